Background: an optimization exercise with open tools, aiming at small area and a short achievable clock period. Do not read the settings as production practice.
Where RTL was checked, it was by simulation tests only, not by an equivalence proof against the original.
Order is by start time. A run may have started before the one above it ended, and the first run may already hold edits.
Some runs may be left out. An edit can pass the tests and still lose a function that they never use.
The RTL of runs 2 to 14, 16, 17, 21, 22, 24, 27, 34 to 36 and 45 was laid out without a check of its function.

==> design/flow/design.v <==
module cordic(clk, angle, sine, cosine);
  input clk;
  input signed [31:0] angle;  
  output signed [15:0] sine;  
  output signed [15:0] cosine;
  reg signed [15:0] x [0:12];
  reg signed [15:0] y [0:12];
  reg signed [31:0] z [0:12];
  parameter scaling_factor = 19896;  
  wire [1:0] sector;
  assign sector = angle[31:30];
  assign sine = y[12];
  assign cosine = x[12];
  wire signed [31:0] theta [0:12];
  assign theta [ 0] = 'h20000000;   
  assign theta [ 1] = 'h12E4051D;   
  assign theta [ 2] = 'h9FB385B;    
  assign theta [ 3] = 'h51111D4;    
  assign theta [ 4] = 'h28B0D43;    
  assign theta [ 5] = 'h145D7E1;    
  assign theta [ 6] = 'hA2F61E;     
  assign theta [ 7] = 'h517C55;     
  assign theta [ 8] = 'h28BE53;     
  assign theta [ 9] = 'h145F2E;     
  assign theta [10] = 'hA2F98;      
  assign theta [11] = 'h517CC;      
  assign theta [12] = 'h28BE6;      
  always @(posedge clk)
  begin 
    if (sector == 2'b00) begin
	  x[0] <= scaling_factor;
      y[0] <= 0;
      z[0] <= angle;      
    end
    else if  (sector == 2'b11) begin
	  x[0] <= scaling_factor;
      y[0] <= 0;
      z[0] <= angle;      
    end      
    else if (sector == 2'b01) begin
      x[0] <= -0;
      y[0] <= scaling_factor;
      z[0] <= {2'b00,angle[29:0]};      
    end
    else if (sector == 2'b10) begin
      x[0] <= 0;
      y[0] <= -scaling_factor;
      z[0] <= {2'b11,angle[29:0]};
    end
  end
  genvar i;
  generate
    for (i=0; i<13; i=i+1)
      begin
        wire sgn; 
	assign sgn = z[i][31];  
	wire signed [15:0] xnew, ynew;
        assign xnew = x[i] >>> i;  
        assign ynew = y[i] >>> i;
        always @(posedge clk)
          begin
            if (sgn==1)
              begin
                x[i+1] <= x[i]+ynew;
                y[i+1] <= y[i]-xnew;
                z[i+1] <= z[i]+theta[i];
              end
            else
              begin
                x[i+1] <= x[i]-ynew;
                y[i+1] <= y[i]+xnew;
                z[i+1] <= z[i]-theta[i];
              end
          end
      end
  endgenerate
endmodule
==> design/flow/run.sh <==
#!/bin/bash
# synth_recipe.tcl (not shown) runs the flow's synth.tcl, then flattens the netlist and writes it again
# the make line also repeats each setting of config.mk as NAME=value (left out here)
make -C /OpenROAD-flow-scripts/flow DESIGN_CONFIG=/design/flow/config.mk WORK_HOME=/design/flow/orfs CLKGATE_MAP_FILE= SYNTH_SCRIPT=/design/flow/synth_recipe.tcl finish
==> design/flow/config.mk <==
export PLATFORM = sky130hd
export DESIGN_NAME = cordic
export DESIGN_NICKNAME = cordic
export VERILOG_FILES = /design/flow/design.v
export SDC_FILE = /design/flow/constraint.sdc
export NUM_CORES = 4
export LEC_CHECK = 0
export CAP_MARGIN = 20
export CORE_MARGIN = 2
export CORE_UTILIZATION = 40
export SLEW_MARGIN = 20
==> design/flow/constraint.sdc <==
create_clock -name core_clock -period 3.5 [get_ports {clk}]
set_input_delay 0.7000 -clock core_clock [delete_from_list [all_inputs] [get_ports {clk}]]
set_output_delay 0.7000 -clock core_clock [all_outputs]
set_load 0.01 [all_outputs]
==> results by group, run 1 <==
Run status
  – Status: no timing/DRC/antenna violations

Worst setup path
  – Worst path cell trace: inv_1, ha_1, mux2_2, ha_1, a21o_1, a21oi_1, o21bai_1, a21oi_1, o21ai_1, a21oi_1, nand3_1, a31o_2, a21oi_1, xnor2_1
  – Cell mode on critical path: a21oi_1
  – CP max stage delay: 0.44 ns
  – Crit. End Element: register
  – WS Path Type: register to register
  – Crit-path max FO: 5
  – Crit start category: register
  – Slowest cell on crit path: dfxtp_1
  – Capturing point of the worst reg2reg path: x[9][15]
  – CP required: 4.07 ns
  – R2R setup slack: 0.16 ns
  – CP arrival: 3.90 ns
  – R2R cell count: 14
  – Crit Reg-Reg Startpoint: y[8][8]

Global route
  – Largest net degree at the start of global routing: 39
  – GRT Total Usage: 0.153
  – Global-route wire length before repair: 158 mm
  – Vias in the first global route: 34389
  – Grt total ovfl: 0
  – Initial antenna violation count: 0

Drt
  – DR pass1 iterations: 7
  – Post-route ant nets: 0
  – Routed wire length per instance: 13.5 um
  – Vias per inst: 5.06
  – DRC: 0
  – Drt initial violations: 1276
  – Final WL: 93.8 mm
  – Vias post-DR: 35124
  – Top routing layer in use: met4
  – Met2 wire length: 47.7 mm
  – Routed length on met1: 40.2 mm
  – Met3 wire len: 2.09 mm

Timing
  – Fmax: 300 MHz
  – Final setup fails: 0
  – Min Clock Period, post-route: 3.34 ns
  – Setup TNS: 0 ns
  – Slew HR: 0.483
  – Crit share post-route: 0.953
  – Max-slew violations: 0
  – Worst clock skew: 0.0305 ns
  – Final hold vios: 0
  – Worst-Margin Slew: 0.774 ns
  – RSZ-0062 raised after global routing: true

Clock tree
  – Htree depth: 3
  – Clock Path Buffers: 3
  – Clock transition at path regs: 0.06 ns
  – Clock latency (worst-skew pair): 0.64 ns
  – TritonCTS Buffers: 81
  – CTS tree: done
  – TritonCTS Sinks: 724
  – Clock Root Buffer: clkbuf_16

Yosys
  – Avg Synthesized Cell Area: 9.04 um2
  – Async SR Flop Fraction: 0
  – Number of distinct library cells after synthesis: 83
  – Synth Instances: 5156
  – Seq/Total Area, Yosys: 0.311
  – Syn Nets: 5921
  – Dominant synthesized flop cell: dfxtp_1
  – #FFs+latches synth: 724
  – EDFF count, synth: 0
  – Mapped Area: 46600 um2
  – Yosys warns: 4

Finish
  – Syn-to-layout area delta: 14.0%
  – Nets: 6116
  – Share of cells above drive strength 1: 0.0723
  – N_diodes: 0
  – Fillers: 11123

Die
  – DIE AREA: 119000 um2
  – IO Count: 65
  – Die Width: 345 um
  – Core area: 116000 um2
  – Die Y: 345 um
  – Row count: 125
  – Initial Utilization: 0.402

Worst hold path
  – Worst hold endpoint: z[1][22]
  – Hold Startpoint: z[0][22]
  – Worst min-delay path category: register to register
  – Cell count of the worst hold path: 0

Placement
  – Port bufs: 64
  – RePlAce Congestion: 0.889
  – Detailed Place HPWL: 75.4 mm

Flow run
  – Maxcap violations: 0
## through the flow
step           area (um2)  setup WS, ns  std cells   util  hold slack (ns)
2_1_floorplan       46700       -0.0625       5156      -            0.310
3_3_place_gp        49900        0.0998       6788  0.431            0.310
3_5_place_dp        49900        0.0656       6788  0.431            0.312
4_1_cts             52800        0.0271       6931  0.456            0.325
5_1_grt             53100       -0.0160       6935  0.458            0.328
6_report            53100         0.163       6935  0.458            0.323
## Yosys cell counts, types with 94 or more instances
cell type,n,area (um2)
inv_1,282,1060
a21o_1,238,1790
ha_1,697,8720
nand2_1,246,923
o21bai_1,94,706
nor3_1,128,641
o21ai_0,200,1000
nor2_1,338,1270
dfxtp_1,724,14500
xor2_1,245,2150
xnor2_1,469,4110
a21oi_1,561,2810
## worst max-delay path: cells and delay by family (launching register included)
kind | cells | cell delay, ns
AOI/OAI and AO/OA | 8 | 1.62
adders and majority gates | 2 | 0.58
DFF | 1 | 0.44
muxes | 1 | 0.29
xor gates and xnor gates | 1 | 0.14
and+or+nand+nor | 1 | 0.12
buffers and inverters | 1 | 0.09
## cells in the final DEF (no fill, tap or decap), drive strengths merged, types with 25 or more instances in the layout
| cell | synthesis | final |
|---|---|---|
| nor3 | 128 | 128 |
| nand3 | 92 | 92 |
| a31oi | 54 | 54 |
| inv | 283 | 280 |
| nand2b | 56 | 56 |
| o21ai | 227 | 227 |
| nand4 | 41 | 41 |
| a21o | 238 | 238 |
| and3 | 49 | 49 |
| o21a | 64 | 64 |
| mux2i | 31 | 31 |
| o21bai | 94 | 94 |
| a21oi | 564 | 564 |
| and2 | 25 | 25 |
| nor2 | 338 | 338 |
| nand2 | 246 | 246 |
| a211oi | 29 | 29 |
| xnor2 | 469 | 469 |
| clkbuf | 58 | 112 |
| nor2b | 57 | 57 |
| buf | 5 | 111 |
| ha | 697 | 697 |
| dfxtp | 724 | 724 |
| clkdlybuf4s50 | 0 | 64 |
| fa | 35 | 35 |
| xor2 | 245 | 245 |
## metal layers
layer / GRT usage / up-vias
met5: 0 / -
met4: 0.0679 / 0
met3: 0.0193 / 207
met2: 0.294 / 419
met1: 0.168 / 15722
li1: - / 18776
## state kept, by name (all words and copies together), names as in the netlist
name and cells:
x 185, y 189, z 349, genblk1.xnew 1
## worst max path at each step
stage	from	to	slack (ns)	depth (start not counted)
floorplan	z[4][31]	z[5][30]	-0.06	14
global placement	z[4][31]	y[5][15]	0.1	12
detailed placement	z[8][31]	z[9][29]	0.07	13
CTS	z[4][31]	y[5][15]	0.03	12
global route	y[11][11]	x[12][14]	-0.02	14
finish	y[8][8]	x[9][15]	0.16	14
## final cells by class
cell class	count	area (um2)	share of cell area
Timing Repair Buffer	175	1580	0.0297
Clock inverter	31	551	0.0104
Tap cell	1524	1910	0.0359
Sequential cell	724	14500	0.273
Clock buffer	112	2380	0.0447
Multi-Input combinational cell	4086	31100	0.586
Inverter	283	1080	0.0204
## logic make-up after synthesis
| kind of cell | Yosys count | synth area share |
|---|---|---|
| AO/OA/AOI/OAI | 1461 | 0.197 |
| AND/OR/NAND/NOR | 1132 | 0.117 |
| adder cells (fa/ha/maj) | 732 | 0.202 |
| flip-flops | 724 | 0.311 |
| XOR/XNOR | 714 | 0.134 |
| buffers and inverters | 346 | 0.0279 |
| multiplexers | 47 | 0.0105 |
## timing repair
item | CTS | global route
setup buffers | 0 | 4
endpoints found under the setup margin | 0 | 40
gates resized for setup | 0 | 60
hold buffers | 0 | 0
Power of run 1 is not shown: default switching activity piles up to over one toggle a cycle in this logic, so the estimate is an artifact.
==> run 2: changes to the inputs <==
==> design/flow/design.v (replaced) <==
module cordic(clk, angle, sine, cosine);
  input clk;
  input signed [31:0] angle;
  output signed [15:0] sine;
  output signed [15:0] cosine;
  reg [31:0] a0;
  always @(posedge clk) a0 <= angle;
  wire [29:0] z1 = {~a0[29], a0[28:0]};
  wire d1_0 = z1[29];
  reg [29:0] z2;   
  always @(posedge clk) z2 <= z1[29] ? z1[29:0] + 30'h12E4051D : z1[29:0] + 30'h2D1BFAE3;
  reg [28:0] z3;   
  always @(posedge clk) z3 <= z2[29] ? z2[28:0] + 29'h9FB385B : z2[28:0] + 29'h1604C7A5;
  reg [27:0] z4;   
  always @(posedge clk) z4 <= z3[28] ? z3[27:0] + 28'h51111D4 : z3[27:0] + 28'hAEEEE2C;
  reg [26:0] z5;   
  always @(posedge clk) z5 <= z4[27] ? z4[26:0] + 27'h28B0D43 : z4[26:0] + 27'h574F2BD;
  reg [25:0] z6;   
  always @(posedge clk) z6 <= z5[26] ? z5[25:0] + 26'h145D7E1 : z5[25:0] + 26'h2BA281F;
  reg [24:0] z7;   
  always @(posedge clk) z7 <= z6[25] ? z6[24:0] + 25'hA2F61E : z6[24:0] + 25'h15D09E2;
  reg [23:0] z8;   
  always @(posedge clk) z8 <= z7[24] ? z7[23:0] + 24'h517C55 : z7[23:0] + 24'hAE83AB;
  reg [22:0] z9;   
  always @(posedge clk) z9 <= z8[23] ? z8[22:0] + 23'h28BE53 : z8[22:0] + 23'h5741AD;
  reg [21:0] z10;   
  always @(posedge clk) z10 <= z9[22] ? z9[21:0] + 22'h145F2E : z9[21:0] + 22'h2BA0D2;
  wire [20:0] z11 = z10[21] ? z10[20:0] + 21'hA2F98 : z10[20:0] + 21'h15D068;
  reg d1_1; always @(posedge clk) d1_1 <= z1[29];
  reg d1_2; always @(posedge clk) d1_2 <= d1_1;
  reg d1_3; always @(posedge clk) d1_3 <= d1_2;
  wire dd1 = d1_3;
  reg d2_2; always @(posedge clk) d2_2 <= z2[29];
  reg d2_3; always @(posedge clk) d2_3 <= d2_2;
  wire dd2 = d2_3;
  reg d3_3; always @(posedge clk) d3_3 <= z3[28];
  wire dd3 = d3_3;
  reg d4_4; always @(posedge clk) d4_4 <= z4[27];
  wire dd4 = d4_4;
  reg d5_5; always @(posedge clk) d5_5 <= z5[26];
  wire dd5 = d5_5;
  reg d6_6; always @(posedge clk) d6_6 <= z6[25];
  wire dd6 = d6_6;
  reg d7_7; always @(posedge clk) d7_7 <= z7[24];
  wire dd7 = d7_7;
  reg d8_8; always @(posedge clk) d8_8 <= z8[23];
  wire dd8 = d8_8;
  reg d9_9; always @(posedge clk) d9_9 <= z9[22];
  wire dd9 = d9_9;
  reg d10_10; always @(posedge clk) d10_10 <= z10[21];
  wire dd10 = d10_10;
  reg d11_10; always @(posedge clk) d11_10 <= z11[20];
  reg d11_11; always @(posedge clk) d11_11 <= d11_10;
  wire dd11 = d11_11;
  reg s31_1, s30_1; always @(posedge clk) begin s31_1 <= a0[31]; s30_1 <= a0[30]; end
  reg s31_2, s30_2; always @(posedge clk) begin s31_2 <= s31_1; s30_2 <= s30_1; end
  reg s31_3, s30_3; always @(posedge clk) begin s31_3 <= s31_2; s30_3 <= s30_2; end
  wire s31 = s31_3, s30 = s30_3;
  wire [4:0] tsel = {s31, s30, dd1, dd2, dd3};
  reg [15:0] tx, ty;
  always @(*) begin
    case (tsel)
      5'd0: begin tx = 16'hF9EE; ty = 16'h7F81; end
      5'd1: begin tx = 16'h1980; ty = 16'h7D15; end
      5'd2: begin tx = 16'h36A6; ty = 16'h735D; end
      5'd3: begin tx = 16'h515C; ty = 16'h625D; end
      5'd4: begin tx = 16'h625D; ty = 16'h515C; end
      5'd5: begin tx = 16'h735D; ty = 16'h36A6; end
      5'd6: begin tx = 16'h7D15; ty = 16'h1980; end
      5'd7: begin tx = 16'h7F81; ty = 16'hF9EE; end
      5'd8: begin tx = 16'h807F; ty = 16'hF9ED; end
      5'd9: begin tx = 16'h82EB; ty = 16'h1981; end
      5'd10: begin tx = 16'h8CA3; ty = 16'h36A5; end
      5'd11: begin tx = 16'h9DA3; ty = 16'h515D; end
      5'd12: begin tx = 16'hAEA4; ty = 16'h625C; end
      5'd13: begin tx = 16'hC95A; ty = 16'h735E; end
      5'd14: begin tx = 16'hE680; ty = 16'h7D14; end
      5'd15: begin tx = 16'h0612; ty = 16'h7F82; end
      5'd16: begin tx = 16'h0613; ty = 16'h807E; end
      5'd17: begin tx = 16'hE67F; ty = 16'h82EC; end
      5'd18: begin tx = 16'hC95B; ty = 16'h8CA2; end
      5'd19: begin tx = 16'hAEA3; ty = 16'h9DA4; end
      5'd20: begin tx = 16'h9DA4; ty = 16'hAEA3; end
      5'd21: begin tx = 16'h8CA2; ty = 16'hC95B; end
      5'd22: begin tx = 16'h82EC; ty = 16'hE67F; end
      5'd23: begin tx = 16'h807E; ty = 16'h0613; end
      5'd24: begin tx = 16'h7F82; ty = 16'h0612; end
      5'd25: begin tx = 16'h7D14; ty = 16'hE680; end
      5'd26: begin tx = 16'h735E; ty = 16'hC95A; end
      5'd27: begin tx = 16'h625C; ty = 16'hAEA4; end
      5'd28: begin tx = 16'h515D; ty = 16'h9DA3; end
      5'd29: begin tx = 16'h36A5; ty = 16'h8CA3; end
      5'd30: begin tx = 16'h1981; ty = 16'h82EB; end
      5'd31: begin tx = 16'hF9ED; ty = 16'h807F; end
      default: begin tx = 16'h0000; ty = 16'h0000; end
    endcase
  end
  reg signed [15:0] x4, y4;
  always @(posedge clk) begin x4 <= tx; y4 <= ty; end
  wire signed [15:0] xs4 = x4 >>> 4, ys4 = y4 >>> 4;
  wire [16:0] xa4 = {x4, 1'b1} + {ys4 ^ {16{~dd4}}, ~dd4};
  wire [16:0] ya4 = {y4, 1'b1} + {xs4 ^ {16{dd4}}, dd4};
  reg signed [15:0] x5, y5;
  always @(posedge clk) begin x5 <= xa4[16:1]; y5 <= ya4[16:1]; end
  wire signed [15:0] xs5 = x5 >>> 5, ys5 = y5 >>> 5;
  wire [16:0] xa5 = {x5, 1'b1} + {ys5 ^ {16{~dd5}}, ~dd5};
  wire [16:0] ya5 = {y5, 1'b1} + {xs5 ^ {16{dd5}}, dd5};
  reg signed [15:0] x6, y6;
  always @(posedge clk) begin x6 <= xa5[16:1]; y6 <= ya5[16:1]; end
  wire signed [15:0] xs6 = x6 >>> 6, ys6 = y6 >>> 6;
  wire [16:0] xa6 = {x6, 1'b1} + {ys6 ^ {16{~dd6}}, ~dd6};
  wire [16:0] ya6 = {y6, 1'b1} + {xs6 ^ {16{dd6}}, dd6};
  reg signed [15:0] x7, y7;
  always @(posedge clk) begin x7 <= xa6[16:1]; y7 <= ya6[16:1]; end
  wire signed [15:0] xs7 = x7 >>> 7, ys7 = y7 >>> 7;
  wire [16:0] xa7 = {x7, 1'b1} + {ys7 ^ {16{~dd7}}, ~dd7};
  wire [16:0] ya7 = {y7, 1'b1} + {xs7 ^ {16{dd7}}, dd7};
  reg signed [15:0] x8, y8;
  always @(posedge clk) begin x8 <= xa7[16:1]; y8 <= ya7[16:1]; end
  wire signed [15:0] xs8 = x8 >>> 8, ys8 = y8 >>> 8;
  wire [16:0] xa8 = {x8, 1'b1} + {ys8 ^ {16{~dd8}}, ~dd8};
  wire [16:0] ya8 = {y8, 1'b1} + {xs8 ^ {16{dd8}}, dd8};
  reg signed [15:0] x9, y9;
  always @(posedge clk) begin x9 <= xa8[16:1]; y9 <= ya8[16:1]; end
  wire signed [15:0] xs9 = x9 >>> 9, ys9 = y9 >>> 9;
  wire [16:0] xa9 = {x9, 1'b1} + {ys9 ^ {16{~dd9}}, ~dd9};
  wire [16:0] ya9 = {y9, 1'b1} + {xs9 ^ {16{dd9}}, dd9};
  reg signed [15:0] x10, y10;
  always @(posedge clk) begin x10 <= xa9[16:1]; y10 <= ya9[16:1]; end
  wire signed [15:0] xs10 = x10 >>> 10, ys10 = y10 >>> 10;
  wire [16:0] xa10 = {x10, 1'b1} + {ys10 ^ {16{~dd10}}, ~dd10};
  wire [16:0] ya10 = {y10, 1'b1} + {xs10 ^ {16{dd10}}, dd10};
  reg signed [15:0] x11, y11;
  always @(posedge clk) begin x11 <= xa10[16:1]; y11 <= ya10[16:1]; end
  wire signed [15:0] xs11 = x11 >>> 11, ys11 = y11 >>> 11;
  wire [16:0] xa11 = {x11, 1'b1} + {ys11 ^ {16{~dd11}}, ~dd11};
  wire [16:0] ya11 = {y11, 1'b1} + {xs11 ^ {16{dd11}}, dd11};
  reg signed [15:0] x12, y12;
  always @(posedge clk) begin x12 <= xa11[16:1]; y12 <= ya11[16:1]; end
  assign sine = y12;
  assign cosine = x12;
endmodule
==> run 2 against run 1 <==
Compared with the run above:
- via count is 26% lower
- routed wire length shrank 29%
- sequential share of layout area increased by 1.6 points
- area after synthesis is 25% lower
- hold slack got worse by 0.0026 ns
- first-iteration DRC count down 25%
- final cell count is 25% lower
- critical path type unchanged
==> results by group, run 2 <==
Yosys
  – EDFF count, synth: 0 (unchanged)
  – Seq/Total Area, Yosys: 0.327 (+0.0162)
  – #FFs+latches synth: 569 (-21%)
  – Synth area leaders: dfxtp_1, ha_1, xnor2_1, a21oi_1, xor2_1
  – Synth Instances: 3836 (-26%)
  – Number of distinct library cells after synthesis: 91 (+9.6%)
  – Most numerous cell in the Yosys netlist: dfxtp_1
  – Syn Nets: 4353 (-26%)
  – Dominant synthesized flop cell: dfxtp_1
  – Leading area contributor after synthesis: dfxtp_1
  – List of most frequent post-synthesis cells: dfxtp_1, ha_1, xnor2_1
  – Async SR Flop Fraction: 0 (unchanged)
  – Avg Synthesized Cell Area: 9.07 um2 (+0.39%)
  – Synth top area share: 0.327 (+0.0162)
  – Mapped Area: 34800 um2 (-25%)
  – Yosys warns: 1 (-3)

Worst setup path
  – WS Path Type: register to register
  – CP max stage delay: 0.48 ns (+0.04 ns)
  – Worst path cell trace: buf_4, xnor2_1, ha_1, a21boi_0, o21ai_0, o21ai_1, a311oi_1, nor3_1, or4_1, nand3_1
  – Crit start category: register
  – WP buf/inv: 1 (unchanged)
  – Crit. End Element: register
  – CP required: 4.04 ns (-0.03 ns)
  – Crit-path max FO: 12 (+7)
  – Top Family by Delay on Critical Path: compound AO/OA/AOI/OAI gates
  – Slowest cell on crit path: dfxtp_1
  – CP arrival: 3.73 ns (-0.17 ns)

Finish
  – Nets: 4479 (-27%)
  – N_diodes: 0 (unchanged)
  – Commonest non-fill, non-tap cells in the layout: dfxtp_1, ha_1, xnor2_1
  – Syn-to-layout area delta: 13.0%
  – Final instance area: 39300 um2 (-26%)
  – Fillers: 8430 (-24%)
  – Share of cells above drive strength 1: 0.0518 (-0.0205)
  – Commonest non-fill, non-tap cell in the layout: dfxtp_1
  – Largest Register: a0
  – Largest regs: a0 (32), z2 (30), z3 (29)
  – Post-route insts no fill: 5172 (-25%)
  – Max reg flops: 32 (-91%)
  – Core Util, Final: 0.455 (-0.00364)

Global route
  – Grt total ovfl: 0 (unchanged)
  – Global-route wire length before repair: 115 mm (-27%)
  – GRT Total Usage: 0.149 (-0.00412)
  – Largest net degree at the start of global routing: 46 (+18%)
  – Vias in the first global route: 25291 (-26%)
  – Initial antenna violation count: 0 (unchanged)

Clock tree
  – Clock transition at path regs: 0.06 ns (about the same)
  – Htree depth: 3 (unchanged)
  – CTS tree: done
  – TritonCTS Sinks: 569 (-21%)
  – Clock latency (worst-skew pair): 0.61 ns (-0.03 ns)
  – Clock Path Buffers: 3 (unchanged)
  – Clock Root Buffer: clkbuf_16
  – TritonCTS Buffers: 69 (-15%)
  – Post-CTS setup buffers: 0 (unchanged)

Timing
  – Setup TNS: 0 ns (unchanged)
  – Final hold vios: 0 (unchanged)
  – Max-slew violations: 0 (unchanged)
  – Min Clock Period, post-route: 3.18 ns (-0.156 ns)
  – RSZ-0062 raised after global routing: false
  – Fmax: 314 MHz (+4.9%)
  – Worst clock skew: 0.0175 ns (-0.0130 ns)
  – Worst-Margin Slew: 0.838 ns (+0.0641 ns)
  – Crit share post-route: 0.909 (-0.0445)
  – Final setup fails: 0 (unchanged)
  – Slew HR: 0.437 (-0.0461)

Die
  – DIE AREA: 89400 um2 (-25%)
  – Core area: 86500 um2 (-25%)
  – Die Width: 299 um (-13%)
  – Initial Utilization: 0.403 (about the same)
  – Row count: 108 (-14%)
  – Die Y: 299 um (-13%)
  – IO Count: 65 (unchanged)

Placement
  – Detailed Place HPWL: 52.7 mm (-30%)
  – Port bufs: 64 (unchanged)
  – Placed cell areas: 37000 um2 (-26%)
  – Placed Cells: 5046 (-26%)
  – RePlAce Congestion: 0.840 (-5.4%)

Drt
  – DR pass1 iterations: 6 (-1)
  – DRC: 0 (unchanged)
  – Final WL: 67.0 mm (-29%)
  – Vias per inst: 5.05 (-0.38%)
  – Routed wire length per instance: 13.0 um (-4.2%)
  – Drt initial violations: 951 (-25%)
  – Post-route ant nets: 0 (unchanged)
  – Vias post-DR: 26095 (-26%)

Worst hold path
  – Worst min-delay path category: register to register

Flow run
  – Maxcap violations: 0 (unchanged)

Run status
  – Status: no timing/DRC/antenna violations
## run 2: cell count changes in the layout (fill, tap and decap cells not counted), moves of 80 or more
cell and delta:
inv_1 -109, ha_1 -218, a21o_1 -131, a21oi_1 -254
dfxtp_1 -142, xor2_1 -84, xnor2_1 -80
## run 2: logic make-up (layout without fill, tap and decap cells)
kind of cell | count (synthesis) | in the layout | synth area share
DFF | 569 | 569 | 0.327
AOI/OAI and AO/OA | 1077 | 1077 | 0.202
and+or+nand+nor | 920 | 920 | 0.128
adders and majority gates | 484 | 484 | 0.176
xor gates and xnor gates | 550 | 550 | 0.138
buffers and inverters | 224 | 405 | 0.0251
muxes | 12 | 12 | 0.00352
## run 2: worst reg2reg max path, delay by kind of cell (launching register included)
family,cells,cell delay [ns]
buffers and inverters,1,0.27
adder cells (fa/ha/maj),1,0.31
flip-flops,1,0.48
AO/OA/AOI/OAI,4,1.17
AND/OR/NAND/NOR,3,0.69
XOR/XNOR,1,0.21
## run 2: routing by layer
metal | global-route usage | part of all wire
met1 | 0.174 | 0.45
met2 | 0.275 | 0.49
met3 | 0.0213 | 0.027
met4 | 0.0568 | 0.033
met5 | 0 | 0
## run 2: stage by stage
step                hold WS [ns]  setup WS, ns
floorplan                  0.310         0.160
global placement           0.310         0.353
detailed placement         0.313         0.282
CTS                        0.325         0.257
global route               0.331        0.0536
finish                     0.321         0.319
## run 2: final cells by class
class | count | area (um2) | area share
inverters | 170 | 638 | 0.0162
multi-input cells | 3043 | 22500 | 0.573
well taps | 1155 | 1450 | 0.0368
clock buffers | 93 | 1950 | 0.0495
flip-flops and latches | 569 | 11400 | 0.290
clock inverters | 33 | 358 | 0.00910
repair buffers | 109 | 991 | 0.0252
## run 2: timing repair
item | 4_1_cts | 5_1_grt
gates resized for setup | 0 | 1
hold buffers | 0 | 0
setup endpoints to repair | 0 | 1
## run 2: path summary, 6_finish.rpt
check        slack (ns)  depth (start not counted)  startpoint      end
min                0.32                          0      a0[30]    s30_1
max                0.32                         10      d10_10  x11[14]
min reg2reg        0.32                          0      a0[30]    s30_1
max reg2reg        0.32                         10      d10_10  x11[14]
Power of run 2 is left out for the same reason.
==> run 3: changes to the inputs <==
--- a/design/flow/config.mk
+++ b/design/flow/config.mk
@@ -8,4 +8,5 @@
 export CAP_MARGIN = 20
 export CORE_MARGIN = 2
 export CORE_UTILIZATION = 40
+export SETUP_SLACK_MARGIN = 1.6
 export SLEW_MARGIN = 20
==> run 3 against run 2 <==
Compared with the run above:
- still clean on timing, DRC and antenna
- clock skew increased by 0.0079 ns
- area after synthesis is the same
- via count is 14% higher
- utilization grew 15 points
- routed wire length up 35%
- setup slack improved by 0.36 ns
- design area rose by 32%
- synthesized cell count unchanged
- hold slack got worse by 0.013 ns
- sequential share of layout area decreased by 6.9 points
- die area unchanged
==> results by group, run 3 <==
Yosys
  – #FFs+latches synth: 569 (unchanged)
  – Avg Synthesized Cell Area: 9.07 um2 (unchanged)
  – Post-Synth Simple-Gate Area: 0.128 (unchanged)
  – Async SR Flop Fraction: 0 (unchanged)
  – Synth top area share: 0.327 (unchanged)
  – List of most frequent post-synthesis cells: dfxtp_1, ha_1, xnor2_1
  – Mapped Area: 34800 um2 (unchanged)
  – Seq/Total Area, Yosys: 0.327 (unchanged)
  – Mux contribution to synthesized area: 0.00352 (unchanged)
  – EDFF count, synth: 0 (unchanged)
  – Xor-xnor portion of the synthesized cell area: 0.138 (unchanged)
  – Dominant synthesized flop cell: dfxtp_1
  – Yosys warns: 1 (unchanged)
  – Most numerous cell in the Yosys netlist: dfxtp_1
  – Leading area contributor after synthesis: dfxtp_1
  – Synth Instances: 3836 (unchanged)
  – Synth area leaders: dfxtp_1, ha_1, xnor2_1, a21oi_1, xor2_1
  – Number of distinct library cells after synthesis: 91 (unchanged)
  – Syn Nets: 4353 (unchanged)
  – Largest family of logic cells by synthesized area: compound AO/OA/AOI/OAI gates
  – Synth Area in Compound Gates: 0.202 (unchanged)
  – Synth Area in Adders: 0.176 (unchanged)

Clock tree
  – CTS tree: done
  – Clock latency (worst-skew pair): 0.62 ns (about the same)
  – Clock transition at path regs: 0.06 ns (about the same)
  – Clock Path Buffers: 3 (unchanged)
  – Htree depth: 3 (unchanged)
  – Cts-stage hold buffer count: 0 (unchanged)
  – TritonCTS Buffers: 69 (unchanged)
  – TritonCTS Sinks: 569 (unchanged)
  – Clock Root Buffer: clkbuf_16

Die
  – Row count: 108 (unchanged)
  – DIE AREA: 89400 um2 (unchanged)
  – Initial Utilization: 0.403 (unchanged)
  – IO Count: 65 (unchanged)
  – Core area: 86500 um2 (unchanged)
  – Die Y: 299 um (unchanged)
  – Die Width: 299 um (unchanged)

Drt
  – Vias per inst: 5.16 (+2.3%)
  – DRC: 0 (unchanged)
  – Vias post-DR: 29787 (+14%)
  – DR pass1 iterations: 5 (-1)
  – Drt initial violations: 922 (-3.0%)
  – Routed wire length per instance: 15.7 um (+21%)
  – Routed length on met1: 36.6 mm (+21%)
  – Met2 wire length: 48.6 mm (+49%)
  – Top routing layer in use: met4
  – Final WL: 90.5 mm (+35%)
  – Met3 wire len: 2.77 mm (+53%)
  – Post-route ant nets: 0 (unchanged)

Finish
  – Syn-to-layout area delta: 49.5%
  – Multi-input logic area: 29300 um2 (+30%)
  – Area occupied by registers: 11500 um2 (+0.96%)
  – Largest Register: a0
  – Max reg flops: 32 (unchanged)
  – Largest regs: a0 (32), z2 (30), z3 (29)
  – Nets: 5085 (+14%)
  – Fillers: 6854 (-19%)
  – N_diodes: 0 (unchanged)
  – Share of cells above drive strength 1: 0.384 (+0.332)
  – Commonest non-fill, non-tap cell in the layout: dfxtp_1
  – Commonest non-fill, non-tap cells in the layout: dfxtp_1, buf_4, ha_1

Global route
  – Initial antenna violation count: 0 (unchanged)
  – Grt total ovfl: 0 (unchanged)
  – Vias in the first global route: 29405 (+16%)
  – Largest net degree at the start of global routing: 42 (-8.7%)
  – GRT Total Usage: 0.184 (+0.0345)
  – Global-route wire length before repair: 139 mm (+21%)

Worst setup path
  – CP arrival: 3.36 ns (-0.37 ns)
  – WS Path Type: register to register
  – Worst path cell trace: buf_8, ha_2, nand4_1, a311oi_2, o311a_1, a21oi_2, a211o_1, nor2b_2, o2111ai_1, a21oi_1, xor2_1
  – Crit-path max FO: 6 (-6)
  – Crit. End Element: register
  – CP max stage delay: 0.42 ns (-0.06 ns)
  – Crit start category: register
  – CP required: 4.04 ns (about the same)
  – Slowest cell on crit path: ha_2

Timing
  – Crit share post-route: 0.805 (-0.104)
  – Worst-Margin Slew: 0.899 ns (+0.0605 ns)
  – Min Clock Period, post-route: 2.82 ns (-0.363 ns)
  – Fmax: 355 MHz (+13%)
  – Slew HR: 0.395 (-0.0426)
  – Worst clock skew: 0.0254 ns (+0.00793 ns)
  – Setup TNS: 0 ns (unchanged)
  – RSZ-0062 raised after global routing: true
  – Final setup fails: 0 (unchanged)
  – PnR worst setup slack: 0.682 ns (+0.363 ns)
  – Final hold vios: 0 (unchanged)
  – Max-slew violations: 0 (unchanged)

Placement
  – RePlAce Congestion: 0.853 (+1.5%)
  – Detailed Place HPWL: 54.7 mm (+3.7%)
  – Dpl ws: 0.377 ns (+0.0945 ns)
  – Port bufs: 64 (unchanged)

Flow run
  – Maxcap violations: 0 (unchanged)

Worst hold path
  – Worst min-delay path category: register to register

Run status
  – Status: no timing/DRC/antenna violations
## run 3: cell counts after synthesis
No cell type changed its count.
## run 3: kinds of logic (layout without fill, tap and decap cells)
kind of cell,count (synthesis),in the layout
fa+ha+maj,484,484
xor+xnor,550,550
mux,12,12
simple gates,920,920
compound gates,1077,1077
flops,569,569
buf+inv,224,1005
## run 3: metrics by stage
step                hold WS, ns  std cells  utilization  instance area, um2
finish                    0.307       5772        0.602               52000
global route              0.311       5772        0.602               52000
CTS                       0.312       5592        0.554               47900
detailed placement        0.312       5028        0.448               38700
global placement          0.311       5028        0.448               38700
floorplan                 0.310       3836            -               36900
## run 3: worst max-delay path, delay by kind of cell (launching register included)
family | cells | cell delay, ns
AND/OR/NAND/NOR | 2 | 0.34
buffers and inverters | 1 | 0.14
flip-flops | 1 | 0.36
AO/OA/AOI/OAI | 6 | 1.33
adder cells (fa/ha/maj) | 1 | 0.42
XOR/XNOR | 1 | 0.15
## run 3: per-layer routing
| metal | vias to the layer above | global-route usage |
|---|---|---|
| li1 | 15280 | - |
| met1 | 13853 | 0.205 |
| met2 | 477 | 0.354 |
| met3 | 177 | 0.0251 |
| met4 | 0 | 0.0619 |
| met5 | - | 0 |
## run 3: final timing paths
| path | from | end | slack (ns) | cells after the start |
|---|---|---|---|---|
| max reg2reg | a0[29] | z2[26] | 0.68 | 11 |
| min | d1_2 | d1_3 | 0.31 | 0 |
| min reg2reg | d1_2 | d1_3 | 0.31 | 0 |
| max | a0[29] | z2[26] | 0.68 | 11 |
## run 3: cell type report
class / count / area share
clock buffers: 106 / 0.0408
clock inverters: 14 / 0.00337
inverters: 170 / 0.0138
multi-input cells: 3043 / 0.563
flip-flops and latches: 569 / 0.221
well taps: 1155 / 0.0278
repair buffers: 715 / 0.130
## run 3: timing repair
item | CTS | global route
endpoints found under the setup margin | 425 | 383
pin swaps | 520 | 497
resized for setup | 754 | 553
endpoints found under the hold margin | 0 | 0
buffers inserted | 439 | 180
gates cloned | 5 | 0
Power of run 3 is left out for the same reason.
==> run 4: changes to the inputs <==
--- a/design/flow/config.mk
+++ b/design/flow/config.mk
@@ -8,5 +8,5 @@
 export CAP_MARGIN = 20
 export CORE_MARGIN = 2
 export CORE_UTILIZATION = 40
-export SETUP_SLACK_MARGIN = 1.6
+export SETUP_SLACK_MARGIN = 1.2
 export SLEW_MARGIN = 20
==> run 4 against run 3 <==
Compared with the run above:
- still clean on timing, DRC and antenna
- die area did not move
- sequential share of layout area rose by 1.1 points
- via count decreased by 1.4%
- synthesized cell count did not move
- maximum frequency increased by 0.14%
- clock skew up 0.0034 ns
- utilization decreased by 3.0 points
- critical path depth rose by 2
- flip-flop and latch count unchanged
- clock-buffer cell count down 7
- register-to-register slack about the same
- critical path type unchanged
- critical endpoint is now z5[22]
- highest routed layer unchanged
==> results by group, run 4 <==
Run status
  – Status: no timing/DRC/antenna violations

Worst hold path
  – Worst hold endpoint: z7[0]
  – Worst min-delay path category: register to register
  – Cell count of the worst hold path: 0 (unchanged)
  – Hold Startpoint: z6[0]

Yosys
  – Synth Instances: 3836 (unchanged)
  – Synth Area in Compound Gates: 0.202 (unchanged)
  – Dominant synthesized flop cell: dfxtp_1
  – Yosys warns: 1 (unchanged)
  – EDFF count, synth: 0 (unchanged)
  – Syn Nets: 4353 (unchanged)
  – Avg Synthesized Cell Area: 9.07 um2 (unchanged)
  – Async SR Flop Fraction: 0 (unchanged)
  – Largest family of logic cells by synthesized area: compound AO/OA/AOI/OAI gates
  – Synth top area share: 0.327 (unchanged)
  – Synth Area in Adders: 0.176 (unchanged)
  – Number of distinct library cells after synthesis: 91 (unchanged)
  – Mapped Area: 34800 um2 (unchanged)
  – #FFs+latches synth: 569 (unchanged)
  – List of most frequent post-synthesis cells: dfxtp_1, ha_1, xnor2_1
  – Most numerous cell in the Yosys netlist: dfxtp_1
  – Leading area contributor after synthesis: dfxtp_1
  – Seq/Total Area, Yosys: 0.327 (unchanged)
  – Mux contribution to synthesized area: 0.00352 (unchanged)
  – Post-Synth Simple-Gate Area: 0.128 (unchanged)
  – Xor-xnor portion of the synthesized cell area: 0.138 (unchanged)
  – Synth area leaders: dfxtp_1, ha_1, xnor2_1, a21oi_1, xor2_1

Timing
  – Min Clock Period, post-route: 2.81 ns (-0.00382 ns)
  – Final hold vios: 0 (unchanged)
  – Crit share post-route: 0.804 (-0.00109)
  – Slew HR: 0.314 (-0.0807)
  – Max-slew violations: 0 (unchanged)
  – Worst-Margin Slew: 1.02 ns (+0.120 ns)
  – Fmax: 355 MHz (+0.14%)
  – Setup TNS: 0 ns (unchanged)
  – RSZ-0062 raised after global routing: true
  – Final setup fails: 0 (unchanged)
  – Worst clock skew: 0.0289 ns (+0.00345 ns)

Global route
  – Largest net degree at the start of global routing: 46 (+9.5%)
  – Global-route wire length before repair: 135 mm (-3.4%)
  – Grt total ovfl: 0 (unchanged)
  – Initial antenna violation count: 0 (unchanged)
  – GRT Total Usage: 0.177 (-0.00670)
  – Vias in the first global route: 28941 (-1.6%)

Finish
  – Nets: 4978 (-2.1%)
  – Commonest non-fill, non-tap cell in the layout: dfxtp_1
  – Syn-to-layout area delta: 41.9%
  – Largest Register: a0
  – Largest regs: a0 (32), z2 (30), z3 (29)
  – Fillers: 7094 (+3.5%)
  – N_diodes: 0 (unchanged)
  – Commonest non-fill, non-tap cells in the layout: dfxtp_1, buf_4, ha_1
  – Max reg flops: 32 (unchanged)
  – Share of cells above drive strength 1: 0.329 (-0.0550)

Clock tree
  – Cts-stage hold buffer count: 0 (unchanged)
  – TritonCTS Sinks: 569 (unchanged)
  – Clock latency (worst-skew pair): 0.62 ns (about the same)
  – Clock Path Buffers: 3 (unchanged)
  – CTS tree: done
  – Clock Root Buffer: clkbuf_16
  – Htree depth: 3 (unchanged)
  – TritonCTS Buffers: 69 (unchanged)
  – Clock transition at path regs: 0.06 ns (about the same)

Die
  – DIE AREA: 89400 um2 (unchanged)
  – Die Y: 299 um (unchanged)
  – IO Count: 65 (unchanged)
  – Core area: 86500 um2 (unchanged)
  – Row count: 108 (unchanged)
  – Die Width: 299 um (unchanged)
  – Initial Utilization: 0.403 (unchanged)

Placement
  – RePlAce Congestion: 0.813 (-4.7%)
  – Detailed Place HPWL: 54.4 mm (-0.52%)
  – Port bufs: 64 (unchanged)

Worst setup path
  – Worst path cell trace: clkinvlp_4, buf_12, fa_2, nor2b_2, o21ai_2, a21boi_2, o211ai_1, a21oi_2, and4b_4, or4_4, buf_4, a21oi_2, a31oi_1
  – WS Path Type: register to register
  – Crit-path max FO: 3 (-3)
  – Slowest cell on crit path: or4_4
  – CP required: 3.98 ns (-0.06 ns)
  – Cell mode on critical path: a21oi_2
  – CP arrival: 3.30 ns (-0.06 ns)
  – R2R setup slack: 0.69 ns (about the same)
  – Crit. End Element: register
  – Crit Reg-Reg Startpoint: z4[27]
  – R2R cell count: 13 (+2)
  – Crit start category: register
  – Capturing point of the worst reg2reg path: z5[22]
  – CP max stage delay: 0.44 ns (+0.02 ns)

Drt
  – DRC: 0 (unchanged)
  – Routed wire length per instance: 15.4 um (-2.1%)
  – Drt initial violations: 1093 (+19%)
  – DR pass1 iterations: 5 (unchanged)
  – Post-route ant nets: 0 (unchanged)
  – Met3 wire len: 2.41 mm (-13%)
  – Routed length on met1: 35.9 mm (-2.0%)
  – Final WL: 87.0 mm (-3.9%)
  – Vias post-DR: 29384 (-1.4%)
  – Top routing layer in use: met4
  – Vias per inst: 5.19 (+0.51%)
  – Met2 wire length: 45.6 mm (-6.2%)

Flow run
  – Maxcap violations: 0 (unchanged)
run 4: changes by cell type in the layout (fill, tap and decap cells not counted), sizes merged:
cell and change:
clkdlybuf4s15 -19, bufinv +5, clkinvlp -5, clkbuf -12, inv +5, clkinv +3, bufbuf -2, buf -114
clkdlybuf4s50 +32
run 4: how the worst max path moves through the flow:
stage / endpoint / start / cells past startpoint / slack (ns)
3_5_place_dp: y8[15] / d7_7 / 11 / 0.37
5_1_grt: z2[26] / a0[29] / 11 / 0.57
4_1_cts: z8[20] / z7[24] / 11 / 0.71
2_1_floorplan: z5[26] / z4[27] / 11 / 0.69
6_report: z5[22] / z4[27] / 13 / 0.69
3_3_place_gp: y8[15] / d7_7 / 11 / 0.41
run 4: layout make-up:
cell class / instances / area (um2) / area share
clock inverter: 21 / 335 / 0.00679
timing repair buffer: 607 / 5540 / 0.112
tap: 1155 / 1450 / 0.0293
sequential: 569 / 11500 / 0.232
multi-input combinational: 3043 / 28000 / 0.566
inverter: 170 / 688 / 0.0139
timing repair inverter: 1 / 6.26 / 0.000127
clock buffer: 99 / 1930 / 0.0391
run 4: repair_timing:
action                     CTS  global route
cloned                       3             1
pin swaps                  402           427
setup endpoints to repair  272           260
gates resized for setup    458           575
buffers inserted           347           159
run 4: per-layer routing:
layer	vias up	global-route usage
li1	15083	-
met1	13586	0.200
met2	510	0.332
met3	205	0.0264
met4	0	0.0690
met5	-	0
run 4: kinds of logic after synthesis:
family	count (synthesis)
multiplexers	12
AO/OA/AOI/OAI	1077
flip-flops	569
AND/OR/NAND/NOR	920
buffers and inverters	224
XOR/XNOR	550
adder cells (fa/ha/maj)	484
run 4: per-stage QoR:
stage                     setup WS (ns)  area, um2   util  hold slack (ns)  instances
after detailed placement          0.368      38100  0.440            0.312       5035
after global placement            0.407      38100  0.440            0.312       5035
after global routing              0.573      49400  0.571            0.340       5665
final                             0.686      49400  0.571            0.324       5665
after CTS                         0.710      45300  0.523            0.326       5505
after floorplan                   0.685      36200      -            0.310       3836
run 4: critical path: cells and delay by family, from the launching register on:
| family | cells | cell delay, ns |
|---|---|---|
| AOI/OAI and AO/OA | 6 | 0.75 |
| adders and majority gates | 1 | 0.37 |
| buffers and inverters | 3 | 0.42 |
| DFF | 1 | 0.36 |
| and+or+nand+nor | 3 | 0.82 |
Power of run 4 is left out for the same reason.
==> run 5: too many edits to list; what changed since run 4 <==
design/flow/design.v: 142 -> 3917 lines; modules unchanged: 0
  cordic: edited, 142 -> 3917 lines, not shown
--- a/design/flow/config.mk
+++ b/design/flow/config.mk
@@ -8,5 +8,4 @@
 export CAP_MARGIN = 20
 export CORE_MARGIN = 2
 export CORE_UTILIZATION = 40
-export SETUP_SLACK_MARGIN = 1.2
 export SLEW_MARGIN = 20
==> run 5 against run 4 <==
Compared with the run above:
- still clean on timing, DRC and antenna
- maximum frequency shrank 13%
- sequential share of layout area grew 8.0 points
- flip-flop and latch count is the same
- final cell count shrank 22%
- via count shrank 31%
- clock skew shrank 0.0069 ns
- utilization shrank 11 points
- register-to-register slack lost 0.41 ns
- design area shrank 26%
- area after synthesis shrank 8.2%
- largest cell class unchanged
==> results by group, run 5 <==
Run status
  – Status: no timing/DRC/antenna violations

Global route
  – GRT Total Usage: 0.130 (-0.0470)
  – Vias in the first global route: 20067 (-31%)
  – Initial antenna violation count: 0 (unchanged)
  – Largest net degree at the start of global routing: 48 (+4.3%)
  – Grt total ovfl: 0 (unchanged)
  – Global-route wire length before repair: 91.0 mm (-32%)

Yosys
  – Mapped Area: 31900 um2 (-8.2%)
  – Async SR Flop Fraction: 0 (unchanged)
  – List of most frequent post-synthesis cells: dfxtp_1, ha_1, xnor2_1
  – #FFs+latches synth: 569 (unchanged)
  – Seq/Total Area, Yosys: 0.357 (+0.0293)
  – EDFF count, synth: 0 (unchanged)
  – Avg Synthesized Cell Area: 10.1 um2 (+12%)
  – Most numerous cell in the Yosys netlist: dfxtp_1
  – Dominant synthesized flop cell: dfxtp_1
  – Leading area contributor after synthesis: dfxtp_1
  – Yosys warns: 1 (unchanged)
  – Number of distinct library cells after synthesis: 68 (-25%)
  – Syn Nets: 3764 (-14%)
  – Synth Instances: 3153 (-18%)
  – Synth top area share: 0.357 (+0.0293)
  – Synth area leaders: dfxtp_1, ha_1, xnor2_1, fa_1, xor2_1

Worst setup path
  – Worst path cell trace: inv_2, ha_1, o21ai_0, nand2b_1, o311a_1, a311o_1, a311o_1, a41oi_2, nor2_1, a21o_1, a211oi_1, nor2_1
  – CP arrival: 3.70 ns (+0.40 ns)
  – Crit-path max FO: 8 (+5)
  – CP required: 3.97 ns (about the same)
  – Crit start category: register
  – R2R cell count: 12 (-1)
  – Capturing point of the worst reg2reg path: z5[23]
  – Critical Path Start: z4[27]
  – WS Path Type: register to register
  – Crit Reg-Reg Startpoint: z4[27]
  – Crit path to: z5[23]
  – CP max stage delay: 0.45 ns (about the same)
  – Crit. End Element: register
  – R2R setup slack: 0.27 ns (-0.41 ns)
  – Slowest cell on crit path: dfxtp_1

Finish
  – Largest regs: a0 (32), z2 (30), z3 (29)
  – Syn-to-layout area delta: 14.1%
  – Share of cells above drive strength 1: 0.0594 (-0.270)
  – Max reg flops: 32 (unchanged)
  – N_diodes: 0 (unchanged)
  – Fillers: 7440 (+4.9%)
  – Commonest non-fill, non-tap cell in the layout: dfxtp_1
  – Nets: 3910 (-21%)
  – Core Util, Final: 0.461 (-0.110)
  – Commonest non-fill, non-tap cells in the layout: dfxtp_1, ha_1, xnor2_1
  – Largest Register: a0

Drt
  – Vias post-DR: 20230 (-31%)
  – Routed wire length per instance: 11.8 um (-23%)
  – Post-route ant nets: 0 (unchanged)
  – DRC: 0 (unchanged)
  – DR pass1 iterations: 5 (unchanged)
  – Drt initial violations: 688 (-37%)
  – Final WL: 51.9 mm (-40%)
  – Vias per inst: 4.60 (-11%)

Die
  – Die Y: 287 um (-4.1%)
  – Row count: 103 (-4.6%)
  – IO Count: 65 (unchanged)
  – Core area: 79000 um2 (-8.7%)
  – DIE AREA: 82100 um2 (-8.1%)
  – Initial Utilization: 0.404 (+0.00187)
  – Die Width: 287 um (-4.1%)

Timing
  – Worst-Margin Slew: 1.11 ns (+0.0952 ns)
  – Worst clock skew: 0.0219 ns (-0.00693 ns)
  – Worst Hold Margin: 0.305 ns (-0.0189 ns)
  – RSZ-0062 raised after global routing: false
  – Max-slew violations: 0 (unchanged)
  – Slew HR: 0.257 (-0.0569)
  – Final setup fails: 0 (unchanged)
  – Min Clock Period, post-route: 3.23 ns (+0.411 ns)
  – Crit share post-route: 0.922 (+0.117)
  – Fmax: 310 MHz (-13%)
  – Setup TNS: 0 ns (unchanged)
  – Final hold vios: 0 (unchanged)

Clock tree
  – Cts-stage hold buffer count: 0 (unchanged)
  – CTS tree: done
  – Clock Root Buffer: clkbuf_16
  – Clock Path Buffers: 3 (unchanged)
  – Post-cts resize count: 0 (-100%)
  – Post-CTS setup buffers: 0 (-100%)
  – Clock transition at path regs: 0.06 ns (about the same)
  – Htree depth: 3 (unchanged)
  – TritonCTS Buffers: 67 (-2.9%)
  – TritonCTS Sinks: 569 (unchanged)
  – Clock latency (worst-skew pair): 0.60 ns (-0.02 ns)

Worst hold path
  – Worst min-delay path category: register to register

Placement
  – RePlAce Congestion: 0.796 (-2.0%)
  – Port bufs: 64 (unchanged)
  – Detailed Place HPWL: 41.0 mm (-25%)

Flow run
  – Maxcap violations: 0 (unchanged)
[run 5: critical path, delay by kind of cell (launching register included)]
kind	cells	cell delay, ns
compound gates	7	1.93
flops	1	0.45
fa+ha+maj	1	0.34
simple gates	3	0.22
buf+inv	1	0.14
[run 5: kinds of logic after synthesis]
group	share of synthesized area
compound gates	0.127
fa+ha+maj	0.248
simple gates	0.0859
xor+xnor	0.145
flops	0.357
mux	0.00188
buf+inv	0.0352
[run 5: per-stage QoR]
step	instances	worst slack, ns	cell area (um2)
after global placement	4280	0.178	34200
after detailed placement	4280	0.172	34200
after CTS	4399	0.159	36400
after floorplan	3153	0.0168	32000
after global routing	4399	0.0133	36400
final	4399	0.275	36400
[run 5: how the worst min path moves through the flow]
stage	from	to	cells after the start
finish	d2_1	d2_2	0
global route	d2_1	d2_2	0
CTS	d2_1	d2_2	0
detailed placement	a0[31]	s31_1	0
global placement	s31_1	s31_2	0
floorplan	d1_1	d1_2	0
[run 5: final cells by class]
class	count	area (um2)	area share
Multi-Input combinational cell	2284	19500	0.535
Sequential cell	569	11400	0.313
Clock buffer	90	1910	0.0525
Tap cell	1050	1310	0.0361
Inverter	274	1030	0.0283
Timing Repair Buffer	103	933	0.0256
Clock inverter	29	343	0.00941
[run 5: per-layer routing]
metal / track usage / wire [um] / vias up
met4: 0.0453 / 1390 / 0
met3: 0.0219 / 1550 / 97
met1: 0.158 / 24300 / 8822
met2: 0.231 / 24700 / 215
li1: - / - / 11096
met5: 0 / 0 / -
Power of run 5 is left out for the same reason.
--- run 6: outline of the changes from run 5 ---
design/flow/design.v: 3917 -> 5415 lines; modules unchanged: 0
  cordic: edited, 3917 -> 5415 lines, not shown
==> run 6 against run 5 <==
Compared with the run above:
- routed wire length up 41%
- non-clock buffer count down 8
- first-iteration DRC count up 75%
- largest cell class unchanged
- flip-flop and latch count unchanged
- critical endpoint is now z3[26]
- setup slack better by 0.058 ns
- final cell count up 26%
- die area up 16%
- utilization down 0.88 points
- clock-buffer cell count up 12
- global-route usage up 2.3 points
- clock skew down 0.00093 ns
==> results by group, run 6 <==
Finish
  – Commonest non-fill, non-tap cells in the layout: dfxtp_1, ha_1, xnor2_1
  – Largest regs: a0 (32), z2 (30), z3 (29)
  – Syn-to-layout area delta: 11.8%
  – Max reg flops: 32 (unchanged)
  – Nets: 4825 (+23%)
  – Largest Register: a0
  – Commonest non-fill, non-tap cell in the layout: dfxtp_1
  – Fillers: 9081 (+22%)
  – Share of cells above drive strength 1: 0.0467 (-0.0127)
  – Core Util, Final: 0.453 (-0.00879)
  – N_diodes: 0 (unchanged)

Timing
  – PnR worst setup slack: 0.332 ns (+0.0577 ns)
  – Crit share post-route: 0.905 (-0.0165)
  – Max-slew violations: 0 (unchanged)
  – Slew HR: 0.444 (+0.187)
  – Worst-Margin Slew: 0.831 ns (-0.283 ns)
  – Worst clock skew: 0.0210 ns (-0.000931 ns)
  – Fmax: 316 MHz (+1.8%)
  – RSZ-0062 raised after global routing: false
  – Final hold vios: 0 (unchanged)
  – Final setup fails: 0 (unchanged)
  – Min Clock Period, post-route: 3.17 ns (-0.0577 ns)
  – Setup TNS: 0 ns (unchanged)

Yosys
  – Syn Nets: 4725 (+26%)
  – Avg Synthesized Cell Area: 8.92 um2 (-12%)
  – Dominant synthesized flop cell: dfxtp_1
  – Mapped Area: 37200 um2 (+16%)
  – Number of distinct library cells after synthesis: 90 (+32%)
  – Synth Instances: 4171 (+32%)
  – List of most frequent post-synthesis cells: dfxtp_1, ha_1, xnor2_1
  – Most numerous cell in the Yosys netlist: dfxtp_1
  – Yosys warns: 1 (unchanged)
  – #FFs+latches synth: 569 (unchanged)
  – EDFF count, synth: 0 (unchanged)
  – Seq/Total Area, Yosys: 0.306 (-0.0504)
  – Synth area leaders: dfxtp_1, ha_1, xnor2_1, a21oi_1, xor2_1
  – Synth top area share: 0.306 (-0.0504)
  – Async SR Flop Fraction: 0 (unchanged)
  – Leading area contributor after synthesis: dfxtp_1

Die
  – Die Y: 309 um (+7.8%)
  – Core area: 91900 um2 (+16%)
  – Row count: 111 (+7.8%)
  – Die Width: 309 um (+7.8%)
  – Initial Utilization: 0.405 (about the same)
  – IO Count: 65 (unchanged)
  – DIE AREA: 95500 um2 (+16%)

Placement
  – Port bufs: 64 (unchanged)
  – RePlAce Congestion: 0.844 (+6.0%)
  – Dpl ws: 0.357 ns (+0.186 ns)
  – Detailed Place HPWL: 58.0 mm (+41%)

Drt
  – Post-route ant nets: 0 (unchanged)
  – Drt initial violations: 1203 (+75%)
  – DR pass1 iterations: 5 (unchanged)
  – Final WL: 73.4 mm (+41%)
  – DRC: 0 (unchanged)
  – Vias per inst: 5.08 (+11%)
  – Routed wire length per instance: 13.2 um (+12%)
  – Vias post-DR: 28290 (+40%)

Worst setup path
  – CP arrival: 3.67 ns (-0.03 ns)
  – Crit. End Element: register
  – Capturing point of the worst reg2reg path: z3[26]
  – Crit-path max FO: 12 (+4)
  – Critical Path Start: z2[29]
  – R2R setup slack: 0.33 ns (+0.06 ns)
  – WS Path Type: register to register
  – Crit Reg-Reg Startpoint: z2[29]
  – R2R cell count: 11 (-1)
  – Crit start category: register
  – CP required: 4.00 ns (+0.03 ns)

Clock tree
  – Clock latency (worst-skew pair): 0.61 ns (about the same)
  – TritonCTS Buffers: 69 (+3.0%)
  – Clock transition at path regs: 0.06 ns (about the same)
  – Cts-stage hold buffer count: 0 (unchanged)
  – Post-CTS setup buffers: 0 (unchanged)
  – Clock Path Buffers: 3 (unchanged)
  – Clock Root Buffer: clkbuf_16
  – TritonCTS Sinks: 569 (unchanged)
  – Htree depth: 3 (unchanged)
  – Post-cts resize count: 0 (unchanged)
  – CTS tree: done

Global route
  – Grt total ovfl: 0 (unchanged)
  – Global-route wire length before repair: 126 mm (+38%)
  – Vias in the first global route: 27301 (+36%)
  – Initial antenna violation count: 0 (unchanged)
  – Largest net degree at the start of global routing: 35 (-27%)
  – GRT Total Usage: 0.153 (+0.0232)

Run status
  – Status: no timing/DRC/antenna violations

Flow run
  – Maxcap violations: 0 (unchanged)

Worst hold path
  – Worst hold endpoint: d1_3
  – Hold Startpoint: d1_2
  – Cell count of the worst hold path: 0 (unchanged)
  – Worst min-delay path category: register to register
run 6: cell types whose count changed after synthesis, moves of 33 or more:
cell	before	now
o21ai_1	3	89
clkbuf_1	20	54
nand3_1	50	102
o21ai_0	83	139
a21oi_1	170	342
nand4_1	10	43
fa_1	91	14
nand2_1	79	221
xnor2_1	360	401
a21o_1	113	193
run 6: layer usage:
metal / track usage / share of wire
met5: 0 / 0
met4: 0.0434 / 0.023
met3: 0.0227 / 0.031
met2: 0.275 / 0.47
met1: 0.190 / 0.47
run 6: worst max path at each step:
stage                   to  slack [ns]  cells past startpoint
finish              z3[26]        0.33                     11
detailed placement  z3[26]        0.36                     11
CTS                 z3[26]        0.35                     11
floorplan           z2[15]        0.28                     11
global route        z3[26]        0.03                     11
global placement    z3[26]        0.42                     11
run 6: cell type report:
class / count / area (um2) / share of cell area
multi-input combinational: 3288 / 24600 / 0.592
sequential: 569 / 11400 / 0.274
clock buffer: 102 / 2050 / 0.0492
tap: 1243 / 1560 / 0.0374
inverter: 248 / 931 / 0.0224
timing repair buffer: 95 / 873 / 0.0210
clock inverter: 19 / 179 / 0.00430
run 6: logic make-up (layout without fill, tap and decap cells):
group	after synthesis	after routing	synth area share
multiplexers	18	18	0.00521
flip-flops	569	569	0.306
AO/OA/AOI/OAI	1186	1186	0.209
XOR/XNOR	577	577	0.137
buffers and inverters	314	464	0.0321
AND/OR/NAND/NOR	986	986	0.133
adder cells (fa/ha/maj)	521	521	0.178
run 6: stage by stage:
stage | std cells | area, um2 | hold slack (ns)
6_report | 5564 | 41600 | 0.311
3_5_place_dp | 5443 | 39400 | 0.312
2_1_floorplan | 4171 | 37200 | 0.310
3_3_place_gp | 5443 | 39400 | 0.310
5_1_grt | 5564 | 41600 | 0.336
4_1_cts | 5564 | 41600 | 0.313
run 6: worst max-delay path: stages (launching register included):
cell      delay [ns]
dfxtp_1         0.48
inv_1           0.30
ha_1            0.44
a21oi_1         0.28
nand2_1         0.11
a211oi_1        0.31
nor4_1          0.13
o31ai_1         0.29
o21ai_1         0.14
a31oi_1         0.31
o21ai_1         0.14
xnor2_1         0.14
Power of run 6 is left out for the same reason.
--- run 7: outline of the changes from run 6 ---
design/flow/design.v: 5415 -> 2271 lines; modules unchanged: 0
  cordic: edited, 5415 -> 2271 lines, not shown
==> run 7 against run 6 <==
Compared with the run above:
- design area fell by 10%
- routed wire length fell by 3.5%
- clock skew rose by 0.0019 ns
- die area fell by 9.3%
- final cell count fell by 11%
- setup slack improved by 0.54 ns
- highest routed layer unchanged
- clock-buffer cell count fell by 6
- first-iteration DRC count rose by 1.0%
- area after synthesis fell by 9.5%
- non-clock buffer count fell by 1
- maximum frequency rose by 21%
- critical path depth fell by 2
==> results by group, run 7 <==
Timing
  – Min Clock Period, post-route: 2.63 ns (-0.542 ns)
  – Slew HR: 0.411 (-0.0327)
  – Final hold vios: 0 (unchanged)
  – RSZ-0062 raised after global routing: false
  – Final setup fails: 0 (unchanged)
  – Fmax: 381 MHz (+21%)
  – Setup TNS: 0 ns (unchanged)
  – Worst-Margin Slew: 0.872 ns (+0.0405 ns)
  – Crit share post-route: 0.750 (-0.155)
  – Worst clock skew: 0.0229 ns (+0.00188 ns)
  – Max-slew violations: 0 (unchanged)

Finish
  – Share of cells above drive strength 1: 0.0488 (+0.00210)
  – Largest Register: a0
  – Syn-to-layout area delta: 11.2%
  – N_diodes: 0 (unchanged)
  – Nets: 4177 (-13%)
  – Max reg flops: 32 (unchanged)
  – Largest regs: a0 (32), z2 (30), z3 (29)
  – Core Util, Final: 0.448 (-0.00427)
  – Area occupied by registers: 11400 um2 (about the same)
  – Commonest non-fill, non-tap cells in the layout: dfxtp_1, xnor2_1, nor2_1, ha_1, inv_1
  – Commonest non-fill, non-tap cell in the layout: dfxtp_1
  – Multi-input logic area: 20800 um2 (-16%)
  – Fillers: 8074 (-11%)

Global route
  – Initial antenna violation count: 0 (unchanged)
  – Grt total ovfl: 0 (unchanged)
  – GRT Total Usage: 0.164 (+0.0101)
  – Largest net degree at the start of global routing: 45 (+29%)
  – Vias in the first global route: 25129 (-8.0%)
  – Global-route wire length before repair: 120 mm (-4.7%)

Die
  – Die Y: 294 um (-4.8%)
  – Die Width: 294 um (-4.8%)
  – Core area: 83600 um2 (-9.1%)
  – Initial Utilization: 0.403 (-0.00154)
  – Row count: 106 (-4.5%)
  – DIE AREA: 86600 um2 (-9.3%)
  – IO Count: 65 (unchanged)

Yosys
  – Seq/Total Area, Yosys: 0.338 (+0.0320)
  – Synth area leaders: dfxtp_1, ha_1, xnor2_1, xor2_1, a21oi_1
  – Xor-xnor portion of the synthesized cell area: 0.147 (+0.00961)
  – List of most frequent post-synthesis cells: dfxtp_1, xnor2_1, ha_1, nor2_1, inv_1
  – Mapped Area: 33700 um2 (-9.5%)
  – Async SR Flop Fraction: 0 (unchanged)
  – Largest family of logic cells by synthesized area: compound AO/OA/AOI/OAI gates
  – #FFs+latches synth: 569 (unchanged)
  – Number of distinct library cells after synthesis: 93 (+3.3%)
  – EDFF count, synth: 0 (unchanged)
  – Most numerous cell in the Yosys netlist: dfxtp_1
  – Syn Nets: 4171 (-12%)
  – Yosys warns: 1 (unchanged)
  – Synth top area share: 0.338 (+0.0320)
  – Synth Area in Compound Gates: 0.169 (-0.0394)
  – Dominant synthesized flop cell: dfxtp_1
  – Post-Synth Simple-Gate Area: 0.153 (+0.0205)
  – Mux contribution to synthesized area: 0.0123 (+0.00712)
  – Leading area contributor after synthesis: dfxtp_1
  – Synth Area in Adders: 0.134 (-0.0437)
  – Avg Synthesized Cell Area: 8.84 um2 (-0.89%)
  – Synth Instances: 3810 (-8.7%)

Worst setup path
  – WP buf/inv: 0 (-1)
  – Crit-path max FO: 4 (-8)
  – Crit. End Element: register
  – Crit Reg-Reg Startpoint: d8_1
  – CP required: 3.96 ns (-0.04 ns)
  – Slowest cell on crit path: fa_1
  – WS Path Type: register to register
  – Crit start category: register
  – R2R cell count: 9 (-2)
  – Worst path cell trace: fa_1, nand2b_1, a21oi_1, o21ai_0, nand2b_1, a21o_1, a21oi_1, fa_1, xnor2_1
  – Critical Path Start: d8_1
  – Worst path depth: 9 (-2)
  – CP arrival: 3.09 ns (-0.58 ns)
  – Top Family by Delay on Critical Path: adder cells
  – CP max stage delay: 0.46 ns (-0.02 ns)

Placement
  – Detailed Place HPWL: 55.2 mm (-4.9%)
  – Port bufs: 64 (unchanged)
  – RePlAce Congestion: 0.850 (+0.75%)

Drt
  – DRC: 0 (unchanged)
  – Vias per inst: 5.21 (+2.5%)
  – Post-route ant nets: 0 (unchanged)
  – Vias post-DR: 25782 (-8.9%)
  – Final WL: 70.8 mm (-3.5%)
  – DR pass1 iterations: 5 (unchanged)
  – Drt initial violations: 1215 (+1.0%)
  – Routed wire length per instance: 14.3 um (+8.5%)

Clock tree
  – Clock latency (worst-skew pair): 0.60 ns (about the same)
  – CTS tree: done
  – Htree depth: 3 (unchanged)
  – Clock Path Buffers: 3 (unchanged)
  – Clock transition at path regs: 0.06 ns (about the same)
  – Cts-stage hold buffer count: 0 (unchanged)
  – Post-cts resize count: 0 (unchanged)
  – TritonCTS Sinks: 569 (unchanged)
  – Post-CTS setup buffers: 0 (unchanged)
  – TritonCTS Buffers: 66 (-4.3%)
  – Clock Root Buffer: clkbuf_16

Run status
  – Status: no timing/DRC/antenna violations

Worst hold path
  – Cell count of the worst hold path: 0 (unchanged)
  – Hold Startpoint: s31_2
  – Worst min-delay path category: register to register

Flow run
  – Maxcap violations: 0 (unchanged)
==> run 7: cell families (layout without fill, tap and decap cells) <==
kind of cell	Yosys count	after routing
buf+inv	403	462
compound gates	885	885
mux	40	40
simple gates	1021	1021
xor+xnor	564	564
flops	569	569
fa+ha+maj	328	328
==> run 7: layer usage <==
layer  global-route usage  routed length, um  vias up
met5                    0                  0        -
met4               0.0595               2190        0
met3               0.0231               2110      142
met2                0.303              35800      404
met1                0.190              30700    11853
li1                     -                  -    13383
==> run 7: layout make-up <==
cell class	count	share of cell area
Timing Repair Buffer	94	0.0231
Sequential cell	569	0.304
Multi-Input combinational cell	2838	0.555
Clock inverter	25	0.00591
Tap cell	1080	0.0361
Inverter	247	0.0248
Clock buffer	96	0.0506
==> run 7: through the flow <==
step	cell area, um2	hold WS, ns	std cells	setup slack [ns]
detailed placement	35300	0.314	4828	0.908
global placement	35300	0.311	4828	0.926
CTS	37500	0.322	4949	0.891
finish	37500	0.324	4949	0.874
floorplan	33700	0.310	3810	1.18
global route	37500	0.327	4949	0.627
==> run 7: path summary, 6_finish.rpt <==
path,endpoint,slack (ns)
worst min-delay path,s31_3,0.32
worst max register to register,x9[8],0.87
worst max-delay path,x9[8],0.87
worst min register to register,s31_3,0.32
Power of run 7 is not shown: the default activity estimate is doubtful for this run.
## Run 8: large edit since run 7, in outline
design/flow/design.v: 2271 -> 7737 lines; modules unchanged: 0
  cordic: edited, 2271 -> 7737 lines, not shown
==> run 8 against run 7 <==
Compared with the run above:
- synthesized cell count decreased by 14%
- utilization increased by 0.85 points
- critical path depth is the same
- first-iteration DRC count down 33%
- still clean
- die area fell by 8.9%
- largest cell class unchanged
- via count down 18%
- setup slack worse by 0.23 ns
==> results by group, run 8 <==
Run status
  – Status: no timing/DRC/antenna violations

Clock tree
  – Post-cts resize count: 0 (unchanged)
  – Clock Root Buffer: clkbuf_16
  – Clock Path Buffers: 3 (unchanged)
  – Htree depth: 3 (unchanged)
  – Post-CTS setup buffers: 0 (unchanged)
  – TritonCTS Buffers: 67 (+1.5%)
  – Clock transition at path regs: 0.06 ns (about the same)
  – Cts-stage hold buffer count: 0 (unchanged)
  – Clock latency (worst-skew pair): 0.62 ns (+0.02 ns)
  – CTS tree: done
  – TritonCTS Sinks: 569 (unchanged)

Worst setup path
  – Slowest cell on crit path: a21boi_0
  – WS Path Type: register to register
  – Top Family by Delay on Critical Path: compound AO/OA/AOI/OAI gates
  – WP buf/inv: 0 (unchanged)
  – CP max stage delay: 0.56 ns (+0.10 ns)
  – Worst path cell trace: fa_1, nor2b_1, o211ai_1, a21boi_0, o41ai_1, a211oi_1, o32a_1, a21o_1, xnor2_1
  – CP arrival: 3.35 ns (+0.26 ns)
  – Crit-path max FO: 3 (-1)
  – Crit. End Element: register
  – CP required: 3.99 ns (+0.03 ns)
  – Crit start category: register

Flow run
  – Maxcap violations: 0 (unchanged)

Timing
  – Slew HR: 0.305 (-0.106)
  – Final hold vios: 0 (unchanged)
  – Setup TNS: 0 ns (unchanged)
  – Final setup fails: 0 (unchanged)
  – Worst-Margin Slew: 1.04 ns (+0.170 ns)
  – Crit share post-route: 0.815 (+0.0650)
  – Max-slew violations: 0 (unchanged)
  – Worst Hold Margin: 0.323 ns (-0.00142 ns)
  – Fmax: 350 MHz (-8.0%)
  – Worst clock skew: 0.0254 ns (+0.00247 ns)
  – PnR worst setup slack: 0.647 ns (-0.228 ns)
  – Min Clock Period, post-route: 2.85 ns (+0.228 ns)
  – RSZ-0062 raised after global routing: false

Yosys
  – Synth Instances: 3286 (-14%)
  – Leading area contributor after synthesis: dfxtp_1
  – Number of distinct library cells after synthesis: 88 (-5.4%)
  – Synth area leaders: dfxtp_1, xnor2_1, ha_1, xor2_1, fa_1
  – Most numerous cell in the Yosys netlist: dfxtp_1
  – List of most frequent post-synthesis cells: dfxtp_1, xnor2_1, inv_1
  – EDFF count, synth: 0 (unchanged)
  – Mapped Area: 30700 um2 (-9.0%)
  – Synth top area share: 0.372 (+0.0334)
  – Async SR Flop Fraction: 0 (unchanged)
  – Avg Synthesized Cell Area: 9.33 um2 (+5.5%)
  – Dominant synthesized flop cell: dfxtp_1
  – Yosys warns: 1 (unchanged)
  – Seq/Total Area, Yosys: 0.372 (+0.0334)
  – #FFs+latches synth: 569 (unchanged)
  – Syn Nets: 3618 (-13%)

Die
  – IO Count: 65 (unchanged)
  – Die Y: 281 um (-4.5%)
  – Core area: 75900 um2 (-9.1%)
  – DIE AREA: 78900 um2 (-8.9%)
  – Initial Utilization: 0.404 (+0.000540)
  – Die Width: 281 um (-4.5%)
  – Row count: 101 (-4.7%)

Global route
  – Largest net degree at the start of global routing: 43 (-4.4%)
  – Grt total ovfl: 0 (unchanged)
  – GRT Total Usage: 0.138 (-0.0255)
  – Vias in the first global route: 20062 (-20%)
  – Initial antenna violation count: 0 (unchanged)
  – Global-route wire length before repair: 92.1 mm (-23%)

Finish
  – Max reg flops: 32 (unchanged)
  – Share of cells above drive strength 1: 0.0532 (+0.00435)
  – Commonest non-fill, non-tap cells in the layout: dfxtp_1, xnor2_1, inv_1
  – Final instance area: 34700 um2 (-7.4%)
  – Largest regs: a0 (32), z2 (30), z3 (29)
  – N_diodes: 0 (unchanged)
  – Syn-to-layout area delta: 13.1%
  – Commonest non-fill, non-tap cell in the layout: dfxtp_1
  – Nets: 3683 (-12%)
  – Largest Register: a0

Placement
  – Detailed Place HPWL: 41.9 mm (-24%)
  – Port bufs: 64 (unchanged)
  – RePlAce Congestion: 0.794 (-6.6%)
  – Placed cell areas: 32500 um2 (-8.2%)
  – Dpl ws: 0.619 ns (-0.289 ns)

Worst hold path
  – Worst min-delay path category: register to register

Drt
  – Final WL: 53.9 mm (-24%)
  – Vias per inst: 4.77 (-8.5%)
  – DRC: 0 (unchanged)
  – DR pass1 iterations: 5 (unchanged)
  – Drt initial violations: 816 (-33%)
  – Post-route ant nets: 0 (unchanged)
  – Routed wire length per instance: 12.2 um (-15%)
  – Vias post-DR: 21125 (-18%)
==> run 8: area by class of cell <==
class | count | area [um2]
clock buffer | 101 | 1960
clock inverter | 19 | 241
fill | 7358 | 41300
inverter | 263 | 987
multi-input combinational | 2362 | 18000
sequential | 569 | 11400
tap | 1030 | 1290
timing repair buffer | 88 | 825
==> run 8: layer usage <==
| layer | vias to the layer above | track usage | part of all wire |
|---|---|---|---|
| met5 | - | 0 | 0 |
| met1 | 9340 | 0.160 | 0.45 |
| li1 | 11426 | - | - |
| met4 | 0 | 0.0554 | 0.035 |
| met2 | 251 | 0.250 | 0.48 |
| met3 | 108 | 0.0251 | 0.029 |
==> run 8: through the flow <==
stage          utilization  instances
4_1_cts              0.456       4431
3_3_place_gp         0.427       4311
2_1_floorplan            -       3286
3_5_place_dp         0.427       4311
5_1_grt              0.457       4432
6_report             0.457       4432
==> run 8: cell families (layout without fill, tap and decap cells) <==
kind of cell | after synthesis | after routing | share of synthesized area
mux | 45 | 45 | 0.0155
fa+ha+maj | 299 | 299 | 0.136
simple gates | 782 | 782 | 0.125
flops | 569 | 569 | 0.372
compound gates | 655 | 655 | 0.142
xor+xnor | 581 | 581 | 0.166
buf+inv | 355 | 471 | 0.0441
==> run 8: path summary, 6_finish.rpt <==
| check | start | end | slack [ns] | cells after the start |
|---|---|---|---|---|
| worst min-delay path | d1_1 | d1_2 | 0.32 | 0 |
| worst min register to register | d1_1 | d1_2 | 0.32 | 0 |
| worst max register to register | d10_1 | x11[15] | 0.65 | 9 |
| worst max-delay path | d10_1 | x11[15] | 0.65 | 9 |
Power of run 8 is not shown: the default activity estimate is doubtful for this run.
--- run 9: outline of the changes from run 8 ---
design/flow/design.v: 7737 -> 7865 lines; modules unchanged: 0
  cordic: edited, 7737 -> 7865 lines, not shown
==> run 9 against run 8 <==
Compared with the run above:
- still clean on timing, DRC and antenna
- die area decreased by 2.0%
- non-clock buffer count increased by 1
- flip-flop and latch count unchanged
- via count decreased by 2.5%
- hold slack improved by 0.0013 ns
- synthesized cell count decreased by 1.1%
- utilization decreased by 0.27 points
- clock-buffer cell count decreased by 10
- maximum frequency increased by 3.6%
- critical path depth unchanged
- clock skew decreased by 0.0063 ns
==> results by group, run 9 <==
Run status
  – Status: no timing/DRC/antenna violations

Clock tree
  – Htree depth: 2 (-1)
  – TritonCTS Buffers: 61 (-9.0%)
  – Clock latency (worst-skew pair): 0.63 ns (about the same)
  – Clock transition at path regs: 0.06 ns (about the same)
  – Post-CTS setup buffers: 0 (unchanged)
  – Post-cts resize count: 0 (unchanged)
  – CTS tree: done
  – Clock Root Buffer: clkbuf_16
  – Cts-stage hold buffer count: 0 (unchanged)
  – TritonCTS Sinks: 569 (unchanged)
  – Clock Path Buffers: 3 (unchanged)

Finish
  – Largest regs: a0 (32), z2 (30), z3 (29)
  – Multi-input logic area: 17500 um2 (-2.8%)
  – Max reg flops: 32 (unchanged)
  – Post-route insts no fill: 4318 (-2.6%)
  – Syn-to-layout area delta: 12.5%
  – Share of cells above drive strength 1: 0.0460 (-0.00722)
  – N_diodes: 0 (unchanged)
  – Nets: 3612 (-1.9%)
  – Fillers: 7195 (-2.2%)
  – Largest Register: a0
  – Commonest non-fill, non-tap cell in the layout: dfxtp_1
  – Core Util, Final: 0.454 (-0.00266)
  – Area occupied by registers: 11400 um2 (about the same)
  – Commonest non-fill, non-tap cells in the layout: dfxtp_1, xnor2_1, ha_1
  – Final instance area: 33800 um2 (-2.5%)

Yosys
  – Synth Instances: 3250 (-1.1%)
  – Async SR Flop Fraction: 0 (unchanged)
  – List of most frequent post-synthesis cells: dfxtp_1, xnor2_1, ha_1
  – Seq/Total Area, Yosys: 0.379 (+0.00756)
  – #FFs+latches synth: 569 (unchanged)
  – EDFF count, synth: 0 (unchanged)
  – Dominant synthesized flop cell: dfxtp_1
  – Number of distinct library cells after synthesis: 88 (unchanged)
  – Most numerous cell in the Yosys netlist: dfxtp_1
  – Leading area contributor after synthesis: dfxtp_1
  – Synth area leaders: dfxtp_1, xnor2_1, ha_1, xor2_1, a21oi_1
  – Mapped Area: 30000 um2 (-2.0%)
  – Synth top area share: 0.379 (+0.00756)
  – Yosys warns: 1 (unchanged)
  – Syn Nets: 3558 (-1.7%)
  – Avg Synthesized Cell Area: 9.25 um2 (-0.91%)

Worst setup path
  – Crit-path max FO: 12 (+9)
  – R2R cell count: 9 (unchanged)
  – CP required: 4.06 ns (+0.07 ns)
  – Slowest cell on crit path: dfxtp_1
  – Cell mode on critical path: a21oi_1
  – Crit start category: register
  – Crit. End Element: register
  – CP arrival: 3.31 ns (-0.04 ns)
  – Worst path cell trace: ha_1, o21ai_0, or3_1, a21oi_1, nor4_1, a21oi_1, a41oi_1, o21bai_1, xor2_1
  – CP max stage delay: 0.64 ns (+0.08 ns)
  – WS Path Type: register to register

Placement
  – Port bufs: 64 (unchanged)
  – Placed cell areas: 31800 um2 (-2.1%)
  – RePlAce Congestion: 0.814 (+2.5%)
  – Detailed Place HPWL: 39.4 mm (-6.0%)
  – Placed Cells: 4210 (-2.3%)

Die
  – Core area: 74400 um2 (-2.0%)
  – Die Y: 278 um (-0.99%)
  – Initial Utilization: 0.404 (about the same)
  – Row count: 100 (-0.99%)
  – Die Width: 278 um (-0.99%)
  – IO Count: 65 (unchanged)
  – DIE AREA: 77300 um2 (-2.0%)

Drt
  – DR pass1 iterations: 5 (unchanged)
  – Post-route ant nets: 0 (unchanged)
  – Drt initial violations: 645 (-21%)
  – Vias per inst: 4.77 (about the same)
  – Vias post-DR: 20588 (-2.5%)
  – Routed wire length per instance: 11.8 um (-3.1%)
  – Final WL: 51.0 mm (-5.5%)
  – DRC: 0 (unchanged)

Timing
  – Slew HR: 0.394 (+0.0885)
  – Final setup fails: 0 (unchanged)
  – Max-slew violations: 0 (unchanged)
  – Worst-Margin Slew: 0.909 ns (-0.133 ns)
  – Final hold vios: 0 (unchanged)
  – Min Clock Period, post-route: 2.75 ns (-0.100 ns)
  – Setup TNS: 0 ns (unchanged)
  – Fmax: 363 MHz (+3.6%)
  – RSZ-0062 raised after global routing: false
  – Crit share post-route: 0.787 (-0.0286)
  – Worst clock skew: 0.0190 ns (-0.00632 ns)

Global route
  – Global-route wire length before repair: 87.5 mm (-5.0%)
  – Initial antenna violation count: 0 (unchanged)
  – Vias in the first global route: 19390 (-3.3%)
  – Largest net degree at the start of global routing: 36 (-16%)
  – GRT Total Usage: 0.131 (-0.00746)
  – Grt total ovfl: 0 (unchanged)

Flow run
  – Maxcap violations: 0 (unchanged)

Worst hold path
  – Worst min-delay path category: register to register
  – Cell count of the worst hold path: 0 (unchanged)
[run 9: changes by cell type in the layout (fill, tap and decap cells not counted), moves of 12 or more]
cell	previous run	this run
nand2_1	183	148
or3_1	39	25
o21ai_1	2	84
a21oi_1	176	214
nand2b_1	22	69
fa_1	56	32
o21ai_0	117	80
inv_1	262	219
a21boi_0	12	0
or2_2	25	7
nand3_1	79	52
nor2_1	179	200
nor2b_1	45	19
[run 9: worst paths after layout]
kind | slack (ns) | from | end
hold reg to reg | 0.32 | d2_1 | d2_2
setup reg to reg | 0.75 | y10[15] | x11[14]
setup / recovery | 0.75 | y10[15] | x11[14]
hold / removal | 0.32 | d2_1 | d2_2
[run 9: worst max-delay path, delay by kind of cell, from the launching register on]
family	cells	cell delay, ns
AOI/OAI and AO/OA	5	1.16
DFF	1	0.64
and+or+nand+nor	2	0.42
adders and majority gates	1	0.33
xor gates and xnor gates	1	0.15
[run 9: kinds of logic (layout without fill, tap and decap cells)]
family	after synthesis	after routing	synth area share
xor gates and xnor gates	598	598	0.174
adders and majority gates	275	275	0.123
and+or+nand+nor	759	759	0.127
AOI/OAI and AO/OA	695	695	0.145
muxes	32	32	0.0111
DFF	569	569	0.379
buffers and inverters	322	421	0.0407
[run 9: layer usage]
layer | routed length (um) | global-route usage
met5 | 0 | 0
met4 | 1910 | 0.0539
met3 | 1430 | 0.0194
met2 | 24500 | 0.236
met1 | 23100 | 0.154
[run 9: cell type report]
type                       instances  share of cell area
clock inverter                    17             0.00729
clock buffer                      91              0.0533
tap                              969              0.0359
sequential                       569               0.337
multi-input combinational       2359               0.517
timing repair buffer              89              0.0245
inverter                         224              0.0249
[run 9: through the flow]
step	hold slack (ns)	worst slack, ns
5_1_grt	0.330	0.381
3_5_place_dp	0.312	0.717
6_report	0.324	0.747
2_1_floorplan	0.310	0.976
3_3_place_gp	0.310	0.751
4_1_cts	0.325	0.706
Power of run 9 is not shown: the default activity estimate is doubtful for this run.
## Run 10: large edit since run 9, in outline
design/flow/design.v: 7865 -> 7673 lines; modules unchanged: 0
  cordic: edited, 7865 -> 7673 lines, not shown
==> run 10 against run 9 <==
Compared with the run above:
- sequential share of layout area is 0.44 points lower
- critical path depth is 1 lower
- area after synthesis is 1.6% higher
- die area is 1.6% higher
- maximum frequency is 2.9% higher
- critical path type unchanged
- largest cell class unchanged
==> results by group, run 10 <==
Run status
  – Status: no timing/DRC/antenna violations

Finish
  – Share of cells above drive strength 1: 0.0555 (+0.00947)
  – Nets: 3590 (-0.61%)
  – Largest regs: a0 (32), z2 (30), z3 (29)
  – Largest Register: a0
  – Max reg flops: 32 (unchanged)
  – Commonest non-fill, non-tap cells in the layout: dfxtp_1, xnor2_1, ha_1
  – Final instance area: 34300 um2 (+1.3%)
  – Commonest non-fill, non-tap cell in the layout: dfxtp_1
  – Fillers: 7232 (+0.51%)
  – N_diodes: 0 (unchanged)
  – Syn-to-layout area delta: 12.2%

Timing
  – Worst-Margin Slew: 1.08 ns (+0.168 ns)
  – PnR worst setup slack: 0.825 ns (+0.0780 ns)
  – Worst clock skew: 0.0343 ns (+0.0153 ns)
  – Crit share post-route: 0.764 (-0.0223)
  – Slew HR: 0.281 (-0.112)
  – Min Clock Period, post-route: 2.68 ns (-0.0780 ns)
  – RSZ-0062 raised after global routing: false
  – Final setup fails: 0 (unchanged)
  – Fmax: 374 MHz (+2.9%)
  – Max-slew violations: 0 (unchanged)
  – Setup TNS: 0 ns (unchanged)
  – Final hold vios: 0 (unchanged)

Clock tree
  – Clock latency (worst-skew pair): 0.63 ns (about the same)
  – Post-CTS setup buffers: 0 (unchanged)
  – Htree depth: 2 (unchanged)
  – Clock Path Buffers: 3 (unchanged)
  – Clock transition at path regs: 0.06 ns (about the same)
  – Post-cts resize count: 0 (unchanged)
  – Cts-stage hold buffer count: 0 (unchanged)
  – Clock Root Buffer: clkbuf_16
  – TritonCTS Sinks: 569 (unchanged)
  – TritonCTS Buffers: 60 (-1.6%)
  – CTS tree: done

Yosys
  – Synth area leaders: dfxtp_1, xnor2_1, ha_1, xor2_1, fa_1
  – Seq/Total Area, Yosys: 0.373 (-0.00595)
  – Number of distinct library cells after synthesis: 86 (-2.3%)
  – Synth Instances: 3202 (-1.5%)
  – Synth top area share: 0.373 (-0.00595)
  – Mapped Area: 30500 um2 (+1.6%)
  – Syn Nets: 3541 (-0.48%)
  – Async SR Flop Fraction: 0 (unchanged)
  – Yosys warns: 1 (unchanged)
  – List of most frequent post-synthesis cells: dfxtp_1, xnor2_1, ha_1
  – Leading area contributor after synthesis: dfxtp_1
  – Dominant synthesized flop cell: dfxtp_1
  – Avg Synthesized Cell Area: 9.53 um2 (+3.1%)
  – EDFF count, synth: 0 (unchanged)
  – Most numerous cell in the Yosys netlist: dfxtp_1
  – #FFs+latches synth: 569 (unchanged)

Worst setup path
  – Crit start category: register
  – CP required: 4.01 ns (-0.05 ns)
  – Crit. End Element: register
  – Crit-path max FO: 14 (+2)
  – R2R cell count: 8 (-1)
  – WS Path Type: register to register
  – CP arrival: 3.19 ns (-0.12 ns)

Global route
  – Largest net degree at the start of global routing: 39 (+8.3%)
  – GRT Total Usage: 0.138 (+0.00711)
  – Vias in the first global route: 19923 (+2.7%)
  – Grt total ovfl: 0 (unchanged)
  – Initial antenna violation count: 0 (unchanged)
  – Global-route wire length before repair: 91.9 mm (+5.1%)

Drt
  – Post-route ant nets: 0 (unchanged)
  – Drt initial violations: 768 (+19%)
  – Vias per inst: 4.87 (+2.0%)
  – DRC: 0 (unchanged)
  – DR pass1 iterations: 5 (unchanged)
  – Final WL: 54.2 mm (+6.3%)
  – Routed wire length per instance: 12.7 um (+7.3%)
  – Vias post-DR: 20813 (+1.1%)

Die
  – IO Count: 65 (unchanged)
  – Initial Utilization: 0.403 (about the same)
  – DIE AREA: 78500 um2 (+1.6%)
  – Row count: 101 (+1.0%)
  – Core area: 75700 um2 (+1.7%)
  – Die Y: 280 um (+0.78%)
  – Die Width: 280 um (+0.78%)

Placement
  – Placed cell areas: 32200 um2 (+1.4%)
  – RePlAce Congestion: 0.825 (+1.2%)
  – Detailed Place HPWL: 42.4 mm (+7.7%)
  – Port bufs: 64 (unchanged)
  – Dpl ws: 0.830 ns (+0.113 ns)

Worst hold path
  – Cell count of the worst hold path: 0 (unchanged)
  – Worst min-delay path category: register to register

Flow run
  – Maxcap violations: 0 (unchanged)
-- run 10: changes by cell type after synthesis, sizes merged, moves of 25 or more --
| cell | before | now |
|---|---|---|
| a21oi | 214 | 171 |
| and3 | 21 | 49 |
| fa | 32 | 64 |
| nand2b | 70 | 39 |
| nor2 | 202 | 163 |
| o21ai | 164 | 126 |
| xnor2 | 421 | 396 |
-- run 10: layer usage --
metal | routed length, um | global-route usage
met4 | 1700 | 0.0499
met5 | 0 | 0
met2 | 27000 | 0.256
met1 | 24000 | 0.159
met3 | 1490 | 0.0194
-- run 10: stage by stage --
stage / cells / util / hold WS [ns]
2_1_floorplan: 3202 / - / 0.310
3_3_place_gp: 4167 / 0.426 / 0.310
3_5_place_dp: 4167 / 0.426 / 0.312
4_1_cts: 4278 / 0.453 / 0.324
5_1_grt: 4278 / 0.453 / 0.335
6_report: 4278 / 0.453 / 0.324
-- run 10: final timing paths --
path / startpoint / to / slack [ns]
worst max register to register: y9[15] / x10[14] / 0.82
worst max-delay path: y9[15] / x10[14] / 0.82
worst min-delay path: d1_2 / d1_3 / 0.32
worst min register to register: d1_2 / d1_3 / 0.32
-- run 10: final cells by class --
type	count	area [um2]	area share
clock inverters	32	395	0.0115
well taps	978	1220	0.0357
flip-flops and latches	569	11400	0.333
clock buffers	79	1650	0.0482
inverters	241	905	0.0264
repair buffers	84	791	0.0231
multi-input cells	2295	17900	0.522
-- run 10: cell families after synthesis --
family	count (synthesis)	synth area share
flops	569	0.373
fa+ha+maj	307	0.141
mux	38	0.0129
simple gates	718	0.121
buf+inv	338	0.0423
xor+xnor	578	0.166
compound gates	654	0.144
-- run 10: worst max-delay path: stages (launching register included) --
cell and delay [ns]:
dfxtp_1 0.75, ha_1 0.40, and3_1 0.16, a21oi_1 0.17, a31oi_1 0.16, a31oi_1 0.29, inv_1 0.09, fa_1 0.38
xor2_1 0.17
Power of run 10 is not shown: the default activity estimate is doubtful for this run.
==> run 11: changes to the inputs <==
--- a/design/flow/config.mk
+++ b/design/flow/config.mk
@@ -8,4 +8,5 @@
 export CAP_MARGIN = 20
 export CORE_MARGIN = 2
 export CORE_UTILIZATION = 40
+export SETUP_SLACK_MARGIN = 0.5
 export SLEW_MARGIN = 20
==> run 11 against run 10 <==
Compared with the run above:
- still clean on timing, DRC and antenna
- first-iteration DRC count is the same
- area after synthesis is the same
- clock skew is the same
- via count is the same
- non-clock buffer count is the same
- utilization is the same
- clock-buffer cell count is the same
- final cell count is the same
- sequential share of layout area is the same
- routed wire length is the same
- die area is the same
- global-route usage is the same
==> results by group, run 11 <==
Run status
  – Status: no timing/DRC/antenna violations

Drt
  – Routed wire length per instance: 12.7 um (unchanged)
  – Vias post-DR: 20813 (unchanged)
  – Post-route ant nets: 0 (unchanged)
  – DR pass1 iterations: 5 (unchanged)
  – Drt initial violations: 768 (unchanged)
  – Final WL: 54.2 mm (unchanged)
  – DRC: 0 (unchanged)
  – Vias per inst: 4.87 (unchanged)

Yosys
  – Yosys warns: 1 (unchanged)
  – #FFs+latches synth: 569 (unchanged)
  – List of most frequent post-synthesis cells: dfxtp_1, xnor2_1, ha_1
  – Synth top area share: 0.373 (unchanged)
  – Avg Synthesized Cell Area: 9.53 um2 (unchanged)
  – EDFF count, synth: 0 (unchanged)
  – Synth Instances: 3202 (unchanged)
  – Number of distinct library cells after synthesis: 86 (unchanged)
  – Leading area contributor after synthesis: dfxtp_1
  – Syn Nets: 3541 (unchanged)
  – Dominant synthesized flop cell: dfxtp_1
  – Synth area leaders: dfxtp_1, xnor2_1, ha_1, xor2_1, fa_1
  – Async SR Flop Fraction: 0 (unchanged)
  – Mapped Area: 30500 um2 (unchanged)
  – Seq/Total Area, Yosys: 0.373 (unchanged)
  – Most numerous cell in the Yosys netlist: dfxtp_1

Worst setup path
  – Slowest cell on crit path: dfxtp_1
  – CP max stage delay: 0.75 ns (about the same)
  – Worst path cell trace: ha_1, and3_1, a21oi_1, a31oi_1, a31oi_1, inv_1, fa_1, xor2_1
  – R2R cell count: 8 (unchanged)
  – R2R setup slack: 0.82 ns (about the same)
  – CP arrival: 3.19 ns (about the same)
  – Crit. End Element: register
  – CP required: 4.01 ns (about the same)
  – Crit-path max FO: 14 (unchanged)
  – WS Path Type: register to register
  – Crit start category: register
  – Cell mode on critical path: a31oi_1

Finish
  – N_diodes: 0 (unchanged)
  – Final instance area: 34300 um2 (unchanged)
  – Largest regs: a0 (32), z2 (30), z3 (29)
  – Nets: 3590 (unchanged)
  – Largest Register: a0
  – Max reg flops: 32 (unchanged)
  – Fillers: 7232 (unchanged)
  – Share of cells above drive strength 1: 0.0555 (unchanged)
  – Commonest non-fill, non-tap cell in the layout: dfxtp_1
  – Commonest non-fill, non-tap cells in the layout: dfxtp_1, xnor2_1, ha_1
  – Syn-to-layout area delta: 12.2% (unchanged)

Timing
  – Worst-Margin Slew: 1.08 ns (unchanged)
  – Setup TNS: 0 ns (unchanged)
  – Slew HR: 0.281 (unchanged)
  – RSZ-0062 raised after global routing: false
  – Fmax: 374 MHz (unchanged)
  – Final setup fails: 0 (unchanged)
  – Min Clock Period, post-route: 2.68 ns (unchanged)
  – Final hold vios: 0 (unchanged)
  – Crit share post-route: 0.764 (unchanged)
  – Max-slew violations: 0 (unchanged)
  – Worst clock skew: 0.0343 ns (unchanged)

Placement
  – Detailed Place HPWL: 42.4 mm (unchanged)
  – Placed cell areas: 32200 um2 (unchanged)
  – Port bufs: 64 (unchanged)
  – RePlAce Congestion: 0.825 (unchanged)

Die
  – DIE AREA: 78500 um2 (unchanged)
  – Initial Utilization: 0.403 (unchanged)
  – IO Count: 65 (unchanged)
  – Row count: 101 (unchanged)
  – Core area: 75700 um2 (unchanged)
  – Die Width: 280 um (unchanged)
  – Die Y: 280 um (unchanged)

Clock tree
  – Post-CTS setup buffers: 0 (unchanged)
  – Clock latency (worst-skew pair): 0.63 ns (about the same)
  – CTS tree: done
  – TritonCTS Buffers: 60 (unchanged)
  – Cts-stage hold buffer count: 0 (unchanged)
  – Clock transition at path regs: 0.06 ns (about the same)
  – Clock Root Buffer: clkbuf_16
  – TritonCTS Sinks: 569 (unchanged)
  – Post-cts resize count: 0 (unchanged)
  – Htree depth: 2 (unchanged)
  – Clock Path Buffers: 3 (unchanged)

Global route
  – Global-route wire length before repair: 91.9 mm (unchanged)
  – Initial antenna violation count: 0 (unchanged)
  – Largest net degree at the start of global routing: 39 (unchanged)
  – Grt total ovfl: 0 (unchanged)
  – GRT Total Usage: 0.138 (unchanged)
  – Vias in the first global route: 19923 (unchanged)

Worst hold path
  – Worst min-delay path category: register to register
  – Cell count of the worst hold path: 0 (unchanged)

Flow run
  – Maxcap violations: 0 (unchanged)
-- run 11: cell counts after synthesis --
No cell type changed its count.
-- run 11: cells by family after synthesis --
family / share of synthesized area
simple gates: 0.121
compound gates: 0.144
xor+xnor: 0.166
flops: 0.373
buf+inv: 0.0423
fa+ha+maj: 0.141
mux: 0.0129
-- run 11: path summary, 6_finish.rpt --
kind | from | end
worst min-delay path | d1_2 | d1_3
worst max register to register | y9[15] | x10[14]
worst min register to register | d1_2 | d1_3
worst max-delay path | y9[15] | x10[14]
-- run 11: through the flow --
stage | cells | utilization | worst slack (ns) | hold WS [ns]
6_report | 4278 | 0.453 | 0.825 | 0.324
3_3_place_gp | 4167 | 0.426 | 0.874 | 0.310
3_5_place_dp | 4167 | 0.426 | 0.830 | 0.312
5_1_grt | 4278 | 0.453 | 0.612 | 0.335
4_1_cts | 4278 | 0.453 | 0.821 | 0.324
2_1_floorplan | 3202 | - | 1.07 | 0.310
-- run 11: area by class of cell --
type	instances	area [um2]	share of cell area
clock buffers	79	1650	0.0482
clock inverters	32	395	0.0115
inverters	241	905	0.0264
multi-input cells	2295	17900	0.522
flip-flops and latches	569	11400	0.333
well taps	978	1220	0.0357
repair buffers	84	791	0.0231
-- run 11: routing by layer --
metal  vias to the layer above  routed length, um  part of all wire  GRT usage
met2                       231              27000              0.50      0.256
met3                        98               1490             0.027     0.0194
met1                      9272              24000              0.44      0.159
met4                         0               1700             0.031     0.0499
li1                      11212                  -                 -          -
met5                         -                  0                 0          0
-- run 11: critical path, delay by kind of cell, from the launching register on --
| kind | cells | cell delay [ns] |
|---|---|---|
| buf+inv | 1 | 0.09 |
| fa+ha+maj | 2 | 0.78 |
| flops | 1 | 0.75 |
| simple gates | 1 | 0.16 |
| compound gates | 3 | 0.62 |
| xor+xnor | 1 | 0.17 |
Power of run 11 is not shown: the default activity estimate is doubtful for this run.
==> run 12: changes to the inputs <==
--- a/design/flow/config.mk
+++ b/design/flow/config.mk
@@ -8,5 +8,5 @@
 export CAP_MARGIN = 20
 export CORE_MARGIN = 2
 export CORE_UTILIZATION = 40
-export SETUP_SLACK_MARGIN = 0.5
+export SETUP_SLACK_MARGIN = 1.0
 export SLEW_MARGIN = 20
==> run 12 against run 11 <==
Compared with the run above:
- sequential share of layout area fell by 0.47 points
- critical path depth did not move
- hold slack barely moved
- first-iteration DRC count rose by 6.1%
- clock-buffer cell count did not move
- area after synthesis did not move
- utilization rose by 0.71 points
- largest cell class unchanged
==> results by group, run 12 <==
Run status
  – Status: no timing/DRC/antenna violations

Die
  – Initial Utilization: 0.403 (unchanged)
  – Die Y: 280 um (unchanged)
  – Die Width: 280 um (unchanged)
  – DIE AREA: 78500 um2 (unchanged)
  – Row count: 101 (unchanged)
  – IO Count: 65 (unchanged)
  – Core area: 75700 um2 (unchanged)

Timing
  – Slew HR: 0.280 (-0.00109)
  – Worst clock skew: 0.0339 ns (-0.000438 ns)
  – Crit share post-route: 0.709 (-0.0549)
  – PnR worst setup slack: 1.02 ns (+0.192 ns)
  – Fmax: 403 MHz (+7.7%)
  – RSZ-0062 raised after global routing: true
  – Max-slew violations: 0 (unchanged)
  – Setup TNS: 0 ns (unchanged)
  – Worst-Margin Slew: 1.08 ns (+0.00164 ns)
  – Min Clock Period, post-route: 2.48 ns (-0.192 ns)
  – Final setup fails: 0 (unchanged)
  – Final hold vios: 0 (unchanged)

Yosys
  – Avg Synthesized Cell Area: 9.53 um2 (unchanged)
  – #FFs+latches synth: 569 (unchanged)
  – Most numerous cell in the Yosys netlist: dfxtp_1
  – Syn Nets: 3541 (unchanged)
  – List of most frequent post-synthesis cells: dfxtp_1, xnor2_1, ha_1
  – EDFF count, synth: 0 (unchanged)
  – Synth area leaders: dfxtp_1, xnor2_1, ha_1, xor2_1, fa_1
  – Leading area contributor after synthesis: dfxtp_1
  – Yosys warns: 1 (unchanged)
  – Async SR Flop Fraction: 0 (unchanged)
  – Synth Instances: 3202 (unchanged)
  – Number of distinct library cells after synthesis: 86 (unchanged)
  – Synth top area share: 0.373 (unchanged)
  – Mapped Area: 30500 um2 (unchanged)
  – Dominant synthesized flop cell: dfxtp_1
  – Seq/Total Area, Yosys: 0.373 (unchanged)

Drt
  – Vias post-DR: 20932 (+0.57%)
  – DR pass1 iterations: 5 (unchanged)
  – Routed wire length per instance: 12.8 um (+1.3%)
  – DRC: 0 (unchanged)
  – Drt initial violations: 815 (+6.1%)
  – Vias per inst: 4.89 (+0.43%)
  – Post-route ant nets: 0 (unchanged)
  – Final WL: 54.9 mm (+1.4%)

Placement
  – Port bufs: 64 (unchanged)
  – RePlAce Congestion: 0.825 (unchanged)
  – Dpl ws: 0.830 ns (unchanged)
  – Detailed Place HPWL: 42.4 mm (unchanged)

Worst hold path
  – Worst min-delay path category: register to register
  – Worst hold endpoint: d1_3
  – Cell count of the worst hold path: 0 (unchanged)
  – Hold Startpoint: d1_2

Global route
  – Vias in the first global route: 19976 (+0.27%)
  – Largest net degree at the start of global routing: 39 (unchanged)
  – Initial antenna violation count: 0 (unchanged)
  – Global-route wire length before repair: 92.2 mm (+0.33%)
  – Grt total ovfl: 0 (unchanged)
  – GRT Total Usage: 0.138 (+0.000448)

Finish
  – Largest Register: a0
  – Largest regs: a0 (32), z2 (30), z3 (29)
  – Commonest non-fill, non-tap cells in the layout: dfxtp_1, xnor2_1, ha_1
  – N_diodes: 0 (unchanged)
  – Nets: 3596 (+0.17%)
  – Syn-to-layout area delta: 14.0%
  – Max reg flops: 32 (unchanged)
  – Share of cells above drive strength 1: 0.0796 (+0.0241)
  – Commonest non-fill, non-tap cell in the layout: dfxtp_1

Worst setup path
  – Capturing point of the worst reg2reg path: x11[13]
  – R2R setup slack: 1.02 ns (+0.19 ns)
  – Crit-path max FO: 3 (-11)
  – Worst path cell trace: fa_1, nand2b_1, a21oi_2, o2111ai_1, a31oi_1, a31oi_2, inv_1, fa_1
  – Top Family by Delay on Critical Path: compound AO/OA/AOI/OAI gates
  – CP max stage delay: 0.45 ns (-0.30 ns)
  – Slowest cell on crit path: fa_1
  – Cell mode on critical path: fa_1
  – Crit. End Element: register
  – Critical Path Start: d10_1
  – CP arrival: 2.99 ns (-0.20 ns)
  – WS Path Type: register to register
  – Crit Reg-Reg Startpoint: d10_1
  – R2R cell count: 8 (unchanged)
  – WP buf/inv: 1 (unchanged)
  – Crit start category: register
  – CP required: 4.01 ns (about the same)

Clock tree
  – TritonCTS Buffers: 60 (unchanged)
  – Htree depth: 2 (unchanged)
  – Cts-stage hold buffer count: 0 (unchanged)
  – Clock Root Buffer: clkbuf_16
  – Clock Path Buffers: 3 (unchanged)
  – CTS tree: done
  – Clock latency (worst-skew pair): 0.63 ns (about the same)
  – TritonCTS Sinks: 569 (unchanged)
  – Clock transition at path regs: 0.06 ns (about the same)

Flow run
  – Maxcap violations: 0 (unchanged)
run 12: per-stage QoR:
stage	hold WS [ns]	cell area, um2	std cells	utilization
6_report	0.324	34800	4284	0.460
4_1_cts	0.324	34400	4280	0.454
3_3_place_gp	0.310	32200	4167	0.426
2_1_floorplan	0.310	30500	3202	-
5_1_grt	0.335	34800	4284	0.460
3_5_place_dp	0.312	32200	4167	0.426
run 12: what timing repair did:
| action | 4_1_cts | 5_1_grt |
|---|---|---|
| buffers inserted | 2 | 4 |
| pin swaps | 0 | 14 |
| resized for setup | 27 | 68 |
| setup endpoints to repair | 24 | 46 |
run 12: area by class of cell:
cell class | instances | area [um2]
Clock inverter | 32 | 395
Clock buffer | 79 | 1650
Inverter | 241 | 916
Fill cell | 7166 | 40900
Timing Repair Buffer | 90 | 836
Tap cell | 978 | 1220
Sequential cell | 569 | 11400
Multi-Input combinational cell | 2295 | 18400
run 12: layer usage:
layer  vias to the layer above  track usage  routed length (um)
met5                         -            0                   0
met4                         0       0.0498                1660
li1                      11219            -                   -
met3                        98       0.0194                1540
met1                      9372        0.160               24100
met2                       243        0.257               27700
run 12: worst register-to-register path: cells and delay by family (launching register included):
family | cells | cell delay [ns]
compound gates | 4 | 0.91
fa+ha+maj | 2 | 0.86
flops | 1 | 0.35
simple gates | 1 | 0.18
buf+inv | 1 | 0.09
run 12: worst max-delay path by stage:
| stage | to | depth (start not counted) |
|---|---|---|
| final | x11[13] | 8 |
| after global routing | x11[13] | 8 |
| after detailed placement | x10[13] | 8 |
| after CTS | x8[13] | 9 |
| after global placement | x12[13] | 7 |
| after floorplan | x12[14] | 8 |
run 12: cells by family (layout without fill, tap and decap cells):
group | Yosys count | in the layout | synth area share
compound gates | 654 | 654 | 0.144
xor+xnor | 578 | 578 | 0.166
fa+ha+maj | 307 | 307 | 0.141
buf+inv | 338 | 442 | 0.0423
flops | 569 | 569 | 0.373
mux | 38 | 38 | 0.0129
simple gates | 718 | 718 | 0.121
Power of run 12 is not shown: default switching activity piles up to over one toggle a cycle in this logic, so the estimate is an artifact.
==> run 13: changes to the inputs <==
--- a/design/flow/config.mk
+++ b/design/flow/config.mk
@@ -8,5 +8,5 @@
 export CAP_MARGIN = 20
 export CORE_MARGIN = 2
 export CORE_UTILIZATION = 40
-export SETUP_SLACK_MARGIN = 1.0
+export SETUP_SLACK_MARGIN = 1.6
 export SLEW_MARGIN = 20
==> run 13 against run 12 <==
Compared with the run above:
- utilization rose by 8.6 points
- flip-flop and latch count did not move
- highest routed layer unchanged
- synthesized cell count did not move
- via count rose by 7.8%
- non-clock buffer count rose by 262
- design area rose by 19%
- hold slack got worse by 0.012 ns
- clock-buffer cell count rose by 11
==> results by group, run 13 <==
Clock tree
  – Cts-stage hold buffer count: 0 (unchanged)
  – Clock latency (worst-skew pair): 0.62 ns (about the same)
  – TritonCTS Buffers: 66 (+10%)
  – Clock transition at path regs: 0.06 ns (about the same)
  – Clock Path Buffers: 3 (unchanged)
  – Htree depth: 3 (+1)
  – TritonCTS Sinks: 569 (unchanged)
  – Clock Root Buffer: clkbuf_16
  – CTS tree: done

Timing
  – Worst-Margin Slew: 0.984 ns (-0.0950 ns)
  – Setup TNS: 0 ns (unchanged)
  – Final setup fails: 0 (unchanged)
  – Fmax: 442 MHz (+9.8%)
  – Worst Hold Margin: 0.312 ns (-0.0121 ns)
  – RSZ-0062 raised after global routing: true
  – Slew HR: 0.344 (+0.0634)
  – Crit share post-route: 0.646 (-0.0635)
  – Min Clock Period, post-route: 2.26 ns (-0.222 ns)
  – Max-slew violations: 0 (unchanged)
  – Worst clock skew: 0.0288 ns (-0.00513 ns)
  – Final hold vios: 0 (unchanged)

Yosys
  – Avg Synthesized Cell Area: 9.53 um2 (unchanged)
  – Syn Nets: 3541 (unchanged)
  – Number of distinct library cells after synthesis: 86 (unchanged)
  – Synth top area share: 0.373 (unchanged)
  – Leading area contributor after synthesis: dfxtp_1
  – Async SR Flop Fraction: 0 (unchanged)
  – Post-Synth Simple-Gate Area: 0.121 (unchanged)
  – Synth Instances: 3202 (unchanged)
  – Synth area leaders: dfxtp_1, xnor2_1, ha_1, xor2_1, fa_1
  – Mapped Area: 30500 um2 (unchanged)
  – Xor-xnor portion of the synthesized cell area: 0.166 (unchanged)
  – Seq/Total Area, Yosys: 0.373 (unchanged)
  – Most numerous cell in the Yosys netlist: dfxtp_1
  – #FFs+latches synth: 569 (unchanged)
  – Dominant synthesized flop cell: dfxtp_1
  – Synth Area in Compound Gates: 0.144 (unchanged)
  – EDFF count, synth: 0 (unchanged)
  – List of most frequent post-synthesis cells: dfxtp_1, xnor2_1, ha_1
  – Largest family of logic cells by synthesized area: XOR/XNOR gates
  – Yosys warns: 1 (unchanged)
  – Synth Area in Adders: 0.141 (unchanged)
  – Mux contribution to synthesized area: 0.0129 (unchanged)

Global route
  – GRT Total Usage: 0.159 (+0.0211)
  – Initial antenna violation count: 0 (unchanged)
  – Grt total ovfl: 0 (unchanged)
  – Largest net degree at the start of global routing: 44 (+13%)
  – Vias in the first global route: 22496 (+13%)
  – Global-route wire length before repair: 106 mm (+15%)

Finish
  – Largest Register: a0
  – Syn-to-layout area delta: 35.2%
  – Share of cells above drive strength 1: 0.342 (+0.263)
  – Core Util, Final: 0.545 (+0.0858)
  – Commonest non-fill, non-tap cells in the layout: dfxtp_1, xnor2_1, buf_4
  – N_diodes: 0 (unchanged)
  – Largest regs: a0 (32), z2 (30), z3 (29)
  – Nets: 3864 (+7.5%)
  – Max reg flops: 32 (unchanged)
  – Fillers: 6412 (-11%)
  – Post-route insts no fill: 4553 (+6.3%)
  – Commonest non-fill, non-tap cell in the layout: dfxtp_1

Worst hold path
  – Cell count of the worst hold path: 0 (unchanged)
  – Worst min-delay path category: register to register
  – Hold Startpoint: s30_1

Worst setup path
  – WS Path Type: register to register
  – Crit-path max FO: 3 (unchanged)
  – Crit start category: register
  – WP buf/inv: 0 (-1)
  – CP max stage delay: 0.44 ns (about the same)
  – Worst path depth: 7 (-1)
  – Crit Reg-Reg Startpoint: d11_1
  – Worst path cell trace: fa_2, nand2b_4, a21oi_4, o2111ai_4, a31oi_2, a31o_2, fa_2
  – Slowest cell on crit path: fa_2
  – CP arrival: 2.74 ns (-0.25 ns)
  – Top Family by Delay on Critical Path: adder cells
  – CP required: 3.98 ns (-0.03 ns)
  – Crit. End Element: register
  – R2R cell count: 7 (-1)
  – R2R setup slack: 1.24 ns (+0.22 ns)
  – Critical Path Start: d11_1
  – Cell mode on critical path: fa_2

Placement
  – Placed Cells: 4165 (-0.048%)
  – Detailed Place HPWL: 44.1 mm (+4.0%)
  – Port bufs: 64 (unchanged)
  – RePlAce Congestion: 0.805 (-2.4%)

Die
  – Row count: 101 (unchanged)
  – Initial Utilization: 0.403 (unchanged)
  – Die Y: 280 um (unchanged)
  – IO Count: 65 (unchanged)
  – Die Width: 280 um (unchanged)
  – Core area: 75700 um2 (unchanged)
  – DIE AREA: 78500 um2 (unchanged)

Drt
  – Final WL: 63.9 mm (+16%)
  – DR pass1 iterations: 5 (unchanged)
  – Routed wire length per instance: 14.0 um (+9.4%)
  – Post-route ant nets: 0 (unchanged)
  – Vias post-DR: 22560 (+7.8%)
  – Vias per inst: 4.95 (+1.4%)
  – Drt initial violations: 879 (+7.9%)
  – DRC: 0 (unchanged)

Flow run
  – Maxcap violations: 0 (unchanged)

Run status
  – Status: no timing/DRC/antenna violations
==> run 13: cell count changes in the layout (fill, tap and decap cells not counted), moves of 38 or more <==
cell | previous run | this run
fa_2 | 1 | 41
buf_4 | 26 | 222
a21oi_1 | 163 | 91
dfxtp_2 | 5 | 111
inv_1 | 236 | 193
dfxtp_1 | 562 | 397
dfxtp_4 | 2 | 61
ha_1 | 239 | 153
a21oi_2 | 5 | 48
ha_4 | 3 | 71
o21ai_0 | 119 | 81
buf_6 | 0 | 64
fa_1 | 63 | 23
==> run 13: worst register-to-register path: stages (launching register included) <==
cell	delay, ns
dfxtp_4	0.35
fa_2	0.38
nand2b_4	0.16
a21oi_4	0.24
o2111ai_4	0.14
a31oi_2	0.23
a31o_2	0.22
fa_2	0.44
==> run 13: area by class of cell <==
type	count	area, um2	area share
Multi-Input combinational cell	2295	22100	0.536
Clock inverter	28	295	0.00715
Clock buffer	90	1860	0.0451
Timing Repair Buffer	352	3050	0.0738
Tap cell	978	1220	0.0296
Inverter	241	952	0.0231
Sequential cell	569	11800	0.285
==> run 13: timing repair <==
action	in CTS	in global routing
pin swaps	308	254
resized for setup	568	342
setup endpoints to repair	301	294
gates cloned	0	0
setup buffers	190	80
==> run 13: cells by family after synthesis <==
group           after synthesis
compound gates              654
xor+xnor                    578
fa+ha+maj                   307
buf+inv                     338
flops                       569
mux                          38
simple gates                718
==> run 13: routing by layer <==
layer  track usage  routed length [um]  up-vias
met5             0                   0        -
met4        0.0553                2000        0
met3        0.0229                1490      132
met2         0.307               33900      261
met1         0.176               26500    10409
li1              -                   -    11758
==> run 13: final timing paths <==
kind / endpoint
min reg2reg: s30_2
min: s30_2
max: x12[13]
max reg2reg: x12[13]
==> run 13: through the flow <==
stage,setup WS (ns),area (um2)
finish,1.24,41300
global route,1.16,41300
CTS,1.25,39300
detailed placement,0.940,33500
global placement,1.00,33500
floorplan,1.33,31900
Power of run 13 is left out for the same reason.
==> run 14: changes to the inputs <==
--- a/design/flow/config.mk
+++ b/design/flow/config.mk
@@ -8,5 +8,5 @@
 export CAP_MARGIN = 20
 export CORE_MARGIN = 2
 export CORE_UTILIZATION = 40
-export SETUP_SLACK_MARGIN = 1.6
+export SETUP_SLACK_MARGIN = 1.3
 export SLEW_MARGIN = 20
==> run 14 against run 13 <==
Compared with the run above:
- critical path type unchanged
- global-route usage shrank 1.3 points
- critical path depth grew 1
- flip-flop and latch count is the same
- hold slack lost 0.0039 ns
- setup slack lost 0.0090 ns
==> results by group, run 14 <==
Run status
  – Status: no timing/DRC/antenna violations

Global route
  – Grt total ovfl: 0 (unchanged)
  – Met1 usage: 0.165 (-0.0111)
  – GRT met2 Usage: 0.274 (-0.0334)
  – GR Util met3: 0.0259 (+0.00300)
  – GRT Total Usage: 0.146 (-0.0130)
  – GRT Max-Usage Layer: met2
  – Global-route wire length before repair: 97.1 mm (-8.1%)
  – Initial antenna violation count: 0 (unchanged)
  – Vias in the first global route: 20848 (-7.3%)
  – Largest net degree at the start of global routing: 43 (-2.3%)

Die
  – Die Width: 280 um (unchanged)
  – Row count: 101 (unchanged)
  – Core area: 75700 um2 (unchanged)
  – DIE AREA: 78500 um2 (unchanged)
  – IO Count: 65 (unchanged)
  – Die Y: 280 um (unchanged)
  – Initial Utilization: 0.403 (unchanged)

Yosys
  – Syn Nets: 3541 (unchanged)
  – Synth top area share: 0.373 (unchanged)
  – Dominant synthesized flop cell: dfxtp_1
  – Synth Instances: 3202 (unchanged)
  – Avg Synthesized Cell Area: 9.53 um2 (unchanged)
  – #FFs+latches synth: 569 (unchanged)
  – Leading area contributor after synthesis: dfxtp_1
  – Number of distinct library cells after synthesis: 86 (unchanged)
  – EDFF count, synth: 0 (unchanged)
  – Yosys warns: 1 (unchanged)
  – Most numerous cell in the Yosys netlist: dfxtp_1
  – List of most frequent post-synthesis cells: dfxtp_1, xnor2_1, ha_1
  – Mapped Area: 30500 um2 (unchanged)
  – Seq/Total Area, Yosys: 0.373 (unchanged)
  – Async SR Flop Fraction: 0 (unchanged)
  – Synth area leaders: dfxtp_1, xnor2_1, ha_1, xor2_1, fa_1

Finish
  – Commonest non-fill, non-tap cell in the layout: dfxtp_1
  – Largest Register: a0
  – Commonest non-fill, non-tap cells in the layout: dfxtp_1, xnor2_1, inv_1
  – Max reg flops: 32 (unchanged)
  – Nets: 3707 (-4.1%)
  – Post-route insts no fill: 4393 (-3.5%)
  – Syn-to-layout area delta: 24.0%
  – Largest regs: a0 (32), z2 (30), z3 (29)
  – Multi-input logic area: 20200 um2 (-8.6%)
  – Area occupied by registers: 11600 um2 (-1.7%)
  – N_diodes: 0 (unchanged)
  – Fillers: 6826 (+6.5%)
  – Share of cells above drive strength 1: 0.204 (-0.138)

Flow run
  – Maxcap violations: 0 (unchanged)

Timing
  – Crit share post-route: 0.649 (+0.00258)
  – Max-slew violations: 0 (unchanged)
  – Setup TNS: 0 ns (unchanged)
  – Worst-Margin Slew: 0.982 ns (-0.00150 ns)
  – Final hold vios: 0 (unchanged)
  – Worst clock skew: 0.0323 ns (+0.00355 ns)
  – Min Clock Period, post-route: 2.27 ns (+0.00904 ns)
  – Slew HR: 0.345 (+0.00100)
  – Fmax: 441 MHz (-0.40%)
  – RSZ-0062 raised after global routing: true
  – Final setup fails: 0 (unchanged)

Worst hold path
  – Worst min-delay path category: register to register

Clock tree
  – Clock Root Buffer: clkbuf_16
  – Clock transition at path regs: 0.06 ns (about the same)
  – TritonCTS Sinks: 569 (unchanged)
  – TritonCTS Buffers: 66 (unchanged)
  – Clock Path Buffers: 3 (unchanged)
  – Clock latency (worst-skew pair): 0.62 ns (about the same)
  – Cts-stage hold buffer count: 0 (unchanged)
  – CTS tree: done
  – Htree depth: 3 (unchanged)

Placement
  – Placed Cells: 4167 (+0.048%)
  – Detailed Place HPWL: 42.8 mm (-3.0%)
  – RePlAce Congestion: 0.815 (+1.2%)
  – Port bufs: 64 (unchanged)

Worst setup path
  – Cell mode on critical path: fa_2
  – Slowest cell on crit path: fa_2
  – CP required: 3.99 ns (about the same)
  – CP max stage delay: 0.42 ns (-0.02 ns)
  – Crit start category: register
  – Crit-path max FO: 2 (-1)
  – CP arrival: 2.75 ns (about the same)
  – Worst path cell trace: fa_2, nand2b_4, a21oi_4, o2111ai_4, a31oi_4, a31oi_2, inv_1, fa_2
  – WS Path Type: register to register
  – Crit. End Element: register

Drt
  – Vias post-DR: 21763 (-3.5%)
  – Drt initial violations: 722 (-18%)
  – DR pass1 iterations: 4 (-1)
  – Vias per inst: 4.95 (about the same)
  – Final WL: 59.5 mm (-6.9%)
  – DRC: 0 (unchanged)
  – Post-route ant nets: 0 (unchanged)
  – Routed wire length per instance: 13.5 um (-3.5%)
==> run 14: cell counts after synthesis <==
Identical to the previous run, type by type.
==> run 14: timing repair <==
| item | CTS | global route |
|---|---|---|
| setup endpoints to repair | 131 | 152 |
| resized for setup | 270 | 252 |
| pin swaps | 90 | 164 |
| buffers inserted | 46 | 64 |
==> run 14: routing by layer <==
layer  vias up  share of wire
li1      11425              -
met1      9961           0.43
met2       247           0.51
met3       130          0.027
met4         0          0.032
met5         -              0
==> run 14: area by class of cell <==
type,instances,area share
clock buffers,94,0.0499
clock inverters,21,0.00856
inverters,241,0.0247
multi-input cells,2295,0.535
flip-flops and latches,569,0.306
well taps,978,0.0323
repair buffers,195,0.0441
==> run 14: cell families after synthesis <==
| kind of cell | count (synthesis) | synth area share |
|---|---|---|
| simple gates | 718 | 0.121 |
| compound gates | 654 | 0.144 |
| xor+xnor | 578 | 0.166 |
| flops | 569 | 0.373 |
| buf+inv | 338 | 0.0423 |
| fa+ha+maj | 307 | 0.141 |
| mux | 38 | 0.0129 |
==> run 14: path summary, 6_finish.rpt <==
check	start	depth (start not counted)	endpoint	slack, ns
worst max-delay path	d10_1	8	x11[13]	1.23
worst min-delay path	s30_1	0	s30_2	0.31
worst max register to register	d10_1	8	x11[13]	1.23
worst min register to register	s30_1	0	s30_2	0.31
==> run 14: per-stage QoR <==
stage	hold slack (ns)	setup slack, ns	instance area, um2	utilization
finish	0.308	1.23	37800	0.500
global route	0.316	1.16	37800	0.500
CTS	0.316	1.22	36100	0.478
detailed placement	0.312	0.825	32300	0.427
global placement	0.311	0.877	32300	0.427
floorplan	0.310	1.24	30600	-
==> run 14: worst max-delay path, delay by kind of cell, from the launching register on <==
family / cells / cell delay, ns
fa+ha+maj: 2 / 0.81
compound gates: 4 / 0.74
flops: 1 / 0.35
simple gates: 1 / 0.16
buf+inv: 1 / 0.09
Power of run 14 is left out for the same reason.
==> run 15: too many edits to list; what changed since run 14 <==
design/flow/design.v: 7673 -> 7232 lines; modules unchanged: 0
  cordic: edited, 7673 -> 7232 lines, shown in part
==> module cordic, changes in run 15, first 35 of 587 lines <==
@@ -5775,10 +5775,17 @@
   reg d1_1; always @(posedge clk) d1_1 <= ~a0[29];
   reg d1_2; always @(posedge clk) d1_2 <= d1_1;
   reg d1_3; always @(posedge clk) d1_3 <= d1_2;
+  reg d1_4; always @(posedge clk) d1_4 <= d1_3;
+  reg d1_5; always @(posedge clk) d1_5 <= d1_4;
   reg d2_1; always @(posedge clk) d2_1 <= z2[29];
   reg d2_2; always @(posedge clk) d2_2 <= d2_1;
+  reg d2_3; always @(posedge clk) d2_3 <= d2_2;
+  reg d2_4; always @(posedge clk) d2_4 <= d2_3;
   reg d3_1; always @(posedge clk) d3_1 <= z3[28];
+  reg d3_2; always @(posedge clk) d3_2 <= d3_1;
+  reg d3_3; always @(posedge clk) d3_3 <= d3_2;
   reg d4_1; always @(posedge clk) d4_1 <= z4[27];
+  reg d4_2; always @(posedge clk) d4_2 <= d4_1;
   reg d5_1; always @(posedge clk) d5_1 <= z5[26];
   reg d6_1; always @(posedge clk) d6_1 <= z6[25];
   reg d7_1; always @(posedge clk) d7_1 <= z7[24];
@@ -5789,529 +5796,81 @@
   reg s31_1; always @(posedge clk) s31_1 <= a0[31];
   reg s31_2; always @(posedge clk) s31_2 <= s31_1;
   reg s31_3; always @(posedge clk) s31_3 <= s31_2;
+  reg s31_4; always @(posedge clk) s31_4 <= s31_3;
+  reg s31_5; always @(posedge clk) s31_5 <= s31_4;
   reg s30_1; always @(posedge clk) s30_1 <= a0[30];
   reg s30_2; always @(posedge clk) s30_2 <= s30_1;
   reg s30_3; always @(posedge clk) s30_3 <= s30_2;
-  wire [4:0] tsel = {s31_3, s30_3, d1_3, d2_2, d3_1};
+  reg s30_4; always @(posedge clk) s30_4 <= s30_3;
+  reg s30_5; always @(posedge clk) s30_5 <= s30_4;
+  wire [6:0] tsel = {s31_5, s30_5, d1_5, d2_4, d3_3, d4_2, d5_1};
   wire [15:0] tx, ty;
-  wire [31:0] tx0_tt = 32'hF00F0FF0;
-  wire [31:0] ty0_tt = 32'hF0F00F0F;
+  wire [127:0] tx0_tt = 128'hCF3CC3CFFCC33CF0F0C33CC0033CC30C;
--- a/design/flow/config.mk
+++ b/design/flow/config.mk
@@ -8,5 +8,5 @@
 export CAP_MARGIN = 20
 export CORE_MARGIN = 2
 export CORE_UTILIZATION = 40
-export SETUP_SLACK_MARGIN = 1.3
+export SETUP_SLACK_MARGIN = 1.0
 export SLEW_MARGIN = 20
==> run 15 against run 14 <==
Compared with the run above:
- still clean on timing, DRC and antenna
- hold slack better by 0.0055 ns
- largest cell class unchanged
- non-clock buffer count is 44 lower
- sequential share of layout area rose by 0.60 points
==> results by group, run 15 <==
Worst hold path
  – Cell count of the worst hold path: 0 (unchanged)
  – Worst min-delay path category: register to register

Timing
  – Min Clock Period, post-route: 2.48 ns (+0.206 ns)
  – Fmax: 404 MHz (-8.3%)
  – Worst clock skew: 0.0308 ns (-0.00151 ns)
  – Final setup fails: 0 (unchanged)
  – Final hold vios: 0 (unchanged)
  – Slew HR: 0.352 (+0.00730)
  – Worst-Margin Slew: 0.971 ns (-0.0109 ns)
  – RSZ-0062 raised after global routing: true
  – PnR worst setup slack: 1.02 ns (-0.206 ns)
  – Max-slew violations: 0 (unchanged)
  – Setup TNS: 0 ns (unchanged)
  – Crit share post-route: 0.708 (+0.0590)

Worst setup path
  – CP arrival: 2.95 ns (+0.20 ns)
  – Crit-path max FO: 4 (+2)
  – R2R cell count: 8 (unchanged)
  – Crit start category: register
  – WS Path Type: register to register
  – CP required: 3.97 ns (-0.02 ns)
  – Crit. End Element: register

Placement
  – Detailed Place HPWL: 42.4 mm (-1.0%)
  – Port bufs: 64 (unchanged)
  – Dpl ws: 0.732 ns (-0.0936 ns)
  – RePlAce Congestion: 0.906 (+11%)

Finish
  – Commonest non-fill, non-tap cell in the layout: dfxtp_1
  – Fillers: 6816 (-0.15%)
  – N_diodes: 0 (unchanged)
  – Largest regs: a0 (32), z2 (30), z3 (29)
  – Syn-to-layout area delta: 17.0%
  – Share of cells above drive strength 1: 0.126 (-0.0781)
  – Largest Register: a0
  – Nets: 3487 (-5.9%)
  – Max reg flops: 32 (unchanged)
  – Commonest non-fill, non-tap cells in the layout: dfxtp_1, xnor2_1, a21oi_1

Drt
  – Vias post-DR: 21173 (-2.7%)
  – Vias per inst: 5.04 (+1.7%)
  – Post-route ant nets: 0 (unchanged)
  – Routed wire length per instance: 13.8 um (+1.9%)
  – DR pass1 iterations: 6 (+2)
  – Drt initial violations: 860 (+19%)
  – Final WL: 58.0 mm (-2.5%)
  – DRC: 0 (unchanged)

Die
  – DIE AREA: 73700 um2 (-6.1%)
  – Row count: 98 (-3.0%)
  – Die Width: 272 um (-3.1%)
  – Initial Utilization: 0.403 (-0.000745)
  – Die Y: 272 um (-3.1%)
  – IO Count: 65 (unchanged)
  – Core area: 71100 um2 (-6.0%)

Yosys
  – Mapped Area: 28600 um2 (-6.2%)
  – Number of distinct library cells after synthesis: 89 (+3.5%)
  – EDFF count, synth: 0 (unchanged)
  – List of most frequent post-synthesis cells: dfxtp_1, xnor2_1, ha_1
  – Mux contribution to synthesized area: 0.0182 (+0.00536)
  – Post-Synth Simple-Gate Area: 0.133 (+0.0117)
  – Synth Area in Compound Gates: 0.173 (+0.0290)
  – Largest family of logic cells by synthesized area: compound AO/OA/AOI/OAI gates
  – Synth area leaders: dfxtp_1, xnor2_1, ha_1, xor2_1, a21oi_1
  – Synth Instances: 3129 (-2.3%)
  – Async SR Flop Fraction: 0 (unchanged)
  – Xor-xnor portion of the synthesized cell area: 0.150 (-0.0159)
  – Seq/Total Area, Yosys: 0.362 (-0.0109)
  – Avg Synthesized Cell Area: 9.15 um2 (-4.0%)
  – Yosys warns: 1 (unchanged)
  – Synth Area in Adders: 0.122 (-0.0192)
  – Synth top area share: 0.362 (-0.0109)
  – Syn Nets: 3413 (-3.6%)
  – #FFs+latches synth: 518 (-9.0%)
  – Leading area contributor after synthesis: dfxtp_1
  – Dominant synthesized flop cell: dfxtp_1
  – Most numerous cell in the Yosys netlist: dfxtp_1

Global route
  – Global-route wire length before repair: 95.9 mm (-1.2%)
  – GRT Total Usage: 0.153 (+0.00666)
  – Initial antenna violation count: 0 (unchanged)
  – Grt total ovfl: 0 (unchanged)
  – Largest net degree at the start of global routing: 68 (+58%)
  – Vias in the first global route: 19973 (-4.2%)

Clock tree
  – Clock transition at path regs: 0.06 ns (about the same)
  – Cts-stage hold buffer count: 0 (unchanged)
  – Clock Path Buffers: 3 (unchanged)
  – Clock latency (worst-skew pair): 0.62 ns (about the same)
  – TritonCTS Sinks: 518 (-9.0%)
  – TritonCTS Buffers: 58 (-12%)
  – Clock Root Buffer: clkbuf_16
  – CTS tree: done
  – Htree depth: 2 (-1)

Flow run
  – Maxcap violations: 0 (unchanged)

Run status
  – Status: no timing/DRC/antenna violations
## run 15: worst paths after layout
check	slack, ns	end	start
min	0.31	d1_3	d1_2
min reg2reg	0.31	d1_3	d1_2
max	1.02	z4[24]	z3[3]
max reg2reg	1.02	z4[24]	z3[3]
## run 15: stage by stage
step | instances | hold WS, ns | utilization | area, um2
4_1_cts | 4162 | 0.312 | 0.459 | 32600
3_3_place_gp | 4034 | 0.311 | 0.425 | 30200
3_5_place_dp | 4034 | 0.312 | 0.425 | 30200
5_1_grt | 4203 | 0.320 | 0.471 | 33500
6_report | 4203 | 0.313 | 0.471 | 33500
2_1_floorplan | 3129 | 0.310 | - | 28600
## run 15: critical path: stages (launching register included)
cell and delay [ns]:
dfxtp_4 0.34, o21a_1 0.18, o2111a_1 0.25, o41a_1 0.34
o41a_1 0.35, o41a_1 0.41, nor3b_2 0.21, a31oi_1 0.07
xor2_1 0.18
## run 15: what timing repair did
item | 4_1_cts | 5_1_grt
gates resized for setup | 77 | 128
pin swaps | 29 | 70
endpoints found under the setup margin | 66 | 86
gates cloned | 0 | 0
setup buffers | 18 | 41
## run 15: cells by family after synthesis
group	count (synthesis)
simple gates	756
compound gates	752
flops	518
xor+xnor	490
buf+inv	320
fa+ha+maj	251
mux	42
## run 15: final cells by class
class                      instances  area [um2]  area share
multi-input combinational       2291       17900       0.534
inverter                         183         706      0.0211
sequential                       518       10400       0.312
clock buffer                      80        1660      0.0494
clock inverter                    30         305     0.00911
tap                              950        1190      0.0355
timing repair buffer             151        1310      0.0392
## run 15: metal layers
metal	global-route usage	part of all wire	vias up	wire length, um
li1	-	-	11094	-
met1	0.186	0.44	9554	25200
met2	0.273	0.49	402	28500
met3	0.0235	0.043	123	2510
met4	0.0528	0.030	0	1740
met5	0.00193	0	-	0
Power of run 15 is not shown: the default activity estimate is doubtful for this run.
==> run 16: changes to the inputs <==
==> design/flow/design.v: back to that of run 10 <==
--- a/design/flow/config.mk
+++ b/design/flow/config.mk
@@ -8,5 +8,7 @@
 export CAP_MARGIN = 20
 export CORE_MARGIN = 2
 export CORE_UTILIZATION = 40
+export CTS_CLUSTER_DIAMETER = 100
+export CTS_CLUSTER_SIZE = 30
 export SETUP_SLACK_MARGIN = 1.0
 export SLEW_MARGIN = 20
==> run 16 against run 15 <==
Compared with the run above:
- hold slack gained 0.020 ns
- utilization is 2.5 points lower
- final cell count is 0.40% higher
- maximum frequency up 3.0%
- register-to-register slack improved by 0.07 ns
- critical path type unchanged
- critical endpoint is now x10[13]
- highest routed layer unchanged
==> results by group, run 16 <==
Drt
  – DR pass1 iterations: 5 (-1)
  – Drt initial violations: 755 (-12%)
  – Routed wire length per instance: 12.7 um (-8.0%)
  – DRC: 0 (unchanged)
  – Vias per inst: 4.90 (-2.8%)
  – Post-route ant nets: 0 (unchanged)
  – Vias post-DR: 20674 (-2.4%)
  – Final WL: 53.6 mm (-7.6%)

Timing
  – Setup TNS: 0 ns (unchanged)
  – Worst clock skew: 0.0201 ns (-0.0107 ns)
  – Slew HR: 0.288 (-0.0641)
  – Fmax: 416 MHz (+3.0%)
  – Final hold vios: 0 (unchanged)
  – RSZ-0062 raised after global routing: true
  – Final setup fails: 0 (unchanged)
  – Crit share post-route: 0.687 (-0.0205)
  – Min Clock Period, post-route: 2.40 ns (-0.0717 ns)
  – Max-slew violations: 0 (unchanged)
  – Worst-Margin Slew: 1.07 ns (+0.0960 ns)

Global route
  – GRT Total Usage: 0.134 (-0.0190)
  – Initial antenna violation count: 0 (unchanged)
  – Largest net degree at the start of global routing: 39 (-43%)
  – Global-route wire length before repair: 90.3 mm (-5.9%)
  – Grt total ovfl: 0 (unchanged)
  – Vias in the first global route: 19583 (-2.0%)

Yosys
  – Xor-xnor portion of the synthesized cell area: 0.166 (+0.0159)
  – Largest family of logic cells by synthesized area: XOR/XNOR gates
  – EDFF count, synth: 0 (unchanged)
  – Dominant synthesized flop cell: dfxtp_1
  – Async SR Flop Fraction: 0 (unchanged)
  – #FFs+latches synth: 569 (+9.8%)
  – List of most frequent post-synthesis cells: dfxtp_1, xnor2_1, ha_1
  – Leading area contributor after synthesis: dfxtp_1
  – Mux contribution to synthesized area: 0.0129 (-0.00536)
  – Post-Synth Simple-Gate Area: 0.121 (-0.0117)
  – Yosys warns: 1 (unchanged)
  – Most numerous cell in the Yosys netlist: dfxtp_1
  – Mapped Area: 30500 um2 (+6.6%)
  – Seq/Total Area, Yosys: 0.373 (+0.0109)
  – Number of distinct library cells after synthesis: 86 (-3.4%)
  – Synth Area in Compound Gates: 0.144 (-0.0290)
  – Avg Synthesized Cell Area: 9.53 um2 (+4.2%)
  – Synth area leaders: dfxtp_1, xnor2_1, ha_1, xor2_1, fa_1
  – Syn Nets: 3541 (+3.8%)
  – Synth Instances: 3202 (+2.3%)
  – Synth Area in Adders: 0.141 (+0.0192)
  – Synth top area share: 0.373 (+0.0109)

Finish
  – Largest Register: a0
  – Share of cells above drive strength 1: 0.0669 (-0.0591)
  – Commonest non-fill, non-tap cell in the layout: dfxtp_1
  – Largest regs: a0 (32), z2 (30), z3 (29)
  – Max reg flops: 32 (unchanged)
  – Commonest non-fill, non-tap cells in the layout: dfxtp_1, xnor2_1, ha_1
  – N_diodes: 0 (unchanged)
  – Nets: 3563 (+2.2%)
  – Core Util, Final: 0.446 (-0.0253)
  – Syn-to-layout area delta: 10.5%

Clock tree
  – Cts-stage hold buffer count: 0 (unchanged)
  – Clock Root Buffer: clkbuf_16
  – TritonCTS Sinks: 569 (+9.8%)
  – Htree depth: 1 (-1)
  – CTS tree: done
  – Clock transition at path regs: 0.10 ns (+0.04 ns)
  – Clock latency (worst-skew pair): 0.60 ns (-0.02 ns)
  – TritonCTS Buffers: 26 (-55%)
  – Clock Path Buffers: 3 (unchanged)

Worst setup path
  – CP arrival: 2.88 ns (-0.07 ns)
  – Capturing point of the worst reg2reg path: x10[13]
  – R2R cell count: 8 (unchanged)
  – R2R setup slack: 1.10 ns (+0.07 ns)
  – Crit-path max FO: 3 (-1)
  – Slowest cell on crit path: fa_1
  – Worst path cell trace: fa_1, nand2b_4, a21oi_4, o2111ai_2, a31oi_2, a31oi_1, inv_1, fa_1
  – Crit. End Element: register
  – CP required: 3.98 ns (about the same)
  – Cell mode on critical path: fa_1
  – WP buf/inv: 1 (+1)
  – WS Path Type: register to register
  – Top Family by Delay on Critical Path: adder cells
  – Crit Reg-Reg Startpoint: d9_1
  – Crit start category: register
  – CP max stage delay: 0.47 ns (+0.06 ns)

Placement
  – Port bufs: 64 (unchanged)
  – Detailed Place HPWL: 42.4 mm (+0.14%)
  – RePlAce Congestion: 0.825 (-9.0%)

Die
  – Die Width: 280 um (+3.2%)
  – Row count: 101 (+3.1%)
  – Die Y: 280 um (+3.2%)
  – Core area: 75700 um2 (+6.4%)
  – IO Count: 65 (unchanged)
  – DIE AREA: 78500 um2 (+6.5%)
  – Initial Utilization: 0.403 (+0.000745)

Worst hold path
  – Cell count of the worst hold path: 0 (unchanged)
  – Worst min-delay path category: register to register
  – Worst hold endpoint: d2_2
  – Hold Startpoint: d2_1

Run status
  – Status: no timing/DRC/antenna violations

Flow run
  – Maxcap violations: 0 (unchanged)
-- run 16: timing repair --
item | in CTS | in global routing
hold endpoints to repair | 0 | 0
pin swaps | 2 | 13
buffers inserted | 3 | 4
gates cloned | 0 | 0
resized for setup | 31 | 75
endpoints found under the setup margin | 29 | 49
-- run 16: cell families (layout without fill, tap and decap cells) --
logic type / count (synthesis) / count (layout)
AOI/OAI and AO/OA: 654 / 654
xor gates and xnor gates: 578 / 578
adders and majority gates: 307 / 307
buffers and inverters: 338 / 378
DFF: 569 / 569
muxes: 38 / 38
and+or+nand+nor: 718 / 718
-- run 16: final cells by class --
class / count / area [um2]
Sequential cell: 569 / 11400
Clock inverter: 16 / 248
Timing Repair Buffer: 91 / 843
Inverter: 241 / 916
Clock buffer: 30 / 697
Fill cell: 7264 / 42000
Tap cell: 978 / 1220
Multi-Input combinational cell: 2295 / 18400
-- run 16: worst max path at each step --
stage | from | to | slack, ns | cells after the start
after floorplan | y11[15] | x12[14] | 1.07 | 8
after detailed placement | d9_1 | x10[13] | 0.83 | 8
after CTS | d9_1 | x10[13] | 0.94 | 8
after global routing | y6[6] | x7[13] | 0.97 | 9
final | d9_1 | x10[13] | 1.10 | 8
after global placement | d11_1 | x12[13] | 0.87 | 7
-- run 16: layer usage --
metal	wire [um]	track usage	vias to the layer above
li1	-	-	11124
met1	23800	0.158	9279
met2	27300	0.255	195
met3	970	0.0127	76
met4	1540	0.0380	0
met5	0	0	-
-- run 16: through the flow --
step	cell area (um2)	hold slack, ns	instances	worst slack [ns]
floorplan	30500	0.310	3202	1.07
global placement	32200	0.310	4167	0.874
detailed placement	32200	0.312	4167	0.830
CTS	33300	0.337	4216	0.941
global route	33700	0.341	4220	0.967
finish	33700	0.333	4220	1.10
Power of run 16 is left out: the tool's default activity adds up to more than one toggle a clock period on the data nets, which glitch-free logic cannot reach.
==> run 17: changes to the inputs <==
==> design/flow/flow/run.sh (new file) <==
#!/bin/bash
# The standard layout (standard.sh, standard synthesis unchanged), with two
# changes to how the layout is made:
#  - port buffers are buf_2 cells instead of the delay cell buffer_ports picks by default;
#  - the resizer may swap a cell for any cell of the same function, not only one
#    of the same footprint.
set -uo pipefail
export BUFFER_PORTS_ARGS="-buffer_cell sky130_fd_sc_hd__buf_2"
bash standard.sh MATCH_CELL_FOOTPRINT=0 finish > standard.log 2>&1
status=$?
exit $status
==> design/flow/standard.sh (new file) <==
#!/bin/bash
# synth_recipe.tcl (not shown) runs the flow's synth.tcl, then flattens the netlist and writes it again
# the make line also repeats each setting of config.mk as NAME=value (left out here)
make -C /OpenROAD-flow-scripts/flow DESIGN_CONFIG=/design/flow/config.mk WORK_HOME=/design/flow/orfs CLKGATE_MAP_FILE= SYNTH_SCRIPT=/design/flow/synth_recipe.tcl "${@:-finish}"
--- a/design/flow/config.mk
+++ b/design/flow/config.mk
@@ -8,7 +8,5 @@
 export CAP_MARGIN = 20
 export CORE_MARGIN = 2
 export CORE_UTILIZATION = 40
-export CTS_CLUSTER_DIAMETER = 100
-export CTS_CLUSTER_SIZE = 30
-export SETUP_SLACK_MARGIN = 1.0
+export SETUP_SLACK_MARGIN = 1.3
 export SLEW_MARGIN = 20
removed: design/flow/run.sh
==> run 17 against run 16 <==
Compared with the run above:
- still clean on timing, DRC and antenna
- synthesized cell count is the same
- critical path depth is 1 higher
- first-iteration DRC count shrank 2.3%
- clock skew increased by 0.0040 ns
==> results by group, run 17 <==
Timing
  – Fmax: 448 MHz (+7.7%)
  – Crit share post-route: 0.638 (-0.0490)
  – Final setup fails: 0 (unchanged)
  – Min Clock Period, post-route: 2.23 ns (-0.171 ns)
  – RSZ-0062 raised after global routing: true
  – Max-slew violations: 0 (unchanged)
  – Slew HR: 0.272 (-0.0158)
  – Worst-Margin Slew: 1.09 ns (+0.0236 ns)
  – Setup TNS: 0 ns (unchanged)
  – Worst clock skew: 0.0242 ns (+0.00404 ns)
  – Final hold vios: 0 (unchanged)

Finish
  – Largest regs: a0 (32), z2 (30), z3 (29)
  – Fillers: 6830 (-6.0%)
  – Nets: 3703 (+3.9%)
  – Commonest non-fill, non-tap cells in the layout: dfxtp_1, xnor2_1, inv_1
  – Share of cells above drive strength 1: 0.221 (+0.154)
  – Commonest non-fill, non-tap cell in the layout: dfxtp_1
  – N_diodes: 0 (unchanged)
  – Syn-to-layout area delta: 22.6%
  – Largest Register: a0
  – Max reg flops: 32 (unchanged)

Worst setup path
  – CP max stage delay: 0.42 ns (-0.05 ns)
  – Slowest cell on crit path: fa_2
  – Crit-path max FO: 3 (unchanged)
  – R2R setup slack: 1.27 ns (+0.17 ns)
  – WS Path Type: register to register
  – CP arrival: 2.69 ns (-0.19 ns)
  – Worst path cell trace: inv_2, fa_2, nand2b_4, a21oi_4, o2111ai_4, a31oi_4, a31oi_2, inv_1, fa_2
  – Cell mode on critical path: fa_2
  – Crit start category: register
  – R2R cell count: 9 (+1)
  – Crit Reg-Reg Startpoint: y8[8]
  – CP required: 3.96 ns (-0.02 ns)
  – Capturing point of the worst reg2reg path: x9[13]
  – Top Family by Delay on Critical Path: adder cells
  – Crit. End Element: register
  – WP buf/inv: 2 (+1)

Yosys
  – Avg Synthesized Cell Area: 9.53 um2 (unchanged)
  – Synth Area in Compound Gates: 0.144 (unchanged)
  – Dominant synthesized flop cell: dfxtp_1
  – Seq/Total Area, Yosys: 0.373 (unchanged)
  – Number of distinct library cells after synthesis: 86 (unchanged)
  – Post-Synth Simple-Gate Area: 0.121 (unchanged)
  – List of most frequent post-synthesis cells: dfxtp_1, xnor2_1, ha_1
  – Async SR Flop Fraction: 0 (unchanged)
  – Most numerous cell in the Yosys netlist: dfxtp_1
  – Syn Nets: 3541 (unchanged)
  – Synth area leaders: dfxtp_1, xnor2_1, ha_1, xor2_1, fa_1
  – Yosys warns: 1 (unchanged)
  – EDFF count, synth: 0 (unchanged)
  – Xor-xnor portion of the synthesized cell area: 0.166 (unchanged)
  – #FFs+latches synth: 569 (unchanged)
  – Synth top area share: 0.373 (unchanged)
  – Synth Area in Adders: 0.141 (unchanged)
  – Mux contribution to synthesized area: 0.0129 (unchanged)
  – Mapped Area: 30500 um2 (unchanged)
  – Leading area contributor after synthesis: dfxtp_1
  – Largest family of logic cells by synthesized area: XOR/XNOR gates
  – Synth Instances: 3202 (unchanged)

Die
  – Die Width: 280 um (unchanged)
  – Core area: 75700 um2 (unchanged)
  – IO Count: 65 (unchanged)
  – Row count: 101 (unchanged)
  – Initial Utilization: 0.403 (unchanged)
  – Die Y: 280 um (unchanged)
  – DIE AREA: 78500 um2 (unchanged)

Clock tree
  – TritonCTS Sinks: 569 (unchanged)
  – Clock Root Buffer: clkbuf_16
  – Clock latency (worst-skew pair): 0.59 ns (about the same)
  – Clock Path Buffers: 3 (unchanged)
  – Htree depth: 3 (+2)
  – TritonCTS Buffers: 67 (+160%)
  – Clock transition at path regs: 0.06 ns (-0.04 ns)
  – Cts-stage hold buffer count: 0 (unchanged)
  – CTS tree: done

Global route
  – Initial antenna violation count: 0 (unchanged)
  – GRT Total Usage: 0.147 (+0.0135)
  – Vias in the first global route: 21120 (+7.8%)
  – Largest net degree at the start of global routing: 44 (+13%)
  – Grt total ovfl: 0 (unchanged)
  – Global-route wire length before repair: 98.4 mm (+9.0%)

Drt
  – Post-route ant nets: 0 (unchanged)
  – Drt initial violations: 738 (-2.3%)
  – Routed wire length per instance: 13.6 um (+6.8%)
  – DRC: 0 (unchanged)
  – Vias post-DR: 21756 (+5.2%)
  – DR pass1 iterations: 7 (+2)
  – Vias per inst: 4.95 (+1.1%)
  – Final WL: 59.5 mm (+11%)

Flow run
  – Maxcap violations: 0 (unchanged)

Placement
  – Port bufs: 64 (unchanged)
  – RePlAce Congestion: 0.818 (-0.78%)
  – Detailed Place HPWL: 42.8 mm (+0.75%)

Worst hold path
  – Worst hold endpoint: a0[31]
  – Cell count of the worst hold path: 1 (+1)
  – Worst min-delay path category: primary input to register
  – Hold Startpoint: angle[31]

Run status
  – Status: no timing/DRC/antenna violations
## run 17: worst reg2reg max path, cell delays in order (launching register included)
cell	delay, ns
dfxtp_2	0.34
inv_2	0.04
fa_2	0.35
nand2b_4	0.16
a21oi_4	0.21
o2111ai_4	0.19
a31oi_4	0.21
a31oi_2	0.11
inv_1	0.08
fa_2	0.42
## run 17: cell families (layout without fill, tap and decap cells)
family	Yosys count	after routing
AO/OA/AOI/OAI	654	654
XOR/XNOR	578	578
multiplexers	38	38
flip-flops	569	569
adder cells (fa/ha/maj)	307	307
buffers and inverters	338	549
AND/OR/NAND/NOR	718	718
## run 17: worst max-delay path by stage
stage | startpoint | endpoint | slack, ns | cells past startpoint
floorplan | y10[15] | x11[14] | 1.24 | 8
global placement | y7[7] | x8[13] | 0.87 | 9
detailed placement | d11_1 | x12[13] | 0.86 | 7
CTS | y7[10] | x8[14] | 1.20 | 8
global route | x4[5] | x5[14] | 1.17 | 8
finish | y8[8] | x9[13] | 1.27 | 9
## run 17: timing repair
action	CTS	global route
pin swaps	87	139
hold endpoints to repair	0	0
endpoints found under the setup margin	133	140
resized for setup	263	241
setup buffers	47	60
## run 17: through the flow
step	instances	utilization	setup WS [ns]	hold WS, ns	cell area [um2]
final	4391	0.494	1.27	0.206	37400
after global placement	4165	0.422	0.874	0.310	32000
after global routing	4391	0.494	1.17	0.173	37400
after detailed placement	4165	0.422	0.862	0.313	32000
after CTS	4330	0.474	1.20	0.162	35900
after floorplan	3202	-	1.24	0.310	30600
## run 17: final cells by class
cell class                      instances  area [um2]  share of cell area
Clock inverter                         22         294             0.00786
Multi-Input combinational cell       2295       20200               0.540
Clock buffer                           96        1940              0.0517
Timing Repair Buffer                  190        1270              0.0340
Inverter                              241         930              0.0248
Tap cell                              978        1220              0.0327
Sequential cell                       569       11600               0.309
## run 17: layer usage
layer	share of wire	up-vias	track usage	routed length [um]
li1	-	11448	-	-
met1	0.43	9947	0.169	25500
met2	0.52	255	0.277	31000
met3	0.026	106	0.0230	1530
met4	0.025	0	0.0458	1460
met5	0	-	0	0
Power of run 17 is left out for the same reason.
==> run 18: changes to the inputs <==
==> design/flow/design.v: back to that of run 15 <==
--- a/design/flow/config.mk
+++ b/design/flow/config.mk
@@ -8,5 +8,7 @@
 export CAP_MARGIN = 20
 export CORE_MARGIN = 2
 export CORE_UTILIZATION = 40
-export SETUP_SLACK_MARGIN = 1.3
+export CTS_CLUSTER_DIAMETER = 100
+export CTS_CLUSTER_SIZE = 30
+export SETUP_SLACK_MARGIN = 1.4
 export SLEW_MARGIN = 20
==> run 18 against run 17 <==
Compared with the run above:
- still clean on timing, DRC and antenna
- sequential share of layout area decreased by 1.4 points
- flip-flop and latch count decreased by 51
- area after synthesis decreased by 6.2%
- hold slack got worse by 0.017 ns
- utilization increased by 1.1 points
- critical endpoint is now z4[22]
==> results by group, run 18 <==
Timing
  – Worst clock skew: 0.0251 ns (+0.000947 ns)
  – Worst-Margin Slew: 1.03 ns (-0.0641 ns)
  – Min Clock Period, post-route: 2.50 ns (+0.265 ns)
  – Max-slew violations: 0 (unchanged)
  – Setup TNS: 0 ns (unchanged)
  – Worst Hold Margin: 0.189 ns (-0.0169 ns)
  – Crit share post-route: 0.714 (+0.0758)
  – RSZ-0062 raised after global routing: true
  – Final hold vios: 0 (unchanged)
  – Fmax: 400 MHz (-11%)
  – Slew HR: 0.315 (+0.0428)
  – Final setup fails: 0 (unchanged)

Clock tree
  – Htree depth: 1 (-2)
  – Clock Path Buffers: 3 (unchanged)
  – CTS tree: done
  – Clock latency (worst-skew pair): 0.61 ns (+0.02 ns)
  – Cts-stage hold buffer count: 0 (unchanged)
  – TritonCTS Sinks: 518 (-9.0%)
  – TritonCTS Buffers: 27 (-60%)
  – Clock transition at path regs: 0.11 ns (+0.05 ns)
  – Clock Root Buffer: clkbuf_16

Yosys
  – Synth Instances: 3129 (-2.3%)
  – Async SR Flop Fraction: 0 (unchanged)
  – EDFF count, synth: 0 (unchanged)
  – Avg Synthesized Cell Area: 9.15 um2 (-4.0%)
  – Most numerous cell in the Yosys netlist: dfxtp_1
  – Syn Nets: 3413 (-3.6%)
  – Synth area leaders: dfxtp_1, xnor2_1, ha_1, xor2_1, a21oi_1
  – Yosys warns: 1 (unchanged)
  – Seq/Total Area, Yosys: 0.362 (-0.0109)
  – Dominant synthesized flop cell: dfxtp_1
  – Leading area contributor after synthesis: dfxtp_1
  – List of most frequent post-synthesis cells: dfxtp_1, xnor2_1, ha_1
  – Mapped Area: 28600 um2 (-6.2%)
  – Number of distinct library cells after synthesis: 89 (+3.5%)
  – #FFs+latches synth: 518 (-9.0%)
  – Synth top area share: 0.362 (-0.0109)

Worst setup path
  – R2R setup slack: 1.00 ns (-0.27 ns)
  – Crit-path max FO: 4 (+1)
  – Top Family by Delay on Critical Path: compound AO/OA/AOI/OAI gates
  – Capturing point of the worst reg2reg path: z4[22]
  – Slowest cell on crit path: o41a_1
  – R2R cell count: 9 (unchanged)
  – WS Path Type: register to register
  – Worst path cell trace: o21a_1, o2111a_1, o41a_1, o41a_1, o41a_1, buf_4, nor3_2, a31oi_1, xnor2_1
  – Crit Reg-Reg Startpoint: z3[2]
  – Crit start category: register
  – WP buf/inv: 1 (-1)
  – CP arrival: 2.99 ns (+0.30 ns)
  – CP required: 3.99 ns (+0.03 ns)
  – Cell mode on critical path: o41a_1
  – CP max stage delay: 0.41 ns (about the same)
  – Worst path depth: 9 (unchanged)
  – Crit. End Element: register

Finish
  – Largest regs: a0 (32), z2 (30), z3 (29)
  – Syn-to-layout area delta: 25.5%
  – Nets: 3654 (-1.3%)
  – Commonest non-fill, non-tap cell in the layout: dfxtp_1
  – Share of cells above drive strength 1: 0.286 (+0.0651)
  – Commonest non-fill, non-tap cells in the layout: dfxtp_1, xnor2_1, buf_4
  – Largest Register: a0
  – N_diodes: 0 (unchanged)
  – Max reg flops: 32 (unchanged)

Drt
  – Post-route ant nets: 0 (unchanged)
  – Final WL: 62.0 mm (+4.1%)
  – Drt initial violations: 1132 (+53%)
  – Vias post-DR: 22233 (+2.2%)
  – DR pass1 iterations: 5 (-2)
  – DRC: 0 (unchanged)
  – Routed wire length per instance: 14.3 um (+5.4%)
  – Vias per inst: 5.13 (+3.4%)

Global route
  – Initial antenna violation count: 0 (unchanged)
  – Largest net degree at the start of global routing: 63 (+43%)
  – GRT Total Usage: 0.158 (+0.0104)
  – Global-route wire length before repair: 99.7 mm (+1.3%)
  – Vias in the first global route: 20722 (-1.9%)
  – Grt total ovfl: 0 (unchanged)

Worst hold path
  – Worst min-delay path category: primary input to register
  – Cell count of the worst hold path: 1 (unchanged)
  – Hold Startpoint: angle[10]
  – Worst hold endpoint: a0[10]

Die
  – Initial Utilization: 0.403 (-0.000745)
  – Core area: 71100 um2 (-6.0%)
  – IO Count: 65 (unchanged)
  – Row count: 98 (-3.0%)
  – Die Y: 272 um (-3.1%)
  – DIE AREA: 73700 um2 (-6.1%)
  – Die Width: 272 um (-3.1%)

Placement
  – RePlAce Congestion: 0.911 (+11%)
  – Port bufs: 64 (unchanged)
  – Detailed Place HPWL: 42.5 mm (-0.54%)

Flow run
  – Maxcap violations: 0 (unchanged)

Run status
  – Status: no timing/DRC/antenna violations
==> run 18: changes by cell type in the layout (fill, tap and decap cells not counted), moves of 28 or more <==
cell	delta
ha_1	-30
buf_6	+32
a21oi_2	+28
fa_1	-31
clkbuf_16	-40
xor2_1	-46
nand2_1	+46
xnor2_1	-49
dfxtp_1	-66
inv_1	-69
buf_4	+117
==> run 18: area by class of cell <==
class | count | area (um2)
clock buffer | 28 | 689
clock inverter | 19 | 260
fill | 6520 | 35200
inverter | 183 | 746
multi-input combinational | 2291 | 19700
sequential | 518 | 10600
tap | 950 | 1190
timing repair buffer | 348 | 2690
timing repair inverter | 1 | 8.76
==> run 18: through the flow <==
stage / setup slack, ns / std cells / util / instance area (um2)
after floorplan: 1.14 / 3129 / - / 29100
after global placement: 0.913 / 4036 / 0.427 / 30400
after detailed placement: 0.908 / 4036 / 0.427 / 30400
after CTS: 1.01 / 4239 / 0.477 / 33900
after global routing: 0.883 / 4338 / 0.505 / 35900
final: 1.00 / 4338 / 0.505 / 35900
==> run 18: worst max-delay path by stage <==
stage	from	to	slack (ns)
after global routing	z3[2]	z4[22]	0.88
after floorplan	z3[2]	z4[24]	1.14
after CTS	z3[2]	z4[24]	1.01
after global placement	x7[9]	y8[15]	0.91
after detailed placement	x11[1]	x12[14]	0.91
final	z3[2]	z4[22]	1.00
==> run 18: per-layer routing <==
metal | part of all wire | vias up | GRT usage
met5 | 0 | - | 0
met4 | 0.037 | 0 | 0.0529
met3 | 0.042 | 155 | 0.0192
met2 | 0.50 | 490 | 0.291
met1 | 0.42 | 10195 | 0.188
li1 | - | 11393 | -
==> run 18: repair_timing <==
item	CTS	global route
pin swaps	188	193
gates resized for setup	357	282
gates cloned	2	0
buffers inserted	154	99
endpoints found under the setup margin	177	195
==> run 18: logic make-up (layout without fill, tap and decap cells) <==
| group | Yosys count | in the layout | synth area share |
|---|---|---|---|
| compound gates | 752 | 752 | 0.173 |
| xor+xnor | 490 | 490 | 0.150 |
| fa+ha+maj | 251 | 251 | 0.122 |
| buf+inv | 320 | 579 | 0.0422 |
| flops | 518 | 518 | 0.362 |
| mux | 42 | 42 | 0.0182 |
| simple gates | 756 | 756 | 0.133 |
Power of run 18 is not shown: the default activity estimate is doubtful for this run.
==> run 19: changes to the inputs <==
==> design/flow/run.sh (new file) <==
#!/bin/bash
# synth_recipe.tcl (not shown) runs the flow's synth.tcl, then flattens the netlist and writes it again
# the make line also repeats each setting of config.mk as NAME=value (left out here)
make -C /OpenROAD-flow-scripts/flow DESIGN_CONFIG=/design/flow/config.mk WORK_HOME=/design/flow/orfs CLKGATE_MAP_FILE= SYNTH_SCRIPT=/design/flow/synth_recipe.tcl finish
--- a/design/flow/config.mk
+++ b/design/flow/config.mk
@@ -10,5 +10,5 @@
 export CORE_UTILIZATION = 40
 export CTS_CLUSTER_DIAMETER = 100
 export CTS_CLUSTER_SIZE = 30
-export SETUP_SLACK_MARGIN = 1.4
+export SETUP_SLACK_MARGIN = 1.0
 export SLEW_MARGIN = 20
removed: design/flow/flow/run.sh
removed: design/flow/standard.sh
==> run 19 against run 18 <==
Compared with the run above:
- maximum frequency rose by 0.41%
- final cell count fell by 4.7%
- non-clock buffer count fell by 205
- synthesized cell count did not move
- hold slack improved by 0.14 ns
- still clean on timing, DRC and antenna
- routed wire length fell by 9.0%
==> results by group, run 19 <==
Placement
  – Detailed Place HPWL: 42.4 mm (-0.34%)
  – RePlAce Congestion: 0.906 (-0.52%)
  – Port bufs: 64 (unchanged)

Drt
  – Vias post-DR: 20792 (-6.5%)
  – DRC: 0 (unchanged)
  – Post-route ant nets: 0 (unchanged)
  – Drt initial violations: 946 (-16%)
  – Routed wire length per instance: 13.6 um (-4.5%)
  – Final WL: 56.4 mm (-9.0%)
  – Vias per inst: 5.03 (-1.8%)
  – DR pass1 iterations: 5 (unchanged)

Yosys
  – Dominant synthesized flop cell: dfxtp_1
  – Synth Area in Compound Gates: 0.173 (unchanged)
  – Leading area contributor after synthesis: dfxtp_1
  – Synth top area share: 0.362 (unchanged)
  – EDFF count, synth: 0 (unchanged)
  – Mapped Area: 28600 um2 (unchanged)
  – Synth area leaders: dfxtp_1, xnor2_1, ha_1, xor2_1, a21oi_1
  – Largest family of logic cells by synthesized area: compound AO/OA/AOI/OAI gates
  – Syn Nets: 3413 (unchanged)
  – Async SR Flop Fraction: 0 (unchanged)
  – Post-Synth Simple-Gate Area: 0.133 (unchanged)
  – List of most frequent post-synthesis cells: dfxtp_1, xnor2_1, ha_1
  – Xor-xnor portion of the synthesized cell area: 0.150 (unchanged)
  – Avg Synthesized Cell Area: 9.15 um2 (unchanged)
  – Number of distinct library cells after synthesis: 89 (unchanged)
  – Synth Area in Adders: 0.122 (unchanged)
  – Yosys warns: 1 (unchanged)
  – Mux contribution to synthesized area: 0.0182 (unchanged)
  – Most numerous cell in the Yosys netlist: dfxtp_1
  – #FFs+latches synth: 518 (unchanged)
  – Seq/Total Area, Yosys: 0.362 (unchanged)
  – Synth Instances: 3129 (unchanged)

Timing
  – Fmax: 402 MHz (+0.41%)
  – Setup TNS: 0 ns (unchanged)
  – Min Clock Period, post-route: 2.49 ns (-0.0103 ns)
  – Final setup fails: 0 (unchanged)
  – Worst clock skew: 0.0210 ns (-0.00417 ns)
  – Slew HR: 0.351 (+0.0356)
  – RSZ-0062 raised after global routing: true
  – Worst-Margin Slew: 0.973 ns (-0.0533 ns)
  – Final hold vios: 0 (unchanged)
  – Max-slew violations: 0 (unchanged)
  – Crit share post-route: 0.711 (-0.00295)

Die
  – DIE AREA: 73700 um2 (unchanged)
  – Initial Utilization: 0.403 (unchanged)
  – Die Y: 272 um (unchanged)
  – Row count: 98 (unchanged)
  – Die Width: 272 um (unchanged)
  – IO Count: 65 (unchanged)
  – Core area: 71100 um2 (unchanged)

Clock tree
  – Clock transition at path regs: 0.11 ns (about the same)
  – Clock latency (worst-skew pair): 0.60 ns (about the same)
  – TritonCTS Buffers: 27 (unchanged)
  – Clock Root Buffer: clkbuf_16
  – CTS tree: done
  – Htree depth: 1 (unchanged)
  – Clock Path Buffers: 3 (unchanged)
  – Cts-stage hold buffer count: 0 (unchanged)
  – TritonCTS Sinks: 518 (unchanged)

Global route
  – Global-route wire length before repair: 94.0 mm (-5.7%)
  – Met1 usage: 0.182 (-0.00589)
  – Initial antenna violation count: 0 (unchanged)
  – Largest net degree at the start of global routing: 68 (+7.9%)
  – GR Util met3: 0.0192 (unchanged)
  – Grt total ovfl: 0 (unchanged)
  – Vias in the first global route: 19546 (-5.7%)
  – GRT Max-Usage Layer: met2
  – GRT Total Usage: 0.149 (-0.00920)
  – GRT met2 Usage: 0.270 (-0.0211)

Finish
  – N_diodes: 0 (unchanged)
  – Largest regs: a0 (32), z2 (30), z3 (29)
  – Nets: 3448 (-5.6%)
  – Max reg flops: 32 (unchanged)
  – Share of cells above drive strength 1: 0.109 (-0.177)
  – Commonest non-fill, non-tap cell in the layout: dfxtp_1
  – Largest Register: a0
  – Area occupied by registers: 10400 um2 (-1.5%)
  – Multi-input logic area: 17800 um2 (-9.7%)
  – Fillers: 6912 (+6.0%)
  – Commonest non-fill, non-tap cells in the layout: dfxtp_1, xnor2_1, a21oi_1
  – Syn-to-layout area delta: 13.0%

Worst setup path
  – Critical Path Start: z3[2]
  – Worst path cell trace: o21a_1, o2111a_1, o41a_1, o41a_1, o41a_1, nor3b_2, a31oi_1, xor2_1
  – CP max stage delay: 0.41 ns (about the same)
  – WS Path Type: register to register
  – Crit-path max FO: 4 (unchanged)
  – CP arrival: 2.97 ns (-0.02 ns)
  – Cell mode on critical path: o41a_1
  – R2R cell count: 8 (-1)
  – CP required: 3.98 ns (about the same)
  – Crit start category: register
  – Slowest cell on crit path: o41a_1
  – Crit. End Element: register
  – Crit Reg-Reg Startpoint: z3[2]

Flow run
  – Maxcap violations: 0 (unchanged)

Worst hold path
  – Hold Startpoint: d2_3
  – Worst min-delay path category: register to register
  – Cell count of the worst hold path: 0 (-1)

Run status
  – Status: no timing/DRC/antenna violations
run 19: cell count changes in the layout (fill, tap and decap cells not counted), moves of 29 or more:
cell             change
a21oi_1             +47
a21oi_2             -36
buf_2               -64
buf_4              -167
buf_6               -29
clkdlybuf4s50_1     +64
dfxtp_1             +69
dfxtp_2             -40
dfxtp_4             -29
ha_1                +32
ha_4                -31
o21ai_0             +41
run 19: worst paths after layout:
check,endpoint,slack [ns]
hold / removal,d2_4,0.33
setup / recovery,z4[24],1.01
hold reg to reg,d2_4,0.33
setup reg to reg,z4[24],1.01
run 19: final cells by class:
| cell class | count | area share |
|---|---|---|
| multi-input cells | 2291 | 0.551 |
| flip-flops and latches | 518 | 0.322 |
| repair buffers | 143 | 0.0387 |
| well taps | 950 | 0.0367 |
| inverters | 183 | 0.0220 |
| clock buffers | 29 | 0.0214 |
| clock inverters | 18 | 0.00766 |
run 19: cell families (layout without fill, tap and decap cells):
| family | after synthesis | count (layout) |
|---|---|---|
| xor+xnor | 490 | 490 |
| flops | 518 | 518 |
| fa+ha+maj | 251 | 251 |
| buf+inv | 320 | 373 |
| mux | 42 | 42 |
| simple gates | 756 | 756 |
| compound gates | 752 | 752 |
run 19: what timing repair did:
action,4_1_cts,5_1_grt
setup buffers,18,33
pin swaps,29,58
endpoints found under the setup margin,70,94
resized for setup,74,119
run 19: critical path, delay by kind of cell, from the launching register on:
family	cells	cell delay (ns)
xor gates and xnor gates	1	0.18
AOI/OAI and AO/OA	6	1.61
and+or+nand+nor	1	0.21
DFF	1	0.36
run 19: through the flow:
step	worst slack [ns]	instances	area, um2	utilization	hold WS, ns
final	1.01	4132	32400	0.455	0.330
after global routing	0.910	4132	32400	0.455	0.335
after CTS	0.932	4099	31600	0.444	0.331
after detailed placement	0.732	4034	30200	0.425	0.312
after global placement	0.736	4034	30200	0.425	0.311
after floorplan	1.04	3129	28600	-	0.310
run 19: per-layer routing:
metal,up-vias,share of wire
met2,339,0.50
met5,-,0
li1,10972,-
met4,0,0.027
met3,88,0.039
met1,9393,0.44
Power of run 19 is not shown: the default activity estimate is doubtful for this run.
==> run 20: changes to the inputs <==
--- a/design/flow/config.mk
+++ b/design/flow/config.mk
@@ -10,5 +10,5 @@
 export CORE_UTILIZATION = 40
 export CTS_CLUSTER_DIAMETER = 100
 export CTS_CLUSTER_SIZE = 30
-export SETUP_SLACK_MARGIN = 1.0
+export SETUP_SLACK_MARGIN = 1.2
 export SLEW_MARGIN = 20
==> run 20 against run 19 <==
Compared with the run above:
- area after synthesis unchanged
- routed wire length increased by 6.2%
- critical path type unchanged
- utilization increased by 2.8 points
- global-route usage rose by 0.64 points
- synthesized cell count unchanged
- clock-buffer cell count did not move
==> results by group, run 20 <==
Finish
  – Nets: 3559 (+3.2%)
  – Max reg flops: 32 (unchanged)
  – Largest Register: a0
  – N_diodes: 0 (unchanged)
  – Syn-to-layout area delta: 20.1%
  – Commonest non-fill, non-tap cell in the layout: dfxtp_1
  – Share of cells above drive strength 1: 0.192 (+0.0837)
  – Commonest non-fill, non-tap cells in the layout: dfxtp_1, xnor2_1, nand2_1
  – Largest regs: a0 (32), z2 (30), z3 (29)

Worst setup path
  – Cell mode on critical path: o41a_1
  – R2R cell count: 8 (unchanged)
  – Crit Reg-Reg Startpoint: z3[3]
  – Slowest cell on crit path: o41a_1
  – CP required: 3.97 ns (about the same)
  – CP max stage delay: 0.42 ns (about the same)
  – Crit. End Element: register
  – WS Path Type: register to register
  – Crit-path max FO: 4 (unchanged)
  – Capturing point of the worst reg2reg path: z4[24]
  – R2R setup slack: 1.02 ns (about the same)
  – Worst path cell trace: o21a_1, o2111a_1, o41a_1, o41a_1, o41a_1, nor3b_2, a31oi_1, xor2_1
  – CP arrival: 2.95 ns (-0.02 ns)
  – Crit start category: register

Yosys
  – EDFF count, synth: 0 (unchanged)
  – Number of distinct library cells after synthesis: 89 (unchanged)
  – List of most frequent post-synthesis cells: dfxtp_1, xnor2_1, ha_1
  – Avg Synthesized Cell Area: 9.15 um2 (unchanged)
  – Synth area leaders: dfxtp_1, xnor2_1, ha_1, xor2_1, a21oi_1
  – Leading area contributor after synthesis: dfxtp_1
  – Seq/Total Area, Yosys: 0.362 (unchanged)
  – Dominant synthesized flop cell: dfxtp_1
  – Synth Instances: 3129 (unchanged)
  – Mapped Area: 28600 um2 (unchanged)
  – Most numerous cell in the Yosys netlist: dfxtp_1
  – Async SR Flop Fraction: 0 (unchanged)
  – Yosys warns: 1 (unchanged)
  – Syn Nets: 3413 (unchanged)
  – Synth top area share: 0.362 (unchanged)
  – #FFs+latches synth: 518 (unchanged)

Timing
  – Worst Hold Margin: 0.314 ns (-0.0160 ns)
  – Slew HR: 0.325 (-0.0254)
  – Min Clock Period, post-route: 2.48 ns (-0.00805 ns)
  – Crit share post-route: 0.709 (-0.00230)
  – Max-slew violations: 0 (unchanged)
  – Setup TNS: 0 ns (unchanged)
  – Final setup fails: 0 (unchanged)
  – Final hold vios: 0 (unchanged)
  – Fmax: 403 MHz (+0.32%)
  – Worst-Margin Slew: 1.01 ns (+0.0381 ns)
  – Worst clock skew: 0.0200 ns (-0.000936 ns)
  – RSZ-0062 raised after global routing: true

Drt
  – Final WL: 59.9 mm (+6.2%)
  – Vias per inst: 5.10 (+1.3%)
  – Vias post-DR: 21617 (+4.0%)
  – DR pass1 iterations: 5 (unchanged)
  – DRC: 0 (unchanged)
  – Post-route ant nets: 0 (unchanged)
  – Routed wire length per instance: 14.1 um (+3.6%)
  – Drt initial violations: 1072 (+13%)

Clock tree
  – Clock latency (worst-skew pair): 0.59 ns (about the same)
  – TritonCTS Buffers: 25 (-7.4%)
  – Clock transition at path regs: 0.11 ns (about the same)
  – TritonCTS Sinks: 518 (unchanged)
  – Clock Root Buffer: clkbuf_16
  – Htree depth: 1 (unchanged)
  – Clock Path Buffers: 3 (unchanged)
  – Cts-stage hold buffer count: 0 (unchanged)
  – CTS tree: done

Placement
  – Detailed Place HPWL: 42.7 mm (+0.74%)
  – Port bufs: 64 (unchanged)
  – RePlAce Congestion: 0.916 (+1.1%)

Die
  – IO Count: 65 (unchanged)
  – Core area: 71100 um2 (unchanged)
  – Initial Utilization: 0.403 (unchanged)
  – Die Width: 272 um (unchanged)
  – Row count: 98 (unchanged)
  – DIE AREA: 73700 um2 (unchanged)
  – Die Y: 272 um (unchanged)

Global route
  – Vias in the first global route: 20335 (+4.0%)
  – Initial antenna violation count: 0 (unchanged)
  – Grt total ovfl: 0 (unchanged)
  – GRT Total Usage: 0.155 (+0.00640)
  – Largest net degree at the start of global routing: 69 (+1.5%)
  – Global-route wire length before repair: 97.7 mm (+4.0%)

Worst hold path
  – Hold Startpoint: s30_2
  – Cell count of the worst hold path: 0 (unchanged)
  – Worst hold endpoint: s30_3
  – Worst min-delay path category: register to register

Flow run
  – Maxcap violations: 0 (unchanged)

Run status
  – Status: no timing/DRC/antenna violations
==> run 20: cell counts after synthesis <==
Identical to the previous run, type by type.
==> run 20: cells by family (layout without fill, tap and decap cells) <==
| logic type | after synthesis | in the layout | synth area share |
|---|---|---|---|
| XOR/XNOR | 490 | 490 | 0.150 |
| buffers and inverters | 320 | 480 | 0.0422 |
| flip-flops | 518 | 518 | 0.362 |
| AND/OR/NAND/NOR | 756 | 756 | 0.133 |
| adder cells (fa/ha/maj) | 251 | 251 | 0.122 |
| AO/OA/AOI/OAI | 752 | 752 | 0.173 |
| multiplexers | 42 | 42 | 0.0182 |
==> run 20: how the worst max path moves through the flow <==
stage	from	endpoint	depth (start not counted)
5_1_grt	z3[3]	z4[24]	8
4_1_cts	z3[3]	z4[24]	8
3_3_place_gp	d3_3	y6[1]	10
6_report	z3[3]	z4[24]	8
3_5_place_dp	d3_3	y6[1]	10
2_1_floorplan	z3[2]	z4[24]	8
==> run 20: area by class of cell <==
type | count | area [um2]
fill | 6711 | 36700
sequential | 518 | 10500
tap | 950 | 1190
inverter | 183 | 711
clock buffer | 29 | 661
clock inverter | 12 | 189
multi-input combinational | 2291 | 18800
timing repair buffer | 256 | 2260
==> run 20: worst max-delay path: cells and delay by family, from the launching register on <==
family | cells | cell delay (ns)
flip-flops | 1 | 0.36
XOR/XNOR | 1 | 0.17
AO/OA/AOI/OAI | 6 | 1.62
AND/OR/NAND/NOR | 1 | 0.23
==> run 20: metrics by stage <==
stage               setup slack (ns)  area [um2]  std cells   util
finish                          1.02       34400       4239  0.483
detailed placement             0.718       30400       4041  0.427
global placement               0.643       30400       4041  0.427
global route                   0.935       34400       4239  0.483
floorplan                       1.14       28800       3129      -
CTS                             1.02       32900       4179  0.463
==> run 20: timing repair <==
action | CTS | global route
cloned | 0 | 1
setup endpoints to repair | 135 | 141
buffers inserted | 97 | 59
gates resized for setup | 230 | 234
pin swaps | 135 | 124
==> run 20: per-layer routing <==
| layer | GRT usage | share of wire |
|---|---|---|
| met4 | 0.0395 | 0.027 |
| met5 | 0 | 0 |
| met2 | 0.289 | 0.50 |
| met3 | 0.0189 | 0.040 |
| met1 | 0.187 | 0.43 |
Power of run 20 is not shown: the default activity estimate is doubtful for this run.
==> run 21: too many edits to list; what changed since run 20 <==
design/flow/design.v: 7232 -> 5580 lines; modules unchanged: 0
  cordic: edited, 7232 -> 5580 lines, not shown
--- a/design/flow/config.mk
+++ b/design/flow/config.mk
@@ -10,5 +10,5 @@
 export CORE_UTILIZATION = 40
 export CTS_CLUSTER_DIAMETER = 100
 export CTS_CLUSTER_SIZE = 30
-export SETUP_SLACK_MARGIN = 1.2
+export SETUP_SLACK_MARGIN = 1.0
 export SLEW_MARGIN = 20
==> run 21 against run 20 <==
Compared with the run above:
- still clean on timing, DRC and antenna
- non-clock buffer count fell by 100
- synthesized cell count rose by 2.0%
- clock-buffer cell count did not move
- area after synthesis rose by 1.5%
- maximum frequency fell by 5.3%
- clock skew rose by 0.0052 ns
- sequential share of layout area rose by 0.98 points
- first-iteration DRC count rose by 26%
- utilization fell by 2.3 points
- critical path type unchanged
==> results by group, run 21 <==
Die
  – Row count: 98 (unchanged)
  – Die Width: 274 um (+0.74%)
  – Die Y: 274 um (+0.74%)
  – Core area: 71700 um2 (+0.86%)
  – IO Count: 65 (unchanged)
  – DIE AREA: 74800 um2 (+1.5%)
  – Initial Utilization: 0.405 (+0.00261)

Placement
  – Placed cell areas: 30800 um2 (+1.3%)
  – Port bufs: 64 (unchanged)
  – Placed Cells: 4117 (+1.9%)
  – RePlAce Congestion: 0.947 (+3.4%)
  – Detailed Place HPWL: 42.4 mm (-0.73%)

Drt
  – Vias post-DR: 21281 (-1.6%)
  – Post-route ant nets: 0 (unchanged)
  – Drt initial violations: 1350 (+26%)
  – DRC: 0 (unchanged)
  – Final WL: 57.3 mm (-4.4%)
  – DR pass1 iterations: 5 (unchanged)
  – Routed wire length per instance: 13.6 um (-4.0%)
  – Vias per inst: 5.04 (-1.2%)

Timing
  – Worst-Margin Slew: 1.09 ns (+0.0759 ns)
  – Min Clock Period, post-route: 2.62 ns (+0.138 ns)
  – Slew HR: 0.274 (-0.0507)
  – Max-slew violations: 0 (unchanged)
  – RSZ-0062 raised after global routing: true
  – Setup TNS: 0 ns (unchanged)
  – Final setup fails: 0 (unchanged)
  – Fmax: 382 MHz (-5.3%)
  – Crit share post-route: 0.748 (+0.0395)
  – Final hold vios: 0 (unchanged)
  – Worst clock skew: 0.0252 ns (+0.00521 ns)

Finish
  – Area occupied by registers: 10500 um2 (-0.77%)
  – Commonest non-fill, non-tap cells in the layout: dfxtp_1, xnor2_1, ha_1
  – Largest regs: a0 (32), z2 (30), z3 (29)
  – Nets: 3593 (+0.96%)
  – Final instance area: 33100 um2 (-3.8%)
  – N_diodes: 0 (unchanged)
  – Post-route insts no fill: 4224 (-0.35%)
  – Syn-to-layout area delta: 13.7%
  – Max reg flops: 32 (unchanged)
  – Multi-input logic area: 18300 um2 (-3.0%)
  – Share of cells above drive strength 1: 0.108 (-0.0843)
  – Commonest non-fill, non-tap cell in the layout: dfxtp_1
  – Largest Register: a0
  – Fillers: 6944 (+3.5%)
  – Core Util, Final: 0.461 (-0.0226)

Yosys
  – Synth top area share: 0.357 (-0.00541)
  – Most numerous cell in the Yosys netlist: dfxtp_1
  – Async SR Flop Fraction: 0 (unchanged)
  – Seq/Total Area, Yosys: 0.357 (-0.00541)
  – #FFs+latches synth: 518 (unchanged)
  – Syn Nets: 3528 (+3.4%)
  – Mapped Area: 29100 um2 (+1.5%)
  – Synth Instances: 3192 (+2.0%)
  – Yosys warns: 1 (unchanged)
  – Leading area contributor after synthesis: dfxtp_1
  – EDFF count, synth: 0 (unchanged)
  – List of most frequent post-synthesis cells: dfxtp_1, xnor2_1, ha_1
  – Dominant synthesized flop cell: dfxtp_1
  – Avg Synthesized Cell Area: 9.10 um2 (-0.49%)
  – Synth area leaders: dfxtp_1, ha_1, xnor2_1, xor2_1, a21oi_1
  – Number of distinct library cells after synthesis: 75 (-16%)

Global route
  – Met1 usage: 0.191 (+0.00438)
  – Global-route wire length before repair: 95.3 mm (-2.4%)
  – GRT Max-Usage Layer: met2
  – Grt total ovfl: 0 (unchanged)
  – Vias in the first global route: 19908 (-2.1%)
  – Initial antenna violation count: 0 (unchanged)
  – GR Util met3: 0.0199 (+0.000983)
  – GRT Total Usage: 0.149 (-0.00605)
  – Largest net degree at the start of global routing: 118 (+71%)
  – GRT met2 Usage: 0.258 (-0.0314)

Clock tree
  – CTS tree: done
  – Clock Root Buffer: clkbuf_16
  – TritonCTS Sinks: 518 (unchanged)
  – Clock Path Buffers: 3 (unchanged)
  – TritonCTS Buffers: 26 (+4.0%)
  – Cts-stage hold buffer count: 0 (unchanged)
  – Htree depth: 1 (unchanged)
  – Clock latency (worst-skew pair): 0.60 ns (about the same)
  – Clock transition at path regs: 0.11 ns (about the same)

Flow run
  – Maxcap violations: 0 (unchanged)

Worst setup path
  – Crit-path max FO: 2 (-2)
  – WS Path Type: register to register
  – CP max stage delay: 0.53 ns (+0.11 ns)
  – Slowest cell on crit path: or4_4
  – Crit start category: register
  – Crit. End Element: register
  – Worst path cell trace: or4_4, and4_4, o31a_1, o41a_1, o21a_1, or4b_4, nand3_2, xnor2_1
  – CP required: 4.02 ns (+0.05 ns)
  – CP arrival: 3.14 ns (+0.19 ns)

Run status
  – Status: no timing/DRC/antenna violations

Worst hold path
  – Worst min-delay path category: register to register
## run 21: changes by cell type after synthesis, moves of 14 or more
| cell | previous run | this run |
|---|---|---|
| ha_1 | 203 | 255 |
| xnor2_1 | 355 | 313 |
| inv_1 | 179 | 218 |
| a21o_1 | 30 | 62 |
| nor2_1 | 177 | 206 |
| xor2_1 | 135 | 163 |
| mux2i_1 | 33 | 58 |
| o21a_1 | 34 | 10 |
| nand2b_1 | 47 | 30 |
| o31a_1 | 18 | 4 |
## run 21: final cells by class
cell class / instances / share of cell area
inverters: 222 / 0.0257
repair inverters: 1 / 0.000151
clock inverters: 16 / 0.00625
well taps: 950 / 0.0360
clock buffers: 29 / 0.0210
repair buffers: 156 / 0.0421
multi-input cells: 2332 / 0.552
flip-flops and latches: 518 / 0.316
## run 21: worst paths after layout
kind	startpoint	end	slack (ns)	cells after the start
setup / recovery	z6[2]	z7[24]	0.88	8
hold / removal	s30_3	s30_4	0.32	0
setup reg to reg	z6[2]	z7[24]	0.88	8
hold reg to reg	s30_3	s30_4	0.32	0
## run 21: through the flow
step / hold WS, ns / worst slack (ns)
2_1_floorplan: 0.310 / 0.866
3_3_place_gp: 0.309 / 0.523
3_5_place_dp: 0.312 / 0.478
4_1_cts: 0.327 / 0.753
5_1_grt: 0.319 / 0.819
6_report: 0.318 / 0.882
## run 21: routing by layer
metal,share of wire,vias to the layer above
met1,0.45,9517
li1,-,11215
met3,0.044,110
met4,0.033,0
met2,0.47,439
met5,0,-
## run 21: what timing repair did
item	4_1_cts	5_1_grt
endpoints found under the setup margin	87	84
setup buffers	24	37
pin swaps	35	56
cloned	0	1
resized for setup	110	117
## run 21: worst max-delay path, delay by kind of cell (launching register included)
kind	cells	cell delay, ns
AND/OR/NAND/NOR	4	1.30
AO/OA/AOI/OAI	3	0.80
flip-flops	1	0.34
XOR/XNOR	1	0.11
## run 21: cell families after synthesis
group           synth area share
xor+xnor                   0.143
mux                       0.0227
buf+inv                   0.0442
compound gates             0.166
fa+ha+maj                  0.143
simple gates               0.123
flops                      0.357
Power of run 21 is not shown: the default activity estimate is doubtful for this run.
==> run 22: too many edits to list; what changed since run 21 <==
design/flow/design.v: 5580 -> 5004 lines; modules unchanged: 0
  cordic: edited, 5580 -> 5004 lines, not shown
==> run 22 against run 21 <==
Compared with the run above:
- non-clock buffer count shrank 5
- via count grew 0.44%
- global-route usage shrank 0.61 points
- register-to-register slack lost 0.25 ns
- setup slack lost 0.25 ns
- area after synthesis grew 4.5%
- utilization shrank 0.27 points
- critical path type unchanged
- clock-buffer cell count shrank 2
- highest routed layer unchanged
- clock skew shrank 0.010 ns
- critical path depth grew 2
- critical endpoint is now z5[25]
==> results by group, run 22 <==
Run status
  – Status: no timing/DRC/antenna violations

Worst setup path
  – WS Path Type: register to register
  – CP arrival: 3.40 ns (+0.26 ns)
  – Crit start category: register
  – CP required: 4.03 ns (about the same)
  – R2R cell count: 10 (+2)
  – R2R setup slack: 0.63 ns (-0.25 ns)
  – Crit. End Element: register
  – Crit-path max FO: 3 (+1)

Clock tree
  – Htree depth: 1 (unchanged)
  – Clock Root Buffer: clkbuf_16
  – CTS tree: done
  – TritonCTS Sinks: 518 (unchanged)
  – Clock Path Buffers: 3 (unchanged)
  – Clock transition at path regs: 0.11 ns (about the same)
  – TritonCTS Buffers: 27 (+3.8%)
  – Clock latency (worst-skew pair): 0.60 ns (about the same)

Yosys
  – Synth Instances: 3245 (+1.7%)
  – Avg Synthesized Cell Area: 9.36 um2 (+2.8%)
  – Async SR Flop Fraction: 0 (unchanged)
  – Mapped Area: 30400 um2 (+4.5%)
  – Dominant synthesized flop cell: dfxtp_1
  – Syn Nets: 3729 (+5.7%)
  – EDFF count, synth: 0 (unchanged)
  – Seq/Total Area, Yosys: 0.341 (-0.0155)
  – #FFs+latches synth: 518 (unchanged)
  – Synth top area share: 0.341 (-0.0155)
  – Yosys warns: 1 (unchanged)
  – List of most frequent post-synthesis cells: dfxtp_1, ha_1, inv_1
  – Synth area leaders: dfxtp_1, ha_1, xnor2_1, mux2i_1, inv_1
  – Number of distinct library cells after synthesis: 77 (+2.7%)
  – Leading area contributor after synthesis: dfxtp_1
  – Most numerous cell in the Yosys netlist: dfxtp_1

Drt
  – Vias per inst: 4.95 (-1.7%)
  – Routed wire length per instance: 13.1 um (-3.1%)
  – DR pass1 iterations: 6 (+1)
  – DRC: 0 (unchanged)
  – Post-route ant nets: 0 (unchanged)
  – Drt initial violations: 991 (-27%)
  – Vias post-DR: 21375 (+0.44%)
  – Final WL: 56.7 mm (-1.0%)

Die
  – Row count: 101 (+3.1%)
  – Die Y: 280 um (+2.2%)
  – Core area: 75600 um2 (+5.4%)
  – DIE AREA: 78200 um2 (+4.5%)
  – Initial Utilization: 0.402 (-0.00313)
  – Die Width: 280 um (+2.2%)
  – IO Count: 65 (unchanged)

Worst hold path
  – Worst min-delay path category: register to register
  – Cell count of the worst hold path: 0 (unchanged)

Timing
  – Slew HR: 0.313 (+0.0387)
  – Final setup fails: 0 (unchanged)
  – RSZ-0062 raised after global routing: true
  – Worst clock skew: 0.0148 ns (-0.0104 ns)
  – PnR worst setup slack: 0.634 ns (-0.248 ns)
  – Final hold vios: 0 (unchanged)
  – Fmax: 349 MHz (-8.7%)
  – Crit share post-route: 0.819 (+0.0709)
  – Min Clock Period, post-route: 2.87 ns (+0.248 ns)
  – Max-slew violations: 0 (unchanged)
  – Setup TNS: 0 ns (unchanged)
  – Worst-Margin Slew: 1.03 ns (-0.0580 ns)

Global route
  – Initial antenna violation count: 0 (unchanged)
  – Largest net degree at the start of global routing: 53 (-55%)
  – Vias in the first global route: 20617 (+3.6%)
  – Grt total ovfl: 0 (unchanged)
  – Global-route wire length before repair: 95.8 mm (+0.45%)
  – GRT Total Usage: 0.143 (-0.00610)

Finish
  – Max reg flops: 32 (unchanged)
  – Nets: 3805 (+5.9%)
  – N_diodes: 0 (unchanged)
  – Fillers: 7229 (+4.1%)
  – Core Util, Final: 0.458 (-0.00273)
  – Multi-input logic area: 19400 um2 (+6.1%)
  – Largest Register: a0
  – Commonest non-fill, non-tap cell in the layout: dfxtp_1
  – Area occupied by registers: 10500 um2 (about the same)
  – Share of cells above drive strength 1: 0.101 (-0.00750)
  – Post-route insts no fill: 4317 (+2.2%)
  – Syn-to-layout area delta: 13.9%
  – Commonest non-fill, non-tap cells in the layout: dfxtp_1, ha_1, inv_1
  – Largest regs: a0 (32), z2 (30), z3 (29)

Placement
  – Placed Cells: 4217 (+2.4%)
  – Dpl ws: 0.496 ns (+0.0183 ns)
  – Port bufs: 64 (unchanged)
  – Detailed Place HPWL: 42.6 mm (+0.50%)
  – RePlAce Congestion: 0.909 (-4.0%)

Flow run
  – Maxcap violations: 0 (unchanged)
-- run 22: critical path, cell delays in order (launching register included) --
cell	delay, ns
dfxtp_4	0.36
a2111oi_4	0.39
a21bo_4	0.20
o22ai_4	0.07
a2111o_1	0.41
a311o_1	0.36
a2111o_1	0.39
a21o_1	0.17
ha_2	0.30
inv_1	0.03
mux2i_1	0.11
-- run 22: repair_timing --
action,in CTS,in global routing
hold buffers,0,0
pin swaps,31,58
setup endpoints to repair,79,80
gates resized for setup,89,130
setup buffers,23,30
-- run 22: worst paths after layout --
check | from | end
worst max-delay path | z4[1] | z5[25]
worst min-delay path | z3[0] | z4[0]
worst max register to register | z4[1] | z5[25]
worst min register to register | z3[0] | z4[0]
-- run 22: cell families (layout without fill, tap and decap cells) --
| group | Yosys count | in the layout | synth area share |
|---|---|---|---|
| and+or+nand+nor | 619 | 619 | 0.0967 |
| muxes | 159 | 159 | 0.0545 |
| DFF | 518 | 518 | 0.341 |
| adders and majority gates | 451 | 451 | 0.198 |
| buffers and inverters | 431 | 525 | 0.0534 |
| AOI/OAI and AO/OA | 667 | 667 | 0.141 |
| xor gates and xnor gates | 400 | 400 | 0.115 |
-- run 22: metal layers --
metal	up-vias	GRT usage	wire length (um)
met5	-	0	0
met4	0	0.0431	1860
met3	101	0.0163	2220
met2	380	0.258	27200
met1	9614	0.177	25400
li1	11280	-	-
-- run 22: layout make-up --
class,count,share of cell area
timing repair buffer,151,0.0392
inverter,327,0.0357
clock buffer,27,0.0195
clock inverter,20,0.00828
tap,978,0.0354
multi-input combinational,2296,0.560
sequential,518,0.302
-- run 22: through the flow --
stage	area, um2	hold slack, ns
after floorplan	30400	0.310
after global placement	32200	0.310
after detailed placement	32200	0.312
after CTS	33700	0.324
after global routing	34600	0.330
final	34600	0.327
Power of run 22 is not shown: the default activity estimate is doubtful for this run.
==> run 23: changes to the inputs <==
==> design/flow/design.v: back to that of run 15 <==
--- a/design/flow/config.mk
+++ b/design/flow/config.mk
@@ -7,8 +7,9 @@
 export LEC_CHECK = 0
 export CAP_MARGIN = 20
 export CORE_MARGIN = 2
-export CORE_UTILIZATION = 40
+export CORE_UTILIZATION = 60
 export CTS_CLUSTER_DIAMETER = 100
 export CTS_CLUSTER_SIZE = 30
+export PLACE_DENSITY = 0.75
 export SETUP_SLACK_MARGIN = 1.0
 export SLEW_MARGIN = 20
==> run 23 against run 22 <==
Compared with the run above:
- still clean
- setup slack improved by 0.37 ns
- maximum frequency increased by 15%
- die area decreased by 37%
- critical path depth decreased by 2
- first-iteration DRC count increased by 11%
- synthesized cell count decreased by 3.6%
- non-clock buffer count increased by 32
- final cell count decreased by 12%
- clock skew increased by 0.0044 ns
- routed wire length increased by 13%
- hold slack improved by 0.0074 ns
==> results by group, run 23 <==
Run status
  – Status: no timing/DRC/antenna violations

Placement
  – Detailed Place HPWL: 47.6 mm (+12%)
  – Placed cell areas: 29900 um2 (-7.2%)
  – Dpl ws: 0.696 ns (+0.199 ns)
  – Placed Cells: 3713 (-12%)
  – Port bufs: 64 (unchanged)
  – RePlAce Congestion: 0.971 (+6.8%)

Worst setup path
  – Crit start category: register
  – CP arrival: 2.95 ns (-0.45 ns)
  – CP required: 3.96 ns (-0.07 ns)
  – Crit. End Element: register
  – WS Path Type: register to register
  – Crit-path max FO: 4 (+1)

Timing
  – Worst clock skew: 0.0192 ns (+0.00440 ns)
  – Max-slew violations: 0 (unchanged)
  – Crit share post-route: 0.712 (-0.107)
  – Worst-Margin Slew: 1.01 ns (-0.0160 ns)
  – Fmax: 401 MHz (+15%)
  – Final hold vios: 0 (unchanged)
  – Setup TNS: 0 ns (unchanged)
  – PnR worst setup slack: 1.01 ns (+0.374 ns)
  – RSZ-0062 raised after global routing: true
  – Slew HR: 0.324 (+0.0107)
  – Min Clock Period, post-route: 2.49 ns (-0.374 ns)
  – Final setup fails: 0 (unchanged)

Finish
  – Post-route insts no fill: 3817 (-12%)
  – Commonest non-fill, non-tap cell in the layout: dfxtp_1
  – Share of cells above drive strength 1: 0.121 (+0.0202)
  – Largest Register: a0
  – Commonest non-fill, non-tap cells in the layout: dfxtp_1, xnor2_1, a21oi_1
  – Largest regs: a0 (32), z2 (30), z3 (29)
  – Max reg flops: 32 (unchanged)
  – Final instance area: 32000 um2 (-7.7%)
  – Syn-to-layout area delta: 11.6%
  – Nets: 3483 (-8.5%)
  – N_diodes: 0 (unchanged)

Yosys
  – Yosys warns: 1 (unchanged)
  – EDFF count, synth: 0 (unchanged)
  – Seq/Total Area, Yosys: 0.362 (+0.0209)
  – Syn Nets: 3413 (-8.5%)
  – List of most frequent post-synthesis cells: dfxtp_1, xnor2_1, ha_1
  – #FFs+latches synth: 518 (unchanged)
  – Most numerous cell in the Yosys netlist: dfxtp_1
  – Avg Synthesized Cell Area: 9.15 um2 (-2.3%)
  – Dominant synthesized flop cell: dfxtp_1
  – Async SR Flop Fraction: 0 (unchanged)
  – Number of distinct library cells after synthesis: 89 (+16%)
  – Synth area leaders: dfxtp_1, xnor2_1, ha_1, xor2_1, a21oi_1
  – Synth top area share: 0.362 (+0.0209)
  – Mapped Area: 28600 um2 (-5.8%)
  – Leading area contributor after synthesis: dfxtp_1
  – Synth Instances: 3129 (-3.6%)

Drt
  – DRC: 0 (unchanged)
  – DR pass1 iterations: 5 (-1)
  – Drt initial violations: 1100 (+11%)
  – Post-route ant nets: 0 (unchanged)
  – Routed wire length per instance: 16.8 um (+28%)
  – Vias per inst: 5.76 (+16%)
  – Vias post-DR: 21994 (+2.9%)
  – Final WL: 64.0 mm (+13%)

Die
  – DIE AREA: 49500 um2 (-37%)
  – Die Y: 222 um (-20%)
  – Row count: 80 (-21%)
  – Initial Utilization: 0.603 (+0.201)
  – IO Count: 65 (unchanged)
  – Die Width: 222 um (-20%)
  – Core area: 47400 um2 (-37%)

Global route
  – Grt total ovfl: 0 (unchanged)
  – GRT Total Usage: 0.246 (+0.103)
  – Vias in the first global route: 21192 (+2.8%)
  – Global-route wire length before repair: 101 mm (+5.7%)
  – Initial antenna violation count: 1 (+1)
  – Largest net degree at the start of global routing: 80 (+51%)

Clock tree
  – Clock Root Buffer: clkbuf_16
  – CTS tree: done
  – Htree depth: 1 (unchanged)
  – Clock latency (worst-skew pair): 0.57 ns (-0.03 ns)
  – Clock transition at path regs: 0.10 ns (about the same)
  – TritonCTS Sinks: 518 (unchanged)
  – Clock Path Buffers: 3 (unchanged)
  – TritonCTS Buffers: 22 (-19%)

Flow run
  – Maxcap violations: 0 (unchanged)

Worst hold path
  – Worst min-delay path category: register to register
==> run 23: path summary, 6_finish.rpt <==
kind	startpoint	to	slack, ns	depth (start not counted)
worst max-delay path	z3[2]	z4[24]	1.01	8
worst min-delay path	d1_4	d1_5	0.33	0
worst max register to register	z3[2]	z4[24]	1.01	8
worst min register to register	d1_4	d1_5	0.33	0
==> run 23: layout make-up <==
type	instances	area [um2]
well taps	615	769
clock inverters	5	80.1
fillers	3640	15500
flip-flops and latches	518	10500
inverters	183	698
multi-input cells	2291	17800
repair buffers	183	1590
clock buffers	22	551
==> run 23: what timing repair did <==
action                                  CTS  global route
endpoints found under the setup margin   61            91
buffers inserted                         38            39
gates resized for setup                  79           127
hold buffers                              0             0
pin swaps                                34            69
==> run 23: kinds of logic (layout without fill, tap and decap cells) <==
logic type	Yosys count	count (layout)	share of synthesized area
muxes	42	42	0.0182
xor gates and xnor gates	490	490	0.150
and+or+nand+nor	756	756	0.133
DFF	518	518	0.362
buffers and inverters	320	393	0.0422
adders and majority gates	251	251	0.122
AOI/OAI and AO/OA	752	752	0.173
==> run 23: critical path: stages, from the launching register on <==
cell and delay (ns):
dfxtp_4 0.35, o21a_1 0.19, o2111a_1 0.28, o41a_1 0.34, o41a_1 0.36, o41a_1 0.41
nor3b_2 0.22, a31oi_1 0.07, xor2_1 0.16
==> run 23: metal layers <==
metal,part of all wire,global-route usage,up-vias
met3,0.034,0.0214,164
met2,0.52,0.473,502
met5,0.00028,0,-
met4,0.041,0.101,2
li1,-,-,11025
met1,0.40,0.278,10301
==> run 23: per-stage QoR <==
| step | hold slack, ns | util |
|---|---|---|
| 6_report | 0.335 | 0.674 |
| 5_1_grt | 0.343 | 0.674 |
| 4_1_cts | 0.335 | 0.656 |
| 3_5_place_dp | 0.312 | 0.630 |
| 3_3_place_gp | 0.309 | 0.630 |
| 2_1_floorplan | 0.310 | - |
Power of run 23 is not shown: the default activity estimate is doubtful for this run.
==> run 24: changes to the inputs <==
--- a/design/flow/design.v
+++ b/design/flow/design.v
@@ -5776,16 +5776,12 @@
   reg d1_2; always @(posedge clk) d1_2 <= d1_1;
   reg d1_3; always @(posedge clk) d1_3 <= d1_2;
   reg d1_4; always @(posedge clk) d1_4 <= d1_3;
-  reg d1_5; always @(posedge clk) d1_5 <= d1_4;
   reg d2_1; always @(posedge clk) d2_1 <= z2[29];
   reg d2_2; always @(posedge clk) d2_2 <= d2_1;
   reg d2_3; always @(posedge clk) d2_3 <= d2_2;
-  reg d2_4; always @(posedge clk) d2_4 <= d2_3;
   reg d3_1; always @(posedge clk) d3_1 <= z3[28];
   reg d3_2; always @(posedge clk) d3_2 <= d3_1;
-  reg d3_3; always @(posedge clk) d3_3 <= d3_2;
   reg d4_1; always @(posedge clk) d4_1 <= z4[27];
-  reg d4_2; always @(posedge clk) d4_2 <= d4_1;
   reg d5_1; always @(posedge clk) d5_1 <= z5[26];
   reg d6_1; always @(posedge clk) d6_1 <= z6[25];
   reg d7_1; always @(posedge clk) d7_1 <= z7[24];
@@ -5797,80 +5793,304 @@
   reg s31_2; always @(posedge clk) s31_2 <= s31_1;
   reg s31_3; always @(posedge clk) s31_3 <= s31_2;
   reg s31_4; always @(posedge clk) s31_4 <= s31_3;
-  reg s31_5; always @(posedge clk) s31_5 <= s31_4;
   reg s30_1; always @(posedge clk) s30_1 <= a0[30];
   reg s30_2; always @(posedge clk) s30_2 <= s30_1;
   reg s30_3; always @(posedge clk) s30_3 <= s30_2;
   reg s30_4; always @(posedge clk) s30_4 <= s30_3;
-  reg s30_5; always @(posedge clk) s30_5 <= s30_4;
-  wire [6:0] tsel = {s31_5, s30_5, d1_5, d2_4, d3_3, d4_2, d5_1};
+  wire [5:0] tsel = {s31_4, s30_4, d1_4, d2_3, d3_2, d4_1};
   wire [15:0] tx, ty;
-  wire [127:0] tx0_tt = 128'hCF3CC3CFFCC33CF0F0C33CC0033CC30C;
-  wire [127:0] ty0_tt = 128'h33CC30F0F3CC33FF3C33CF330C33CC0;
+  wire [63:0] tx0_tt = 64'h3F33FCFC3F3FFCFC;
+  wire [63:0] ty0_tt = 64'hFCFC3F3FCCFC3F3F;
   assign tx[0] = tx0_tt[tsel];
   assign ty[0] = ty0_tt[tsel];
-  wire [127:0] tx1_tt = 128'hB37D447CC2E1823F9A142D15AB88EB57;
-  wire [127:0] ty1_tt = 128'hA8B42859FC4187433E22BECDEAD711D5;
+  wire [63:0] tx1_tt = 64'h7FE2AB02D94CCE67;
+  wire [63:0] ty1_tt = 64'h329B40D547FEE673;
   assign tx[1] = tx1_tt[tsel];
   assign ty[1] = ty1_tt[tsel];
-  wire [127:0] tx2_tt = 128'h77411B60F83B3C110DBDF79C925356EF;
-  wire [127:0] ty2_tt = 128'h39EFBDB0883CDC1F06D882EEF76ACA49;
+  wire [63:0] tx2_tt = 64'hEA8CDEA91D62B847;
+  wire [63:0] ty2_tt = 64'h46B8957B3157E21D;
   assign tx[2] = tx2_tt[tsel];
   assign ty[2] = ty2_tt[tsel];
-  wire [127:0] tx3_tt = 128'hC9BBB230F2B6636C36464DCC884D9D93;
-  wire [127:0] ty3_tt = 128'h33B2626C36C66D4F0C4DDD93C9B9B211;
+  wire [63:0] tx3_tt = 64'h2C1CC7CBDBF2B124;
+  wire [63:0] ty3_tt = 64'h4FDBD3E33834248D;
   assign tx[3] = tx3_tt[tsel];
   assign ty[3] = ty3_tt[tsel];
-  wire [127:0] tx4_tt = 128'h8ABE20BF03FB82AE7541DF4379047D51;
-  wire [127:0] ty4_tt = 128'hC2FB82AE7541DFC0FD047D518ABE209E;
+  wire [63:0] tx4_tt = 64'h9668E99661969679;
+  wire [63:0] ty4_tt = 64'h6986699716699E69;
   assign tx[4] = tx4_tt[tsel];
   assign ty[4] = ty4_tt[tsel];
-  wire [127:0] tx5_tt = 128'hFFCD049556DF4C000032FB6AAD20B3FF;
-  wire [127:0] ty5_tt = 128'h56DF4C000032FB6AA920B3FFFFCD04B5;
+  wire [63:0] tx5_tt = 64'hEA6F09A815917657;
+  wire [63:0] ty5_tt = 64'h89A81590F657EA6E;
   assign tx[5] = tx5_tt[tsel];
   assign ty[5] = ty5_tt[tsel];
-  wire [127:0] tx6_tt = 128'hF23D178CCE1743B00DC2E87331E8BC4F;
-  wire [127:0] ty6_tt = 128'hCE1743B00DC2E87331E8BC4FF23D178C;
+  wire [63:0] tx6_tt = 64'hDCFAA0C423055F3B;
+  wire [63:0] ty6_tt = 64'hA0C423055F3BDCFA;
   assign tx[6] = tx6_tt[tsel];
   assign ty[6] = ty6_tt[tsel];
-  wire [127:0] tx7_tt = 128'hFC8A944F0DD6AEC003756BB0F229513F;
-  wire [127:0] ty7_tt = 128'hDD6AEC003756BB0F229513FFC8A944F;
+  wire [63:0] tx7_tt = 64'hE53693581AC96CA7;
+  wire [63:0] ty7_tt = 64'h93581AC96CA7E536;
   assign tx[7] = tx7_tt[tsel];
   assign ty[7] = ty7_tt[tsel];
-  wire [127:0] tx8_tt = 128'hFFD8361E8793E4000027C9E1786C1BFF;
-  wire [127:0] ty8_tt = 128'h8793E4000027C9E1786C1BFFFFD8361E;
+  wire [63:0] tx8_tt = 64'hFFEB28000014D7FF;
+  wire [63:0] ty8_tt = 64'h28000014D7FFFFEB;
   assign tx[8] = tx8_tt[tsel];
   assign ty[8] = ty8_tt[tsel];
-  wire [127:0] tx9_tt = 128'hED88BF02EE48FFFF127740FD11B700;
-  wire [127:0] ty9_tt = 128'h2EE48FFFF127740FD11B70000ED88BF;
+  wire [63:0] tx9_tt = 64'hB7F012FF480FED0;
+  wire [63:0] ty9_tt = 64'h12FF480FED00B7F;
   assign tx[9] = tx9_tt[tsel];
   assign ty[9] = ty9_tt[tsel];
-  wire [127:0] tx10_tt = 128'hFF0E2A7F01AB8F0000F1D580FE5470FF;
-  wire [127:0] ty10_tt = 128'h1AB8F0000F1D580FE5470FFFF0E2A7F;
+  wire [63:0] tx10_tt = 64'hDF7104FF208EFB0;
+  wire [63:0] ty10_tt = 64'h104FF208EFB00DF7;
   assign tx[10] = tx10_tt[tsel];
   assign ty[10] = ty10_tt[tsel];
-  wire [127:0] tx11_tt = 128'hAAA599FF00665AAA555A6600FF99A555;
-  wire [127:0] ty11_tt = 128'h665AAA555A6600FF99A555AAA599FF;
+  wire [63:0] tx11_tt = 64'hEAF0A8FF150F570;
+  wire [63:0] ty11_tt = 64'hA8FF150F5700EAF;
   assign tx[11] = tx11_tt[tsel];
   assign ty[11] = ty11_tt[tsel];
-  wire [127:0] tx12_tt = 128'h666387FF001E3999999C7800FFE1C666;
-  wire [127:0] ty12_tt = 128'h1E3999999C7800FFE1C666666387FF;
+  wire [63:0] tx12_tt = 64'hA59F065A5A60F9A5;
+  wire [63:0] ty12_tt = 64'h65A5A60F9A5A59F;
   assign tx[12] = tx12_tt[tsel];
   assign ty[12] = ty12_tt[tsel];
-  wire [127:0] tx13_tt = 128'hE1E07FFF0001F8781E1F8000FFFE0787;
-  wire [127:0] ty13_tt = 128'h1F8781E1F8000FFFE0787E1E07FFF;
+  wire [63:0] tx13_tt = 64'h9C7F01C66380FE39;
+  wire [63:0] ty13_tt = 64'h1C66380FE399C7F;
   assign tx[13] = tx13_tt[tsel];
   assign ty[13] = ty13_tt[tsel];
-  wire [127:0] tx14_tt = 128'hE01FFFFF000007F81FE00000FFFFF807;
-  wire [127:0] ty14_tt = 128'h7F81FE00000FFFFF807E01FFFFF;
+  wire [63:0] tx14_tt = 64'h83FF003E7C00FFC1;
+  wire [63:0] ty14_tt = 64'h3E7C00FFC183FF;
   assign tx[14] = tx14_tt[tsel];
   assign ty[14] = ty14_tt[tsel];
-  wire [127:0] tx15_tt = 128'hE0000000FFFFFFF81FFFFFFF00000007;
-  wire [127:0] ty15_tt = 128'hFFFFFFF81FFFFFFF00000007E0000000;
+  wire [63:0] tx15_tt = 64'h8000FFFE7FFF0001;
+  wire [63:0] ty15_tt = 64'hFFFE7FFF00018000;
   assign tx[15] = tx15_tt[tsel];
   assign ty[15] = ty15_tt[tsel];
-  reg [15:0] x6, y6;   
-  always @(posedge clk) begin x6 <= tx; y6 <= ty ^ {16{~z6[25]}}; end
+  reg [15:0] x5, y5;   
+  always @(posedge clk) begin x5 <= tx; y5 <= ty ^ {16{~z5[26]}}; end
+  wire xa5_p0 = x5[0] ^ y5[5];
+  wire xa5_g0 = x5[0] & y5[5];
+  wire xa5_p1 = x5[1] ^ y5[6];
+  wire xa5_g1 = x5[1] & y5[6];
+  wire xa5_p2 = x5[2] ^ y5[7];
+  wire xa5_g2 = x5[2] & y5[7];
+  wire xa5_p3 = x5[3] ^ y5[8];
+  wire xa5_g3 = x5[3] & y5[8];
+  wire xa5_p4 = x5[4] ^ y5[9];
+  wire xa5_g4 = x5[4] & y5[9];
+  wire xa5_p5 = x5[5] ^ y5[10];
+  wire xa5_g5 = x5[5] & y5[10];
+  wire xa5_p6 = x5[6] ^ y5[11];
+  wire xa5_g6 = x5[6] & y5[11];
+  wire xa5_p7 = x5[7] ^ y5[12];
+  wire xa5_g7 = x5[7] & y5[12];
+  wire xa5_p8 = x5[8] ^ y5[13];
+  wire xa5_g8 = x5[8] & y5[13];
+  wire xa5_p9 = x5[9] ^ y5[14];
+  wire xa5_g9 = x5[9] & y5[14];
+  wire xa5_p10 = x5[10] ^ y5[15];
+  wire xa5_g10 = x5[10] & y5[15];
+  wire xa5_p11 = x5[11] ^ y5[15];
+  wire xa5_g11 = x5[11] & y5[15];
+  wire xa5_p12 = x5[12] ^ y5[15];
+  wire xa5_g12 = x5[12] & y5[15];
+  wire xa5_p13 = x5[13] ^ y5[15];
+  wire xa5_g13 = x5[13] & y5[15];
+  wire xa5_p14 = x5[14] ^ y5[15];
+  wire xa5_g14 = x5[14] & y5[15];
+  wire xa5_p15 = x5[15] ^ y5[15];
+  wire xa5_g15 = x5[15] & y5[15];
+  wire xa5_G0_1 = xa5_g0 | (xa5_p0 & ~d5_1);
+  wire xa5_P0_1 = xa5_p0 & 1'b0;
+  wire xa5_G0_3 = xa5_g2 | (xa5_p2 & xa5_g1);
+  wire xa5_P0_3 = xa5_p2 & xa5_p1;
+  wire xa5_G0_5 = xa5_g4 | (xa5_p4 & xa5_g3);
+  wire xa5_P0_5 = xa5_p4 & xa5_p3;
+  wire xa5_G0_7 = xa5_g6 | (xa5_p6 & xa5_g5);
+  wire xa5_P0_7 = xa5_p6 & xa5_p5;
+  wire xa5_G0_9 = xa5_g8 | (xa5_p8 & xa5_g7);
+  wire xa5_P0_9 = xa5_p8 & xa5_p7;
+  wire xa5_G0_11 = xa5_g10 | (xa5_p10 & xa5_g9);
+  wire xa5_P0_11 = xa5_p10 & xa5_p9;
+  wire xa5_G0_13 = xa5_g12 | (xa5_p12 & xa5_g11);
+  wire xa5_P0_13 = xa5_p12 & xa5_p11;
+  wire xa5_G0_15 = xa5_g14 | (xa5_p14 & xa5_g13);
+  wire xa5_P0_15 = xa5_p14 & xa5_p13;
+  wire xa5_G1_3 = xa5_G0_3 | (xa5_P0_3 & xa5_G0_1);
+  wire xa5_P1_3 = xa5_P0_3 & xa5_P0_1;
+  wire xa5_G1_7 = xa5_G0_7 | (xa5_P0_7 & xa5_G0_5);
+  wire xa5_P1_7 = xa5_P0_7 & xa5_P0_5;
+  wire xa5_G1_11 = xa5_G0_11 | (xa5_P0_11 & xa5_G0_9);
+  wire xa5_P1_11 = xa5_P0_11 & xa5_P0_9;
+  wire xa5_G1_15 = xa5_G0_15 | (xa5_P0_15 & xa5_G0_13);
+  wire xa5_P1_15 = xa5_P0_15 & xa5_P0_13;
+  wire xa5_G2_7 = xa5_G1_7 | (xa5_P1_7 & xa5_G1_3);
+  wire xa5_P2_7 = xa5_P1_7 & xa5_P1_3;
+  wire xa5_G2_15 = xa5_G1_15 | (xa5_P1_15 & xa5_G1_11);
+  wire xa5_P2_15 = xa5_P1_15 & xa5_P1_11;
+  wire xa5_G3_15 = xa5_G2_15 | (xa5_P2_15 & xa5_G2_7);
+  wire xa5_P3_15 = xa5_P2_15 & xa5_P2_7;
+  wire xa5_G7_11 = xa5_G1_11 | (xa5_P1_11 & xa5_G2_7);
+  wire xa5_P7_11 = xa5_P1_11 & xa5_P2_7;
+  wire xa5_G8_5 = xa5_G0_5 | (xa5_P0_5 & xa5_G1_3);
+  wire xa5_P8_5 = xa5_P0_5 & xa5_P1_3;
+  wire xa5_G8_9 = xa5_G0_9 | (xa5_P0_9 & xa5_G2_7);
+  wire xa5_P8_9 = xa5_P0_9 & xa5_P2_7;
+  wire xa5_G8_13 = xa5_G0_13 | (xa5_P0_13 & xa5_G7_11);
+  wire xa5_P8_13 = xa5_P0_13 & xa5_P7_11;
+  wire xa5_G9_2 = xa5_g1 | (xa5_p1 & xa5_G0_1);
+  wire xa5_P9_2 = xa5_p1 & xa5_P0_1;
+  wire xa5_G9_4 = xa5_g3 | (xa5_p3 & xa5_G1_3);
+  wire xa5_P9_4 = xa5_p3 & xa5_P1_3;
+  wire xa5_G9_6 = xa5_g5 | (xa5_p5 & xa5_G8_5);
+  wire xa5_P9_6 = xa5_p5 & xa5_P8_5;
+  wire xa5_G9_8 = xa5_g7 | (xa5_p7 & xa5_G2_7);
+  wire xa5_P9_8 = xa5_p7 & xa5_P2_7;
+  wire xa5_G9_10 = xa5_g9 | (xa5_p9 & xa5_G8_9);
+  wire xa5_P9_10 = xa5_p9 & xa5_P8_9;
+  wire xa5_G9_12 = xa5_g11 | (xa5_p11 & xa5_G7_11);
+  wire xa5_P9_12 = xa5_p11 & xa5_P7_11;
+  wire xa5_G9_14 = xa5_g13 | (xa5_p13 & xa5_G8_13);
+  wire xa5_P9_14 = xa5_p13 & xa5_P8_13;
+  wire xa5_G9_16 = xa5_g15 | (xa5_p15 & xa5_G3_15);
+  wire xa5_P9_16 = xa5_p15 & xa5_P3_15;
+  wire xa5_s0 = xa5_p0 ^ ~d5_1;
+  wire xa5_s1 = xa5_p1 ^ xa5_G0_1;
+  wire xa5_s2 = xa5_p2 ^ xa5_G9_2;
+  wire xa5_s3 = xa5_p3 ^ xa5_G1_3;
+  wire xa5_s4 = xa5_p4 ^ xa5_G9_4;
+  wire xa5_s5 = xa5_p5 ^ xa5_G8_5;
+  wire xa5_s6 = xa5_p6 ^ xa5_G9_6;
+  wire xa5_s7 = xa5_p7 ^ xa5_G2_7;
+  wire xa5_s8 = xa5_p8 ^ xa5_G9_8;
+  wire xa5_s9 = xa5_p9 ^ xa5_G8_9;
+  wire xa5_s10 = xa5_p10 ^ xa5_G9_10;
+  wire xa5_s11 = xa5_p11 ^ xa5_G7_11;
+  wire xa5_s12 = xa5_p12 ^ xa5_G9_12;
+  wire xa5_s13 = xa5_p13 ^ xa5_G8_13;
+  wire xa5_s14 = xa5_p14 ^ xa5_G9_14;
+  wire xa5_s15 = xa5_p15 ^ xa5_G3_15;
+  wire m5 = d5_1 ^ z6[25];
+  wire ya5_p0 = y5[0] ^ ~x5[5];
+  wire ya5_g0 = y5[0] & ~x5[5];
+  wire ya5_p1 = y5[1] ^ ~x5[6];
+  wire ya5_g1 = y5[1] & ~x5[6];
+  wire ya5_p2 = y5[2] ^ ~x5[7];
+  wire ya5_g2 = y5[2] & ~x5[7];
+  wire ya5_p3 = y5[3] ^ ~x5[8];
+  wire ya5_g3 = y5[3] & ~x5[8];
+  wire ya5_p4 = y5[4] ^ ~x5[9];
+  wire ya5_g4 = y5[4] & ~x5[9];
+  wire ya5_p5 = y5[5] ^ ~x5[10];
+  wire ya5_g5 = y5[5] & ~x5[10];
+  wire ya5_p6 = y5[6] ^ ~x5[11];
+  wire ya5_g6 = y5[6] & ~x5[11];
+  wire ya5_p7 = y5[7] ^ ~x5[12];
+  wire ya5_g7 = y5[7] & ~x5[12];
+  wire ya5_p8 = y5[8] ^ ~x5[13];
+  wire ya5_g8 = y5[8] & ~x5[13];
+  wire ya5_p9 = y5[9] ^ ~x5[14];
+  wire ya5_g9 = y5[9] & ~x5[14];
+  wire ya5_p10 = y5[10] ^ ~x5[15];
+  wire ya5_g10 = y5[10] & ~x5[15];
+  wire ya5_p11 = y5[11] ^ ~x5[15];
+  wire ya5_g11 = y5[11] & ~x5[15];
+  wire ya5_p12 = y5[12] ^ ~x5[15];
+  wire ya5_g12 = y5[12] & ~x5[15];
+  wire ya5_p13 = y5[13] ^ ~x5[15];
+  wire ya5_g13 = y5[13] & ~x5[15];
+  wire ya5_p14 = y5[14] ^ ~x5[15];
+  wire ya5_g14 = y5[14] & ~x5[15];
+  wire ya5_p15 = y5[15] ^ ~x5[15];
+  wire ya5_g15 = y5[15] & ~x5[15];
+  wire ya5_G0_1 = ya5_g0 | (ya5_p0 & 1'b1);
+  wire ya5_P0_1 = ya5_p0 & 1'b0;
+  wire ya5_G0_3 = ya5_g2 | (ya5_p2 & ya5_g1);
+  wire ya5_P0_3 = ya5_p2 & ya5_p1;
+  wire ya5_G0_5 = ya5_g4 | (ya5_p4 & ya5_g3);
+  wire ya5_P0_5 = ya5_p4 & ya5_p3;
+  wire ya5_G0_7 = ya5_g6 | (ya5_p6 & ya5_g5);
+  wire ya5_P0_7 = ya5_p6 & ya5_p5;
+  wire ya5_G0_9 = ya5_g8 | (ya5_p8 & ya5_g7);
+  wire ya5_P0_9 = ya5_p8 & ya5_p7;
+  wire ya5_G0_11 = ya5_g10 | (ya5_p10 & ya5_g9);
+  wire ya5_P0_11 = ya5_p10 & ya5_p9;
+  wire ya5_G0_13 = ya5_g12 | (ya5_p12 & ya5_g11);
+  wire ya5_P0_13 = ya5_p12 & ya5_p11;
+  wire ya5_G0_15 = ya5_g14 | (ya5_p14 & ya5_g13);
+  wire ya5_P0_15 = ya5_p14 & ya5_p13;
+  wire ya5_G1_3 = ya5_G0_3 | (ya5_P0_3 & ya5_G0_1);
+  wire ya5_P1_3 = ya5_P0_3 & ya5_P0_1;
+  wire ya5_G1_7 = ya5_G0_7 | (ya5_P0_7 & ya5_G0_5);
+  wire ya5_P1_7 = ya5_P0_7 & ya5_P0_5;
+  wire ya5_G1_11 = ya5_G0_11 | (ya5_P0_11 & ya5_G0_9);
+  wire ya5_P1_11 = ya5_P0_11 & ya5_P0_9;
+  wire ya5_G1_15 = ya5_G0_15 | (ya5_P0_15 & ya5_G0_13);
+  wire ya5_P1_15 = ya5_P0_15 & ya5_P0_13;
+  wire ya5_G2_7 = ya5_G1_7 | (ya5_P1_7 & ya5_G1_3);
+  wire ya5_P2_7 = ya5_P1_7 & ya5_P1_3;
+  wire ya5_G2_15 = ya5_G1_15 | (ya5_P1_15 & ya5_G1_11);
+  wire ya5_P2_15 = ya5_P1_15 & ya5_P1_11;
+  wire ya5_G3_15 = ya5_G2_15 | (ya5_P2_15 & ya5_G2_7);
+  wire ya5_P3_15 = ya5_P2_15 & ya5_P2_7;
+  wire ya5_G7_11 = ya5_G1_11 | (ya5_P1_11 & ya5_G2_7);
+  wire ya5_P7_11 = ya5_P1_11 & ya5_P2_7;
+  wire ya5_G8_5 = ya5_G0_5 | (ya5_P0_5 & ya5_G1_3);
+  wire ya5_P8_5 = ya5_P0_5 & ya5_P1_3;
+  wire ya5_G8_9 = ya5_G0_9 | (ya5_P0_9 & ya5_G2_7);
+  wire ya5_P8_9 = ya5_P0_9 & ya5_P2_7;
+  wire ya5_G8_13 = ya5_G0_13 | (ya5_P0_13 & ya5_G7_11);
+  wire ya5_P8_13 = ya5_P0_13 & ya5_P7_11;
+  wire ya5_G9_2 = ya5_g1 | (ya5_p1 & ya5_G0_1);
+  wire ya5_P9_2 = ya5_p1 & ya5_P0_1;
+  wire ya5_G9_4 = ya5_g3 | (ya5_p3 & ya5_G1_3);
+  wire ya5_P9_4 = ya5_p3 & ya5_P1_3;
+  wire ya5_G9_6 = ya5_g5 | (ya5_p5 & ya5_G8_5);
+  wire ya5_P9_6 = ya5_p5 & ya5_P8_5;
+  wire ya5_G9_8 = ya5_g7 | (ya5_p7 & ya5_G2_7);
+  wire ya5_P9_8 = ya5_p7 & ya5_P2_7;
+  wire ya5_G9_10 = ya5_g9 | (ya5_p9 & ya5_G8_9);
+  wire ya5_P9_10 = ya5_p9 & ya5_P8_9;
+  wire ya5_G9_12 = ya5_g11 | (ya5_p11 & ya5_G7_11);
+  wire ya5_P9_12 = ya5_p11 & ya5_P7_11;
+  wire ya5_G9_14 = ya5_g13 | (ya5_p13 & ya5_G8_13);
+  wire ya5_P9_14 = ya5_p13 & ya5_P8_13;
+  wire ya5_G9_16 = ya5_g15 | (ya5_p15 & ya5_G3_15);
+  wire ya5_P9_16 = ya5_p15 & ya5_P3_15;
+  wire ya5_q0 = ya5_p0 ^ m5;
+  wire ya5_s0 = ya5_q0 ^ 1'b1;
+  wire ya5_q1 = ya5_p1 ^ m5;
+  wire ya5_s1 = ya5_q1 ^ ya5_G0_1;
+  wire ya5_q2 = ya5_p2 ^ m5;
+  wire ya5_s2 = ya5_q2 ^ ya5_G9_2;
+  wire ya5_q3 = ya5_p3 ^ m5;
+  wire ya5_s3 = ya5_q3 ^ ya5_G1_3;
+  wire ya5_q4 = ya5_p4 ^ m5;
+  wire ya5_s4 = ya5_q4 ^ ya5_G9_4;
+  wire ya5_q5 = ya5_p5 ^ m5;
+  wire ya5_s5 = ya5_q5 ^ ya5_G8_5;
+  wire ya5_q6 = ya5_p6 ^ m5;
+  wire ya5_s6 = ya5_q6 ^ ya5_G9_6;
+  wire ya5_q7 = ya5_p7 ^ m5;
+  wire ya5_s7 = ya5_q7 ^ ya5_G2_7;
+  wire ya5_q8 = ya5_p8 ^ m5;
+  wire ya5_s8 = ya5_q8 ^ ya5_G9_8;
+  wire ya5_q9 = ya5_p9 ^ m5;
+  wire ya5_s9 = ya5_q9 ^ ya5_G8_9;
+  wire ya5_q10 = ya5_p10 ^ m5;
+  wire ya5_s10 = ya5_q10 ^ ya5_G9_10;
+  wire ya5_q11 = ya5_p11 ^ m5;
+  wire ya5_s11 = ya5_q11 ^ ya5_G7_11;
+  wire ya5_q12 = ya5_p12 ^ m5;
+  wire ya5_s12 = ya5_q12 ^ ya5_G9_12;
+  wire ya5_q13 = ya5_p13 ^ m5;
+  wire ya5_s13 = ya5_q13 ^ ya5_G8_13;
+  wire ya5_q14 = ya5_p14 ^ m5;
+  wire ya5_s14 = ya5_q14 ^ ya5_G9_14;
+  wire ya5_q15 = ya5_p15 ^ m5;
+  wire ya5_s15 = ya5_q15 ^ ya5_G3_15;
+  reg [15:0] x6, y6;
+  always @(posedge clk) begin
+    x6 <= {xa5_s15,xa5_s14,xa5_s13,xa5_s12,xa5_s11,xa5_s10,xa5_s9,xa5_s8,xa5_s7,xa5_s6,xa5_s5,xa5_s4,xa5_s3,xa5_s2,xa5_s1,xa5_s0};
+    y6 <= {ya5_s15,ya5_s14,ya5_s13,ya5_s12,ya5_s11,ya5_s10,ya5_s9,ya5_s8,ya5_s7,ya5_s6,ya5_s5,ya5_s4,ya5_s3,ya5_s2,ya5_s1,ya5_s0};
+  end
   wire xa6_p0 = x6[0] ^ y6[6];
   wire xa6_g0 = x6[0] & y6[6];
   wire xa6_p1 = x6[1] ^ y6[7];
--- a/design/flow/config.mk
+++ b/design/flow/config.mk
@@ -7,9 +7,8 @@
 export LEC_CHECK = 0
 export CAP_MARGIN = 20
 export CORE_MARGIN = 2
-export CORE_UTILIZATION = 60
+export CORE_UTILIZATION = 40
 export CTS_CLUSTER_DIAMETER = 100
 export CTS_CLUSTER_SIZE = 30
-export PLACE_DENSITY = 0.75
 export SETUP_SLACK_MARGIN = 1.0
 export SLEW_MARGIN = 20
==> run 24 against run 23 <==
Compared with the run above:
- synthesized cell count up 0.54%
- clock skew rose by 0.018 ns
- die area up 51%
- critical endpoint is now x6[14]
==> results by group, run 24 <==
Run status
  – Status: no timing/DRC/antenna violations

Die
  – Row count: 98 (+23%)
  – DIE AREA: 74700 um2 (+51%)
  – Die Y: 273 um (+23%)
  – Initial Utilization: 0.405 (-0.199)
  – Die Width: 273 um (+23%)
  – IO Count: 65 (unchanged)
  – Core area: 71700 um2 (+51%)

Yosys
  – Async SR Flop Fraction: 0 (unchanged)
  – Yosys warns: 1 (unchanged)
  – Post-Synth Simple-Gate Area: 0.125 (-0.00761)
  – Mapped Area: 29000 um2 (+1.4%)
  – Avg Synthesized Cell Area: 9.23 um2 (+0.85%)
  – Xor-xnor portion of the synthesized cell area: 0.162 (+0.0118)
  – Synth Area in Compound Gates: 0.150 (-0.0230)
  – Most numerous cell in the Yosys netlist: dfxtp_1
  – Number of distinct library cells after synthesis: 84 (-5.6%)
  – #FFs+latches synth: 544 (+5.0%)
  – Syn Nets: 3442 (+0.85%)
  – Mux contribution to synthesized area: 0.0177 (-0.000554)
  – Synth top area share: 0.375 (+0.0129)
  – EDFF count, synth: 0 (unchanged)
  – Seq/Total Area, Yosys: 0.375 (+0.0129)
  – Leading area contributor after synthesis: dfxtp_1
  – Synth Area in Adders: 0.128 (+0.00555)
  – Dominant synthesized flop cell: dfxtp_1
  – Largest family of logic cells by synthesized area: XOR/XNOR gates
  – Synth Instances: 3146 (+0.54%)
  – List of most frequent post-synthesis cells: dfxtp_1, xnor2_1, inv_1
  – Synth area leaders: dfxtp_1, xnor2_1, ha_1, xor2_1, fa_1

Drt
  – Vias per inst: 4.90 (-15%)
  – Vias post-DR: 20381 (-7.3%)
  – Routed wire length per instance: 12.2 um (-27%)
  – DRC: 0 (unchanged)
  – Final WL: 50.7 mm (-21%)
  – Post-route ant nets: 0 (unchanged)
  – DR pass1 iterations: 5 (unchanged)
  – Drt initial violations: 850 (-23%)

Global route
  – Initial antenna violation count: 0 (-1)
  – Largest net degree at the start of global routing: 57 (-29%)
  – GRT Total Usage: 0.132 (-0.114)
  – Vias in the first global route: 18969 (-10%)
  – Global-route wire length before repair: 86.1 mm (-15%)
  – Grt total ovfl: 0 (unchanged)

Placement
  – RePlAce Congestion: 0.848 (-13%)
  – Detailed Place HPWL: 38.4 mm (-19%)
  – Port bufs: 64 (unchanged)
  – Placed Cells: 4077 (+9.8%)

Finish
  – Largest Register: a0
  – Largest regs: a0 (32), z2 (30), z3 (29)
  – Syn-to-layout area delta: 12.5%
  – Max reg flops: 32 (unchanged)
  – Share of cells above drive strength 1: 0.0876 (-0.0333)
  – N_diodes: 0 (unchanged)
  – Nets: 3489 (+0.17%)
  – Commonest non-fill, non-tap cell in the layout: dfxtp_1
  – Post-route insts no fill: 4158 (+8.9%)
  – Commonest non-fill, non-tap cells in the layout: dfxtp_1, xnor2_1, inv_1

Timing
  – Crit share post-route: 0.708 (-0.00373)
  – Slew HR: 0.260 (-0.0636)
  – Max-slew violations: 0 (unchanged)
  – Worst clock skew: 0.0373 ns (+0.0181 ns)
  – Setup TNS: 0 ns (unchanged)
  – Final hold vios: 0 (unchanged)
  – Worst-Margin Slew: 1.11 ns (+0.0953 ns)
  – Final setup fails: 0 (unchanged)
  – Min Clock Period, post-route: 2.48 ns (-0.0130 ns)
  – RSZ-0062 raised after global routing: true
  – Fmax: 403 MHz (+0.53%)

Worst setup path
  – Crit. End Element: register
  – Crit-path max FO: 3 (-1)
  – CP required: 4.00 ns (+0.04 ns)
  – WS Path Type: register to register
  – CP arrival: 2.98 ns (+0.03 ns)
  – Crit start category: register

Clock tree
  – Htree depth: 1 (unchanged)
  – CTS tree: done
  – Clock latency (worst-skew pair): 0.60 ns (+0.03 ns)
  – Clock Path Buffers: 3 (unchanged)
  – TritonCTS Sinks: 544 (+5.0%)
  – Cts-stage hold buffer count: 0 (unchanged)
  – Clock Root Buffer: clkbuf_16
  – TritonCTS Buffers: 26 (+18%)
  – Clock transition at path regs: 0.11 ns (about the same)

Worst hold path
  – Worst min-delay path category: register to register

Flow run
  – Maxcap violations: 0 (unchanged)
## run 24: path summary, 6_finish.rpt
check | depth (start not counted) | from | slack, ns | endpoint
hold / removal | 0 | d2_2 | 0.32 | d2_3
setup / recovery | 10 | y5[5] | 1.02 | x6[14]
hold reg to reg | 0 | d2_2 | 0.32 | d2_3
setup reg to reg | 10 | y5[5] | 1.02 | x6[14]
## run 24: layout make-up
class	instances	area (um2)
fill	6993	39100
multi-input combinational	2274	17600
sequential	544	10900
tap	950	1190
timing repair buffer	134	1170
inverter	213	811
clock buffer	28	689
clock inverter	15	208
## run 24: cell families after synthesis
| kind of cell | count (synthesis) |
|---|---|
| xor+xnor | 536 |
| simple gates | 738 |
| buf+inv | 328 |
| fa+ha+maj | 263 |
| mux | 50 |
| compound gates | 687 |
| flops | 544 |
## run 24: what timing repair did
| action | 4_1_cts | 5_1_grt |
|---|---|---|
| endpoints found under the setup margin | 65 | 76 |
| endpoints found under the hold margin | 0 | 0 |
| gates cloned | 0 | 0 |
| resized for setup | 82 | 102 |
| buffers inserted | 16 | 22 |
| pin swaps | 20 | 36 |
## run 24: through the flow
step / worst slack (ns) / hold WS (ns) / util / instance area (um2)
finish: 1.02 / 0.322 / 0.455 / 32600
global placement: 0.600 / 0.310 / 0.428 / 30700
floorplan: 1.01 / 0.310 / - / 29000
detailed placement: 0.535 / 0.312 / 0.428 / 30700
CTS: 0.964 / 0.333 / 0.447 / 32100
global route: 0.922 / 0.333 / 0.455 / 32600
## run 24: per-layer routing
layer | routed length (um) | track usage
met5 | 0 | 0
met4 | 1410 | 0.0384
met2 | 24800 | 0.238
met3 | 1470 | 0.0157
met1 | 23000 | 0.165
## run 24: worst max-delay path, cell delays in order, from the launching register on
cell,delay (ns)
dfxtp_2,0.34
inv_2,0.05
fa_2,0.20
inv_2,0.03
a21o_1,0.15
a311o_1,0.35
a21o_1,0.24
a31o_4,0.24
a211o_1,0.28
fa_2,0.34
xor2_1,0.16
Power of run 24 is not shown: the default activity estimate is doubtful for this run.
==> run 25: changes to the inputs <==
==> design/flow/design.v: back to that of run 15 <==
==> design/flow/flow/run.sh (new file) <==
#!/bin/bash
# Own layout flow: the standard flow (standard.sh) with these changes to how
# the layout is made:
#  1. synthesis is the standard synthesis script (synth_recipe.tcl), but ABC
#     maps the logic without the slow 4-high stacked cells (patch_abc.py);
#     registers are mapped before ABC, so they are the standard synthesis's;
#  2. port buffers are buf_2 cells instead of the delay cell buffer_ports picks;
#  3. the resizer may swap a cell for any cell of the same function.
# Each step's full output goes to a log file in this folder.
set -uo pipefail
here=$(pwd)
rm -rf "$here/myscripts"
cp -r "$FLOW_HOME/scripts" "$here/myscripts"
python3 flow/patch_abc.py "$here/myscripts/synth_preamble.tcl" > patch.log 2>&1 || exit 1
bash standard.sh SCRIPTS_DIR="$here/myscripts" synth > synth.log 2>&1 || exit 1
export BUFFER_PORTS_ARGS="-buffer_cell sky130_fd_sc_hd__buf_2"
bash standard.sh MATCH_CELL_FOOTPRINT=0 finish > layout.log 2>&1
==> design/flow/flow/patch_abc.py (new file) <==
# Adds -dont_use for the slow 4-high stacked cells to ABC's arguments only.
import sys
p = sys.argv[1]
s = open(p).read()
anchor = 'set abc_args [list -script $abc_script \\\n  {*}$lib_args {*}$lib_dont_use_args -constr $::env(OBJECTS_DIR)/abc.constr]\n'
assert anchor in s, "anchor not found"
cells = ("a2111o a2111oi o2111a o2111ai a311o a311oi o311a o311ai a41o a41oi o41a o41ai "
         "or4 or4b or4bb nor4 nor4b nor4bb and4 and4b and4bb a221o a221oi o221a o221ai "
         "a222oi a32o a32oi o32a o32ai").split()
extra = "foreach c {%s} {\n  lappend abc_args -dont_use sky130_fd_sc_hd__${c}_*\n}\n" % " ".join(cells)
open(p, "w").write(s.replace(anchor, anchor + extra))
print("patched", p)
==> design/flow/standard.sh (new file) <==
#!/bin/bash
# synth_recipe.tcl (not shown) runs the flow's synth.tcl, then flattens the netlist and writes it again
# the make line also repeats each setting of config.mk as NAME=value (left out here)
make -C /OpenROAD-flow-scripts/flow DESIGN_CONFIG=/design/flow/config.mk WORK_HOME=/design/flow/orfs CLKGATE_MAP_FILE= SYNTH_SCRIPT=/design/flow/synth_recipe.tcl "${@:-finish}"
--- a/design/flow/config.mk
+++ b/design/flow/config.mk
@@ -10,5 +10,5 @@
 export CORE_UTILIZATION = 40
 export CTS_CLUSTER_DIAMETER = 100
 export CTS_CLUSTER_SIZE = 30
-export SETUP_SLACK_MARGIN = 1.0
+export SETUP_SLACK_MARGIN = 1.3
 export SLEW_MARGIN = 20
removed: design/flow/run.sh
==> run 25 against run 24 <==
Compared with the run above:
- register-to-register slack improved by 0.15 ns
- via count rose by 9.6%
- utilization rose by 1.4 points
==> results by group, run 25 <==
Run status
  – Status: no timing/DRC/antenna violations

Worst setup path
  – R2R setup slack: 1.17 ns (+0.15 ns)
  – Crit Reg-Reg Startpoint: y11[12]
  – Critical Path Start: y11[12]
  – Top Family by Delay on Critical Path: compound AO/OA/AOI/OAI gates
  – Worst path cell trace: ha_4, nor2b_4, o31a_1, o22a_2, a211oi_4, o31ai_4, fa_2, xor2_1
  – Crit-path max FO: 3 (unchanged)
  – Crit. End Element: register
  – Crit start category: register
  – CP required: 4.00 ns (about the same)
  – Crit path to: x12[14]
  – R2R cell count: 8 (-2)
  – Slowest cell on crit path: fa_2
  – WP buf/inv: 0 (-2)
  – CP arrival: 2.83 ns (-0.15 ns)
  – WS Path Type: register to register
  – CP max stage delay: 0.38 ns (+0.03 ns)
  – Capturing point of the worst reg2reg path: x12[14]
  – Worst path depth: 8 (-2)

Global route
  – Global-route wire length before repair: 101 mm (+17%)
  – Vias in the first global route: 20752 (+9.4%)
  – GRT Total Usage: 0.157 (+0.0249)
  – Grt total ovfl: 0 (unchanged)
  – Largest net degree at the start of global routing: 62 (+8.8%)
  – Initial antenna violation count: 0 (unchanged)

Yosys
  – Avg Synthesized Cell Area: 8.94 um2 (-3.1%)
  – Dominant synthesized flop cell: dfxtp_1
  – Most numerous cell in the Yosys netlist: dfxtp_1
  – Mapped Area: 29400 um2 (+1.3%)
  – Synth Instances: 3289 (+4.5%)
  – Async SR Flop Fraction: 0 (unchanged)
  – Synth top area share: 0.353 (-0.0226)
  – #FFs+latches synth: 518 (-4.8%)
  – EDFF count, synth: 0 (unchanged)
  – Seq/Total Area, Yosys: 0.353 (-0.0226)
  – Number of distinct library cells after synthesis: 67 (-20%)
  – Synth area leaders: dfxtp_1, xnor2_1, ha_1, xor2_1, a21oi_1
  – Leading area contributor after synthesis: dfxtp_1
  – Yosys warns: 1 (unchanged)
  – List of most frequent post-synthesis cells: dfxtp_1, xnor2_1, ha_1
  – Syn Nets: 3573 (+3.8%)

Timing
  – Worst-Margin Slew: 0.862 ns (-0.246 ns)
  – Setup TNS: 0 ns (unchanged)
  – Worst clock skew: 0.0216 ns (-0.0157 ns)
  – Crit share post-route: 0.665 (-0.0439)
  – Fmax: 430 MHz (+6.6%)
  – Slew HR: 0.425 (+0.164)
  – Final setup fails: 0 (unchanged)
  – Final hold vios: 0 (unchanged)
  – RSZ-0062 raised after global routing: true
  – Worst Hold Margin: 0.193 ns (-0.129 ns)
  – Min Clock Period, post-route: 2.33 ns (-0.153 ns)
  – Max-slew violations: 0 (unchanged)

Drt
  – Vias post-DR: 22336 (+9.6%)
  – Final WL: 61.7 mm (+22%)
  – Drt initial violations: 1288 (+52%)
  – Routed wire length per instance: 14.1 um (+15%)
  – DR pass1 iterations: 5 (unchanged)
  – Vias per inst: 5.10 (+4.0%)
  – DRC: 0 (unchanged)
  – Post-route ant nets: 0 (unchanged)

Clock tree
  – Cts-stage hold buffer count: 0 (unchanged)
  – TritonCTS Sinks: 518 (-4.8%)
  – Clock Root Buffer: clkbuf_16
  – TritonCTS Buffers: 27 (+3.8%)
  – Clock transition at path regs: 0.10 ns (about the same)
  – CTS tree: done
  – Clock latency (worst-skew pair): 0.60 ns (about the same)
  – Clock Path Buffers: 3 (unchanged)
  – Htree depth: 1 (unchanged)

Worst hold path
  – Cell count of the worst hold path: 1 (+1)
  – Hold Startpoint: angle[29]
  – Worst min-delay path category: primary input to register

Finish
  – Largest Register: a0
  – Final instance area: 34200 um2 (+4.6%)
  – Max reg flops: 32 (unchanged)
  – Fillers: 6944 (-0.70%)
  – Syn-to-layout area delta: 16.1%
  – Largest regs: a0 (32), z2 (30), z3 (29)
  – N_diodes: 0 (unchanged)
  – Share of cells above drive strength 1: 0.184 (+0.0960)
  – Commonest non-fill, non-tap cell in the layout: dfxtp_1
  – Nets: 3687 (+5.7%)
  – Commonest non-fill, non-tap cells in the layout: dfxtp_1, xnor2_1, nand2_1

Placement
  – Port bufs: 64 (unchanged)
  – Detailed Place HPWL: 44.9 mm (+17%)
  – RePlAce Congestion: 0.978 (+15%)
  – Placed cell areas: 30900 um2 (+0.69%)

Die
  – Die Y: 275 um (+0.65%)
  – IO Count: 65 (unchanged)
  – Die Width: 275 um (+0.65%)
  – Row count: 99 (+1.0%)
  – Core area: 72800 um2 (+1.5%)
  – Initial Utilization: 0.404 (-0.000841)
  – DIE AREA: 75700 um2 (+1.3%)

Flow run
  – Maxcap violations: 0 (unchanged)
[run 25: cell types whose count changed in the layout (fill, tap and decap cells not counted), moves of 22 or more]
cell and delta:
inv_1 -47, xnor2_1 -30, o21a_1 +28, dfxtp_1 -70, ha_4 +32, ha_1 -40
or3_1 +30, dfxtp_2 +27, a21o_1 -26, buf_4 +64, clkdlybuf4s50_1 -64, or2_2 +22
buf_2 +65
[run 25: how the worst min path moves through the flow]
stage               endpoint  slack [ns]
floorplan               d3_3        0.31
global placement        d3_2        0.31
detailed placement     s31_5        0.31
CTS                   a0[17]        0.15
global route          a0[19]        0.16
finish                a0[29]        0.19
[run 25: cell families (layout without fill, tap and decap cells)]
kind of cell / Yosys count / count (layout) / synth area share
and+or+nand+nor: 919 / 919 / 0.158
DFF: 518 / 518 / 0.353
buffers and inverters: 309 / 441 / 0.0404
adders and majority gates: 251 / 251 / 0.119
AOI/OAI and AO/OA: 753 / 753 / 0.163
xor gates and xnor gates: 486 / 486 / 0.145
muxes: 53 / 53 / 0.0229
[run 25: worst reg2reg max path, cell delays in order, from the launching register on]
cell	delay, ns
dfxtp_4	0.37
ha_4	0.21
nor2b_4	0.12
o31a_1	0.30
o22a_2	0.29
a211oi_4	0.27
o31ai_4	0.12
fa_2	0.38
xor2_1	0.14
[run 25: per-layer routing]
metal	vias to the layer above	GRT usage	part of all wire
met2	494	0.283	0.49
met5	-	0	0
met3	152	0.0187	0.042
met4	0	0.0560	0.036
li1	11673	-	-
met1	10017	0.192	0.44
[run 25: area by class of cell]
class                      count  area, um2  share of cell area
tap                          959       1200              0.0351
multi-input combinational   2462      19300               0.565
timing repair buffer         211       1510              0.0441
sequential                   518      10500               0.308
inverter                     183        721              0.0211
clock inverter                20        249             0.00729
clock buffer                  27        676              0.0198
[run 25: stage by stage]
stage	setup slack [ns]	utilization	instances
2_1_floorplan	1.15	-	3289
3_3_place_gp	0.812	0.424	4222
3_5_place_dp	0.817	0.424	4222
4_1_cts	1.11	0.451	4315
5_1_grt	1.12	0.469	4380
6_report	1.17	0.469	4380
[run 25: timing repair]
item | CTS | global route
setup buffers | 46 | 65
pin swaps | 43 | 88
gates resized for setup | 166 | 204
endpoints found under the setup margin | 123 | 125
Power of run 25 is not shown: the default activity estimate is doubtful for this run.
==> run 26: changes to the inputs <==
--- a/design/flow/config.mk
+++ b/design/flow/config.mk
@@ -10,5 +10,5 @@
 export CORE_UTILIZATION = 40
 export CTS_CLUSTER_DIAMETER = 100
 export CTS_CLUSTER_SIZE = 30
-export SETUP_SLACK_MARGIN = 1.3
+export SETUP_SLACK_MARGIN = 1.0
 export SLEW_MARGIN = 20
==> run 26 against run 25 <==
Compared with the run above:
- global-route usage shrank 0.23 points
- hold slack got worse by 0.0053 ns
- final cell count is 2.1% lower
- critical path depth decreased by 4
- still clean on timing, DRC and antenna
- utilization decreased by 2.7 points
- via count shrank 2.9%
==> results by group, run 26 <==
Run status
  – Status: no timing/DRC/antenna violations

Clock tree
  – Cts-stage hold buffer count: 0 (unchanged)
  – CTS tree: done
  – Clock Root Buffer: clkbuf_16
  – TritonCTS Sinks: 518 (unchanged)
  – Htree depth: 1 (unchanged)
  – Clock Path Buffers: 3 (unchanged)
  – Clock latency (worst-skew pair): 0.60 ns (about the same)
  – TritonCTS Buffers: 26 (-3.7%)
  – Clock transition at path regs: 0.10 ns (about the same)

Yosys
  – Synth top area share: 0.353 (unchanged)
  – Leading area contributor after synthesis: dfxtp_1
  – EDFF count, synth: 0 (unchanged)
  – List of most frequent post-synthesis cells: dfxtp_1, xnor2_1, ha_1
  – #FFs+latches synth: 518 (unchanged)
  – Syn Nets: 3573 (unchanged)
  – Most numerous cell in the Yosys netlist: dfxtp_1
  – Avg Synthesized Cell Area: 8.94 um2 (unchanged)
  – Number of distinct library cells after synthesis: 67 (unchanged)
  – Synth Instances: 3289 (unchanged)
  – Async SR Flop Fraction: 0 (unchanged)
  – Synth area leaders: dfxtp_1, xnor2_1, ha_1, xor2_1, a21oi_1
  – Yosys warns: 1 (unchanged)
  – Seq/Total Area, Yosys: 0.353 (unchanged)
  – Mapped Area: 29400 um2 (unchanged)
  – Dominant synthesized flop cell: dfxtp_1

Finish
  – Post-route insts no fill: 4289 (-2.1%)
  – N_diodes: 0 (unchanged)
  – Commonest non-fill, non-tap cells in the layout: dfxtp_1, xnor2_1, a21oi_1, nand2_1, nor2_1
  – Final instance area: 32200 um2 (-5.8%)
  – Max reg flops: 32 (unchanged)
  – Largest Register: a0
  – Nets: 3598 (-2.4%)
  – Largest regs: a0 (32), z2 (30), z3 (29)
  – Commonest non-fill, non-tap cell in the layout: dfxtp_1
  – Area occupied by registers: 10400 um2 (-1.2%)
  – Fillers: 7207 (+3.8%)
  – Multi-input logic area: 18200 um2 (-5.9%)
  – Syn-to-layout area delta: 9.33%
  – Share of cells above drive strength 1: 0.0973 (-0.0863)

Die
  – Row count: 99 (unchanged)
  – DIE AREA: 75700 um2 (unchanged)
  – Initial Utilization: 0.404 (unchanged)
  – IO Count: 65 (unchanged)
  – Die Y: 275 um (unchanged)
  – Core area: 72800 um2 (unchanged)
  – Die Width: 275 um (unchanged)

Worst setup path
  – Slowest cell on crit path: dfxtp_2
  – CP max stage delay: 0.71 ns (+0.33 ns)
  – WP buf/inv: 1 (+1)
  – Worst path cell trace: clkinvlp_4, o21a_1, mux4_2, xnor2_1
  – Top Family by Delay on Critical Path: flip-flops
  – WS Path Type: register to register
  – Crit-path max FO: 25 (+22)
  – CP required: 3.96 ns (-0.04 ns)
  – Crit start category: register
  – Crit. End Element: register
  – CP arrival: 2.90 ns (+0.07 ns)

Drt
  – Post-route ant nets: 0 (unchanged)
  – Vias per inst: 5.06 (-0.81%)
  – Drt initial violations: 1004 (-22%)
  – Vias post-DR: 21695 (-2.9%)
  – DRC: 0 (unchanged)
  – Final WL: 59.3 mm (-3.8%)
  – DR pass1 iterations: 6 (+1)
  – Routed wire length per instance: 13.8 um (-1.8%)

Timing
  – Min Clock Period, post-route: 2.44 ns (+0.119 ns)
  – Final hold vios: 0 (unchanged)
  – Fmax: 409 MHz (-4.9%)
  – Crit share post-route: 0.699 (+0.0341)
  – Final setup fails: 0 (unchanged)
  – RSZ-0062 raised after global routing: true
  – Max-slew violations: 0 (unchanged)
  – Worst clock skew: 0.0230 ns (+0.00137 ns)
  – Worst-Margin Slew: 1.01 ns (+0.148 ns)
  – Worst Hold Margin: 0.188 ns (-0.00534 ns)
  – Setup TNS: 0 ns (unchanged)
  – Slew HR: 0.326 (-0.0988)

Placement
  – Port bufs: 64 (unchanged)
  – Detailed Place HPWL: 45.4 mm (+1.0%)
  – Placed cell areas: 30800 um2 (-0.42%)
  – RePlAce Congestion: 0.911 (-6.9%)
  – Placed Cells: 4222 (unchanged)

Global route
  – Grt total ovfl: 0 (unchanged)
  – Initial antenna violation count: 0 (unchanged)
  – Global-route wire length before repair: 98.5 mm (-2.0%)
  – Largest net degree at the start of global routing: 86 (+39%)
  – Vias in the first global route: 20397 (-1.7%)
  – GRT Total Usage: 0.155 (-0.00230)

Worst hold path
  – Worst min-delay path category: primary input to register

Flow run
  – Maxcap violations: 0 (unchanged)
[run 26: cell counts after synthesis]
No cell type changed its count.
[run 26: logic make-up after synthesis]
logic type,Yosys count,share of synthesized area
compound gates,753,0.163
flops,518,0.353
mux,53,0.0229
buf+inv,309,0.0404
fa+ha+maj,251,0.119
simple gates,919,0.158
xor+xnor,486,0.145
[run 26: layer usage]
layer  vias up  track usage  wire, um  share of wire
met5         -            0         0              0
met4         0       0.0469      1770          0.030
met3       100       0.0159      1810          0.030
met2       342        0.284     29300           0.49
met1      9788        0.189     26400           0.45
li1      11465            -         -              -
[run 26: final cells by class]
class / count / area share
inverter: 183 / 0.0219
sequential: 518 / 0.323
clock inverter: 16 / 0.00731
multi-input combinational: 2462 / 0.564
tap: 959 / 0.0373
clock buffer: 28 / 0.0211
timing repair buffer: 123 / 0.0249
[run 26: through the flow]
step	setup WS (ns)	util
after floorplan	1.02	-
after global placement	0.766	0.423
after detailed placement	0.759	0.423
after CTS	0.952	0.437
after global routing	0.935	0.442
final	1.06	0.442
[run 26: timing repair]
action / 4_1_cts / 5_1_grt
buffers inserted: 8 / 15
pin swaps: 7 / 15
endpoints found under the setup margin: 35 / 51
resized for setup: 24 / 55
[run 26: path summary, 6_finish.rpt]
check            to  cells after the start  slack [ns]      start
max           y6[3]                      4        1.06      s30_5
min          a0[23]                      1        0.19  angle[23]
max reg2reg   y6[3]                      4        1.06      s30_5
min reg2reg    d1_5                      0        0.33       d1_4
Power of run 26 is not shown: the default activity estimate is doubtful for this run.
## Run 27: large edit since run 26, in outline
design/flow/design.v: 7232 -> 7453 lines; modules unchanged: 0
  cordic: edited, 7232 -> 7453 lines, shown in part
==> module cordic, changes in run 27, first 20 of 392 lines <==
@@ -5776,16 +5776,12 @@
   reg d1_2; always @(posedge clk) d1_2 <= d1_1;
   reg d1_3; always @(posedge clk) d1_3 <= d1_2;
   reg d1_4; always @(posedge clk) d1_4 <= d1_3;
-  reg d1_5; always @(posedge clk) d1_5 <= d1_4;
   reg d2_1; always @(posedge clk) d2_1 <= z2[29];
   reg d2_2; always @(posedge clk) d2_2 <= d2_1;
   reg d2_3; always @(posedge clk) d2_3 <= d2_2;
-  reg d2_4; always @(posedge clk) d2_4 <= d2_3;
   reg d3_1; always @(posedge clk) d3_1 <= z3[28];
   reg d3_2; always @(posedge clk) d3_2 <= d3_1;
-  reg d3_3; always @(posedge clk) d3_3 <= d3_2;
   reg d4_1; always @(posedge clk) d4_1 <= z4[27];
-  reg d4_2; always @(posedge clk) d4_2 <= d4_1;
   reg d5_1; always @(posedge clk) d5_1 <= z5[26];
   reg d6_1; always @(posedge clk) d6_1 <= z6[25];
   reg d7_1; always @(posedge clk) d7_1 <= z7[24];
@@ -5797,80 +5793,305 @@
   reg s31_2; always @(posedge clk) s31_2 <= s31_1;
   reg s31_3; always @(posedge clk) s31_3 <= s31_2;
==> design/flow/flow/run.sh (replaced) <==
#!/bin/bash
# Own layout flow: the standard flow (standard.sh) with these changes to how
# the layout is made:
#  1. synthesis is the standard synthesis script (synth_recipe.tcl), but ABC
#     maps the logic without the slow 4-high stacked cells (patch_abc.py) and
#     without first mapping adders to fa/ha cells (ADDER_MAP_FILE empty);
#     registers are mapped before ABC, so they are the standard synthesis's;
#  2. port buffers are buf_2 cells instead of the delay cell buffer_ports picks;
#  3. the resizer may swap a cell for any cell of the same function.
# Each step's full output goes to a log file in this folder.
set -uo pipefail
here=$(pwd)
rm -rf "$here/myscripts"
cp -r "$FLOW_HOME/scripts" "$here/myscripts"
python3 flow/patch_abc.py "$here/myscripts/synth_preamble.tcl" > patch.log 2>&1 || exit 1
bash standard.sh SCRIPTS_DIR="$here/myscripts" ADDER_MAP_FILE= synth > synth.log 2>&1 || exit 1
export BUFFER_PORTS_ARGS="-buffer_cell sky130_fd_sc_hd__buf_2"
bash standard.sh MATCH_CELL_FOOTPRINT=0 finish > layout.log 2>&1
--- a/design/flow/config.mk
+++ b/design/flow/config.mk
@@ -10,5 +10,5 @@
 export CORE_UTILIZATION = 40
 export CTS_CLUSTER_DIAMETER = 100
 export CTS_CLUSTER_SIZE = 30
-export SETUP_SLACK_MARGIN = 1.0
+export SETUP_SLACK_MARGIN = 1.3
 export SLEW_MARGIN = 20
==> run 27 against run 26 <==
Compared with the run above:
- still clean on timing, DRC and antenna
- clock-buffer cell count fell by 1
- clock skew shrank 0.0075 ns
- critical path depth increased by 6
- non-clock buffer count increased by 223
- maximum frequency shrank 12%
- flip-flop and latch count rose by 26
- hold slack better by 0.017 ns
==> results by group, run 27 <==
Run status
  – Status: no timing/DRC/antenna violations

Drt
  – DR pass1 iterations: 5 (-1)
  – Vias post-DR: 21196 (-2.3%)
  – DRC: 0 (unchanged)
  – Final WL: 53.2 mm (-10%)
  – Routed wire length per instance: 12.4 um (-11%)
  – Vias per inst: 4.93 (-2.6%)
  – Drt initial violations: 1097 (+9.3%)
  – Post-route ant nets: 0 (unchanged)

Clock tree
  – Clock Root Buffer: clkbuf_16
  – TritonCTS Buffers: 25 (-3.8%)
  – Clock latency (worst-skew pair): 0.59 ns (about the same)
  – Clock transition at path regs: 0.10 ns (about the same)
  – Htree depth: 1 (unchanged)
  – Clock Path Buffers: 3 (unchanged)
  – TritonCTS Sinks: 544 (+5.0%)
  – CTS tree: done
  – Cts-stage hold buffer count: 0 (unchanged)

Flow run
  – Maxcap violations: 0 (unchanged)

Worst setup path
  – WS Path Type: register to register
  – CP arrival: 3.31 ns (+0.41 ns)
  – CP required: 4.03 ns (+0.07 ns)
  – Top Family by Delay on Critical Path: adder cells
  – Cell mode on critical path: maj3_2
  – Worst path cell trace: a21boi_4, o31ai_4, maj3_2, maj3_2, maj3_2, nand4bb_4, or3_4, or3_1, o21ai_2, xor2_1
  – Crit start category: register
  – Crit-path max FO: 4 (-84%)
  – Crit. End Element: register
  – Slowest cell on crit path: dfxtp_4
  – WP buf/inv: 0 (-1)
  – CP max stage delay: 0.38 ns (-0.33 ns)

Finish
  – Largest Register: a0
  – Max reg flops: 32 (unchanged)
  – Share of cells above drive strength 1: 0.262 (+0.165)
  – Commonest non-fill, non-tap cells in the layout: xnor2_1, dfxtp_1, buf_4
  – N_diodes: 0 (unchanged)
  – Nets: 3439 (-4.4%)
  – Syn-to-layout area delta: 23.4%
  – Commonest non-fill, non-tap cell in the layout: xnor2_1
  – Largest regs: a0 (32), z2 (30), z3 (29)
  – Fillers: 6281 (-13%)

Timing
  – Final hold vios: 0 (unchanged)
  – Slew HR: 0.527 (+0.202)
  – Worst-Margin Slew: 0.708 ns (-0.303 ns)
  – Final setup fails: 0 (unchanged)
  – RSZ-0062 raised after global routing: true
  – Setup TNS: 0 ns (unchanged)
  – Fmax: 359 MHz (-12%)
  – Min Clock Period, post-route: 2.78 ns (+0.338 ns)
  – Worst clock skew: 0.0155 ns (-0.00750 ns)
  – Max-slew violations: 0 (unchanged)
  – Crit share post-route: 0.795 (+0.0967)

Yosys
  – Syn Nets: 3207 (-10%)
  – Most numerous cell in the Yosys netlist: dfxtp_1
  – Synth Instances: 3174 (-3.5%)
  – Async SR Flop Fraction: 0 (unchanged)
  – List of most frequent post-synthesis cells: dfxtp_1, xnor2_1, nor2_1
  – Yosys warns: 1 (unchanged)
  – EDFF count, synth: 0 (unchanged)
  – Leading area contributor after synthesis: dfxtp_1
  – Avg Synthesized Cell Area: 8.65 um2 (-3.2%)
  – Number of distinct library cells after synthesis: 62 (-7.5%)
  – Mapped Area: 27500 um2 (-6.6%)
  – Seq/Total Area, Yosys: 0.396 (+0.0439)
  – Synth area leaders: dfxtp_1, xnor2_1, xor2_1, nor2_1, a21oi_1
  – Dominant synthesized flop cell: dfxtp_1
  – Synth top area share: 0.396 (+0.0439)
  – #FFs+latches synth: 544 (+5.0%)

Global route
  – Global-route wire length before repair: 87.4 mm (-11%)
  – Largest net degree at the start of global routing: 62 (-28%)
  – Initial antenna violation count: 0 (unchanged)
  – Grt total ovfl: 0 (unchanged)
  – GRT Total Usage: 0.141 (-0.0132)
  – Vias in the first global route: 19315 (-5.3%)

Die
  – DIE AREA: 70800 um2 (-6.5%)
  – Row count: 96 (-3.0%)
  – Core area: 68300 um2 (-6.2%)
  – Initial Utilization: 0.402 (-0.00194)
  – IO Count: 65 (unchanged)
  – Die Width: 266 um (-3.3%)
  – Die Y: 266 um (-3.3%)

Placement
  – Port bufs: 64 (unchanged)
  – RePlAce Congestion: 0.836 (-8.2%)
  – Detailed Place HPWL: 35.9 mm (-21%)

Worst hold path
  – Worst min-delay path category: primary input to register
==> run 27: cell count changes after synthesis, moves of 28 or more <==
| cell | before | now |
|---|---|---|
| inv_1 | 178 | 90 |
| nor2_1 | 195 | 243 |
| nor2b_1 | 29 | 57 |
| o21a_1 | 41 | 13 |
| fa_1 | 48 | 0 |
| nand2_1 | 194 | 223 |
| ha_1 | 203 | 0 |
| maj3_1 | 0 | 32 |
| or3_1 | 73 | 36 |
| xnor2_1 | 328 | 509 |
==> run 27: routing by layer <==
metal  GRT usage  vias to the layer above  routed length, um
li1            -                    11269                  -
met1       0.165                     9578              22800
met2       0.273                      277              28000
met5           0                        -                  0
met3      0.0136                       72               1260
met4      0.0381                        0               1110
==> run 27: area by class of cell <==
type | instances | area, um2 | share of cell area
tap | 882 | 1100 | 0.0325
clock buffer | 27 | 654 | 0.0193
timing repair buffer | 346 | 2640 | 0.0777
sequential | 544 | 11200 | 0.329
clock inverter | 14 | 154 | 0.00454
multi-input combinational | 2391 | 17800 | 0.526
inverter | 98 | 382 | 0.0113
==> run 27: per-stage QoR <==
| stage | instances | util | hold slack [ns] | worst slack, ns | area, um2 |
|---|---|---|---|---|---|
| floorplan | 3174 | - | 0.310 | 0.694 | 28200 |
| global placement | 3999 | 0.427 | 0.312 | 0.531 | 29200 |
| detailed placement | 4000 | 0.427 | 0.312 | 0.521 | 29200 |
| CTS | 4228 | 0.473 | 0.168 | 0.673 | 32300 |
| global route | 4302 | 0.496 | 0.170 | 0.632 | 33900 |
| finish | 4302 | 0.496 | 0.205 | 0.717 | 33900 |
==> run 27: repair_timing <==
| item | in CTS | in global routing |
|---|---|---|
| resized for setup | 278 | 246 |
| pin swaps | 190 | 191 |
| buffers inserted | 187 | 74 |
| setup endpoints to repair | 175 | 187 |
| cloned | 0 | 0 |
==> run 27: logic make-up after synthesis <==
logic type / Yosys count / share of synthesized area
simple gates: 976 / 0.175
xor+xnor: 682 / 0.217
compound gates: 642 / 0.144
flops: 544 / 0.396
buf+inv: 239 / 0.0331
mux: 52 / 0.0190
fa+ha+maj: 39 / 0.0145
==> run 27: worst register-to-register path, delay by kind of cell (launching register included) <==
family / cells / cell delay, ns
compound gates: 3 / 0.34
fa+ha+maj: 3 / 0.96
simple gates: 3 / 0.90
xor+xnor: 1 / 0.14
flops: 1 / 0.38
==> run 27: worst paths after layout <==
kind | startpoint | endpoint | slack (ns) | depth (start not counted)
worst min register to register | d2_1 | d2_2 | 0.32 | 0
worst max register to register | y10[10] | x11[14] | 0.72 | 10
worst max-delay path | y10[10] | x11[14] | 0.72 | 10
worst min-delay path | angle[12] | a0[12] | 0.20 | 1
Power of run 27 is not shown: the default activity estimate is doubtful for this run.
==> run 28: changes to the inputs <==
--- a/design/flow/design.v
+++ b/design/flow/design.v
@@ -5776,12 +5776,16 @@
   reg d1_2; always @(posedge clk) d1_2 <= d1_1;
   reg d1_3; always @(posedge clk) d1_3 <= d1_2;
   reg d1_4; always @(posedge clk) d1_4 <= d1_3;
+  reg d1_5; always @(posedge clk) d1_5 <= d1_4;
   reg d2_1; always @(posedge clk) d2_1 <= z2[29];
   reg d2_2; always @(posedge clk) d2_2 <= d2_1;
   reg d2_3; always @(posedge clk) d2_3 <= d2_2;
+  reg d2_4; always @(posedge clk) d2_4 <= d2_3;
   reg d3_1; always @(posedge clk) d3_1 <= z3[28];
   reg d3_2; always @(posedge clk) d3_2 <= d3_1;
+  reg d3_3; always @(posedge clk) d3_3 <= d3_2;
   reg d4_1; always @(posedge clk) d4_1 <= z4[27];
+  reg d4_2; always @(posedge clk) d4_2 <= d4_1;
   reg d5_1; always @(posedge clk) d5_1 <= z5[26];
   reg d6_1; always @(posedge clk) d6_1 <= z6[25];
   reg d7_1; always @(posedge clk) d7_1 <= z7[24];
@@ -5793,305 +5797,81 @@
   reg s31_2; always @(posedge clk) s31_2 <= s31_1;
   reg s31_3; always @(posedge clk) s31_3 <= s31_2;
   reg s31_4; always @(posedge clk) s31_4 <= s31_3;
+  reg s31_5; always @(posedge clk) s31_5 <= s31_4;
   reg s30_1; always @(posedge clk) s30_1 <= a0[30];
   reg s30_2; always @(posedge clk) s30_2 <= s30_1;
   reg s30_3; always @(posedge clk) s30_3 <= s30_2;
   reg s30_4; always @(posedge clk) s30_4 <= s30_3;
-  wire [5:0] tselx = {s31_4, s30_4, d1_4, d2_3, d3_2, d4_1};
-  wire [5:0] tsely = tselx;
+  reg s30_5; always @(posedge clk) s30_5 <= s30_4;
+  wire [6:0] tselx = {s31_5, s30_5, d1_5, d2_4, d3_3, d4_2, d5_1};
+  wire [6:0] tsely = tselx;
   wire [15:0] tx, ty;
-  wire [63:0] tx0_tt = 64'h3F33FCFC3F3FFCFC;
-  wire [63:0] ty0_tt = 64'hFCFC3F3FCCFC3F3F;
+  wire [127:0] tx0_tt = 128'hCF3CC3CFFCC33CF0F0C33CC0033CC30C;
+  wire [127:0] ty0_tt = 128'h33CC30F0F3CC33FF3C33CF330C33CC0;
   assign tx[0] = tx0_tt[tselx];
   assign ty[0] = ty0_tt[tsely];
-  wire [63:0] tx1_tt = 64'h7FE2AB02D94CCE67;
-  wire [63:0] ty1_tt = 64'h329B40D547FEE673;
+  wire [127:0] tx1_tt = 128'hB37D447CC2E1823F9A142D15AB88EB57;
+  wire [127:0] ty1_tt = 128'hA8B42859FC4187433E22BECDEAD711D5;
   assign tx[1] = tx1_tt[tselx];
   assign ty[1] = ty1_tt[tsely];
-  wire [63:0] tx2_tt = 64'hEA8CDEA91D62B847;
-  wire [63:0] ty2_tt = 64'h46B8957B3157E21D;
+  wire [127:0] tx2_tt = 128'h77411B60F83B3C110DBDF79C925356EF;
+  wire [127:0] ty2_tt = 128'h39EFBDB0883CDC1F06D882EEF76ACA49;
   assign tx[2] = tx2_tt[tselx];
   assign ty[2] = ty2_tt[tsely];
-  wire [63:0] tx3_tt = 64'h2C1CC7CBDBF2B124;
-  wire [63:0] ty3_tt = 64'h4FDBD3E33834248D;
+  wire [127:0] tx3_tt = 128'hC9BBB230F2B6636C36464DCC884D9D93;
+  wire [127:0] ty3_tt = 128'h33B2626C36C66D4F0C4DDD93C9B9B211;
   assign tx[3] = tx3_tt[tselx];
   assign ty[3] = ty3_tt[tsely];
-  wire [63:0] tx4_tt = 64'h9668E99661969679;
-  wire [63:0] ty4_tt = 64'h6986699716699E69;
+  wire [127:0] tx4_tt = 128'h8ABE20BF03FB82AE7541DF4379047D51;
+  wire [127:0] ty4_tt = 128'hC2FB82AE7541DFC0FD047D518ABE209E;
   assign tx[4] = tx4_tt[tselx];
   assign ty[4] = ty4_tt[tsely];
-  wire [63:0] tx5_tt = 64'hEA6F09A815917657;
-  wire [63:0] ty5_tt = 64'h89A81590F657EA6E;
+  wire [127:0] tx5_tt = 128'hFFCD049556DF4C000032FB6AAD20B3FF;
+  wire [127:0] ty5_tt = 128'h56DF4C000032FB6AA920B3FFFFCD04B5;
   assign tx[5] = tx5_tt[tselx];
   assign ty[5] = ty5_tt[tsely];
-  wire [63:0] tx6_tt = 64'hDCFAA0C423055F3B;
-  wire [63:0] ty6_tt = 64'hA0C423055F3BDCFA;
+  wire [127:0] tx6_tt = 128'hF23D178CCE1743B00DC2E87331E8BC4F;
+  wire [127:0] ty6_tt = 128'hCE1743B00DC2E87331E8BC4FF23D178C;
   assign tx[6] = tx6_tt[tselx];
   assign ty[6] = ty6_tt[tsely];
-  wire [63:0] tx7_tt = 64'hE53693581AC96CA7;
-  wire [63:0] ty7_tt = 64'h93581AC96CA7E536;
+  wire [127:0] tx7_tt = 128'hFC8A944F0DD6AEC003756BB0F229513F;
+  wire [127:0] ty7_tt = 128'hDD6AEC003756BB0F229513FFC8A944F;
   assign tx[7] = tx7_tt[tselx];
   assign ty[7] = ty7_tt[tsely];
-  wire [63:0] tx8_tt = 64'hFFEB28000014D7FF;
-  wire [63:0] ty8_tt = 64'h28000014D7FFFFEB;
+  wire [127:0] tx8_tt = 128'hFFD8361E8793E4000027C9E1786C1BFF;
+  wire [127:0] ty8_tt = 128'h8793E4000027C9E1786C1BFFFFD8361E;
   assign tx[8] = tx8_tt[tselx];
   assign ty[8] = ty8_tt[tsely];
-  wire [63:0] tx9_tt = 64'hB7F012FF480FED0;
-  wire [63:0] ty9_tt = 64'h12FF480FED00B7F;
+  wire [127:0] tx9_tt = 128'hED88BF02EE48FFFF127740FD11B700;
+  wire [127:0] ty9_tt = 128'h2EE48FFFF127740FD11B70000ED88BF;
   assign tx[9] = tx9_tt[tselx];
   assign ty[9] = ty9_tt[tsely];
-  wire [63:0] tx10_tt = 64'hDF7104FF208EFB0;
-  wire [63:0] ty10_tt = 64'h104FF208EFB00DF7;
+  wire [127:0] tx10_tt = 128'hFF0E2A7F01AB8F0000F1D580FE5470FF;
+  wire [127:0] ty10_tt = 128'h1AB8F0000F1D580FE5470FFFF0E2A7F;
   assign tx[10] = tx10_tt[tselx];
   assign ty[10] = ty10_tt[tsely];
-  wire [63:0] tx11_tt = 64'hEAF0A8FF150F570;
-  wire [63:0] ty11_tt = 64'hA8FF150F5700EAF;
+  wire [127:0] tx11_tt = 128'hAAA599FF00665AAA555A6600FF99A555;
+  wire [127:0] ty11_tt = 128'h665AAA555A6600FF99A555AAA599FF;
   assign tx[11] = tx11_tt[tselx];
   assign ty[11] = ty11_tt[tsely];
-  wire [63:0] tx12_tt = 64'hA59F065A5A60F9A5;
-  wire [63:0] ty12_tt = 64'h65A5A60F9A5A59F;
+  wire [127:0] tx12_tt = 128'h666387FF001E3999999C7800FFE1C666;
+  wire [127:0] ty12_tt = 128'h1E3999999C7800FFE1C666666387FF;
   assign tx[12] = tx12_tt[tselx];
   assign ty[12] = ty12_tt[tsely];
-  wire [63:0] tx13_tt = 64'h9C7F01C66380FE39;
-  wire [63:0] ty13_tt = 64'h1C66380FE399C7F;
+  wire [127:0] tx13_tt = 128'hE1E07FFF0001F8781E1F8000FFFE0787;
+  wire [127:0] ty13_tt = 128'h1F8781E1F8000FFFE0787E1E07FFF;
   assign tx[13] = tx13_tt[tselx];
   assign ty[13] = ty13_tt[tsely];
-  wire [63:0] tx14_tt = 64'h83FF003E7C00FFC1;
-  wire [63:0] ty14_tt = 64'h3E7C00FFC183FF;
+  wire [127:0] tx14_tt = 128'hE01FFFFF000007F81FE00000FFFFF807;
+  wire [127:0] ty14_tt = 128'h7F81FE00000FFFFF807E01FFFFF;
   assign tx[14] = tx14_tt[tselx];
   assign ty[14] = ty14_tt[tsely];
-  wire [63:0] tx15_tt = 64'h8000FFFE7FFF0001;
-  wire [63:0] ty15_tt = 64'hFFFE7FFF00018000;
+  wire [127:0] tx15_tt = 128'hE0000000FFFFFFF81FFFFFFF00000007;
+  wire [127:0] ty15_tt = 128'hFFFFFFF81FFFFFFF00000007E0000000;
   assign tx[15] = tx15_tt[tselx];
   assign ty[15] = ty15_tt[tsely];
-  reg [15:0] x5, y5;   
-  always @(posedge clk) begin x5 <= tx; y5 <= ty ^ {16{~z5[26]}}; end
-  wire xa5_p0 = x5[0] ^ y5[5];
-  wire xa5_g0 = x5[0] & y5[5];
-  wire xa5_p1 = x5[1] ^ y5[6];
-  wire xa5_g1 = x5[1] & y5[6];
-  wire xa5_p2 = x5[2] ^ y5[7];
-  wire xa5_g2 = x5[2] & y5[7];
-  wire xa5_p3 = x5[3] ^ y5[8];
-  wire xa5_g3 = x5[3] & y5[8];
-  wire xa5_p4 = x5[4] ^ y5[9];
-  wire xa5_g4 = x5[4] & y5[9];
-  wire xa5_p5 = x5[5] ^ y5[10];
-  wire xa5_g5 = x5[5] & y5[10];
-  wire xa5_p6 = x5[6] ^ y5[11];
-  wire xa5_g6 = x5[6] & y5[11];
-  wire xa5_p7 = x5[7] ^ y5[12];
-  wire xa5_g7 = x5[7] & y5[12];
-  wire xa5_p8 = x5[8] ^ y5[13];
-  wire xa5_g8 = x5[8] & y5[13];
-  wire xa5_p9 = x5[9] ^ y5[14];
-  wire xa5_g9 = x5[9] & y5[14];
-  wire xa5_p10 = x5[10] ^ y5[15];
-  wire xa5_g10 = x5[10] & y5[15];
-  wire xa5_p11 = x5[11] ^ y5[15];
-  wire xa5_g11 = x5[11] & y5[15];
-  wire xa5_p12 = x5[12] ^ y5[15];
-  wire xa5_g12 = x5[12] & y5[15];
-  wire xa5_p13 = x5[13] ^ y5[15];
-  wire xa5_g13 = x5[13] & y5[15];
-  wire xa5_p14 = x5[14] ^ y5[15];
-  wire xa5_g14 = x5[14] & y5[15];
-  wire xa5_p15 = x5[15] ^ y5[15];
-  wire xa5_g15 = x5[15] & y5[15];
-  wire xa5_G0_1 = xa5_g0 | (xa5_p0 & ~d5_1);
-  wire xa5_P0_1 = xa5_p0 & 1'b0;
-  wire xa5_G0_3 = xa5_g2 | (xa5_p2 & xa5_g1);
-  wire xa5_P0_3 = xa5_p2 & xa5_p1;
-  wire xa5_G0_5 = xa5_g4 | (xa5_p4 & xa5_g3);
-  wire xa5_P0_5 = xa5_p4 & xa5_p3;
-  wire xa5_G0_7 = xa5_g6 | (xa5_p6 & xa5_g5);
-  wire xa5_P0_7 = xa5_p6 & xa5_p5;
-  wire xa5_G0_9 = xa5_g8 | (xa5_p8 & xa5_g7);
-  wire xa5_P0_9 = xa5_p8 & xa5_p7;
-  wire xa5_G0_11 = xa5_g10 | (xa5_p10 & xa5_g9);
-  wire xa5_P0_11 = xa5_p10 & xa5_p9;
-  wire xa5_G0_13 = xa5_g12 | (xa5_p12 & xa5_g11);
-  wire xa5_P0_13 = xa5_p12 & xa5_p11;
-  wire xa5_G0_15 = xa5_g14 | (xa5_p14 & xa5_g13);
-  wire xa5_P0_15 = xa5_p14 & xa5_p13;
-  wire xa5_G1_3 = xa5_G0_3 | (xa5_P0_3 & xa5_G0_1);
-  wire xa5_P1_3 = xa5_P0_3 & xa5_P0_1;
-  wire xa5_G1_7 = xa5_G0_7 | (xa5_P0_7 & xa5_G0_5);
-  wire xa5_P1_7 = xa5_P0_7 & xa5_P0_5;
-  wire xa5_G1_11 = xa5_G0_11 | (xa5_P0_11 & xa5_G0_9);
-  wire xa5_P1_11 = xa5_P0_11 & xa5_P0_9;
-  wire xa5_G1_15 = xa5_G0_15 | (xa5_P0_15 & xa5_G0_13);
-  wire xa5_P1_15 = xa5_P0_15 & xa5_P0_13;
-  wire xa5_G2_7 = xa5_G1_7 | (xa5_P1_7 & xa5_G1_3);
-  wire xa5_P2_7 = xa5_P1_7 & xa5_P1_3;
-  wire xa5_G2_15 = xa5_G1_15 | (xa5_P1_15 & xa5_G1_11);
-  wire xa5_P2_15 = xa5_P1_15 & xa5_P1_11;
-  wire xa5_G3_15 = xa5_G2_15 | (xa5_P2_15 & xa5_G2_7);
-  wire xa5_P3_15 = xa5_P2_15 & xa5_P2_7;
-  wire xa5_G7_11 = xa5_G1_11 | (xa5_P1_11 & xa5_G2_7);
-  wire xa5_P7_11 = xa5_P1_11 & xa5_P2_7;
-  wire xa5_G8_5 = xa5_G0_5 | (xa5_P0_5 & xa5_G1_3);
-  wire xa5_P8_5 = xa5_P0_5 & xa5_P1_3;
-  wire xa5_G8_9 = xa5_G0_9 | (xa5_P0_9 & xa5_G2_7);
-  wire xa5_P8_9 = xa5_P0_9 & xa5_P2_7;
-  wire xa5_G8_13 = xa5_G0_13 | (xa5_P0_13 & xa5_G7_11);
-  wire xa5_P8_13 = xa5_P0_13 & xa5_P7_11;
-  wire xa5_G9_2 = xa5_g1 | (xa5_p1 & xa5_G0_1);
-  wire xa5_P9_2 = xa5_p1 & xa5_P0_1;
-  wire xa5_G9_4 = xa5_g3 | (xa5_p3 & xa5_G1_3);
-  wire xa5_P9_4 = xa5_p3 & xa5_P1_3;
-  wire xa5_G9_6 = xa5_g5 | (xa5_p5 & xa5_G8_5);
-  wire xa5_P9_6 = xa5_p5 & xa5_P8_5;
-  wire xa5_G9_8 = xa5_g7 | (xa5_p7 & xa5_G2_7);
-  wire xa5_P9_8 = xa5_p7 & xa5_P2_7;
-  wire xa5_G9_10 = xa5_g9 | (xa5_p9 & xa5_G8_9);
-  wire xa5_P9_10 = xa5_p9 & xa5_P8_9;
-  wire xa5_G9_12 = xa5_g11 | (xa5_p11 & xa5_G7_11);
-  wire xa5_P9_12 = xa5_p11 & xa5_P7_11;
-  wire xa5_G9_14 = xa5_g13 | (xa5_p13 & xa5_G8_13);
-  wire xa5_P9_14 = xa5_p13 & xa5_P8_13;
-  wire xa5_G9_16 = xa5_g15 | (xa5_p15 & xa5_G3_15);
-  wire xa5_P9_16 = xa5_p15 & xa5_P3_15;
-  wire xa5_s0 = xa5_p0 ^ ~d5_1;
-  wire xa5_s1 = xa5_p1 ^ xa5_G0_1;
-  wire xa5_s2 = xa5_p2 ^ xa5_G9_2;
-  wire xa5_s3 = xa5_p3 ^ xa5_G1_3;
-  wire xa5_s4 = xa5_p4 ^ xa5_G9_4;
-  wire xa5_s5 = xa5_p5 ^ xa5_G8_5;
-  wire xa5_s6 = xa5_p6 ^ xa5_G9_6;
-  wire xa5_s7 = xa5_p7 ^ xa5_G2_7;
-  wire xa5_s8 = xa5_p8 ^ xa5_G9_8;
-  wire xa5_s9 = xa5_p9 ^ xa5_G8_9;
-  wire xa5_s10 = xa5_p10 ^ xa5_G9_10;
-  wire xa5_s11 = xa5_p11 ^ xa5_G7_11;
-  wire xa5_s12 = xa5_p12 ^ xa5_G9_12;
-  wire xa5_s13 = xa5_p13 ^ xa5_G8_13;
-  wire xa5_s14 = xa5_p14 ^ xa5_G9_14;
-  wire xa5_s15 = xa5_p15 ^ xa5_G3_15;
-  wire m5 = d5_1 ^ z6[25];
-  wire ya5_p0 = y5[0] ^ ~x5[5];
-  wire ya5_g0 = y5[0] & ~x5[5];
-  wire ya5_p1 = y5[1] ^ ~x5[6];
-  wire ya5_g1 = y5[1] & ~x5[6];
-  wire ya5_p2 = y5[2] ^ ~x5[7];
-  wire ya5_g2 = y5[2] & ~x5[7];
-  wire ya5_p3 = y5[3] ^ ~x5[8];
-  wire ya5_g3 = y5[3] & ~x5[8];
-  wire ya5_p4 = y5[4] ^ ~x5[9];
-  wire ya5_g4 = y5[4] & ~x5[9];
-  wire ya5_p5 = y5[5] ^ ~x5[10];
-  wire ya5_g5 = y5[5] & ~x5[10];
-  wire ya5_p6 = y5[6] ^ ~x5[11];
-  wire ya5_g6 = y5[6] & ~x5[11];
-  wire ya5_p7 = y5[7] ^ ~x5[12];
-  wire ya5_g7 = y5[7] & ~x5[12];
-  wire ya5_p8 = y5[8] ^ ~x5[13];
-  wire ya5_g8 = y5[8] & ~x5[13];
-  wire ya5_p9 = y5[9] ^ ~x5[14];
-  wire ya5_g9 = y5[9] & ~x5[14];
-  wire ya5_p10 = y5[10] ^ ~x5[15];
-  wire ya5_g10 = y5[10] & ~x5[15];
-  wire ya5_p11 = y5[11] ^ ~x5[15];
-  wire ya5_g11 = y5[11] & ~x5[15];
-  wire ya5_p12 = y5[12] ^ ~x5[15];
-  wire ya5_g12 = y5[12] & ~x5[15];
-  wire ya5_p13 = y5[13] ^ ~x5[15];
-  wire ya5_g13 = y5[13] & ~x5[15];
-  wire ya5_p14 = y5[14] ^ ~x5[15];
-  wire ya5_g14 = y5[14] & ~x5[15];
-  wire ya5_p15 = y5[15] ^ ~x5[15];
-  wire ya5_g15 = y5[15] & ~x5[15];
-  wire ya5_G0_1 = ya5_g0 | (ya5_p0 & 1'b1);
-  wire ya5_P0_1 = ya5_p0 & 1'b0;
-  wire ya5_G0_3 = ya5_g2 | (ya5_p2 & ya5_g1);
-  wire ya5_P0_3 = ya5_p2 & ya5_p1;
-  wire ya5_G0_5 = ya5_g4 | (ya5_p4 & ya5_g3);
-  wire ya5_P0_5 = ya5_p4 & ya5_p3;
-  wire ya5_G0_7 = ya5_g6 | (ya5_p6 & ya5_g5);
-  wire ya5_P0_7 = ya5_p6 & ya5_p5;
-  wire ya5_G0_9 = ya5_g8 | (ya5_p8 & ya5_g7);
-  wire ya5_P0_9 = ya5_p8 & ya5_p7;
-  wire ya5_G0_11 = ya5_g10 | (ya5_p10 & ya5_g9);
-  wire ya5_P0_11 = ya5_p10 & ya5_p9;
-  wire ya5_G0_13 = ya5_g12 | (ya5_p12 & ya5_g11);
-  wire ya5_P0_13 = ya5_p12 & ya5_p11;
-  wire ya5_G0_15 = ya5_g14 | (ya5_p14 & ya5_g13);
-  wire ya5_P0_15 = ya5_p14 & ya5_p13;
-  wire ya5_G1_3 = ya5_G0_3 | (ya5_P0_3 & ya5_G0_1);
-  wire ya5_P1_3 = ya5_P0_3 & ya5_P0_1;
-  wire ya5_G1_7 = ya5_G0_7 | (ya5_P0_7 & ya5_G0_5);
-  wire ya5_P1_7 = ya5_P0_7 & ya5_P0_5;
-  wire ya5_G1_11 = ya5_G0_11 | (ya5_P0_11 & ya5_G0_9);
-  wire ya5_P1_11 = ya5_P0_11 & ya5_P0_9;
-  wire ya5_G1_15 = ya5_G0_15 | (ya5_P0_15 & ya5_G0_13);
-  wire ya5_P1_15 = ya5_P0_15 & ya5_P0_13;
-  wire ya5_G2_7 = ya5_G1_7 | (ya5_P1_7 & ya5_G1_3);
-  wire ya5_P2_7 = ya5_P1_7 & ya5_P1_3;
-  wire ya5_G2_15 = ya5_G1_15 | (ya5_P1_15 & ya5_G1_11);
-  wire ya5_P2_15 = ya5_P1_15 & ya5_P1_11;
-  wire ya5_G3_15 = ya5_G2_15 | (ya5_P2_15 & ya5_G2_7);
-  wire ya5_P3_15 = ya5_P2_15 & ya5_P2_7;
-  wire ya5_G7_11 = ya5_G1_11 | (ya5_P1_11 & ya5_G2_7);
-  wire ya5_P7_11 = ya5_P1_11 & ya5_P2_7;
-  wire ya5_G8_5 = ya5_G0_5 | (ya5_P0_5 & ya5_G1_3);
-  wire ya5_P8_5 = ya5_P0_5 & ya5_P1_3;
-  wire ya5_G8_9 = ya5_G0_9 | (ya5_P0_9 & ya5_G2_7);
-  wire ya5_P8_9 = ya5_P0_9 & ya5_P2_7;
-  wire ya5_G8_13 = ya5_G0_13 | (ya5_P0_13 & ya5_G7_11);
-  wire ya5_P8_13 = ya5_P0_13 & ya5_P7_11;
-  wire ya5_G9_2 = ya5_g1 | (ya5_p1 & ya5_G0_1);
-  wire ya5_P9_2 = ya5_p1 & ya5_P0_1;
-  wire ya5_G9_4 = ya5_g3 | (ya5_p3 & ya5_G1_3);
-  wire ya5_P9_4 = ya5_p3 & ya5_P1_3;
-  wire ya5_G9_6 = ya5_g5 | (ya5_p5 & ya5_G8_5);
-  wire ya5_P9_6 = ya5_p5 & ya5_P8_5;
-  wire ya5_G9_8 = ya5_g7 | (ya5_p7 & ya5_G2_7);
-  wire ya5_P9_8 = ya5_p7 & ya5_P2_7;
-  wire ya5_G9_10 = ya5_g9 | (ya5_p9 & ya5_G8_9);
-  wire ya5_P9_10 = ya5_p9 & ya5_P8_9;
-  wire ya5_G9_12 = ya5_g11 | (ya5_p11 & ya5_G7_11);
-  wire ya5_P9_12 = ya5_p11 & ya5_P7_11;
-  wire ya5_G9_14 = ya5_g13 | (ya5_p13 & ya5_G8_13);
-  wire ya5_P9_14 = ya5_p13 & ya5_P8_13;
-  wire ya5_G9_16 = ya5_g15 | (ya5_p15 & ya5_G3_15);
-  wire ya5_P9_16 = ya5_p15 & ya5_P3_15;
-  wire ya5_q0 = ya5_p0 ^ m5;
-  wire ya5_s0 = ya5_q0 ^ 1'b1;
-  wire ya5_q1 = ya5_p1 ^ m5;
-  wire ya5_s1 = ya5_q1 ^ ya5_G0_1;
-  wire ya5_q2 = ya5_p2 ^ m5;
-  wire ya5_s2 = ya5_q2 ^ ya5_G9_2;
-  wire ya5_q3 = ya5_p3 ^ m5;
-  wire ya5_s3 = ya5_q3 ^ ya5_G1_3;
-  wire ya5_q4 = ya5_p4 ^ m5;
-  wire ya5_s4 = ya5_q4 ^ ya5_G9_4;
-  wire ya5_q5 = ya5_p5 ^ m5;
-  wire ya5_s5 = ya5_q5 ^ ya5_G8_5;
-  wire ya5_q6 = ya5_p6 ^ m5;
-  wire ya5_s6 = ya5_q6 ^ ya5_G9_6;
-  wire ya5_q7 = ya5_p7 ^ m5;
-  wire ya5_s7 = ya5_q7 ^ ya5_G2_7;
-  wire ya5_q8 = ya5_p8 ^ m5;
-  wire ya5_s8 = ya5_q8 ^ ya5_G9_8;
-  wire ya5_q9 = ya5_p9 ^ m5;
-  wire ya5_s9 = ya5_q9 ^ ya5_G8_9;
-  wire ya5_q10 = ya5_p10 ^ m5;
-  wire ya5_s10 = ya5_q10 ^ ya5_G9_10;
-  wire ya5_q11 = ya5_p11 ^ m5;
-  wire ya5_s11 = ya5_q11 ^ ya5_G7_11;
-  wire ya5_q12 = ya5_p12 ^ m5;
-  wire ya5_s12 = ya5_q12 ^ ya5_G9_12;
-  wire ya5_q13 = ya5_p13 ^ m5;
-  wire ya5_s13 = ya5_q13 ^ ya5_G8_13;
-  wire ya5_q14 = ya5_p14 ^ m5;
-  wire ya5_s14 = ya5_q14 ^ ya5_G9_14;
-  wire ya5_q15 = ya5_p15 ^ m5;
-  wire ya5_s15 = ya5_q15 ^ ya5_G3_15;
-  reg [15:0] x6, y6;
-  always @(posedge clk) begin
-    x6 <= {xa5_s15,xa5_s14,xa5_s13,xa5_s12,xa5_s11,xa5_s10,xa5_s9,xa5_s8,xa5_s7,xa5_s6,xa5_s5,xa5_s4,xa5_s3,xa5_s2,xa5_s1,xa5_s0};
-    y6 <= {ya5_s15,ya5_s14,ya5_s13,ya5_s12,ya5_s11,ya5_s10,ya5_s9,ya5_s8,ya5_s7,ya5_s6,ya5_s5,ya5_s4,ya5_s3,ya5_s2,ya5_s1,ya5_s0};
-  end
+  reg [15:0] x6, y6;   
+  always @(posedge clk) begin x6 <= tx; y6 <= ty ^ {16{~z6[25]}}; end
   wire xa6_p0 = x6[0] ^ y6[6];
   wire xa6_g0 = x6[0] & y6[6];
   wire xa6_p1 = x6[1] ^ y6[7];
--- a/design/flow/config.mk
+++ b/design/flow/config.mk
@@ -10,5 +10,5 @@
 export CORE_UTILIZATION = 40
 export CTS_CLUSTER_DIAMETER = 100
 export CTS_CLUSTER_SIZE = 30
-export SETUP_SLACK_MARGIN = 1.3
+export SETUP_SLACK_MARGIN = 1.6
 export SLEW_MARGIN = 20
==> run 28 against run 27 <==
Compared with the run above:
- critical path depth is 1 lower
- design area is 7.8% higher
- clock-buffer cell count is 2 higher
- area after synthesis is 0.61% higher
==> results by group, run 28 <==
Global route
  – Met1 usage: 0.199 (+0.0337)
  – Global-route wire length before repair: 103 mm (+17%)
  – GRT Max-Usage Layer: met2
  – Largest net degree at the start of global routing: 52 (-16%)
  – Vias in the first global route: 21447 (+11%)
  – GRT Total Usage: 0.169 (+0.0276)
  – GR Util met3: 0.0296 (+0.0160)
  – Grt total ovfl: 0 (unchanged)
  – Initial antenna violation count: 0 (unchanged)
  – GRT met2 Usage: 0.310 (+0.0372)

Timing
  – RSZ-0062 raised after global routing: true
  – Worst-Margin Slew: 0.788 ns (+0.0806 ns)
  – Setup TNS: 0 ns (unchanged)
  – Worst clock skew: 0.0329 ns (+0.0174 ns)
  – Fmax: 426 MHz (+18%)
  – Max-slew violations: 0 (unchanged)
  – Min Clock Period, post-route: 2.35 ns (-0.434 ns)
  – Crit share post-route: 0.671 (-0.124)
  – Final setup fails: 0 (unchanged)
  – Slew HR: 0.474 (-0.0537)
  – Final hold vios: 0 (unchanged)

Yosys
  – Number of distinct library cells after synthesis: 74 (+19%)
  – Mapped Area: 27600 um2 (+0.61%)
  – Yosys warns: 1 (unchanged)
  – Largest family of logic cells by synthesized area: XOR/XNOR gates
  – Synth Instances: 3339 (+5.2%)
  – #FFs+latches synth: 518 (-4.8%)
  – Synth area leaders: dfxtp_1, xnor2_1, xor2_1, a21oi_1, nor2_1
  – Leading area contributor after synthesis: dfxtp_1
  – List of most frequent post-synthesis cells: dfxtp_1, xnor2_1, nor2_1
  – Syn Nets: 3372 (+5.1%)
  – Synth top area share: 0.375 (-0.0212)
  – Synth Area in Adders: 0.0113 (-0.00321)
  – Most numerous cell in the Yosys netlist: dfxtp_1
  – Post-Synth Simple-Gate Area: 0.190 (+0.0151)
  – Synth Area in Compound Gates: 0.168 (+0.0237)
  – Async SR Flop Fraction: 0 (unchanged)
  – Mux contribution to synthesized area: 0.0175 (-0.00152)
  – Xor-xnor portion of the synthesized cell area: 0.198 (-0.0197)
  – Dominant synthesized flop cell: dfxtp_1
  – EDFF count, synth: 0 (unchanged)
  – Seq/Total Area, Yosys: 0.375 (-0.0212)
  – Avg Synthesized Cell Area: 8.28 um2 (-4.4%)

Worst setup path
  – R2R setup slack: 1.15 ns (+0.43 ns)
  – Crit. End Element: register
  – CP max stage delay: 0.40 ns (+0.02 ns)
  – Cell mode on critical path: or3_4
  – Worst path cell trace: or3_4, o211ai_4, nor3_4, o31a_1, or3_4, or3b_4, a21oi_4, a211oi_2, xnor2_1
  – WS Path Type: register to register
  – CP arrival: 2.88 ns (-0.43 ns)
  – Crit-path max FO: 4 (unchanged)
  – Slowest cell on crit path: or3_4
  – CP required: 4.03 ns (about the same)
  – Crit start category: register

Clock tree
  – Clock transition at path regs: 0.11 ns (about the same)
  – Htree depth: 1 (unchanged)
  – TritonCTS Sinks: 518 (-4.8%)
  – Cts-stage hold buffer count: 0 (unchanged)
  – CTS tree: done
  – Clock Path Buffers: 3 (unchanged)
  – Clock Root Buffer: clkbuf_16
  – TritonCTS Buffers: 26 (+4.0%)
  – Clock latency (worst-skew pair): 0.61 ns (+0.02 ns)

Finish
  – Final instance area: 36500 um2 (+7.8%)
  – Fillers: 6111 (-2.7%)
  – Post-route insts no fill: 4549 (+5.7%)
  – Nets: 3683 (+7.1%)
  – Commonest non-fill, non-tap cell in the layout: xnor2_1
  – Syn-to-layout area delta: 32.2%
  – Commonest non-fill, non-tap cells in the layout: xnor2_1, dfxtp_1, buf_4
  – Max reg flops: 32 (unchanged)
  – N_diodes: 0 (unchanged)
  – Largest Register: a0
  – Largest regs: a0 (32), z2 (30), z3 (29)
  – Share of cells above drive strength 1: 0.335 (+0.0732)

Placement
  – Port bufs: 64 (unchanged)
  – RePlAce Congestion: 0.949 (+14%)
  – Detailed Place HPWL: 41.2 mm (+15%)
  – Placed Cells: 4138 (+3.5%)
  – Placed cell areas: 29400 um2 (+0.57%)

Run status
  – Status: no timing/DRC/antenna violations

Die
  – Die Width: 267 um (+0.30%)
  – DIE AREA: 71200 um2 (+0.60%)
  – Core area: 68500 um2 (+0.18%)
  – Initial Utilization: 0.404 (+0.00174)
  – IO Count: 65 (unchanged)
  – Row count: 96 (unchanged)
  – Die Y: 267 um (+0.30%)

Drt
  – Drt initial violations: 1649 (+50%)
  – Vias post-DR: 23801 (+12%)
  – DR pass1 iterations: 10 (+5)
  – Final WL: 66.3 mm (+25%)
  – Post-route ant nets: 0 (unchanged)
  – Routed wire length per instance: 14.6 um (+18%)
  – Vias per inst: 5.23 (+6.2%)
  – DRC: 0 (unchanged)

Worst hold path
  – Worst min-delay path category: primary input to register

Flow run
  – Maxcap violations: 0 (unchanged)
-- run 28: changes by cell type in the layout (fill, tap and decap cells not counted), sizes merged, moves of 13 or more --
cell / previous run / this run
nor2: 243 / 293
xnor2: 509 / 472
buf: 346 / 467
nand2: 223 / 243
xor2: 173 / 152
a21oi: 174 / 221
or2: 14 / 31
nand4: 28 / 41
a211oi: 32 / 45
o21ai: 149 / 185
nand3: 90 / 106
and3: 51 / 32
dfxtp: 544 / 518
-- run 28: layout make-up --
type,instances,area (um2),area share
clock buffer,29,683,0.0187
clock inverter,16,199,0.00544
inverter,96,374,0.0102
multi-input combinational,2533,19400,0.532
sequential,518,10700,0.293
tap,882,1100,0.0302
timing repair buffer,475,4060,0.111
-- run 28: worst max-delay path, delay by kind of cell (launching register included) --
family | cells | cell delay (ns)
AND/OR/NAND/NOR | 4 | 1.10
AO/OA/AOI/OAI | 4 | 0.72
flip-flops | 1 | 0.34
XOR/XNOR | 1 | 0.13
-- run 28: stage by stage --
| stage | utilization | worst slack (ns) | hold WS (ns) |
|---|---|---|---|
| global route | 0.534 | 1.05 | 0.158 |
| finish | 0.534 | 1.15 | 0.186 |
| global placement | 0.429 | 0.946 | 0.310 |
| detailed placement | 0.429 | 0.900 | 0.312 |
| floorplan | - | 1.13 | 0.310 |
| CTS | 0.493 | 1.15 | 0.159 |
-- run 28: layer usage --
layer | routed length, um | part of all wire | up-vias
met2 | 33000 | 0.50 | 709
met1 | 26500 | 0.40 | 10789
li1 | - | - | 12069
met5 | 0 | 0 | -
met3 | 4150 | 0.063 | 234
met4 | 2730 | 0.041 | 0
-- run 28: worst paths after layout --
check / from / endpoint / depth (start not counted)
setup / recovery: z6[3] / z7[24] / 9
hold / removal: angle[29] / a0[29] / 1
setup reg to reg: z6[3] / z7[24] / 9
hold reg to reg: d1_4 / d1_5 / 0
-- run 28: cells by family after synthesis --
group / Yosys count
flip-flops: 518
AND/OR/NAND/NOR: 1078
adder cells (fa/ha/maj): 30
multiplexers: 48
buffers and inverters: 288
AO/OA/AOI/OAI: 753
XOR/XNOR: 624
-- run 28: timing repair --
| item | CTS | global route |
|---|---|---|
| cloned | 2 | 6 |
| pin swaps | 263 | 307 |
| gates resized for setup | 463 | 422 |
| endpoints found under the setup margin | 259 | 257 |
| buffers inserted | 237 | 121 |
Power of run 28 is not shown: the default activity estimate is doubtful for this run.
==> run 29: changes to the inputs <==
--- a/design/flow/config.mk
+++ b/design/flow/config.mk
@@ -10,5 +10,5 @@
 export CORE_UTILIZATION = 40
 export CTS_CLUSTER_DIAMETER = 100
 export CTS_CLUSTER_SIZE = 30
-export SETUP_SLACK_MARGIN = 1.6
+export SETUP_SLACK_MARGIN = 1.45
 export SLEW_MARGIN = 20
==> run 29 against run 28 <==
Compared with the run above:
- still clean
- utilization fell by 3.1 points
- clock skew shrank 0.017 ns
- design area down 5.9%
- clock-buffer cell count shrank 1
- sequential share of layout area up 1.8 points
- via count fell by 3.6%
- register-to-register slack about the same
- maximum frequency down 0.12%
- die area stayed put
- area after synthesis unchanged
- critical endpoint unchanged
==> results by group, run 29 <==
Global route
  – Global-route wire length before repair: 99.1 mm (-3.3%)
  – Grt total ovfl: 0 (unchanged)
  – GRT Total Usage: 0.163 (-0.00626)
  – Largest net degree at the start of global routing: 52 (unchanged)
  – Vias in the first global route: 20867 (-2.7%)
  – Initial antenna violation count: 0 (unchanged)

Finish
  – Fillers: 6405 (+4.8%)
  – Largest Register: a0
  – Multi-input logic area: 18400 um2 (-5.2%)
  – Syn-to-layout area delta: 24.5%
  – Commonest non-fill, non-tap cell in the layout: xnor2_1
  – Commonest non-fill, non-tap cells in the layout: xnor2_1, dfxtp_1, buf_4
  – N_diodes: 0 (unchanged)
  – Max reg flops: 32 (unchanged)
  – Nets: 3571 (-3.0%)
  – Largest regs: a0 (32), z2 (30), z3 (29)
  – Share of cells above drive strength 1: 0.270 (-0.0654)
  – Area occupied by registers: 10700 um2 (-0.20%)

Worst setup path
  – Critical Path Start: z6[3]
  – CP required: 4.01 ns (-0.02 ns)
  – R2R cell count: 9 (unchanged)
  – Crit path to: z7[24]
  – Capturing point of the worst reg2reg path: z7[24]
  – Crit. End Element: register
  – Crit start category: register
  – R2R setup slack: 1.15 ns (about the same)
  – WS Path Type: register to register
  – CP arrival: 2.87 ns (about the same)
  – Crit Reg-Reg Startpoint: z6[3]
  – Crit-path max FO: 4 (unchanged)

Die
  – Initial Utilization: 0.404 (unchanged)
  – Die Width: 267 um (unchanged)
  – Core area: 68500 um2 (unchanged)
  – IO Count: 65 (unchanged)
  – Die Y: 267 um (unchanged)
  – DIE AREA: 71200 um2 (unchanged)
  – Row count: 96 (unchanged)

Flow run
  – Maxcap violations: 0 (unchanged)

Worst hold path
  – Worst min-delay path category: primary input to register

Yosys
  – Seq/Total Area, Yosys: 0.375 (unchanged)
  – Dominant synthesized flop cell: dfxtp_1
  – Synth Area in Adders: 0.0113 (unchanged)
  – Syn Nets: 3372 (unchanged)
  – Mapped Area: 27600 um2 (unchanged)
  – Number of distinct library cells after synthesis: 74 (unchanged)
  – Leading area contributor after synthesis: dfxtp_1
  – Avg Synthesized Cell Area: 8.28 um2 (unchanged)
  – Yosys warns: 1 (unchanged)
  – Async SR Flop Fraction: 0 (unchanged)
  – Post-Synth Simple-Gate Area: 0.190 (unchanged)
  – Most numerous cell in the Yosys netlist: dfxtp_1
  – Largest family of logic cells by synthesized area: XOR/XNOR gates
  – EDFF count, synth: 0 (unchanged)
  – Synth area leaders: dfxtp_1, xnor2_1, xor2_1, a21oi_1, nor2_1
  – #FFs+latches synth: 518 (unchanged)
  – Synth Area in Compound Gates: 0.168 (unchanged)
  – Synth top area share: 0.375 (unchanged)
  – Synth Instances: 3339 (unchanged)
  – List of most frequent post-synthesis cells: dfxtp_1, xnor2_1, nor2_1
  – Mux contribution to synthesized area: 0.0175 (unchanged)
  – Xor-xnor portion of the synthesized cell area: 0.198 (unchanged)

Drt
  – DR pass1 iterations: 5 (-5)
  – Routed wire length per instance: 14.0 um (-3.9%)
  – DRC: 0 (unchanged)
  – Drt initial violations: 1511 (-8.4%)
  – Final WL: 62.1 mm (-6.3%)
  – Vias per inst: 5.17 (-1.1%)
  – Post-route ant nets: 0 (unchanged)
  – Vias post-DR: 22938 (-3.6%)

Timing
  – Worst-Margin Slew: 0.799 ns (+0.0108 ns)
  – Crit share post-route: 0.672 (+0.000797)
  – Min Clock Period, post-route: 2.35 ns (+0.00279 ns)
  – Final setup fails: 0 (unchanged)
  – Worst clock skew: 0.0161 ns (-0.0168 ns)
  – Fmax: 425 MHz (-0.12%)
  – Max-slew violations: 0 (unchanged)
  – Setup TNS: 0 ns (unchanged)
  – Slew HR: 0.467 (-0.00719)
  – Final hold vios: 0 (unchanged)
  – RSZ-0062 raised after global routing: true

Placement
  – Detailed Place HPWL: 40.1 mm (-2.7%)
  – Port bufs: 64 (unchanged)
  – RePlAce Congestion: 0.933 (-1.7%)

Run status
  – Status: no timing/DRC/antenna violations

Clock tree
  – CTS tree: done
  – Htree depth: 1 (unchanged)
  – Clock transition at path regs: 0.10 ns (about the same)
  – TritonCTS Sinks: 518 (unchanged)
  – Clock Root Buffer: clkbuf_16
  – Clock latency (worst-skew pair): 0.57 ns (-0.04 ns)
  – TritonCTS Buffers: 25 (-3.8%)
  – Cts-stage hold buffer count: 0 (unchanged)
  – Clock Path Buffers: 3 (unchanged)
==> run 29: cell types whose count changed in the layout (fill, tap and decap cells not counted), moves of 13 or more <==
cell     change
o21ai_0     +35
o21ai_1     -22
nand2_1     +18
nor2_1      +16
xnor2_2     -13
buf_6       -44
a21oi_1     +24
a21oi_2     -22
buf_4       -57
xnor2_1     +14
==> run 29: worst min path at each step <==
stage	from	endpoint	slack [ns]	depth (start not counted)
2_1_floorplan	d1_1	d1_2	0.31	0
3_3_place_gp	d2_3	d2_4	0.31	0
3_5_place_dp	s31_4	s31_5	0.31	0
4_1_cts	angle[28]	a0[28]	0.18	1
5_1_grt	angle[31]	a0[31]	0.18	1
6_report	angle[0]	a0[0]	0.22	1
==> run 29: what timing repair did <==
item | 4_1_cts | 5_1_grt
endpoints found under the hold margin | 0 | 0
gates cloned | 4 | 3
endpoints found under the setup margin | 216 | 211
buffers inserted | 161 | 95
pin swaps | 184 | 224
resized for setup | 332 | 312
==> run 29: final cells by class <==
cell class / count / share of cell area
Clock buffer: 28 / 0.0188
Clock inverter: 13 / 0.00582
Inverter: 96 / 0.0109
Multi-Input combinational cell: 2533 / 0.535
Sequential cell: 518 / 0.311
Tap cell: 882 / 0.0321
Timing Repair Buffer: 364 / 0.0864
==> run 29: cells by family (layout without fill, tap and decap cells) <==
family,Yosys count,in the layout
and+or+nand+nor,1078,1078
muxes,48,48
xor gates and xnor gates,624,624
DFF,518,518
adders and majority gates,30,30
buffers and inverters,288,501
AOI/OAI and AO/OA,753,753
==> run 29: through the flow <==
stage,instance area [um2],std cells,worst slack [ns],utilization,hold slack (ns)
5_1_grt,34400,4434,1.07,0.502,0.184
3_5_place_dp,29100,4130,0.850,0.425,0.312
6_report,34400,4434,1.15,0.502,0.217
4_1_cts,32400,4336,1.18,0.473,0.177
3_3_place_gp,29100,4130,0.858,0.425,0.309
2_1_floorplan,28100,3339,1.13,-,0.310
==> run 29: critical path, cell delays in order (launching register included) <==
cell	delay, ns
dfxtp_2	0.33
or3_4	0.40
o211ai_4	0.20
nor3_4	0.07
o31a_1	0.27
or3_4	0.39
or3b_4	0.27
a21oi_2	0.06
a211oi_2	0.17
xnor2_1	0.13
==> run 29: per-layer routing <==
metal	part of all wire	up-vias	routed length, um	GRT usage
met1	0.41	10250	25200	0.193
met5	0	-	0	0
met3	0.060	170	3750	0.0279
li1	-	11851	-	-
met2	0.50	667	30800	0.295
met4	0.037	0	2310	0.0551
Power of run 29 is not shown: the default activity estimate is doubtful for this run.
==> run 30: changes to the inputs <==
--- a/design/flow/config.mk
+++ b/design/flow/config.mk
@@ -10,5 +10,5 @@
 export CORE_UTILIZATION = 40
 export CTS_CLUSTER_DIAMETER = 100
 export CTS_CLUSTER_SIZE = 30
-export SETUP_SLACK_MARGIN = 1.45
+export SETUP_SLACK_MARGIN = 1.3
 export SLEW_MARGIN = 20
==> run 30 against run 29 <==
Compared with the run above:
- hold slack lost 0.012 ns
- clock skew grew 0.014 ns
- maximum frequency shrank 0.31%
- first-iteration DRC count shrank 3.1%
- setup slack got worse by 0.0074 ns
- design area decreased by 4.8%
- routed wire length shrank 2.5%
- flip-flop and latch count stayed put
- sequential share of layout area rose by 1.3 points
- clock-buffer cell count unchanged
- synthesized cell count did not move
- global-route usage is 0.41 points lower
==> results by group, run 30 <==
Run status
  – Status: no timing/DRC/antenna violations

Flow run
  – Maxcap violations: 0 (unchanged)

Yosys
  – Synth Instances: 3339 (unchanged)
  – #FFs+latches synth: 518 (unchanged)
  – Syn Nets: 3372 (unchanged)
  – List of most frequent post-synthesis cells: dfxtp_1, xnor2_1, nor2_1
  – Number of distinct library cells after synthesis: 74 (unchanged)
  – Synth top area share: 0.375 (unchanged)
  – Leading area contributor after synthesis: dfxtp_1
  – Yosys warns: 1 (unchanged)
  – Dominant synthesized flop cell: dfxtp_1
  – Most numerous cell in the Yosys netlist: dfxtp_1
  – Avg Synthesized Cell Area: 8.28 um2 (unchanged)
  – Async SR Flop Fraction: 0 (unchanged)
  – Synth area leaders: dfxtp_1, xnor2_1, xor2_1, a21oi_1, nor2_1
  – EDFF count, synth: 0 (unchanged)
  – Seq/Total Area, Yosys: 0.375 (unchanged)
  – Mapped Area: 27600 um2 (unchanged)

Die
  – Die Y: 267 um (unchanged)
  – IO Count: 65 (unchanged)
  – Core area: 68500 um2 (unchanged)
  – Initial Utilization: 0.404 (unchanged)
  – Row count: 96 (unchanged)
  – Die Width: 267 um (unchanged)
  – DIE AREA: 71200 um2 (unchanged)

Global route
  – Global-route wire length before repair: 96.5 mm (-2.7%)
  – Initial antenna violation count: 1 (+1)
  – GRT Total Usage: 0.159 (-0.00410)
  – Grt total ovfl: 0 (unchanged)
  – Vias in the first global route: 20115 (-3.6%)
  – Largest net degree at the start of global routing: 102 (+96%)

Finish
  – Share of cells above drive strength 1: 0.212 (-0.0575)
  – Area occupied by registers: 10600 um2 (-0.66%)
  – Syn-to-layout area delta: 18.5%
  – Nets: 3483 (-2.5%)
  – N_diodes: 0 (unchanged)
  – Largest regs: a0 (32), z2 (30), z3 (29)
  – Multi-input logic area: 17800 um2 (-3.6%)
  – Largest Register: a0
  – Max reg flops: 32 (unchanged)
  – Commonest non-fill, non-tap cells in the layout: xnor2_1, dfxtp_1, nor2_1
  – Fillers: 6531 (+2.0%)
  – Commonest non-fill, non-tap cell in the layout: xnor2_1

Drt
  – Post-route ant nets: 0 (unchanged)
  – Final WL: 60.6 mm (-2.5%)
  – Vias post-DR: 22392 (-2.4%)
  – Routed wire length per instance: 13.9 um (-0.51%)
  – DRC: 0 (unchanged)
  – Vias per inst: 5.15 (-0.40%)
  – Drt initial violations: 1464 (-3.1%)
  – DR pass1 iterations: 11 (+6)

Timing
  – RSZ-0062 raised after global routing: true
  – Final setup fails: 0 (unchanged)
  – Final hold vios: 0 (unchanged)
  – PnR worst setup slack: 1.14 ns (-0.00741 ns)
  – Setup TNS: 0 ns (unchanged)
  – Fmax: 424 MHz (-0.31%)
  – Worst-Margin Slew: 0.802 ns (+0.00322 ns)
  – Slew HR: 0.465 (-0.00187)
  – Crit share post-route: 0.674 (+0.00212)
  – Min Clock Period, post-route: 2.36 ns (+0.00741 ns)
  – Worst clock skew: 0.0305 ns (+0.0144 ns)
  – Max-slew violations: 0 (unchanged)

Worst setup path
  – CP max stage delay: 0.40 ns (about the same)
  – Worst path cell trace: or3_4, o211ai_4, nor3_4, o31a_1, or3_4, or3b_4, a21oi_2, a211oi_2, xnor2_1
  – Slowest cell on crit path: or3_4
  – Cell mode on critical path: or3_4
  – WS Path Type: register to register
  – CP required: 4.02 ns (about the same)
  – CP arrival: 2.88 ns (about the same)
  – Crit. End Element: register
  – Crit start category: register
  – Crit-path max FO: 4 (unchanged)

Worst hold path
  – Worst min-delay path category: primary input to register

Clock tree
  – Clock latency (worst-skew pair): 0.60 ns (+0.03 ns)
  – Clock Path Buffers: 3 (unchanged)
  – CTS tree: done
  – Htree depth: 1 (unchanged)
  – TritonCTS Sinks: 518 (unchanged)
  – Cts-stage hold buffer count: 0 (unchanged)
  – Clock transition at path regs: 0.10 ns (about the same)
  – TritonCTS Buffers: 24 (-4.0%)
  – Clock Root Buffer: clkbuf_16

Placement
  – Dpl ws: 0.781 ns (-0.0687 ns)
  – Port bufs: 64 (unchanged)
  – RePlAce Congestion: 0.945 (+1.3%)
  – Detailed Place HPWL: 41.1 mm (+2.6%)
-- run 30: per-layer routing --
layer / global-route usage / part of all wire
met3: 0.0194 / 0.050
met4: 0.0518 / 0.033
met5: 0 / 0
met1: 0.194 / 0.42
met2: 0.288 / 0.50
-- run 30: final cells by class --
class | count | area share
multi-input cells | 2533 | 0.542
repair buffers | 277 | 0.0642
clock inverters | 12 | 0.00470
flip-flops and latches | 518 | 0.324
clock buffers | 28 | 0.0201
well taps | 882 | 0.0337
inverters | 96 | 0.0110
-- run 30: path summary, 6_finish.rpt --
check	end	from	slack, ns	cells past startpoint
setup / recovery	z7[24]	z6[3]	1.14	9
hold / removal	a0[12]	angle[12]	0.21	1
setup reg to reg	z7[24]	z6[3]	1.14	9
hold reg to reg	z4[1]	z3[1]	0.32	0
-- run 30: critical path: cells and delay by family, from the launching register on --
kind / cells / cell delay, ns
AOI/OAI and AO/OA: 4 / 0.73
and+or+nand+nor: 4 / 1.10
xor gates and xnor gates: 1 / 0.13
DFF: 1 / 0.34
-- run 30: through the flow --
step / hold slack (ns) / instances / util / area (um2)
2_1_floorplan: 0.310 / 3339 / - / 27800
3_5_place_dp: 0.312 / 4140 / 0.423 / 28900
5_1_grt: 0.159 / 4346 / 0.478 / 32800
4_1_cts: 0.161 / 4261 / 0.454 / 31100
3_3_place_gp: 0.310 / 4140 / 0.423 / 28900
6_report: 0.205 / 4346 / 0.478 / 32800
-- run 30: kinds of logic after synthesis --
kind of cell / synth area share
compound gates: 0.168
fa+ha+maj: 0.0113
flops: 0.375
mux: 0.0175
simple gates: 0.190
buf+inv: 0.0401
xor+xnor: 0.198
-- run 30: repair_timing --
action / CTS / global route
setup endpoints to repair: 175 / 156
pin swaps: 90 / 171
cloned: 0 / 3
resized for setup: 206 / 257
buffers inserted: 81 / 82
hold endpoints to repair: 0 / 0
Power of run 30 is not shown: the default activity estimate is doubtful for this run.
==> run 31: changes to the inputs <==
--- a/design/flow/flow/run.sh
+++ b/design/flow/flow/run.sh
@@ -2,7 +2,7 @@
 # Own layout flow: the standard flow (standard.sh) with these changes to how
 # the layout is made:
 #  1. synthesis is the standard synthesis script (synth_recipe.tcl), but ABC
-#     maps the logic without the slow 4-high stacked cells (patch_abc.py) and
+#     maps the logic without the slow 4-high stacked cells and a few slow two-stage cells (patch_abc.py) and
 #     without first mapping adders to fa/ha cells (ADDER_MAP_FILE empty);
 #     registers are mapped before ABC, so they are the standard synthesis's;
 #  2. port buffers are buf_2 cells instead of the delay cell buffer_ports picks;
--- a/design/flow/flow/patch_abc.py
+++ b/design/flow/flow/patch_abc.py
@@ -6,7 +6,7 @@
 assert anchor in s, "anchor not found"
 cells = ("a2111o a2111oi o2111a o2111ai a311o a311oi o311a o311ai a41o a41oi o41a o41ai "
          "or4 or4b or4bb nor4 nor4b nor4bb and4 and4b and4bb a221o a221oi o221a o221ai "
-         "a222oi a32o a32oi o32a o32ai").split()
+         "a222oi a32o a32oi o32a o32ai maj3 or3 or3b and3b o31a a31o o2bb2a a2bb2o").split()
 extra = "foreach c {%s} {\n  lappend abc_args -dont_use sky130_fd_sc_hd__${c}_*\n}\n" % " ".join(cells)
 open(p, "w").write(s.replace(anchor, anchor + extra))
 print("patched", p)
--- a/design/flow/config.mk
+++ b/design/flow/config.mk
@@ -10,5 +10,5 @@
 export CORE_UTILIZATION = 40
 export CTS_CLUSTER_DIAMETER = 100
 export CTS_CLUSTER_SIZE = 30
-export SETUP_SLACK_MARGIN = 1.3
+export SETUP_SLACK_MARGIN = 1.5
 export SLEW_MARGIN = 20
==> run 31 against run 30 <==
Compared with the run above:
- routed wire length up 5.6%
- sequential share of layout area down 1.9 points
- design area up 7.0%
- clock skew up 0.0080 ns
- first-iteration DRC count about the same
- utilization up 3.1 points
- critical path type unchanged
- largest cell class unchanged
- highest routed layer unchanged
==> results by group, run 31 <==
Worst setup path
  – CP required: 3.97 ns (-0.05 ns)
  – WP buf/inv: 0 (unchanged)
  – CP max stage delay: 0.38 ns (-0.02 ns)
  – Crit start category: register
  – CP arrival: 2.70 ns (-0.18 ns)
  – Crit-path max FO: 6 (+2)
  – Top Family by Delay on Critical Path: compound AO/OA/AOI/OAI gates
  – Cell mode on critical path: a22o_1
  – Crit. End Element: register
  – Worst path cell trace: a22o_1, a211o_4, a31oi_4, o21ai_2, a21oi_4, a211oi_2, o21a_1, a22o_1, xor2_1
  – Slowest cell on crit path: dfxtp_4
  – WS Path Type: register to register

Clock tree
  – CTS tree: done
  – Clock transition at path regs: 0.10 ns (about the same)
  – Clock Root Buffer: clkbuf_16
  – TritonCTS Sinks: 518 (unchanged)
  – Clock Path Buffers: 3 (unchanged)
  – Clock latency (worst-skew pair): 0.61 ns (about the same)
  – Htree depth: 1 (unchanged)
  – TritonCTS Buffers: 26 (+8.3%)

Finish
  – Syn-to-layout area delta: 25.4%
  – Commonest non-fill, non-tap cells in the layout: xnor2_1, dfxtp_1, buf_4
  – N_diodes: 0 (unchanged)
  – Commonest non-fill, non-tap cell in the layout: xnor2_1
  – Largest regs: a0 (32), z2 (30), z3 (29)
  – Core Util, Final: 0.509 (+0.0310)
  – Largest Register: a0
  – Share of cells above drive strength 1: 0.282 (+0.0695)
  – Nets: 3625 (+4.1%)
  – Max reg flops: 32 (unchanged)

Drt
  – Final WL: 64.0 mm (+5.6%)
  – Vias post-DR: 23042 (+2.9%)
  – DR pass1 iterations: 7 (-4)
  – Vias per inst: 5.07 (-1.5%)
  – Routed wire length per instance: 14.1 um (+1.1%)
  – Post-route ant nets: 0 (unchanged)
  – DRC: 0 (unchanged)
  – Drt initial violations: 1463 (-0.068%)

Yosys
  – Yosys warns: 1 (unchanged)
  – Seq/Total Area, Yosys: 0.371 (-0.00418)
  – Avg Synthesized Cell Area: 8.28 um2 (about the same)
  – Synth Area in Adders: 0 (-0.0113)
  – Post-Synth Simple-Gate Area: 0.194 (+0.00357)
  – Most numerous cell in the Yosys netlist: dfxtp_1
  – EDFF count, synth: 0 (unchanged)
  – Mux contribution to synthesized area: 0.0191 (+0.00160)
  – Number of distinct library cells after synthesis: 79 (+6.8%)
  – List of most frequent post-synthesis cells: dfxtp_1, xnor2_1, nor2_1
  – Mapped Area: 27900 um2 (+1.1%)
  – Async SR Flop Fraction: 0 (unchanged)
  – Synth Area in Compound Gates: 0.180 (+0.0116)
  – Xor-xnor portion of the synthesized cell area: 0.195 (-0.00288)
  – Syn Nets: 3409 (+1.1%)
  – Leading area contributor after synthesis: dfxtp_1
  – Synth Instances: 3376 (+1.1%)
  – Largest family of logic cells by synthesized area: XOR/XNOR gates
  – #FFs+latches synth: 518 (unchanged)
  – Dominant synthesized flop cell: dfxtp_1
  – Synth area leaders: dfxtp_1, xnor2_1, xor2_1, nor2_1, a21oi_1
  – Synth top area share: 0.371 (-0.00418)

Global route
  – Initial antenna violation count: 0 (-1)
  – Largest net degree at the start of global routing: 50 (-51%)
  – Vias in the first global route: 21121 (+5.0%)
  – Grt total ovfl: 0 (unchanged)
  – Global-route wire length before repair: 102 mm (+5.6%)
  – GRT Total Usage: 0.167 (+0.00877)

Die
  – Die Y: 268 um (+0.55%)
  – Core area: 68800 um2 (+0.53%)
  – Die Width: 268 um (+0.55%)
  – Initial Utilization: 0.406 (+0.00241)
  – DIE AREA: 72000 um2 (+1.1%)
  – IO Count: 65 (unchanged)
  – Row count: 96 (unchanged)

Timing
  – Slew HR: 0.509 (+0.0442)
  – Worst-Margin Slew: 0.732 ns (-0.0701 ns)
  – RSZ-0062 raised after global routing: true
  – Final setup fails: 0 (unchanged)
  – Fmax: 449 MHz (+6.0%)
  – Final hold vios: 0 (unchanged)
  – Max-slew violations: 0 (unchanged)
  – Setup TNS: 0 ns (unchanged)
  – Worst clock skew: 0.0385 ns (+0.00802 ns)
  – Min Clock Period, post-route: 2.23 ns (-0.134 ns)
  – Crit share post-route: 0.636 (-0.0384)

Placement
  – Port bufs: 64 (unchanged)
  – Detailed Place HPWL: 41.2 mm (+0.24%)
  – RePlAce Congestion: 0.917 (-2.9%)

Worst hold path
  – Worst min-delay path category: primary input to register

Flow run
  – Maxcap violations: 0 (unchanged)

Run status
  – Status: no timing/DRC/antenna violations
## run 31: final timing paths
| check | start | to | slack [ns] | cells past startpoint |
|---|---|---|---|---|
| worst max-delay path | y6[7] | x7[15] | 1.27 | 9 |
| worst min-delay path | angle[10] | a0[10] | 0.19 | 1 |
| worst max register to register | y6[7] | x7[15] | 1.27 | 9 |
| worst min register to register | s30_4 | s30_5 | 0.33 | 0 |
## run 31: through the flow
stage               hold slack [ns]  cell area [um2]  setup slack [ns]  instances
finish                        0.185            35100              1.27       4542
global route                  0.145            35100              1.19       4542
CTS                           0.154            32800              1.25       4441
detailed placement            0.312            29200             0.861       4221
global placement              0.310            29200             0.865       4221
floorplan                     0.310            28200              1.34       3376
## run 31: layer usage
| metal | share of wire | vias to the layer above | global-route usage |
|---|---|---|---|
| li1 | - | 11930 | - |
| met1 | 0.41 | 10343 | 0.197 |
| met2 | 0.50 | 604 | 0.305 |
| met3 | 0.059 | 165 | 0.0280 |
| met4 | 0.034 | 0 | 0.0598 |
| met5 | 0 | - | 0 |
## run 31: cell type report
type / count / area [um2]
clock buffers: 28 / 689
fillers: 6364 / 33800
flip-flops and latches: 518 / 10700
clock inverters: 19 / 240
repair buffers: 377 / 3070
inverters: 98 / 374
well taps: 931 / 1160
multi-input cells: 2571 / 18800
## run 31: kinds of logic after synthesis
group / after synthesis
AO/OA/AOI/OAI: 785
buffers and inverters: 287
AND/OR/NAND/NOR: 1113
XOR/XNOR: 621
flip-flops: 518
multiplexers: 52
## run 31: timing repair
item,4_1_cts,5_1_grt
pin swaps,194,217
gates cloned,5,1
setup endpoints to repair,212,210
setup buffers,168,100
gates resized for setup,379,364
hold buffers,0,0
## run 31: worst reg2reg max path, stage by stage, from the launching register on
cell	delay, ns
dfxtp_4	0.38
a22o_1	0.27
a211o_4	0.35
a31oi_4	0.16
o21ai_2	0.10
a21oi_4	0.19
a211oi_2	0.11
o21a_1	0.19
a22o_1	0.21
xor2_1	0.13
Power of run 31 is not shown: the default activity estimate is doubtful for this run.
==> run 32: changes to the inputs <==
--- a/design/flow/config.mk
+++ b/design/flow/config.mk
@@ -10,5 +10,5 @@
 export CORE_UTILIZATION = 40
 export CTS_CLUSTER_DIAMETER = 100
 export CTS_CLUSTER_SIZE = 30
-export SETUP_SLACK_MARGIN = 1.5
+export SETUP_SLACK_MARGIN = 1.3
 export SLEW_MARGIN = 20
==> run 32 against run 31 <==
Compared with the run above:
- flip-flop and latch count did not move
- utilization fell by 4.0 points
- area after synthesis did not move
- clock-buffer cell count fell by 2
- non-clock buffer count fell by 137
- design area fell by 7.9%
- still clean on timing, DRC and antenna
- first-iteration DRC count fell by 9.7%
- clock skew fell by 0.014 ns
- via count fell by 4.3%
- die area did not move
- final cell count fell by 3.2%
==> results by group, run 32 <==
Worst setup path
  – CP max stage delay: 0.38 ns (about the same)
  – Crit-path max FO: 6 (unchanged)
  – R2R cell count: 9 (unchanged)
  – CP required: 4.01 ns (+0.04 ns)
  – Capturing point of the worst reg2reg path: x7[15]
  – Crit start category: register
  – R2R setup slack: 1.26 ns (about the same)
  – WS Path Type: register to register
  – Crit Reg-Reg Startpoint: x6[0]
  – Worst path cell trace: o22a_4, a211o_4, nand4_1, nand4b_1, a31oi_1, a21o_4, nor3b_4, a22o_1, xor2_1
  – Slowest cell on crit path: dfxtp_4
  – Crit. End Element: register
  – CP arrival: 2.75 ns (+0.05 ns)

Drt
  – Vias per inst: 5.01 (-1.2%)
  – DR pass1 iterations: 5 (-2)
  – Post-route ant nets: 0 (unchanged)
  – DRC: 0 (unchanged)
  – Final WL: 58.7 mm (-8.3%)
  – Routed wire length per instance: 13.3 um (-5.3%)
  – Vias post-DR: 22043 (-4.3%)
  – Drt initial violations: 1321 (-9.7%)

Yosys
  – Synth top area share: 0.371 (unchanged)
  – Synth area leaders: dfxtp_1, xnor2_1, xor2_1, nor2_1, a21oi_1
  – List of most frequent post-synthesis cells: dfxtp_1, xnor2_1, nor2_1
  – Seq/Total Area, Yosys: 0.371 (unchanged)
  – EDFF count, synth: 0 (unchanged)
  – Most numerous cell in the Yosys netlist: dfxtp_1
  – Syn Nets: 3409 (unchanged)
  – Synth Instances: 3376 (unchanged)
  – Mapped Area: 27900 um2 (unchanged)
  – Avg Synthesized Cell Area: 8.28 um2 (unchanged)
  – Dominant synthesized flop cell: dfxtp_1
  – Async SR Flop Fraction: 0 (unchanged)
  – #FFs+latches synth: 518 (unchanged)
  – Leading area contributor after synthesis: dfxtp_1
  – Yosys warns: 1 (unchanged)
  – Number of distinct library cells after synthesis: 79 (unchanged)

Clock tree
  – Clock Path Buffers: 3 (unchanged)
  – Clock Root Buffer: clkbuf_16
  – CTS tree: done
  – TritonCTS Buffers: 24 (-7.7%)
  – Clock transition at path regs: 0.11 ns (about the same)
  – TritonCTS Sinks: 518 (unchanged)
  – Htree depth: 1 (unchanged)
  – Clock latency (worst-skew pair): 0.59 ns (-0.02 ns)
  – Cts-stage hold buffer count: 0 (unchanged)

Placement
  – Placed cell areas: 29100 um2 (-0.38%)
  – RePlAce Congestion: 0.971 (+5.9%)
  – Detailed Place HPWL: 40.9 mm (-0.79%)
  – Port bufs: 64 (unchanged)

Timing
  – Fmax: 446 MHz (-0.65%)
  – Crit share post-route: 0.640 (+0.00415)
  – Setup TNS: 0 ns (unchanged)
  – RSZ-0062 raised after global routing: true
  – Worst-Margin Slew: 1.08 ns (+0.346 ns)
  – Slew HR: 0.281 (-0.228)
  – Worst clock skew: 0.0249 ns (-0.0136 ns)
  – Max-slew violations: 0 (unchanged)
  – Final setup fails: 0 (unchanged)
  – Final hold vios: 0 (unchanged)
  – Min Clock Period, post-route: 2.24 ns (+0.0145 ns)

Worst hold path
  – Cell count of the worst hold path: 1 (unchanged)
  – Worst hold endpoint: a0[25]
  – Hold Startpoint: angle[25]
  – Worst min-delay path category: primary input to register

Global route
  – Global-route wire length before repair: 94.0 mm (-7.7%)
  – GRT Total Usage: 0.153 (-0.0141)
  – Grt total ovfl: 0 (unchanged)
  – Initial antenna violation count: 0 (unchanged)
  – Largest net degree at the start of global routing: 99 (+98%)
  – Vias in the first global route: 19597 (-7.2%)

Finish
  – N_diodes: 0 (unchanged)
  – Largest regs: a0 (32), z2 (30), z3 (29)
  – Commonest non-fill, non-tap cell in the layout: xnor2_1
  – Share of cells above drive strength 1: 0.187 (-0.0946)
  – Nets: 3486 (-3.8%)
  – Max reg flops: 32 (unchanged)
  – Syn-to-layout area delta: 15.5%
  – Fillers: 6729 (+5.7%)
  – Largest Register: a0
  – Commonest non-fill, non-tap cells in the layout: xnor2_1, dfxtp_1, nor2_1
  – Final instance area: 32300 um2 (-7.9%)

Run status
  – Status: no timing/DRC/antenna violations

Die
  – IO Count: 65 (unchanged)
  – Initial Utilization: 0.406 (unchanged)
  – DIE AREA: 72000 um2 (unchanged)
  – Die Y: 268 um (unchanged)
  – Die Width: 268 um (unchanged)
  – Row count: 96 (unchanged)
  – Core area: 68800 um2 (unchanged)

Flow run
  – Maxcap violations: 0 (unchanged)
## run 32: final cells by class
cell class	instances	area, um2	area share
inverter	98	372	0.0115
sequential	518	10600	0.327
tap	931	1160	0.0361
clock buffer	26	639	0.0198
clock inverter	12	153	0.00473
multi-input combinational	2571	17600	0.545
timing repair buffer	240	1780	0.0551
## run 32: stage by stage
stage	std cells	hold WS, ns	utilization	setup slack [ns]
4_1_cts	4314	0.159	0.446	1.22
5_1_grt	4396	0.167	0.469	1.15
3_3_place_gp	4225	0.310	0.422	0.870
6_report	4396	0.204	0.469	1.26
3_5_place_dp	4225	0.312	0.422	0.885
2_1_floorplan	3376	0.310	-	1.34
## run 32: kinds of logic (layout without fill, tap and decap cells)
kind of cell	count (synthesis)	count (layout)	share of synthesized area
muxes	52	52	0.0191
xor gates and xnor gates	621	621	0.195
and+or+nand+nor	1113	1113	0.194
DFF	518	518	0.371
AOI/OAI and AO/OA	785	785	0.180
buffers and inverters	287	376	0.0417
## run 32: worst max-delay path by stage
stage | start | to | slack, ns | cells past startpoint
detailed placement | x7[8] | y8[15] | 0.88 | 9
floorplan | y6[7] | x7[15] | 1.34 | 10
finish | x6[0] | x7[15] | 1.26 | 9
CTS | x6[0] | x7[15] | 1.22 | 9
global placement | x7[8] | y8[14] | 0.87 | 9
global route | x11[11] | y12[14] | 1.15 | 9
## run 32: critical path, delay by kind of cell, from the launching register on
family | cells | cell delay, ns
DFF | 1 | 0.38
and+or+nand+nor | 3 | 0.49
AOI/OAI and AO/OA | 5 | 1.17
xor gates and xnor gates | 1 | 0.13
## run 32: routing by layer
metal	routed length, um	vias up	global-route usage
li1	-	11653	-
met1	25400	9757	0.190
met2	28500	513	0.274
met3	2940	120	0.0218
met4	1840	0	0.0471
met5	0	-	0
## run 32: repair_timing
action	CTS	global route
gates resized for setup	133	247
pin swaps	58	134
gates cloned	0	1
setup endpoints to repair	143	158
buffers inserted	51	81
hold endpoints to repair	0	0
Power of run 32 is not shown: the default activity estimate is doubtful for this run.
==> run 33: changes to the inputs <==
--- a/design/flow/flow/patch_abc.py
+++ b/design/flow/flow/patch_abc.py
@@ -6,7 +6,7 @@
 assert anchor in s, "anchor not found"
 cells = ("a2111o a2111oi o2111a o2111ai a311o a311oi o311a o311ai a41o a41oi o41a o41ai "
          "or4 or4b or4bb nor4 nor4b nor4bb and4 and4b and4bb a221o a221oi o221a o221ai "
-         "a222oi a32o a32oi o32a o32ai maj3 or3 or3b and3b o31a a31o o2bb2a a2bb2o").split()
+         "a222oi a32o a32oi o32a o32ai maj3 or3 or3b and3b o31a a31o o2bb2a a2bb2o a211o a22o a21o a21bo o211a o21a o21ba nand4 nand4b nand4bb and3 nor3b o22a").split()
 extra = "foreach c {%s} {\n  lappend abc_args -dont_use sky130_fd_sc_hd__${c}_*\n}\n" % " ".join(cells)
 open(p, "w").write(s.replace(anchor, anchor + extra))
 print("patched", p)
==> run 33 against run 32 <==
Compared with the run above:
- final cell count up 2.6%
- non-clock buffer count down 27
- clock skew about the same
- flip-flop and latch count unchanged
- via count up 3.2%
- synthesized cell count up 3.6%
- global-route usage up 0.21 points
- largest cell class unchanged
- highest routed layer unchanged
==> results by group, run 33 <==
Yosys
  – EDFF count, synth: 0 (unchanged)
  – Leading area contributor after synthesis: dfxtp_1
  – Yosys warns: 1 (unchanged)
  – Most numerous cell in the Yosys netlist: dfxtp_1
  – Number of distinct library cells after synthesis: 57 (-28%)
  – Synth top area share: 0.372 (+0.000516)
  – Synth Instances: 3499 (+3.6%)
  – Mapped Area: 27900 um2 (-0.14%)
  – Syn Nets: 3532 (+3.6%)
  – Synth area leaders: dfxtp_1, xnor2_1, nor2_1, nand2_1, a21oi_1
  – Async SR Flop Fraction: 0 (unchanged)
  – Dominant synthesized flop cell: dfxtp_1
  – #FFs+latches synth: 518 (unchanged)
  – Seq/Total Area, Yosys: 0.372 (+0.000516)
  – Avg Synthesized Cell Area: 7.98 um2 (-3.6%)
  – List of most frequent post-synthesis cells: dfxtp_1, xnor2_1, nor2_1

Finish
  – Commonest non-fill, non-tap cells in the layout: xnor2_1, dfxtp_1, nand2_1
  – Nets: 3596 (+3.2%)
  – N_diodes: 0 (unchanged)
  – Largest Register: a0
  – Share of cells above drive strength 1: 0.187 (about the same)
  – Syn-to-layout area delta: 16.6%
  – Fillers: 6644 (-1.3%)
  – Largest regs: a0 (32), z2 (30), z3 (29)
  – Max reg flops: 32 (unchanged)
  – Commonest non-fill, non-tap cell in the layout: xnor2_1

Worst hold path
  – Cell count of the worst hold path: 1 (unchanged)
  – Worst min-delay path category: primary input to register

Clock tree
  – Clock latency (worst-skew pair): 0.59 ns (about the same)
  – TritonCTS Buffers: 26 (+8.3%)
  – TritonCTS Sinks: 518 (unchanged)
  – CTS tree: done
  – Clock Root Buffer: clkbuf_16
  – Clock Path Buffers: 3 (unchanged)
  – Clock transition at path regs: 0.11 ns (about the same)
  – Htree depth: 1 (unchanged)

Global route
  – Initial antenna violation count: 0 (unchanged)
  – Largest net degree at the start of global routing: 88 (-11%)
  – Global-route wire length before repair: 95.4 mm (+1.5%)
  – Grt total ovfl: 0 (unchanged)
  – GRT Total Usage: 0.155 (+0.00212)
  – Vias in the first global route: 20179 (+3.0%)

Worst setup path
  – Critical Path Start: x8[8]
  – Crit-path max FO: 5 (-1)
  – R2R cell count: 9 (unchanged)
  – CP arrival: 2.77 ns (+0.02 ns)
  – CP required: 3.98 ns (-0.03 ns)
  – Capturing point of the worst reg2reg path: y9[12]
  – Crit start category: register
  – WS Path Type: register to register
  – Crit path to: y9[12]
  – Crit. End Element: register
  – Crit Reg-Reg Startpoint: x8[8]
  – R2R setup slack: 1.21 ns (-0.05 ns)

Timing
  – PnR worst setup slack: 1.21 ns (-0.0505 ns)
  – Final setup fails: 0 (unchanged)
  – Setup TNS: 0 ns (unchanged)
  – Worst-Margin Slew: 1.10 ns (+0.0241 ns)
  – Crit share post-route: 0.654 (+0.0144)
  – Final hold vios: 0 (unchanged)
  – Slew HR: 0.265 (-0.0161)
  – RSZ-0062 raised after global routing: true
  – Worst clock skew: 0.0250 ns (+0.000114 ns)
  – Max-slew violations: 0 (unchanged)
  – Fmax: 437 MHz (-2.2%)
  – Min Clock Period, post-route: 2.29 ns (+0.0505 ns)

Drt
  – Vias post-DR: 22750 (+3.2%)
  – Final WL: 59.3 mm (+1.1%)
  – DRC: 0 (unchanged)
  – Post-route ant nets: 0 (unchanged)
  – Drt initial violations: 1587 (+20%)
  – Vias per inst: 5.04 (+0.58%)
  – Routed wire length per instance: 13.2 um (-1.4%)
  – DR pass1 iterations: 8 (+3)

Flow run
  – Maxcap violations: 0 (unchanged)

Die
  – Die Width: 268 um (about the same)
  – Row count: 96 (unchanged)
  – DIE AREA: 71900 um2 (-0.14%)
  – IO Count: 65 (unchanged)
  – Initial Utilization: 0.406 (-0.000564)
  – Die Y: 268 um (about the same)
  – Core area: 68800 um2 (unchanged)

Placement
  – Dpl ws: 0.968 ns (+0.0835 ns)
  – Port bufs: 64 (unchanged)
  – Detailed Place HPWL: 41.2 mm (+0.60%)
  – RePlAce Congestion: 0.955 (-1.6%)

Run status
  – Status: no timing/DRC/antenna violations
## run 33: cell count changes after synthesis, sizes merged, moves of 30 or more
cell    before  now
a211oi      44   74
a21oi      211  242
nor2       294  364
nand4       32    0
inv         94  125
nand2      271  351
and3        52    0
## run 33: worst min path at each step
stage	from	to	slack (ns)
after floorplan	d1_1	d1_2	0.31
after global placement	s31_4	s31_5	0.31
after detailed placement	z3[0]	z4[0]	0.31
after CTS	angle[12]	a0[12]	0.14
after global routing	angle[9]	a0[9]	0.15
final	angle[18]	a0[18]	0.19
## run 33: layout make-up
| type | instances | area, um2 | share of cell area |
|---|---|---|---|
| clock buffer | 28 | 679 | 0.0209 |
| tap | 931 | 1160 | 0.0358 |
| multi-input combinational | 2670 | 17900 | 0.550 |
| clock inverter | 17 | 230 | 0.00707 |
| inverter | 132 | 509 | 0.0156 |
| sequential | 518 | 10600 | 0.324 |
| timing repair buffer | 213 | 1510 | 0.0464 |
| timing repair inverter | 2 | 12.5 | 0.000384 |
## run 33: what timing repair did
item / 4_1_cts / 5_1_grt
cloned: 0 / 2
buffers inserted: 51 / 54
resized for setup: 177 / 283
hold buffers: 0 / 0
pin swaps: 69 / 141
setup endpoints to repair: 151 / 168
hold endpoints to repair: 0 / 0
## run 33: cell families (layout without fill, tap and decap cells)
logic type / count (synthesis) / count (layout) / synth area share
AND/OR/NAND/NOR: 1199 / 1199 / 0.197
flip-flops: 518 / 518 / 0.372
XOR/XNOR: 616 / 616 / 0.193
buffers and inverters: 311 / 392 / 0.0434
AO/OA/AOI/OAI: 807 / 807 / 0.178
multiplexers: 48 / 48 / 0.0173
## run 33: worst max-delay path: stages (launching register included)
cell and delay (ns):
dfxtp_2 0.36, and2b_2 0.23, a211oi_4 0.30, o21ai_2 0.10, a211oi_2 0.33, a211oi_2 0.11
nor3_4 0.27, nand3_2 0.17, and2_1 0.20, xnor2_1 0.11
## run 33: metal layers
| layer | routed length, um | track usage | share of wire | vias up |
|---|---|---|---|---|
| met2 | 28700 | 0.276 | 0.48 | 653 |
| met3 | 3610 | 0.0253 | 0.061 | 134 |
| met4 | 1830 | 0.0491 | 0.031 | 0 |
| met5 | 0 | 0 | 0 | - |
| li1 | - | - | - | 11884 |
| met1 | 25200 | 0.192 | 0.42 | 10079 |
## run 33: metrics by stage
stage               hold WS (ns)   util  cells  cell area, um2
CTS                        0.144  0.451   4455           31000
finish                     0.192  0.473   4511           32500
global placement           0.310  0.423   4359           29100
floorplan                  0.310      -   3499           27900
global route               0.146  0.473   4511           32500
detailed placement         0.312  0.423   4359           29100
Power of run 33 is not shown: the default activity estimate is doubtful for this run.
==> run 34: changes to the inputs <==
==> design/flow/design.v: back to that of run 27 <==
==> design/flow/flow/patch_abc.py (replaced) <==
# Adds -dont_use for the slow 4-high stacked cells to ABC's arguments only.
import sys
p = sys.argv[1]
s = open(p).read()
anchor = 'set abc_args [list -script $abc_script \\\n  {*}$lib_args {*}$lib_dont_use_args -constr $::env(OBJECTS_DIR)/abc.constr]\n'
assert anchor in s, "anchor not found"
cells = ("a2111o a2111oi o2111a o2111ai a311o a311oi o311a o311ai a41o a41oi o41a o41ai "
         "or4 or4b or4bb nor4 nor4b nor4bb and4 and4b and4bb a221o a221oi o221a o221ai "
         "a222oi a32o a32oi o32a o32ai maj3 or3 or3b and3b o31a a31o o2bb2a a2bb2o").split()
extra = "foreach c {%s} {\n  lappend abc_args -dont_use sky130_fd_sc_hd__${c}_*\n}\n" % " ".join(cells)
open(p, "w").write(s.replace(anchor, anchor + extra))
print("patched", p)
==> run 34 against run 33 <==
Compared with the run above:
- maximum frequency down 2.7%
- global-route usage down 1.2 points
- non-clock buffer count up 94
- utilization up 1.5 points
- critical endpoint is now y7[13]
- highest routed layer unchanged
==> results by group, run 34 <==
Run status
  – Status: no timing/DRC/antenna violations

Finish
  – Share of cells above drive strength 1: 0.239 (+0.0523)
  – Largest regs: a0 (32), z2 (30), z3 (29)
  – Largest Register: a0
  – Commonest non-fill, non-tap cell in the layout: xnor2_1
  – Core Util, Final: 0.488 (+0.0147)
  – N_diodes: 0 (unchanged)
  – Commonest non-fill, non-tap cells in the layout: xnor2_1, dfxtp_1, nor2_1
  – Syn-to-layout area delta: 21.2%
  – Max reg flops: 32 (unchanged)
  – Nets: 3516 (-2.2%)

Worst setup path
  – Crit-path max FO: 4 (-1)
  – WS Path Type: register to register
  – CP required: 4.00 ns (+0.02 ns)
  – R2R setup slack: 1.15 ns (-0.06 ns)
  – Capturing point of the worst reg2reg path: y7[13]
  – CP arrival: 2.85 ns (+0.08 ns)
  – Crit Reg-Reg Startpoint: x6[6]
  – Crit. End Element: register
  – R2R cell count: 12 (+3)
  – Crit start category: register

Placement
  – Detailed Place HPWL: 37.0 mm (-10%)
  – Dpl ws: 0.836 ns (-0.132 ns)
  – Port bufs: 64 (unchanged)
  – RePlAce Congestion: 0.846 (-11%)

Timing
  – Min Clock Period, post-route: 2.35 ns (+0.0625 ns)
  – Worst-Margin Slew: 1.07 ns (-0.0276 ns)
  – RSZ-0062 raised after global routing: true
  – Worst Hold Margin: 0.198 ns (+0.00620 ns)
  – Worst clock skew: 0.0313 ns (+0.00633 ns)
  – Max-slew violations: 0 (unchanged)
  – Setup TNS: 0 ns (unchanged)
  – Crit share post-route: 0.672 (+0.0179)
  – Slew HR: 0.283 (+0.0184)
  – Final setup fails: 0 (unchanged)
  – PnR worst setup slack: 1.15 ns (-0.0625 ns)
  – Final hold vios: 0 (unchanged)
  – Fmax: 425 MHz (-2.7%)

Yosys
  – Leading area contributor after synthesis: dfxtp_1
  – Yosys warns: 1 (unchanged)
  – Mapped Area: 28100 um2 (+0.59%)
  – Synth Area in Compound Gates: 0.162 (-0.0158)
  – Xor-xnor portion of the synthesized cell area: 0.215 (+0.0213)
  – EDFF count, synth: 0 (unchanged)
  – Most numerous cell in the Yosys netlist: dfxtp_1
  – Synth Area in Adders: 0 (unchanged)
  – Syn Nets: 3334 (-5.6%)
  – Seq/Total Area, Yosys: 0.388 (+0.0164)
  – Dominant synthesized flop cell: dfxtp_1
  – Avg Synthesized Cell Area: 8.50 um2 (+6.6%)
  – Async SR Flop Fraction: 0 (unchanged)
  – Number of distinct library cells after synthesis: 71 (+25%)
  – Synth Instances: 3301 (-5.7%)
  – Synth top area share: 0.388 (+0.0164)
  – Synth area leaders: dfxtp_1, xnor2_1, xor2_1, nor2_1, a21oi_1
  – Mux contribution to synthesized area: 0.0203 (+0.00302)
  – Largest family of logic cells by synthesized area: XOR/XNOR gates
  – List of most frequent post-synthesis cells: dfxtp_1, xnor2_1, nor2_1
  – #FFs+latches synth: 544 (+5.0%)
  – Post-Synth Simple-Gate Area: 0.179 (-0.0173)

Clock tree
  – Htree depth: 1 (unchanged)
  – TritonCTS Sinks: 544 (+5.0%)
  – Clock Path Buffers: 3 (unchanged)
  – Cts-stage hold buffer count: 0 (unchanged)
  – Clock transition at path regs: 0.11 ns (about the same)
  – Clock Root Buffer: clkbuf_16
  – TritonCTS Buffers: 26 (unchanged)
  – Clock latency (worst-skew pair): 0.60 ns (about the same)
  – CTS tree: done

Global route
  – GRT Total Usage: 0.143 (-0.0124)
  – Grt total ovfl: 0 (unchanged)
  – Vias in the first global route: 19587 (-2.9%)
  – Largest net degree at the start of global routing: 65 (-26%)
  – Initial antenna violation count: 0 (unchanged)
  – Global-route wire length before repair: 89.4 mm (-6.3%)

Die
  – IO Count: 65 (unchanged)
  – Die Y: 269 um (+0.29%)
  – Row count: 97 (+1.0%)
  – Core area: 69800 um2 (+1.4%)
  – Die Width: 269 um (+0.29%)
  – DIE AREA: 72300 um2 (+0.58%)
  – Initial Utilization: 0.402 (-0.00323)

Flow run
  – Maxcap violations: 0 (unchanged)

Worst hold path
  – Worst hold endpoint: a0[2]
  – Hold Startpoint: angle[2]
  – Worst min-delay path category: primary input to register
  – Cell count of the worst hold path: 1 (unchanged)

Drt
  – Routed wire length per instance: 12.4 um (-6.0%)
  – DR pass1 iterations: 5 (-3)
  – Vias post-DR: 21857 (-3.9%)
  – DRC: 0 (unchanged)
  – Post-route ant nets: 0 (unchanged)
  – Final WL: 54.9 mm (-7.5%)
  – Drt initial violations: 1009 (-36%)
  – Vias per inst: 4.92 (-2.4%)
-- run 34: worst max-delay path by stage --
stage	start	endpoint	slack (ns)
2_1_floorplan	y5[2]	y6[11]	1.25
3_3_place_gp	y10[11]	x11[15]	0.83
3_5_place_dp	y10[11]	x11[15]	0.84
4_1_cts	y5[2]	y6[14]	1.15
5_1_grt	y10[11]	x11[15]	1.02
6_report	x6[6]	y7[13]	1.15
-- run 34: per-layer routing --
layer  vias to the layer above  wire [um]  global-route usage  part of all wire
li1                      11555          -                   -                 -
met1                      9854      23400               0.170              0.43
met2                       342      28200               0.269              0.51
met3                       106       1740              0.0160             0.032
met4                         0       1530              0.0422             0.028
met5                         -          0                   0                 0
-- run 34: metrics by stage --
stage / cells / instance area, um2
6_report: 4439 / 34000
5_1_grt: 4439 / 34000
4_1_cts: 4353 / 32300
3_5_place_dp: 4174 / 29400
3_3_place_gp: 4174 / 29400
2_1_floorplan: 3301 / 28400
-- run 34: cell type report --
type	instances	area, um2
fill	6611	35800
inverter	97	383
clock buffer	29	683
timing repair inverter	1	5.00
timing repair buffer	307	2260
multi-input combinational	2506	18100
clock inverter	15	194
tap	940	1180
sequential	544	11200
-- run 34: worst max-delay path, cell delays in order, from the launching register on --
cell      delay, ns
dfxtp_4        0.37
nor2b_4        0.13
a21o_1         0.17
a211o_1        0.24
o211ai_1       0.09
buf_4          0.18
a21oi_4        0.07
o31ai_4        0.35
buf_4          0.17
nand4_1        0.09
a21oi_1        0.16
o21ai_1        0.10
xnor2_1        0.14
-- run 34: cell families (layout without fill, tap and decap cells) --
group | after synthesis | count (layout)
muxes | 57 | 57
DFF | 544 | 544
xor gates and xnor gates | 687 | 687
AOI/OAI and AO/OA | 713 | 713
and+or+nand+nor | 1048 | 1049
buffers and inverters | 252 | 449
-- run 34: timing repair --
item	in CTS	in global routing
endpoints found under the setup margin	172	164
gates resized for setup	297	280
endpoints found under the hold margin	0	0
pin swaps	151	203
cloned	1	1
setup buffers	134	85
Power of run 34 is not shown: the default activity estimate is doubtful for this run.
==> run 35: too many edits to list; what changed since run 34 <==
design/flow/design.v: 7453 -> 7377 lines; modules unchanged: 0
  cordic: edited, 7453 -> 7377 lines, shown in part
==> module cordic, changes in run 35, first 37 of 1735 lines <==
@@ -5776,12 +5776,16 @@
   reg d1_2; always @(posedge clk) d1_2 <= d1_1;
   reg d1_3; always @(posedge clk) d1_3 <= d1_2;
   reg d1_4; always @(posedge clk) d1_4 <= d1_3;
+  reg d1_5; always @(posedge clk) d1_5 <= d1_4;
   reg d2_1; always @(posedge clk) d2_1 <= z2[29];
   reg d2_2; always @(posedge clk) d2_2 <= d2_1;
   reg d2_3; always @(posedge clk) d2_3 <= d2_2;
+  reg d2_4; always @(posedge clk) d2_4 <= d2_3;
   reg d3_1; always @(posedge clk) d3_1 <= z3[28];
   reg d3_2; always @(posedge clk) d3_2 <= d3_1;
+  reg d3_3; always @(posedge clk) d3_3 <= d3_2;
   reg d4_1; always @(posedge clk) d4_1 <= z4[27];
+  reg d4_2; always @(posedge clk) d4_2 <= d4_1;
   reg d5_1; always @(posedge clk) d5_1 <= z5[26];
   reg d6_1; always @(posedge clk) d6_1 <= z6[25];
   reg d7_1; always @(posedge clk) d7_1 <= z7[24];
@@ -5793,305 +5797,81 @@
   reg s31_2; always @(posedge clk) s31_2 <= s31_1;
   reg s31_3; always @(posedge clk) s31_3 <= s31_2;
   reg s31_4; always @(posedge clk) s31_4 <= s31_3;
+  reg s31_5; always @(posedge clk) s31_5 <= s31_4;
   reg s30_1; always @(posedge clk) s30_1 <= a0[30];
   reg s30_2; always @(posedge clk) s30_2 <= s30_1;
   reg s30_3; always @(posedge clk) s30_3 <= s30_2;
   reg s30_4; always @(posedge clk) s30_4 <= s30_3;
-  wire [5:0] tselx = {s31_4, s30_4, d1_4, d2_3, d3_2, d4_1};
-  wire [5:0] tsely = tselx;
+  reg s30_5; always @(posedge clk) s30_5 <= s30_4;
+  wire [6:0] tselx = {s31_5, s30_5, d1_5, d2_4, d3_3, d4_2, d5_1};
+  wire [6:0] tsely = tselx;
   wire [15:0] tx, ty;
-  wire [63:0] tx0_tt = 64'h3F33FCFC3F3FFCFC;
-  wire [63:0] ty0_tt = 64'hFCFC3F3FCCFC3F3F;
+  wire [127:0] tx0_tt = 128'hCF3CC3CFFCC33CF0F0C33CC0033CC30C;
+  wire [127:0] ty0_tt = 128'h33CC30F0F3CC33FF3C33CF330C33CC0;
   assign tx[0] = tx0_tt[tselx];
==> run 35 against run 34 <==
Compared with the run above:
- still clean on timing, DRC and antenna
- maximum frequency grew 2.6%
- area after synthesis is 1.3% higher
- sequential share of layout area shrank 1.2 points
- non-clock buffer count fell by 48
- hold slack got worse by 0.023 ns
- design area down 1.5%
- utilization decreased by 1.1 points
- final cell count is 2.6% higher
- register-to-register slack better by 0.06 ns
- global-route usage grew 1.2 points
- first-iteration DRC count is 60% higher
- largest cell class unchanged
==> results by group, run 35 <==
Clock tree
  – TritonCTS Buffers: 25 (-3.8%)
  – Htree depth: 1 (unchanged)
  – Clock Root Buffer: clkbuf_16
  – Clock latency (worst-skew pair): 0.63 ns (+0.03 ns)
  – CTS tree: done
  – Cts-stage hold buffer count: 0 (unchanged)
  – Clock Path Buffers: 3 (unchanged)
  – TritonCTS Sinks: 518 (-4.8%)
  – Clock transition at path regs: 0.10 ns (about the same)

Yosys
  – Avg Synthesized Cell Area: 8.06 um2 (-5.2%)
  – Mapped Area: 28400 um2 (+1.3%)
  – Seq/Total Area, Yosys: 0.364 (-0.0234)
  – Synth area leaders: dfxtp_1, xnor2_1, xor2_1, nor2_1, a21oi_1
  – Synth top area share: 0.364 (-0.0234)
  – List of most frequent post-synthesis cells: dfxtp_1, xnor2_1, nor2_1
  – Yosys warns: 1 (unchanged)
  – Synth Instances: 3529 (+6.9%)
  – Largest family of logic cells by synthesized area: simple AND/OR/NAND/NOR gates
  – Syn Nets: 3562 (+6.8%)
  – #FFs+latches synth: 518 (-4.8%)
  – Post-Synth Simple-Gate Area: 0.195 (+0.0153)
  – EDFF count, synth: 0 (unchanged)
  – Mux contribution to synthesized area: 0.0177 (-0.00260)
  – Number of distinct library cells after synthesis: 68 (-4.2%)
  – Xor-xnor portion of the synthesized cell area: 0.189 (-0.0259)
  – Synth Area in Adders: 0 (unchanged)
  – Synth Area in Compound Gates: 0.190 (+0.0276)
  – Leading area contributor after synthesis: dfxtp_1
  – Dominant synthesized flop cell: dfxtp_1
  – Most numerous cell in the Yosys netlist: dfxtp_1
  – Async SR Flop Fraction: 0 (unchanged)

Finish
  – Share of cells above drive strength 1: 0.199 (-0.0402)
  – Commonest non-fill, non-tap cell in the layout: xnor2_1
  – Area occupied by registers: 10600 um2 (-5.0%)
  – Fillers: 6685 (+1.1%)
  – N_diodes: 0 (unchanged)
  – Largest regs: a0 (32), z2 (30), z3 (29)
  – Multi-input logic area: 18400 um2 (+1.6%)
  – Commonest non-fill, non-tap cells in the layout: xnor2_1, dfxtp_1, nor2_1
  – Largest Register: a0
  – Nets: 3630 (+3.2%)
  – Max reg flops: 32 (unchanged)
  – Syn-to-layout area delta: 17.8%

Timing
  – Slew HR: 0.455 (+0.172)
  – Crit share post-route: 0.655 (-0.0171)
  – Worst clock skew: 0.0496 ns (+0.0183 ns)
  – Max-slew violations: 0 (unchanged)
  – Final hold vios: 0 (unchanged)
  – RSZ-0062 raised after global routing: true
  – Fmax: 436 MHz (+2.6%)
  – Worst-Margin Slew: 0.817 ns (-0.258 ns)
  – Final setup fails: 0 (unchanged)
  – Setup TNS: 0 ns (unchanged)
  – Min Clock Period, post-route: 2.29 ns (-0.0600 ns)

Drt
  – Vias per inst: 5.17 (+5.0%)
  – DRC: 0 (unchanged)
  – Routed wire length per instance: 13.9 um (+12%)
  – Post-route ant nets: 0 (unchanged)
  – Vias post-DR: 23544 (+7.7%)
  – DR pass1 iterations: 6 (+1)
  – Final WL: 63.1 mm (+15%)
  – Drt initial violations: 1619 (+60%)

Worst setup path
  – Worst path cell trace: a211oi_4, o22ai_4, a31oi_4, o31ai_4, a21bo_2, o21ai_2, and2_4, mux2i_2, xor2_1
  – Top Family by Delay on Critical Path: compound AO/OA/AOI/OAI gates
  – CP arrival: 2.81 ns (-0.04 ns)
  – Worst path depth: 9 (-3)
  – WP buf/inv: 0 (-2)
  – WS Path Type: register to register
  – Crit. End Element: register
  – Crit start category: register
  – CP required: 4.01 ns (about the same)
  – Crit-path max FO: 8 (+4)
  – CP max stage delay: 0.41 ns (+0.04 ns)
  – Slowest cell on crit path: dfxtp_4
  – Critical Path Start: y7[8]
  – Crit Reg-Reg Startpoint: y7[8]
  – R2R cell count: 9 (-3)

Placement
  – Detailed Place HPWL: 42.1 mm (+14%)
  – Port bufs: 64 (unchanged)
  – RePlAce Congestion: 0.918 (+8.6%)

Die
  – DIE AREA: 73300 um2 (+1.3%)
  – Core area: 70300 um2 (+0.70%)
  – Initial Utilization: 0.405 (+0.00256)
  – Die Width: 271 um (+0.66%)
  – IO Count: 65 (unchanged)
  – Die Y: 271 um (+0.66%)
  – Row count: 97 (unchanged)

Global route
  – Largest net degree at the start of global routing: 109 (+68%)
  – Global-route wire length before repair: 98.4 mm (+10%)
  – Initial antenna violation count: 0 (unchanged)
  – Vias in the first global route: 20810 (+6.2%)
  – Grt total ovfl: 0 (unchanged)
  – GRT Total Usage: 0.155 (+0.0116)

Worst hold path
  – Worst min-delay path category: primary input to register
  – Cell count of the worst hold path: 1 (unchanged)
  – Hold Startpoint: angle[2]

Run status
  – Status: no timing/DRC/antenna violations

Flow run
  – Maxcap violations: 0 (unchanged)
[run 35: cell count changes in the layout (fill, tap and decap cells not counted), sizes merged, moves of 21 or more]
cell	change
xnor2	-64
dfxtp	-26
nor2	+56
o21ai	+59
nand4	+25
a21oi	+40
nand2	+27
buf	-51
o22ai	+21
[run 35: cell families after synthesis]
family	after synthesis
simple gates	1163
mux	50
flops	518
buf+inv	320
xor+xnor	613
compound gates	865
[run 35: worst paths after layout]
check	to	slack [ns]
max	x8[12]	1.21
min	a0[2]	0.18
max reg2reg	x8[12]	1.21
min reg2reg	d1_4	0.32
[run 35: routing by layer]
layer | part of all wire | vias up | track usage | wire length, um
met1 | 0.42 | 10494 | 0.192 | 26500
li1 | - | 12194 | - | -
met2 | 0.48 | 671 | 0.271 | 30400
met4 | 0.038 | 0 | 0.0541 | 2380
met3 | 0.062 | 185 | 0.0250 | 3880
met5 | 0 | - | 0 | 0
[run 35: what timing repair did]
action                                  4_1_cts  5_1_grt
endpoints found under the setup margin      156      163
pin swaps                                    70      145
gates resized for setup                     209      330
setup buffers                                51      103
gates cloned                                  0        3
[run 35: metrics by stage]
step / cells / area (um2) / setup WS [ns] / hold WS [ns] / utilization
floorplan: 3529 / 28500 / 1.30 / 0.310 / -
global placement: 4353 / 29400 / 0.872 / 0.310 / 0.419
detailed placement: 4353 / 29400 / 0.845 / 0.312 / 0.419
CTS: 4447 / 31500 / 1.20 / 0.138 / 0.448
global route: 4553 / 33500 / 1.13 / 0.144 / 0.477
finish: 4553 / 33500 / 1.21 / 0.175 / 0.477
[run 35: final cells by class]
class	instances	share of cell area
clock buffers	26	0.0191
flip-flops and latches	518	0.318
multi-input cells	2692	0.550
inverters	101	0.0117
clock inverters	17	0.00852
well taps	940	0.0351
repair buffers	259	0.0580
Power of run 35 is not shown: the default activity estimate is doubtful for this run.
==> run 36: too many edits to list; what changed since run 35 <==
design/flow/design.v: 7377 -> 7014 lines; modules unchanged: 0
  cordic: edited, 7377 -> 7014 lines, shown in part
==> module cordic, changes in run 36, first 36 of 1536 lines <==
@@ -5777,16 +5777,21 @@
   reg d1_3; always @(posedge clk) d1_3 <= d1_2;
   reg d1_4; always @(posedge clk) d1_4 <= d1_3;
   reg d1_5; always @(posedge clk) d1_5 <= d1_4;
+  reg d1_6; always @(posedge clk) d1_6 <= d1_5;
   reg d2_1; always @(posedge clk) d2_1 <= z2[29];
   reg d2_2; always @(posedge clk) d2_2 <= d2_1;
   reg d2_3; always @(posedge clk) d2_3 <= d2_2;
   reg d2_4; always @(posedge clk) d2_4 <= d2_3;
+  reg d2_5; always @(posedge clk) d2_5 <= d2_4;
   reg d3_1; always @(posedge clk) d3_1 <= z3[28];
   reg d3_2; always @(posedge clk) d3_2 <= d3_1;
   reg d3_3; always @(posedge clk) d3_3 <= d3_2;
+  reg d3_4; always @(posedge clk) d3_4 <= d3_3;
   reg d4_1; always @(posedge clk) d4_1 <= z4[27];
   reg d4_2; always @(posedge clk) d4_2 <= d4_1;
+  reg d4_3; always @(posedge clk) d4_3 <= d4_2;
   reg d5_1; always @(posedge clk) d5_1 <= z5[26];
+  reg d5_2; always @(posedge clk) d5_2 <= d5_1;
   reg d6_1; always @(posedge clk) d6_1 <= z6[25];
   reg d7_1; always @(posedge clk) d7_1 <= z7[24];
   reg d8_1; always @(posedge clk) d8_1 <= z8[23];
@@ -5798,330 +5803,82 @@
   reg s31_3; always @(posedge clk) s31_3 <= s31_2;
   reg s31_4; always @(posedge clk) s31_4 <= s31_3;
   reg s31_5; always @(posedge clk) s31_5 <= s31_4;
+  reg s31_6; always @(posedge clk) s31_6 <= s31_5;
   reg s30_1; always @(posedge clk) s30_1 <= a0[30];
   reg s30_2; always @(posedge clk) s30_2 <= s30_1;
   reg s30_3; always @(posedge clk) s30_3 <= s30_2;
   reg s30_4; always @(posedge clk) s30_4 <= s30_3;
   reg s30_5; always @(posedge clk) s30_5 <= s30_4;
-  wire [6:0] tselx = {s31_5, s30_5, d1_5, d2_4, d3_3, d4_2, d5_1};
-  wire [6:0] tsely = tselx;
+  reg s30_6; always @(posedge clk) s30_6 <= s30_5;
+  wire [7:0] tselx = {s31_6, s30_6, d1_6, d2_5, d3_4, d4_3, d5_2, d6_1};
==> run 36 against run 35 <==
Compared with the run above:
- synthesized cell count increased by 3.0%
- hold slack worse by 0.0089 ns
- utilization is 2.4 points higher
- clock-buffer cell count up 3
- global-route usage increased by 7.8 points
- via count grew 14%
- first-iteration DRC count up 63%
- still clean on timing, DRC and antenna
- sequential share of layout area down 3.1 points
- largest cell class unchanged
- design area up 5.1%
- setup slack worse by 0.12 ns
- routed wire length rose by 47%
==> results by group, run 36 <==
Worst setup path
  – Slowest cell on crit path: mux4_2
  – Crit-path max FO: 10 (+2)
  – CP max stage delay: 0.49 ns (+0.08 ns)
  – Crit. End Element: register
  – WS Path Type: register to register
  – Top Family by Delay on Critical Path: buffers and inverters
  – WP buf/inv: 3 (+3)
  – Crit start category: register
  – CP arrival: 2.91 ns (+0.10 ns)
  – CP required: 3.99 ns (-0.02 ns)
  – Worst path cell trace: buf_4, nor2_2, buf_6, a21oi_1, o21ai_1, a22oi_2, buf_4, o21a_1, mux4_2, xnor2_1
  – Cell mode on critical path: buf_4

Yosys
  – Avg Synthesized Cell Area: 7.85 um2 (-2.7%)
  – #FFs+latches synth: 493 (-4.8%)
  – Synth area leaders: dfxtp_1, xnor2_1, a21oi_1, o21ai_0, nor2_1
  – Synth top area share: 0.346 (-0.0186)
  – Post-Synth Simple-Gate Area: 0.196 (+0.00161)
  – Leading area contributor after synthesis: dfxtp_1
  – Dominant synthesized flop cell: dfxtp_1
  – Xor-xnor portion of the synthesized cell area: 0.168 (-0.0205)
  – Most numerous cell in the Yosys netlist: dfxtp_1
  – List of most frequent post-synthesis cells: dfxtp_1, xnor2_1, nor2_1
  – Mapped Area: 28500 um2 (+0.30%)
  – Synth Area in Compound Gates: 0.218 (+0.0278)
  – Synth Area in Adders: 0 (unchanged)
  – Syn Nets: 3669 (+3.0%)
  – Largest family of logic cells by synthesized area: compound AO/OA/AOI/OAI gates
  – Mux contribution to synthesized area: 0.0250 (+0.00731)
  – Yosys warns: 1 (unchanged)
  – Seq/Total Area, Yosys: 0.346 (-0.0186)
  – Async SR Flop Fraction: 0 (unchanged)
  – Synth Instances: 3636 (+3.0%)
  – EDFF count, synth: 0 (unchanged)
  – Number of distinct library cells after synthesis: 74 (+8.8%)

Timing
  – Fmax: 414 MHz (-5.2%)
  – RSZ-0062 raised after global routing: true
  – Slew HR: 0.276 (-0.179)
  – Worst-Margin Slew: 1.09 ns (+0.269 ns)
  – Final setup fails: 0 (unchanged)
  – Min Clock Period, post-route: 2.42 ns (+0.125 ns)
  – Final hold vios: 0 (unchanged)
  – Worst clock skew: 0.0349 ns (-0.0147 ns)
  – Crit share post-route: 0.691 (+0.0356)
  – Setup TNS: 0 ns (unchanged)
  – Max-slew violations: 0 (unchanged)

Global route
  – Largest net degree at the start of global routing: 103 (-5.5%)
  – Initial antenna violation count: 1 (+1)
  – Grt total ovfl: 0 (unchanged)
  – GRT Total Usage: 0.233 (+0.0778)
  – Vias in the first global route: 23760 (+14%)
  – Global-route wire length before repair: 136 mm (+38%)

Placement
  – Placed Cells: 4545 (+4.4%)
  – Detailed Place HPWL: 61.1 mm (+45%)
  – Port bufs: 64 (unchanged)
  – RePlAce Congestion: 1.06 (+15%)

Clock tree
  – Clock Path Buffers: 3 (unchanged)
  – CTS tree: done
  – Clock latency (worst-skew pair): 0.62 ns (about the same)
  – Htree depth: 1 (unchanged)
  – Clock Root Buffer: clkbuf_16
  – TritonCTS Sinks: 493 (-4.8%)
  – TritonCTS Buffers: 26 (+4.0%)
  – Clock transition at path regs: 0.11 ns (about the same)
  – Cts-stage hold buffer count: 0 (unchanged)

Die
  – Row count: 97 (unchanged)
  – DIE AREA: 73500 um2 (+0.30%)
  – IO Count: 65 (unchanged)
  – Die Y: 271 um (+0.15%)
  – Die Width: 271 um (+0.15%)
  – Core area: 70300 um2 (unchanged)
  – Initial Utilization: 0.406 (+0.00121)

Worst hold path
  – Worst min-delay path category: primary input to register

Finish
  – Largest Register: a0
  – Post-route insts no fill: 4772 (+4.8%)
  – Max reg flops: 32 (unchanged)
  – Largest regs: a0 (32), z2 (30), z3 (29)
  – Nets: 3849 (+6.0%)
  – N_diodes: 0 (unchanged)
  – Syn-to-layout area delta: 23.4%
  – Commonest non-fill, non-tap cell in the layout: xnor2_1
  – Commonest non-fill, non-tap cells in the layout: xnor2_1, dfxtp_1, nor2_1
  – Fillers: 6690 (+0.075%)
  – Share of cells above drive strength 1: 0.235 (+0.0361)

Drt
  – DRC: 0 (unchanged)
  – DR pass1 iterations: 9 (+3)
  – Drt initial violations: 2632 (+63%)
  – Post-route ant nets: 0 (unchanged)
  – Vias post-DR: 26871 (+14%)
  – Final WL: 93.0 mm (+47%)
  – Vias per inst: 5.63 (+8.9%)
  – Routed wire length per instance: 19.5 um (+41%)

Run status
  – Status: no timing/DRC/antenna violations

Flow run
  – Maxcap violations: 0 (unchanged)
-- run 36: path summary, 6_finish.rpt --
check | cells after the start | startpoint | to | slack [ns]
setup reg to reg | 10 | d5_2 | y7[7] | 1.08
hold reg to reg | 0 | d2_1 | d2_2 | 0.33
setup / recovery | 10 | d5_2 | y7[7] | 1.08
hold / removal | 1 | angle[18] | a0[18] | 0.17
-- run 36: worst reg2reg max path, stage by stage, from the launching register on --
cell     delay, ns
dfxtp_4       0.42
buf_4         0.19
nor2_2        0.25
buf_6         0.23
a21oi_1       0.06
o21ai_1       0.15
a22oi_2       0.10
buf_4         0.16
o21a_1        0.09
mux4_2        0.49
xnor2_1       0.15
-- run 36: cell families (layout without fill, tap and decap cells) --
| group | count (synthesis) | after routing |
|---|---|---|
| AND/OR/NAND/NOR | 1185 | 1185 |
| flip-flops | 493 | 493 |
| XOR/XNOR | 548 | 548 |
| AO/OA/AOI/OAI | 1019 | 1019 |
| buffers and inverters | 325 | 521 |
| multiplexers | 66 | 66 |
-- run 36: layout make-up --
| cell class | count | area, um2 | share of cell area |
|---|---|---|---|
| Inverter | 81 | 318 | 0.00903 |
| Timing Repair Buffer | 396 | 3560 | 0.101 |
| Clock buffer | 29 | 672 | 0.0191 |
| Tap cell | 940 | 1180 | 0.0334 |
| Multi-Input combinational cell | 2818 | 19200 | 0.544 |
| Clock inverter | 15 | 248 | 0.00704 |
| Sequential cell | 493 | 10100 | 0.286 |
-- run 36: per-layer routing --
| metal | global-route usage | vias to the layer above | part of all wire |
|---|---|---|---|
| li1 | - | 12952 | - |
| met1 | 0.275 | 12169 | 0.38 |
| met2 | 0.382 | 1295 | 0.45 |
| met3 | 0.0649 | 453 | 0.10 |
| met4 | 0.124 | 2 | 0.070 |
| met5 | 0 | - | 0.00018 |
-- run 36: through the flow --
step / hold slack, ns / util / area [um2] / setup slack, ns
CTS: 0.146 / 0.470 / 33000 / 1.16
detailed placement: 0.312 / 0.431 / 30300 / 0.617
finish: 0.166 / 0.501 / 35200 / 1.08
global route: 0.145 / 0.501 / 35200 / 1.08
floorplan: 0.310 / - / 28500 / 1.32
global placement: 0.310 / 0.431 / 30300 / 0.621
-- run 36: repair_timing --
action / in CTS / in global routing
setup endpoints to repair: 146 / 151
gates resized for setup: 269 / 370
pin swaps: 61 / 161
gates cloned: 8 / 7
setup buffers: 91 / 77
endpoints found under the hold margin: 0 / 0
Power of run 36 is not shown: the default activity estimate is doubtful for this run.
==> run 37: changes to the inputs <==
==> design/flow/design.v: back to that of run 28 <==
--- a/design/flow/config.mk
+++ b/design/flow/config.mk
@@ -10,5 +10,5 @@
 export CORE_UTILIZATION = 40
 export CTS_CLUSTER_DIAMETER = 100
 export CTS_CLUSTER_SIZE = 30
-export SETUP_SLACK_MARGIN = 1.3
+export SETUP_SLACK_MARGIN = 1.4
 export SLEW_MARGIN = 20
==> run 37 against run 36 <==
Compared with the run above:
- global-route usage down 7.6 points
- sequential share of layout area up 3.2 points
- largest cell class unchanged
- design area down 4.5%
- clock-buffer cell count down 3
- first-iteration DRC count down 42%
- still clean on timing, DRC and antenna
- critical path type unchanged
==> results by group, run 37 <==
Yosys
  – #FFs+latches synth: 518 (+5.1%)
  – Dominant synthesized flop cell: dfxtp_1
  – Leading area contributor after synthesis: dfxtp_1
  – Avg Synthesized Cell Area: 8.28 um2 (+5.5%)
  – Mapped Area: 27900 um2 (-2.1%)
  – EDFF count, synth: 0 (unchanged)
  – Synth top area share: 0.371 (+0.0252)
  – Number of distinct library cells after synthesis: 79 (+6.8%)
  – Yosys warns: 1 (unchanged)
  – List of most frequent post-synthesis cells: dfxtp_1, xnor2_1, nor2_1
  – Seq/Total Area, Yosys: 0.371 (+0.0252)
  – Async SR Flop Fraction: 0 (unchanged)
  – Syn Nets: 3409 (-7.1%)
  – Synth Instances: 3376 (-7.2%)
  – Synth area leaders: dfxtp_1, xnor2_1, xor2_1, nor2_1, a21oi_1
  – Most numerous cell in the Yosys netlist: dfxtp_1

Finish
  – Max reg flops: 32 (unchanged)
  – Commonest non-fill, non-tap cell in the layout: xnor2_1
  – Syn-to-layout area delta: 20.3%
  – Commonest non-fill, non-tap cells in the layout: xnor2_1, dfxtp_1, nand2_1
  – Nets: 3543 (-8.0%)
  – Final instance area: 33600 um2 (-4.5%)
  – Share of cells above drive strength 1: 0.236 (+0.000492)
  – Core Util, Final: 0.488 (-0.0125)
  – N_diodes: 0 (unchanged)
  – Largest Register: a0
  – Largest regs: a0 (32), z2 (30), z3 (29)

Die
  – DIE AREA: 72000 um2 (-2.0%)
  – Die Y: 268 um (-1.0%)
  – IO Count: 65 (unchanged)
  – Core area: 68800 um2 (-2.1%)
  – Die Width: 268 um (-1.0%)
  – Row count: 96 (-1.0%)
  – Initial Utilization: 0.406 (about the same)

Global route
  – Vias in the first global route: 20214 (-15%)
  – GRT Total Usage: 0.156 (-0.0764)
  – Grt total ovfl: 0 (unchanged)
  – Initial antenna violation count: 0 (-1)
  – Largest net degree at the start of global routing: 96 (-6.8%)
  – Global-route wire length before repair: 95.6 mm (-30%)

Worst setup path
  – WS Path Type: register to register
  – Capturing point of the worst reg2reg path: x7[15]
  – Crit start category: register
  – Crit Reg-Reg Startpoint: x6[0]
  – Crit. End Element: register
  – R2R setup slack: 1.18 ns (+0.10 ns)
  – R2R cell count: 9 (-1)
  – Crit-path max FO: 6 (-4)
  – CP arrival: 2.78 ns (-0.13 ns)
  – CP required: 3.97 ns (-0.02 ns)

Drt
  – Routed wire length per instance: 13.8 um (-29%)
  – Drt initial violations: 1527 (-42%)
  – Vias post-DR: 22863 (-15%)
  – DRC: 0 (unchanged)
  – Post-route ant nets: 0 (unchanged)
  – Final WL: 61.6 mm (-34%)
  – Vias per inst: 5.13 (-8.8%)
  – DR pass1 iterations: 6 (-3)

Timing
  – Fmax: 431 MHz (+4.3%)
  – Final setup fails: 0 (unchanged)
  – Worst clock skew: 0.0209 ns (-0.0140 ns)
  – Crit share post-route: 0.662 (-0.0284)
  – Max-slew violations: 0 (unchanged)
  – Final hold vios: 0 (unchanged)
  – Slew HR: 0.269 (-0.00688)
  – Setup TNS: 0 ns (unchanged)
  – Worst-Margin Slew: 1.10 ns (+0.0103 ns)
  – Min Clock Period, post-route: 2.32 ns (-0.0995 ns)
  – RSZ-0062 raised after global routing: true

Placement
  – Port bufs: 64 (unchanged)
  – Detailed Place HPWL: 40.7 mm (-33%)
  – RePlAce Congestion: 0.948 (-10%)
  – Placed cell areas: 29100 um2 (-4.1%)

Clock tree
  – Clock Path Buffers: 3 (unchanged)
  – Htree depth: 1 (unchanged)
  – Clock Root Buffer: clkbuf_16
  – TritonCTS Sinks: 518 (+5.1%)
  – Clock transition at path regs: 0.11 ns (about the same)
  – TritonCTS Buffers: 25 (-3.8%)
  – CTS tree: done
  – Clock latency (worst-skew pair): 0.60 ns (-0.02 ns)

Flow run
  – Maxcap violations: 0 (unchanged)

Worst hold path
  – Worst min-delay path category: primary input to register
  – Cell count of the worst hold path: 1 (unchanged)
  – Hold Startpoint: angle[11]
  – Worst hold endpoint: a0[11]

Run status
  – Status: no timing/DRC/antenna violations
-- run 37: cell types whose count changed in the layout (fill, tap and decap cells not counted), sizes merged, moves of 17 or more --
cell    before  now
a21oi      296  211
nor2       339  294
dfxtp      493  518
o22ai       71   45
nor3       139  119
a211oi      63   44
a22oi       35   18
inv         82   99
nand2      314  271
o21ai      276  209
xnor2      409  475
a21o        35   18
buf        382  291
-- run 37: worst max-delay path by stage --
stage / from / end / cells past startpoint
finish: x6[0] / x7[15] / 9
global route: y8[0] / y9[13] / 9
CTS: x6[1] / x7[15] / 9
detailed placement: x7[8] / y8[15] / 9
global placement: x7[8] / y8[14] / 9
floorplan: y6[7] / x7[15] / 10
-- run 37: area by class of cell --
class | count | area (um2)
Tap cell | 931 | 1160
Fill cell | 6543 | 35200
Clock buffer | 26 | 629
Inverter | 98 | 375
Timing Repair Buffer | 296 | 2300
Multi-Input combinational cell | 2571 | 18300
Clock inverter | 14 | 205
Sequential cell | 518 | 10700
-- run 37: metrics by stage --
stage               instances  setup slack (ns)  hold WS, ns
floorplan                3376              1.34        0.310
global placement         4222             0.878        0.310
detailed placement       4222             0.857        0.312
CTS                      4360              1.23        0.159
global route             4454              1.10        0.167
finish                   4454              1.18        0.202
-- run 37: critical path, cell delays in order, from the launching register on --
cell	delay, ns
dfxtp_4	0.37
o22a_4	0.26
a211o_4	0.38
a31oi_4	0.18
o21ai_2	0.11
a21oi_4	0.19
a211oi_2	0.11
o21a_1	0.23
a22o_1	0.23
xor2_1	0.13
-- run 37: cell families after synthesis --
logic type                count (synthesis)  share of synthesized area
AOI/OAI and AO/OA                       785                      0.180
muxes                                    52                     0.0191
buffers and inverters                   287                     0.0417
and+or+nand+nor                        1113                      0.194
xor gates and xnor gates                621                      0.195
DFF                                     518                      0.371
-- run 37: what timing repair did --
item | 4_1_cts | 5_1_grt
gates cloned | 0 | 4
setup buffers | 98 | 90
resized for setup | 241 | 345
setup endpoints to repair | 182 | 155
pin swaps | 121 | 166
hold buffers | 0 | 0
-- run 37: routing by layer --
layer	vias to the layer above	GRT usage	wire (um)
met5	-	0	0
met4	0	0.0449	1840
met3	155	0.0237	3790
met2	662	0.284	30600
met1	10271	0.189	25400
li1	11775	-	-
Power of run 37 is not shown: the default activity estimate is doubtful for this run.
==> run 38: changes to the inputs <==
--- a/design/flow/config.mk
+++ b/design/flow/config.mk
@@ -10,5 +10,5 @@
 export CORE_UTILIZATION = 40
 export CTS_CLUSTER_DIAMETER = 100
 export CTS_CLUSTER_SIZE = 30
-export SETUP_SLACK_MARGIN = 1.4
+export SETUP_SLACK_MARGIN = 1.2
 export SLEW_MARGIN = 20
==> run 38 against run 37 <==
Compared with the run above:
- critical path type unchanged
- maximum frequency decreased by 0.26%
- setup slack got worse by 0.0060 ns
- die area unchanged
- sequential share of layout area increased by 1.9 points
- flip-flop and latch count unchanged
- critical endpoint unchanged
- design area decreased by 7.4%
- still clean
- hold slack improved by 0.00092 ns
==> results by group, run 38 <==
Finish
  – N_diodes: 0 (unchanged)
  – Syn-to-layout area delta: 11.4%
  – Commonest non-fill, non-tap cell in the layout: xnor2_1
  – Max reg flops: 32 (unchanged)
  – Share of cells above drive strength 1: 0.138 (-0.0981)
  – Nets: 3410 (-3.8%)
  – Largest regs: a0 (32), z2 (30), z3 (29)
  – Post-route insts no fill: 4320 (-3.0%)
  – Commonest non-fill, non-tap cells in the layout: xnor2_1, dfxtp_1, nor2_1
  – Largest Register: a0

Worst setup path
  – Crit Reg-Reg Startpoint: y6[6]
  – Capturing point of the worst reg2reg path: x7[15]
  – Critical Path Start: y6[6]
  – WS Path Type: register to register
  – Crit start category: register
  – CP arrival: 2.78 ns (about the same)
  – CP required: 3.96 ns (about the same)
  – Crit. End Element: register
  – R2R setup slack: 1.18 ns (about the same)
  – Crit-path max FO: 6 (unchanged)
  – R2R cell count: 9 (unchanged)

Timing
  – Min Clock Period, post-route: 2.32 ns (+0.00604 ns)
  – Worst clock skew: 0.0237 ns (+0.00284 ns)
  – PnR worst setup slack: 1.18 ns (-0.00604 ns)
  – RSZ-0062 raised after global routing: true
  – Setup TNS: 0 ns (unchanged)
  – Final setup fails: 0 (unchanged)
  – Fmax: 430 MHz (-0.26%)
  – Max-slew violations: 0 (unchanged)
  – Final hold vios: 0 (unchanged)
  – Slew HR: 0.276 (+0.00675)
  – Crit share post-route: 0.664 (+0.00173)
  – Worst-Margin Slew: 1.09 ns (-0.0101 ns)

Placement
  – Detailed Place HPWL: 40.9 mm (+0.40%)
  – RePlAce Congestion: 0.971 (+2.5%)
  – Port bufs: 64 (unchanged)
  – Dpl ws: 0.885 ns (+0.0279 ns)
  – Placed Cells: 4225 (+0.071%)

Global route
  – Global-route wire length before repair: 92.3 mm (-3.5%)
  – GRT Total Usage: 0.150 (-0.00574)
  – Grt total ovfl: 0 (unchanged)
  – Largest net degree at the start of global routing: 99 (+3.1%)
  – Initial antenna violation count: 0 (unchanged)
  – Vias in the first global route: 19176 (-5.1%)

Clock tree
  – Cts-stage hold buffer count: 0 (unchanged)
  – CTS tree: done
  – Htree depth: 1 (unchanged)
  – TritonCTS Sinks: 518 (unchanged)
  – Clock Path Buffers: 3 (unchanged)
  – Clock transition at path regs: 0.10 ns (about the same)
  – Clock Root Buffer: clkbuf_16
  – Clock latency (worst-skew pair): 0.59 ns (about the same)
  – TritonCTS Buffers: 24 (-4.0%)

Drt
  – Drt initial violations: 1207 (-21%)
  – Post-route ant nets: 0 (unchanged)
  – DRC: 0 (unchanged)
  – Final WL: 56.8 mm (-7.7%)
  – DR pass1 iterations: 5 (-1)
  – Vias per inst: 5.00 (-2.6%)
  – Vias post-DR: 21594 (-5.6%)
  – Routed wire length per instance: 13.2 um (-4.9%)

Die
  – DIE AREA: 72000 um2 (unchanged)
  – Initial Utilization: 0.406 (unchanged)
  – Core area: 68800 um2 (unchanged)
  – Die Y: 268 um (unchanged)
  – Die Width: 268 um (unchanged)
  – Row count: 96 (unchanged)
  – IO Count: 65 (unchanged)

Yosys
  – EDFF count, synth: 0 (unchanged)
  – Seq/Total Area, Yosys: 0.371 (unchanged)
  – Dominant synthesized flop cell: dfxtp_1
  – Async SR Flop Fraction: 0 (unchanged)
  – Synth top area share: 0.371 (unchanged)
  – Most numerous cell in the Yosys netlist: dfxtp_1
  – Mapped Area: 27900 um2 (unchanged)
  – Synth area leaders: dfxtp_1, xnor2_1, xor2_1, nor2_1, a21oi_1
  – Synth Instances: 3376 (unchanged)
  – Avg Synthesized Cell Area: 8.28 um2 (unchanged)
  – Leading area contributor after synthesis: dfxtp_1
  – Yosys warns: 1 (unchanged)
  – Number of distinct library cells after synthesis: 79 (unchanged)
  – Syn Nets: 3409 (unchanged)
  – #FFs+latches synth: 518 (unchanged)
  – List of most frequent post-synthesis cells: dfxtp_1, xnor2_1, nor2_1

Worst hold path
  – Worst hold endpoint: a0[25]
  – Hold Startpoint: angle[25]
  – Cell count of the worst hold path: 1 (unchanged)
  – Worst min-delay path category: primary input to register

Run status
  – Status: no timing/DRC/antenna violations

Flow run
  – Maxcap violations: 0 (unchanged)
[run 38: cell families (layout without fill, tap and decap cells)]
family	Yosys count	count (layout)	share of synthesized area
AO/OA/AOI/OAI	785	785	0.180
XOR/XNOR	621	621	0.195
buffers and inverters	287	300	0.0417
flip-flops	518	518	0.371
multiplexers	52	52	0.0191
AND/OR/NAND/NOR	1113	1113	0.194
[run 38: routing by layer]
| layer | track usage | vias up | share of wire |
|---|---|---|---|
| li1 | - | 11497 | - |
| met4 | 0.0453 | 0 | 0.028 |
| met5 | 0 | - | 0 |
| met1 | 0.189 | 9523 | 0.44 |
| met3 | 0.0211 | 97 | 0.050 |
| met2 | 0.265 | 477 | 0.48 |
[run 38: area by class of cell]
type	count	area, um2
clock buffers	26	639
clock inverters	12	153
inverters	98	372
well taps	931	1160
fillers	6856	37700
flip-flops and latches	518	10500
repair buffers	164	1190
multi-input cells	2571	17100
[run 38: stage by stage]
stage                     utilization  hold WS, ns  instance area [um2]
after global placement          0.422        0.310                29100
after CTS                       0.437        0.159                30100
final                           0.453        0.203                31100
after detailed placement        0.422        0.312                29100
after floorplan                     -        0.310                27900
after global routing            0.453        0.169                31100
[run 38: worst max-delay path by stage]
stage | slack, ns | to | cells past startpoint
final | 1.18 | x7[15] | 9
after global routing | 1.08 | z6[25] | 9
after CTS | 1.20 | x7[15] | 9
after detailed placement | 0.88 | y8[15] | 9
after global placement | 0.87 | y8[14] | 9
after floorplan | 1.34 | x7[15] | 10
[run 38: timing repair]
item,in CTS,in global routing
buffers inserted,11,45
pin swaps,18,73
gates resized for setup,50,175
cloned,0,1
endpoints found under the hold margin,0,0
endpoints found under the setup margin,95,127
[run 38: worst max-delay path, cell delays in order (launching register included)]
cell and delay, ns:
dfxtp_4 0.38, o22a_4 0.26, a211o_4 0.36, a31oi_4 0.19, o21ai_4 0.09, a21oi_4 0.21
a211oi_2 0.11, o21a_1 0.23, a22o_1 0.22, xor2_1 0.13
Power of run 38 is not shown: the default activity estimate is doubtful for this run.
==> run 39: changes to the inputs <==
--- a/design/flow/config.mk
+++ b/design/flow/config.mk
@@ -10,5 +10,6 @@
 export CORE_UTILIZATION = 40
 export CTS_CLUSTER_DIAMETER = 100
 export CTS_CLUSTER_SIZE = 30
-export SETUP_SLACK_MARGIN = 1.2
+export GPL_TIMING_DRIVEN = 1
+export SETUP_SLACK_MARGIN = 1.3
 export SLEW_MARGIN = 20
==> run 39 against run 38 <==
Compared with the run above:
- critical endpoint unchanged
- flip-flop and latch count did not move
- global-route usage up 0.30 points
- non-clock buffer count grew 76
- routed wire length increased by 3.2%
- design area increased by 3.7%
- die area stayed put
- critical path depth unchanged
- register-to-register slack improved by 0.08 ns
- hold slack better by 0.0012 ns
- still clean
- maximum frequency up 3.8%
- area after synthesis stayed put
==> results by group, run 39 <==
Clock tree
  – Clock transition at path regs: 0.11 ns (about the same)
  – Htree depth: 1 (unchanged)
  – TritonCTS Sinks: 518 (unchanged)
  – Clock Path Buffers: 3 (unchanged)
  – Cts-stage hold buffer count: 0 (unchanged)
  – TritonCTS Buffers: 24 (unchanged)
  – Clock latency (worst-skew pair): 0.59 ns (about the same)
  – Clock Root Buffer: clkbuf_16
  – CTS tree: done

Worst setup path
  – Crit Reg-Reg Startpoint: x6[0]
  – CP arrival: 2.75 ns (-0.03 ns)
  – Crit-path max FO: 6 (unchanged)
  – Slowest cell on crit path: dfxtp_4
  – Crit. End Element: register
  – Worst path cell trace: o22a_4, a211o_4, nand4_1, nand4b_1, a31oi_1, a21o_4, nor3b_4, a22o_1, xor2_1
  – Crit start category: register
  – WS Path Type: register to register
  – CP max stage delay: 0.38 ns (about the same)
  – CP required: 4.01 ns (+0.05 ns)
  – Critical Path Start: x6[0]

Run status
  – Status: no timing/DRC/antenna violations

Timing
  – Setup TNS: 0 ns (unchanged)
  – Max-slew violations: 0 (unchanged)
  – Slew HR: 0.281 (+0.00516)
  – Fmax: 446 MHz (+3.8%)
  – Worst-Margin Slew: 1.08 ns (-0.00773 ns)
  – Final hold vios: 0 (unchanged)
  – Final setup fails: 0 (unchanged)
  – Worst clock skew: 0.0249 ns (+0.00117 ns)
  – Crit share post-route: 0.640 (-0.0241)
  – Min Clock Period, post-route: 2.24 ns (-0.0844 ns)
  – RSZ-0062 raised after global routing: true

Finish
  – Max reg flops: 32 (unchanged)
  – N_diodes: 0 (unchanged)
  – Syn-to-layout area delta: 15.5%
  – Commonest non-fill, non-tap cells in the layout: xnor2_1, dfxtp_1, nor2_1
  – Largest regs: a0 (32), z2 (30), z3 (29)
  – Commonest non-fill, non-tap cell in the layout: xnor2_1
  – Share of cells above drive strength 1: 0.187 (+0.0492)
  – Largest Register: a0
  – Nets: 3486 (+2.2%)
  – Fillers: 6729 (-1.9%)

Placement
  – RePlAce Congestion: 0.971 (unchanged)
  – Detailed Place HPWL: 40.9 mm (unchanged)
  – Port bufs: 64 (unchanged)

Worst hold path
  – Worst min-delay path category: primary input to register
  – Hold Startpoint: angle[25]

Yosys
  – Yosys warns: 1 (unchanged)
  – Dominant synthesized flop cell: dfxtp_1
  – Mapped Area: 27900 um2 (unchanged)
  – Avg Synthesized Cell Area: 8.28 um2 (unchanged)
  – Number of distinct library cells after synthesis: 79 (unchanged)
  – Syn Nets: 3409 (unchanged)
  – List of most frequent post-synthesis cells: dfxtp_1, xnor2_1, nor2_1
  – Leading area contributor after synthesis: dfxtp_1
  – EDFF count, synth: 0 (unchanged)
  – Most numerous cell in the Yosys netlist: dfxtp_1
  – Synth top area share: 0.371 (unchanged)
  – Async SR Flop Fraction: 0 (unchanged)
  – Synth Instances: 3376 (unchanged)
  – #FFs+latches synth: 518 (unchanged)
  – Seq/Total Area, Yosys: 0.371 (unchanged)
  – Synth area leaders: dfxtp_1, xnor2_1, xor2_1, nor2_1, a21oi_1

Drt
  – DR pass1 iterations: 5 (unchanged)
  – Vias post-DR: 22043 (+2.1%)
  – Post-route ant nets: 0 (unchanged)
  – Vias per inst: 5.01 (+0.31%)
  – Drt initial violations: 1321 (+9.4%)
  – Final WL: 58.7 mm (+3.2%)
  – Routed wire length per instance: 13.3 um (+1.4%)
  – DRC: 0 (unchanged)

Global route
  – Global-route wire length before repair: 94.0 mm (+1.9%)
  – Initial antenna violation count: 0 (unchanged)
  – Vias in the first global route: 19597 (+2.2%)
  – Largest net degree at the start of global routing: 99 (unchanged)
  – Grt total ovfl: 0 (unchanged)
  – GRT Total Usage: 0.153 (+0.00302)

Die
  – Core area: 68800 um2 (unchanged)
  – Row count: 96 (unchanged)
  – Die Y: 268 um (unchanged)
  – Initial Utilization: 0.406 (unchanged)
  – IO Count: 65 (unchanged)
  – DIE AREA: 72000 um2 (unchanged)
  – Die Width: 268 um (unchanged)

Flow run
  – Maxcap violations: 0 (unchanged)
-- run 39: cell counts after synthesis --
Identical to the previous run, type by type.
-- run 39: path summary, 6_finish.rpt --
kind | slack (ns) | depth (start not counted) | end
worst max-delay path | 1.26 | 9 | x7[15]
worst min-delay path | 0.20 | 1 | a0[25]
worst max register to register | 1.26 | 9 | x7[15]
worst min register to register | 0.30 | 0 | s31_4
-- run 39: cell families (layout without fill, tap and decap cells) --
group	after synthesis	count (layout)	synth area share
mux	52	52	0.0191
flops	518	518	0.371
simple gates	1113	1113	0.194
buf+inv	287	376	0.0417
compound gates	785	785	0.180
xor+xnor	621	621	0.195
-- run 39: per-stage QoR --
stage                     hold WS (ns)  instances  area [um2]  setup WS (ns)  utilization
final                            0.204       4396       32300           1.26        0.469
after global routing             0.167       4396       32300           1.15        0.469
after CTS                        0.159       4314       30700           1.22        0.446
after detailed placement         0.312       4225       29100          0.885        0.422
after global placement           0.310       4225       29100          0.870        0.422
after floorplan                  0.310       3376       27900           1.34            -
-- run 39: final cells by class --
cell class              instances  area [um2]  area share
repair buffers                240        1780      0.0551
clock inverters                12         153     0.00473
well taps                     931        1160      0.0361
multi-input cells            2571       17600       0.545
clock buffers                  26         639      0.0198
inverters                      98         372      0.0115
flip-flops and latches        518       10600       0.327
-- run 39: layer usage --
| metal | part of all wire | track usage |
|---|---|---|
| met1 | 0.43 | 0.190 |
| met2 | 0.49 | 0.274 |
| met5 | 0 | 0 |
| met4 | 0.031 | 0.0471 |
| met3 | 0.050 | 0.0218 |
-- run 39: what timing repair did --
item,4_1_cts,5_1_grt
setup buffers,51,81
cloned,0,1
pin swaps,58,134
setup endpoints to repair,143,158
gates resized for setup,133,247
-- run 39: critical path: cells and delay by family, from the launching register on --
kind | cells | cell delay (ns)
AOI/OAI and AO/OA | 5 | 1.17
and+or+nand+nor | 3 | 0.49
DFF | 1 | 0.38
xor gates and xnor gates | 1 | 0.13
Power of run 39 is not shown: the default activity estimate is doubtful for this run.
==> run 40: changes to the inputs <==
--- a/design/flow/config.mk
+++ b/design/flow/config.mk
@@ -10,6 +10,5 @@
 export CORE_UTILIZATION = 40
 export CTS_CLUSTER_DIAMETER = 100
 export CTS_CLUSTER_SIZE = 30
-export GPL_TIMING_DRIVEN = 1
-export SETUP_SLACK_MARGIN = 1.3
+export SETUP_SLACK_MARGIN = 1.0
 export SLEW_MARGIN = 20
==> run 40 against run 39 <==
Compared with the run above:
- still clean on timing, DRC and antenna
- area after synthesis is the same
- final cell count shrank 2.8%
- register-to-register slack lost 0.18 ns
- routed wire length shrank 5.6%
- critical path depth grew 1
- first-iteration DRC count shrank 1.4%
- global-route usage shrank 0.39 points
- non-clock buffer count shrank 125
- maximum frequency shrank 7.3%
==> results by group, run 40 <==
Worst setup path
  – R2R cell count: 10 (+1)
  – WP buf/inv: 2 (+2)
  – CP required: 3.98 ns (-0.03 ns)
  – Crit. End Element: register
  – Crit-path max FO: 29 (+23)
  – Slowest cell on crit path: dfxtp_4
  – WS Path Type: register to register
  – Cell mode on critical path: a21oi_1
  – R2R setup slack: 1.08 ns (-0.18 ns)
  – Capturing point of the worst reg2reg path: y6[1]
  – Worst path cell trace: buf_4, nand2b_1, inv_1, a21oi_1, nand2_1, o21ai_0, o21ai_1, a211oi_1, a21oi_1, xnor2_1
  – CP max stage delay: 0.48 ns (+0.10 ns)
  – CP arrival: 2.90 ns (+0.15 ns)
  – Crit start category: register
  – Crit Reg-Reg Startpoint: d3_3
  – Top Family by Delay on Critical Path: compound AO/OA/AOI/OAI gates

Global route
  – Grt total ovfl: 0 (unchanged)
  – GRT Total Usage: 0.149 (-0.00387)
  – Largest net degree at the start of global routing: 99 (unchanged)
  – Global-route wire length before repair: 91.7 mm (-2.4%)
  – Initial antenna violation count: 0 (unchanged)
  – Vias in the first global route: 19062 (-2.7%)

Placement
  – Detailed Place HPWL: 40.9 mm (unchanged)
  – RePlAce Congestion: 0.971 (unchanged)
  – Port bufs: 64 (unchanged)
  – Placed Cells: 4225 (unchanged)

Yosys
  – Async SR Flop Fraction: 0 (unchanged)
  – Yosys warns: 1 (unchanged)
  – Mapped Area: 27900 um2 (unchanged)
  – Synth top area share: 0.371 (unchanged)
  – Seq/Total Area, Yosys: 0.371 (unchanged)
  – #FFs+latches synth: 518 (unchanged)
  – Synth Instances: 3376 (unchanged)
  – Leading area contributor after synthesis: dfxtp_1
  – Dominant synthesized flop cell: dfxtp_1
  – List of most frequent post-synthesis cells: dfxtp_1, xnor2_1, nor2_1
  – Synth area leaders: dfxtp_1, xnor2_1, xor2_1, nor2_1, a21oi_1
  – Most numerous cell in the Yosys netlist: dfxtp_1
  – Avg Synthesized Cell Area: 8.28 um2 (unchanged)
  – Syn Nets: 3409 (unchanged)
  – EDFF count, synth: 0 (unchanged)
  – Number of distinct library cells after synthesis: 79 (unchanged)

Clock tree
  – Clock Path Buffers: 3 (unchanged)
  – TritonCTS Buffers: 24 (unchanged)
  – Clock Root Buffer: clkbuf_16
  – Htree depth: 1 (unchanged)
  – Clock latency (worst-skew pair): 0.59 ns (about the same)
  – Clock transition at path regs: 0.10 ns (about the same)
  – TritonCTS Sinks: 518 (unchanged)
  – CTS tree: done

Timing
  – Worst clock skew: 0.0223 ns (-0.00257 ns)
  – Crit share post-route: 0.690 (+0.0505)
  – Worst-Margin Slew: 1.08 ns (+0.00534 ns)
  – Max-slew violations: 0 (unchanged)
  – Final setup fails: 0 (unchanged)
  – Min Clock Period, post-route: 2.42 ns (+0.177 ns)
  – Slew HR: 0.277 (-0.00357)
  – Setup TNS: 0 ns (unchanged)
  – Fmax: 414 MHz (-7.3%)
  – Worst Hold Margin: 0.205 ns (+0.000820 ns)
  – RSZ-0062 raised after global routing: false
  – Final hold vios: 0 (unchanged)

Drt
  – Vias post-DR: 21406 (-2.9%)
  – Vias per inst: 5.01 (about the same)
  – Drt initial violations: 1303 (-1.4%)
  – Post-route ant nets: 0 (unchanged)
  – DRC: 0 (unchanged)
  – Routed wire length per instance: 13.0 um (-2.9%)
  – Final WL: 55.4 mm (-5.6%)
  – DR pass1 iterations: 8 (+3)

Worst hold path
  – Hold Startpoint: angle[25]
  – Worst min-delay path category: primary input to register
  – Worst hold endpoint: a0[25]
  – Cell count of the worst hold path: 1 (unchanged)

Finish
  – Max reg flops: 32 (unchanged)
  – Post-route insts no fill: 4271 (-2.8%)
  – Syn-to-layout area delta: 7.75%
  – Largest regs: a0 (32), z2 (30), z3 (29)
  – Largest Register: a0
  – Nets: 3361 (-3.6%)
  – Share of cells above drive strength 1: 0.0895 (-0.0975)
  – Fillers: 6942 (+3.2%)
  – Commonest non-fill, non-tap cells in the layout: dfxtp_1, xnor2_1, nor2_1
  – N_diodes: 0 (unchanged)
  – Commonest non-fill, non-tap cell in the layout: dfxtp_1

Die
  – Core area: 68800 um2 (unchanged)
  – Initial Utilization: 0.406 (unchanged)
  – Row count: 96 (unchanged)
  – Die Width: 268 um (unchanged)
  – IO Count: 65 (unchanged)
  – DIE AREA: 72000 um2 (unchanged)
  – Die Y: 268 um (unchanged)

Flow run
  – Maxcap violations: 0 (unchanged)

Run status
  – Status: no timing/DRC/antenna violations
==> run 40: worst max path at each step <==
stage	depth (start not counted)	startpoint	slack (ns)	end
4_1_cts	9	y10[10]	1.00	x11[15]
2_1_floorplan	10	y6[7]	1.34	x7[15]
3_5_place_dp	9	x7[8]	0.88	y8[15]
5_1_grt	9	z4[1]	0.98	z5[25]
3_3_place_gp	9	x7[8]	0.87	y8[14]
6_report	10	d3_3	1.08	y6[1]
==> run 40: per-layer routing <==
layer | vias to the layer above | GRT usage | share of wire
met2 | 497 | 0.263 | 0.47
met5 | - | 0 | 0
met1 | 9397 | 0.188 | 0.45
met4 | 0 | 0.0471 | 0.031
met3 | 103 | 0.0209 | 0.049
li1 | 11409 | - | -
==> run 40: through the flow <==
stage / worst slack [ns] / cell area, um2 / utilization
after global placement: 0.870 / 29100 / 0.422
after global routing: 0.984 / 30100 / 0.438
after CTS: 1.00 / 29900 / 0.434
final: 1.08 / 30100 / 0.438
after detailed placement: 0.885 / 29100 / 0.422
after floorplan: 1.34 / 27900 / -
==> run 40: final cells by class <==
class                   instances  area, um2  area share
repair buffers                115        757      0.0251
clock inverters                12        153     0.00507
clock buffers                  26        639      0.0212
flip-flops and latches        518      10400       0.346
well taps                     931       1160      0.0387
inverters                      98        372      0.0123
multi-input cells            2571      16600       0.552
==> run 40: cells by family after synthesis <==
logic type,synth area share
flip-flops,0.371
XOR/XNOR,0.195
AO/OA/AOI/OAI,0.180
AND/OR/NAND/NOR,0.194
buffers and inverters,0.0417
multiplexers,0.0191
==> run 40: timing repair <==
action,CTS,global route
pin swaps,2,10
hold buffers,0,0
resized for setup,1,53
endpoints found under the setup margin,10,78
setup buffers,1,7
Power of run 40 is not shown: the default activity estimate is doubtful for this run.
==> run 41: changes to the inputs <==
--- a/design/flow/config.mk
+++ b/design/flow/config.mk
@@ -10,5 +10,5 @@
 export CORE_UTILIZATION = 40
 export CTS_CLUSTER_DIAMETER = 100
 export CTS_CLUSTER_SIZE = 30
-export SETUP_SLACK_MARGIN = 1.0
+export SETUP_SLACK_MARGIN = 1.15
 export SLEW_MARGIN = 20
==> run 41 against run 40 <==
Compared with the run above:
- still clean
- routed wire length grew 1.8%
- clock-buffer cell count is the same
- global-route usage is essentially flat
- die area is the same
- first-iteration DRC count shrank 1.2%
- clock skew grew 0.0016 ns
- utilization grew 0.99 points
- non-clock buffer count grew 32
- synthesized cell count is the same
- largest cell class unchanged
- highest routed layer unchanged
==> results by group, run 41 <==
Die
  – IO Count: 65 (unchanged)
  – DIE AREA: 72000 um2 (unchanged)
  – Die Width: 268 um (unchanged)
  – Die Y: 268 um (unchanged)
  – Initial Utilization: 0.406 (unchanged)
  – Row count: 96 (unchanged)
  – Core area: 68800 um2 (unchanged)

Timing
  – Crit share post-route: 0.655 (-0.0353)
  – Setup TNS: 0 ns (unchanged)
  – Min Clock Period, post-route: 2.29 ns (-0.124 ns)
  – Final hold vios: 0 (unchanged)
  – Max-slew violations: 0 (unchanged)
  – RSZ-0062 raised after global routing: true
  – Worst-Margin Slew: 1.09 ns (+0.00648 ns)
  – Final setup fails: 0 (unchanged)
  – Worst Hold Margin: 0.204 ns (-0.00141 ns)
  – Worst clock skew: 0.0240 ns (+0.00164 ns)
  – Slew HR: 0.273 (-0.00432)
  – Fmax: 436 MHz (+5.4%)

Global route
  – Global-route wire length before repair: 92.0 mm (+0.28%)
  – Vias in the first global route: 19124 (+0.33%)
  – Largest net degree at the start of global routing: 99 (unchanged)
  – GRT Total Usage: 0.150 (+0.000471)
  – Grt total ovfl: 0 (unchanged)
  – GRT met2 Usage: 0.265 (+0.00175)
  – GRT Max-Usage Layer: met2
  – Initial antenna violation count: 0 (unchanged)
  – Met1 usage: 0.189 (+0.000513)
  – GR Util met3: 0.0211 (+0.000183)

Worst setup path
  – Crit start category: register
  – Worst path cell trace: o22a_4, a211o_4, a31oi_4, o21ai_4, a21oi_4, a211oi_2, o21a_1, a22o_1, xor2_1
  – CP required: 3.96 ns (-0.02 ns)
  – Top Family by Delay on Critical Path: compound AO/OA/AOI/OAI gates
  – Crit-path max FO: 6 (-79%)
  – WS Path Type: register to register
  – CP arrival: 2.75 ns (-0.15 ns)
  – CP max stage delay: 0.38 ns (-0.10 ns)
  – Crit. End Element: register
  – Slowest cell on crit path: dfxtp_4
  – WP buf/inv: 0 (-2)

Finish
  – Commonest non-fill, non-tap cell in the layout: xnor2_1
  – Largest regs: a0 (32), z2 (30), z3 (29)
  – Nets: 3393 (+0.95%)
  – Max reg flops: 32 (unchanged)
  – N_diodes: 0 (unchanged)
  – Share of cells above drive strength 1: 0.124 (+0.0344)
  – Largest Register: a0
  – Commonest non-fill, non-tap cells in the layout: xnor2_1, dfxtp_1, nor2_1
  – Syn-to-layout area delta: 10.2%
  – Final instance area: 30800 um2 (+2.3%)
  – Fillers: 6891 (-0.73%)

Yosys
  – Dominant synthesized flop cell: dfxtp_1
  – Leading area contributor after synthesis: dfxtp_1
  – Most numerous cell in the Yosys netlist: dfxtp_1
  – #FFs+latches synth: 518 (unchanged)
  – Synth Instances: 3376 (unchanged)
  – Seq/Total Area, Yosys: 0.371 (unchanged)
  – Synth top area share: 0.371 (unchanged)
  – Number of distinct library cells after synthesis: 79 (unchanged)
  – Syn Nets: 3409 (unchanged)
  – Synth area leaders: dfxtp_1, xnor2_1, xor2_1, nor2_1, a21oi_1
  – Async SR Flop Fraction: 0 (unchanged)
  – Yosys warns: 1 (unchanged)
  – EDFF count, synth: 0 (unchanged)
  – List of most frequent post-synthesis cells: dfxtp_1, xnor2_1, nor2_1
  – Mapped Area: 27900 um2 (unchanged)
  – Avg Synthesized Cell Area: 8.28 um2 (unchanged)

Placement
  – Placed cell areas: 29100 um2 (unchanged)
  – RePlAce Congestion: 0.971 (unchanged)
  – Port bufs: 64 (unchanged)
  – Detailed Place HPWL: 40.9 mm (unchanged)

Clock tree
  – Clock latency (worst-skew pair): 0.59 ns (about the same)
  – TritonCTS Buffers: 24 (unchanged)
  – Clock Path Buffers: 3 (unchanged)
  – CTS tree: done
  – Clock transition at path regs: 0.10 ns (about the same)
  – Clock Root Buffer: clkbuf_16
  – Htree depth: 1 (unchanged)
  – TritonCTS Sinks: 518 (unchanged)

Drt
  – Drt initial violations: 1288 (-1.2%)
  – Final WL: 56.4 mm (+1.8%)
  – Routed wire length per instance: 13.1 um (+1.1%)
  – Vias per inst: 5.02 (+0.11%)
  – Post-route ant nets: 0 (unchanged)
  – DR pass1 iterations: 5 (-3)
  – DRC: 0 (unchanged)
  – Vias post-DR: 21591 (+0.86%)

Worst hold path
  – Worst min-delay path category: primary input to register

Run status
  – Status: no timing/DRC/antenna violations

Flow run
  – Maxcap violations: 0 (unchanged)
[run 41: cell counts after synthesis]
No cell type changed its count.
[run 41: timing repair]
action | 4_1_cts | 5_1_grt
setup buffers | 8 | 31
hold buffers | 0 | 0
gates cloned | 0 | 1
setup endpoints to repair | 68 | 125
pin swaps | 13 | 50
hold endpoints to repair | 0 | 0
gates resized for setup | 29 | 145
[run 41: layer usage]
layer | vias up | part of all wire
met5 | - | 0
met4 | 0 | 0.029
met3 | 105 | 0.051
met2 | 524 | 0.48
met1 | 9491 | 0.44
li1 | 11471 | -
[run 41: worst paths after layout]
check,from,to,slack (ns),cells after the start
hold / removal,angle[25],a0[25],0.20,1
hold reg to reg,s31_3,s31_4,0.30,0
setup / recovery,y6[6],x7[15],1.21,9
setup reg to reg,y6[6],x7[15],1.21,9
[run 41: kinds of logic after synthesis]
kind of cell / count (synthesis) / share of synthesized area
compound gates: 785 / 0.180
xor+xnor: 621 / 0.195
buf+inv: 287 / 0.0417
flops: 518 / 0.371
mux: 52 / 0.0191
simple gates: 1113 / 0.194
[run 41: metrics by stage]
step	utilization	std cells	setup WS, ns
after floorplan	-	3376	1.34
after global placement	0.422	4225	0.870
after detailed placement	0.422	4225	0.885
after CTS	0.436	4271	1.15
after global routing	0.448	4303	1.10
final	0.448	4303	1.21
[run 41: final cells by class]
type	instances	area, um2	area share
Timing Repair Buffer	147	1050	0.0341
Clock buffer	26	639	0.0208
Inverter	98	372	0.0121
Tap cell	931	1160	0.0378
Multi-Input combinational cell	2571	16900	0.550
Clock inverter	12	153	0.00496
Sequential cell	518	10500	0.340
Power of run 41 is not shown: the default activity estimate is doubtful for this run.
==> run 42: changes to the inputs <==
--- a/design/flow/config.mk
+++ b/design/flow/config.mk
@@ -10,5 +10,5 @@
 export CORE_UTILIZATION = 40
 export CTS_CLUSTER_DIAMETER = 100
 export CTS_CLUSTER_SIZE = 30
-export SETUP_SLACK_MARGIN = 1.15
+export SETUP_SLACK_MARGIN = 1.1
 export SLEW_MARGIN = 20
==> run 42 against run 41 <==
Compared with the run above:
- utilization down 0.41 points
- final cell count down 0.35%
- largest cell class unchanged
- critical endpoint unchanged
- global-route usage about the same
- hold slack better by 0.0017 ns
- setup slack worse by 0.0042 ns
- clock skew down 0.0015 ns
- critical path depth unchanged
- via count down 0.84%
==> results by group, run 42 <==
Worst setup path
  – Crit-path max FO: 6 (unchanged)
  – Worst path cell trace: o22a_4, a211o_4, a31oi_2, o21ai_2, a21oi_4, a211oi_2, o21a_1, a22o_1, xor2_1
  – Crit start category: register
  – Slowest cell on crit path: dfxtp_4
  – WP buf/inv: 0 (unchanged)
  – Crit. End Element: register
  – WS Path Type: register to register
  – CP arrival: 2.75 ns (about the same)
  – CP max stage delay: 0.38 ns (about the same)
  – CP required: 3.96 ns (about the same)
  – Top Family by Delay on Critical Path: compound AO/OA/AOI/OAI gates

Finish
  – N_diodes: 0 (unchanged)
  – Core Util, Final: 0.443 (-0.00413)
  – Commonest non-fill, non-tap cell in the layout: xnor2_1
  – Post-route insts no fill: 4288 (-0.35%)
  – Commonest non-fill, non-tap cells in the layout: xnor2_1, dfxtp_1, nor2_1
  – Largest Register: a0
  – Largest regs: a0 (32), z2 (30), z3 (29)
  – Max reg flops: 32 (unchanged)
  – Share of cells above drive strength 1: 0.112 (-0.0117)
  – Nets: 3378 (-0.44%)
  – Syn-to-layout area delta: 9.19%

Yosys
  – Synth Instances: 3376 (unchanged)
  – Number of distinct library cells after synthesis: 79 (unchanged)
  – Syn Nets: 3409 (unchanged)
  – Synth top area share: 0.371 (unchanged)
  – Post-Synth Simple-Gate Area: 0.194 (unchanged)
  – #FFs+latches synth: 518 (unchanged)
  – List of most frequent post-synthesis cells: dfxtp_1, xnor2_1, nor2_1
  – Mapped Area: 27900 um2 (unchanged)
  – Xor-xnor portion of the synthesized cell area: 0.195 (unchanged)
  – Leading area contributor after synthesis: dfxtp_1
  – Dominant synthesized flop cell: dfxtp_1
  – Avg Synthesized Cell Area: 8.28 um2 (unchanged)
  – Async SR Flop Fraction: 0 (unchanged)
  – EDFF count, synth: 0 (unchanged)
  – Seq/Total Area, Yosys: 0.371 (unchanged)
  – Synth Area in Compound Gates: 0.180 (unchanged)
  – Yosys warns: 1 (unchanged)
  – Mux contribution to synthesized area: 0.0191 (unchanged)
  – Most numerous cell in the Yosys netlist: dfxtp_1
  – Largest family of logic cells by synthesized area: XOR/XNOR gates
  – Synth area leaders: dfxtp_1, xnor2_1, xor2_1, nor2_1, a21oi_1
  – Synth Area in Adders: 0 (unchanged)

Placement
  – RePlAce Congestion: 0.971 (unchanged)
  – Port bufs: 64 (unchanged)
  – Placed Cells: 4225 (unchanged)
  – Detailed Place HPWL: 40.9 mm (unchanged)

Clock tree
  – TritonCTS Sinks: 518 (unchanged)
  – Cts-stage hold buffer count: 0 (unchanged)
  – Clock transition at path regs: 0.10 ns (about the same)
  – TritonCTS Buffers: 24 (unchanged)
  – Clock latency (worst-skew pair): 0.58 ns (about the same)
  – CTS tree: done
  – Htree depth: 1 (unchanged)
  – Clock Root Buffer: clkbuf_16
  – Clock Path Buffers: 3 (unchanged)

Timing
  – Slew HR: 0.276 (+0.00348)
  – RSZ-0062 raised after global routing: true
  – Worst-Margin Slew: 1.08 ns (-0.00521 ns)
  – Crit share post-route: 0.656 (+0.00119)
  – Final setup fails: 0 (unchanged)
  – Min Clock Period, post-route: 2.30 ns (+0.00418 ns)
  – Setup TNS: 0 ns (unchanged)
  – Worst clock skew: 0.0224 ns (-0.00154 ns)
  – Fmax: 435 MHz (-0.18%)
  – Final hold vios: 0 (unchanged)
  – Max-slew violations: 0 (unchanged)

Drt
  – Met3 wire len: 2.70 mm (-6.5%)
  – Final WL: 55.6 mm (-1.3%)
  – Routed wire length per instance: 13.0 um (-1.0%)
  – Vias post-DR: 21409 (-0.84%)
  – DR pass1 iterations: 8 (+3)
  – Drt initial violations: 1261 (-2.1%)
  – Top routing layer in use: met4
  – Met2 wire length: 26.5 mm (-1.9%)
  – DRC: 0 (unchanged)
  – Routed length on met1: 24.7 mm (-0.29%)
  – Post-route ant nets: 0 (unchanged)
  – Vias per inst: 4.99 (-0.50%)

Global route
  – Largest net degree at the start of global routing: 99 (unchanged)
  – GRT Total Usage: 0.150 (-0.000295)
  – Initial antenna violation count: 0 (unchanged)
  – Vias in the first global route: 19080 (-0.23%)
  – Global-route wire length before repair: 91.9 mm (-0.14%)
  – Grt total ovfl: 0 (unchanged)

Die
  – Core area: 68800 um2 (unchanged)
  – Row count: 96 (unchanged)
  – DIE AREA: 72000 um2 (unchanged)
  – IO Count: 65 (unchanged)
  – Die Y: 268 um (unchanged)
  – Initial Utilization: 0.406 (unchanged)
  – Die Width: 268 um (unchanged)

Run status
  – Status: no timing/DRC/antenna violations

Flow run
  – Maxcap violations: 0 (unchanged)

Worst hold path
  – Worst min-delay path category: primary input to register
==> run 42: area by class of cell <==
| type | instances | area, um2 |
|---|---|---|
| clock buffer | 26 | 639 |
| clock inverter | 12 | 153 |
| fill | 6912 | 38300 |
| inverter | 98 | 372 |
| multi-input combinational | 2571 | 16800 |
| sequential | 518 | 10500 |
| tap | 931 | 1160 |
| timing repair buffer | 132 | 905 |
==> run 42: kinds of logic after synthesis <==
kind of cell | after synthesis
muxes | 52
AOI/OAI and AO/OA | 785
DFF | 518
and+or+nand+nor | 1113
buffers and inverters | 287
xor gates and xnor gates | 621
==> run 42: path summary, 6_finish.rpt <==
path	slack [ns]	end	cells past startpoint	startpoint
max	1.20	x7[15]	9	y6[6]
max reg2reg	1.20	x7[15]	9	y6[6]
min reg2reg	0.30	s31_4	0	s31_3
min	0.21	a0[25]	1	angle[25]
==> run 42: worst reg2reg max path, stage by stage (launching register included) <==
cell	delay, ns
dfxtp_4	0.38
o22a_4	0.26
a211o_4	0.36
a31oi_2	0.18
o21ai_2	0.11
a21oi_4	0.21
a211oi_2	0.10
o21a_1	0.20
a22o_1	0.24
xor2_1	0.13
==> run 42: through the flow <==
stage	hold WS, ns	cell area [um2]	worst slack (ns)
5_1_grt	0.167	30500	1.08
3_3_place_gp	0.310	29100	0.870
3_5_place_dp	0.312	29100	0.885
6_report	0.206	30500	1.20
4_1_cts	0.159	29900	1.11
2_1_floorplan	0.310	27900	1.34
==> run 42: layer usage <==
layer,global-route usage,vias up
li1,-,11445
met1,0.188,9383
met2,0.264,472
met3,0.0209,109
met4,0.0465,0
met5,0,-
==> run 42: repair_timing <==
item | 4_1_cts | 5_1_grt
setup endpoints to repair | 44 | 105
gates resized for setup | 17 | 115
buffers inserted | 5 | 20
pin swaps | 7 | 34
Power of run 42 is not shown: the default activity estimate is doubtful for this run.
==> run 43: changes to the inputs <==
==> design/flow/config.mk (replaced) <==
export PLATFORM = sky130hd
export DESIGN_NAME = cordic
export DESIGN_NICKNAME = cordic
export VERILOG_FILES = /design/flow/design.v
export SDC_FILE = /design/flow/constraint.sdc
export NUM_CORES = 4
export LEC_CHECK = 0
export CAP_MARGIN = 5
export CORE_MARGIN = 2
export CORE_UTILIZATION = 40
export CTS_CLUSTER_DIAMETER = 100
export CTS_CLUSTER_SIZE = 30
export SETUP_SLACK_MARGIN = 1.1
export SLEW_MARGIN = 5
==> run 43 against run 42 <==
Compared with the run above:
- global-route usage is 0.066 points lower
- via count increased by 0.38%
- final cell count grew 0.14%
- critical endpoint unchanged
- utilization about the same
- design area hardly changed
==> results by group, run 43 <==
Finish
  – Commonest non-fill, non-tap cells in the layout: xnor2_1, dfxtp_1, nor2_1
  – Largest Register: a0
  – Fillers: 6856 (-0.81%)
  – Core Util, Final: 0.443 (about the same)
  – Largest regs: a0 (32), z2 (30), z3 (29)
  – Commonest non-fill, non-tap cell in the layout: xnor2_1
  – Share of cells above drive strength 1: 0.111 (-0.00169)
  – Max reg flops: 32 (unchanged)
  – Syn-to-layout area delta: 9.15% (about the same)
  – N_diodes: 0 (unchanged)
  – Nets: 3383 (+0.15%)

Clock tree
  – Clock Path Buffers: 3 (unchanged)
  – Cts-stage hold buffer count: 0 (unchanged)
  – Clock latency (worst-skew pair): 0.59 ns (about the same)
  – Clock transition at path regs: 0.10 ns (about the same)
  – Htree depth: 1 (unchanged)
  – CTS tree: done
  – TritonCTS Buffers: 24 (unchanged)
  – TritonCTS Sinks: 518 (unchanged)
  – Clock Root Buffer: clkbuf_16

Worst setup path
  – CP required: 3.95 ns (about the same)
  – R2R setup slack: 1.20 ns (about the same)
  – R2R cell count: 9 (unchanged)
  – Slowest cell on crit path: dfxtp_4
  – Crit. End Element: register
  – Capturing point of the worst reg2reg path: x7[15]
  – CP arrival: 2.76 ns (about the same)
  – WP buf/inv: 0 (unchanged)
  – Crit Reg-Reg Startpoint: y6[6]
  – WS Path Type: register to register
  – Crit start category: register
  – CP max stage delay: 0.38 ns (about the same)
  – Crit-path max FO: 6 (unchanged)
  – Top Family by Delay on Critical Path: compound AO/OA/AOI/OAI gates
  – Worst path cell trace: o22a_4, a211o_4, a31oi_4, o21ai_4, a21oi_4, a211oi_2, o21a_1, a22o_1, xor2_1

Yosys
  – EDFF count, synth: 0 (unchanged)
  – Synth area leaders: dfxtp_1, xnor2_1, xor2_1, nor2_1, a21oi_1
  – Mapped Area: 27900 um2 (unchanged)
  – Largest family of logic cells by synthesized area: XOR/XNOR gates
  – Xor-xnor portion of the synthesized cell area: 0.195 (unchanged)
  – Synth Instances: 3376 (unchanged)
  – Dominant synthesized flop cell: dfxtp_1
  – Number of distinct library cells after synthesis: 79 (unchanged)
  – Leading area contributor after synthesis: dfxtp_1
  – List of most frequent post-synthesis cells: dfxtp_1, xnor2_1, nor2_1
  – Async SR Flop Fraction: 0 (unchanged)
  – Avg Synthesized Cell Area: 8.28 um2 (unchanged)
  – Synth top area share: 0.371 (unchanged)
  – Most numerous cell in the Yosys netlist: dfxtp_1
  – Synth Area in Adders: 0 (unchanged)
  – Syn Nets: 3409 (unchanged)
  – Yosys warns: 1 (unchanged)
  – #FFs+latches synth: 518 (unchanged)
  – Seq/Total Area, Yosys: 0.371 (unchanged)
  – Post-Synth Simple-Gate Area: 0.194 (unchanged)
  – Synth Area in Compound Gates: 0.180 (unchanged)
  – Mux contribution to synthesized area: 0.0191 (unchanged)

Timing
  – Final hold vios: 0 (unchanged)
  – Max-slew violations: 0 (unchanged)
  – Worst clock skew: 0.0324 ns (+0.00996 ns)
  – RSZ-0062 raised after global routing: true
  – Worst-Margin Slew: 1.14 ns (+0.0545 ns)
  – Final setup fails: 0 (unchanged)
  – Min Clock Period, post-route: 2.30 ns (+0.00699 ns)
  – Fmax: 434 MHz (-0.30%)
  – Crit share post-route: 0.658 (+0.00200)
  – Worst Hold Margin: 0.197 ns (-0.00804 ns)
  – Slew HR: 0.240 (-0.0364)
  – Setup TNS: 0 ns (unchanged)

Drt
  – DRC: 0 (unchanged)
  – Vias post-DR: 21491 (+0.38%)
  – Routed wire length per instance: 13.0 um (-0.11%)
  – Drt initial violations: 1456 (+15%)
  – Vias per inst: 5.00 (+0.24%)
  – DR pass1 iterations: 6 (-2)
  – Final WL: 55.6 mm (about the same)
  – Post-route ant nets: 0 (unchanged)

Global route
  – Global-route wire length before repair: 91.4 mm (-0.50%)
  – GRT Total Usage: 0.149 (-0.000659)
  – Largest net degree at the start of global routing: 99 (unchanged)
  – Vias in the first global route: 19076 (-0.021%)
  – Grt total ovfl: 0 (unchanged)
  – Initial antenna violation count: 0 (unchanged)

Die
  – DIE AREA: 72000 um2 (unchanged)
  – Die Width: 268 um (unchanged)
  – Initial Utilization: 0.406 (unchanged)
  – Core area: 68800 um2 (unchanged)
  – IO Count: 65 (unchanged)
  – Die Y: 268 um (unchanged)
  – Row count: 96 (unchanged)

Worst hold path
  – Worst min-delay path category: primary input to register
  – Cell count of the worst hold path: 1 (unchanged)
  – Worst hold endpoint: a0[1]
  – Hold Startpoint: angle[1]

Flow run
  – Maxcap violations: 0 (unchanged)

Run status
  – Status: no timing/DRC/antenna violations

Placement
  – Detailed Place HPWL: 40.7 mm (-0.57%)
  – RePlAce Congestion: 0.971 (unchanged)
  – Port bufs: 64 (unchanged)
[run 43: worst max-delay path by stage]
stage / startpoint / to / cells past startpoint
after global placement: x7[8] / y8[14] / 9
after floorplan: y6[7] / x7[15] / 10
after CTS: x8[9] / y9[13] / 9
after global routing: x8[10] / y9[13] / 9
after detailed placement: x7[8] / y8[15] / 9
final: y6[6] / x7[15] / 9
[run 43: what timing repair did]
action,4_1_cts,5_1_grt
pin swaps,7,41
resized for setup,15,107
endpoints found under the setup margin,43,106
buffers inserted,5,25
[run 43: cell type report]
class / count / area (um2) / share of cell area
flip-flops and latches: 518 / 10500 / 0.343
repair buffers: 137 / 932 / 0.0306
well taps: 931 / 1160 / 0.0382
inverters: 98 / 372 / 0.0122
clock inverters: 13 / 171 / 0.00562
clock buffers: 26 / 629 / 0.0206
multi-input cells: 2571 / 16800 / 0.550
[run 43: kinds of logic (layout without fill, tap and decap cells)]
kind of cell	after synthesis	after routing
mux	52	52
flops	518	518
buf+inv	287	274
xor+xnor	621	621
simple gates	1113	1113
compound gates	785	785
[run 43: per-layer routing]
layer	track usage	vias to the layer above	wire [um]
met5	0	-	0
met4	0.0437	0	1510
met3	0.0197	95	2780
met2	0.264	498	26700
met1	0.188	9472	24600
li1	-	11426	-
[run 43: metrics by stage]
stage | setup WS, ns | instance area [um2] | std cells
3_3_place_gp | 0.870 | 29100 | 4225
6_report | 1.20 | 30500 | 4294
5_1_grt | 1.06 | 30500 | 4294
3_5_place_dp | 0.871 | 29100 | 4225
4_1_cts | 1.10 | 29900 | 4269
2_1_floorplan | 1.34 | 27900 | 3376
Power of run 43 is not shown: the default activity estimate is doubtful for this run.
==> run 44: changes to the inputs <==
==> design/flow/config.mk (replaced) <==
export PLATFORM = sky130hd
export DESIGN_NAME = cordic
export DESIGN_NICKNAME = cordic
export VERILOG_FILES = /design/flow/design.v
export SDC_FILE = /design/flow/constraint.sdc
export NUM_CORES = 4
export LEC_CHECK = 0
export CAP_MARGIN = 20
export CORE_MARGIN = 2
export CORE_UTILIZATION = 40
export CTS_BUF_LIST = sky130_fd_sc_hd__clkbuf_8
export CTS_CLUSTER_DIAMETER = 80
export CTS_CLUSTER_SIZE = 20
export SETUP_SLACK_MARGIN = 1.1
export SLEW_MARGIN = 20
==> run 44 against run 43 <==
Compared with the run above:
- hold slack worse by 0.043 ns
- critical path type unchanged
- largest cell class unchanged
- design area hardly changed
- clock-buffer cell count grew 13
- highest routed layer unchanged
- flip-flop and latch count unchanged
- utilization is essentially flat
- via count increased by 0.28%
- still clean on timing, DRC and antenna
- critical endpoint is now x6[1]
- critical path depth shrank 1
==> results by group, run 44 <==
Drt
  – Post-route ant nets: 0 (unchanged)
  – Final WL: 56.1 mm (+0.84%)
  – Drt initial violations: 1385 (-4.9%)
  – DR pass1 iterations: 6 (unchanged)
  – Routed wire length per instance: 13.0 um (+0.44%)
  – Vias post-DR: 21551 (+0.28%)
  – Vias per inst: 5.00 (-0.12%)
  – DRC: 0 (unchanged)

Timing
  – Worst-Margin Slew: 1.08 ns (-0.0634 ns)
  – Fmax: 431 MHz (-0.66%)
  – Crit share post-route: 0.663 (+0.00440)
  – Worst clock skew: 0.0360 ns (+0.00364 ns)
  – Final hold vios: 0 (unchanged)
  – Slew HR: 0.282 (+0.0423)
  – Min Clock Period, post-route: 2.32 ns (+0.0154 ns)
  – Worst Hold Margin: 0.154 ns (-0.0432 ns)
  – RSZ-0062 raised after global routing: true
  – Setup TNS: 0 ns (unchanged)
  – Final setup fails: 0 (unchanged)
  – Max-slew violations: 0 (unchanged)

Placement
  – RePlAce Congestion: 0.971 (unchanged)
  – Port bufs: 64 (unchanged)
  – Detailed Place HPWL: 40.9 mm (+0.58%)

Clock tree
  – Clock transition at path regs: 0.12 ns (+0.02 ns)
  – Clock latency (worst-skew pair): 0.63 ns (+0.04 ns)
  – CTS tree: done
  – TritonCTS Sinks: 518 (unchanged)
  – Htree depth: 2 (+1)
  – TritonCTS Buffers: 36 (+50%)
  – Cts-stage hold buffer count: 0 (unchanged)
  – Clock Path Buffers: 3 (unchanged)
  – Clock Root Buffer: clkbuf_8

Yosys
  – Number of distinct library cells after synthesis: 79 (unchanged)
  – Synth Instances: 3376 (unchanged)
  – Most numerous cell in the Yosys netlist: dfxtp_1
  – Synth area leaders: dfxtp_1, xnor2_1, xor2_1, nor2_1, a21oi_1
  – List of most frequent post-synthesis cells: dfxtp_1, xnor2_1, nor2_1
  – Async SR Flop Fraction: 0 (unchanged)
  – Leading area contributor after synthesis: dfxtp_1
  – Synth top area share: 0.371 (unchanged)
  – Mapped Area: 27900 um2 (unchanged)
  – Dominant synthesized flop cell: dfxtp_1
  – Yosys warns: 1 (unchanged)
  – Syn Nets: 3409 (unchanged)
  – EDFF count, synth: 0 (unchanged)
  – #FFs+latches synth: 518 (unchanged)
  – Seq/Total Area, Yosys: 0.371 (unchanged)
  – Avg Synthesized Cell Area: 8.28 um2 (unchanged)

Flow run
  – Maxcap violations: 0 (unchanged)

Finish
  – Fillers: 6921 (+0.95%)
  – Nets: 3394 (+0.33%)
  – Max reg flops: 32 (unchanged)
  – Largest regs: a0 (32), z2 (30), z3 (29)
  – Largest Register: a0
  – Commonest non-fill, non-tap cell in the layout: xnor2_1
  – Commonest non-fill, non-tap cells in the layout: xnor2_1, dfxtp_1, nor2_1
  – Share of cells above drive strength 1: 0.118 (+0.00691)
  – Syn-to-layout area delta: 9.08% (about the same)

Die
  – Initial Utilization: 0.406 (unchanged)
  – Row count: 96 (unchanged)
  – Core area: 68800 um2 (unchanged)
  – DIE AREA: 72000 um2 (unchanged)
  – Die Y: 268 um (unchanged)
  – Die Width: 268 um (unchanged)
  – IO Count: 65 (unchanged)

Worst setup path
  – CP required: 4.03 ns (+0.08 ns)
  – Crit start category: register
  – WP buf/inv: 2 (+2)
  – Crit. End Element: register
  – Crit-path max FO: 18 (+12)
  – CP arrival: 2.85 ns (+0.09 ns)
  – Top Family by Delay on Critical Path: compound AO/OA/AOI/OAI gates
  – Worst path cell trace: buf_4, buf_4, nand2_1, o22ai_1, a21oi_1, o21ai_0, nor2_1, a21oi_1
  – CP max stage delay: 0.43 ns (+0.05 ns)
  – Slowest cell on crit path: dfxtp_4
  – WS Path Type: register to register

Worst hold path
  – Worst min-delay path category: primary input to register

Global route
  – Largest net degree at the start of global routing: 99 (unchanged)
  – Initial antenna violation count: 1 (+1)
  – GRT Total Usage: 0.152 (+0.00279)
  – Grt total ovfl: 0 (unchanged)
  – Global-route wire length before repair: 92.3 mm (+1.0%)
  – Vias in the first global route: 19148 (+0.38%)

Run status
  – Status: no timing/DRC/antenna violations
[run 44: cell count changes in the layout (fill, tap and decap cells not counted), sizes merged]
cell / previous run / this run
clkbuf: 27 / 39
bufinv: 1 / 3
diode: 0 / 2
inv: 100 / 102
clkinv: 7 / 6
[run 44: area by class of cell]
cell class / count / area [um2] / area share
Antenna cell: 2 / 5.00 / 0.000164
Clock buffer: 39 / 537 / 0.0176
Clock inverter: 16 / 216 / 0.00710
Inverter: 98 / 372 / 0.0122
Multi-Input combinational cell: 2571 / 16800 / 0.551
Sequential cell: 518 / 10500 / 0.343
Tap cell: 931 / 1160 / 0.0382
Timing Repair Buffer: 136 / 935 / 0.0307
[run 44: cell families (layout without fill, tap and decap cells)]
logic type	count (synthesis)	count (layout)	synth area share
muxes	52	52	0.0191
xor gates and xnor gates	621	621	0.195
other	0	2	0
DFF	518	518	0.371
buffers and inverters	287	289	0.0417
AOI/OAI and AO/OA	785	785	0.180
and+or+nand+nor	1113	1113	0.194
[run 44: what timing repair did]
item	CTS	global route
resized for setup	16	111
pin swaps	7	36
setup endpoints to repair	47	105
buffers inserted	5	24
[run 44: per-layer routing]
metal	global-route usage	vias up	wire length, um
met2	0.263	526	26600
met3	0.0258	121	3170
met5	0	-	0
met1	0.190	9419	24700
li1	-	11485	-
met4	0.0526	0	1640
[run 44: worst paths after layout]
| check | cells past startpoint | from | to | slack (ns) |
|---|---|---|---|---|
| max | 8 | d4_2 | x6[1] | 1.18 |
| min | 1 | angle[10] | a0[10] | 0.15 |
| max reg2reg | 8 | d4_2 | x6[1] | 1.18 |
| min reg2reg | 0 | s31_2 | s31_3 | 0.32 |
[run 44: per-stage QoR]
stage | instance area (um2) | util | setup WS [ns] | std cells
6_report | 30500 | 0.443 | 1.18 | 4311
5_1_grt | 30500 | 0.443 | 1.08 | 4311
4_1_cts | 29900 | 0.434 | 1.10 | 4285
3_5_place_dp | 29100 | 0.422 | 0.885 | 4225
3_3_place_gp | 29100 | 0.422 | 0.870 | 4225
2_1_floorplan | 27900 | - | 1.34 | 3376
Power of run 44 is not shown: the default activity estimate is doubtful for this run.
==> run 45: too many edits to list; what changed since run 44 <==
design/flow/design.v: 7233 -> 5925 lines; modules unchanged: 0
  cordic: edited, 7233 -> 5925 lines, not shown
--- a/design/flow/config.mk
+++ b/design/flow/config.mk
@@ -8,8 +8,7 @@
 export CAP_MARGIN = 20
 export CORE_MARGIN = 2
 export CORE_UTILIZATION = 40
-export CTS_BUF_LIST = sky130_fd_sc_hd__clkbuf_8
-export CTS_CLUSTER_DIAMETER = 80
-export CTS_CLUSTER_SIZE = 20
+export CTS_CLUSTER_DIAMETER = 100
+export CTS_CLUSTER_SIZE = 30
 export SETUP_SLACK_MARGIN = 1.1
 export SLEW_MARGIN = 20
==> run 45 against run 44 <==
Compared with the run above:
- still clean
- critical path depth stayed put
- final cell count is 3.7% higher
- setup slack better by 0.0044 ns
==> results by group, run 45 <==
Finish
  – Largest regs: a0 (32), z2 (30), z3 (29)
  – Largest Register: a0
  – Nets: 3537 (+4.2%)
  – Syn-to-layout area delta: 9.46%
  – N_diodes: 0 (-2)
  – Commonest non-fill, non-tap cells in the layout: dfxtp_1, xnor2_1, nor2_1
  – Max reg flops: 32 (unchanged)
  – Commonest non-fill, non-tap cell in the layout: dfxtp_1
  – Share of cells above drive strength 1: 0.112 (-0.00566)

Worst hold path
  – Worst min-delay path category: primary input to register

Drt
  – DRC: 0 (unchanged)
  – Met2 wire length: 30.8 mm (+16%)
  – Post-route ant nets: 0 (unchanged)
  – Vias per inst: 5.14 (+2.8%)
  – Met3 wire len: 3.15 mm (-0.57%)
  – Top routing layer in use: met4
  – Vias post-DR: 22974 (+6.6%)
  – DR pass1 iterations: 8 (+2)
  – Drt initial violations: 1447 (+4.5%)
  – Routed wire length per instance: 13.9 um (+6.6%)
  – Routed length on met1: 26.4 mm (+6.8%)
  – Final WL: 62.1 mm (+11%)

Timing
  – Setup TNS: 0 ns (unchanged)
  – Crit share post-route: 0.661 (-0.00125)
  – Fmax: 432 MHz (+0.19%)
  – Min Clock Period, post-route: 2.32 ns (-0.00438 ns)
  – Final hold vios: 0 (unchanged)
  – Worst-Margin Slew: 1.06 ns (-0.0173 ns)
  – Worst clock skew: 0.0236 ns (-0.0124 ns)
  – Slew HR: 0.294 (+0.0115)
  – Max-slew violations: 0 (unchanged)
  – RSZ-0062 raised after global routing: true
  – Final setup fails: 0 (unchanged)
  – Worst Hold Margin: 0.201 ns (+0.0465 ns)

Yosys
  – Xor-xnor portion of the synthesized cell area: 0.186 (-0.00855)
  – Largest family of logic cells by synthesized area: simple AND/OR/NAND/NOR gates
  – Synth Area in Adders: 0 (unchanged)
  – Avg Synthesized Cell Area: 8.19 um2 (-1.1%)
  – Seq/Total Area, Yosys: 0.358 (-0.0135)
  – Async SR Flop Fraction: 0 (unchanged)
  – Syn Nets: 3574 (+4.8%)
  – List of most frequent post-synthesis cells: dfxtp_1, xnor2_1, nor2_1
  – Synth area leaders: dfxtp_1, xnor2_1, xor2_1, nor2_1, a21oi_1
  – Synth top area share: 0.358 (-0.0135)
  – Leading area contributor after synthesis: dfxtp_1
  – Yosys warns: 1 (unchanged)
  – #FFs+latches synth: 518 (unchanged)
  – Number of distinct library cells after synthesis: 76 (-3.8%)
  – Most numerous cell in the Yosys netlist: dfxtp_1
  – Synth Instances: 3541 (+4.9%)
  – Dominant synthesized flop cell: dfxtp_1
  – Synth Area in Compound Gates: 0.189 (+0.00896)
  – Mux contribution to synthesized area: 0.0235 (+0.00444)
  – EDFF count, synth: 0 (unchanged)
  – Post-Synth Simple-Gate Area: 0.202 (+0.00849)
  – Mapped Area: 29000 um2 (+3.8%)

Global route
  – Initial antenna violation count: 0 (-1)
  – Grt total ovfl: 0 (unchanged)
  – Global-route wire length before repair: 102 mm (+10%)
  – Largest net degree at the start of global routing: 102 (+3.0%)
  – Vias in the first global route: 20841 (+8.8%)
  – GRT Total Usage: 0.159 (+0.00761)

Worst setup path
  – Cell mode on critical path: buf_4
  – WS Path Type: register to register
  – Worst path cell trace: buf_4, nor2b_1, buf_4, nand2_1, o31ai_1, nor3_1, a21oi_1, xnor2_1
  – CP max stage delay: 0.56 ns (+0.13 ns)
  – CP arrival: 2.84 ns (about the same)
  – Slowest cell on crit path: dfxtp_4
  – Crit start category: register
  – Crit-path max FO: 30 (+12)
  – Crit. End Element: register
  – CP required: 4.03 ns (about the same)

Clock tree
  – Htree depth: 1 (-1)
  – Clock Root Buffer: clkbuf_16
  – Clock transition at path regs: 0.10 ns (-0.02 ns)
  – TritonCTS Buffers: 26 (-28%)
  – Clock latency (worst-skew pair): 0.58 ns (-0.05 ns)
  – Clock Path Buffers: 3 (unchanged)
  – TritonCTS Sinks: 518 (unchanged)
  – CTS tree: done

Die
  – Die Y: 273 um (+1.8%)
  – DIE AREA: 74700 um2 (+3.7%)
  – IO Count: 65 (unchanged)
  – Row count: 98 (+2.1%)
  – Initial Utilization: 0.405 (-0.00107)
  – Die Width: 273 um (+1.8%)
  – Core area: 71600 um2 (+4.0%)

Run status
  – Status: no timing/DRC/antenna violations

Placement
  – Port bufs: 64 (unchanged)
  – Detailed Place HPWL: 45.5 mm (+11%)
  – RePlAce Congestion: 0.981 (+1.0%)

Flow run
  – Maxcap violations: 0 (unchanged)
[run 45: changes by cell type after synthesis, sizes merged, moves of 16 or more]
cell | previous run | this run
nand2b | 67 | 94
o22ai | 45 | 63
nand2 | 271 | 292
a21oi | 211 | 227
mux2i | 51 | 67
clkbuf | 117 | 144
[run 45: logic make-up (layout without fill, tap and decap cells)]
kind of cell	after synthesis	count (layout)
AOI/OAI and AO/OA	852	852
xor gates and xnor gates	617	617
buffers and inverters	305	286
DFF	518	518
muxes	68	68
and+or+nand+nor	1181	1181
[run 45: metal layers]
| layer | vias up | GRT usage |
|---|---|---|
| li1 | 12083 | - |
| met1 | 10232 | 0.194 |
| met2 | 541 | 0.292 |
| met3 | 118 | 0.0193 |
| met4 | 0 | 0.0466 |
| met5 | - | 0 |
[run 45: worst max-delay path, delay by kind of cell, from the launching register on]
kind	cells	cell delay (ns)
AOI/OAI and AO/OA	2	0.33
xor gates and xnor gates	1	0.15
buffers and inverters	2	0.49
DFF	1	0.56
and+or+nand+nor	3	0.71
[run 45: layout make-up]
| type | count | area, um2 |
|---|---|---|
| timing repair buffer | 142 | 983 |
| sequential | 518 | 10400 |
| timing repair inverter | 1 | 5.00 |
| inverter | 97 | 372 |
| clock inverter | 18 | 230 |
| fill | 7171 | 39900 |
| multi-input combinational | 2718 | 17900 |
| tap | 950 | 1190 |
| clock buffer | 28 | 679 |
[run 45: path summary, 6_finish.rpt]
path	startpoint	end	slack, ns	cells past startpoint
worst max-delay path	s30_5	y6[3]	1.18	8
worst min-delay path	angle[12]	a0[12]	0.20	1
worst max register to register	s30_5	y6[3]	1.18	8
worst min register to register	s30_4	s30_5	0.33	0
[run 45: repair_timing]
action,in CTS,in global routing
gates cloned,0,1
endpoints found under the hold margin,0,0
buffers inserted,8,18
resized for setup,15,114
hold buffers,0,0
endpoints found under the setup margin,48,143
pin swaps,6,34
[run 45: metrics by stage]
step | setup slack (ns) | util | area [um2] | instances
6_report | 1.18 | 0.443 | 31700 | 4472
3_3_place_gp | 1.03 | 0.421 | 30100 | 4399
5_1_grt | 1.06 | 0.443 | 31700 | 4472
2_1_floorplan | 1.32 | - | 29000 | 3541
4_1_cts | 1.08 | 0.435 | 31100 | 4453
3_5_place_dp | 0.930 | 0.421 | 30100 | 4399
Power of run 45 is not shown: the default activity estimate is doubtful for this run.

==> afterwards: timing with drivers on the ports <==
Ports are ideal in the flow. The routed layouts listed here were re-timed in OpenROAD.
Step 1, drivers: a clkbuf_16 drives clk and a buf_2 each remaining input, both assumed.
Step 2, shift: input delay + t, output delay - t, t = (earliest + latest rising clock arrival at the registers) / 2. This alone moves slack from input paths to output paths.
a / b / c = no drivers / after step 1 / after step 2; a / b = the first two.
run | t (ns) | slack for setup (ns) | slew at the worst register clock pin (ns) | worst data-port slew with drivers (ns) | cell pins on the clock port's net
run 1 | 0.686 | 0.163 / 0.163 / 0.163 | 0.06 / 0.06 | 0.04 | 1
run 2 | 0.658 | 0.319 / 0.319 / 0.319 | 0.06 / 0.06 | 0.06 | 1
run 3 | 0.669 | 0.682 / 0.682 / 0.682 | 0.06 / 0.06 | 0.05 | 1
run 4 | 0.669 | 0.686 / 0.686 / 0.686 | 0.06 / 0.06 | 0.06 | 1
run 5 | 0.651 | 0.275 / 0.275 / 0.275 | 0.06 / 0.06 | 0.05 | 1
run 6 | 0.665 | 0.332 / 0.332 / 0.332 | 0.06 / 0.06 | 0.05 | 1
run 7 | 0.649 | 0.874 / 0.874 / 0.874 | 0.06 / 0.06 | 0.05 | 1
run 8 | 0.665 | 0.647 / 0.647 / 0.647 | 0.06 / 0.06 | 0.04 | 1
run 9 | 0.680 | 0.747 / 0.747 / 0.747 | 0.06 / 0.06 | 0.05 | 1
run 10 | 0.679 | 0.825 / 0.825 / 0.825 | 0.06 / 0.06 | 0.04 | 1
run 11 | 0.679 | 0.825 / 0.825 / 0.825 | 0.06 / 0.06 | 0.04 | 1
run 12 | 0.679 | 1.017 / 1.017 / 1.017 | 0.06 / 0.06 | 0.04 | 1
run 13 | 0.661 | 1.239 / 1.239 / 1.239 | 0.06 / 0.06 | 0.04 | 1
run 14 | 0.666 | 1.230 / 1.230 / 1.230 | 0.06 / 0.06 | 0.03 | 1
run 15 | 0.670 | 1.024 / 1.024 / 1.024 | 0.06 / 0.06 | 0.04 | 1
run 16 | 0.650 | 1.095 / 1.095 / 1.095 | 0.11 / 0.11 | 0.04 | 1
run 17 | 0.642 | 1.267 / 1.267 / 1.267 | 0.06 / 0.06 | 0.03 | 1
run 18 | 0.659 | 1.002 / 1.002 / 1.002 | 0.11 / 0.11 | 0.04 | 1
run 19 | 0.651 | 1.012 / 1.012 / 1.012 | 0.11 / 0.11 | 0.05 | 1
run 20 | 0.636 | 1.020 / 1.020 / 1.020 | 0.11 / 0.11 | 0.04 | 1
run 21 | 0.649 | 0.882 / 0.882 / 0.882 | 0.11 / 0.11 | 0.03 | 1
run 22 | 0.649 | 0.634 / 0.634 / 0.634 | 0.11 / 0.11 | 0.03 | 1
run 23 | 0.624 | 1.008 / 1.008 / 1.008 | 0.11 / 0.11 | 0.05 | 1
run 24 | 0.642 | 1.021 / 1.021 / 1.021 | 0.11 / 0.11 | 0.04 | 1
run 25 | 0.652 | 1.174 / 1.174 / 1.174 | 0.11 / 0.11 | 0.04 | 1
run 26 | 0.646 | 1.055 / 1.055 / 1.055 | 0.11 / 0.11 | 0.04 | 1
run 27 | 0.640 | 0.717 / 0.717 / 0.717 | 0.11 / 0.11 | 0.04 | 1
run 28 | 0.649 | 1.150 / 1.150 / 1.150 | 0.11 / 0.11 | 0.05 | 1
run 29 | 0.627 | 1.148 / 1.148 / 1.148 | 0.11 / 0.11 | 0.05 | 1
run 30 | 0.639 | 1.140 / 1.140 / 1.140 | 0.11 / 0.11 | 0.05 | 1
run 31 | 0.651 | 1.275 / 1.275 / 1.275 | 0.11 / 0.11 | 0.05 | 1
run 32 | 0.636 | 1.260 / 1.260 / 1.260 | 0.11 / 0.11 | 0.05 | 1
run 33 | 0.642 | 1.210 / 1.210 / 1.210 | 0.11 / 0.11 | 0.05 | 1
run 34 | 0.648 | 1.147 / 1.147 / 1.147 | 0.11 / 0.11 | 0.05 | 1
run 35 | 0.652 | 1.207 / 1.207 / 1.207 | 0.12 / 0.12 | 0.04 | 1
run 36 | 0.670 | 1.082 / 1.082 / 1.082 | 0.11 / 0.11 | 0.05 | 1
run 37 | 0.647 | 1.182 / 1.182 / 1.182 | 0.11 / 0.11 | 0.05 | 1
run 38 | 0.635 | 1.176 / 1.176 / 1.176 | 0.11 / 0.11 | 0.05 | 1
run 39 | 0.636 | 1.260 / 1.260 / 1.260 | 0.11 / 0.11 | 0.05 | 1
run 40 | 0.633 | 1.083 / 1.083 / 1.083 | 0.11 / 0.11 | 0.05 | 1
run 41 | 0.635 | 1.207 / 1.207 / 1.207 | 0.11 / 0.11 | 0.06 | 1
run 42 | 0.633 | 1.203 / 1.203 / 1.203 | 0.11 / 0.11 | 0.05 | 1
run 43 | 0.639 | 1.196 / 1.196 / 1.196 | 0.11 / 0.11 | 0.05 | 1
run 44 | 0.662 | 1.180 / 1.180 / 1.180 | 0.12 / 0.12 | 0.06 | 1
run 45 | 0.634 | 1.185 / 1.185 / 1.185 | 0.11 / 0.11 | 0.05 | 1
After both steps every run listed still meets setup and hold.
